From an optimization exercise on the open Yosys and OpenROAD flow, aimed at small area and a short achievable clock period; shortcuts taken in it are not production practice.
Where RTL was checked, it was by simulation tests only, not by an equivalence proof against the original.
The runs stand in the order in which they began. Some may have run side by side, so a run need not build on the results above it, and the first need not be the original design.
Not every run is shown, and edits may drop behaviour that the tests do not exercise.
The RTL of runs 1, 12 and 21 was laid out without a check of its function.
Power figures rest on the tool's default switching activity, not on a simulated workload.

==> flow/constraint.sdc <==
create_clock -name core_clock -period 10.0 [get_ports {clk}]
set_input_delay 2.0000 -clock core_clock [delete_from_list [all_inputs] [get_ports {clk}]]
set_output_delay 2.0000 -clock core_clock [all_outputs]
set_load 0.01 [all_outputs]
==> flow/run.sh <==
#!/bin/bash
# synth_recipe.tcl (not shown) runs the flow's synth.tcl, then flattens the netlist and writes it again
# the make line also repeats each setting of config.mk as NAME=value (left out here)
make -C /OpenROAD-flow-scripts/flow DESIGN_CONFIG=/design/flow/config.mk WORK_HOME=/design/flow/orfs CLKGATE_MAP_FILE= SYNTH_SCRIPT=/design/flow/synth_recipe.tcl finish
==> flow/design.v <==
module fpga_top (clk, rstn, addr, we, dx, dw, dt, out);
  input clk;
  input we;
  input [255:0] dx;
  input [255:0] dw;
  input [15:0] dt;
  input [2:0] addr;
  input rstn;
  output out;
  wire [255:0] xn = dx ~^ dw;
  reg [255:0] p1;
  wire s1, c2;
  wire s3, c4;
  wire s5, c6;
  wire s7, c8;
  wire s9, c10;
  wire s11, c12;
  wire s13, c14;
  wire s15, c16;
  wire s17, c18;
  wire s19, c20;
  wire s21, c22;
  wire s23, c24;
  wire s25, c26;
  wire s27, c28;
  wire s29, c30;
  wire s31, c32;
  wire s33, c34;
  wire s35, c36;
  wire s37, c38;
  wire s39, c40;
  wire s41, c42;
  wire s43, c44;
  wire s45, c46;
  wire s47, c48;
  wire s49, c50;
  wire s51, c52;
  wire s53, c54;
  wire s55, c56;
  wire s57, c58;
  wire s59, c60;
  wire s61, c62;
  wire s63, c64;
  wire s65, c66;
  wire s67, c68;
  wire s69, c70;
  wire s71, c72;
  wire s73, c74;
  wire s75, c76;
  wire s77, c78;
  wire s79, c80;
  wire s81, c82;
  wire s83, c84;
  wire s85, c86;
  wire s87, c88;
  wire s89, c90;
  wire s91, c92;
  wire s93, c94;
  wire s95, c96;
  wire s97, c98;
  wire s99, c100;
  wire s101, c102;
  wire s103, c104;
  wire s105, c106;
  wire s107, c108;
  wire s109, c110;
  wire s111, c112;
  wire s113, c114;
  wire s115, c116;
  wire s117, c118;
  wire s119, c120;
  wire s121, c122;
  wire s123, c124;
  wire s125, c126;
  wire s127, c128;
  wire s129, c130;
  wire s131, c132;
  wire s133, c134;
  wire s135, c136;
  wire s137, c138;
  wire s139, c140;
  wire s141, c142;
  wire s143, c144;
  wire s145, c146;
  wire s147, c148;
  wire s149, c150;
  wire s151, c152;
  wire s153, c154;
  wire s155, c156;
  wire s157, c158;
  wire s159, c160;
  wire s161, c162;
  wire s163, c164;
  wire s165, c166;
  wire s167, c168;
  wire s169, c170;
  wire s171, c172;
  wire s173, c174;
  wire s175, c176;
  wire s177, c178;
  wire s179, c180;
  wire s181, c182;
  wire s183, c184;
  wire s185, c186;
  wire s187, c188;
  wire s189, c190;
  wire s191, c192;
  wire s193, c194;
  wire s195, c196;
  wire s197, c198;
  wire s199, c200;
  wire s201, c202;
  wire s203, c204;
  wire s205, c206;
  wire s207, c208;
  wire s209, c210;
  wire s211, c212;
  wire s213, c214;
  wire s215, c216;
  wire s217, c218;
  wire s219, c220;
  wire s221, c222;
  wire s223, c224;
  wire s225, c226;
  wire s227, c228;
  wire s229, c230;
  wire s231, c232;
  wire s233, c234;
  wire s235, c236;
  wire s237, c238;
  wire s239, c240;
  wire s241, c242;
  wire s243, c244;
  wire s245, c246;
  wire s247, c248;
  wire s249, c250;
  wire s251, c252;
  wire s253, c254;
  wire s255, c256;
  wire s257, c258;
  wire s259, c260;
  wire s261, c262;
  wire s263, c264;
  wire s265, c266;
  wire s267, c268;
  wire s269, c270;
  wire s271, c272;
  wire s273, c274;
  wire s275, c276;
  wire s277, c278;
  wire s279, c280;
  wire s281, c282;
  wire s283, c284;
  wire s285, c286;
  wire s287, c288;
  wire s289, c290;
  wire s291, c292;
  wire s293, c294;
  wire s295, c296;
  wire s297, c298;
  wire s299, c300;
  wire s301, c302;
  wire s303, c304;
  wire s305, c306;
  wire s307, c308;
  wire s309, c310;
  wire s311, c312;
  wire s313, c314;
  wire s315, c316;
  wire s317, c318;
  wire s319, c320;
  wire s321, c322;
  wire s323, c324;
  wire s325, c326;
  wire s327, c328;
  wire s329, c330;
  wire s331, c332;
  wire s333, c334;
  wire s335, c336;
  wire s337, c338;
  wire s339, c340;
  wire s341, c342;
  wire s343, c344;
  wire s345, c346;
  wire s347, c348;
  wire s349, c350;
  wire s351, c352;
  wire s353, c354;
  wire s355, c356;
  wire s357, c358;
  wire s359, c360;
  wire s361, c362;
  wire s363, c364;
  wire s365, c366;
  wire s367, c368;
  wire s369, c370;
  wire s371, c372;
  wire s373, c374;
  wire s375, c376;
  wire s377, c378;
  wire s379, c380;
  wire s381, c382;
  wire s383, c384;
  wire s385, c386;
  wire s387, c388;
  wire s389, c390;
  wire s391, c392;
  wire s393, c394;
  wire s395, c396;
  wire s397, c398;
  wire s399, c400;
  wire s401, c402;
  wire s403, c404;
  wire s405, c406;
  wire s407, c408;
  wire s409, c410;
  wire s411, c412;
  wire s413, c414;
  wire s415, c416;
  wire s417, c418;
  wire s419, c420;
  wire s421, c422;
  wire s423, c424;
  wire s425, c426;
  wire s427, c428;
  wire s429, c430;
  wire s431, c432;
  wire s433, c434;
  wire s435, c436;
  wire s437, c438;
  wire s439, c440;
  wire s441, c442;
  wire s443, c444;
  wire s445, c446;
  wire s447, c448;
  wire s449, c450;
  wire s451, c452;
  wire s453, c454;
  wire s455, c456;
  wire s457, c458;
  wire s459, c460;
  wire s461, c462;
  wire s463, c464;
  wire s465, c466;
  wire s467, c468;
  wire s469, c470;
  reg [26:0] p2;
  wire s471, c472;
  wire s473, c474;
  wire s475, c476;
  wire s477, c478;
  wire s479, c480;
  wire s481, c482;
  wire s483, c484;
  wire s485, c486;
  wire s487, c488;
  wire s489, c490;
  wire s491, c492;
  wire s493, c494;
  wire s495, c496;
  wire s497, c498;
  wire s499, c500;
  wire s501, c502;
  reg [15:0] wt1;
  reg wv1; reg [2:0] wa1;
  reg wv2; reg [2:0] wa2;
  assign s1 = p1[0] ^ p1[1] ^ p1[2];
  assign c2 = (p1[0] & p1[1]) | (p1[0] & p1[2]) | (p1[1] & p1[2]);
  assign s3 = p1[3] ^ p1[4] ^ p1[5];
  assign c4 = (p1[3] & p1[4]) | (p1[3] & p1[5]) | (p1[4] & p1[5]);
  assign s5 = p1[6] ^ p1[7] ^ p1[8];
  assign c6 = (p1[6] & p1[7]) | (p1[6] & p1[8]) | (p1[7] & p1[8]);
  assign s7 = p1[9] ^ p1[10] ^ p1[11];
  assign c8 = (p1[9] & p1[10]) | (p1[9] & p1[11]) | (p1[10] & p1[11]);
  assign s9 = p1[12] ^ p1[13] ^ p1[14];
  assign c10 = (p1[12] & p1[13]) | (p1[12] & p1[14]) | (p1[13] & p1[14]);
  assign s11 = p1[15] ^ p1[16] ^ p1[17];
  assign c12 = (p1[15] & p1[16]) | (p1[15] & p1[17]) | (p1[16] & p1[17]);
  assign s13 = p1[18] ^ p1[19] ^ p1[20];
  assign c14 = (p1[18] & p1[19]) | (p1[18] & p1[20]) | (p1[19] & p1[20]);
  assign s15 = p1[21] ^ p1[22] ^ p1[23];
  assign c16 = (p1[21] & p1[22]) | (p1[21] & p1[23]) | (p1[22] & p1[23]);
  assign s17 = p1[24] ^ p1[25] ^ p1[26];
  assign c18 = (p1[24] & p1[25]) | (p1[24] & p1[26]) | (p1[25] & p1[26]);
  assign s19 = p1[27] ^ p1[28] ^ p1[29];
  assign c20 = (p1[27] & p1[28]) | (p1[27] & p1[29]) | (p1[28] & p1[29]);
  assign s21 = p1[30] ^ p1[31] ^ p1[32];
  assign c22 = (p1[30] & p1[31]) | (p1[30] & p1[32]) | (p1[31] & p1[32]);
  assign s23 = p1[33] ^ p1[34] ^ p1[35];
  assign c24 = (p1[33] & p1[34]) | (p1[33] & p1[35]) | (p1[34] & p1[35]);
  assign s25 = p1[36] ^ p1[37] ^ p1[38];
  assign c26 = (p1[36] & p1[37]) | (p1[36] & p1[38]) | (p1[37] & p1[38]);
  assign s27 = p1[39] ^ p1[40] ^ p1[41];
  assign c28 = (p1[39] & p1[40]) | (p1[39] & p1[41]) | (p1[40] & p1[41]);
  assign s29 = p1[42] ^ p1[43] ^ p1[44];
  assign c30 = (p1[42] & p1[43]) | (p1[42] & p1[44]) | (p1[43] & p1[44]);
  assign s31 = p1[45] ^ p1[46] ^ p1[47];
  assign c32 = (p1[45] & p1[46]) | (p1[45] & p1[47]) | (p1[46] & p1[47]);
  assign s33 = p1[48] ^ p1[49] ^ p1[50];
  assign c34 = (p1[48] & p1[49]) | (p1[48] & p1[50]) | (p1[49] & p1[50]);
  assign s35 = p1[51] ^ p1[52] ^ p1[53];
  assign c36 = (p1[51] & p1[52]) | (p1[51] & p1[53]) | (p1[52] & p1[53]);
  assign s37 = p1[54] ^ p1[55] ^ p1[56];
  assign c38 = (p1[54] & p1[55]) | (p1[54] & p1[56]) | (p1[55] & p1[56]);
  assign s39 = p1[57] ^ p1[58] ^ p1[59];
  assign c40 = (p1[57] & p1[58]) | (p1[57] & p1[59]) | (p1[58] & p1[59]);
  assign s41 = p1[60] ^ p1[61] ^ p1[62];
  assign c42 = (p1[60] & p1[61]) | (p1[60] & p1[62]) | (p1[61] & p1[62]);
  assign s43 = p1[63] ^ p1[64] ^ p1[65];
  assign c44 = (p1[63] & p1[64]) | (p1[63] & p1[65]) | (p1[64] & p1[65]);
  assign s45 = p1[66] ^ p1[67] ^ p1[68];
  assign c46 = (p1[66] & p1[67]) | (p1[66] & p1[68]) | (p1[67] & p1[68]);
  assign s47 = p1[69] ^ p1[70] ^ p1[71];
  assign c48 = (p1[69] & p1[70]) | (p1[69] & p1[71]) | (p1[70] & p1[71]);
  assign s49 = p1[72] ^ p1[73] ^ p1[74];
  assign c50 = (p1[72] & p1[73]) | (p1[72] & p1[74]) | (p1[73] & p1[74]);
  assign s51 = p1[75] ^ p1[76] ^ p1[77];
  assign c52 = (p1[75] & p1[76]) | (p1[75] & p1[77]) | (p1[76] & p1[77]);
  assign s53 = p1[78] ^ p1[79] ^ p1[80];
  assign c54 = (p1[78] & p1[79]) | (p1[78] & p1[80]) | (p1[79] & p1[80]);
  assign s55 = p1[81] ^ p1[82] ^ p1[83];
  assign c56 = (p1[81] & p1[82]) | (p1[81] & p1[83]) | (p1[82] & p1[83]);
  assign s57 = p1[84] ^ p1[85] ^ p1[86];
  assign c58 = (p1[84] & p1[85]) | (p1[84] & p1[86]) | (p1[85] & p1[86]);
  assign s59 = p1[87] ^ p1[88] ^ p1[89];
  assign c60 = (p1[87] & p1[88]) | (p1[87] & p1[89]) | (p1[88] & p1[89]);
  assign s61 = p1[90] ^ p1[91] ^ p1[92];
  assign c62 = (p1[90] & p1[91]) | (p1[90] & p1[92]) | (p1[91] & p1[92]);
  assign s63 = p1[93] ^ p1[94] ^ p1[95];
  assign c64 = (p1[93] & p1[94]) | (p1[93] & p1[95]) | (p1[94] & p1[95]);
  assign s65 = p1[96] ^ p1[97] ^ p1[98];
  assign c66 = (p1[96] & p1[97]) | (p1[96] & p1[98]) | (p1[97] & p1[98]);
  assign s67 = p1[99] ^ p1[100] ^ p1[101];
  assign c68 = (p1[99] & p1[100]) | (p1[99] & p1[101]) | (p1[100] & p1[101]);
  assign s69 = p1[102] ^ p1[103] ^ p1[104];
  assign c70 = (p1[102] & p1[103]) | (p1[102] & p1[104]) | (p1[103] & p1[104]);
  assign s71 = p1[105] ^ p1[106] ^ p1[107];
  assign c72 = (p1[105] & p1[106]) | (p1[105] & p1[107]) | (p1[106] & p1[107]);
  assign s73 = p1[108] ^ p1[109] ^ p1[110];
  assign c74 = (p1[108] & p1[109]) | (p1[108] & p1[110]) | (p1[109] & p1[110]);
  assign s75 = p1[111] ^ p1[112] ^ p1[113];
  assign c76 = (p1[111] & p1[112]) | (p1[111] & p1[113]) | (p1[112] & p1[113]);
  assign s77 = p1[114] ^ p1[115] ^ p1[116];
  assign c78 = (p1[114] & p1[115]) | (p1[114] & p1[116]) | (p1[115] & p1[116]);
  assign s79 = p1[117] ^ p1[118] ^ p1[119];
  assign c80 = (p1[117] & p1[118]) | (p1[117] & p1[119]) | (p1[118] & p1[119]);
  assign s81 = p1[120] ^ p1[121] ^ p1[122];
  assign c82 = (p1[120] & p1[121]) | (p1[120] & p1[122]) | (p1[121] & p1[122]);
  assign s83 = p1[123] ^ p1[124] ^ p1[125];
  assign c84 = (p1[123] & p1[124]) | (p1[123] & p1[125]) | (p1[124] & p1[125]);
  assign s85 = p1[126] ^ p1[127] ^ p1[128];
  assign c86 = (p1[126] & p1[127]) | (p1[126] & p1[128]) | (p1[127] & p1[128]);
  assign s87 = p1[129] ^ p1[130] ^ p1[131];
  assign c88 = (p1[129] & p1[130]) | (p1[129] & p1[131]) | (p1[130] & p1[131]);
  assign s89 = p1[132] ^ p1[133] ^ p1[134];
  assign c90 = (p1[132] & p1[133]) | (p1[132] & p1[134]) | (p1[133] & p1[134]);
  assign s91 = p1[135] ^ p1[136] ^ p1[137];
  assign c92 = (p1[135] & p1[136]) | (p1[135] & p1[137]) | (p1[136] & p1[137]);
  assign s93 = p1[138] ^ p1[139] ^ p1[140];
  assign c94 = (p1[138] & p1[139]) | (p1[138] & p1[140]) | (p1[139] & p1[140]);
  assign s95 = p1[141] ^ p1[142] ^ p1[143];
  assign c96 = (p1[141] & p1[142]) | (p1[141] & p1[143]) | (p1[142] & p1[143]);
  assign s97 = p1[144] ^ p1[145] ^ p1[146];
  assign c98 = (p1[144] & p1[145]) | (p1[144] & p1[146]) | (p1[145] & p1[146]);
  assign s99 = p1[147] ^ p1[148] ^ p1[149];
  assign c100 = (p1[147] & p1[148]) | (p1[147] & p1[149]) | (p1[148] & p1[149]);
  assign s101 = p1[150] ^ p1[151] ^ p1[152];
  assign c102 = (p1[150] & p1[151]) | (p1[150] & p1[152]) | (p1[151] & p1[152]);
  assign s103 = p1[153] ^ p1[154] ^ p1[155];
  assign c104 = (p1[153] & p1[154]) | (p1[153] & p1[155]) | (p1[154] & p1[155]);
  assign s105 = p1[156] ^ p1[157] ^ p1[158];
  assign c106 = (p1[156] & p1[157]) | (p1[156] & p1[158]) | (p1[157] & p1[158]);
  assign s107 = p1[159] ^ p1[160] ^ p1[161];
  assign c108 = (p1[159] & p1[160]) | (p1[159] & p1[161]) | (p1[160] & p1[161]);
  assign s109 = p1[162] ^ p1[163] ^ p1[164];
  assign c110 = (p1[162] & p1[163]) | (p1[162] & p1[164]) | (p1[163] & p1[164]);
  assign s111 = p1[165] ^ p1[166] ^ p1[167];
  assign c112 = (p1[165] & p1[166]) | (p1[165] & p1[167]) | (p1[166] & p1[167]);
  assign s113 = p1[168] ^ p1[169] ^ p1[170];
  assign c114 = (p1[168] & p1[169]) | (p1[168] & p1[170]) | (p1[169] & p1[170]);
  assign s115 = p1[171] ^ p1[172] ^ p1[173];
  assign c116 = (p1[171] & p1[172]) | (p1[171] & p1[173]) | (p1[172] & p1[173]);
  assign s117 = p1[174] ^ p1[175] ^ p1[176];
  assign c118 = (p1[174] & p1[175]) | (p1[174] & p1[176]) | (p1[175] & p1[176]);
  assign s119 = p1[177] ^ p1[178] ^ p1[179];
  assign c120 = (p1[177] & p1[178]) | (p1[177] & p1[179]) | (p1[178] & p1[179]);
  assign s121 = p1[180] ^ p1[181] ^ p1[182];
  assign c122 = (p1[180] & p1[181]) | (p1[180] & p1[182]) | (p1[181] & p1[182]);
  assign s123 = p1[183] ^ p1[184] ^ p1[185];
  assign c124 = (p1[183] & p1[184]) | (p1[183] & p1[185]) | (p1[184] & p1[185]);
  assign s125 = p1[186] ^ p1[187] ^ p1[188];
  assign c126 = (p1[186] & p1[187]) | (p1[186] & p1[188]) | (p1[187] & p1[188]);
  assign s127 = p1[189] ^ p1[190] ^ p1[191];
  assign c128 = (p1[189] & p1[190]) | (p1[189] & p1[191]) | (p1[190] & p1[191]);
  assign s129 = p1[192] ^ p1[193] ^ p1[194];
  assign c130 = (p1[192] & p1[193]) | (p1[192] & p1[194]) | (p1[193] & p1[194]);
  assign s131 = p1[195] ^ p1[196] ^ p1[197];
  assign c132 = (p1[195] & p1[196]) | (p1[195] & p1[197]) | (p1[196] & p1[197]);
  assign s133 = p1[198] ^ p1[199] ^ p1[200];
  assign c134 = (p1[198] & p1[199]) | (p1[198] & p1[200]) | (p1[199] & p1[200]);
  assign s135 = p1[201] ^ p1[202] ^ p1[203];
  assign c136 = (p1[201] & p1[202]) | (p1[201] & p1[203]) | (p1[202] & p1[203]);
  assign s137 = p1[204] ^ p1[205] ^ p1[206];
  assign c138 = (p1[204] & p1[205]) | (p1[204] & p1[206]) | (p1[205] & p1[206]);
  assign s139 = p1[207] ^ p1[208] ^ p1[209];
  assign c140 = (p1[207] & p1[208]) | (p1[207] & p1[209]) | (p1[208] & p1[209]);
  assign s141 = p1[210] ^ p1[211] ^ p1[212];
  assign c142 = (p1[210] & p1[211]) | (p1[210] & p1[212]) | (p1[211] & p1[212]);
  assign s143 = p1[213] ^ p1[214] ^ p1[215];
  assign c144 = (p1[213] & p1[214]) | (p1[213] & p1[215]) | (p1[214] & p1[215]);
  assign s145 = p1[216] ^ p1[217] ^ p1[218];
  assign c146 = (p1[216] & p1[217]) | (p1[216] & p1[218]) | (p1[217] & p1[218]);
  assign s147 = p1[219] ^ p1[220] ^ p1[221];
  assign c148 = (p1[219] & p1[220]) | (p1[219] & p1[221]) | (p1[220] & p1[221]);
  assign s149 = p1[222] ^ p1[223] ^ p1[224];
  assign c150 = (p1[222] & p1[223]) | (p1[222] & p1[224]) | (p1[223] & p1[224]);
  assign s151 = p1[225] ^ p1[226] ^ p1[227];
  assign c152 = (p1[225] & p1[226]) | (p1[225] & p1[227]) | (p1[226] & p1[227]);
  assign s153 = p1[228] ^ p1[229] ^ p1[230];
  assign c154 = (p1[228] & p1[229]) | (p1[228] & p1[230]) | (p1[229] & p1[230]);
  assign s155 = p1[231] ^ p1[232] ^ p1[233];
  assign c156 = (p1[231] & p1[232]) | (p1[231] & p1[233]) | (p1[232] & p1[233]);
  assign s157 = p1[234] ^ p1[235] ^ p1[236];
  assign c158 = (p1[234] & p1[235]) | (p1[234] & p1[236]) | (p1[235] & p1[236]);
  assign s159 = p1[237] ^ p1[238] ^ p1[239];
  assign c160 = (p1[237] & p1[238]) | (p1[237] & p1[239]) | (p1[238] & p1[239]);
  assign s161 = p1[240] ^ p1[241] ^ p1[242];
  assign c162 = (p1[240] & p1[241]) | (p1[240] & p1[242]) | (p1[241] & p1[242]);
  assign s163 = p1[243] ^ p1[244] ^ p1[245];
  assign c164 = (p1[243] & p1[244]) | (p1[243] & p1[245]) | (p1[244] & p1[245]);
  assign s165 = p1[246] ^ p1[247] ^ p1[248];
  assign c166 = (p1[246] & p1[247]) | (p1[246] & p1[248]) | (p1[247] & p1[248]);
  assign s167 = p1[249] ^ p1[250] ^ p1[251];
  assign c168 = (p1[249] & p1[250]) | (p1[249] & p1[251]) | (p1[250] & p1[251]);
  assign s169 = p1[252] ^ p1[253] ^ p1[254];
  assign c170 = (p1[252] & p1[253]) | (p1[252] & p1[254]) | (p1[253] & p1[254]);
  assign s171 = s1 ^ s3 ^ s5;
  assign c172 = (s1 & s3) | (s1 & s5) | (s3 & s5);
  assign s173 = s7 ^ s9 ^ s11;
  assign c174 = (s7 & s9) | (s7 & s11) | (s9 & s11);
  assign s175 = s13 ^ s15 ^ s17;
  assign c176 = (s13 & s15) | (s13 & s17) | (s15 & s17);
  assign s177 = s19 ^ s21 ^ s23;
  assign c178 = (s19 & s21) | (s19 & s23) | (s21 & s23);
  assign s179 = s25 ^ s27 ^ s29;
  assign c180 = (s25 & s27) | (s25 & s29) | (s27 & s29);
  assign s181 = s31 ^ s33 ^ s35;
  assign c182 = (s31 & s33) | (s31 & s35) | (s33 & s35);
  assign s183 = s37 ^ s39 ^ s41;
  assign c184 = (s37 & s39) | (s37 & s41) | (s39 & s41);
  assign s185 = s43 ^ s45 ^ s47;
  assign c186 = (s43 & s45) | (s43 & s47) | (s45 & s47);
  assign s187 = s49 ^ s51 ^ s53;
  assign c188 = (s49 & s51) | (s49 & s53) | (s51 & s53);
  assign s189 = s55 ^ s57 ^ s59;
  assign c190 = (s55 & s57) | (s55 & s59) | (s57 & s59);
  assign s191 = s61 ^ s63 ^ s65;
  assign c192 = (s61 & s63) | (s61 & s65) | (s63 & s65);
  assign s193 = s67 ^ s69 ^ s71;
  assign c194 = (s67 & s69) | (s67 & s71) | (s69 & s71);
  assign s195 = s73 ^ s75 ^ s77;
  assign c196 = (s73 & s75) | (s73 & s77) | (s75 & s77);
  assign s197 = s79 ^ s81 ^ s83;
  assign c198 = (s79 & s81) | (s79 & s83) | (s81 & s83);
  assign s199 = s85 ^ s87 ^ s89;
  assign c200 = (s85 & s87) | (s85 & s89) | (s87 & s89);
  assign s201 = s91 ^ s93 ^ s95;
  assign c202 = (s91 & s93) | (s91 & s95) | (s93 & s95);
  assign s203 = s97 ^ s99 ^ s101;
  assign c204 = (s97 & s99) | (s97 & s101) | (s99 & s101);
  assign s205 = s103 ^ s105 ^ s107;
  assign c206 = (s103 & s105) | (s103 & s107) | (s105 & s107);
  assign s207 = s109 ^ s111 ^ s113;
  assign c208 = (s109 & s111) | (s109 & s113) | (s111 & s113);
  assign s209 = s115 ^ s117 ^ s119;
  assign c210 = (s115 & s117) | (s115 & s119) | (s117 & s119);
  assign s211 = s121 ^ s123 ^ s125;
  assign c212 = (s121 & s123) | (s121 & s125) | (s123 & s125);
  assign s213 = s127 ^ s129 ^ s131;
  assign c214 = (s127 & s129) | (s127 & s131) | (s129 & s131);
  assign s215 = s133 ^ s135 ^ s137;
  assign c216 = (s133 & s135) | (s133 & s137) | (s135 & s137);
  assign s217 = s139 ^ s141 ^ s143;
  assign c218 = (s139 & s141) | (s139 & s143) | (s141 & s143);
  assign s219 = s145 ^ s147 ^ s149;
  assign c220 = (s145 & s147) | (s145 & s149) | (s147 & s149);
  assign s221 = s151 ^ s153 ^ s155;
  assign c222 = (s151 & s153) | (s151 & s155) | (s153 & s155);
  assign s223 = s157 ^ s159 ^ s161;
  assign c224 = (s157 & s159) | (s157 & s161) | (s159 & s161);
  assign s225 = s163 ^ s165 ^ s167;
  assign c226 = (s163 & s165) | (s163 & s167) | (s165 & s167);
  assign s227 = s169 ^ p1[255];
  assign c228 = s169 & p1[255];
  assign s229 = c2 ^ c4 ^ c6;
  assign c230 = (c2 & c4) | (c2 & c6) | (c4 & c6);
  assign s231 = c8 ^ c10 ^ c12;
  assign c232 = (c8 & c10) | (c8 & c12) | (c10 & c12);
  assign s233 = c14 ^ c16 ^ c18;
  assign c234 = (c14 & c16) | (c14 & c18) | (c16 & c18);
  assign s235 = c20 ^ c22 ^ c24;
  assign c236 = (c20 & c22) | (c20 & c24) | (c22 & c24);
  assign s237 = c26 ^ c28 ^ c30;
  assign c238 = (c26 & c28) | (c26 & c30) | (c28 & c30);
  assign s239 = c32 ^ c34 ^ c36;
  assign c240 = (c32 & c34) | (c32 & c36) | (c34 & c36);
  assign s241 = c38 ^ c40 ^ c42;
  assign c242 = (c38 & c40) | (c38 & c42) | (c40 & c42);
  assign s243 = c44 ^ c46 ^ c48;
  assign c244 = (c44 & c46) | (c44 & c48) | (c46 & c48);
  assign s245 = c50 ^ c52 ^ c54;
  assign c246 = (c50 & c52) | (c50 & c54) | (c52 & c54);
  assign s247 = c56 ^ c58 ^ c60;
  assign c248 = (c56 & c58) | (c56 & c60) | (c58 & c60);
  assign s249 = c62 ^ c64 ^ c66;
  assign c250 = (c62 & c64) | (c62 & c66) | (c64 & c66);
  assign s251 = c68 ^ c70 ^ c72;
  assign c252 = (c68 & c70) | (c68 & c72) | (c70 & c72);
  assign s253 = c74 ^ c76 ^ c78;
  assign c254 = (c74 & c76) | (c74 & c78) | (c76 & c78);
  assign s255 = c80 ^ c82 ^ c84;
  assign c256 = (c80 & c82) | (c80 & c84) | (c82 & c84);
  assign s257 = c86 ^ c88 ^ c90;
  assign c258 = (c86 & c88) | (c86 & c90) | (c88 & c90);
  assign s259 = c92 ^ c94 ^ c96;
  assign c260 = (c92 & c94) | (c92 & c96) | (c94 & c96);
  assign s261 = c98 ^ c100 ^ c102;
  assign c262 = (c98 & c100) | (c98 & c102) | (c100 & c102);
  assign s263 = c104 ^ c106 ^ c108;
  assign c264 = (c104 & c106) | (c104 & c108) | (c106 & c108);
  assign s265 = c110 ^ c112 ^ c114;
  assign c266 = (c110 & c112) | (c110 & c114) | (c112 & c114);
  assign s267 = c116 ^ c118 ^ c120;
  assign c268 = (c116 & c118) | (c116 & c120) | (c118 & c120);
  assign s269 = c122 ^ c124 ^ c126;
  assign c270 = (c122 & c124) | (c122 & c126) | (c124 & c126);
  assign s271 = c128 ^ c130 ^ c132;
  assign c272 = (c128 & c130) | (c128 & c132) | (c130 & c132);
  assign s273 = c134 ^ c136 ^ c138;
  assign c274 = (c134 & c136) | (c134 & c138) | (c136 & c138);
  assign s275 = c140 ^ c142 ^ c144;
  assign c276 = (c140 & c142) | (c140 & c144) | (c142 & c144);
  assign s277 = c146 ^ c148 ^ c150;
  assign c278 = (c146 & c148) | (c146 & c150) | (c148 & c150);
  assign s279 = c152 ^ c154 ^ c156;
  assign c280 = (c152 & c154) | (c152 & c156) | (c154 & c156);
  assign s281 = c158 ^ c160 ^ c162;
  assign c282 = (c158 & c160) | (c158 & c162) | (c160 & c162);
  assign s283 = c164 ^ c166 ^ c168;
  assign c284 = (c164 & c166) | (c164 & c168) | (c166 & c168);
  assign s285 = s171 ^ s173 ^ s175;
  assign c286 = (s171 & s173) | (s171 & s175) | (s173 & s175);
  assign s287 = s177 ^ s179 ^ s181;
  assign c288 = (s177 & s179) | (s177 & s181) | (s179 & s181);
  assign s289 = s183 ^ s185 ^ s187;
  assign c290 = (s183 & s185) | (s183 & s187) | (s185 & s187);
  assign s291 = s189 ^ s191 ^ s193;
  assign c292 = (s189 & s191) | (s189 & s193) | (s191 & s193);
  assign s293 = s195 ^ s197 ^ s199;
  assign c294 = (s195 & s197) | (s195 & s199) | (s197 & s199);
  assign s295 = s201 ^ s203 ^ s205;
  assign c296 = (s201 & s203) | (s201 & s205) | (s203 & s205);
  assign s297 = s207 ^ s209 ^ s211;
  assign c298 = (s207 & s209) | (s207 & s211) | (s209 & s211);
  assign s299 = s213 ^ s215 ^ s217;
  assign c300 = (s213 & s215) | (s213 & s217) | (s215 & s217);
  assign s301 = s219 ^ s221 ^ s223;
  assign c302 = (s219 & s221) | (s219 & s223) | (s221 & s223);
  assign s303 = s225 ^ s227;
  assign c304 = s225 & s227;
  assign s305 = c172 ^ c174 ^ c176;
  assign c306 = (c172 & c174) | (c172 & c176) | (c174 & c176);
  assign s307 = c178 ^ c180 ^ c182;
  assign c308 = (c178 & c180) | (c178 & c182) | (c180 & c182);
  assign s309 = c184 ^ c186 ^ c188;
  assign c310 = (c184 & c186) | (c184 & c188) | (c186 & c188);
  assign s311 = c190 ^ c192 ^ c194;
  assign c312 = (c190 & c192) | (c190 & c194) | (c192 & c194);
  assign s313 = c196 ^ c198 ^ c200;
  assign c314 = (c196 & c198) | (c196 & c200) | (c198 & c200);
  assign s315 = c202 ^ c204 ^ c206;
  assign c316 = (c202 & c204) | (c202 & c206) | (c204 & c206);
  assign s317 = c208 ^ c210 ^ c212;
  assign c318 = (c208 & c210) | (c208 & c212) | (c210 & c212);
  assign s319 = c214 ^ c216 ^ c218;
  assign c320 = (c214 & c216) | (c214 & c218) | (c216 & c218);
  assign s321 = c220 ^ c222 ^ c224;
  assign c322 = (c220 & c222) | (c220 & c224) | (c222 & c224);
  assign s323 = c226 ^ c228 ^ s229;
  assign c324 = (c226 & c228) | (c226 & s229) | (c228 & s229);
  assign s325 = s231 ^ s233 ^ s235;
  assign c326 = (s231 & s233) | (s231 & s235) | (s233 & s235);
  assign s327 = s237 ^ s239 ^ s241;
  assign c328 = (s237 & s239) | (s237 & s241) | (s239 & s241);
  assign s329 = s243 ^ s245 ^ s247;
  assign c330 = (s243 & s245) | (s243 & s247) | (s245 & s247);
  assign s331 = s249 ^ s251 ^ s253;
  assign c332 = (s249 & s251) | (s249 & s253) | (s251 & s253);
  assign s333 = s255 ^ s257 ^ s259;
  assign c334 = (s255 & s257) | (s255 & s259) | (s257 & s259);
  assign s335 = s261 ^ s263 ^ s265;
  assign c336 = (s261 & s263) | (s261 & s265) | (s263 & s265);
  assign s337 = s267 ^ s269 ^ s271;
  assign c338 = (s267 & s269) | (s267 & s271) | (s269 & s271);
  assign s339 = s273 ^ s275 ^ s277;
  assign c340 = (s273 & s275) | (s273 & s277) | (s275 & s277);
  assign s341 = s279 ^ s281 ^ s283;
  assign c342 = (s279 & s281) | (s279 & s283) | (s281 & s283);
  assign s343 = c230 ^ c232 ^ c234;
  assign c344 = (c230 & c232) | (c230 & c234) | (c232 & c234);
  assign s345 = c236 ^ c238 ^ c240;
  assign c346 = (c236 & c238) | (c236 & c240) | (c238 & c240);
  assign s347 = c242 ^ c244 ^ c246;
  assign c348 = (c242 & c244) | (c242 & c246) | (c244 & c246);
  assign s349 = c248 ^ c250 ^ c252;
  assign c350 = (c248 & c250) | (c248 & c252) | (c250 & c252);
  assign s351 = c254 ^ c256 ^ c258;
  assign c352 = (c254 & c256) | (c254 & c258) | (c256 & c258);
  assign s353 = c260 ^ c262 ^ c264;
  assign c354 = (c260 & c262) | (c260 & c264) | (c262 & c264);
  assign s355 = c266 ^ c268 ^ c270;
  assign c356 = (c266 & c268) | (c266 & c270) | (c268 & c270);
  assign s357 = c272 ^ c274 ^ c276;
  assign c358 = (c272 & c274) | (c272 & c276) | (c274 & c276);
  assign s359 = c278 ^ c280 ^ c282;
  assign c360 = (c278 & c280) | (c278 & c282) | (c280 & c282);
  assign s361 = s285 ^ s287 ^ s289;
  assign c362 = (s285 & s287) | (s285 & s289) | (s287 & s289);
  assign s363 = s291 ^ s293 ^ s295;
  assign c364 = (s291 & s293) | (s291 & s295) | (s293 & s295);
  assign s365 = s297 ^ s299 ^ s301;
  assign c366 = (s297 & s299) | (s297 & s301) | (s299 & s301);
  assign s367 = c286 ^ c288 ^ c290;
  assign c368 = (c286 & c288) | (c286 & c290) | (c288 & c290);
  assign s369 = c292 ^ c294 ^ c296;
  assign c370 = (c292 & c294) | (c292 & c296) | (c294 & c296);
  assign s371 = c298 ^ c300 ^ c302;
  assign c372 = (c298 & c300) | (c298 & c302) | (c300 & c302);
  assign s373 = c304 ^ s305 ^ s307;
  assign c374 = (c304 & s305) | (c304 & s307) | (s305 & s307);
  assign s375 = s309 ^ s311 ^ s313;
  assign c376 = (s309 & s311) | (s309 & s313) | (s311 & s313);
  assign s377 = s315 ^ s317 ^ s319;
  assign c378 = (s315 & s317) | (s315 & s319) | (s317 & s319);
  assign s379 = s321 ^ s323 ^ s325;
  assign c380 = (s321 & s323) | (s321 & s325) | (s323 & s325);
  assign s381 = s327 ^ s329 ^ s331;
  assign c382 = (s327 & s329) | (s327 & s331) | (s329 & s331);
  assign s383 = s333 ^ s335 ^ s337;
  assign c384 = (s333 & s335) | (s333 & s337) | (s335 & s337);
  assign s385 = s339 ^ s341 ^ c170;
  assign c386 = (s339 & s341) | (s339 & c170) | (s341 & c170);
  assign s387 = c306 ^ c308 ^ c310;
  assign c388 = (c306 & c308) | (c306 & c310) | (c308 & c310);
  assign s389 = c312 ^ c314 ^ c316;
  assign c390 = (c312 & c314) | (c312 & c316) | (c314 & c316);
  assign s391 = c318 ^ c320 ^ c322;
  assign c392 = (c318 & c320) | (c318 & c322) | (c320 & c322);
  assign s393 = c324 ^ c326 ^ c328;
  assign c394 = (c324 & c326) | (c324 & c328) | (c326 & c328);
  assign s395 = c330 ^ c332 ^ c334;
  assign c396 = (c330 & c332) | (c330 & c334) | (c332 & c334);
  assign s397 = c336 ^ c338 ^ c340;
  assign c398 = (c336 & c338) | (c336 & c340) | (c338 & c340);
  assign s399 = c342 ^ s343 ^ s345;
  assign c400 = (c342 & s343) | (c342 & s345) | (s343 & s345);
  assign s401 = s347 ^ s349 ^ s351;
  assign c402 = (s347 & s349) | (s347 & s351) | (s349 & s351);
  assign s403 = s353 ^ s355 ^ s357;
  assign c404 = (s353 & s355) | (s353 & s357) | (s355 & s357);
  assign s405 = s359 ^ c284;
  assign c406 = s359 & c284;
  assign s407 = c344 ^ c346 ^ c348;
  assign c408 = (c344 & c346) | (c344 & c348) | (c346 & c348);
  assign s409 = c350 ^ c352 ^ c354;
  assign c410 = (c350 & c352) | (c350 & c354) | (c352 & c354);
  assign s411 = c356 ^ c358 ^ c360;
  assign c412 = (c356 & c358) | (c356 & c360) | (c358 & c360);
  assign s413 = s361 ^ s363 ^ s365;
  assign c414 = (s361 & s363) | (s361 & s365) | (s363 & s365);
  assign s415 = c362 ^ c364 ^ c366;
  assign c416 = (c362 & c364) | (c362 & c366) | (c364 & c366);
  assign s417 = s367 ^ s369 ^ s371;
  assign c418 = (s367 & s369) | (s367 & s371) | (s369 & s371);
  assign s419 = s373 ^ s375 ^ s377;
  assign c420 = (s373 & s375) | (s373 & s377) | (s375 & s377);
  assign s421 = s379 ^ s381 ^ s383;
  assign c422 = (s379 & s381) | (s379 & s383) | (s381 & s383);
  assign s423 = c368 ^ c370 ^ c372;
  assign c424 = (c368 & c370) | (c368 & c372) | (c370 & c372);
  assign s425 = c374 ^ c376 ^ c378;
  assign c426 = (c374 & c376) | (c374 & c378) | (c376 & c378);
  assign s427 = c380 ^ c382 ^ c384;
  assign c428 = (c380 & c382) | (c380 & c384) | (c382 & c384);
  assign s429 = c386 ^ s387 ^ s389;
  assign c430 = (c386 & s387) | (c386 & s389) | (s387 & s389);
  assign s431 = s391 ^ s393 ^ s395;
  assign c432 = (s391 & s393) | (s391 & s395) | (s393 & s395);
  assign s433 = s397 ^ s399 ^ s401;
  assign c434 = (s397 & s399) | (s397 & s401) | (s399 & s401);
  assign s435 = s403 ^ s405;
  assign c436 = s403 & s405;
  assign s437 = c388 ^ c390 ^ c392;
  assign c438 = (c388 & c390) | (c388 & c392) | (c390 & c392);
  assign s439 = c394 ^ c396 ^ c398;
  assign c440 = (c394 & c396) | (c394 & c398) | (c396 & c398);
  assign s441 = c400 ^ c402 ^ c404;
  assign c442 = (c400 & c402) | (c400 & c404) | (c402 & c404);
  assign s443 = c406 ^ s407 ^ s409;
  assign c444 = (c406 & s407) | (c406 & s409) | (s407 & s409);
  assign s445 = c408 ^ c410 ^ c412;
  assign c446 = (c408 & c410) | (c408 & c412) | (c410 & c412);
  assign s447 = c414 ^ s415 ^ s417;
  assign c448 = (c414 & s415) | (c414 & s417) | (s415 & s417);
  assign s449 = s419 ^ s421 ^ s385;
  assign c450 = (s419 & s421) | (s419 & s385) | (s421 & s385);
  assign s451 = c416 ^ c418 ^ c420;
  assign c452 = (c416 & c418) | (c416 & c420) | (c418 & c420);
  assign s453 = c422 ^ s423 ^ s425;
  assign c454 = (c422 & s423) | (c422 & s425) | (s423 & s425);
  assign s455 = s427 ^ s429 ^ s431;
  assign c456 = (s427 & s429) | (s427 & s431) | (s429 & s431);
  assign s457 = s433 ^ s435;
  assign c458 = s433 & s435;
  assign s459 = c424 ^ c426 ^ c428;
  assign c460 = (c424 & c426) | (c424 & c428) | (c426 & c428);
  assign s461 = c430 ^ c432 ^ c434;
  assign c462 = (c430 & c432) | (c430 & c434) | (c432 & c434);
  assign s463 = c436 ^ s437 ^ s439;
  assign c464 = (c436 & s437) | (c436 & s439) | (s437 & s439);
  assign s465 = s441 ^ s443 ^ s411;
  assign c466 = (s441 & s443) | (s441 & s411) | (s443 & s411);
  assign s467 = c438 ^ c440 ^ c442;
  assign c468 = (c438 & c440) | (c438 & c442) | (c440 & c442);
  assign s469 = c444 ^ s445;
  assign c470 = c444 & s445;
  assign s471 = p2[4] ^ p2[5] ^ p2[6];
  assign c472 = (p2[4] & p2[5]) | (p2[4] & p2[6]) | (p2[5] & p2[6]);
  assign s473 = p2[7] ^ p2[8] ^ p2[9];
  assign c474 = (p2[7] & p2[8]) | (p2[7] & p2[9]) | (p2[8] & p2[9]);
  assign s475 = p2[10] ^ p2[11] ^ p2[12];
  assign c476 = (p2[10] & p2[11]) | (p2[10] & p2[12]) | (p2[11] & p2[12]);
  assign s477 = p2[13] ^ p2[14] ^ p2[15];
  assign c478 = (p2[13] & p2[14]) | (p2[13] & p2[15]) | (p2[14] & p2[15]);
  assign s479 = p2[16] ^ p2[17];
  assign c480 = p2[16] & p2[17];
  assign s481 = p2[18] ^ p2[19] ^ p2[20];
  assign c482 = (p2[18] & p2[19]) | (p2[18] & p2[20]) | (p2[19] & p2[20]);
  assign s483 = p2[21] ^ p2[22] ^ p2[23];
  assign c484 = (p2[21] & p2[22]) | (p2[21] & p2[23]) | (p2[22] & p2[23]);
  assign s485 = p2[24] ^ p2[25] ^ p2[26];
  assign c486 = (p2[24] & p2[25]) | (p2[24] & p2[26]) | (p2[25] & p2[26]);
  assign s487 = c472 ^ c474 ^ s475;
  assign c488 = (c472 & c474) | (c472 & s475) | (c474 & s475);
  assign s489 = s477 ^ s479;
  assign c490 = s477 & s479;
  assign s491 = c476 ^ c478 ^ c480;
  assign c492 = (c476 & c478) | (c476 & c480) | (c478 & c480);
  assign s493 = s481 ^ s483;
  assign c494 = s481 & s483;
  assign s495 = c482 ^ c484 ^ s485;
  assign c496 = (c482 & c484) | (c482 & s485) | (c484 & s485);
  assign s497 = c488 ^ c490 ^ s491;
  assign c498 = (c488 & c490) | (c488 & s491) | (c490 & s491);
  assign s499 = c492 ^ c494 ^ s495;
  assign c500 = (c492 & c494) | (c492 & s495) | (c494 & s495);
  assign s501 = c500 ^ c496 ^ c486;
  assign c502 = (c500 & c496) | (c500 & c486) | (c496 & c486);
  wire [7:0] ra = {c502, s501, c498, s497, s487, s471, p2[2], p2[0]};
  wire [7:0] rb = {1'b0, 1'b0, s499, s493, s489, s473, p2[3], p2[1]};
  wire [8:0] fsum = ra + rb;
  wire [8:0] fpop = fsum[8:0];
  always @(posedge clk) begin
    p1[0] <= xn[0];
    p1[1] <= xn[1];
    p1[2] <= xn[2];
    p1[3] <= xn[3];
    p1[4] <= xn[4];
    p1[5] <= xn[5];
    p1[6] <= xn[6];
    p1[7] <= xn[7];
    p1[8] <= xn[8];
    p1[9] <= xn[9];
    p1[10] <= xn[10];
    p1[11] <= xn[11];
    p1[12] <= xn[12];
    p1[13] <= xn[13];
    p1[14] <= xn[14];
    p1[15] <= xn[15];
    p1[16] <= xn[16];
    p1[17] <= xn[17];
    p1[18] <= xn[18];
    p1[19] <= xn[19];
    p1[20] <= xn[20];
    p1[21] <= xn[21];
    p1[22] <= xn[22];
    p1[23] <= xn[23];
    p1[24] <= xn[24];
    p1[25] <= xn[25];
    p1[26] <= xn[26];
    p1[27] <= xn[27];
    p1[28] <= xn[28];
    p1[29] <= xn[29];
    p1[30] <= xn[30];
    p1[31] <= xn[31];
    p1[32] <= xn[32];
    p1[33] <= xn[33];
    p1[34] <= xn[34];
    p1[35] <= xn[35];
    p1[36] <= xn[36];
    p1[37] <= xn[37];
    p1[38] <= xn[38];
    p1[39] <= xn[39];
    p1[40] <= xn[40];
    p1[41] <= xn[41];
    p1[42] <= xn[42];
    p1[43] <= xn[43];
    p1[44] <= xn[44];
    p1[45] <= xn[45];
    p1[46] <= xn[46];
    p1[47] <= xn[47];
    p1[48] <= xn[48];
    p1[49] <= xn[49];
    p1[50] <= xn[50];
    p1[51] <= xn[51];
    p1[52] <= xn[52];
    p1[53] <= xn[53];
    p1[54] <= xn[54];
    p1[55] <= xn[55];
    p1[56] <= xn[56];
    p1[57] <= xn[57];
    p1[58] <= xn[58];
    p1[59] <= xn[59];
    p1[60] <= xn[60];
    p1[61] <= xn[61];
    p1[62] <= xn[62];
    p1[63] <= xn[63];
    p1[64] <= xn[64];
    p1[65] <= xn[65];
    p1[66] <= xn[66];
    p1[67] <= xn[67];
    p1[68] <= xn[68];
    p1[69] <= xn[69];
    p1[70] <= xn[70];
    p1[71] <= xn[71];
    p1[72] <= xn[72];
    p1[73] <= xn[73];
    p1[74] <= xn[74];
    p1[75] <= xn[75];
    p1[76] <= xn[76];
    p1[77] <= xn[77];
    p1[78] <= xn[78];
    p1[79] <= xn[79];
    p1[80] <= xn[80];
    p1[81] <= xn[81];
    p1[82] <= xn[82];
    p1[83] <= xn[83];
    p1[84] <= xn[84];
    p1[85] <= xn[85];
    p1[86] <= xn[86];
    p1[87] <= xn[87];
    p1[88] <= xn[88];
    p1[89] <= xn[89];
    p1[90] <= xn[90];
    p1[91] <= xn[91];
    p1[92] <= xn[92];
    p1[93] <= xn[93];
    p1[94] <= xn[94];
    p1[95] <= xn[95];
    p1[96] <= xn[96];
    p1[97] <= xn[97];
    p1[98] <= xn[98];
    p1[99] <= xn[99];
    p1[100] <= xn[100];
    p1[101] <= xn[101];
    p1[102] <= xn[102];
    p1[103] <= xn[103];
    p1[104] <= xn[104];
    p1[105] <= xn[105];
    p1[106] <= xn[106];
    p1[107] <= xn[107];
    p1[108] <= xn[108];
    p1[109] <= xn[109];
    p1[110] <= xn[110];
    p1[111] <= xn[111];
    p1[112] <= xn[112];
    p1[113] <= xn[113];
    p1[114] <= xn[114];
    p1[115] <= xn[115];
    p1[116] <= xn[116];
    p1[117] <= xn[117];
    p1[118] <= xn[118];
    p1[119] <= xn[119];
    p1[120] <= xn[120];
    p1[121] <= xn[121];
    p1[122] <= xn[122];
    p1[123] <= xn[123];
    p1[124] <= xn[124];
    p1[125] <= xn[125];
    p1[126] <= xn[126];
    p1[127] <= xn[127];
    p1[128] <= xn[128];
    p1[129] <= xn[129];
    p1[130] <= xn[130];
    p1[131] <= xn[131];
    p1[132] <= xn[132];
    p1[133] <= xn[133];
    p1[134] <= xn[134];
    p1[135] <= xn[135];
    p1[136] <= xn[136];
    p1[137] <= xn[137];
    p1[138] <= xn[138];
    p1[139] <= xn[139];
    p1[140] <= xn[140];
    p1[141] <= xn[141];
    p1[142] <= xn[142];
    p1[143] <= xn[143];
    p1[144] <= xn[144];
    p1[145] <= xn[145];
    p1[146] <= xn[146];
    p1[147] <= xn[147];
    p1[148] <= xn[148];
    p1[149] <= xn[149];
    p1[150] <= xn[150];
    p1[151] <= xn[151];
    p1[152] <= xn[152];
    p1[153] <= xn[153];
    p1[154] <= xn[154];
    p1[155] <= xn[155];
    p1[156] <= xn[156];
    p1[157] <= xn[157];
    p1[158] <= xn[158];
    p1[159] <= xn[159];
    p1[160] <= xn[160];
    p1[161] <= xn[161];
    p1[162] <= xn[162];
    p1[163] <= xn[163];
    p1[164] <= xn[164];
    p1[165] <= xn[165];
    p1[166] <= xn[166];
    p1[167] <= xn[167];
    p1[168] <= xn[168];
    p1[169] <= xn[169];
    p1[170] <= xn[170];
    p1[171] <= xn[171];
    p1[172] <= xn[172];
    p1[173] <= xn[173];
    p1[174] <= xn[174];
    p1[175] <= xn[175];
    p1[176] <= xn[176];
    p1[177] <= xn[177];
    p1[178] <= xn[178];
    p1[179] <= xn[179];
    p1[180] <= xn[180];
    p1[181] <= xn[181];
    p1[182] <= xn[182];
    p1[183] <= xn[183];
    p1[184] <= xn[184];
    p1[185] <= xn[185];
    p1[186] <= xn[186];
    p1[187] <= xn[187];
    p1[188] <= xn[188];
    p1[189] <= xn[189];
    p1[190] <= xn[190];
    p1[191] <= xn[191];
    p1[192] <= xn[192];
    p1[193] <= xn[193];
    p1[194] <= xn[194];
    p1[195] <= xn[195];
    p1[196] <= xn[196];
    p1[197] <= xn[197];
    p1[198] <= xn[198];
    p1[199] <= xn[199];
    p1[200] <= xn[200];
    p1[201] <= xn[201];
    p1[202] <= xn[202];
    p1[203] <= xn[203];
    p1[204] <= xn[204];
    p1[205] <= xn[205];
    p1[206] <= xn[206];
    p1[207] <= xn[207];
    p1[208] <= xn[208];
    p1[209] <= xn[209];
    p1[210] <= xn[210];
    p1[211] <= xn[211];
    p1[212] <= xn[212];
    p1[213] <= xn[213];
    p1[214] <= xn[214];
    p1[215] <= xn[215];
    p1[216] <= xn[216];
    p1[217] <= xn[217];
    p1[218] <= xn[218];
    p1[219] <= xn[219];
    p1[220] <= xn[220];
    p1[221] <= xn[221];
    p1[222] <= xn[222];
    p1[223] <= xn[223];
    p1[224] <= xn[224];
    p1[225] <= xn[225];
    p1[226] <= xn[226];
    p1[227] <= xn[227];
    p1[228] <= xn[228];
    p1[229] <= xn[229];
    p1[230] <= xn[230];
    p1[231] <= xn[231];
    p1[232] <= xn[232];
    p1[233] <= xn[233];
    p1[234] <= xn[234];
    p1[235] <= xn[235];
    p1[236] <= xn[236];
    p1[237] <= xn[237];
    p1[238] <= xn[238];
    p1[239] <= xn[239];
    p1[240] <= xn[240];
    p1[241] <= xn[241];
    p1[242] <= xn[242];
    p1[243] <= xn[243];
    p1[244] <= xn[244];
    p1[245] <= xn[245];
    p1[246] <= xn[246];
    p1[247] <= xn[247];
    p1[248] <= xn[248];
    p1[249] <= xn[249];
    p1[250] <= xn[250];
    p1[251] <= xn[251];
    p1[252] <= xn[252];
    p1[253] <= xn[253];
    p1[254] <= xn[254];
    p1[255] <= xn[255];
    p2[0] <= s413;
    p2[1] <= s303;
    p2[2] <= s447;
    p2[3] <= s449;
    p2[4] <= c448;
    p2[5] <= c450;
    p2[6] <= s451;
    p2[7] <= s453;
    p2[8] <= s455;
    p2[9] <= s457;
    p2[10] <= c452;
    p2[11] <= c454;
    p2[12] <= c456;
    p2[13] <= c458;
    p2[14] <= s459;
    p2[15] <= s461;
    p2[16] <= s463;
    p2[17] <= s465;
    p2[18] <= c460;
    p2[19] <= c462;
    p2[20] <= c464;
    p2[21] <= c466;
    p2[22] <= s467;
    p2[23] <= s469;
    p2[24] <= c468;
    p2[25] <= c470;
    p2[26] <= c446;
    wv1 <= we; wa1 <= addr; wt1 <= dt;
    wv2 <= wv1; wa2 <= wa1;
  end
  reg [8:0]  pmem [0:7];
  reg [15:0] tmem [0:7];
  always @(posedge clk) begin
    if (wv1) tmem[wa1] <= wt1;
    if (wv2) pmem[wa2] <= fpop;
  end
  reg [2:0] R;
  reg fresh;
  reg [8:0] XPp;
  reg [15:0] XPt;
  reg [8:0] Y;
  reg [15:0] S;
  reg outr;
  wire [15:0] XRt = fresh ? tmem[R] : XPt;
  wire byp = wv2 && (wa2 == R);
  wire [8:0] XRp = fresh ? (byp ? fpop : pmem[R]) : XPp;
  wire [15:0] Snext = S + {7'd0, Y};
  always @(posedge clk) begin
    if (!we) R <= addr;
    fresh <= ~we;
    XPp <= XRp;
    XPt <= XRt;
    if (rstn) begin
      Y <= 9'd0;
      S <= 16'd0;
      outr <= 1'b0;
    end else begin
      Y <= XPp;
      S <= Snext;
      outr <= Snext > XRt;
    end
  end
  assign out = outr;
endmodule
==> flow/config.mk <==
export PLATFORM = sky130hd
export DESIGN_NAME = fpga_top
export DESIGN_NICKNAME = fpga_top
export VERILOG_FILES = /design/flow/design.v
export SDC_FILE = /design/flow/constraint.sdc
export NUM_CORES = 4
export LEC_CHECK = 0
export CAP_MARGIN = 20
export CORE_MARGIN = 2
export CORE_UTILIZATION = 40
export SLEW_MARGIN = 20
==> results of run 1 <==
cells by family after synthesis:
logic type	synth area share [%]
compound gates	2.10
flops	53.0
xor+xnor	9.48
simple gates	2.51
fa+ha+maj	21.3
mux	5.95
buf+inv	5.64
stage by stage:
stage / util (%) / worst slack (ns) / instances / hold slack [ns]
global route: 53.5 / 6.07 / 3260 / 0.369
finish: 53.5 / 6.25 / 3261 / 0.367
detailed placement: 50.4 / 6.23 / 3145 / 0.362
CTS: 53.5 / 6.21 / 3255 / 0.365
floorplan: - / 6.49 / 1779 / 0.343
global placement: 50.4 / 6.25 / 3143 / 0.353
routing by layer:
| layer | global-route usage (%) | part of all wire (%) |
|---|---|---|
| met1 | 21.6 | 37 |
| met2 | 36.5 | 56 |
| met3 | 3.38 | 4.5 |
| met4 | 5.88 | 2.5 |
| met5 | 0 | 0.062 |
area by class of cell:
cell class	count	area [sq um]	share of cell area, %
Sequential cell	565	13400	40.0
Multi-Input combinational cell	853	10500	31.3
Timing Repair Buffer	542	5420	16.1
Clock buffer	76	1580	4.70
Inverter	340	1280	3.80
Tap cell	846	1060	3.15
Clock inverter	34	334	0.993
Antenna cell	5	12.5	0.0372
sequential cells by signal, indices dropped and copies added (netlist names), named ones only:
name,cells
p1,256
tmem,128
pmem,72
p2,27
S,16
XPt,16
wt1,16
XPp,9
Y,9
R,3
wa1,3
wa2,3
fresh,1
outr,1
wv1,1
wv2,1
power breakdown:
part	total [W]	internal [W]	switching, W	leakage [nW]
logic	0.00568	0.00233	0.00335	7.73
registers	0.00360	0.00346	0.000133	4.89
clock network	0.00212	0.00121	0.000917	0.937
total	0.0114	0.00700	0.00440	13.6
cell usage in the layout, fill, tap and decap left out, drive strengths merged, types with 2 or more instances in the layout:
cell type      instances
a21o                  20
o31ai                  2
mux2i                 25
xnor2                267
edfxtp               212
o311a                  2
mux4                  50
xor2                   7
clkinvlp               4
dfxtp                353
nor2b                 24
o21ai                  8
inv                  344
nor3                   6
nor2                  60
clkbuf                76
clkdlybuf4s50        534
nand2                 20
diode                  5
a21oi                 22
nand4                  6
bufinv                 3
mux2                  11
a221oi                 2
o21a                   6
nand2b                 8
clkinv                23
buf                    8
fa                   244
a21boi                 5
ha                    40
nand3                  2
and3                   2
a211oi                 4
worst max-delay path, cell delays in order, from the launching register on:
cell,delay [ns]
dfxtp_1,0.32
fa_1,0.53
inv_1,0.05
fa_1,0.55
fa_1,0.49
fa_1,0.59
fa_1,0.56
inv_1,0.06
fa_1,0.47
final timing paths:
path	slack (ns)	to	startpoint
min reg2reg	0.37	wv2$_DFF_P_	wv1$_DFF_P_
max	6.25	p2[2]$_DFF_P_	p1[240]$_DFF_P_
max reg2reg	6.25	p2[2]$_DFF_P_	p1[240]$_DFF_P_
min	0.37	wv2$_DFF_P_	wv1$_DFF_P_
==> results by group, run 1 <==
Run status
  – Status: timing/DRC/antenna clean

Layout
  – Final nets: 3178
  – Fin area: 0.0336 sq mm
  – Layout area overhead: 32.8%
  – Fraction of layout cells with a size suffix above 1: approximately 7.6%
  – Layout filler cell count: 5366

Place
  – IO buf count: 534
  – Global placement routability congestion: between 0.8 and 0.9
  – DP HPWL: 50.3 mm
  – Post-DP Area: between 0.03 and 0.04 sq mm

Power and ir drop
  – LEAKAGE: approximately 14 nW
  – PwrDens: 339 mW/mm^2
  – Peak VDD IR: 516 uV
  – Tot Pwr: 0.0114 W

Clock tree
  – Clock Tree Buf Depth: 3
  – CTS buffer count: 58
  – CTS tree: built
  – CTS resizes: 0
  – Clk sink count: 565
  – Clock-pin slew on the worst setup and hold paths: approximately 0.06 ns
  – Post-CTS Setup Bufs: 0
  – Root Driver: clkbuf_16
  – Clock latency (worst-skew pair): 0.63 ns
  – H-tree Lvls: 2
  – Hold Buf Count CTS: 0

Yosys
  – Yosys Warn Count: 1
  – Yosys reg bits: 565
  – Ys async rst share: 0%
  – Number of synthesized flops with an enable pin: around 210
  – Syn_nets: 2597
  – Sequential fraction of the synthesis area: 53.0%
  – Syn Inst Count: 1779
  – Synth top area share: 27.9%
  – Avg Inst Size Synth: 14.2 sq um
  – Synthesized cell area: 0.0253 sq mm
  – Most numerous cell in the Yosys netlist: dfxtp_1
  – Post-synth top cells: dfxtp_1 (353), inv_1 (338), xnor2_1 (267)
  – Synth unique cells: 52
  – Synth area leader: dfxtp_1
  – Synth Flop Type: dfxtp_1
  – Top cells by area, synth: dfxtp_1 (28%), edfxtp_1 (25%), fa_1 (19%), xnor2_1 (9.2%), inv_1 (5.0%)

STA
  – Setup violators final: 0
  – Crit path time final: 3.75 ns
  – Max Clk Rate: 267 MHz
  – Slew at the pin closest to its max-slew limit: roughly 1.1 ns
  – Worst slew margin: 29.7%
  – Crit share post-route: 37.5%
  – RSZ-0062 raised after global routing: no
  – Worst Skew: 0.0280 ns
  – Setup_tns: 0 ns
  – Final Hold Viols: 0
  – Max Slew Vio Count: 0

GRT
  – Vias in the first global route: 16162
  – First-pass GRT wire length: a little over 90 mm
  – Total GRT Usage: 19.1%
  – Initial antenna violation count: 9
  – Largest net degree at the start of global routing: 42
  – Total congestion overflow: 0

Floorplanning
  – Initial Util: 40.3%
  – Die ar.: 0.0653 sq mm
  – Core Area: 0.0629 sq mm
  – Die X: 256 um
  – Cell Rows: slightly above 90
  – Die Height: 256 um
  – I/O pin cnt: 535

Critical path
  – Type of origin of the critical path: register
  – Crit path kind: register to register
  – WP data required: approximately 11 ns
  – Critical path arrival: 4.25 ns
  – Crit. End Element: register
  – Reg2reg path depth: 8
  – Crit Path Max Fanout: 1

Drt
  – Final wirelength: 61.2 mm
  – Wirelength per Cell: approximately 19 um
  – Drt pass-1 iters: 4
  – 1st-iter DRT viols: 428
  – ANT nets after route: 0
  – Via density: 4.30
  – Vias post-DR: 14037
  – # DRC: 0

Hold path
  – Worst hold stages: 0
  – Hold WC Path Type: register to register

Run
  – Maxcap violations: 0
==> run 2: changes to the inputs <==
==> flow/design.v (replaced) <==
module fpga_top (clk, rstn, addr, we, dx, dw, dt, out);
  input clk;
  input we;
  input [255:0] dx;
  input [255:0] dw;
  input [15:0] dt;
  input [2:0] addr;
  input rstn;
  output out;
  wire [255:0] mm = dx ^ dw;
  wire s1, c2;
  wire s3, c4;
  wire s5, c6;
  wire s7, c8;
  wire s9, c10;
  wire s11, c12;
  wire s13, c14;
  wire s15, c16;
  wire s17, c18;
  wire s19, c20;
  wire s21, c22;
  wire s23, c24;
  wire s25, c26;
  wire s27, c28;
  wire s29, c30;
  wire s31, c32;
  wire s33, c34;
  wire s35, c36;
  wire s37, c38;
  wire s39, c40;
  wire s41, c42;
  wire s43, c44;
  wire s45, c46;
  wire s47, c48;
  wire s49, c50;
  wire s51, c52;
  wire s53, c54;
  wire s55, c56;
  wire s57, c58;
  wire s59, c60;
  wire s61, c62;
  wire s63, c64;
  wire s65, c66;
  wire s67, c68;
  wire s69, c70;
  wire s71, c72;
  wire s73, c74;
  wire s75, c76;
  wire s77, c78;
  wire s79, c80;
  wire s81, c82;
  wire s83, c84;
  wire s85, c86;
  wire s87, c88;
  wire s89, c90;
  wire s91, c92;
  wire s93, c94;
  wire s95, c96;
  wire s97, c98;
  wire s99, c100;
  wire s101, c102;
  wire s103, c104;
  wire s105, c106;
  wire s107, c108;
  wire s109, c110;
  wire s111, c112;
  wire s113, c114;
  wire s115, c116;
  wire s117, c118;
  wire s119, c120;
  wire s121, c122;
  wire s123, c124;
  wire s125, c126;
  wire s127, c128;
  wire s129, c130;
  wire s131, c132;
  wire s133, c134;
  wire s135, c136;
  wire s137, c138;
  wire s139, c140;
  wire s141, c142;
  wire s143, c144;
  wire s145, c146;
  wire s147, c148;
  wire s149, c150;
  wire s151, c152;
  wire s153, c154;
  wire s155, c156;
  wire s157, c158;
  wire s159, c160;
  wire s161, c162;
  wire s163, c164;
  wire s165, c166;
  wire s167, c168;
  wire s169, c170;
  wire s171, c172;
  wire s173, c174;
  wire s175, c176;
  wire s177, c178;
  wire s179, c180;
  wire s181, c182;
  wire s183, c184;
  wire s185, c186;
  wire s187, c188;
  wire s189, c190;
  wire s191, c192;
  wire s193, c194;
  wire s195, c196;
  wire s197, c198;
  wire s199, c200;
  wire s201, c202;
  wire s203, c204;
  wire s205, c206;
  wire s207, c208;
  wire s209, c210;
  wire s211, c212;
  wire s213, c214;
  wire s215, c216;
  wire s217, c218;
  wire s219, c220;
  wire s221, c222;
  wire s223, c224;
  wire s225, c226;
  wire s227, c228;
  wire s229, c230;
  wire s231, c232;
  wire s233, c234;
  wire s235, c236;
  wire s237, c238;
  wire s239, c240;
  wire s241, c242;
  wire s243, c244;
  wire s245, c246;
  wire s247, c248;
  wire s249, c250;
  wire s251, c252;
  wire s253, c254;
  wire s255, c256;
  wire s257, c258;
  wire s259, c260;
  wire s261, c262;
  wire s263, c264;
  wire s265, c266;
  wire s267, c268;
  wire s269, c270;
  wire s271, c272;
  wire s273, c274;
  wire s275, c276;
  wire s277, c278;
  wire s279, c280;
  wire s281, c282;
  wire s283, c284;
  reg [114:0] p1;
  wire s285, c286;
  wire s287, c288;
  wire s289, c290;
  wire s291, c292;
  wire s293, c294;
  wire s295, c296;
  wire s297, c298;
  wire s299, c300;
  wire s301, c302;
  wire s303, c304;
  wire s305, c306;
  wire s307, c308;
  wire s309, c310;
  wire s311, c312;
  wire s313, c314;
  wire s315, c316;
  wire s317, c318;
  wire s319, c320;
  wire s321, c322;
  wire s323, c324;
  wire s325, c326;
  wire s327, c328;
  wire s329, c330;
  wire s331, c332;
  wire s333, c334;
  wire s335, c336;
  wire s337, c338;
  wire s339, c340;
  wire s341, c342;
  wire s343, c344;
  wire s345, c346;
  wire s347, c348;
  wire s349, c350;
  wire s351, c352;
  wire s353, c354;
  wire s355, c356;
  wire s357, c358;
  wire s359, c360;
  wire s361, c362;
  wire s363, c364;
  wire s365, c366;
  wire s367, c368;
  wire s369, c370;
  wire s371, c372;
  wire s373, c374;
  wire s375, c376;
  wire s377, c378;
  wire s379, c380;
  wire s381, c382;
  wire s383, c384;
  wire s385, c386;
  wire s387, c388;
  wire s389, c390;
  wire s391, c392;
  wire s393, c394;
  wire s395, c396;
  wire s397, c398;
  wire s399, c400;
  wire s401, c402;
  wire s403, c404;
  wire s405, c406;
  wire s407, c408;
  wire s409, c410;
  wire s411, c412;
  wire s413, c414;
  wire s415, c416;
  wire s417, c418;
  wire s419, c420;
  wire s421, c422;
  wire s423, c424;
  wire s425, c426;
  wire s427, c428;
  wire s429, c430;
  wire s431, c432;
  wire s433, c434;
  wire s435, c436;
  wire s437, c438;
  wire s439, c440;
  wire s441, c442;
  wire s443, c444;
  wire s445, c446;
  wire s447, c448;
  wire s449, c450;
  wire s451, c452;
  wire s453, c454;
  wire s455, c456;
  wire s457, c458;
  wire s459, c460;
  wire s461, c462;
  wire s463, c464;
  wire s465, c466;
  wire s467, c468;
  wire s469, c470;
  wire s471, c472;
  wire s473, c474;
  wire s475, c476;
  wire s477, c478;
  wire s479, c480;
  wire s481, c482;
  wire s483, c484;
  wire s485, c486;
  reg [19:0] p2;
  wire s487, c488;
  wire s489, c490;
  wire s491, c492;
  wire s493, c494;
  wire s495, c496;
  wire s497, c498;
  wire s499, c500;
  wire s501, c502;
  reg [8:0] p3;
  reg [15:0] wt1;
  reg wv1; reg [2:0] wa1;
  reg wv2; reg [2:0] wa2;
  reg wv3; reg [2:0] wa3;
  assign s1 = mm[0] ^ mm[1] ^ mm[2];
  assign c2 = (mm[0] & mm[1]) | (mm[0] & mm[2]) | (mm[1] & mm[2]);
  assign s3 = mm[3] ^ mm[4] ^ mm[5];
  assign c4 = (mm[3] & mm[4]) | (mm[3] & mm[5]) | (mm[4] & mm[5]);
  assign s5 = mm[6] ^ mm[7] ^ mm[8];
  assign c6 = (mm[6] & mm[7]) | (mm[6] & mm[8]) | (mm[7] & mm[8]);
  assign s7 = mm[9] ^ mm[10] ^ mm[11];
  assign c8 = (mm[9] & mm[10]) | (mm[9] & mm[11]) | (mm[10] & mm[11]);
  assign s9 = mm[12] ^ mm[13] ^ mm[14];
  assign c10 = (mm[12] & mm[13]) | (mm[12] & mm[14]) | (mm[13] & mm[14]);
  assign s11 = mm[15] ^ mm[16] ^ mm[17];
  assign c12 = (mm[15] & mm[16]) | (mm[15] & mm[17]) | (mm[16] & mm[17]);
  assign s13 = mm[18] ^ mm[19] ^ mm[20];
  assign c14 = (mm[18] & mm[19]) | (mm[18] & mm[20]) | (mm[19] & mm[20]);
  assign s15 = mm[21] ^ mm[22] ^ mm[23];
  assign c16 = (mm[21] & mm[22]) | (mm[21] & mm[23]) | (mm[22] & mm[23]);
  assign s17 = mm[24] ^ mm[25] ^ mm[26];
  assign c18 = (mm[24] & mm[25]) | (mm[24] & mm[26]) | (mm[25] & mm[26]);
  assign s19 = mm[27] ^ mm[28] ^ mm[29];
  assign c20 = (mm[27] & mm[28]) | (mm[27] & mm[29]) | (mm[28] & mm[29]);
  assign s21 = mm[30] ^ mm[31] ^ mm[32];
  assign c22 = (mm[30] & mm[31]) | (mm[30] & mm[32]) | (mm[31] & mm[32]);
  assign s23 = mm[33] ^ mm[34] ^ mm[35];
  assign c24 = (mm[33] & mm[34]) | (mm[33] & mm[35]) | (mm[34] & mm[35]);
  assign s25 = mm[36] ^ mm[37] ^ mm[38];
  assign c26 = (mm[36] & mm[37]) | (mm[36] & mm[38]) | (mm[37] & mm[38]);
  assign s27 = mm[39] ^ mm[40] ^ mm[41];
  assign c28 = (mm[39] & mm[40]) | (mm[39] & mm[41]) | (mm[40] & mm[41]);
  assign s29 = mm[42] ^ mm[43] ^ mm[44];
  assign c30 = (mm[42] & mm[43]) | (mm[42] & mm[44]) | (mm[43] & mm[44]);
  assign s31 = mm[45] ^ mm[46] ^ mm[47];
  assign c32 = (mm[45] & mm[46]) | (mm[45] & mm[47]) | (mm[46] & mm[47]);
  assign s33 = mm[48] ^ mm[49] ^ mm[50];
  assign c34 = (mm[48] & mm[49]) | (mm[48] & mm[50]) | (mm[49] & mm[50]);
  assign s35 = mm[51] ^ mm[52] ^ mm[53];
  assign c36 = (mm[51] & mm[52]) | (mm[51] & mm[53]) | (mm[52] & mm[53]);
  assign s37 = mm[54] ^ mm[55] ^ mm[56];
  assign c38 = (mm[54] & mm[55]) | (mm[54] & mm[56]) | (mm[55] & mm[56]);
  assign s39 = mm[57] ^ mm[58] ^ mm[59];
  assign c40 = (mm[57] & mm[58]) | (mm[57] & mm[59]) | (mm[58] & mm[59]);
  assign s41 = mm[60] ^ mm[61] ^ mm[62];
  assign c42 = (mm[60] & mm[61]) | (mm[60] & mm[62]) | (mm[61] & mm[62]);
  assign s43 = mm[63] ^ mm[64] ^ mm[65];
  assign c44 = (mm[63] & mm[64]) | (mm[63] & mm[65]) | (mm[64] & mm[65]);
  assign s45 = mm[66] ^ mm[67] ^ mm[68];
  assign c46 = (mm[66] & mm[67]) | (mm[66] & mm[68]) | (mm[67] & mm[68]);
  assign s47 = mm[69] ^ mm[70] ^ mm[71];
  assign c48 = (mm[69] & mm[70]) | (mm[69] & mm[71]) | (mm[70] & mm[71]);
  assign s49 = mm[72] ^ mm[73] ^ mm[74];
  assign c50 = (mm[72] & mm[73]) | (mm[72] & mm[74]) | (mm[73] & mm[74]);
  assign s51 = mm[75] ^ mm[76] ^ mm[77];
  assign c52 = (mm[75] & mm[76]) | (mm[75] & mm[77]) | (mm[76] & mm[77]);
  assign s53 = mm[78] ^ mm[79] ^ mm[80];
  assign c54 = (mm[78] & mm[79]) | (mm[78] & mm[80]) | (mm[79] & mm[80]);
  assign s55 = mm[81] ^ mm[82] ^ mm[83];
  assign c56 = (mm[81] & mm[82]) | (mm[81] & mm[83]) | (mm[82] & mm[83]);
  assign s57 = mm[84] ^ mm[85] ^ mm[86];
  assign c58 = (mm[84] & mm[85]) | (mm[84] & mm[86]) | (mm[85] & mm[86]);
  assign s59 = mm[87] ^ mm[88] ^ mm[89];
  assign c60 = (mm[87] & mm[88]) | (mm[87] & mm[89]) | (mm[88] & mm[89]);
  assign s61 = mm[90] ^ mm[91] ^ mm[92];
  assign c62 = (mm[90] & mm[91]) | (mm[90] & mm[92]) | (mm[91] & mm[92]);
  assign s63 = mm[93] ^ mm[94] ^ mm[95];
  assign c64 = (mm[93] & mm[94]) | (mm[93] & mm[95]) | (mm[94] & mm[95]);
  assign s65 = mm[96] ^ mm[97] ^ mm[98];
  assign c66 = (mm[96] & mm[97]) | (mm[96] & mm[98]) | (mm[97] & mm[98]);
  assign s67 = mm[99] ^ mm[100] ^ mm[101];
  assign c68 = (mm[99] & mm[100]) | (mm[99] & mm[101]) | (mm[100] & mm[101]);
  assign s69 = mm[102] ^ mm[103] ^ mm[104];
  assign c70 = (mm[102] & mm[103]) | (mm[102] & mm[104]) | (mm[103] & mm[104]);
  assign s71 = mm[105] ^ mm[106] ^ mm[107];
  assign c72 = (mm[105] & mm[106]) | (mm[105] & mm[107]) | (mm[106] & mm[107]);
  assign s73 = mm[108] ^ mm[109] ^ mm[110];
  assign c74 = (mm[108] & mm[109]) | (mm[108] & mm[110]) | (mm[109] & mm[110]);
  assign s75 = mm[111] ^ mm[112] ^ mm[113];
  assign c76 = (mm[111] & mm[112]) | (mm[111] & mm[113]) | (mm[112] & mm[113]);
  assign s77 = mm[114] ^ mm[115] ^ mm[116];
  assign c78 = (mm[114] & mm[115]) | (mm[114] & mm[116]) | (mm[115] & mm[116]);
  assign s79 = mm[117] ^ mm[118] ^ mm[119];
  assign c80 = (mm[117] & mm[118]) | (mm[117] & mm[119]) | (mm[118] & mm[119]);
  assign s81 = mm[120] ^ mm[121] ^ mm[122];
  assign c82 = (mm[120] & mm[121]) | (mm[120] & mm[122]) | (mm[121] & mm[122]);
  assign s83 = mm[123] ^ mm[124] ^ mm[125];
  assign c84 = (mm[123] & mm[124]) | (mm[123] & mm[125]) | (mm[124] & mm[125]);
  assign s85 = mm[126] ^ mm[127] ^ mm[128];
  assign c86 = (mm[126] & mm[127]) | (mm[126] & mm[128]) | (mm[127] & mm[128]);
  assign s87 = mm[129] ^ mm[130] ^ mm[131];
  assign c88 = (mm[129] & mm[130]) | (mm[129] & mm[131]) | (mm[130] & mm[131]);
  assign s89 = mm[132] ^ mm[133] ^ mm[134];
  assign c90 = (mm[132] & mm[133]) | (mm[132] & mm[134]) | (mm[133] & mm[134]);
  assign s91 = mm[135] ^ mm[136] ^ mm[137];
  assign c92 = (mm[135] & mm[136]) | (mm[135] & mm[137]) | (mm[136] & mm[137]);
  assign s93 = mm[138] ^ mm[139] ^ mm[140];
  assign c94 = (mm[138] & mm[139]) | (mm[138] & mm[140]) | (mm[139] & mm[140]);
  assign s95 = mm[141] ^ mm[142] ^ mm[143];
  assign c96 = (mm[141] & mm[142]) | (mm[141] & mm[143]) | (mm[142] & mm[143]);
  assign s97 = mm[144] ^ mm[145] ^ mm[146];
  assign c98 = (mm[144] & mm[145]) | (mm[144] & mm[146]) | (mm[145] & mm[146]);
  assign s99 = mm[147] ^ mm[148] ^ mm[149];
  assign c100 = (mm[147] & mm[148]) | (mm[147] & mm[149]) | (mm[148] & mm[149]);
  assign s101 = mm[150] ^ mm[151] ^ mm[152];
  assign c102 = (mm[150] & mm[151]) | (mm[150] & mm[152]) | (mm[151] & mm[152]);
  assign s103 = mm[153] ^ mm[154] ^ mm[155];
  assign c104 = (mm[153] & mm[154]) | (mm[153] & mm[155]) | (mm[154] & mm[155]);
  assign s105 = mm[156] ^ mm[157] ^ mm[158];
  assign c106 = (mm[156] & mm[157]) | (mm[156] & mm[158]) | (mm[157] & mm[158]);
  assign s107 = mm[159] ^ mm[160] ^ mm[161];
  assign c108 = (mm[159] & mm[160]) | (mm[159] & mm[161]) | (mm[160] & mm[161]);
  assign s109 = mm[162] ^ mm[163] ^ mm[164];
  assign c110 = (mm[162] & mm[163]) | (mm[162] & mm[164]) | (mm[163] & mm[164]);
  assign s111 = mm[165] ^ mm[166] ^ mm[167];
  assign c112 = (mm[165] & mm[166]) | (mm[165] & mm[167]) | (mm[166] & mm[167]);
  assign s113 = mm[168] ^ mm[169] ^ mm[170];
  assign c114 = (mm[168] & mm[169]) | (mm[168] & mm[170]) | (mm[169] & mm[170]);
  assign s115 = mm[171] ^ mm[172] ^ mm[173];
  assign c116 = (mm[171] & mm[172]) | (mm[171] & mm[173]) | (mm[172] & mm[173]);
  assign s117 = mm[174] ^ mm[175] ^ mm[176];
  assign c118 = (mm[174] & mm[175]) | (mm[174] & mm[176]) | (mm[175] & mm[176]);
  assign s119 = mm[177] ^ mm[178] ^ mm[179];
  assign c120 = (mm[177] & mm[178]) | (mm[177] & mm[179]) | (mm[178] & mm[179]);
  assign s121 = mm[180] ^ mm[181] ^ mm[182];
  assign c122 = (mm[180] & mm[181]) | (mm[180] & mm[182]) | (mm[181] & mm[182]);
  assign s123 = mm[183] ^ mm[184] ^ mm[185];
  assign c124 = (mm[183] & mm[184]) | (mm[183] & mm[185]) | (mm[184] & mm[185]);
  assign s125 = mm[186] ^ mm[187] ^ mm[188];
  assign c126 = (mm[186] & mm[187]) | (mm[186] & mm[188]) | (mm[187] & mm[188]);
  assign s127 = mm[189] ^ mm[190] ^ mm[191];
  assign c128 = (mm[189] & mm[190]) | (mm[189] & mm[191]) | (mm[190] & mm[191]);
  assign s129 = mm[192] ^ mm[193] ^ mm[194];
  assign c130 = (mm[192] & mm[193]) | (mm[192] & mm[194]) | (mm[193] & mm[194]);
  assign s131 = mm[195] ^ mm[196] ^ mm[197];
  assign c132 = (mm[195] & mm[196]) | (mm[195] & mm[197]) | (mm[196] & mm[197]);
  assign s133 = mm[198] ^ mm[199] ^ mm[200];
  assign c134 = (mm[198] & mm[199]) | (mm[198] & mm[200]) | (mm[199] & mm[200]);
  assign s135 = mm[201] ^ mm[202] ^ mm[203];
  assign c136 = (mm[201] & mm[202]) | (mm[201] & mm[203]) | (mm[202] & mm[203]);
  assign s137 = mm[204] ^ mm[205] ^ mm[206];
  assign c138 = (mm[204] & mm[205]) | (mm[204] & mm[206]) | (mm[205] & mm[206]);
  assign s139 = mm[207] ^ mm[208] ^ mm[209];
  assign c140 = (mm[207] & mm[208]) | (mm[207] & mm[209]) | (mm[208] & mm[209]);
  assign s141 = mm[210] ^ mm[211] ^ mm[212];
  assign c142 = (mm[210] & mm[211]) | (mm[210] & mm[212]) | (mm[211] & mm[212]);
  assign s143 = mm[213] ^ mm[214] ^ mm[215];
  assign c144 = (mm[213] & mm[214]) | (mm[213] & mm[215]) | (mm[214] & mm[215]);
  assign s145 = mm[216] ^ mm[217] ^ mm[218];
  assign c146 = (mm[216] & mm[217]) | (mm[216] & mm[218]) | (mm[217] & mm[218]);
  assign s147 = mm[219] ^ mm[220] ^ mm[221];
  assign c148 = (mm[219] & mm[220]) | (mm[219] & mm[221]) | (mm[220] & mm[221]);
  assign s149 = mm[222] ^ mm[223] ^ mm[224];
  assign c150 = (mm[222] & mm[223]) | (mm[222] & mm[224]) | (mm[223] & mm[224]);
  assign s151 = mm[225] ^ mm[226] ^ mm[227];
  assign c152 = (mm[225] & mm[226]) | (mm[225] & mm[227]) | (mm[226] & mm[227]);
  assign s153 = mm[228] ^ mm[229] ^ mm[230];
  assign c154 = (mm[228] & mm[229]) | (mm[228] & mm[230]) | (mm[229] & mm[230]);
  assign s155 = mm[231] ^ mm[232] ^ mm[233];
  assign c156 = (mm[231] & mm[232]) | (mm[231] & mm[233]) | (mm[232] & mm[233]);
  assign s157 = mm[234] ^ mm[235] ^ mm[236];
  assign c158 = (mm[234] & mm[235]) | (mm[234] & mm[236]) | (mm[235] & mm[236]);
  assign s159 = mm[237] ^ mm[238] ^ mm[239];
  assign c160 = (mm[237] & mm[238]) | (mm[237] & mm[239]) | (mm[238] & mm[239]);
  assign s161 = mm[240] ^ mm[241] ^ mm[242];
  assign c162 = (mm[240] & mm[241]) | (mm[240] & mm[242]) | (mm[241] & mm[242]);
  assign s163 = mm[243] ^ mm[244] ^ mm[245];
  assign c164 = (mm[243] & mm[244]) | (mm[243] & mm[245]) | (mm[244] & mm[245]);
  assign s165 = mm[246] ^ mm[247] ^ mm[248];
  assign c166 = (mm[246] & mm[247]) | (mm[246] & mm[248]) | (mm[247] & mm[248]);
  assign s167 = mm[249] ^ mm[250] ^ mm[251];
  assign c168 = (mm[249] & mm[250]) | (mm[249] & mm[251]) | (mm[250] & mm[251]);
  assign s169 = mm[252] ^ mm[253] ^ mm[254];
  assign c170 = (mm[252] & mm[253]) | (mm[252] & mm[254]) | (mm[253] & mm[254]);
  assign s171 = s1 ^ s3 ^ s5;
  assign c172 = (s1 & s3) | (s1 & s5) | (s3 & s5);
  assign s173 = s7 ^ s9 ^ s11;
  assign c174 = (s7 & s9) | (s7 & s11) | (s9 & s11);
  assign s175 = s13 ^ s15 ^ s17;
  assign c176 = (s13 & s15) | (s13 & s17) | (s15 & s17);
  assign s177 = s19 ^ s21 ^ s23;
  assign c178 = (s19 & s21) | (s19 & s23) | (s21 & s23);
  assign s179 = s25 ^ s27 ^ s29;
  assign c180 = (s25 & s27) | (s25 & s29) | (s27 & s29);
  assign s181 = s31 ^ s33 ^ s35;
  assign c182 = (s31 & s33) | (s31 & s35) | (s33 & s35);
  assign s183 = s37 ^ s39 ^ s41;
  assign c184 = (s37 & s39) | (s37 & s41) | (s39 & s41);
  assign s185 = s43 ^ s45 ^ s47;
  assign c186 = (s43 & s45) | (s43 & s47) | (s45 & s47);
  assign s187 = s49 ^ s51 ^ s53;
  assign c188 = (s49 & s51) | (s49 & s53) | (s51 & s53);
  assign s189 = s55 ^ s57 ^ s59;
  assign c190 = (s55 & s57) | (s55 & s59) | (s57 & s59);
  assign s191 = s61 ^ s63 ^ s65;
  assign c192 = (s61 & s63) | (s61 & s65) | (s63 & s65);
  assign s193 = s67 ^ s69 ^ s71;
  assign c194 = (s67 & s69) | (s67 & s71) | (s69 & s71);
  assign s195 = s73 ^ s75 ^ s77;
  assign c196 = (s73 & s75) | (s73 & s77) | (s75 & s77);
  assign s197 = s79 ^ s81 ^ s83;
  assign c198 = (s79 & s81) | (s79 & s83) | (s81 & s83);
  assign s199 = s85 ^ s87 ^ s89;
  assign c200 = (s85 & s87) | (s85 & s89) | (s87 & s89);
  assign s201 = s91 ^ s93 ^ s95;
  assign c202 = (s91 & s93) | (s91 & s95) | (s93 & s95);
  assign s203 = s97 ^ s99 ^ s101;
  assign c204 = (s97 & s99) | (s97 & s101) | (s99 & s101);
  assign s205 = s103 ^ s105 ^ s107;
  assign c206 = (s103 & s105) | (s103 & s107) | (s105 & s107);
  assign s207 = s109 ^ s111 ^ s113;
  assign c208 = (s109 & s111) | (s109 & s113) | (s111 & s113);
  assign s209 = s115 ^ s117 ^ s119;
  assign c210 = (s115 & s117) | (s115 & s119) | (s117 & s119);
  assign s211 = s121 ^ s123 ^ s125;
  assign c212 = (s121 & s123) | (s121 & s125) | (s123 & s125);
  assign s213 = s127 ^ s129 ^ s131;
  assign c214 = (s127 & s129) | (s127 & s131) | (s129 & s131);
  assign s215 = s133 ^ s135 ^ s137;
  assign c216 = (s133 & s135) | (s133 & s137) | (s135 & s137);
  assign s217 = s139 ^ s141 ^ s143;
  assign c218 = (s139 & s141) | (s139 & s143) | (s141 & s143);
  assign s219 = s145 ^ s147 ^ s149;
  assign c220 = (s145 & s147) | (s145 & s149) | (s147 & s149);
  assign s221 = s151 ^ s153 ^ s155;
  assign c222 = (s151 & s153) | (s151 & s155) | (s153 & s155);
  assign s223 = s157 ^ s159 ^ s161;
  assign c224 = (s157 & s159) | (s157 & s161) | (s159 & s161);
  assign s225 = s163 ^ s165 ^ s167;
  assign c226 = (s163 & s165) | (s163 & s167) | (s165 & s167);
  assign s227 = s169 ^ mm[255];
  assign c228 = s169 & mm[255];
  assign s229 = c2 ^ c4 ^ c6;
  assign c230 = (c2 & c4) | (c2 & c6) | (c4 & c6);
  assign s231 = c8 ^ c10 ^ c12;
  assign c232 = (c8 & c10) | (c8 & c12) | (c10 & c12);
  assign s233 = c14 ^ c16 ^ c18;
  assign c234 = (c14 & c16) | (c14 & c18) | (c16 & c18);
  assign s235 = c20 ^ c22 ^ c24;
  assign c236 = (c20 & c22) | (c20 & c24) | (c22 & c24);
  assign s237 = c26 ^ c28 ^ c30;
  assign c238 = (c26 & c28) | (c26 & c30) | (c28 & c30);
  assign s239 = c32 ^ c34 ^ c36;
  assign c240 = (c32 & c34) | (c32 & c36) | (c34 & c36);
  assign s241 = c38 ^ c40 ^ c42;
  assign c242 = (c38 & c40) | (c38 & c42) | (c40 & c42);
  assign s243 = c44 ^ c46 ^ c48;
  assign c244 = (c44 & c46) | (c44 & c48) | (c46 & c48);
  assign s245 = c50 ^ c52 ^ c54;
  assign c246 = (c50 & c52) | (c50 & c54) | (c52 & c54);
  assign s247 = c56 ^ c58 ^ c60;
  assign c248 = (c56 & c58) | (c56 & c60) | (c58 & c60);
  assign s249 = c62 ^ c64 ^ c66;
  assign c250 = (c62 & c64) | (c62 & c66) | (c64 & c66);
  assign s251 = c68 ^ c70 ^ c72;
  assign c252 = (c68 & c70) | (c68 & c72) | (c70 & c72);
  assign s253 = c74 ^ c76 ^ c78;
  assign c254 = (c74 & c76) | (c74 & c78) | (c76 & c78);
  assign s255 = c80 ^ c82 ^ c84;
  assign c256 = (c80 & c82) | (c80 & c84) | (c82 & c84);
  assign s257 = c86 ^ c88 ^ c90;
  assign c258 = (c86 & c88) | (c86 & c90) | (c88 & c90);
  assign s259 = c92 ^ c94 ^ c96;
  assign c260 = (c92 & c94) | (c92 & c96) | (c94 & c96);
  assign s261 = c98 ^ c100 ^ c102;
  assign c262 = (c98 & c100) | (c98 & c102) | (c100 & c102);
  assign s263 = c104 ^ c106 ^ c108;
  assign c264 = (c104 & c106) | (c104 & c108) | (c106 & c108);
  assign s265 = c110 ^ c112 ^ c114;
  assign c266 = (c110 & c112) | (c110 & c114) | (c112 & c114);
  assign s267 = c116 ^ c118 ^ c120;
  assign c268 = (c116 & c118) | (c116 & c120) | (c118 & c120);
  assign s269 = c122 ^ c124 ^ c126;
  assign c270 = (c122 & c124) | (c122 & c126) | (c124 & c126);
  assign s271 = c128 ^ c130 ^ c132;
  assign c272 = (c128 & c130) | (c128 & c132) | (c130 & c132);
  assign s273 = c134 ^ c136 ^ c138;
  assign c274 = (c134 & c136) | (c134 & c138) | (c136 & c138);
  assign s275 = c140 ^ c142 ^ c144;
  assign c276 = (c140 & c142) | (c140 & c144) | (c142 & c144);
  assign s277 = c146 ^ c148 ^ c150;
  assign c278 = (c146 & c148) | (c146 & c150) | (c148 & c150);
  assign s279 = c152 ^ c154 ^ c156;
  assign c280 = (c152 & c154) | (c152 & c156) | (c154 & c156);
  assign s281 = c158 ^ c160 ^ c162;
  assign c282 = (c158 & c160) | (c158 & c162) | (c160 & c162);
  assign s283 = c164 ^ c166 ^ c168;
  assign c284 = (c164 & c166) | (c164 & c168) | (c166 & c168);
  assign s285 = p1[0] ^ p1[1] ^ p1[2];
  assign c286 = (p1[0] & p1[1]) | (p1[0] & p1[2]) | (p1[1] & p1[2]);
  assign s287 = p1[3] ^ p1[4] ^ p1[5];
  assign c288 = (p1[3] & p1[4]) | (p1[3] & p1[5]) | (p1[4] & p1[5]);
  assign s289 = p1[6] ^ p1[7] ^ p1[8];
  assign c290 = (p1[6] & p1[7]) | (p1[6] & p1[8]) | (p1[7] & p1[8]);
  assign s291 = p1[9] ^ p1[10] ^ p1[11];
  assign c292 = (p1[9] & p1[10]) | (p1[9] & p1[11]) | (p1[10] & p1[11]);
  assign s293 = p1[12] ^ p1[13] ^ p1[14];
  assign c294 = (p1[12] & p1[13]) | (p1[12] & p1[14]) | (p1[13] & p1[14]);
  assign s295 = p1[15] ^ p1[16] ^ p1[17];
  assign c296 = (p1[15] & p1[16]) | (p1[15] & p1[17]) | (p1[16] & p1[17]);
  assign s297 = p1[18] ^ p1[19] ^ p1[20];
  assign c298 = (p1[18] & p1[19]) | (p1[18] & p1[20]) | (p1[19] & p1[20]);
  assign s299 = p1[21] ^ p1[22] ^ p1[23];
  assign c300 = (p1[21] & p1[22]) | (p1[21] & p1[23]) | (p1[22] & p1[23]);
  assign s301 = p1[24] ^ p1[25] ^ p1[26];
  assign c302 = (p1[24] & p1[25]) | (p1[24] & p1[26]) | (p1[25] & p1[26]);
  assign s303 = p1[27] ^ p1[28];
  assign c304 = p1[27] & p1[28];
  assign s305 = p1[29] ^ p1[30] ^ p1[31];
  assign c306 = (p1[29] & p1[30]) | (p1[29] & p1[31]) | (p1[30] & p1[31]);
  assign s307 = p1[32] ^ p1[33] ^ p1[34];
  assign c308 = (p1[32] & p1[33]) | (p1[32] & p1[34]) | (p1[33] & p1[34]);
  assign s309 = p1[35] ^ p1[36] ^ p1[37];
  assign c310 = (p1[35] & p1[36]) | (p1[35] & p1[37]) | (p1[36] & p1[37]);
  assign s311 = p1[38] ^ p1[39] ^ p1[40];
  assign c312 = (p1[38] & p1[39]) | (p1[38] & p1[40]) | (p1[39] & p1[40]);
  assign s313 = p1[41] ^ p1[42] ^ p1[43];
  assign c314 = (p1[41] & p1[42]) | (p1[41] & p1[43]) | (p1[42] & p1[43]);
  assign s315 = p1[44] ^ p1[45] ^ p1[46];
  assign c316 = (p1[44] & p1[45]) | (p1[44] & p1[46]) | (p1[45] & p1[46]);
  assign s317 = p1[47] ^ p1[48] ^ p1[49];
  assign c318 = (p1[47] & p1[48]) | (p1[47] & p1[49]) | (p1[48] & p1[49]);
  assign s319 = p1[50] ^ p1[51] ^ p1[52];
  assign c320 = (p1[50] & p1[51]) | (p1[50] & p1[52]) | (p1[51] & p1[52]);
  assign s321 = p1[53] ^ p1[54] ^ p1[55];
  assign c322 = (p1[53] & p1[54]) | (p1[53] & p1[55]) | (p1[54] & p1[55]);
  assign s323 = p1[56] ^ p1[57] ^ p1[58];
  assign c324 = (p1[56] & p1[57]) | (p1[56] & p1[58]) | (p1[57] & p1[58]);
  assign s325 = p1[59] ^ p1[60] ^ p1[61];
  assign c326 = (p1[59] & p1[60]) | (p1[59] & p1[61]) | (p1[60] & p1[61]);
  assign s327 = p1[62] ^ p1[63] ^ p1[64];
  assign c328 = (p1[62] & p1[63]) | (p1[62] & p1[64]) | (p1[63] & p1[64]);
  assign s329 = p1[65] ^ p1[66] ^ p1[67];
  assign c330 = (p1[65] & p1[66]) | (p1[65] & p1[67]) | (p1[66] & p1[67]);
  assign s331 = p1[68] ^ p1[69] ^ p1[70];
  assign c332 = (p1[68] & p1[69]) | (p1[68] & p1[70]) | (p1[69] & p1[70]);
  assign s333 = p1[71] ^ p1[72] ^ p1[73];
  assign c334 = (p1[71] & p1[72]) | (p1[71] & p1[73]) | (p1[72] & p1[73]);
  assign s335 = p1[74] ^ p1[75] ^ p1[76];
  assign c336 = (p1[74] & p1[75]) | (p1[74] & p1[76]) | (p1[75] & p1[76]);
  assign s337 = p1[77] ^ p1[78] ^ p1[79];
  assign c338 = (p1[77] & p1[78]) | (p1[77] & p1[79]) | (p1[78] & p1[79]);
  assign s339 = p1[80] ^ p1[81] ^ p1[82];
  assign c340 = (p1[80] & p1[81]) | (p1[80] & p1[82]) | (p1[81] & p1[82]);
  assign s341 = p1[83] ^ p1[84] ^ p1[85];
  assign c342 = (p1[83] & p1[84]) | (p1[83] & p1[85]) | (p1[84] & p1[85]);
  assign s343 = p1[87] ^ p1[88] ^ p1[89];
  assign c344 = (p1[87] & p1[88]) | (p1[87] & p1[89]) | (p1[88] & p1[89]);
  assign s345 = p1[90] ^ p1[91] ^ p1[92];
  assign c346 = (p1[90] & p1[91]) | (p1[90] & p1[92]) | (p1[91] & p1[92]);
  assign s347 = p1[93] ^ p1[94] ^ p1[95];
  assign c348 = (p1[93] & p1[94]) | (p1[93] & p1[95]) | (p1[94] & p1[95]);
  assign s349 = p1[96] ^ p1[97] ^ p1[98];
  assign c350 = (p1[96] & p1[97]) | (p1[96] & p1[98]) | (p1[97] & p1[98]);
  assign s351 = p1[99] ^ p1[100] ^ p1[101];
  assign c352 = (p1[99] & p1[100]) | (p1[99] & p1[101]) | (p1[100] & p1[101]);
  assign s353 = p1[102] ^ p1[103] ^ p1[104];
  assign c354 = (p1[102] & p1[103]) | (p1[102] & p1[104]) | (p1[103] & p1[104]);
  assign s355 = p1[105] ^ p1[106] ^ p1[107];
  assign c356 = (p1[105] & p1[106]) | (p1[105] & p1[107]) | (p1[106] & p1[107]);
  assign s357 = p1[108] ^ p1[109] ^ p1[110];
  assign c358 = (p1[108] & p1[109]) | (p1[108] & p1[110]) | (p1[109] & p1[110]);
  assign s359 = p1[111] ^ p1[112] ^ p1[113];
  assign c360 = (p1[111] & p1[112]) | (p1[111] & p1[113]) | (p1[112] & p1[113]);
  assign s361 = s285 ^ s287 ^ s289;
  assign c362 = (s285 & s287) | (s285 & s289) | (s287 & s289);
  assign s363 = s291 ^ s293 ^ s295;
  assign c364 = (s291 & s293) | (s291 & s295) | (s293 & s295);
  assign s365 = s297 ^ s299 ^ s301;
  assign c366 = (s297 & s299) | (s297 & s301) | (s299 & s301);
  assign s367 = c286 ^ c288 ^ c290;
  assign c368 = (c286 & c288) | (c286 & c290) | (c288 & c290);
  assign s369 = c292 ^ c294 ^ c296;
  assign c370 = (c292 & c294) | (c292 & c296) | (c294 & c296);
  assign s371 = c298 ^ c300 ^ c302;
  assign c372 = (c298 & c300) | (c298 & c302) | (c300 & c302);
  assign s373 = c304 ^ s305 ^ s307;
  assign c374 = (c304 & s305) | (c304 & s307) | (s305 & s307);
  assign s375 = s309 ^ s311 ^ s313;
  assign c376 = (s309 & s311) | (s309 & s313) | (s311 & s313);
  assign s377 = s315 ^ s317 ^ s319;
  assign c378 = (s315 & s317) | (s315 & s319) | (s317 & s319);
  assign s379 = s321 ^ s323 ^ s325;
  assign c380 = (s321 & s323) | (s321 & s325) | (s323 & s325);
  assign s381 = s327 ^ s329 ^ s331;
  assign c382 = (s327 & s329) | (s327 & s331) | (s329 & s331);
  assign s383 = s333 ^ s335 ^ s337;
  assign c384 = (s333 & s335) | (s333 & s337) | (s335 & s337);
  assign s385 = s339 ^ s341 ^ p1[86];
  assign c386 = (s339 & s341) | (s339 & p1[86]) | (s341 & p1[86]);
  assign s387 = c306 ^ c308 ^ c310;
  assign c388 = (c306 & c308) | (c306 & c310) | (c308 & c310);
  assign s389 = c312 ^ c314 ^ c316;
  assign c390 = (c312 & c314) | (c312 & c316) | (c314 & c316);
  assign s391 = c318 ^ c320 ^ c322;
  assign c392 = (c318 & c320) | (c318 & c322) | (c320 & c322);
  assign s393 = c324 ^ c326 ^ c328;
  assign c394 = (c324 & c326) | (c324 & c328) | (c326 & c328);
  assign s395 = c330 ^ c332 ^ c334;
  assign c396 = (c330 & c332) | (c330 & c334) | (c332 & c334);
  assign s397 = c336 ^ c338 ^ c340;
  assign c398 = (c336 & c338) | (c336 & c340) | (c338 & c340);
  assign s399 = c342 ^ s343 ^ s345;
  assign c400 = (c342 & s343) | (c342 & s345) | (s343 & s345);
  assign s401 = s347 ^ s349 ^ s351;
  assign c402 = (s347 & s349) | (s347 & s351) | (s349 & s351);
  assign s403 = s353 ^ s355 ^ s357;
  assign c404 = (s353 & s355) | (s353 & s357) | (s355 & s357);
  assign s405 = s359 ^ p1[114];
  assign c406 = s359 & p1[114];
  assign s407 = c344 ^ c346 ^ c348;
  assign c408 = (c344 & c346) | (c344 & c348) | (c346 & c348);
  assign s409 = c350 ^ c352 ^ c354;
  assign c410 = (c350 & c352) | (c350 & c354) | (c352 & c354);
  assign s411 = c356 ^ c358 ^ c360;
  assign c412 = (c356 & c358) | (c356 & c360) | (c358 & c360);
  assign s413 = s361 ^ s363 ^ s365;
  assign c414 = (s361 & s363) | (s361 & s365) | (s363 & s365);
  assign s415 = c362 ^ c364 ^ c366;
  assign c416 = (c362 & c364) | (c362 & c366) | (c364 & c366);
  assign s417 = s367 ^ s369 ^ s371;
  assign c418 = (s367 & s369) | (s367 & s371) | (s369 & s371);
  assign s419 = s373 ^ s375 ^ s377;
  assign c420 = (s373 & s375) | (s373 & s377) | (s375 & s377);
  assign s421 = s379 ^ s381 ^ s383;
  assign c422 = (s379 & s381) | (s379 & s383) | (s381 & s383);
  assign s423 = c368 ^ c370 ^ c372;
  assign c424 = (c368 & c370) | (c368 & c372) | (c370 & c372);
  assign s425 = c374 ^ c376 ^ c378;
  assign c426 = (c374 & c376) | (c374 & c378) | (c376 & c378);
  assign s427 = c380 ^ c382 ^ c384;
  assign c428 = (c380 & c382) | (c380 & c384) | (c382 & c384);
  assign s429 = c386 ^ s387 ^ s389;
  assign c430 = (c386 & s387) | (c386 & s389) | (s387 & s389);
  assign s431 = s391 ^ s393 ^ s395;
  assign c432 = (s391 & s393) | (s391 & s395) | (s393 & s395);
  assign s433 = s397 ^ s399 ^ s401;
  assign c434 = (s397 & s399) | (s397 & s401) | (s399 & s401);
  assign s435 = s403 ^ s405;
  assign c436 = s403 & s405;
  assign s437 = c388 ^ c390 ^ c392;
  assign c438 = (c388 & c390) | (c388 & c392) | (c390 & c392);
  assign s439 = c394 ^ c396 ^ c398;
  assign c440 = (c394 & c396) | (c394 & c398) | (c396 & c398);
  assign s441 = c400 ^ c402 ^ c404;
  assign c442 = (c400 & c402) | (c400 & c404) | (c402 & c404);
  assign s443 = c406 ^ s407 ^ s409;
  assign c444 = (c406 & s407) | (c406 & s409) | (s407 & s409);
  assign s445 = c408 ^ c410 ^ c412;
  assign c446 = (c408 & c410) | (c408 & c412) | (c410 & c412);
  assign s447 = c414 ^ s415 ^ s417;
  assign c448 = (c414 & s415) | (c414 & s417) | (s415 & s417);
  assign s449 = s419 ^ s421 ^ s385;
  assign c450 = (s419 & s421) | (s419 & s385) | (s421 & s385);
  assign s451 = c416 ^ c418 ^ c420;
  assign c452 = (c416 & c418) | (c416 & c420) | (c418 & c420);
  assign s453 = c422 ^ s423 ^ s425;
  assign c454 = (c422 & s423) | (c422 & s425) | (s423 & s425);
  assign s455 = s427 ^ s429 ^ s431;
  assign c456 = (s427 & s429) | (s427 & s431) | (s429 & s431);
  assign s457 = s433 ^ s435;
  assign c458 = s433 & s435;
  assign s459 = c424 ^ c426 ^ c428;
  assign c460 = (c424 & c426) | (c424 & c428) | (c426 & c428);
  assign s461 = c430 ^ c432 ^ c434;
  assign c462 = (c430 & c432) | (c430 & c434) | (c432 & c434);
  assign s463 = c436 ^ s437 ^ s439;
  assign c464 = (c436 & s437) | (c436 & s439) | (s437 & s439);
  assign s465 = s441 ^ s443 ^ s411;
  assign c466 = (s441 & s443) | (s441 & s411) | (s443 & s411);
  assign s467 = c438 ^ c440 ^ c442;
  assign c468 = (c438 & c440) | (c438 & c442) | (c440 & c442);
  assign s469 = c444 ^ s445;
  assign c470 = c444 & s445;
  assign s471 = c448 ^ c450 ^ s451;
  assign c472 = (c448 & c450) | (c448 & s451) | (c450 & s451);
  assign s473 = s453 ^ s455 ^ s457;
  assign c474 = (s453 & s455) | (s453 & s457) | (s455 & s457);
  assign s475 = c452 ^ c454 ^ c456;
  assign c476 = (c452 & c454) | (c452 & c456) | (c454 & c456);
  assign s477 = c458 ^ s459 ^ s461;
  assign c478 = (c458 & s459) | (c458 & s461) | (s459 & s461);
  assign s479 = s463 ^ s465;
  assign c480 = s463 & s465;
  assign s481 = c460 ^ c462 ^ c464;
  assign c482 = (c460 & c462) | (c460 & c464) | (c462 & c464);
  assign s483 = c466 ^ s467 ^ s469;
  assign c484 = (c466 & s467) | (c466 & s469) | (s467 & s469);
  assign s485 = c468 ^ c470 ^ c446;
  assign c486 = (c468 & c470) | (c468 & c446) | (c470 & c446);
  assign s487 = p2[6] ^ p2[7] ^ p2[8];
  assign c488 = (p2[6] & p2[7]) | (p2[6] & p2[8]) | (p2[7] & p2[8]);
  assign s489 = p2[9] ^ p2[10];
  assign c490 = p2[9] & p2[10];
  assign s491 = p2[11] ^ p2[12] ^ p2[13];
  assign c492 = (p2[11] & p2[12]) | (p2[11] & p2[13]) | (p2[12] & p2[13]);
  assign s493 = p2[14] ^ p2[15];
  assign c494 = p2[14] & p2[15];
  assign s495 = p2[16] ^ p2[17] ^ p2[18];
  assign c496 = (p2[16] & p2[17]) | (p2[16] & p2[18]) | (p2[17] & p2[18]);
  assign s497 = c488 ^ c490 ^ s491;
  assign c498 = (c488 & c490) | (c488 & s491) | (c490 & s491);
  assign s499 = c492 ^ c494 ^ s495;
  assign c500 = (c492 & c494) | (c492 & s495) | (c494 & s495);
  assign s501 = c500 ^ c496 ^ p2[19];
  assign c502 = (c500 & c496) | (c500 & p2[19]) | (c496 & p2[19]);
  wire [7:0] ra = {c502, s501, c498, s497, s487, p2[4], p2[2], p2[0]};
  wire [7:0] rb = {1'b0, 1'b0, s499, s493, s489, p2[5], p2[3], p2[1]};
  wire [8:0] mcount = ra + rb;
  wire [8:0] pc = 9'd256 - mcount;
  always @(posedge clk) begin
    p1[0] <= s171;
    p1[1] <= s173;
    p1[2] <= s175;
    p1[3] <= s177;
    p1[4] <= s179;
    p1[5] <= s181;
    p1[6] <= s183;
    p1[7] <= s185;
    p1[8] <= s187;
    p1[9] <= s189;
    p1[10] <= s191;
    p1[11] <= s193;
    p1[12] <= s195;
    p1[13] <= s197;
    p1[14] <= s199;
    p1[15] <= s201;
    p1[16] <= s203;
    p1[17] <= s205;
    p1[18] <= s207;
    p1[19] <= s209;
    p1[20] <= s211;
    p1[21] <= s213;
    p1[22] <= s215;
    p1[23] <= s217;
    p1[24] <= s219;
    p1[25] <= s221;
    p1[26] <= s223;
    p1[27] <= s225;
    p1[28] <= s227;
    p1[29] <= c172;
    p1[30] <= c174;
    p1[31] <= c176;
    p1[32] <= c178;
    p1[33] <= c180;
    p1[34] <= c182;
    p1[35] <= c184;
    p1[36] <= c186;
    p1[37] <= c188;
    p1[38] <= c190;
    p1[39] <= c192;
    p1[40] <= c194;
    p1[41] <= c196;
    p1[42] <= c198;
    p1[43] <= c200;
    p1[44] <= c202;
    p1[45] <= c204;
    p1[46] <= c206;
    p1[47] <= c208;
    p1[48] <= c210;
    p1[49] <= c212;
    p1[50] <= c214;
    p1[51] <= c216;
    p1[52] <= c218;
    p1[53] <= c220;
    p1[54] <= c222;
    p1[55] <= c224;
    p1[56] <= c226;
    p1[57] <= c228;
    p1[58] <= s229;
    p1[59] <= s231;
    p1[60] <= s233;
    p1[61] <= s235;
    p1[62] <= s237;
    p1[63] <= s239;
    p1[64] <= s241;
    p1[65] <= s243;
    p1[66] <= s245;
    p1[67] <= s247;
    p1[68] <= s249;
    p1[69] <= s251;
    p1[70] <= s253;
    p1[71] <= s255;
    p1[72] <= s257;
    p1[73] <= s259;
    p1[74] <= s261;
    p1[75] <= s263;
    p1[76] <= s265;
    p1[77] <= s267;
    p1[78] <= s269;
    p1[79] <= s271;
    p1[80] <= s273;
    p1[81] <= s275;
    p1[82] <= s277;
    p1[83] <= s279;
    p1[84] <= s281;
    p1[85] <= s283;
    p1[86] <= c170;
    p1[87] <= c230;
    p1[88] <= c232;
    p1[89] <= c234;
    p1[90] <= c236;
    p1[91] <= c238;
    p1[92] <= c240;
    p1[93] <= c242;
    p1[94] <= c244;
    p1[95] <= c246;
    p1[96] <= c248;
    p1[97] <= c250;
    p1[98] <= c252;
    p1[99] <= c254;
    p1[100] <= c256;
    p1[101] <= c258;
    p1[102] <= c260;
    p1[103] <= c262;
    p1[104] <= c264;
    p1[105] <= c266;
    p1[106] <= c268;
    p1[107] <= c270;
    p1[108] <= c272;
    p1[109] <= c274;
    p1[110] <= c276;
    p1[111] <= c278;
    p1[112] <= c280;
    p1[113] <= c282;
    p1[114] <= c284;
    p2[0] <= s413;
    p2[1] <= s303;
    p2[2] <= s447;
    p2[3] <= s449;
    p2[4] <= s471;
    p2[5] <= s473;
    p2[6] <= c472;
    p2[7] <= c474;
    p2[8] <= s475;
    p2[9] <= s477;
    p2[10] <= s479;
    p2[11] <= c476;
    p2[12] <= c478;
    p2[13] <= c480;
    p2[14] <= s481;
    p2[15] <= s483;
    p2[16] <= c482;
    p2[17] <= c484;
    p2[18] <= s485;
    p2[19] <= c486;
    p3 <= pc;
    wv1 <= we; wa1 <= addr; wt1 <= dt;
    wv2 <= wv1; wa2 <= wa1;
    wv3 <= wv2; wa3 <= wa2;
  end
  reg [8:0]  pmem [0:7];
  reg [15:0] tmem [0:7];
  always @(posedge clk) begin
    if (wv1) tmem[wa1] <= wt1;
    if (wv3) pmem[wa3] <= p3;
  end
  reg [2:0] R;
  reg fresh;
  reg [8:0] XPp;
  reg [15:0] XPt;
  reg [15:0] Sn;
  reg outr;
  wire [15:0] XRt = fresh ? tmem[R] : XPt;
  reg XPpend;
  wire hitP = wv2 && (wa2 == R);
  wire hitF = wv3 && (wa3 == R);
  wire [8:0] XPe = XPpend ? p3 : XPp;
  wire [8:0] XRp = fresh ? (hitF ? p3 : pmem[R]) : XPe;
  always @(posedge clk) XPpend <= fresh && hitP;
  always @(posedge clk) begin
    if (!we) R <= addr;
    fresh <= ~we;
    XPp <= XRp;
    XPt <= XRt;
    if (rstn) begin
      Sn <= 16'd0;
      outr <= 1'b0;
    end else begin
      Sn <= Sn + {7'd0, XPe};
      outr <= Sn > XRt;
    end
  end
  assign out = outr;
endmodule
==> results by group, run 2 <==
Drt
  – Final wirelength: 65.6 mm
  – ANT nets after route: 0
  – Wirelength per Cell: roughly 22 um
  – Vias post-DR: 13471
  – # DRC: 0
  – Via density: 4.56
  – Drt pass-1 iters: 5
  – Met2 routed WL: 32.0 mm
  – 1st-iter DRT viols: slightly above 600
  – Wl on met1: ~28 mm
  – Met3 WL: 4.54 mm
  – Top sig layer: met5

Yosys
  – Syn_nets: 2414
  – Synth top area share: 27.5%
  – Avg Inst Size Synth: 14.0 sq um
  – Yosys reg bits: 422
  – Syn Inst Count: 1589
  – Top cells by area, synth: edfxtp_1 (27%), fa_1 (22%), dfxtp_1 (20%), xnor2_1 (6.9%), mux4_2 (5.1%)
  – Number of synthesized flops with an enable pin: a little over 200
  – Synth Flop Type: dfxtp_1
  – Post-synth top cells: inv_1 (287), fa_1 (244), dfxtp_1 (219)
  – Synth area leader: edfxtp_1
  – Synthesized cell area: 0.0222 sq mm
  – Sequential fraction of the synthesis area: 47.2%
  – Ys async rst share: 0%
  – Most numerous cell in the Yosys netlist: inv_1
  – Synth unique cells: 44
  – Yosys Warn Count: 1

GRT
  – Vias in the first global route: roughly 15000
  – Total GRT Usage: 23.4%
  – Initial antenna violation count: 21
  – Total congestion overflow: 0
  – Largest net degree at the start of global routing: 33
  – First-pass GRT wire length: 95.0 mm

STA
  – Max Slew Vio Count: 0
  – Max Clk Rate: around 270 MHz
  – Crit share post-route: 36.9%
  – Setup_tns: 0 ns
  – RSZ-0062 raised after global routing: no
  – Slew at the pin closest to its max-slew limit: approximately 0.99 ns
  – Final Hold Viols: 0
  – Setup violators final: 0
  – Crit path time final: 3.69 ns
  – Final worst setup slack: 6.31 ns
  – Worst slew margin: between 30% and 40%
  – Worst Skew: 0.0189 ns

Place
  – Dpl cells: 2860
  – DP HPWL: 54.8 mm
  – Global placement routability congestion: 0.909
  – Post-DP Area: approximately 0.028 sq mm
  – IO buf count: 534
  – Post-Place Setup Slack: 5.85 ns

Floorplanning
  – Die X: 240 um
  – I/O pin cnt: 535
  – Die ar.: 0.0574 sq mm
  – Core Area: 0.0550 sq mm
  – Cell Rows: 86
  – Die Height: 240 um
  – Initial Util: between 40% and 50%

Clock tree
  – CTS tree: built
  – Clock-pin slew on the worst setup and hold paths: 0.06 ns
  – Root Driver: clkbuf_16
  – Clk sink count: 422
  – CTS buffer count: 44
  – Post-CTS Setup Bufs: 0
  – H-tree Lvls: 2
  – Hold Buf Count CTS: 0
  – Clock Tree Buf Depth: 3
  – Clock latency (worst-skew pair): 0.57 ns
  – CTS resizes: 0

Layout
  – Fin area: 0.0300 sq mm
  – Most flop-heavy register: tmem
  – Layout area overhead: 35.1%
  – Layout filler cell count: 4620
  – Fraction of layout cells with a size suffix above 1: 7.47%
  – Largest register FFs: 128
  – Final nets: about 3000
  – Final Instance Count excl. Fillers: ~3000
  – Commonest non-fill, non-tap cells in the layout: clkdlybuf4s50_1 (534), inv_1 (287), fa_1 (244), dfxtp_1 (216), edfxtp_1 (203)
  – Biggest regs: tmem: 128 flops, p1: 115 flops, pmem: 72 flops
  – Most common cell after layout, fill and taps aside: clkdlybuf4s50_1

Critical path
  – Critical path arrival: 4.14 ns
  – Crit path kind: register to register
  – Crit Path Max Fanout: 32
  – WP data required: 10.45 ns
  – Type of origin of the critical path: register
  – Crit. End Element: register

Power and ir drop
  – Peak VDD IR: 425 uV
  – PwrDens: 307 mW/mm^2
  – LEAKAGE: 12.0 nW
  – Tot Pwr: 0.00922 W

Run status
  – Status: timing/DRC/antenna clean

Hold path
  – Hold WC Path Type: register to register
  – HP Start: wa2[1]$_DFF_P_

Run
  – Maxcap violations: 0
-- run 2: area by class of cell --
cell class | instances | area (sq um) | share of cell area, %
inverters | 288 | 1080 | 3.61
well taps | 748 | 936 | 3.12
clock buffers | 65 | 1330 | 4.44
flip-flops and latches | 422 | 10500 | 35.0
diodes | 9 | 22.5 | 0.0751
clock inverters | 17 | 134 | 0.447
repair buffers | 547 | 5440 | 18.2
multi-input cells | 856 | 10600 | 35.2
-- run 2: where the power goes --
part / leakage [nW] / total (W) / switching, W / internal, W
logic: 7.59 / 0.00499 / 0.00274 / 0.00224
registers: 3.69 / 0.00259 / 0.000227 / 0.00236
clock network: 0.720 / 0.00165 / 0.000692 / 0.000953
-- run 2: per-stage QoR --
stage / hold WS, ns / utilization [%]
4_1_cts: 0.366 / 54.5
5_1_grt: 0.367 / 54.5
3_3_place_gp: 0.355 / 51.8
2_1_floorplan: 0.330 / -
6_report: 0.367 / 54.5
3_5_place_dp: 0.357 / 51.8
-- run 2: final timing paths --
path | endpoint | slack, ns | cells past startpoint
worst max-delay path | outr$_SDFF_PP0_ | 6.31 | 9
worst min-delay path | wa3[1]$_DFF_P_ | 0.37 | 0
worst max register to register | outr$_SDFF_PP0_ | 6.31 | 9
worst min register to register | wa3[1]$_DFF_P_ | 0.37 | 0
-- run 2: kinds of logic after synthesis --
group / count (synthesis) / synth area share (%)
flops: 422 / 47.2
simple gates: 129 / 2.69
fa+ha+maj: 291 / 24.7
mux: 88 / 6.87
compound gates: 77 / 2.41
xor+xnor: 271 / 10.7
buf+inv: 311 / 5.46
-- run 2: critical path, cell delays in order, from the launching register on --
cell	delay [ns]
dfxtp_2	0.79
buf_4	0.65
mux4_2	0.59
mux2i_1	0.25
a21o_1	0.20
ha_1	0.23
and4_1	0.19
a221oi_1	0.27
o21ai_0	0.13
o21a_1	0.21
-- run 2: metal layers --
metal	vias up	track usage, %
met5	-	0
met4	22	7.12
met3	89	5.88
met2	407	38.5
met1	6691	30.7
li1	6262	-
==> run 3: changes to the inputs <==
==> flow/flow/run.sh (new file) <==
#!/bin/bash
# The standard layout (standard.sh), with the port buffers made of
# sky130_fd_sc_hd__buf_1 instead of the buffer the resizer picks by default.
set -euo pipefail
bash standard.sh "BUFFER_PORTS_ARGS=-buffer_cell sky130_fd_sc_hd__buf_1" finish > standard_flow.log 2>&1
==> flow/standard.sh (new file) <==
#!/bin/bash
# synth_recipe.tcl (not shown) runs the flow's synth.tcl, then flattens the netlist and writes it again
# the make line also repeats each setting of config.mk as NAME=value (left out here)
make -C /OpenROAD-flow-scripts/flow DESIGN_CONFIG=/design/flow/config.mk WORK_HOME=/design/flow/orfs CLKGATE_MAP_FILE= SYNTH_SCRIPT=/design/flow/synth_recipe.tcl "${@:-finish}"
removed: flow/run.sh
==> results by group, run 3 <==
Run status
  – Status: timing/DRC/antenna clean

Hold path
  – HP Start: wv2$_DFF_P_
  – Hold EP: wv3$_DFF_P_
  – Worst hold stages: 0
  – Hold WC Path Type: register to register

Clock tree
  – CTS buffer count: between 40 and 50
  – Clock-pin slew on the worst setup and hold paths: approximately 0.060 ns
  – Clock latency (worst-skew pair): approximately 0.59 ns
  – Clk sink count: 422
  – H-tree Lvls: 2
  – CTS resizes: 0
  – Post-CTS Setup Bufs: 0
  – Hold Buf Count CTS: 0
  – Root Driver: clkbuf_16
  – Clock Tree Buf Depth: 3
  – CTS tree: built

Yosys
  – Top cells by area, synth: edfxtp_1 (27%), fa_1 (22%), dfxtp_1 (20%), xnor2_1 (6.9%), mux4_2 (5.1%)
  – Sequential fraction of the synthesis area: 47.2%
  – Synthesized cell area: 0.0222 sq mm
  – Ys async rst share: 0%
  – Syn Inst Count: 1589
  – Synth unique cells: 44
  – Number of synthesized flops with an enable pin: between 200 and 250
  – Yosys Warn Count: 1
  – Area fraction in compound gates after synthesis: 2.41%
  – Yosys reg bits: 422
  – Synth Area in Simple Gates: 2.69%
  – Combinational family with the most area after synthesis: adder cells
  – Most numerous cell in the Yosys netlist: inv_1
  – Post-synth top cells: inv_1 (287), fa_1 (244), dfxtp_1 (219)
  – Synth Area in Adders: approximately a quarter
  – Post-Synth XOR/XNOR Area: 10.7%
  – Avg Inst Size Synth: 14.0 sq um
  – Synth Flop Type: dfxtp_1
  – Synth area leader: edfxtp_1
  – Syn_nets: 2414
  – Synth top area share: 27.5%
  – Multiplexer share of the synthesized area: under 10%

Power and ir drop
  – Tot Pwr: ~0.0094 W
  – PwrDens: between 300 and 400 mW/mm^2
  – Int Pwr: between 0.005 and 0.006 W
  – Sw frac: roughly two fifths
  – Clock power share: 19.8%
  – Peak VDD IR: slightly below 400 uV
  – Combinational share of power: 52.7%
  – Sequential Power Share: between 20% and 30%
  – LEAKAGE: 10.6 nW
  – Psw: between 0.003 and 0.004 W

Layout
  – Largest register FFs: 128
  – Fin area: ~0.027 sq mm
  – Final Instance Count excl. Fillers: 2946
  – Biggest regs: tmem: 128 flops, p1: 115 flops, pmem: 72 flops
  – Commonest non-fill, non-tap cells in the layout: buf_1 (534), inv_1 (287), fa_1 (244), dfxtp_1 (216), edfxtp_1 (203)
  – Layout area overhead: 21.0%
  – Final nets: 2984
  – Most flop-heavy register: tmem
  – Fin util: 48.8%
  – Fraction of layout cells with a size suffix above 1: 7.56%
  – Most common cell after layout, fill and taps aside: buf_1

Floorplanning
  – Die ar.: ~0.057 sq mm
  – Cell Rows: 86
  – Core Area: 0.0550 sq mm
  – Initial Util: 40.4%
  – Die X: around 240 um
  – I/O pin cnt: 535
  – Die Height: between 200 and 250 um

Critical path
  – Crit. End Element: register
  – Critical R2R Capture: outr$_SDFF_PP0_
  – Crit path max-delay cell type: dfxtp_2
  – Top delay family on crit path: flip-flops
  – Type of origin of the critical path: register
  – CP Cell Sequence: buf_4 > mux4_2 > mux2i_1 > a21o_1 > ha_1 > and4_1 > a221oi_1 > o21ai_0 > o21a_1
  – Crit path kind: register to register
  – Critical path arrival: 4.04 ns
  – Crit Path Max Fanout: 30
  – Reg2reg path depth: 9
  – Worst stage delay on the critical path: 0.85 ns
  – CP Buf/Inv Count: 1
  – WP data required: 10.49 ns
  – Setup slack, reg-to-reg: 6.45 ns

Place
  – IO buf count: ~530
  – Global placement routability congestion: between 0.9 and 1
  – DP HPWL: 51.5 mm
  – Dpl cells: 2857
  – Post-DP Area: 0.0252 sq mm

Drt
  – Via density: 4.60
  – Drt pass-1 iters: 7
  – Vias post-DR: between 10000 and 15000
  – # DRC: 0
  – 1st-iter DRT viols: 677
  – ANT nets after route: 0
  – Final wirelength: roughly 62 mm
  – Wirelength per Cell: about 21 um

GRT
  – Largest net degree at the start of global routing: 33
  – Vias in the first global route: 14814
  – Initial antenna violation count: 8
  – Total congestion overflow: 0
  – Total GRT Usage: 22.1%
  – First-pass GRT wire length: 90.1 mm

STA
  – RSZ-0062 raised after global routing: no
  – Worst slew margin: 28.8%
  – Setup_tns: 0 ns
  – Setup violators final: 0
  – Worst Skew: around 0.016 ns
  – Max Slew Vio Count: 0
  – Crit share post-route: 35.5%
  – Max Clk Rate: 282 MHz
  – Slew at the pin closest to its max-slew limit: between 1 and 1.5 ns
  – Final Hold Viols: 0
  – Crit path time final: approximately 3.6 ns

Run
  – Maxcap violations: 0
## run 3: cell counts after synthesis
Identical to the previous run, type by type.
## run 3: cells by family (layout without fill, tap and decap cells)
group                    count (synthesis)  after routing
flip-flops                             422            422
XOR/XNOR                               271            271
AO/OA/AOI/OAI                           77             77
other                                    0              1
buffers and inverters                  311            919
AND/OR/NAND/NOR                        129            129
adder cells (fa/ha/maj)                291            291
multiplexers                            88             88
## run 3: layer usage
metal | part of all wire (%) | up-vias | GRT usage (%)
met5 | 0.12 | - | 0
met4 | 2.2 | 12 | 5.32
met3 | 7.4 | 82 | 5.45
met2 | 48 | 430 | 36.1
met1 | 43 | 6778 | 29.7
li1 | - | 6261 | -
## run 3: stage by stage
step	hold slack [ns]	worst slack [ns]
finish	0.365	6.45
global route	0.374	6.14
CTS	0.364	6.33
detailed placement	0.346	6.23
global placement	0.354	6.20
floorplan	0.330	6.72
## run 3: area by class of cell
class / instances / area, sq um
tap: 748 / 936
inverter: 288 / 1080
sequential: 422 / 10500
clock inverter: 26 / 390
multi-input combinational: 856 / 10600
timing repair buffer: 544 / 2100
antenna: 1 / 2.50
fill: 4977 / 28100
clock buffer: 61 / 1300
## run 3: worst max path at each step
stage	from	endpoint	slack (ns)	cells past startpoint
detailed placement	dx[88]	p1[9]$_DFF_P_	6.23	5
global route	register	outr$_SDFF_PP0_	6.14	9
finish	register	outr$_SDFF_PP0_	6.45	9
global placement	dx[89]	p1[9]$_DFF_P_	6.20	5
floorplan	dx[8]	p1[0]$_DFF_P_	6.72	4
CTS	register	outr$_SDFF_PP0_	6.33	9
## run 3: power by group through the flow
stage                     Clock, W  Sequential (W)  Combinational (W)
after floorplan                  0         0.00253            0.00350
after global placement           0         0.00261            0.00488
after detailed placement         0         0.00262            0.00502
after CTS                  0.00190         0.00259            0.00509
after global routing       0.00196         0.00263            0.00583
final                      0.00186         0.00258            0.00495
==> run 4: changes to the inputs <==
==> flow/flow/run.sh (replaced) <==
#!/bin/bash
# The standard layout (standard.sh), with port buffers made of
# sky130_fd_sc_hd__buf_1, and timing repair aimed at a 3 ns period.
set -euo pipefail
bash standard.sh "BUFFER_PORTS_ARGS=-buffer_cell sky130_fd_sc_hd__buf_1" SETUP_SLACK_MARGIN=7 finish > standard_flow.log 2>&1
==> results by group, run 4 <==
Floorplanning
  – Die Height: approximately 240 um
  – Die ar.: between 0.05 and 0.06 sq mm
  – I/O pin cnt: 535
  – Initial Util: slightly above 40%
  – Cell Rows: between 80 and 90
  – Core Area: between 0.05 and 0.06 sq mm
  – Die X: 240 um

Layout
  – Fraction of layout cells with a size suffix above 1: around 17%
  – Layout area overhead: 27.6%
  – Layout filler cell count: 4781
  – Most flop-heavy register: tmem
  – Commonest non-fill, non-tap cells in the layout: buf_1 (521), inv_1 (269), dfxtp_1 (209), edfxtp_1 (203), fa_1 (164)
  – Most common cell after layout, fill and taps aside: buf_1
  – Largest register FFs: ~130
  – Biggest regs: tmem: 128 flops, p1: 115 flops, pmem: 72 flops
  – Final nets: 2987

Power and ir drop
  – Tot Pwr: around 0.0095 W
  – Sequential Power Share: 27.3%
  – PwrDens: between 300 and 400 mW/mm^2
  – Clock power share: 18.9%
  – Psw: 0.00374 W
  – LEAKAGE: 11.0 nW
  – Combinational share of power: 53.8%
  – Sw frac: 39.5%
  – Int Pwr: 0.00573 W
  – Peak VDD IR: between 400 and 500 uV

Yosys
  – Number of synthesized flops with an enable pin: 203
  – Synthesized cell area: 0.0222 sq mm
  – Syn Inst Count: 1589
  – Synth top area share: 27.5%
  – Top cells by area, synth: edfxtp_1 (27%), fa_1 (22%), dfxtp_1 (20%), xnor2_1 (6.9%), mux4_2 (5.1%)
  – Yosys reg bits: between 400 and 500
  – Sequential fraction of the synthesis area: 47.2%
  – Synth unique cells: 44
  – Avg Inst Size Synth: 14.0 sq um
  – Ys async rst share: 0%
  – Syn_nets: 2414
  – Synth Flop Type: dfxtp_1
  – Yosys Warn Count: 1
  – Synth area leader: edfxtp_1
  – Most numerous cell in the Yosys netlist: inv_1
  – Post-synth top cells: inv_1 (287), fa_1 (244), dfxtp_1 (219)

GRT
  – Largest net degree at the start of global routing: 51
  – Vias in the first global route: 14920
  – Initial antenna violation count: 15
  – First-pass GRT wire length: 90.4 mm
  – Total congestion overflow: 0
  – Total GRT Usage: 22.1%

Drt
  – 1st-iter DRT viols: 732
  – Final wirelength: 61.7 mm
  – Via density: 4.56
  – Drt pass-1 iters: 5
  – Wirelength per Cell: about 21 um
  – Vias post-DR: between 10000 and 15000
  – # DRC: 0
  – ANT nets after route: 0

STA
  – Final Hold Viols: 0
  – Worst hold slack: around 0.35 ns
  – Crit share post-route: a little under a third
  – Slew at the pin closest to its max-slew limit: 1.05 ns
  – Max Clk Rate: 318 MHz
  – Crit path time final: roughly 3.1 ns
  – Setup_tns: 0 ns
  – RSZ-0062 raised after global routing: yes
  – Worst slew margin: 29.5%
  – Setup violators final: 0
  – Max Slew Vio Count: 0
  – Worst Skew: 0.0183 ns

Critical path
  – WP data required: 10.45 ns
  – Type of origin of the critical path: primary input
  – Crit Path Max Fanout: 1
  – Crit. End Element: register
  – Critical path arrival: between 3 and 4 ns
  – Crit path kind: primary input to register

Clock tree
  – Clock-pin slew on the worst setup and hold paths: 0.06 ns
  – CTS buffer count: 47
  – Hold Buf Count CTS: 0
  – Clk sink count: 422
  – Clock latency (worst-skew pair): about 0.6 ns
  – CTS tree: built
  – Clock Tree Buf Depth: 3
  – Root Driver: clkbuf_16
  – H-tree Lvls: 2

Place
  – IO buf count: 534
  – Global placement routability congestion: 0.968
  – DP HPWL: approximately 51 mm

Run
  – Maxcap violations: 0

Run status
  – Status: timing/DRC/antenna clean

Hold path
  – Hold WC Path Type: register to register
run 4: cell counts after synthesis:
Identical to the previous run, type by type.
run 4: layout make-up:
class                           instances  area (sq um)  area share, %
Antenna cell                            6          15.0         0.0530
Clock buffer                           63          1310           4.61
Clock inverter                         25           327           1.15
Inverter                              288          1080           3.83
Multi-Input combinational cell        856         12000           42.4
Sequential cell                       422         10500           37.1
Tap cell                              748           936           3.30
Timing Repair Buffer                  547          2150           7.60
run 4: timing repair:
item	CTS	global route
pin swaps	21	11
resized for setup	35	33
setup buffers	0	1
endpoints found under the setup margin	17	19
run 4: cells by family after synthesis:
family / synth area share [%]
DFF: 47.2
AOI/OAI and AO/OA: 2.41
and+or+nand+nor: 2.69
xor gates and xnor gates: 10.7
adders and majority gates: 24.7
buffers and inverters: 5.46
muxes: 6.87
run 4: worst max-delay path, stage by stage:
cell	delay, ns
buf_1	0.08
xnor2_1	0.14
fa_1	0.60
clkinvlp_4	0.26
fa_1	0.51
run 4: metrics by stage:
| stage | cells | area [sq um] | setup slack (ns) | utilization, % |
|---|---|---|---|---|
| 2_1_floorplan | 1589 | 23600 | 6.72 | - |
| 3_3_place_gp | 2858 | 26500 | 6.17 | 48.2 |
| 3_5_place_dp | 2858 | 26500 | 6.14 | 48.2 |
| 4_1_cts | 2946 | 28200 | 6.86 | 51.3 |
| 5_1_grt | 2951 | 28300 | 6.86 | 51.5 |
| 6_report | 2955 | 28300 | 6.85 | 51.5 |
run 4: metal layers:
| metal | global-route usage (%) | wire length [um] |
|---|---|---|
| met3 | 4.92 | 3950 |
| met2 | 36.4 | 30100 |
| met5 | 2.16 | 263 |
| met1 | 28.7 | 25300 |
| met4 | 7.80 | 2050 |
run 4: power groups by stage:
stage          clock network [W]  registers [W]  logic, W
6_report                 0.00179        0.00258   0.00509
3_3_place_gp                   0        0.00261   0.00493
2_1_floorplan                  0        0.00253   0.00355
5_1_grt                  0.00190        0.00263   0.00607
3_5_place_dp                   0        0.00262   0.00502
4_1_cts                  0.00183        0.00259   0.00514
run 4: path summary, 6_finish.rpt:
path	startpoint	endpoint	slack [ns]	cells past startpoint
max reg2reg	p1[29]$_DFF_P_	p2[5]$_DFF_P_	7.01	9
max	dx[8]	p1[0]$_DFF_P_	6.85	5
min reg2reg	wv2$_DFF_P_	wv3$_DFF_P_	0.35	0
min	wv2$_DFF_P_	wv3$_DFF_P_	0.35	0
==> run 5: changes to the inputs <==
--- a/flow/config.mk
+++ b/flow/config.mk
@@ -7,2 +7,3 @@
 export LEC_CHECK = 0
+export ABC_CLOCK_PERIOD_IN_PS = 3000
 export CAP_MARGIN = 20
==> results by group, run 5 <==
Run status
  – Status: timing/DRC/antenna clean

Floorplanning
  – Die ar.: 0.0574 sq mm
  – Core Area: 0.0550 sq mm
  – Initial Util: 40.4%
  – Die X: 240 um
  – I/O pin cnt: 535
  – Die Height: 240 um
  – Cell Rows: between 80 and 90

STA
  – Max Clk Rate: between 300 and 400 MHz
  – Crit share post-route: between 30% and 40%
  – Setup_tns: 0 ns
  – Worst hold slack: 0.355 ns
  – Final worst setup slack: around 6.9 ns
  – Crit path time final: between 3 and 4 ns
  – RSZ-0062 raised after global routing: yes
  – Slew at the pin closest to its max-slew limit: 1.05 ns
  – Setup violators final: 0
  – Worst slew margin: 29.5%
  – Worst Skew: roughly 0.018 ns
  – Max Slew Vio Count: 0
  – Final Hold Viols: 0

Critical path
  – Type of origin of the critical path: primary input
  – Worst stage delay on the critical path: 0.60 ns
  – Top delay family on crit path: adder cells
  – Crit Path Max Fanout: 1
  – Crit path kind: primary input to register
  – Crit path max-delay cell type: fa_1
  – CP Buf/Inv Count: 2
  – CP Cell Sequence: buf_1 > xnor2_1 > fa_1 > clkinvlp_4 > fa_1
  – Crit. End Element: register
  – WP data required: between 10 and 15 ns
  – CP dominant cell by count: fa_1
  – Critical path arrival: 3.59 ns

Yosys
  – Avg Inst Size Synth: 14.0 sq um
  – Top cells by area, synth: edfxtp_1 (27%), fa_1 (22%), dfxtp_1 (20%), xnor2_1 (6.9%), mux4_2 (5.1%)
  – Number of synthesized flops with an enable pin: 203
  – Synth Flop Type: dfxtp_1
  – Synth Area in Simple Gates: ~2.7%
  – Multiplexer share of the synthesized area: under 10%
  – Synth Area in Adders: 24.7%
  – Syn Inst Count: 1589
  – Synth unique cells: 44
  – Post-Synth XOR/XNOR Area: 10.7%
  – Yosys reg bits: 422
  – Combinational family with the most area after synthesis: adder cells
  – Most numerous cell in the Yosys netlist: inv_1
  – Synth area leader: edfxtp_1
  – Area fraction in compound gates after synthesis: approximately 2.4%
  – Syn_nets: 2414
  – Synthesized cell area: roughly 0.022 sq mm
  – Post-synth top cells: inv_1 (287), fa_1 (244), dfxtp_1 (219)
  – Ys async rst share: 0%
  – Synth top area share: 27.5%
  – Sequential fraction of the synthesis area: 47.2%
  – Yosys Warn Count: 1

Layout
  – Fraction of layout cells with a size suffix above 1: 16.9%
  – Commonest non-fill, non-tap cells in the layout: buf_1 (521), inv_1 (269), dfxtp_1 (209), edfxtp_1 (203), fa_1 (164)
  – Fin util: between 50% and 60%
  – Layout area overhead: 27.6%
  – Largest register FFs: 128
  – Most common cell after layout, fill and taps aside: buf_1
  – Most flop-heavy register: tmem
  – Biggest regs: tmem: 128 flops, p1: 115 flops, pmem: 72 flops
  – Layout filler cell count: 4781
  – Final nets: 2987

Drt
  – 1st-iter DRT viols: 732
  – Drt pass-1 iters: 5
  – # DRC: 0
  – ANT nets after route: 0
  – Via density: 4.56
  – Vias post-DR: 13464
  – Final wirelength: 61.7 mm
  – Wirelength per Cell: ~21 um

Clock tree
  – H-tree Lvls: 2
  – Clock Tree Buf Depth: 3
  – Clock-pin slew on the worst setup and hold paths: approximately 0.060 ns
  – Clock latency (worst-skew pair): 0.59 ns
  – Clk sink count: 422
  – CTS buffer count: 47
  – CTS tree: built
  – Root Driver: clkbuf_16

Place
  – Global placement routability congestion: roughly 0.97
  – Post-Place Setup Slack: 6.14 ns
  – DP HPWL: 50.6 mm
  – IO buf count: 534

GRT
  – Total congestion overflow: 0
  – First-pass GRT wire length: 90.4 mm
  – Largest net degree at the start of global routing: 51
  – Vias in the first global route: ~15000
  – Total GRT Usage: 22.1%
  – Initial antenna violation count: 15

Run
  – Maxcap violations: 0

Hold path
  – Hold WC Path Type: register to register

Power and ir drop
  – LEAKAGE: 11.0 nW
  – Peak VDD IR: 461 uV
  – PwrDens: 334 mW/mm^2
  – Tot Pwr: 0.00947 W
-- run 5: cell counts after synthesis --
No cell type changed its count.
-- run 5: path summary, 6_finish.rpt --
path,from,endpoint,slack (ns),depth (start not counted)
max reg2reg,p1[29]$_DFF_P_,p2[5]$_DFF_P_,7.01,9
min reg2reg,wv2$_DFF_P_,wv3$_DFF_P_,0.35,0
min,wv2$_DFF_P_,wv3$_DFF_P_,0.35,0
max,dx[8],p1[0]$_DFF_P_,6.85,5
-- run 5: repair_timing --
item / CTS / global route
setup buffers: 0 / 1
resized for setup: 35 / 33
pin swaps: 21 / 11
hold buffers: 0 / 0
endpoints found under the setup margin: 17 / 19
cloned: 0 / 0
hold endpoints to repair: 0 / 0
-- run 5: kinds of logic (layout without fill, tap and decap cells) --
group,Yosys count,count (layout)
AND/OR/NAND/NOR,129,129
adder cells (fa/ha/maj),291,291
other,0,6
flip-flops,422,422
multiplexers,88,88
AO/OA/AOI/OAI,77,77
buffers and inverters,311,923
XOR/XNOR,271,271
-- run 5: final cells by class --
cell class	instances	area (sq um)	area share, %
Clock inverter	25	327	1.15
Clock buffer	63	1310	4.61
Inverter	288	1080	3.83
Tap cell	748	936	3.30
Sequential cell	422	10500	37.1
Antenna cell	6	15.0	0.0530
Multi-Input combinational cell	856	12000	42.4
Timing Repair Buffer	547	2150	7.60
-- run 5: routing by layer --
layer  part of all wire, %  track usage, %  routed length, um  vias to the layer above
met2                    49            36.4              30100                      441
met5                  0.43            2.16                263                        -
met3                   6.4            4.92               3950                      101
li1                      -               -                  -                     6262
met1                    41            28.7              25300                     6644
met4                   3.3            7.80               2050                       16
-- run 5: power by group --
part | total, W | internal [W] | switching [W]
Combinational | 0.00509 | 0.00228 | 0.00281
Clock | 0.00179 | 0.00108 | 0.000710
Sequential | 0.00258 | 0.00237 | 0.000219
Total | 0.00947 | 0.00573 | 0.00374
-- run 5: worst reg2reg max path, cell delays in order (launching register included) --
cell     delay, ns
dfxtp_2       0.35
inv_1         0.06
fa_2          0.55
inv_1         0.06
fa_1          0.39
inv_1         0.08
fa_1          0.40
inv_1         0.08
fa_1          0.44
fa_1          0.46
-- run 5: through the flow --
stage               std cells  instance area (sq um)
floorplan                1589                  23600
global placement         2858                  26500
detailed placement       2858                  26500
CTS                      2946                  28200
global route             2951                  28300
finish                   2955                  28300
==> run 6: changes to the inputs <==
==> flow/flow/run.sh (replaced) <==
#!/bin/bash
# The standard layout with three changes:
#  1. after the standard synthesis, invpush.py flips full adders (and xor/xnor
#     gates) to remove most inverters between them (same function, same registers);
#  2. the port buffers are sky130_fd_sc_hd__buf_1;
#  3. timing repair aims at a shorter period (SETUP_SLACK_MARGIN).
set -euo pipefail
MARGIN=${MARGIN:-7.3}
bash standard.sh synth > flow_synth.log 2>&1
R=orfs/results/sky130hd/fpga_top/base
cp $R/1_2_yosys.v $R/1_2_yosys.standard.v
python3 flow/invpush.py $R/1_2_yosys.standard.v $R/1_2_yosys.v > flow_invpush.log 2>&1
rm -f $R/1_synth.odb $R/1_synth.sdc
bash standard.sh "BUFFER_PORTS_ARGS=-buffer_cell sky130_fd_sc_hd__buf_1" SETUP_SLACK_MARGIN=$MARGIN finish > flow_layout.log 2>&1
==> flow/flow/invpush.py (new file) <==
#!/usr/bin/env python3
"""Rewrite a mapped Yosys netlist so that fewer inverters sit between full adders.

A full adder is self-dual: FA(~a,~b,~c) = (~sum, ~cout).  So any sky130 fa cell may be
"flipped": it then computes the complement of its old outputs from the complement of its
old inputs.  This script chooses which full adders to flip so that the fewest signals need
an inverter, removes every inverter of the netlist and adds back one inverter per signal
that still needs its complement.  Registers, ports and all other cells are untouched.

usage: invpush.py IN.v OUT.v
"""
import re, sys, random

src = open(sys.argv[1]).read()
inst_re = re.compile(r'^  (sky130_fd_sc_hd__\w+) (\S+)\s*\((.*?)\n  \);\n', re.S | re.M)
pin_re = re.compile(r'\.(\w+)\(([^()]*?)\)')

insts = []
for m in inst_re.finditer(src):
    typ, name, body = m.group(1), m.group(2), m.group(3)
    pins = [(p, n.strip()) for p, n in pin_re.findall(body)]
    insts.append(dict(typ=typ, name=name, pins=pins, span=m.span()))

OUTPINS = {'X', 'Y', 'Q', 'Q_N', 'SUM', 'COUT', 'HI', 'LO'}
def is_inv(t): return re.fullmatch(r'sky130_fd_sc_hd__(clk)?inv_\d+', t) is not None
def is_fa(t): return re.fullmatch(r'sky130_fd_sc_hd__fa_\d+', t) is not None
def is_x(t): return re.fullmatch(r'sky130_fd_sc_hd__x(n)?or2_\d+', t) is not None
def is_flip(t): return is_fa(t) or is_x(t)

# output ports
outports = set()
for m in re.finditer(r'^\s*output\s+(\[[^\]]*\]\s*)?(\w+);', src, re.M):
    outports.add(m.group(2))
def base(n):
    return re.sub(r'\s*\[\d+\]\s*$', '', n).lstrip('\\').strip()

driver = {}
for i, c in enumerate(insts):
    for p, n in c['pins']:
        if p in OUTPINS:
            driver[n] = (i, p)

inv_of = {}  # net driven by an inverter -> its input net
for c in insts:
    if is_inv(c['typ']):
        d = dict(c['pins'])
        inv_of[d['Y']] = d['A']
# an inverter driving a port stays; keep it simple: refuse
for y in inv_of:
    if base(y) in outports:
        sys.exit('inverter drives an output port: ' + y)

def root(n):
    q = 0
    while n in inv_of:
        n = inv_of[n]; q ^= 1
    return n, q

fas = [i for i, c in enumerate(insts) if is_flip(c['typ'])]
faidx = {i: k for k, i in enumerate(fas)}
x = [0] * len(fas)

# loads: (root, q, fa_k or None)
loads = {}
for i, c in enumerate(insts):
    if is_inv(c['typ']):
        continue
    for p, n in c['pins']:
        if p in OUTPINS or n == '' or n.startswith("1'") or n == 'clk':
            continue
        r, q = root(n)
        loads.setdefault(r, []).append((q, faidx.get(i) if is_fa(c['typ']) else None, i, p))
# output port nets driven through inverters: none (checked)

def drvflip(r):
    d = driver.get(r)
    if d is not None and d[0] in faidx:
        return faidx[d[0]]
    return None

roots = list(loads)
rdrv = {r: drvflip(r) for r in roots}
# roots touching each fa
touch = [[] for _ in fas]
for r in roots:
    s = set()
    if rdrv[r] is not None: s.add(rdrv[r])
    for q, k, i, p in loads[r]:
        if k is not None: s.add(k)
    for k in s: touch[k].append(r)

def cost_root(r):
    d = rdrv[r]
    dp = x[d] if d is not None else 0
    for q, k, i, p in loads[r]:
        e = x[k] if k is not None else 0
        if q ^ e ^ dp:
            return 1
    return 0

def total():
    return sum(cost_root(r) for r in roots)

before = sum(1 for c in insts if is_inv(c['typ']))
best = total()
random.seed(1)
import math
cur = best
bestx = list(x)
T = 2.0
n = len(fas)
iters = 400000
for it in range(iters):
    T = 2.0 * (1 - it / iters) + 0.01
    k = random.randrange(n)
    old = sum(cost_root(r) for r in touch[k])
    x[k] ^= 1
    new = sum(cost_root(r) for r in touch[k])
    dlt = new - old
    if dlt <= 0 or random.random() < math.exp(-dlt / T):
        cur += dlt
        if cur < best:
            best = cur; bestx = list(x)
    else:
        x[k] ^= 1
x[:] = bestx
after = total()

# rewrite
out = []
pos = 0
newinv = []
need = {r for r in roots if cost_root(r)}
invnet = {r: f'_invp{j}_' for j, r in enumerate(sorted(need))}
repl = {}
for i, c in enumerate(insts):
    if is_inv(c['typ']):
        repl[i] = ''
        continue
    changed = False
    pins = []
    for p, n in c['pins']:
        if p in OUTPINS or n == '' or n.startswith("1'") or n == 'clk':
            pins.append((p, n)); continue
        r, q = root(n)
        d = rdrv[r]
        dp = x[d] if d is not None else 0
        e = x[faidx[i]] if (i in faidx and is_fa(c['typ'])) else 0
        nn = invnet[r] if (q ^ e ^ dp) else r
        pins.append((p, nn))
    typ = c['typ']
    if is_x(typ) and x[faidx[i]]:
        # xor2 drives X, xnor2 drives Y
        if 'xnor2' in typ:
            typ = typ.replace('xnor2', 'xor2'); pins = [('X' if p == 'Y' else p, n) for p, n in pins]
        else:
            typ = typ.replace('xor2', 'xnor2'); pins = [('Y' if p == 'X' else p, n) for p, n in pins]
    body = ',\n'.join(f'    .{p}({n} )' if n.startswith('\\') else f'    .{p}({n})' for p, n in pins)
    repl[i] = f"  {typ} {c['name']} (\n{body}\n  );\n"
for r in sorted(need):
    newinv.append(f"  sky130_fd_sc_hd__inv_1 {invnet[r]}cell (\n    .A({r + ' ' if r.startswith(chr(92)) else r}),\n    .Y({invnet[r]})\n  );\n")
for i, c in enumerate(insts):
    a, b = c['span']
    out.append(src[pos:a]); out.append(repl[i]); pos = b
rest = src[pos:]
k = rest.rfind('endmodule')
rest = rest[:k] + ''.join(newinv) + rest[k:]
out.append(rest)
text = ''.join(out)
# declare the new wires
decl = ''.join(f'  wire {invnet[r]};\n' for r in sorted(need))
text = re.sub(r'(\n  output out;\n  wire out;\n)', lambda m: m.group(1) + decl, text, count=1) if decl else text
assert all(f'wire {invnet[r]};' in text for r in need)
open(sys.argv[2], 'w').write(text)
print(f'invpush: {len(fas)} full adders and xors, {sum(x)} flipped; inverters {before} -> {len(need)}', file=sys.stderr)
--- a/flow/config.mk
+++ b/flow/config.mk
@@ -7,3 +7,2 @@
 export LEC_CHECK = 0
-export ABC_CLOCK_PERIOD_IN_PS = 3000
 export CAP_MARGIN = 20
==> results by group, run 6 <==
Run status
  – Status: timing/DRC/antenna clean

Run
  – Maxcap violations: 0

Floorplanning
  – Initial Util: between 40% and 50%
  – Die Height: roughly 230 um
  – I/O pin cnt: 535
  – Core Area: between 0.05 and 0.06 sq mm
  – Die X: 235 um
  – Cell Rows: 84
  – Die ar.: 0.0550 sq mm

Clock tree
  – Clock Tree Buf Depth: 3
  – CTS tree: built
  – Clk sink count: about 420
  – CTS buffer count: 45
  – Clock-pin slew on the worst setup and hold paths: 0.07 ns
  – H-tree Lvls: 2
  – Root Driver: clkbuf_16
  – Hold Buf Count CTS: 0
  – Clock latency (worst-skew pair): 0.58 ns

STA
  – Final Hold Viols: 0
  – Crit path time final: 3.06 ns
  – Worst slew margin: 26.3%
  – RSZ-0062 raised after global routing: yes
  – Crit share post-route: 30.6%
  – Max Slew Vio Count: 0
  – Max Clk Rate: 327 MHz
  – Worst Skew: 0.0178 ns
  – Setup_tns: 0 ns
  – Setup violators final: 0
  – Slew at the pin closest to its max-slew limit: 1.10 ns

Layout
  – Most flop-heavy register: tmem
  – Fraction of layout cells with a size suffix above 1: 48.6%
  – Final Instance Count excl. Fillers: 2638
  – Layout filler cell count: 4077
  – Most common cell after layout, fill and taps aside: edfxtp_1
  – Biggest regs: tmem: 128 flops, p1: 115 flops, pmem: 72 flops
  – Fin area: approximately 0.030 sq mm
  – Final nets: 2740
  – Layout area overhead: 41.7%
  – Largest register FFs: 128
  – Commonest non-fill, non-tap cells in the layout: edfxtp_1 (203), dfxtp_1 (194), buf_1 (191), fa_2 (189), xor2_2 (169)

GRT
  – Total congestion overflow: 0
  – Total GRT Usage: ~24%
  – Vias in the first global route: 14378
  – First-pass GRT wire length: roughly 92 mm
  – Largest net degree at the start of global routing: 51
  – Initial antenna violation count: 7

Critical path
  – Setup slack, reg-to-reg: 7.06 ns
  – Worst stage delay on the critical path: 0.36 ns
  – Crit path kind: register to output pin
  – Top delay family on crit path: flip-flops
  – CP Cell Sequence: buf_6
  – CP Buf/Inv Count: 1
  – WP data required: 8.00 ns
  – Crit path max-delay cell type: dfxtp_4
  – Critical path arrival: 1.06 ns
  – Crit Path Max Fanout: 1
  – Crit. End Element: output pin
  – Type of origin of the critical path: register

Drt
  – Wirelength per Cell: 25.6 um
  – # DRC: 0
  – Drt pass-1 iters: 5
  – 1st-iter DRT viols: 756
  – Final wirelength: ~67 mm
  – Vias post-DR: 12747
  – ANT nets after route: 0
  – Via density: slightly below 5

Hold path
  – Hold WC Path Type: register to register

Yosys
  – Avg Inst Size Synth: 15.8 sq um
  – Syn_nets: 2167
  – Synthesized cell area: 0.0213 sq mm
  – Syn Inst Count: 1342
  – Yosys Warn Count: 1

Place
  – IO buf count: 534
  – Dpl cells: roughly 2600
  – Post-DP Area: 0.0245 sq mm
  – DP HPWL: 53.4 mm
  – Global placement routability congestion: 0.925

Power and ir drop
  – Psw: between 0.003 and 0.004 W
  – Combinational share of power: 57.4%
  – Clock power share: approximately 17%
  – PwrDens: 338 mW/mm^2
  – Sw frac: 37.4%
  – Int Pwr: 0.00637 W
  – Tot Pwr: a little over 0.01 W
  – Sequential Power Share: about a quarter
  – Peak VDD IR: 476 uV
  – LEAKAGE: 11.3 nW
## run 6: routing by layer
layer,track usage (%),wire length [um],up-vias
li1,-,-,5556
met1,32.2,27500,6598
met2,37.4,31500,491
met3,10.1,6880,90
met4,5.66,1480,12
met5,0,77,-
## run 6: final timing paths
check                                      from              end  cells after the start
worst max-delay path            outr$_SDFF_PP0_              out                      1
worst min-delay path                wv2$_DFF_P_      wv3$_DFF_P_                      0
worst max register to register         register  outr$_SDFF_PP0_                      9
worst min register to register      wv2$_DFF_P_      wv3$_DFF_P_                      0
## run 6: area by class of cell
type	count	area, sq um	area share (%)
Multi-Input combinational cell	856	13200	43.8
Sequential cell	422	10500	34.9
Timing Repair Buffer	549	3880	12.9
Clock buffer	67	1320	4.38
Tap cell	688	861	2.86
Clock inverter	14	189	0.627
Inverter	41	154	0.511
Antenna cell	1	2.50	0.00830
## run 6: timing repair
action,in CTS,in global routing
setup endpoints to repair,133,109
pin swaps,238,291
setup buffers,2,1
hold endpoints to repair,0,0
gates resized for setup,516,655
## run 6: through the flow
step	util (%)	worst slack [ns]	hold slack [ns]
global route	57.4	6.91	0.367
CTS	52.8	6.92	0.366
floorplan	-	6.75	0.330
detailed placement	46.6	6.18	0.357
finish	57.4	6.94	0.370
global placement	46.5	6.21	0.356
## run 6: power by group through the flow
stage               combinational, W  sequential (W)  clock (W)
floorplan                    0.00348         0.00256          0
global placement             0.00497         0.00264          0
detailed placement           0.00513         0.00265          0
CTS                          0.00567         0.00263    0.00173
global route                 0.00667         0.00267    0.00179
finish                       0.00585         0.00263    0.00170
==> run 7: changes to the inputs <==
--- a/flow/flow/run.sh
+++ b/flow/flow/run.sh
@@ -7,3 +7,3 @@
 set -euo pipefail
-MARGIN=${MARGIN:-7.3}
+MARGIN=${MARGIN:-7}
 bash standard.sh synth > flow_synth.log 2>&1
==> results by group, run 7 <==
STA
  – Crit path time final: 3.05 ns
  – Worst hold slack: 0.362 ns
  – Setup violators final: 0
  – Worst slew margin: 27.9%
  – Worst Skew: around 0.024 ns
  – Max Slew Vio Count: 0
  – RSZ-0062 raised after global routing: yes
  – Crit share post-route: between 30% and 40%
  – Slew at the pin closest to its max-slew limit: ~1.1 ns
  – Final Hold Viols: 0
  – Setup_tns: 0 ns
  – Max Clk Rate: 328 MHz

Critical path
  – Type of origin of the critical path: register
  – WP depth: 1
  – CP Buf/Inv Count: 1
  – Critical path arrival: 1.05 ns
  – Crit path max-delay cell type: dfxtp_2
  – Reg2reg path depth: 5
  – Worst stage delay on the critical path: 0.36 ns
  – RR Startpoint: p1[56]$_DFF_P_
  – Critical Path Sink: out
  – Crit path kind: register to output pin
  – Crit Path Max Fanout: 1
  – WP data required: ~8 ns
  – Critical R2R Capture: p2[5]$_DFF_P_
  – Setup slack, reg-to-reg: 7.07 ns
  – Top delay family on crit path: flip-flops
  – CP Cell Sequence: buf_6
  – Crit path launch: outr$_SDFF_PP0_
  – Crit. End Element: output pin

Layout
  – Fraction of layout cells with a size suffix above 1: between 10% and 20%
  – Most common cell after layout, fill and taps aside: buf_1
  – Biggest regs: tmem: 128 flops, p1: 115 flops, pmem: 72 flops
  – Commonest non-fill, non-tap cells in the layout: buf_1 (498), xor2_1 (229), dfxtp_1 (213), fa_1 (212), edfxtp_1 (203)
  – Final nets: 2736
  – Layout area overhead: 23.2%
  – Largest register FFs: 128
  – Layout filler cell count: 4538
  – Most flop-heavy register: tmem

Clock tree
  – Clock-pin slew on the worst setup and hold paths: 0.06 ns
  – Clk sink count: 422
  – Clock latency (worst-skew pair): 0.58 ns
  – Root Driver: clkbuf_16
  – H-tree Lvls: 2
  – Clock Tree Buf Depth: 3
  – CTS tree: built
  – Hold Buf Count CTS: 0
  – CTS buffer count: between 40 and 50

Floorplanning
  – Cell Rows: 84
  – Die Height: roughly 230 um
  – Initial Util: 40.5%
  – Die X: 235 um
  – Core Area: 0.0526 sq mm
  – Die ar.: 0.0550 sq mm
  – I/O pin cnt: roughly 540

Hold path
  – Worst hold stages: 0
  – Hold WC Path Type: register to register

Drt
  – 1st-iter DRT viols: just under 800
  – Vias post-DR: 12829
  – # DRC: 0
  – Via density: 4.86
  – Drt pass-1 iters: 7
  – Final wirelength: ~65 mm
  – Wirelength per Cell: between 20 and 25 um
  – ANT nets after route: 0

GRT
  – Total congestion overflow: 0
  – Vias in the first global route: roughly 14000
  – Total GRT Usage: 24.2%
  – Largest net degree at the start of global routing: 51
  – First-pass GRT wire length: 92.6 mm
  – Initial antenna violation count: 16

Place
  – IO buf count: 534
  – Global placement routability congestion: 0.889
  – DP HPWL: ~54 mm

Power and ir drop
  – PwrDens: about 350 mW/mm^2
  – Sequential Power Share: 28.1%
  – Clock power share: 18.7%
  – Peak VDD IR: 418 uV
  – Psw: around 0.0035 W
  – Sw frac: a little under two fifths
  – LEAKAGE: 9.78 nW
  – Combinational share of power: 53.2%
  – Int Pwr: 0.00577 W
  – Tot Pwr: 0.00929 W

Yosys
  – Synthesized cell area: 0.0213 sq mm
  – Avg Inst Size Synth: 15.8 sq um
  – Syn Inst Count: between 1000 and 1500
  – Yosys Warn Count: 1
  – Syn_nets: between 2000 and 2500

Run
  – Maxcap violations: 0

Run status
  – Status: timing/DRC/antenna clean
## run 7: cell types whose count changed in the layout (fill, tap and decap cells not counted), moves of 92 or more
| cell | before | now |
|---|---|---|
| buf_1 | 191 | 498 |
| xor2_1 | 51 | 229 |
| fa_1 | 55 | 212 |
| fa_2 | 189 | 32 |
| buf_6 | 141 | 1 |
| xor2_2 | 169 | 32 |
| clkbuf_2 | 103 | 11 |
## run 7: power groups by stage
stage	sequential (W)	clock, W	combinational (W)
after floorplan	0.00255	0	0.00332
after global placement	0.00264	0	0.00471
after detailed placement	0.00265	0	0.00482
after CTS	0.00262	0.00177	0.00489
after global routing	0.00266	0.00183	0.00574
final	0.00261	0.00173	0.00494
## run 7: worst min-delay path by stage
| stage | start | endpoint |
|---|---|---|
| 3_5_place_dp | wv2$_DFF_P_ | wv3$_DFF_P_ |
| 3_3_place_gp | wv2$_DFF_P_ | wv3$_DFF_P_ |
| 6_report | wa2[0]$_DFF_P_ | wa3[0]$_DFF_P_ |
| 4_1_cts | wa2[0]$_DFF_P_ | wa3[0]$_DFF_P_ |
| 5_1_grt | wa2[0]$_DFF_P_ | wa3[0]$_DFF_P_ |
| 2_1_floorplan | wv2$_DFF_P_ | wv3$_DFF_P_ |
## run 7: metrics by stage
stage	std cells	util (%)	setup slack [ns]	cell area [sq um]
global route	2639	49.8	6.92	26200
CTS	2634	49.6	6.92	26100
floorplan	1342	-	6.75	21500
detailed placement	2550	46.5	6.21	24400
global placement	2548	46.4	6.26	24400
finish	2639	49.8	6.95	26200
## run 7: layout make-up
class | count | area [sq um] | area share (%)
Multi-Input combinational cell | 856 | 10900 | 41.8
Sequential cell | 422 | 10500 | 40.0
Timing Repair Buffer | 545 | 2190 | 8.34
Clock buffer | 64 | 1320 | 5.04
Tap cell | 688 | 861 | 3.29
Clock inverter | 19 | 231 | 0.884
Inverter | 41 | 154 | 0.588
Antenna cell | 4 | 10.0 | 0.0382
## run 7: metal layers
layer | vias up | GRT usage [%] | part of all wire (%)
met3 | 95 | 7.84 | 9.2
met1 | 6488 | 33.7 | 43
met2 | 494 | 37.0 | 45
met5 | - | 1.52 | 0.24
met4 | 22 | 5.54 | 1.8
li1 | 5730 | - | -
## run 7: timing repair
item | in CTS | in global routing
cloned | 0 | 0
pin swaps | 2 | 16
gates resized for setup | 37 | 32
buffers inserted | 1 | 0
endpoints found under the setup margin | 20 | 28
==> run 8: changes to the inputs <==
--- a/flow/config.mk
+++ b/flow/config.mk
@@ -9,3 +9,3 @@
 export CORE_MARGIN = 2
-export CORE_UTILIZATION = 40
+export CORE_UTILIZATION = 60
 export SLEW_MARGIN = 20
==> results by group, run 8 <==
Run status
  – Status: timing/DRC/antenna clean

Floorplanning
  – Die Height: 192 um
  – Core Area: 0.0347 sq mm
  – Initial Util: between 60 and 70%
  – Cell Rows: ~70
  – Die X: a little under 200 um
  – I/O pin cnt: 535
  – Die ar.: 0.0370 sq mm

STA
  – Final worst setup slack: 6.99 ns
  – Worst Skew: about 0.023 ns
  – Setup violators final: 0
  – Crit share post-route: 30.1%
  – Worst slew margin: 25.9%
  – Max Slew Vio Count: 0
  – Max Clk Rate: ~330 MHz
  – RSZ-0062 raised after global routing: yes
  – Final Hold Viols: 0
  – Setup_tns: 0 ns
  – Crit path time final: about 3 ns
  – Slew at the pin closest to its max-slew limit: roughly 1.1 ns

Critical path
  – Type of origin of the critical path: primary input
  – Crit Path Max Fanout: 1
  – Critical path arrival: 3.41 ns
  – WP data required: about 10 ns
  – Crit path kind: primary input to register
  – Reg2reg path depth: 5
  – Crit. End Element: register

Power and ir drop
  – Combinational share of power: 53.5%
  – LEAKAGE: just under 10 nW
  – PwrDens: 360 mW/mm^2
  – Peak VDD IR: ~460 uV
  – Sw frac: 37.9%
  – Tot Pwr: 0.00940 W
  – Int Pwr: ~0.0058 W
  – Clock power share: 18.7%
  – Sequential Power Share: roughly 28%
  – Psw: around 0.0036 W

Layout
  – Biggest regs: tmem: 128 flops, p1: 115 flops, pmem: 72 flops
  – Layout filler cell count: 2177
  – Final nets: ~2700
  – Fraction of layout cells with a size suffix above 1: 15.2%
  – Most common cell after layout, fill and taps aside: buf_1
  – Layout area overhead: 22.9%
  – Commonest non-fill, non-tap cells in the layout: buf_1 (491), dfxtp_1 (214), fa_1 (211), xor2_1 (207), edfxtp_1 (203)
  – Largest register FFs: 128
  – Most flop-heavy register: tmem
  – Fin area: 0.0261 sq mm

Clock tree
  – CTS buffer count: 43
  – Hold Buf Count CTS: 0
  – Clock-pin slew on the worst setup and hold paths: 0.06 ns
  – CTS tree: built
  – Root Driver: clkbuf_16
  – Clk sink count: 422
  – Clock Tree Buf Depth: 3
  – H-tree Lvls: 2
  – Clock latency (worst-skew pair): 0.55 ns

GRT
  – Initial antenna violation count: 16
  – Largest net degree at the start of global routing: 51
  – Total congestion overflow: 0
  – Total GRT Usage: 35.5%
  – Vias in the first global route: between 10000 and 15000
  – First-pass GRT wire length: 90.3 mm

Place
  – IO buf count: 534
  – DP HPWL: roughly 52 mm
  – Post-DP Area: about 0.024 sq mm
  – Global placement routability congestion: just over 1
  – Post-Place Setup Slack: approximately 6.3 ns

Drt
  – Via density: between 5 and 6
  – ANT nets after route: 0
  – 1st-iter DRT viols: 1075
  – Drt pass-1 iters: 5
  – # DRC: 0
  – Wirelength per Cell: 27.1 um
  – Vias post-DR: between 10000 and 15000
  – Final wirelength: ~65 mm

Run
  – Maxcap violations: 0

Yosys
  – Avg Inst Size Synth: 15.8 sq um
  – Synthesized cell area: 0.0213 sq mm
  – Syn_nets: 2167
  – Syn Inst Count: 1342
  – Yosys Warn Count: 1

Hold path
  – Hold WC Path Type: register to register
  – Worst hold stages: 0
-- run 8: layout make-up --
cell class                 instances  area, sq um  area share (%)
antenna                           12         30.0           0.115
multi-input combinational        856        11200            42.7
sequential                       422        10500            40.1
tap                              455          569            2.18
clock buffer                      57         1260            4.83
timing repair buffer             542         2170            8.30
inverter                          41          154           0.589
clock inverter                    22          318            1.22
-- run 8: path summary, 6_finish.rpt --
path,startpoint,endpoint,slack (ns)
worst max-delay path,dx[13],p1[1]$_DFF_P_,6.99
worst max register to register,p1[79]$_DFF_P_,p2[5]$_DFF_P_,7.05
worst min-delay path,wv2$_DFF_P_,wv3$_DFF_P_,0.36
worst min register to register,wv2$_DFF_P_,wv3$_DFF_P_,0.36
-- run 8: what timing repair did --
action	CTS	global route
setup buffers	1	2
pin swaps	6	24
resized for setup	48	58
setup endpoints to repair	31	30
gates cloned	0	0
-- run 8: power by group through the flow --
stage | Clock (W) | Sequential (W) | Combinational [W]
5_1_grt | 0.00184 | 0.00265 | 0.00570
4_1_cts | 0.00177 | 0.00262 | 0.00495
6_report | 0.00176 | 0.00261 | 0.00503
2_1_floorplan | 0 | 0.00255 | 0.00332
3_5_place_dp | 0 | 0.00265 | 0.00481
3_3_place_gp | 0 | 0.00263 | 0.00456
-- run 8: critical path: stages --
cell    delay [ns]
buf_1         0.12
xor2_1        0.24
fa_1          0.52
fa_1          0.53
-- run 8: metrics by stage --
step,utilization [%],cells,hold WS (ns)
after global routing,75.3,2403,0.357
after global placement,69.3,2312,0.350
after floorplan,-,1342,0.330
after detailed placement,69.3,2312,0.354
after CTS,74.3,2392,0.355
final,75.3,2407,0.356
-- run 8: metal layers --
metal,track usage [%],vias to the layer above,share of wire [%]
li1,-,5712,-
met1,46.9,6830,37
met2,54.8,667,48
met3,14.3,94,12
met4,9.81,10,2.6
met5,0,-,0.095
==> run 9: changes to the inputs <==
--- a/flow/config.mk
+++ b/flow/config.mk
@@ -9,3 +9,4 @@
 export CORE_MARGIN = 2
-export CORE_UTILIZATION = 60
+export CORE_UTILIZATION = 40
+export CTS_BUF_LIST = sky130_fd_sc_hd__clkbuf_8
 export SLEW_MARGIN = 20
==> results by group, run 9 <==
Critical path
  – Critical path arrival: 1.09 ns
  – Critical R2R Capture: p2[5]$_DFF_P_
  – CP Buf/Inv Count: 1
  – Crit path max-delay cell type: dfxtp_2
  – CP Cell Sequence: buf_6
  – Crit. End Element: output pin
  – Crit path kind: register to output pin
  – Type of origin of the critical path: register
  – Reg2reg path depth: 5
  – Crit Path Max Fanout: 1
  – Setup slack, reg-to-reg: between 7 and 8 ns
  – WP data required: 8.00 ns
  – RR Startpoint: p1[35]$_DFF_P_
  – Worst stage delay on the critical path: 0.37 ns
  – Top delay family on crit path: flip-flops

Floorplanning
  – Die X: roughly 230 um
  – Cell Rows: 84
  – I/O pin cnt: 535
  – Core Area: 0.0526 sq mm
  – Initial Util: approximately two fifths
  – Die ar.: 0.0550 sq mm
  – Die Height: 235 um

GRT
  – First-pass GRT wire length: 92.8 mm
  – Total congestion overflow: 0
  – Total GRT Usage: roughly 24%
  – Initial antenna violation count: 15
  – Largest net degree at the start of global routing: 51
  – Vias in the first global route: 14336

Layout
  – Final nets: about 2800
  – Commonest non-fill, non-tap cells in the layout: buf_1 (512), xor2_1 (232), dfxtp_1 (212), fa_1 (209), edfxtp_1 (203)
  – Largest register FFs: 128
  – Layout filler cell count: 4607
  – Fin util: 49.5%
  – Biggest regs: tmem: 128 flops, p1: 115 flops, pmem: 72 flops
  – Fraction of layout cells with a size suffix above 1: 14.2%
  – Most flop-heavy register: tmem
  – Most common cell after layout, fill and taps aside: buf_1
  – Layout area overhead: 22.4%

Yosys
  – Avg Inst Size Synth: approximately 16 sq um
  – Syn_nets: 2167
  – Synthesized cell area: 0.0213 sq mm
  – Yosys Warn Count: 1
  – Syn Inst Count: 1342

Clock tree
  – CTS tree: built
  – Clock latency (worst-skew pair): ~0.64 ns
  – Clock-pin slew on the worst setup and hold paths: 0.06 ns
  – Root Driver: clkbuf_8
  – CTS buffer count: 72
  – Clk sink count: approximately 420
  – Hold Buf Count CTS: 0
  – H-tree Lvls: 3
  – Clock Tree Buf Depth: 3

Run status
  – Status: timing/DRC/antenna clean

Drt
  – Via density: 4.85
  – # DRC: 0
  – ANT nets after route: 0
  – 1st-iter DRT viols: 752
  – Final wirelength: roughly 65 mm
  – Wirelength per Cell: 24.3 um
  – Drt pass-1 iters: 5
  – Vias post-DR: 13050

STA
  – Max Slew Vio Count: 0
  – Slew at the pin closest to its max-slew limit: 1.14 ns
  – Worst Skew: 0.0337 ns
  – Final Hold Viols: 0
  – Setup violators final: 0
  – Crit share post-route: 30.9%
  – Crit path time final: 3.09 ns
  – RSZ-0062 raised after global routing: yes
  – Max Clk Rate: about 320 MHz
  – Setup_tns: 0 ns
  – Worst slew margin: 23.4%

Hold path
  – Hold EP: wa3[0]$_DFF_P_
  – Worst hold stages: 0
  – Hold WC Path Type: register to register
  – HP Start: wa2[0]$_DFF_P_

Place
  – Global placement routability congestion: 0.889
  – DP HPWL: 53.7 mm
  – IO buf count: 534

Power and ir drop
  – LEAKAGE: between 9 and 10 nW
  – PwrDens: 346 mW/mm^2
  – Peak VDD IR: between 400 and 500 uV

Run
  – Maxcap violations: 0
-- run 9: cell count changes in the layout (fill, tap and decap cells not counted), moves of 19 or more --
| cell | previous run | this run |
|---|---|---|
| clkbuf_8 | 5 | 85 |
| clkbuf_16 | 47 | 0 |
| xor2_1 | 207 | 232 |
| inv_1 | 41 | 65 |
| buf_1 | 491 | 512 |
| xor2_2 | 48 | 29 |
-- run 9: worst max path at each step --
stage | start | end | slack, ns | depth (start not counted)
after global placement | dx[85] | p1[9]$_DFF_P_ | 6.26 | 4
after floorplan | dw[110] | p1[12]$_DFF_P_ | 6.75 | 3
after CTS | outr$_SDFF_PP0_ | out | 6.87 | 1
after global routing | outr$_SDFF_PP0_ | out | 6.86 | 1
final | outr$_SDFF_PP0_ | out | 6.91 | 1
after detailed placement | dx[82] | p1[9]$_DFF_P_ | 6.21 | 4
-- run 9: power breakdown --
part / switching (W) / internal (W)
clock network: 0.000703 / 0.000831
registers: 0.000250 / 0.00237
logic: 0.00255 / 0.00232
-- run 9: layout make-up --
class	instances	area (sq um)	area share [%]
Antenna cell	4	10.0	0.0385
Clock buffer	85	1170	4.50
Clock inverter	49	272	1.04
Inverter	41	154	0.591
Multi-Input combinational cell	856	10900	41.9
Sequential cell	422	10500	40.3
Tap cell	688	861	3.31
Timing Repair Buffer	545	2170	8.33
-- run 9: per-layer routing --
metal  track usage (%)  part of all wire, %  wire length (um)  up-vias
li1                  -                    -                 -     5810
met1              33.9                   44             28700     6605
met2              36.9                   45             29500      533
met3              8.01                  9.0              5870       82
met4              5.35                  1.6              1030       20
met5              1.52                 0.22               143        -
-- run 9: what timing repair did --
| action | 4_1_cts | 5_1_grt |
|---|---|---|
| setup buffers | 1 | 0 |
| pin swaps | 2 | 16 |
| gates resized for setup | 26 | 29 |
| endpoints found under the setup margin | 13 | 27 |
-- run 9: per-stage QoR --
step	cells	setup slack [ns]	area, sq um	hold slack [ns]	total power, W
after floorplan	1342	6.75	21500	0.330	0.00588
after global placement	2548	6.26	24400	0.355	0.00735
after detailed placement	2550	6.21	24400	0.355	0.00747
after CTS	2685	6.87	25900	0.359	0.00904
after global routing	2690	6.86	26000	0.362	0.00998
final	2690	6.91	26000	0.357	0.00901
==> run 10: changes to the inputs <==
--- a/flow/config.mk
+++ b/flow/config.mk
@@ -10,3 +10,3 @@
 export CORE_UTILIZATION = 40
-export CTS_BUF_LIST = sky130_fd_sc_hd__clkbuf_8
+export CTS_BUF_LIST = sky130_fd_sc_hd__clkbuf_4
 export SLEW_MARGIN = 20
==> results by group, run 10 <==
Clock tree
  – CTS tree: built
  – CTS buffer count: 107
  – Post-CTS Setup Bufs: 0
  – Clk sink count: 422
  – H-tree Lvls: 3
  – Clock Tree Buf Depth: 3
  – Clock latency (worst-skew pair): roughly 0.86 ns
  – Clock-pin slew on the worst setup and hold paths: about 0.080 ns
  – Root Driver: clkbuf_4

GRT
  – Total GRT Usage: 24.4%
  – Initial antenna violation count: 20
  – Largest net degree at the start of global routing: 51
  – First-pass GRT wire length: about 93 mm
  – Vias in the first global route: 14597
  – Met2 Use GR: a little under two fifths
  – M3 GR Usage: 11.3%
  – Met1 GRT Util: 31.9%
  – Busiest grt layer: met2
  – Total congestion overflow: 0

Layout
  – Layout area overhead: 22.4%
  – Final nets: about 2800
  – Biggest regs: tmem: 128 flops, p1: 115 flops, pmem: 72 flops
  – Commonest non-fill, non-tap cells in the layout: buf_1 (531), xor2_1 (233), dfxtp_1 (213), fa_1 (213), edfxtp_1 (203)
  – Fraction of layout cells with a size suffix above 1: 16.5%
  – Most common cell after layout, fill and taps aside: buf_1
  – Largest register FFs: 128
  – Most flop-heavy register: tmem

Critical path
  – Crit path max-delay cell type: dfxtp_2
  – Reg2reg path depth: 9
  – Setup slack, reg-to-reg: between 6 and 7 ns
  – Crit Path Max Fanout: 1
  – Critical path arrival: 1.32 ns
  – CP Buf/Inv Count: 1
  – CP Cell Sequence: buf_6
  – WP data required: ~8.0 ns
  – Type of origin of the critical path: register
  – Crit path kind: register to output pin
  – Crit. End Element: output pin
  – Worst stage delay on the critical path: 0.37 ns
  – Critical R2R Capture: outr$_SDFF_PP0_
  – Top delay family on crit path: flip-flops

STA
  – Max Clk Rate: approximately 300 MHz
  – Worst hold slack: 0.345 ns
  – Final Hold Viols: 0
  – Crit share post-route: 33.2%
  – Setup_tns: 0 ns
  – Setup violators final: 0
  – Crit path time final: around 3.3 ns
  – RSZ-0062 raised after global routing: yes
  – Max Slew Vio Count: 0
  – Slew at the pin closest to its max-slew limit: 1.12 ns
  – Worst slew margin: 25.3%
  – Worst Skew: around 0.054 ns

Floorplanning
  – Die ar.: 0.0550 sq mm
  – Die X: between 200 and 250 um
  – Die Height: 235 um
  – I/O pin cnt: 535
  – Core Area: 0.0526 sq mm
  – Initial Util: 40.5%
  – Cell Rows: 84

Hold path
  – Worst hold stages: 0
  – Hold EP: wa3[1]$_DFF_P_
  – HP Start: wa2[1]$_DFF_P_
  – Hold WC Path Type: register to register

Power and ir drop
  – PwrDens: 347 mW/mm^2
  – Peak VDD IR: 420 uV
  – LEAKAGE: 9.81 nW

Drt
  – # DRC: 0
  – 1st-iter DRT viols: 718
  – Via density: ~4.8
  – ANT nets after route: 0
  – Vias post-DR: 13231
  – Final wirelength: 65.6 mm
  – Wirelength per Cell: between 20 and 25 um
  – Drt pass-1 iters: 7

Place
  – IO buf count: 534
  – DP HPWL: around 54 mm
  – Global placement routability congestion: 0.889

Yosys
  – Syn Inst Count: 1342
  – Yosys Warn Count: 1
  – Synthesized cell area: 0.0213 sq mm
  – Avg Inst Size Synth: approximately 16 sq um
  – Syn_nets: 2167

Run
  – Maxcap violations: 0

Run status
  – Status: timing/DRC/antenna clean
[run 10: power by group]
part,internal [W],switching [W]
registers,0.00236,0.000251
logic,0.00230,0.00254
clock network,0.000842,0.000717
total,0.00551,0.00351
[run 10: layer usage]
| metal | up-vias | share of wire, % |
|---|---|---|
| li1 | 5959 | - |
| met1 | 6600 | 41 |
| met2 | 555 | 45 |
| met3 | 95 | 11 |
| met4 | 22 | 2.1 |
| met5 | - | 0.25 |
[run 10: worst register-to-register path, cell delays in order (launching register included)]
cell,delay [ns]
dfxtp_4,0.65
buf_6,0.46
mux4_2,0.58
mux2i_1,0.16
a21o_1,0.16
ha_1,0.24
and4_1,0.21
a221oi_1,0.30
o21ai_0,0.12
o21a_1,0.18
[run 10: final cells by class]
cell class / count / area, sq um
fill: 4664 / 26500
multi-input combinational: 856 / 10900
sequential: 422 / 10500
timing repair buffer: 544 / 2120
clock buffer: 174 / 1310
tap: 688 / 861
clock inverter: 27 / 190
inverter: 41 / 154
antenna: 9 / 22.5
[run 10: how the worst max path moves through the flow]
stage,start,to,slack (ns),cells after the start
floorplan,dw[110],p1[12]$_DFF_P_,6.75,3
global placement,dx[85],p1[9]$_DFF_P_,6.26,4
detailed placement,dx[82],p1[9]$_DFF_P_,6.21,4
CTS,outr$_SDFF_PP0_,out,6.57,1
global route,outr$_SDFF_PP0_,out,6.56,1
finish,outr$_SDFF_PP0_,out,6.68,1
[run 10: metrics by stage]
| step | setup WS (ns) | cells | utilization [%] | instance area, sq um | total power (W) |
|---|---|---|---|---|---|
| 5_1_grt | 6.56 | 2759 | 49.5 | 26000 | 0.0100 |
| 4_1_cts | 6.57 | 2751 | 49.3 | 25900 | 0.00907 |
| 6_report | 6.68 | 2761 | 49.5 | 26000 | 0.00902 |
| 2_1_floorplan | 6.75 | 1342 | - | 21500 | 0.00588 |
| 3_5_place_dp | 6.21 | 2550 | 46.5 | 24400 | 0.00747 |
| 3_3_place_gp | 6.26 | 2548 | 46.4 | 24400 | 0.00735 |
[run 10: repair_timing]
| item | in CTS | in global routing |
|---|---|---|
| endpoints found under the hold margin | 0 | 0 |
| hold buffers | 0 | 0 |
| resized for setup | 9 | 18 |
| endpoints found under the setup margin | 6 | 21 |
| pin swaps | 0 | 12 |
==> run 11: changes to the inputs <==
--- a/flow/flow/run.sh
+++ b/flow/flow/run.sh
@@ -5,3 +5,4 @@
 #  2. the port buffers are sky130_fd_sc_hd__buf_1;
-#  3. timing repair aims at a shorter period (SETUP_SLACK_MARGIN).
+#  3. timing repair aims at a shorter period (SETUP_SLACK_MARGIN);
+#  4. clock tree of clkbuf_8 without dummy loads.
 set -euo pipefail
@@ -13,2 +14,2 @@
 rm -f $R/1_synth.odb $R/1_synth.sdc
-bash standard.sh "BUFFER_PORTS_ARGS=-buffer_cell sky130_fd_sc_hd__buf_1" SETUP_SLACK_MARGIN=$MARGIN finish > flow_layout.log 2>&1
+bash standard.sh "BUFFER_PORTS_ARGS=-buffer_cell sky130_fd_sc_hd__buf_1" SETUP_SLACK_MARGIN=$MARGIN "CTS_ARGS=-sink_clustering_enable -repair_clock_nets -dont_use_dummy_load -buf_list sky130_fd_sc_hd__clkbuf_8" finish > flow_layout.log 2>&1
--- a/flow/config.mk
+++ b/flow/config.mk
@@ -10,3 +10,2 @@
 export CORE_UTILIZATION = 40
-export CTS_BUF_LIST = sky130_fd_sc_hd__clkbuf_4
 export SLEW_MARGIN = 20
==> results by group, run 11 <==
Critical path
  – Crit Path Max Fanout: 1
  – CP Buf/Inv Count: 1
  – Worst stage delay on the critical path: 0.36 ns
  – CP Cell Sequence: buf_6
  – Crit path launch: outr$_SDFF_PP0_
  – Type of origin of the critical path: register
  – RR Startpoint: p1[35]$_DFF_P_
  – Crit path kind: register to output pin
  – Crit. End Element: output pin
  – Top delay family on crit path: flip-flops
  – Crit path max-delay cell type: dfxtp_2
  – WP data required: 8.00 ns
  – Critical path arrival: 1.07 ns

STA
  – Crit path time final: 3.07 ns
  – Crit share post-route: a little under a third
  – Worst hold slack: ~0.36 ns
  – Worst slew margin: 26.7%
  – Setup violators final: 0
  – Worst Skew: 0.0617 ns
  – Setup_tns: 0 ns
  – Final Hold Viols: 0
  – RSZ-0062 raised after global routing: yes
  – Max Clk Rate: 326 MHz
  – Max Slew Vio Count: 0
  – Slew at the pin closest to its max-slew limit: about 1.1 ns

Drt
  – # DRC: 0
  – Vias post-DR: 12866
  – Final wirelength: 65.2 mm
  – 1st-iter DRT viols: 717
  – Wirelength per Cell: 24.8 um
  – Drt pass-1 iters: 5
  – Via density: 4.89
  – ANT nets after route: 0

Floorplanning
  – Core Area: ~0.053 sq mm
  – Die X: approximately 230 um
  – Die Height: 235 um
  – Cell Rows: 84
  – Die ar.: around 0.055 sq mm
  – Initial Util: 40.5%
  – I/O pin cnt: 535

GRT
  – Total congestion overflow: 0
  – Largest net degree at the start of global routing: 51
  – Total GRT Usage: ~24%
  – Initial antenna violation count: 16
  – First-pass GRT wire length: between 90 and 100 mm
  – Vias in the first global route: 14258

Layout
  – Biggest regs: tmem: 128 flops, p1: 115 flops, pmem: 72 flops
  – Most common cell after layout, fill and taps aside: buf_1
  – Most flop-heavy register: tmem
  – Largest register FFs: 128
  – Fraction of layout cells with a size suffix above 1: 13.2%
  – Commonest non-fill, non-tap cells in the layout: buf_1 (509), xor2_1 (232), dfxtp_1 (213), fa_1 (210), edfxtp_1 (203)
  – Layout area overhead: 20.3%
  – Final nets: around 2800

Power and ir drop
  – Peak VDD IR: between 400 and 500 uV
  – Combinational share of power: 55.8%
  – PwrDens: between 300 and 400 mW/mm^2
  – Psw: 0.00340 W
  – Sequential Power Share: between 30% and 40%
  – Clock power share: 14.2%
  – Int Pwr: 0.00532 W
  – LEAKAGE: 9.51 nW
  – Sw frac: 39.0%

Yosys
  – Avg Inst Size Synth: about 16 sq um
  – Yosys Warn Count: 1
  – Syn Inst Count: 1342
  – Synthesized cell area: 0.0213 sq mm
  – Syn_nets: 2167

Place
  – DP HPWL: 53.7 mm
  – Global placement routability congestion: 0.889
  – IO buf count: roughly 530

Hold path
  – HP Start: wv1$_DFF_P_
  – Hold WC Path Type: register to register

Run status
  – Status: timing/DRC/antenna clean

Clock tree
  – CTS buffer count: slightly above 70
  – CTS tree: built
  – Clock latency (worst-skew pair): 0.63 ns
  – Root Driver: clkbuf_8
  – Clock-pin slew on the worst setup and hold paths: 0.05 ns
  – H-tree Lvls: 3
  – Clk sink count: 422
  – Clock Tree Buf Depth: 3

Run
  – Maxcap violations: 0
## run 11: per-stage QoR
stage                     cell area [sq um]  power, W  util [%]  cells  setup slack [ns]
after floorplan                       21500   0.00588         -   1342              6.75
after global placement                24400   0.00735      46.4   2548              6.26
after detailed placement              24400   0.00747      46.5   2550              6.21
after CTS                             25500   0.00875      48.5   2623              6.88
after global routing                  25600   0.00968      48.7   2629              6.88
final                                 25600   0.00872      48.7   2629              6.93
## run 11: metal layers
metal,share of wire (%),up-vias,global-route usage [%],routed length (um)
met5,0.22,-,1.52,143
met4,1.6,20,5.42,1060
met3,9.4,81,8.94,6140
met2,45,518,36.9,29400
met1,44,6502,33.1,28400
li1,-,5745,-,-
## run 11: final timing paths
kind                   endpoint  slack (ns)  cells after the start
hold reg to reg     wv2$_DFF_P_        0.36                      0
setup / recovery            out        6.93                      1
hold / removal      wv2$_DFF_P_        0.36                      0
setup reg to reg  p2[5]$_DFF_P_        7.04                      5
## run 11: final cells by class
type                    instances  area [sq um]
inverters                      41           154
diodes                          5          12.5
multi-input cells             856         10900
repair buffers                545          2170
well taps                     688           861
fillers                      4605         27000
clock buffers                  72           991
flip-flops and latches        422         10500
## run 11: timing repair
| action | CTS | global route |
|---|---|---|
| setup endpoints to repair | 17 | 22 |
| pin swaps | 7 | 14 |
| gates resized for setup | 28 | 28 |
| setup buffers | 1 | 0 |
| hold buffers | 0 | 0 |
## run 11: power by group through the flow
stage          clock [W]  sequential (W)  combinational, W
4_1_cts          0.00128         0.00262           0.00485
6_report         0.00124         0.00262           0.00486
2_1_floorplan          0         0.00255           0.00332
3_3_place_gp           0         0.00264           0.00471
3_5_place_dp           0         0.00265           0.00482
5_1_grt          0.00135         0.00266           0.00567
==> run 12: changes to the inputs <==
--- a/flow/design.v
+++ b/flow/design.v
@@ -264,3 +264,2 @@
   reg [8:0] p3;
-  reg [15:0] wt1;
   reg wv1; reg [2:0] wa1;
@@ -911,3 +910,3 @@
     p3 <= pc;
-    wv1 <= we; wa1 <= addr; wt1 <= dt;
+    wv1 <= we; wa1 <= addr;
     wv2 <= wv1; wa2 <= wa1;
@@ -918,3 +917,3 @@
   always @(posedge clk) begin
-    if (wv1) tmem[wa1] <= wt1;
+    if (we) tmem[addr] <= dt;
     if (wv3) pmem[wa3] <= p3;
==> results by group, run 12 <==
Layout
  – Largest register FFs: 128
  – Layout area overhead: 20.9%
  – Most common cell after layout, fill and taps aside: buf_1
  – Biggest regs: tmem: 128 flops, p1: 115 flops, pmem: 72 flops
  – Fin util: 48.6%
  – Most flop-heavy register: tmem
  – Fraction of layout cells with a size suffix above 1: 13.4%
  – Commonest non-fill, non-tap cells in the layout: buf_1 (519), xor2_1 (231), fa_1 (211), edfxtp_1 (203), dfxtp_1 (198)
  – Final nets: 2760

Yosys
  – Syn Inst Count: about 1300
  – Syn_nets: 2164
  – Avg Inst Size Synth: 15.7 sq um
  – Synthesized cell area: approximately 0.021 sq mm
  – Yosys Warn Count: 1

Critical path
  – Type of origin of the critical path: register
  – CP Cell Sequence: buf_6
  – Crit path max-delay cell type: dfxtp_2
  – Crit path kind: register to output pin
  – Crit Path Max Fanout: 1
  – Critical path arrival: between 1 and 1.5 ns
  – CP Buf/Inv Count: 1
  – Worst stage delay on the critical path: 0.32 ns
  – Top delay family on crit path: flip-flops
  – WP data required: 8.00 ns
  – Crit. End Element: output pin

STA
  – RSZ-0062 raised after global routing: yes
  – Final worst setup slack: 6.97 ns
  – Max Slew Vio Count: 0
  – Max Clk Rate: approximately 330 MHz
  – Setup_tns: 0 ns
  – Setup violators final: 0
  – Final Hold Viols: 0
  – Crit path time final: 3.03 ns
  – Slew at the pin closest to its max-slew limit: roughly 1.1 ns
  – Worst Skew: roughly 0.041 ns
  – Crit share post-route: 30.3%
  – Worst slew margin: ~28%

Floorplanning
  – I/O pin cnt: 535
  – Die X: 233 um
  – Initial Util: 40.2%
  – Die Height: 233 um
  – Die ar.: 0.0545 sq mm
  – Cell Rows: 84
  – Core Area: 0.0523 sq mm

Clock tree
  – Hold Buf Count CTS: 0
  – CTS tree: built
  – Clock-pin slew on the worst setup and hold paths: 0.06 ns
  – CTS buffer count: 71
  – H-tree Lvls: 3
  – Clk sink count: between 400 and 500
  – Clock Tree Buf Depth: 3
  – Clock latency (worst-skew pair): 0.62 ns
  – Root Driver: clkbuf_8

GRT
  – Initial antenna violation count: 12
  – First-pass GRT wire length: 91.2 mm
  – Vias in the first global route: 14043
  – Total congestion overflow: 0
  – Largest net degree at the start of global routing: 37
  – Total GRT Usage: 24.0%

Drt
  – Via density: 4.95
  – Wirelength per Cell: 24.5 um
  – Final wirelength: 64.5 mm
  – 1st-iter DRT viols: 785
  – # DRC: 0
  – ANT nets after route: 0
  – Drt pass-1 iters: 4
  – Vias post-DR: 13001

Place
  – Global placement routability congestion: about 0.94
  – Post-Place Setup Slack: 6.06 ns
  – DP HPWL: 53.5 mm
  – IO buf count: approximately 530

Run
  – Maxcap violations: 0

Power and ir drop
  – LEAKAGE: around 9.4 nW
  – PwrDens: 351 mW/mm^2
  – Peak VDD IR: 499 uV

Hold path
  – Hold WC Path Type: register to register

Run status
  – Status: timing/DRC/antenna clean
## run 12: where the power goes
part	switching (W)	leakage [nW]	internal, W	total (W)
Sequential	0.000261	3.56	0.00231	0.00257
Combinational	0.00271	5.34	0.00244	0.00515
Clock	0.000599	0.511	0.000624	0.00122
Total	0.00357	9.41	0.00537	0.00895
## run 12: timing repair
action | CTS | global route
setup endpoints to repair | 141 | 66
cloned | 0 | 0
pin swaps | 5 | 15
gates resized for setup | 23 | 37
buffers inserted | 3 | 10
## run 12: final cells by class
| class | count | area (sq um) |
|---|---|---|
| Fill cell | 4599 | 26900 |
| Sequential cell | 406 | 10200 |
| Timing Repair Buffer | 550 | 2240 |
| Antenna cell | 5 | 12.5 |
| Clock buffer | 71 | 977 |
| Multi-Input combinational cell | 864 | 11000 |
| Tap cell | 688 | 861 |
| Inverter | 42 | 158 |
## run 12: worst paths after layout
kind	from	endpoint	slack [ns]	cells after the start
max	outr$_SDFF_PP0_	out	6.97	1
min	wa1[0]$_DFF_P_	wa2[0]$_DFF_P_	0.33	0
max reg2reg	register	outr$_SDFF_PP0_	7.03	7
min reg2reg	wa1[0]$_DFF_P_	wa2[0]$_DFF_P_	0.33	0
## run 12: stage by stage
stage	hold WS (ns)	std cells	cell area [sq um]	power, W
after floorplan	0.310	1339	21300	0.00592
final	0.328	2626	25500	0.00895
after global routing	0.333	2622	25400	0.00986
after detailed placement	0.315	2537	24100	0.00768
after CTS	0.329	2611	25200	0.00895
after global placement	0.314	2537	24100	0.00752
## run 12: routing by layer
metal	global-route usage [%]	up-vias	routed length, um	share of wire (%)
met1	33.9	6591	27800	43
met5	0	-	114	0.18
met4	5.85	18	1320	2.0
met2	37.2	529	29800	46
li1	-	5760	-	-
met3	6.35	103	5390	8.4
==> run 13: changes to the inputs <==
--- a/flow/design.v
+++ b/flow/design.v
@@ -920,3 +920,14 @@
   end
-  reg [2:0] R;
+  reg [7:0] Roh;             
+  reg [15:0] tsel;
+  reg [8:0] psel;
+  integer i;
+  always @(*) begin
+    tsel = 16'd0;
+    psel = 9'd0;
+    for (i = 0; i < 8; i = i + 1) begin
+      tsel = tsel | (tmem[i] & {16{Roh[i]}});
+      psel = psel | (pmem[i] & {9{Roh[i]}});
+    end
+  end
   reg fresh;
@@ -926,11 +937,11 @@
   reg outr;
-  wire [15:0] XRt = fresh ? tmem[R] : XPt;
+  wire [15:0] XRt = fresh ? tsel : XPt;
   reg XPpend;
-  wire hitP = wv2 && (wa2 == R);
-  wire hitF = wv3 && (wa3 == R);
+  wire hitP = wv2 && Roh[wa2];
+  wire hitF = wv3 && Roh[wa3];
   wire [8:0] XPe = XPpend ? p3 : XPp;
-  wire [8:0] XRp = fresh ? (hitF ? p3 : pmem[R]) : XPe;
+  wire [8:0] XRp = fresh ? (hitF ? p3 : psel) : XPe;
   always @(posedge clk) XPpend <= fresh && hitP;
   always @(posedge clk) begin
-    if (!we) R <= addr;
+    if (!we) Roh <= 8'd1 << addr;
     fresh <= ~we;
--- a/flow/flow/run.sh
+++ b/flow/flow/run.sh
@@ -14,2 +14,2 @@
 rm -f $R/1_synth.odb $R/1_synth.sdc
-bash standard.sh "BUFFER_PORTS_ARGS=-buffer_cell sky130_fd_sc_hd__buf_1" SETUP_SLACK_MARGIN=$MARGIN "CTS_ARGS=-sink_clustering_enable -repair_clock_nets -dont_use_dummy_load -buf_list sky130_fd_sc_hd__clkbuf_8" finish > flow_layout.log 2>&1
+bash standard.sh "BUFFER_PORTS_ARGS=-buffer_cell sky130_fd_sc_hd__buf_1" SETUP_SLACK_MARGIN=$MARGIN "CTS_ARGS=-sink_clustering_enable -repair_clock_nets -dont_use_dummy_load -buf_list sky130_fd_sc_hd__clkbuf_8 -sink_clustering_size 14 -sink_clustering_max_diameter 60" finish > flow_layout.log 2>&1
==> results by group, run 13 <==
Yosys
  – Yosys Warn Count: 1
  – Avg Inst Size Synth: 14.9 sq um
  – Synthesized cell area: 0.0207 sq mm
  – Syn_nets: roughly 2200
  – Syn Inst Count: roughly 1400

GRT
  – First-pass GRT wire length: 88.9 mm
  – Total GRT Usage: 23.1%
  – Total congestion overflow: 0
  – Largest net degree at the start of global routing: 52
  – Initial antenna violation count: 14
  – Vias in the first global route: 13934

Clock tree
  – Clock-pin slew on the worst setup and hold paths: 0.09 ns
  – Clock latency (worst-skew pair): ~0.64 ns
  – Hold Buf Count CTS: 0
  – CTS tree: built
  – Clk sink count: 408
  – Clock Tree Buf Depth: 3
  – CTS buffer count: 40
  – H-tree Lvls: 2
  – Root Driver: clkbuf_8

STA
  – Worst Skew: between 0.09 and 0.1 ns
  – Max Clk Rate: 319 MHz
  – Worst slew margin: a little under a third
  – Max Slew Vio Count: 0
  – Crit path time final: 3.14 ns
  – Final Hold Viols: 0
  – Worst hold slack: 0.388 ns
  – Crit share post-route: a little under a third
  – Setup violators final: 0
  – RSZ-0062 raised after global routing: yes
  – Slew at the pin closest to its max-slew limit: 1.04 ns
  – Setup_tns: 0 ns

Drt
  – ANT nets after route: 0
  – Vias post-DR: 13071
  – Wirelength per Cell: between 20 and 25 um
  – # DRC: 0
  – 1st-iter DRT viols: 870
  – Via density: 4.98
  – Drt pass-1 iters: 5
  – Final wirelength: 62.1 mm

Layout
  – Most common cell after layout, fill and taps aside: buf_1
  – Layout area overhead: 19.2%
  – Layout filler cell count: 4539
  – Area occupied by multi-input gates: 0.0106 sq mm
  – Fraction of layout cells with a size suffix above 1: under 10%
  – Most flop-heavy register: tmem
  – Largest register FFs: 128
  – Commonest non-fill, non-tap cells in the layout: buf_1 (531), xor2_1 (233), edfxtp_1 (208), fa_1 (207), dfxtp_1 (199)
  – Final nets: 2772
  – Final Instance Count excl. Fillers: 2627
  – Fin util: 48.2%
  – Register Area: about 0.010 sq mm
  – Biggest regs: tmem: 128 flops, p1: 115 flops, pmem: 72 flops

Floorplanning
  – Die X: 232 um
  – Die ar.: 0.0536 sq mm
  – Core Area: 0.0512 sq mm
  – Die Height: 232 um
  – Initial Util: 40.4%
  – Cell Rows: 83
  – I/O pin cnt: about 540

Run status
  – Status: timing/DRC/antenna clean

Critical path
  – Crit path kind: primary input to register
  – Type of origin of the critical path: primary input
  – Crit path max-delay cell type: nor2_2
  – Crit Path Max Fanout: 16
  – CP Cell Sequence: buf_1 > nand2_1 > nor2_2
  – WP data required: 10.25 ns
  – Top delay family on crit path: simple AND/OR/NAND/NOR gates
  – Worst stage delay on the critical path: about 0.8 ns
  – Critical path arrival: 3.39 ns
  – Setup slack, reg-to-reg: 7.07 ns
  – Crit. End Element: register
  – CP Buf/Inv Count: 1

Run
  – Maxcap violations: 0

Power and ir drop
  – Peak VDD IR: 505 uV
  – LEAKAGE: slightly above 9 nW
  – PwrDens: 344 mW/mm^2

Place
  – DP HPWL: approximately 50 mm
  – Dpl cells: around 2600
  – Global placement routability congestion: 0.969
  – IO buf count: 534

Hold path
  – Hold WC Path Type: register to register
## run 13: cell count changes in the layout (fill, tap and decap cells not counted), moves of 6 or more
cell | previous run | this run
inv_1 | 42 | 36
nand2_1 | 22 | 12
mux4_2 | 50 | 2
clkbuf_2 | 10 | 2
clkbuf_8 | 71 | 40
nor2_1 | 44 | 55
nand4_1 | 4 | 12
o22ai_1 | 9 | 0
and4_1 | 0 | 15
xnor2_1 | 8 | 2
a22oi_1 | 0 | 96
mux2i_1 | 28 | 11
buf_1 | 519 | 531
## run 13: routing by layer
layer  wire length (um)  global-route usage (%)  vias up
li1                   -                       -     5889
met1              25000                    29.8     6630
met2              31400                    39.5      427
met3               3680                    4.49      103
met4               1810                    7.16       22
met5                138                       0        -
## run 13: area by class of cell
type                            count  share of cell area [%]
Timing Repair Buffer              550                    9.17
Inverter                           37                   0.573
Antenna cell                        2                  0.0203
Multi-Input combinational cell    910                    43.0
Tap cell                          680                    3.45
Clock buffer                       40                    2.23
Sequential cell                   408                    41.5
## run 13: worst paths after layout
check / startpoint / cells after the start / to
worst max-delay path: addr[1] / 3 / tmem[3][9]$_DFFE_PP_
worst min-delay path: wv2$_DFF_P_ / 0 / wv3$_DFF_P_
worst max register to register: p1[46]$_DFF_P_ / 5 / p2[5]$_DFF_P_
worst min register to register: wv2$_DFF_P_ / 0 / wv3$_DFF_P_
## run 13: power by group
part	switching, W	internal (W)	total (W)
combinational	0.00266	0.00240	0.00506
sequential	0.000231	0.00230	0.00253
clock	0.000532	0.000357	0.000889
total	0.00343	0.00506	0.00849
## run 13: repair_timing
item | 4_1_cts | 5_1_grt
gates resized for setup | 25 | 30
setup buffers | 2 | 3
setup endpoints to repair | 93 | 91
pin swaps | 9 | 16
cloned | 0 | 1
## run 13: per-stage QoR
stage,power [W],setup slack [ns],area [sq um]
3_5_place_dp,0.00759,6.18,23800
6_report,0.00849,6.86,24700
5_1_grt,0.00936,6.76,24700
2_1_floorplan,0.00582,6.75,21000
3_3_place_gp,0.00735,6.24,23800
4_1_cts,0.00861,6.88,24500
==> run 14: changes to the inputs <==
--- a/flow/flow/run.sh
+++ b/flow/flow/run.sh
@@ -14,2 +14,2 @@
 rm -f $R/1_synth.odb $R/1_synth.sdc
-bash standard.sh "BUFFER_PORTS_ARGS=-buffer_cell sky130_fd_sc_hd__buf_1" SETUP_SLACK_MARGIN=$MARGIN "CTS_ARGS=-sink_clustering_enable -repair_clock_nets -dont_use_dummy_load -buf_list sky130_fd_sc_hd__clkbuf_8 -sink_clustering_size 14 -sink_clustering_max_diameter 60" finish > flow_layout.log 2>&1
+bash standard.sh "BUFFER_PORTS_ARGS=-buffer_cell sky130_fd_sc_hd__buf_1" SETUP_SLACK_MARGIN=$MARGIN "CTS_ARGS=-sink_clustering_enable -repair_clock_nets -dont_use_dummy_load -buf_list sky130_fd_sc_hd__clkbuf_8 -sink_clustering_size 18 -sink_clustering_max_diameter 70" finish > flow_layout.log 2>&1
==> results by group, run 14 <==
Layout
  – Commonest non-fill, non-tap cells in the layout: buf_1 (533), xor2_1 (234), edfxtp_1 (208), dfxtp_1 (195), fa_1 (195)
  – Most common cell after layout, fill and taps aside: buf_1
  – Fraction of layout cells with a size suffix above 1: 8.48%
  – Most flop-heavy register: tmem
  – Fin util: 47.9%
  – Final nets: about 2800
  – Layout area overhead: 18.3%
  – Fin area: between 0.02 and 0.025 sq mm
  – Layout filler cell count: 4563
  – Biggest regs: tmem: 128 flops, p1: 115 flops, pmem: 72 flops
  – Largest register FFs: ~130
  – Final Instance Count excl. Fillers: approximately 2600

Floorplanning
  – Die ar.: 0.0536 sq mm
  – Cell Rows: 83
  – Core Area: ~0.051 sq mm
  – Initial Util: 40.4%
  – I/O pin cnt: about 540
  – Die X: 232 um
  – Die Height: 232 um

STA
  – Setup_tns: 0 ns
  – Worst slew margin: 30.1%
  – RSZ-0062 raised after global routing: yes
  – Worst Skew: 0.0677 ns
  – Setup violators final: 0
  – Final Hold Viols: 0
  – Slew at the pin closest to its max-slew limit: 1.04 ns
  – Crit path time final: 3.08 ns
  – Worst hold slack: 0.364 ns
  – Max Clk Rate: 324 MHz
  – Max Slew Vio Count: 0
  – Crit share post-route: approximately 31%

Clock tree
  – Clock Tree Buf Depth: 3
  – CTS buffer count: 30
  – CTS tree: built
  – Clock-pin slew on the worst setup and hold paths: 0.10 ns
  – H-tree Lvls: 1
  – Clock latency (worst-skew pair): approximately 0.66 ns
  – Hold Buf Count CTS: 0
  – Root Driver: clkbuf_8
  – Clk sink count: approximately 410

GRT
  – Total congestion overflow: 0
  – Vias in the first global route: 13777
  – Largest net degree at the start of global routing: 52
  – Initial antenna violation count: 14
  – First-pass GRT wire length: 88.5 mm
  – Total GRT Usage: 22.9%

Hold path
  – Hold EP: wv3$_DFF_P_
  – HP Start: wv2$_DFF_P_
  – Worst hold stages: 0
  – Hold WC Path Type: register to register

Run
  – Maxcap violations: 0

Critical path
  – Setup slack, reg-to-reg: about 7.1 ns
  – CP Cell Sequence: buf_2
  – Critical R2R Capture: p2[5]$_DFF_P_
  – Crit path max-delay cell type: dfxtp_1
  – Worst stage delay on the critical path: 0.31 ns
  – Crit. End Element: output pin
  – Crit path kind: register to output pin
  – WP data required: 8.00 ns
  – Crit Path Max Fanout: 1
  – CP Buf/Inv Count: 1
  – RR Startpoint: p1[77]$_DFF_P_
  – Reg2reg path depth: 5
  – Top delay family on crit path: flip-flops
  – Type of origin of the critical path: register
  – Critical path arrival: 1.08 ns

Yosys
  – Synthesized cell area: 0.0207 sq mm
  – Yosys Warn Count: 1
  – Syn_nets: around 2200
  – Avg Inst Size Synth: 14.9 sq um
  – Syn Inst Count: around 1400

Drt
  – # DRC: 0
  – ANT nets after route: 0
  – Vias post-DR: 12998
  – Drt pass-1 iters: 7
  – Via density: 4.96
  – Wirelength per Cell: 23.5 um
  – Final wirelength: 61.5 mm
  – 1st-iter DRT viols: 807

Place
  – Post-DP Area: 0.0238 sq mm
  – IO buf count: 534
  – Dpl cells: roughly 2600
  – DP HPWL: 50.3 mm
  – Global placement routability congestion: 0.969

Run status
  – Status: timing/DRC/antenna clean

Power and ir drop
  – PwrDens: 347 mW/mm^2
  – Peak VDD IR: 540 uV
  – LEAKAGE: 8.97 nW
## run 14: per-stage QoR
step	power (W)	worst slack [ns]
3_3_place_gp	0.00735	6.24
2_1_floorplan	0.00582	6.75
6_report	0.00849	6.92
4_1_cts	0.00854	6.86
3_5_place_dp	0.00759	6.18
5_1_grt	0.00932	6.84
## run 14: per-layer routing
| metal | vias to the layer above | GRT usage, % | routed length (um) |
|---|---|---|---|
| li1 | 5875 | - | - |
| met1 | 6568 | 29.8 | 25000 |
| met2 | 443 | 39.5 | 31300 |
| met3 | 90 | 4.37 | 3580 |
| met4 | 22 | 5.48 | 1470 |
| met5 | - | 0 | 125 |
## run 14: worst max path at each step
stage | endpoint | cells past startpoint | slack, ns | from
5_1_grt | out | 1 | 6.84 | outr$_SDFF_PP0_
2_1_floorplan | p1[0]$_DFF_P_ | 3 | 6.75 | dw[8]
3_5_place_dp | tmem[6][1]$_DFFE_PP_ | 3 | 6.18 | addr[1]
3_3_place_gp | tmem[6][1]$_DFFE_PP_ | 3 | 6.24 | addr[1]
6_report | out | 1 | 6.92 | outr$_SDFF_PP0_
4_1_cts | out | 1 | 6.86 | outr$_SDFF_PP0_
## run 14: timing repair
action                     CTS  global route
buffers inserted             2             3
pin swaps                   13            25
setup endpoints to repair   93            23
resized for setup           28            30
## run 14: report_power, final
part           leakage [nW]  total (W)  switching, W  internal, W
clock network         0.216   0.000771      0.000503     0.000267
logic                  5.18    0.00519       0.00271      0.00248
registers              3.57    0.00253      0.000231      0.00230
## run 14: cell type report
type                       instances  area, sq um  area share [%]
tap                              680          851            3.47
sequential                       408        10300            41.9
multi-input combinational        910        10700            43.5
antenna                            4         10.0          0.0409
inverter                          37          141           0.577
timing repair buffer             549         2170            8.87
clock buffer                      30          413            1.69
==> run 15: changes to the inputs <==
--- a/flow/flow/run.sh
+++ b/flow/flow/run.sh
@@ -8,3 +8,3 @@
 set -euo pipefail
-MARGIN=${MARGIN:-7}
+MARGIN=${MARGIN:-6.8}
 bash standard.sh synth > flow_synth.log 2>&1
==> results by group, run 15 <==
Floorplanning
  – Die Height: 232 um
  – I/O pin cnt: between 500 and 600
  – Initial Util: 40.4%
  – Die ar.: about 0.054 sq mm
  – Die X: ~230 um
  – Core Area: 0.0512 sq mm
  – Cell Rows: 83

Power and ir drop
  – Peak VDD IR: 394 uV
  – LEAKAGE: 8.97 nW
  – PwrDens: roughly 330 mW/mm^2

Drt
  – Wirelength per Cell: around 23 um
  – ANT nets after route: 0
  – Final wirelength: 61.0 mm
  – Via density: 4.91
  – Vias post-DR: 12862
  – 1st-iter DRT viols: 905
  – # DRC: 0
  – Drt pass-1 iters: 5

Layout
  – Biggest regs: tmem: 128 flops, p1: 115 flops, pmem: 72 flops
  – Layout area overhead: 17.1%
  – Largest register FFs: 128
  – Fraction of layout cells with a size suffix above 1: 5.44%
  – Most flop-heavy register: tmem
  – Commonest non-fill, non-tap cells in the layout: buf_1 (533), fa_1 (239), xor2_1 (235), edfxtp_1 (208), dfxtp_1 (199)
  – Final nets: 2758
  – Most common cell after layout, fill and taps aside: buf_1

Clock tree
  – H-tree Lvls: 1
  – CTS tree: built
  – Clock latency (worst-skew pair): slightly below 0.7 ns
  – Clk sink count: 408
  – Clock-pin slew on the worst setup and hold paths: 0.09 ns
  – Post-CTS Setup Bufs: 0
  – Clock Tree Buf Depth: 3
  – Root Driver: clkbuf_8
  – CTS buffer count: 30

STA
  – Max Slew Vio Count: 0
  – Crit share post-route: 31.5%
  – Final Hold Viols: 0
  – Worst slew margin: between 20 and 25%
  – Max Clk Rate: 318 MHz
  – Worst Skew: 0.152 ns
  – Crit path time final: 3.15 ns
  – RSZ-0062 raised after global routing: yes
  – Setup violators final: 0
  – Final worst setup slack: slightly below 7 ns
  – Worst hold slack: about 0.40 ns
  – Setup_tns: 0 ns
  – Slew at the pin closest to its max-slew limit: between 1 and 1.5 ns

Critical path
  – CP Buf/Inv Count: 2
  – WP data required: 10.31 ns
  – Top delay family on crit path: simple AND/OR/NAND/NOR gates
  – CP Cell Sequence: buf_1 > inv_1 > nand2_1 > nor3_4
  – Worst stage delay on the critical path: 0.91 ns
  – Crit Path Max Fanout: 16
  – Critical path arrival: 3.45 ns
  – Crit path kind: primary input to register
  – Crit path max-delay cell type: nor3_4
  – Crit. End Element: register
  – Type of origin of the critical path: primary input

Place
  – IO buf count: 534
  – Post-Place Setup Slack: 6.14 ns
  – Global placement routability congestion: 0.944
  – DP HPWL: 49.9 mm

GRT
  – Initial antenna violation count: 22
  – Largest net degree at the start of global routing: 52
  – First-pass GRT wire length: just under 90 mm
  – Vias in the first global route: 13837
  – Total GRT Usage: 22.7%
  – Total congestion overflow: 0

Hold path
  – Hold WC Path Type: register to register

Yosys
  – Syn_nets: 2215
  – Synthesized cell area: between 0.02 and 0.025 sq mm
  – Syn Inst Count: 1390
  – Avg Inst Size Synth: 14.9 sq um
  – Yosys Warn Count: 1

Run
  – Maxcap violations: 0

Run status
  – Status: timing/DRC/antenna clean
-- run 15: cell types whose count changed in the layout (fill, tap and decap cells not counted), moves of 5 or more --
cell,previous run,this run
fa_2,49,5
nor2_4,6,1
fa_1,195,239
diode_2,4,10
-- run 15: report_power, final --
part           internal (W)  total [W]  switching [W]
Clock              0.000267   0.000774       0.000507
Combinational       0.00220    0.00471        0.00251
Sequential          0.00230    0.00254       0.000235
Total               0.00477    0.00803        0.00325
-- run 15: layout make-up --
type | instances | area [sq um]
multi-input combinational | 910 | 10500
fill | 4579 | 27000
tap | 680 | 851
antenna | 10 | 25.0
sequential | 408 | 10300
clock buffer | 30 | 413
timing repair buffer | 546 | 2110
inverter | 37 | 139
-- run 15: stage by stage --
step | std cells | total power [W] | instance area (sq um) | util, %
6_report | 2621 | 0.00803 | 24200 | 47.3
5_1_grt | 2614 | 0.00885 | 24200 | 47.3
4_1_cts | 2610 | 0.00824 | 24200 | 47.2
3_5_place_dp | 2580 | 0.00745 | 23800 | 46.4
3_3_place_gp | 2578 | 0.00726 | 23700 | 46.4
2_1_floorplan | 1390 | 0.00582 | 20900 | -
-- run 15: per-layer routing --
| layer | wire length, um | GRT usage (%) | vias to the layer above |
|---|---|---|---|
| li1 | - | - | 5863 |
| met1 | 25200 | 29.5 | 6498 |
| met5 | 164 | 0 | - |
| met2 | 30800 | 39.5 | 393 |
| met4 | 1250 | 4.98 | 24 |
| met3 | 3630 | 4.42 | 84 |
-- run 15: timing repair --
item                                    in CTS  in global routing
hold buffers                                 0                  0
gates resized for setup                      3                  5
gates cloned                                 0                  0
endpoints found under the setup margin       3                 18
-- run 15: final timing paths --
| check | from | endpoint | slack (ns) | cells after the start |
|---|---|---|---|---|
| min reg2reg | wa2[2]$_DFF_P_ | wa3[2]$_DFF_P_ | 0.40 | 0 |
| max | addr[2] | tmem[0][4]$_DFFE_PP_ | 6.85 | 4 |
| max reg2reg | p1[53]$_DFF_P_ | p2[5]$_DFF_P_ | 6.88 | 5 |
| min | wa2[2]$_DFF_P_ | wa3[2]$_DFF_P_ | 0.40 | 0 |
==> run 16: changes to the inputs <==
--- a/flow/flow/run.sh
+++ b/flow/flow/run.sh
@@ -8,3 +8,3 @@
 set -euo pipefail
-MARGIN=${MARGIN:-6.8}
+MARGIN=${MARGIN:-7}
 bash standard.sh synth > flow_synth.log 2>&1
@@ -14,2 +14,2 @@
 rm -f $R/1_synth.odb $R/1_synth.sdc
-bash standard.sh "BUFFER_PORTS_ARGS=-buffer_cell sky130_fd_sc_hd__buf_1" SETUP_SLACK_MARGIN=$MARGIN "CTS_ARGS=-sink_clustering_enable -repair_clock_nets -dont_use_dummy_load -buf_list sky130_fd_sc_hd__clkbuf_8 -sink_clustering_size 18 -sink_clustering_max_diameter 70" finish > flow_layout.log 2>&1
+bash standard.sh "BUFFER_PORTS_ARGS=-buffer_cell sky130_fd_sc_hd__buf_1" SETUP_SLACK_MARGIN=$MARGIN "CTS_ARGS=-sink_clustering_enable -repair_clock_nets -dont_use_dummy_load -buf_list sky130_fd_sc_hd__clkbuf_8 -sink_clustering_size 18 -sink_clustering_max_diameter 70 -root_buf sky130_fd_sc_hd__clkbuf_16" finish > flow_layout.log 2>&1
==> results by group, run 16 <==
Layout
  – Most common cell after layout, fill and taps aside: buf_1
  – Biggest regs: tmem: 128 flops, p1: 115 flops, pmem: 72 flops
  – Layout area overhead: 19.1%
  – Commonest non-fill, non-tap cells in the layout: buf_1 (524), xor2_1 (229), edfxtp_1 (208), fa_1 (199), dfxtp_1 (194)
  – Most flop-heavy register: tmem
  – Final Instance Count excl. Fillers: roughly 2600
  – Fraction of layout cells with a size suffix above 1: 9.14%
  – Fin area: between 0.02 and 0.025 sq mm
  – Fin util: 48.2%
  – Final nets: 2763
  – Largest register FFs: 128
  – Layout filler cell count: 4543

Critical path
  – Worst stage delay on the critical path: approximately 0.48 ns
  – Crit. End Element: register
  – WP data required: between 10 and 15 ns
  – Crit path max-delay cell type: fa_1
  – CP dominant cell by count: fa_1
  – Crit Path Max Fanout: 1
  – Critical path arrival: 3.43 ns
  – Type of origin of the critical path: primary input
  – Crit path kind: primary input to register
  – CP Cell Sequence: buf_1 > xor2_1 > fa_1 > fa_1

Drt
  – Via density: 4.96
  – Vias post-DR: 12984
  – Final wirelength: 61.7 mm
  – # DRC: 0
  – Wirelength per Cell: 23.6 um
  – Drt pass-1 iters: 7
  – ANT nets after route: 0
  – 1st-iter DRT viols: 850

Clock tree
  – CTS buffer count: 30
  – Clock Tree Buf Depth: 3
  – CTS tree: built
  – H-tree Lvls: 1
  – Clock-pin slew on the worst setup and hold paths: 0.10 ns
  – Clock latency (worst-skew pair): between 0.5 and 0.6 ns
  – Root Driver: clkbuf_16
  – Clk sink count: 408

STA
  – Worst Skew: approximately 0.050 ns
  – Setup_tns: 0 ns
  – RSZ-0062 raised after global routing: yes
  – Crit share post-route: a little under a third
  – Slew at the pin closest to its max-slew limit: 1.06 ns
  – Setup violators final: 0
  – Max Slew Vio Count: 0
  – Max Clk Rate: 333 MHz
  – Crit path time final: 3.00 ns
  – Worst slew margin: 28.8%
  – Final Hold Viols: 0

Floorplanning
  – Die X: between 200 and 250 um
  – Initial Util: 40.4%
  – I/O pin cnt: 535
  – Cell Rows: 83
  – Die ar.: 0.0536 sq mm
  – Core Area: roughly 0.051 sq mm
  – Die Height: around 230 um

GRT
  – Largest net degree at the start of global routing: 52
  – Initial antenna violation count: 13
  – Vias in the first global route: 13889
  – Total GRT Usage: 22.9%
  – First-pass GRT wire length: 88.7 mm
  – Total congestion overflow: 0

Run status
  – Status: timing/DRC/antenna clean

Place
  – Global placement routability congestion: roughly 0.97
  – DP HPWL: between 50 and 60 mm
  – Post-DP Area: 0.0238 sq mm
  – IO buf count: 534
  – Dpl cells: around 2600

Power and ir drop
  – LEAKAGE: 9.05 nW
  – Psw: 0.00344 W
  – Int Pwr: 0.00506 W
  – Clock power share: about a tenth
  – Sequential Power Share: 29.9%
  – Peak VDD IR: 526 uV
  – PwrDens: approximately 340 mW/mm^2
  – Combinational share of power: 60.7%
  – Sw frac: 40.5%

Yosys
  – Avg Inst Size Synth: 14.9 sq um
  – Yosys Warn Count: 1
  – Syn_nets: ~2200
  – Synthesized cell area: 0.0207 sq mm
  – Syn Inst Count: 1390

Run
  – Maxcap violations: 0

Hold path
  – Hold WC Path Type: register to register
[run 16: changes by cell type in the layout (fill, tap and decap cells not counted), sizes merged]
cell,previous run,this run
buf,546,545
diode,10,2
clkbuf,30,36
[run 16: per-layer routing]
metal | part of all wire, % | global-route usage (%) | vias to the layer above
li1 | - | - | 5864
met1 | 41 | 29.6 | 6587
met2 | 51 | 39.6 | 417
met3 | 5.6 | 4.26 | 94
met4 | 2.6 | 6.19 | 22
met5 | 0.19 | 0 | -
[run 16: repair_timing]
item	in CTS	in global routing
pin swaps	13	32
resized for setup	26	51
buffers inserted	4	4
hold buffers	0	0
endpoints found under the setup margin	112	79
hold endpoints to repair	0	0
gates cloned	0	0
[run 16: worst max-delay path, delay by kind of cell]
kind,cells,cell delay (ns)
adders and majority gates,2,0.94
xor gates and xnor gates,1,0.21
buffers and inverters,1,0.27
[run 16: final cells by class]
cell class	instances	area, sq um	area share, %
Sequential cell	408	10300	41.6
Inverter	37	141	0.573
Antenna cell	2	5.00	0.0203
Clock buffer	30	447	1.81
Multi-Input combinational cell	910	10700	43.3
Tap cell	680	851	3.45
Timing Repair Buffer	551	2280	9.25
[run 16: power by group through the flow]
stage / combinational (W) / clock, W / sequential (W)
floorplan: 0.00333 / 0 / 0.00249
global route: 0.00587 / 0.000891 / 0.00258
global placement: 0.00479 / 0 / 0.00256
detailed placement: 0.00501 / 0 / 0.00257
CTS: 0.00520 / 0.000831 / 0.00254
finish: 0.00515 / 0.000802 / 0.00254
[run 16: path summary, 6_finish.rpt]
path | startpoint | end | slack (ns) | cells past startpoint
max reg2reg | p1[3]$_DFF_P_ | p2[4]$_DFF_P_ | 7.07 | 5
min reg2reg | wv2$_DFF_P_ | wv3$_DFF_P_ | 0.37 | 0
min | wv2$_DFF_P_ | wv3$_DFF_P_ | 0.37 | 0
max | dx[93] | p1[10]$_DFF_P_ | 7.00 | 4
[run 16: stage by stage]
| step | setup slack (ns) | hold WS [ns] | total power (W) |
|---|---|---|---|
| global placement | 6.24 | 0.360 | 0.00735 |
| floorplan | 6.75 | 0.310 | 0.00582 |
| global route | 6.96 | 0.377 | 0.00934 |
| CTS | 6.80 | 0.365 | 0.00857 |
| detailed placement | 6.18 | 0.343 | 0.00759 |
| finish | 7.00 | 0.368 | 0.00849 |
==> run 17: changes to the inputs <==
--- a/flow/flow/run.sh
+++ b/flow/flow/run.sh
@@ -8,3 +8,3 @@
 set -euo pipefail
-MARGIN=${MARGIN:-7}
+MARGIN=${MARGIN:-7.1}
 bash standard.sh synth > flow_synth.log 2>&1
@@ -14,2 +14,2 @@
 rm -f $R/1_synth.odb $R/1_synth.sdc
-bash standard.sh "BUFFER_PORTS_ARGS=-buffer_cell sky130_fd_sc_hd__buf_1" SETUP_SLACK_MARGIN=$MARGIN "CTS_ARGS=-sink_clustering_enable -repair_clock_nets -dont_use_dummy_load -buf_list sky130_fd_sc_hd__clkbuf_8 -sink_clustering_size 18 -sink_clustering_max_diameter 70 -root_buf sky130_fd_sc_hd__clkbuf_16" finish > flow_layout.log 2>&1
+bash standard.sh "BUFFER_PORTS_ARGS=-buffer_cell sky130_fd_sc_hd__buf_1" SETUP_SLACK_MARGIN=$MARGIN "CTS_ARGS=-sink_clustering_enable -repair_clock_nets -dont_use_dummy_load -buf_list sky130_fd_sc_hd__clkbuf_8 -sink_clustering_size 18 -sink_clustering_max_diameter 70" finish > flow_layout.log 2>&1
==> results by group, run 17 <==
Hold path
  – Hold WC Path Type: register to register

Layout
  – Fin util: 48.6%
  – Most common cell after layout, fill and taps aside: buf_1
  – Fraction of layout cells with a size suffix above 1: 11.5%
  – Most flop-heavy register: tmem
  – Layout area overhead: 20.1%
  – Biggest regs: tmem: 128 flops, p1: 115 flops, pmem: 72 flops
  – Largest register FFs: 128
  – Final nets: 2773
  – Commonest non-fill, non-tap cells in the layout: buf_1 (528), xor2_1 (230), edfxtp_1 (208), fa_1 (180), dfxtp_1 (178)

Critical path
  – Type of origin of the critical path: register
  – CP Buf/Inv Count: 1
  – WP data required: about 8 ns
  – Crit. End Element: output pin
  – Top delay family on crit path: flip-flops
  – Crit Path Max Fanout: 1
  – Crit path kind: register to output pin
  – Critical path arrival: 1.09 ns
  – CP Cell Sequence: buf_2
  – Crit path max-delay cell type: dfxtp_1
  – Worst stage delay on the critical path: 0.31 ns

Floorplanning
  – Die ar.: 0.0536 sq mm
  – Initial Util: 40.4%
  – Cell Rows: 83
  – Core Area: ~0.051 sq mm
  – I/O pin cnt: 535
  – Die Height: roughly 230 um
  – Die X: 232 um

GRT
  – First-pass GRT wire length: 88.0 mm
  – Total congestion overflow: 0
  – Initial antenna violation count: 19
  – Largest net degree at the start of global routing: 52
  – Total GRT Usage: 22.8%
  – Vias in the first global route: 14174

Power and ir drop
  – Peak VDD IR: 463 uV
  – Int Pwr: ~0.0051 W
  – PwrDens: between 300 and 400 mW/mm^2
  – Combinational share of power: 61.0%
  – LEAKAGE: 9.07 nW
  – Sw frac: between 40% and 50%
  – Clock power share: 9.0%
  – Sequential Power Share: 30.1%
  – Psw: 0.00340 W

Yosys
  – Synthesized cell area: between 0.02 and 0.025 sq mm
  – Syn Inst Count: 1390
  – Syn_nets: 2215
  – Yosys Warn Count: 1
  – Avg Inst Size Synth: between 10 and 15 sq um

STA
  – RSZ-0062 raised after global routing: yes
  – Crit path time final: 3.09 ns
  – Worst Skew: 0.0637 ns
  – Max Clk Rate: 323 MHz
  – Max Slew Vio Count: 0
  – Worst slew margin: 30.6%
  – Slew at the pin closest to its max-slew limit: just over 1 ns
  – Setup violators final: 0
  – Crit share post-route: 30.9%
  – Setup_tns: 0 ns
  – Final Hold Viols: 0

Run
  – Maxcap violations: 0

Drt
  – # DRC: 0
  – Drt pass-1 iters: 5
  – 1st-iter DRT viols: 908
  – Via density: roughly 5
  – Wl on met1: 24.7 mm
  – Met3 WL: ~4.0 mm
  – Wirelength per Cell: 23.3 um
  – Final wirelength: slightly above 60 mm
  – Vias post-DR: 13119
  – Top sig layer: met5
  – Met2 routed WL: approximately 31 mm
  – ANT nets after route: 0

Run status
  – Status: timing/DRC/antenna clean

Place
  – DP HPWL: 50.0 mm
  – Global placement routability congestion: between 0.9 and 1
  – IO buf count: 534

Clock tree
  – Root Driver: clkbuf_8
  – Hold Buf Count CTS: 0
  – Clock latency (worst-skew pair): 0.66 ns
  – Clock-pin slew on the worst setup and hold paths: 0.11 ns
  – Clock Tree Buf Depth: 3
  – Clk sink count: 408
  – H-tree Lvls: 1
  – CTS tree: built
  – CTS buffer count: 29
[run 17: power by group through the flow]
stage	clock [W]	sequential [W]	combinational, W
final	0.000760	0.00255	0.00517
after global routing	0.000842	0.00259	0.00600
after CTS	0.000789	0.00255	0.00514
after detailed placement	0	0.00257	0.00489
after global placement	0	0.00256	0.00479
after floorplan	0	0.00249	0.00333
[run 17: area by class of cell]
type | instances | area, sq um
diodes | 10 | 25.0
fillers | 4480 | 26300
multi-input cells | 910 | 10800
clock buffers | 29 | 399
repair buffers | 562 | 2390
well taps | 680 | 851
inverters | 37 | 155
flip-flops and latches | 408 | 10300
[run 17: timing repair]
action                                  in CTS  in global routing
endpoints found under the setup margin     135                 15
pin swaps                                   43                 30
gates resized for setup                     58                 53
cloned                                       0                  0
setup buffers                               17                  2
[run 17: metal layers]
metal | vias up | GRT usage [%]
li1 | 5898 | -
met1 | 6643 | 29.6
met2 | 475 | 39.1
met3 | 85 | 4.64
met4 | 18 | 6.17
met5 | - | 0
[run 17: final timing paths]
check | start | endpoint | slack [ns] | depth (start not counted)
worst max-delay path | outr$_SDFF_PP0_ | out | 6.91 | 1
worst min-delay path | wv2$_DFF_P_ | wv3$_DFF_P_ | 0.36 | 0
worst max register to register | p1[78]$_DFF_P_ | p2[5]$_DFF_P_ | 7.08 | 5
worst min register to register | wv2$_DFF_P_ | wv3$_DFF_P_ | 0.36 | 0
[run 17: stage by stage]
stage | total power, W | cells | cell area, sq um | setup slack, ns | hold WS [ns]
6_report | 0.00847 | 2636 | 24900 | 6.91 | 0.359
5_1_grt | 0.00944 | 2632 | 24900 | 6.84 | 0.383
4_1_cts | 0.00848 | 2624 | 24700 | 6.84 | 0.375
3_5_place_dp | 0.00746 | 2578 | 23900 | 6.13 | 0.358
3_3_place_gp | 0.00735 | 2577 | 23900 | 6.17 | 0.350
2_1_floorplan | 0.00582 | 1390 | 21100 | 6.75 | 0.310
==> run 18: changes to the inputs <==
--- a/flow/flow/run.sh
+++ b/flow/flow/run.sh
@@ -8,3 +8,3 @@
 set -euo pipefail
-MARGIN=${MARGIN:-7.1}
+MARGIN=${MARGIN:-7}
 bash standard.sh synth > flow_synth.log 2>&1
--- a/flow/config.mk
+++ b/flow/config.mk
@@ -9,3 +9,3 @@
 export CORE_MARGIN = 2
-export CORE_UTILIZATION = 40
+export CORE_UTILIZATION = 55
 export SLEW_MARGIN = 20
==> results by group, run 18 <==
Critical path
  – Reg2reg path depth: 5
  – WP data required: 8.00 ns
  – Critical R2R Capture: p2[5]$_DFF_P_
  – Crit. End Element: output pin
  – CP Buf/Inv Count: 1
  – WP depth: 1
  – Worst stage delay on the critical path: 0.32 ns
  – Crit path launch: outr$_SDFF_PP0_
  – Top delay family on crit path: flip-flops
  – Crit path max-delay cell type: dfxtp_2
  – Setup slack, reg-to-reg: 7.05 ns
  – Type of origin of the critical path: register
  – RR Startpoint: p1[31]$_DFF_P_
  – Crit path kind: register to output pin
  – CP Cell Sequence: buf_6
  – Critical path arrival: 1.02 ns
  – Critical Path Sink: out
  – Crit Path Max Fanout: 1

STA
  – Setup_tns: 0 ns
  – Crit share post-route: a little under a third
  – Setup violators final: 0
  – Final worst setup slack: 6.98 ns
  – Worst Skew: 0.0403 ns
  – RSZ-0062 raised after global routing: yes
  – Worst slew margin: 29.6%
  – Final Hold Viols: 0
  – Worst hold slack: 0.368 ns
  – Crit path time final: 3.02 ns
  – Slew at the pin closest to its max-slew limit: between 1 and 1.5 ns
  – Max Clk Rate: 331 MHz
  – Max Slew Vio Count: 0

GRT
  – Met1 GRT Util: 47.5%
  – Vias in the first global route: 13850
  – Largest net degree at the start of global routing: 52
  – First-pass GRT wire length: 91.0 mm
  – M3 GR Usage: between 5 and 6%
  – Busiest grt layer: met2
  – Met2 Use GR: 54.0%
  – Total congestion overflow: 0
  – Initial antenna violation count: 21
  – Total GRT Usage: 33.5%

Layout
  – Commonest non-fill, non-tap cells in the layout: buf_1 (522), xor2_1 (233), fa_1 (211), edfxtp_1 (208), dfxtp_1 (196)
  – Most flop-heavy register: tmem
  – Layout area overhead: 17.7%
  – Largest register FFs: 128
  – Fin area: 0.0244 sq mm
  – Final Instance Count excl. Fillers: 2464
  – Final nets: 2766
  – Fraction of layout cells with a size suffix above 1: 8.25%
  – Most common cell after layout, fill and taps aside: buf_1
  – Biggest regs: tmem: 128 flops, p1: 115 flops, pmem: 72 flops

Power and ir drop
  – Sequential Power Share: 30.7%
  – Peak VDD IR: 417 uV
  – Sw frac: 40.2%
  – Int Pwr: 0.00494 W
  – PwrDens: 339 mW/mm^2
  – Psw: approximately 0.0033 W
  – Clock power share: 9.0%
  – LEAKAGE: 9.06 nW
  – Combinational share of power: between 60% and 70%

Drt
  – # DRC: 0
  – Final wirelength: approximately 65 mm
  – ANT nets after route: 0
  – Wirelength per Cell: 26.4 um
  – Drt pass-1 iters: 7
  – 1st-iter DRT viols: 1050
  – Via density: 5.42
  – Vias post-DR: 13358

Floorplanning
  – Die Height: 198 um
  – Die X: 198 um
  – Cell Rows: 71
  – Die ar.: 0.0392 sq mm
  – Core Area: 0.0374 sq mm
  – Initial Util: 55.4%
  – I/O pin cnt: about 540

Place
  – Post-DP Area: 0.0236 sq mm
  – Post-Place Setup Slack: 6.11 ns
  – Dpl cells: 2409
  – DP HPWL: around 53 mm
  – IO buf count: 534
  – Global placement routability congestion: 0.972

Clock tree
  – Clock-pin slew on the worst setup and hold paths: 0.10 ns
  – Clock Tree Buf Depth: 3
  – CTS buffer count: 29
  – Clk sink count: 408
  – H-tree Lvls: 1
  – Clock latency (worst-skew pair): 0.61 ns
  – Root Driver: clkbuf_8
  – Hold Buf Count CTS: 0
  – CTS tree: built

Yosys
  – Avg Inst Size Synth: 14.9 sq um
  – Synthesized cell area: just over 0.02 sq mm
  – Syn Inst Count: roughly 1400
  – Yosys Warn Count: 1
  – Syn_nets: 2215

Run
  – Maxcap violations: 0

Hold path
  – Hold WC Path Type: register to register

Run status
  – Status: timing/DRC/antenna clean
## run 18: worst min-delay path by stage
stage                               from             end  slack [ns]  depth (start not counted)
final                     wa1[0]$_DFF_P_  wa2[0]$_DFF_P_        0.37                          0
after global routing      wa1[0]$_DFF_P_  wa2[0]$_DFF_P_        0.37                          0
after CTS                 wa1[0]$_DFF_P_  wa2[0]$_DFF_P_        0.37                          0
after detailed placement  wa1[0]$_DFF_P_  wa2[0]$_DFF_P_        0.34                          0
after global placement    wa1[0]$_DFF_P_  wa2[0]$_DFF_P_        0.35                          0
after floorplan           wa1[0]$_DFF_P_  wa2[0]$_DFF_P_        0.31                          0
## run 18: power groups by stage
stage	sequential (W)	clock, W	combinational, W
after floorplan	0.00249	0	0.00333
after global placement	0.00256	0	0.00462
after detailed placement	0.00257	0	0.00482
after CTS	0.00254	0.000760	0.00492
after global routing	0.00258	0.000814	0.00561
final	0.00254	0.000748	0.00498
## run 18: final cells by class
type	instances	area, sq um
Fill cell	2863	13000
Multi-Input combinational cell	910	10600
Sequential cell	408	10300
Timing Repair Buffer	555	2310
Tap cell	511	639
Clock buffer	29	399
Inverter	37	141
Antenna cell	14	35.0
## run 18: routing by layer
layer  wire [um]  vias up
met5          30        -
met4        1650        4
met3        4720       93
met2       31700      551
met1       26900     6829
li1            -     5881
## run 18: timing repair
action | in CTS | in global routing
setup buffers | 1 | 11
endpoints found under the setup margin | 94 | 109
pin swaps | 7 | 24
gates resized for setup | 24 | 28
## run 18: stage by stage
stage	util (%)	power (W)
floorplan	-	0.00582
global placement	63.1	0.00719
detailed placement	63.1	0.00739
CTS	64.4	0.00822
global route	65.2	0.00901
finish	65.2	0.00826
==> run 19: changes to the inputs <==
--- a/flow/flow/invpush.py
+++ b/flow/flow/invpush.py
@@ -135,2 +135,3 @@
 repl = {}
+newc = {}
 for i, c in enumerate(insts):
@@ -157,4 +158,45 @@
             typ = typ.replace('xor2', 'xnor2'); pins = [('Y' if p == 'X' else p, n) for p, n in pins]
+    newc[i] = (typ, pins)
+# Full adders are symmetric in A, B and CIN, and CIN is their fastest input:
+# give each full adder's latest-arriving input to CIN and the earliest to A.
+ndrv = {}
+for i, (typ, pins) in newc.items():
+    for p, n in pins:
+        if p in OUTPINS:
+            ndrv[n] = (i, p)
+for r in need:
+    ndrv[invnet[r]] = ('inv', r)
+DLY = {'SUM': 0.5, 'COUT': 0.42}
+arr = {}
+sys.setrecursionlimit(100000)
+def arrival(n):
+    if n in arr:
+        return arr[n]
+    arr[n] = 0.0
+    d = ndrv.get(n)
+    if d is None:
+        a = 0.0
+    elif d[0] == 'inv':
+        a = arrival(d[1]) + 0.06
+    else:
+        typ, pins = newc[d[0]]
+        if re.search(r'__(e?df|sdf|dl)', typ):
+            a = 0.0
+        else:
+            ins = [arrival(m) for p, m in pins if p not in OUTPINS and m and not m.startswith("1'") and m != 'clk']
+            a = (max(ins) if ins else 0.0) + DLY.get(d[1], 0.25)
+    arr[n] = a
+    return a
+nswap = 0
+for i, (typ, pins) in newc.items():
+    if is_fa(typ):
+        pd = dict(pins)
+        ins = sorted([pd['A'], pd['B'], pd['CIN']], key=arrival)
+        if ins != [pd['A'], pd['B'], pd['CIN']]:
+            nswap += 1
+        pd['A'], pd['B'], pd['CIN'] = ins
+        pins = [(p, pd[p]) for p, n in pins]
     body = ',\n'.join(f'    .{p}({n} )' if n.startswith('\\') else f'    .{p}({n})' for p, n in pins)
-    repl[i] = f"  {typ} {c['name']} (\n{body}\n  );\n"
+    repl[i] = f"  {typ} {insts[i]['name']} (\n{body}\n  );\n"
+print(f'invpush: {nswap} full adders had their inputs reordered', file=sys.stderr)
 for r in sorted(need):
--- a/flow/config.mk
+++ b/flow/config.mk
@@ -7,5 +7,6 @@
 export LEC_CHECK = 0
+export ABC_AREA = 1
 export CAP_MARGIN = 20
 export CORE_MARGIN = 2
-export CORE_UTILIZATION = 55
+export CORE_UTILIZATION = 40
 export SLEW_MARGIN = 20
==> results by group, run 19 <==
Place
  – IO buf count: 534
  – Global placement routability congestion: 0.981
  – DP HPWL: 54.1 mm

STA
  – Max Slew Vio Count: 0
  – Crit path time final: 3.07 ns
  – Max Clk Rate: 325 MHz
  – Worst slew margin: 33.0%
  – Final Hold Viols: 0
  – Worst hold slack: slightly below 0.3 ns
  – Slew at the pin closest to its max-slew limit: 1.00 ns
  – Crit share post-route: 30.7%
  – Setup violators final: 0
  – RSZ-0062 raised after global routing: yes
  – Worst Skew: 0.0883 ns
  – Setup_tns: 0 ns

Layout
  – Layout area overhead: 21.0%
  – Layout filler cell count: 4742
  – Fraction of layout cells with a size suffix above 1: between 10% and 20%
  – Most flop-heavy register: tmem
  – Largest register FFs: 128
  – Area occupied by multi-input gates: 0.0116 sq mm
  – Biggest regs: tmem: 128 flops, p1: 115 flops, pmem: 72 flops
  – Most common cell after layout, fill and taps aside: buf_1
  – Register Area: about 0.010 sq mm
  – Commonest non-fill, non-tap cells in the layout: buf_1 (528), nand2_1 (278), edfxtp_1 (208), xor2_1 (201), dfxtp_1 (197)
  – Final nets: 3037

Clock tree
  – Clock-pin slew on the worst setup and hold paths: 0.11 ns
  – Clock latency (worst-skew pair): roughly 0.64 ns
  – H-tree Lvls: 1
  – Clk sink count: slightly above 400
  – Root Driver: clkbuf_8
  – Clock Tree Buf Depth: 3
  – Hold Buf Count CTS: 0
  – CTS tree: built
  – CTS buffer count: 28

Yosys
  – Syn_nets: 2486
  – Synthesized cell area: between 0.02 and 0.025 sq mm
  – Avg Inst Size Synth: 12.8 sq um
  – Syn Inst Count: 1661
  – Yosys Warn Count: 1

Critical path
  – Crit path launch: outr$_SDFF_PP0_
  – Top delay family on crit path: flip-flops
  – Crit path max-delay cell type: dfxtp_1
  – Crit. End Element: output pin
  – Crit path kind: register to output pin
  – Crit Path Max Fanout: 1
  – CP Cell Sequence: buf_2
  – Reg2reg path depth: 5
  – Critical R2R Capture: p2[5]$_DFF_P_
  – WP data required: 8.00 ns
  – Critical path arrival: 1.07 ns
  – CP Buf/Inv Count: 1
  – Worst stage delay on the critical path: 0.31 ns
  – RR Startpoint: p1[74]$_DFF_P_
  – Type of origin of the critical path: register
  – Setup slack, reg-to-reg: 7.06 ns

Power and ir drop
  – Peak VDD IR: 466 uV
  – LEAKAGE: 9.47 nW
  – PwrDens: 308 mW/mm^2

Floorplanning
  – Die Height: around 230 um
  – Die ar.: 0.0550 sq mm
  – Initial Util: 40.5%
  – Cell Rows: 84
  – Die X: 235 um
  – I/O pin cnt: 535
  – Core Area: about 0.053 sq mm

GRT
  – First-pass GRT wire length: ~94 mm
  – Vias in the first global route: about 15000
  – Total congestion overflow: 0
  – Largest net degree at the start of global routing: 30
  – Initial antenna violation count: 6
  – Total GRT Usage: between 20 and 25%

Drt
  – Wirelength per Cell: 22.1 um
  – Drt pass-1 iters: 5
  – Via density: 4.78
  – Vias post-DR: 13883
  – # DRC: 0
  – ANT nets after route: 0
  – Final wirelength: 64.2 mm
  – 1st-iter DRT viols: 697

Run
  – Maxcap violations: 0

Run status
  – Status: timing/DRC/antenna clean

Hold path
  – Hold EP: wa2[2]$_DFF_P_
  – Worst hold stages: 0
  – HP Start: wa1[2]$_DFF_P_
  – Hold WC Path Type: register to register
-- run 19: cell count changes in the layout (fill, tap and decap cells not counted), sizes merged, moves of 15 or more --
cell   change
nand3     +53
a21o      -19
inv       +55
a21oi     +25
and4      -15
nand2    +267
a22oi     -96
o21ai     +23
-- run 19: report_power, final --
group          leakage, nW  switching, W  internal, W
sequential            3.57      0.000234      0.00230
clock                0.201      0.000505     0.000251
combinational         5.70       0.00247      0.00216
total                 9.47       0.00321      0.00471
-- run 19: layer usage --
| layer | GRT usage (%) | vias up | part of all wire (%) |
|---|---|---|---|
| met1 | 29.5 | 6978 | 41 |
| li1 | - | 6469 | - |
| met2 | 42.6 | 373 | 53 |
| met5 | 0 | - | 0.014 |
| met3 | 2.77 | 61 | 4.3 |
| met4 | 3.95 | 2 | 1.8 |
-- run 19: per-stage QoR --
| step | setup WS, ns | util (%) | instance area (sq um) | instances | power, W |
|---|---|---|---|---|---|
| 6_report | 6.93 | 49.0 | 25700 | 2903 | 0.00792 |
| 5_1_grt | 6.86 | 49.0 | 25700 | 2900 | 0.00881 |
| 4_1_cts | 6.87 | 48.7 | 25600 | 2892 | 0.00806 |
| 3_5_place_dp | 5.41 | 47.8 | 25100 | 2859 | 0.00726 |
| 3_3_place_gp | 5.50 | 47.8 | 25100 | 2858 | 0.00716 |
| 2_1_floorplan | 6.50 | - | 22500 | 1661 | 0.00578 |
-- run 19: repair_timing --
item,in CTS,in global routing
setup endpoints to repair,121,23
gates cloned,0,1
pin swaps,7,3
gates resized for setup,14,13
setup buffers,5,3
-- run 19: worst max path at each step --
| stage | endpoint | depth (start not counted) |
|---|---|---|
| after floorplan | tmem[3][0]$_DFFE_PP_ | 2 |
| after global placement | tmem[5][14]$_DFFE_PP_ | 3 |
| after detailed placement | tmem[5][11]$_DFFE_PP_ | 3 |
| after CTS | out | 1 |
| after global routing | out | 1 |
| final | out | 1 |
-- run 19: layout make-up --
class	instances	area share, %
Multi-Input combinational cell	1121	45.0
Sequential cell	408	39.8
Antenna cell	5	0.0486
Tap cell	688	3.35
Inverter	96	1.46
Timing Repair inverter	1	0.0292
Timing Repair Buffer	556	8.73
Clock buffer	28	1.50
==> run 20: changes to the inputs <==
--- a/flow/config.mk
+++ b/flow/config.mk
@@ -7,3 +7,2 @@
 export LEC_CHECK = 0
-export ABC_AREA = 1
 export CAP_MARGIN = 20
==> results by group, run 20 <==
Run status
  – Status: timing/DRC/antenna clean

STA
  – Final worst setup slack: slightly below 7 ns
  – Crit share post-route: 30.7%
  – Worst slew margin: 27.9%
  – Crit path time final: 3.07 ns
  – Setup violators final: 0
  – Final Hold Viols: 0
  – RSZ-0062 raised after global routing: yes
  – Setup_tns: 0 ns
  – Max Clk Rate: 326 MHz
  – Worst Skew: 0.0701 ns
  – Max Slew Vio Count: 0
  – Slew at the pin closest to its max-slew limit: 1.08 ns

GRT
  – Initial antenna violation count: 16
  – Total GRT Usage: 22.8%
  – Largest net degree at the start of global routing: 52
  – Total congestion overflow: 0
  – Vias in the first global route: 14079
  – First-pass GRT wire length: a little under 90 mm

Yosys
  – Yosys Warn Count: 1
  – Syn_nets: 2215
  – Avg Inst Size Synth: 14.9 sq um
  – Syn Inst Count: approximately 1400
  – Synthesized cell area: 0.0207 sq mm

Clock tree
  – CTS buffer count: 29
  – Clk sink count: 408
  – CTS tree: built
  – Clock-pin slew on the worst setup and hold paths: ~0.1 ns
  – Hold Buf Count CTS: 0
  – Clock Tree Buf Depth: 3
  – H-tree Lvls: 1
  – Root Driver: clkbuf_8
  – Clock latency (worst-skew pair): 0.65 ns

Drt
  – Vias post-DR: 12980
  – Via density: 4.96
  – # DRC: 0
  – ANT nets after route: 0
  – Final wirelength: a little over 60 mm
  – Wirelength per Cell: approximately 23 um
  – Drt pass-1 iters: 7
  – 1st-iter DRT viols: approximately 800

Layout
  – Biggest regs: tmem: 128 flops, p1: 115 flops, pmem: 72 flops
  – Most common cell after layout, fill and taps aside: buf_1
  – Most flop-heavy register: tmem
  – Commonest non-fill, non-tap cells in the layout: buf_1 (529), xor2_1 (234), fa_1 (211), edfxtp_1 (208), dfxtp_1 (198)
  – Final nets: 2759
  – Fraction of layout cells with a size suffix above 1: 7.40%
  – Largest register FFs: between 100 and 150
  – Layout filler cell count: 4609
  – Layout area overhead: 18.0%

Critical path
  – CP Cell Sequence: buf_2
  – WP data required: 8.00 ns
  – RR Startpoint: Roh[1]$_SDFFCE_PP0N_
  – CP Buf/Inv Count: 1
  – Critical path arrival: 1.07 ns
  – Reg2reg path depth: 11
  – Top delay family on crit path: flip-flops
  – Crit. End Element: output pin
  – Crit Path Max Fanout: 1
  – Type of origin of the critical path: register
  – Crit path max-delay cell type: dfxtp_1
  – Setup slack, reg-to-reg: 7.03 ns
  – Worst stage delay on the critical path: ~0.3 ns
  – Critical R2R Capture: outr$_SDFF_PP0_
  – Crit path kind: register to output pin

Power and ir drop
  – PwrDens: 329 mW/mm^2
  – Peak VDD IR: ~500 uV
  – LEAKAGE: 8.99 nW

Floorplanning
  – Die X: 232 um
  – Die ar.: ~0.054 sq mm
  – Core Area: 0.0512 sq mm
  – Initial Util: around two fifths
  – Die Height: 232 um
  – I/O pin cnt: 535
  – Cell Rows: 83

Place
  – Post-Place Setup Slack: 6.01 ns
  – Global placement routability congestion: 1.02
  – DP HPWL: ~50 mm
  – IO buf count: 534

Hold path
  – Hold WC Path Type: register to register
  – Worst hold stages: 0
  – Hold EP: wv3$_DFF_P_
  – HP Start: wv2$_DFF_P_

Run
  – Maxcap violations: 0
==> run 20: layer usage <==
metal	GRT usage (%)	share of wire [%]
met1	29.5	41
met2	39.5	50
met3	5.04	6.5
met4	4.48	1.9
met5	0	0.20
==> run 20: through the flow <==
stage	total power [W]	hold slack [ns]	area [sq um]	std cells	util, %
6_report	0.00804	0.374	24400	2619	47.7
5_1_grt	0.00891	0.382	24400	2613	47.7
4_1_cts	0.00817	0.373	24300	2609	47.5
3_5_place_dp	0.00737	0.345	23800	2579	46.5
3_3_place_gp	0.00725	0.355	23800	2578	46.5
2_1_floorplan	0.00582	0.310	21000	1390	-
==> run 20: how the worst max path moves through the flow <==
stage          cells after the start                   end  slack (ns)            start
5_1_grt                            1                   out        6.88  outr$_SDFF_PP0_
2_1_floorplan                      3         p1[0]$_DFF_P_        6.75            dw[8]
6_report                           1                   out        6.93  outr$_SDFF_PP0_
4_1_cts                            1                   out        6.88  outr$_SDFF_PP0_
3_3_place_gp                       3  tmem[5][1]$_DFFE_PP_        6.16          addr[0]
3_5_place_dp                       3  tmem[5][2]$_DFFE_PP_        6.01          addr[0]
==> run 20: final cells by class <==
cell class / count / area (sq um) / area share (%)
multi-input combinational: 910 / 10600 / 43.3
sequential: 408 / 10300 / 42.0
timing repair buffer: 548 / 2190 / 8.95
tap: 680 / 851 / 3.48
clock buffer: 29 / 399 / 1.63
inverter: 37 / 141 / 0.579
antenna: 7 / 17.5 / 0.0717
==> run 20: power by group <==
part	switching, W	internal, W
Clock	0.000503	0.000259
Sequential	0.000233	0.00230
Combinational	0.00250	0.00225
==> run 20: what timing repair did <==
item	in CTS	in global routing
pin swaps	3	10
gates cloned	0	0
gates resized for setup	17	22
setup endpoints to repair	75	30
hold endpoints to repair	0	0
buffers inserted	1	3
==> run 21: changes to the inputs <==
--- a/flow/design.v
+++ b/flow/design.v
@@ -264,2 +264,3 @@
   reg [8:0] p3;
+  reg [15:0] wt1;
   reg wv1; reg [2:0] wa1;
@@ -910,3 +911,3 @@
     p3 <= pc;
-    wv1 <= we; wa1 <= addr;
+    wv1 <= we; wa1 <= addr; wt1 <= dt;
     wv2 <= wv1; wa2 <= wa1;
@@ -917,3 +918,3 @@
   always @(posedge clk) begin
-    if (we) tmem[addr] <= dt;
+    if (wv1) tmem[wa1] <= wt1;
     if (wv3) pmem[wa3] <= p3;
==> results by group, run 21 <==
Power and ir drop
  – LEAKAGE: 9.17 nW
  – Tot Pwr: 0.00826 W
  – PwrDens: ~330 mW/mm^2
  – Peak VDD IR: ~480 uV

Drt
  – ANT nets after route: 0
  – Final wirelength: 63.2 mm
  – 1st-iter DRT viols: between 700 and 800
  – Wirelength per Cell: 23.8 um
  – Vias post-DR: 13059
  – # DRC: 0
  – Drt pass-1 iters: 5
  – Via density: between 4 and 5

STA
  – Setup violators final: 0
  – Max Clk Rate: 329 MHz
  – Max Slew Vio Count: 0
  – Worst Skew: 0.0818 ns
  – Slew at the pin closest to its max-slew limit: 1.12 ns
  – Setup_tns: 0 ns
  – Final Hold Viols: 0
  – Worst hold slack: 0.367 ns
  – Worst slew margin: 25.0%
  – Crit path time final: around 3.0 ns
  – Crit share post-route: around 30%
  – RSZ-0062 raised after global routing: yes

Floorplanning
  – Die X: 233 um
  – I/O pin cnt: 535
  – Die Height: 233 um
  – Cell Rows: 84
  – Die ar.: 0.0544 sq mm
  – Initial Util: 40.3%
  – Core Area: 0.0522 sq mm

Clock tree
  – Clock-pin slew on the worst setup and hold paths: 0.10 ns
  – CTS buffer count: 34
  – Clock Tree Buf Depth: 3
  – Root Driver: clkbuf_8
  – Clk sink count: 424
  – CTS tree: built
  – Clock latency (worst-skew pair): 0.62 ns
  – H-tree Lvls: 2

Place
  – Dpl cells: approximately 2600
  – IO buf count: 534
  – Global placement routability congestion: 0.918
  – Post-DP Area: 0.0242 sq mm
  – DP HPWL: 51.6 mm

Layout
  – Fraction of layout cells with a size suffix above 1: 8.04%
  – Final nets: 2780
  – Layout filler cell count: 4615
  – Fin area: 0.0248 sq mm
  – Largest register FFs: about 130
  – Commonest non-fill, non-tap cells in the layout: buf_1 (525), xor2_1 (232), dfxtp_1 (211), fa_1 (211), edfxtp_1 (208)
  – Most flop-heavy register: tmem
  – Biggest regs: tmem: 128 flops, p1: 115 flops, pmem: 72 flops
  – Most common cell after layout, fill and taps aside: buf_1
  – Final Instance Count excl. Fillers: roughly 2700
  – Layout area overhead: 18.1%

GRT
  – Largest net degree at the start of global routing: 52
  – Total GRT Usage: 23.3%
  – Initial antenna violation count: 25
  – First-pass GRT wire length: 89.1 mm
  – Total congestion overflow: 0
  – Vias in the first global route: 13890

Critical path
  – Crit Path Max Fanout: 1
  – WP data required: 8.00 ns
  – Crit path kind: register to output pin
  – Critical R2R Capture: p2[5]$_DFF_P_
  – RR Startpoint: p1[67]$_DFF_P_
  – Type of origin of the critical path: register
  – Critical Path Sink: out
  – CP Cell Sequence: buf_2
  – Worst stage delay on the critical path: 0.31 ns
  – Crit path max-delay cell type: dfxtp_1
  – Crit path launch: outr$_SDFF_PP0_
  – Crit. End Element: output pin
  – Reg2reg path depth: 5
  – Setup slack, reg-to-reg: 7.05 ns
  – Top delay family on crit path: flip-flops
  – Critical path arrival: 1.04 ns
  – CP Buf/Inv Count: 1
  – WP depth: 1

Yosys
  – Avg Inst Size Synth: 15.0 sq um
  – Syn_nets: approximately 2200
  – Synthesized cell area: 0.0210 sq mm
  – Yosys Warn Count: 1
  – Syn Inst Count: ~1400

Run
  – Maxcap violations: 0

Hold path
  – Hold WC Path Type: register to register

Run status
  – Status: timing/DRC/antenna clean
==> run 21: area by class of cell <==
class / count / area, sq um / share of cell area [%]
multi-input combinational: 908 / 10600 / 42.6
timing repair buffer: 551 / 2190 / 8.80
sequential: 424 / 10600 / 42.6
clock buffer: 34 / 468 / 1.88
antenna: 13 / 32.5 / 0.131
inverter: 36 / 135 / 0.544
tap: 688 / 861 / 3.47
==> run 21: worst min path at each step <==
| stage | to | cells after the start | from | slack, ns |
|---|---|---|---|---|
| 3_3_place_gp | wv3$_DFF_P_ | 0 | wv2$_DFF_P_ | 0.36 |
| 5_1_grt | wv3$_DFF_P_ | 0 | wv2$_DFF_P_ | 0.37 |
| 3_5_place_dp | wv3$_DFF_P_ | 0 | wv2$_DFF_P_ | 0.35 |
| 4_1_cts | wv3$_DFF_P_ | 0 | wv2$_DFF_P_ | 0.37 |
| 2_1_floorplan | wv3$_DFF_P_ | 0 | wv2$_DFF_P_ | 0.33 |
| 6_report | wv3$_DFF_P_ | 0 | wv2$_DFF_P_ | 0.37 |
==> run 21: what timing repair did <==
action                                  4_1_cts  5_1_grt
endpoints found under the setup margin        9       13
resized for setup                            15       31
pin swaps                                     1        7
gates cloned                                  0        0
buffers inserted                              5        0
hold buffers                                  0        0
==> run 21: stage by stage <==
| stage | worst slack, ns | utilization (%) |
|---|---|---|
| floorplan | 6.75 | - |
| global placement | 6.28 | 46.2 |
| detailed placement | 6.29 | 46.2 |
| CTS | 6.90 | 47.3 |
| global route | 6.90 | 47.5 |
| finish | 6.96 | 47.6 |
==> run 21: power breakdown <==
group	internal, W	switching [W]
sequential	0.00237	0.000256
combinational	0.00228	0.00252
clock	0.000307	0.000530
==> run 21: layer usage <==
metal	part of all wire (%)	vias up	wire, um	global-route usage [%]
met5	0.27	-	170	0
met4	3.3	26	2060	9.04
met3	8.0	110	5090	7.06
met2	50	429	31300	38.2
met1	39	6567	24600	28.9
li1	-	5927	-	-
==> run 22: changes to the inputs <==
--- a/flow/design.v
+++ b/flow/design.v
@@ -264,3 +264,2 @@
   reg [8:0] p3;
-  reg [15:0] wt1;
   reg wv1; reg [2:0] wa1;
@@ -911,3 +910,3 @@
     p3 <= pc;
-    wv1 <= we; wa1 <= addr; wt1 <= dt;
+    wv1 <= we; wa1 <= addr;
     wv2 <= wv1; wa2 <= wa1;
@@ -918,3 +917,3 @@
   always @(posedge clk) begin
-    if (wv1) tmem[wa1] <= wt1;
+    if (we) tmem[addr] <= dt;
     if (wv3) pmem[wa3] <= p3;
--- a/flow/config.mk
+++ b/flow/config.mk
@@ -11 +11,2 @@
 export SLEW_MARGIN = 20
+export TNS_END_PERCENT = 5
==> results by group, run 22 <==
Run status
  – Status: timing/DRC/antenna clean

Hold path
  – HP Start: wa2[1]$_DFF_P_
  – Worst hold stages: 0
  – Hold EP: wa3[1]$_DFF_P_
  – Hold WC Path Type: register to register

Layout
  – Final nets: 2756
  – Most flop-heavy register: tmem
  – Fin util: 47.0%
  – Largest register FFs: 128
  – Fin area: 0.0240 sq mm
  – Commonest non-fill, non-tap cells in the layout: buf_1 (533), xor2_1 (263), fa_1 (244), edfxtp_1 (208), dfxtp_1 (199)
  – Most common cell after layout, fill and taps aside: buf_1
  – Fraction of layout cells with a size suffix above 1: 3.78%
  – Final Instance Count excl. Fillers: 2619
  – Layout area overhead: 16.1%
  – Layout filler cell count: 4623
  – Biggest regs: tmem: 128 flops, p1: 115 flops, pmem: 72 flops

Critical path
  – Critical path arrival: 3.45 ns
  – Critical R2R Capture: p2[5]$_DFF_P_
  – CP Cell Sequence: buf_1 > nand2_1 > nor2_2
  – Crit path max-delay cell type: nor2_2
  – Top delay family on crit path: simple AND/OR/NAND/NOR gates
  – Reg2reg path depth: 5
  – CP Buf/Inv Count: 1
  – Worst stage delay on the critical path: 0.88 ns
  – Setup slack, reg-to-reg: 6.94 ns
  – Crit path launch: addr[2]
  – WP data required: 10.27 ns
  – RR Startpoint: p1[53]$_DFF_P_
  – Crit path kind: primary input to register
  – Crit. End Element: register
  – Type of origin of the critical path: primary input
  – Crit Path Max Fanout: 16

STA
  – Crit share post-route: 31.8%
  – Crit path time final: roughly 3.2 ns
  – Worst hold slack: 0.394 ns
  – Worst slew margin: 26.0%
  – Setup_tns: 0 ns
  – Max Slew Vio Count: 0
  – Worst Skew: ~0.050 ns
  – Slew at the pin closest to its max-slew limit: approximately 1.1 ns
  – RSZ-0062 raised after global routing: yes
  – Max Clk Rate: 314 MHz
  – Final Hold Viols: 0
  – Setup violators final: 0

GRT
  – Total congestion overflow: 0
  – Total GRT Usage: 22.6%
  – First-pass GRT wire length: 87.3 mm
  – Initial antenna violation count: 19
  – Largest net degree at the start of global routing: 52
  – Vias in the first global route: 14045

Yosys
  – Yosys Warn Count: 1
  – Syn_nets: 2215
  – Synthesized cell area: 0.0207 sq mm
  – Avg Inst Size Synth: 14.9 sq um
  – Syn Inst Count: between 1000 and 1500

Drt
  – # DRC: 0
  – Drt pass-1 iters: 5
  – Vias post-DR: 12988
  – Wirelength per Cell: 23.0 um
  – Via density: 4.96
  – Final wirelength: 60.3 mm
  – ANT nets after route: 0
  – 1st-iter DRT viols: roughly 840

Clock tree
  – CTS buffer count: 28
  – H-tree Lvls: 1
  – CTS tree: built
  – Clk sink count: 408
  – Clock latency (worst-skew pair): 0.65 ns
  – Clock-pin slew on the worst setup and hold paths: 0.10 ns
  – Clock Tree Buf Depth: 3
  – Root Driver: clkbuf_8

Floorplanning
  – Initial Util: 40.4%
  – Cell Rows: 83
  – Core Area: between 0.05 and 0.06 sq mm
  – Die X: around 230 um
  – I/O pin cnt: approximately 540
  – Die Height: 232 um
  – Die ar.: 0.0536 sq mm

Place
  – Post-DP Area: approximately 0.024 sq mm
  – DP HPWL: 49.0 mm
  – Global placement routability congestion: 0.935
  – IO buf count: 534
  – Dpl cells: 2577

Power and ir drop
  – Peak VDD IR: 375 uV
  – LEAKAGE: 8.93 nW
  – PwrDens: 330 mW/mm^2

Run
  – Maxcap violations: 0
run 22: per-layer routing:
| metal | wire length [um] | global-route usage, % |
|---|---|---|
| met3 | 3980 | 5.24 |
| met4 | 1120 | 5.32 |
| met2 | 30700 | 38.8 |
| met5 | 149 | 0.735 |
| met1 | 24400 | 28.9 |
run 22: power by group:
part	switching (W)	internal (W)	total (W)
clock network	0.000502	0.000251	0.000753
logic	0.00248	0.00216	0.00465
registers	0.000222	0.00230	0.00252
total	0.00321	0.00472	0.00793
run 22: per-stage QoR:
step / setup slack, ns / total power, W
CTS: 6.84 / 0.00817
floorplan: 6.75 / 0.00581
finish: 6.82 / 0.00793
detailed placement: 6.13 / 0.00740
global route: 6.75 / 0.00892
global placement: 6.18 / 0.00725
run 22: area by class of cell:
class,instances,area [sq um],share of cell area [%]
antenna,10,25.0,0.104
clock buffer,28,385,1.60
inverter,37,141,0.588
multi-input combinational,910,10300,42.6
tap,680,851,3.54
sequential,408,10300,42.6
timing repair buffer,546,2130,8.88
run 22: how the worst max path moves through the flow:
stage	cells past startpoint	slack (ns)	endpoint
finish	3	6.82	tmem[7][2]$_DFFE_PP_
global route	11	6.75	outr$_SDFF_PP0_
CTS	3	6.84	tmem[1][2]$_DFFE_PP_
detailed placement	3	6.13	tmem[5][1]$_DFFE_PP_
global placement	3	6.18	tmem[5][6]$_DFFE_PP_
floorplan	3	6.75	p1[0]$_DFF_P_
run 22: timing repair:
| item | CTS | global route |
|---|---|---|
| hold buffers | 0 | 0 |
| endpoints found under the setup margin | 118 | 99 |
| pin swaps | 0 | 1 |
| gates cloned | 0 | 0 |
| gates resized for setup | 3 | 7 |
| buffers inserted | 0 | 1 |
==> run 23: changes to the inputs <==
--- a/flow/design.v
+++ b/flow/design.v
@@ -944,2 +944,39 @@
   always @(posedge clk) XPpend <= fresh && hitP;
+  wire [15:0] cg0 = Sn & ~XRt;
+  wire [15:0] cl0 = ~Sn & XRt;
+  wire [7:0] cg1, cl1;
+  assign cg1[0] = cg0[1] | (~cl0[1] & cg0[0]);
+  assign cl1[0] = cl0[1] | (~cg0[1] & cl0[0]);
+  assign cg1[1] = cg0[3] | (~cl0[3] & cg0[2]);
+  assign cl1[1] = cl0[3] | (~cg0[3] & cl0[2]);
+  assign cg1[2] = cg0[5] | (~cl0[5] & cg0[4]);
+  assign cl1[2] = cl0[5] | (~cg0[5] & cl0[4]);
+  assign cg1[3] = cg0[7] | (~cl0[7] & cg0[6]);
+  assign cl1[3] = cl0[7] | (~cg0[7] & cl0[6]);
+  assign cg1[4] = cg0[9] | (~cl0[9] & cg0[8]);
+  assign cl1[4] = cl0[9] | (~cg0[9] & cl0[8]);
+  assign cg1[5] = cg0[11] | (~cl0[11] & cg0[10]);
+  assign cl1[5] = cl0[11] | (~cg0[11] & cl0[10]);
+  assign cg1[6] = cg0[13] | (~cl0[13] & cg0[12]);
+  assign cl1[6] = cl0[13] | (~cg0[13] & cl0[12]);
+  assign cg1[7] = cg0[15] | (~cl0[15] & cg0[14]);
+  assign cl1[7] = cl0[15] | (~cg0[15] & cl0[14]);
+  wire [3:0] cg2, cl2;
+  assign cg2[0] = cg1[1] | (~cl1[1] & cg1[0]);
+  assign cl2[0] = cl1[1] | (~cg1[1] & cl1[0]);
+  assign cg2[1] = cg1[3] | (~cl1[3] & cg1[2]);
+  assign cl2[1] = cl1[3] | (~cg1[3] & cl1[2]);
+  assign cg2[2] = cg1[5] | (~cl1[5] & cg1[4]);
+  assign cl2[2] = cl1[5] | (~cg1[5] & cl1[4]);
+  assign cg2[3] = cg1[7] | (~cl1[7] & cg1[6]);
+  assign cl2[3] = cl1[7] | (~cg1[7] & cl1[6]);
+  wire [1:0] cg3, cl3;
+  assign cg3[0] = cg2[1] | (~cl2[1] & cg2[0]);
+  assign cl3[0] = cl2[1] | (~cg2[1] & cl2[0]);
+  assign cg3[1] = cg2[3] | (~cl2[3] & cg2[2]);
+  assign cl3[1] = cl2[3] | (~cg2[3] & cl2[2]);
+  wire [0:0] cg4, cl4;
+  assign cg4[0] = cg3[1] | (~cl3[1] & cg3[0]);
+  assign cl4[0] = cl3[1] | (~cg3[1] & cl3[0]);
+  wire sgt = cg4[0];
   always @(posedge clk) begin
@@ -954,3 +991,3 @@
       Sn <= Sn + {7'd0, XPe};
-      outr <= Sn > XRt;
+      outr <= sgt;
     end
--- a/flow/config.mk
+++ b/flow/config.mk
@@ -11,2 +11 @@
 export SLEW_MARGIN = 20
-export TNS_END_PERCENT = 5
==> results by group, run 23 <==
Run
  – Maxcap violations: 0

Critical path
  – Critical path arrival: around 1.1 ns
  – Crit. End Element: output pin
  – Crit Path Max Fanout: 1
  – WP data required: 8.00 ns
  – Type of origin of the critical path: register
  – Worst stage delay on the critical path: 0.34 ns
  – CP Buf/Inv Count: 1
  – Crit path max-delay cell type: dfxtp_2
  – Top delay family on crit path: flip-flops
  – CP Cell Sequence: buf_6
  – Crit path kind: register to output pin

Hold path
  – Hold WC Path Type: register to register

Layout
  – Register Area: roughly 0.010 sq mm
  – Final nets: approximately 2700
  – Fraction of layout cells with a size suffix above 1: about 8.7%
  – Most common cell after layout, fill and taps aside: buf_1
  – Biggest regs: tmem: 128 flops, p1: 115 flops, pmem: 72 flops
  – Commonest non-fill, non-tap cells in the layout: buf_1 (530), xor2_1 (228), edfxtp_1 (208), fa_1 (208), dfxtp_1 (194)
  – Area occupied by multi-input gates: 0.0104 sq mm
  – Fin area: 0.0243 sq mm
  – Largest register FFs: 128
  – Layout filler cell count: 4524
  – Layout area overhead: 18.5%
  – Most flop-heavy register: tmem

Clock tree
  – Clock-pin slew on the worst setup and hold paths: 0.11 ns
  – H-tree Lvls: 1
  – Clk sink count: 408
  – Clock latency (worst-skew pair): 0.66 ns
  – CTS tree: built
  – Root Driver: clkbuf_8
  – Hold Buf Count CTS: 0
  – Clock Tree Buf Depth: 3
  – CTS buffer count: 29

Run status
  – Status: timing/DRC/antenna clean

GRT
  – Vias in the first global route: between 10000 and 15000
  – Largest net degree at the start of global routing: 56
  – Total GRT Usage: 22.4%
  – Total congestion overflow: 0
  – Initial antenna violation count: 13
  – First-pass GRT wire length: around 87 mm

Place
  – DP HPWL: 48.0 mm
  – IO buf count: 534
  – Global placement routability congestion: 0.930
  – Post-DP Area: between 0.02 and 0.025 sq mm

STA
  – Crit share post-route: slightly above 30%
  – Worst slew margin: 26.1%
  – Max Slew Vio Count: 0
  – Setup_tns: 0 ns
  – Worst Skew: ~0.094 ns
  – Crit path time final: 3.12 ns
  – Setup violators final: 0
  – RSZ-0062 raised after global routing: yes
  – Worst hold slack: 0.344 ns
  – Final Hold Viols: 0
  – Slew at the pin closest to its max-slew limit: 1.10 ns
  – Max Clk Rate: 321 MHz

Drt
  – Wirelength per Cell: 23.0 um
  – Via density: 4.91
  – Vias post-DR: 12774
  – Drt pass-1 iters: 5
  – 1st-iter DRT viols: 902
  – Final wirelength: 59.8 mm
  – # DRC: 0
  – ANT nets after route: 0

Floorplanning
  – Cell Rows: between 80 and 90
  – I/O pin cnt: between 500 and 600
  – Die Height: around 230 um
  – Die ar.: 0.0531 sq mm
  – Core Area: roughly 0.051 sq mm
  – Initial Util: 40.2%
  – Die X: approximately 230 um

Yosys
  – Syn_nets: roughly 2200
  – Syn Inst Count: about 1400
  – Avg Inst Size Synth: 15.0 sq um
  – Yosys Warn Count: 1
  – Synthesized cell area: 0.0205 sq mm

Power and ir drop
  – Peak VDD IR: about 470 uV
  – LEAKAGE: 8.71 nW
  – PwrDens: 328 mW/mm^2
run 23: cell count changes in the layout (fill, tap and decap cells not counted), moves of 7 or more:
| cell | before | now |
|---|---|---|
| a31oi_1 | 1 | 8 |
| a21o_1 | 19 | 9 |
| xor2_2 | 0 | 29 |
| fa_1 | 244 | 208 |
| a221oi_1 | 3 | 14 |
| ha_1 | 47 | 31 |
| and4_1 | 15 | 3 |
| a22oi_1 | 96 | 62 |
| maj3_1 | 0 | 10 |
| xor2_1 | 263 | 228 |
| a21oi_1 | 29 | 20 |
| xnor2_1 | 2 | 12 |
| fa_2 | 0 | 36 |
| a22o_1 | 2 | 16 |
run 23: worst paths after layout:
| kind | depth (start not counted) | start | slack (ns) | end |
|---|---|---|---|---|
| worst max register to register | 5 | p1[51]$_DFF_P_ | 7.06 | p2[5]$_DFF_P_ |
| worst min register to register | 0 | wa1[0]$_DFF_P_ | 0.34 | wa2[0]$_DFF_P_ |
| worst min-delay path | 0 | wa1[0]$_DFF_P_ | 0.34 | wa2[0]$_DFF_P_ |
| worst max-delay path | 1 | outr$_SDFF_PP0_ | 6.88 | out |
run 23: layout make-up:
type	instances	share of cell area, %
flip-flops and latches	408	42.2
clock buffers	29	1.64
repair buffers	555	9.43
diodes	6	0.0617
inverters	40	0.628
multi-input cells	884	42.6
well taps	680	3.50
run 23: per-stage QoR:
step,worst slack [ns],cells,power [W],utilization [%]
floorplan,6.75,1367,0.00570,-
global placement,6.18,2555,0.00716,46.2
detailed placement,6.12,2555,0.00731,46.2
CTS,6.80,2587,0.00813,47.1
global route,6.83,2598,0.00882,47.7
finish,6.88,2602,0.00799,47.7
run 23: power breakdown:
group / switching, W / total [W] / internal (W)
combinational: 0.00245 / 0.00468 / 0.00223
clock: 0.000498 / 0.000756 / 0.000259
sequential: 0.000246 / 0.00255 / 0.00230
run 23: metal layers:
metal	up-vias	share of wire, %	track usage, %
met3	95	7.2	5.69
met1	6454	40	28.9
li1	5774	-	-
met5	-	0.16	0
met2	435	50	38.1
met4	16	2.3	5.06
run 23: timing repair:
item,in CTS,in global routing
buffers inserted,3,9
endpoints found under the setup margin,95,108
resized for setup,20,37
pin swaps,4,20
run 23: worst reg2reg max path, stage by stage, from the launching register on:
cell and delay, ns:
dfxtp_1 0.34, fa_1 0.44, fa_2 0.61, fa_1 0.45, fa_1 0.49, fa_1 0.48
==> run 24: changes to the inputs <==
--- a/flow/flow/run.sh
+++ b/flow/flow/run.sh
@@ -14,2 +14,2 @@
 rm -f $R/1_synth.odb $R/1_synth.sdc
-bash standard.sh "BUFFER_PORTS_ARGS=-buffer_cell sky130_fd_sc_hd__buf_1" SETUP_SLACK_MARGIN=$MARGIN "CTS_ARGS=-sink_clustering_enable -repair_clock_nets -dont_use_dummy_load -buf_list sky130_fd_sc_hd__clkbuf_8 -sink_clustering_size 18 -sink_clustering_max_diameter 70" finish > flow_layout.log 2>&1
+bash standard.sh "BUFFER_PORTS_ARGS=-buffer_cell sky130_fd_sc_hd__buf_1" SETUP_SLACK_MARGIN=$MARGIN "CTS_ARGS=-sink_clustering_enable -repair_clock_nets -dont_use_dummy_load -buf_list sky130_fd_sc_hd__clkbuf_8 -sink_clustering_size 18 -sink_clustering_max_diameter 70 -root_buf sky130_fd_sc_hd__clkbuf_16" finish > flow_layout.log 2>&1
==> results by group, run 24 <==
Run status
  – Status: timing/DRC/antenna clean

Yosys
  – Syn Inst Count: 1367
  – Syn_nets: roughly 2200
  – Yosys Warn Count: 1
  – Avg Inst Size Synth: 15.0 sq um
  – Synthesized cell area: 0.0205 sq mm

Run
  – Maxcap violations: 0

STA
  – Setup violators final: 0
  – Worst hold slack: 0.346 ns
  – Slew at the pin closest to its max-slew limit: 1.09 ns
  – Worst Skew: 0.0680 ns
  – Final worst setup slack: 6.97 ns
  – Max Clk Rate: ~330 MHz
  – Setup_tns: 0 ns
  – Crit path time final: 3.03 ns
  – Max Slew Vio Count: 0
  – Worst slew margin: between 20% and 30%
  – Crit share post-route: 30.3%
  – Final Hold Viols: 0
  – RSZ-0062 raised after global routing: yes

Floorplanning
  – Die ar.: 0.0531 sq mm
  – Core Area: 0.0510 sq mm
  – I/O pin cnt: 535
  – Die Height: 231 um
  – Cell Rows: 83
  – Initial Util: approximately 40%
  – Die X: 231 um

GRT
  – Busiest grt layer: met2
  – Largest net degree at the start of global routing: 56
  – Initial antenna violation count: 13
  – Vias in the first global route: 13986
  – M3 GR Usage: under 10%
  – Total GRT Usage: 22.4%
  – Total congestion overflow: 0
  – Met1 GRT Util: 29.0%
  – First-pass GRT wire length: 86.7 mm
  – Met2 Use GR: a little under two fifths

Drt
  – Via density: about 4.9
  – ANT nets after route: 0
  – # DRC: 0
  – Wirelength per Cell: 23.0 um
  – Final wirelength: 59.7 mm
  – Vias post-DR: roughly 13000
  – 1st-iter DRT viols: 974
  – Drt pass-1 iters: 5

Power and ir drop
  – PwrDens: 329 mW/mm^2
  – Peak VDD IR: 469 uV
  – LEAKAGE: 8.75 nW

Layout
  – Layout filler cell count: 4506
  – Fraction of layout cells with a size suffix above 1: 9.29%
  – Layout area overhead: 19.0%
  – Biggest regs: tmem: 128 flops, p1: 115 flops, pmem: 72 flops
  – Most flop-heavy register: tmem
  – Largest register FFs: 128
  – Final nets: 2728
  – Commonest non-fill, non-tap cells in the layout: buf_1 (526), xor2_1 (224), edfxtp_1 (208), fa_1 (208), dfxtp_1 (192)
  – Area occupied by multi-input gates: 0.0104 sq mm
  – Register Area: 0.0103 sq mm
  – Most common cell after layout, fill and taps aside: buf_1
  – Fin util: 47.9%

Critical path
  – Crit Path Max Fanout: 1
  – Crit. End Element: register
  – Type of origin of the critical path: primary input
  – Critical path arrival: 3.46 ns
  – Crit path kind: primary input to register
  – WP data required: 10.42 ns

Hold path
  – Hold WC Path Type: register to register

Clock tree
  – Root Driver: clkbuf_16
  – Clock Tree Buf Depth: 3
  – Clock latency (worst-skew pair): 0.57 ns
  – CTS tree: built
  – Clock-pin slew on the worst setup and hold paths: 0.11 ns
  – Hold Buf Count CTS: 0
  – Clk sink count: 408
  – H-tree Lvls: 1
  – CTS buffer count: 29

Place
  – Global placement routability congestion: 0.930
  – DP HPWL: approximately 48 mm
  – IO buf count: 534
  – Post-Place Setup Slack: 6.12 ns
## run 24: final cells by class
type	count	area share, %
Timing Repair Buffer	556	9.49
Multi-Input combinational cell	884	42.5
Tap cell	680	3.48
Sequential cell	408	42.0
Inverter	40	0.625
Antenna cell	5	0.0512
Clock buffer	29	1.77
## run 24: metal layers
layer,part of all wire [%],up-vias,wire length (um)
li1,-,5769,-
met1,40,6475,24000
met2,50,464,29800
met3,7.5,95,4470
met4,2.4,16,1410
met5,0.16,-,98
## run 24: metrics by stage
stage / cell area [sq um] / power, W / std cells
2_1_floorplan: 20800 / 0.00570 / 1367
3_3_place_gp: 23600 / 0.00716 / 2555
3_5_place_dp: 23600 / 0.00731 / 2555
4_1_cts: 24200 / 0.00818 / 2592
5_1_grt: 24400 / 0.00886 / 2599
6_report: 24400 / 0.00802 / 2602
## run 24: timing repair
| action | CTS | global route |
|---|---|---|
| gates resized for setup | 26 | 41 |
| pin swaps | 7 | 22 |
| endpoints found under the setup margin | 136 | 86 |
| buffers inserted | 8 | 5 |
## run 24: path summary, 6_finish.rpt
check	start	end	slack (ns)	cells past startpoint
setup / recovery	dw[243]	p1[27]$_DFF_P_	6.97	4
hold / removal	wa1[0]$_DFF_P_	wa2[0]$_DFF_P_	0.35	0
setup reg to reg	p1[60]$_DFF_P_	p2[5]$_DFF_P_	7.06	5
hold reg to reg	wa1[0]$_DFF_P_	wa2[0]$_DFF_P_	0.35	0
## run 24: worst max-delay path: stages
cell and delay, ns:
buf_1 0.10, xor2_2 0.19, fa_2 0.73, fa_1 0.43
## run 24: power breakdown
part           total [W]  switching, W  internal [W]
combinational    0.00468       0.00245       0.00223
clock           0.000788      0.000500      0.000288
sequential       0.00255      0.000246       0.00231
total            0.00802       0.00319       0.00483
==> run 25: changes to the inputs <==
--- a/flow/flow/run.sh
+++ b/flow/flow/run.sh
@@ -14,2 +14,2 @@
 rm -f $R/1_synth.odb $R/1_synth.sdc
-bash standard.sh "BUFFER_PORTS_ARGS=-buffer_cell sky130_fd_sc_hd__buf_1" SETUP_SLACK_MARGIN=$MARGIN "CTS_ARGS=-sink_clustering_enable -repair_clock_nets -dont_use_dummy_load -buf_list sky130_fd_sc_hd__clkbuf_8 -sink_clustering_size 18 -sink_clustering_max_diameter 70 -root_buf sky130_fd_sc_hd__clkbuf_16" finish > flow_layout.log 2>&1
+bash standard.sh "BUFFER_PORTS_ARGS=-buffer_cell sky130_fd_sc_hd__buf_1" SETUP_SLACK_MARGIN=$MARGIN "CTS_ARGS=-sink_clustering_enable -repair_clock_nets -dont_use_dummy_load -buf_list sky130_fd_sc_hd__clkbuf_8 -sink_clustering_size 12 -sink_clustering_max_diameter 50" finish > flow_layout.log 2>&1
==> results by group, run 25 <==
STA
  – Setup_tns: 0 ns
  – Final worst setup slack: about 7 ns
  – Crit path time final: slightly above 3 ns
  – Max Slew Vio Count: 0
  – Crit share post-route: 30.4%
  – Worst Skew: 0.0681 ns
  – Setup violators final: 0
  – Max Clk Rate: 329 MHz
  – Slew at the pin closest to its max-slew limit: 1.11 ns
  – RSZ-0062 raised after global routing: yes
  – Final Hold Viols: 0
  – Worst slew margin: 25.8%

GRT
  – Initial antenna violation count: 13
  – Total GRT Usage: 22.6%
  – Largest net degree at the start of global routing: 56
  – Total congestion overflow: 0
  – Vias in the first global route: 14083
  – First-pass GRT wire length: 87.0 mm

Layout
  – Fraction of layout cells with a size suffix above 1: 9.33%
  – Largest register FFs: between 100 and 150
  – Layout filler cell count: around 4500
  – Most common cell after layout, fill and taps aside: buf_1
  – Most flop-heavy register: tmem
  – Biggest regs: tmem: 128 flops, p1: 115 flops, pmem: 72 flops
  – Fin util: between 40% and 50%
  – Commonest non-fill, non-tap cells in the layout: buf_1 (529), xor2_1 (228), edfxtp_1 (208), fa_1 (208), dfxtp_1 (195)
  – Final nets: 2741
  – Fin area: 0.0245 sq mm
  – Layout area overhead: 19.4%

Place
  – Post-DP Area: about 0.024 sq mm
  – DP HPWL: 48.0 mm
  – Global placement routability congestion: 0.930
  – IO buf count: approximately 530
  – Post-Place Setup Slack: 6.12 ns

Floorplanning
  – Cell Rows: a little over 80
  – Die X: 231 um
  – I/O pin cnt: 535
  – Core Area: 0.0510 sq mm
  – Die Height: between 200 and 250 um
  – Die ar.: approximately 0.053 sq mm
  – Initial Util: between 40% and 50%

Clock tree
  – H-tree Lvls: 2
  – CTS tree: built
  – Clock Tree Buf Depth: 3
  – Clk sink count: roughly 410
  – CTS buffer count: 44
  – Root Driver: clkbuf_8
  – Clock-pin slew on the worst setup and hold paths: 0.08 ns
  – Hold Buf Count CTS: 0
  – Clock latency (worst-skew pair): just over 0.6 ns

Run status
  – Status: timing/DRC/antenna clean

Drt
  – ANT nets after route: 0
  – Wirelength per Cell: 23.0 um
  – 1st-iter DRT viols: 926
  – Final wirelength: roughly 60 mm
  – # DRC: 0
  – Vias post-DR: 12915
  – Via density: 4.94
  – Drt pass-1 iters: 5

Critical path
  – CP Buf/Inv Count: 1
  – Crit path kind: register to output pin
  – Crit path launch: outr$_SDFF_PP0_
  – RR Startpoint: p1[51]$_DFF_P_
  – Top delay family on crit path: flip-flops
  – Crit Path Max Fanout: 1
  – WP data required: 8.00 ns
  – Crit. End Element: output pin
  – Worst stage delay on the critical path: 0.33 ns
  – CP Cell Sequence: buf_6
  – Type of origin of the critical path: register
  – Crit path max-delay cell type: dfxtp_2
  – Critical path arrival: around 1.0 ns

Yosys
  – Syn_nets: 2176
  – Yosys Warn Count: 1
  – Avg Inst Size Synth: 15.0 sq um
  – Syn Inst Count: 1367
  – Synthesized cell area: 0.0205 sq mm

Hold path
  – Hold WC Path Type: register to register
  – HP Start: wa1[0]$_DFF_P_

Power and ir drop
  – LEAKAGE: 8.81 nW
  – Peak VDD IR: 472 uV
  – PwrDens: 333 mW/mm^2
  – Tot Pwr: about 0.0082 W

Run
  – Maxcap violations: 0
run 25: through the flow:
| step | hold WS (ns) | std cells |
|---|---|---|
| 2_1_floorplan | 0.310 | 1367 |
| 3_3_place_gp | 0.328 | 2555 |
| 3_5_place_dp | 0.324 | 2555 |
| 4_1_cts | 0.354 | 2604 |
| 5_1_grt | 0.361 | 2612 |
| 6_report | 0.344 | 2615 |
run 25: per-layer routing:
metal / vias up / track usage (%) / wire, um
met5: - / 0 / 105
met4: 16 / 6.37 / 1500
met3: 110 / 5.11 / 4150
met2: 487 / 38.1 / 29900
met1: 6496 / 29.4 / 24400
li1: 5806 / - / -
run 25: what timing repair did:
item	CTS	global route
gates resized for setup	26	27
buffers inserted	5	6
pin swaps	6	15
endpoints found under the setup margin	103	112
run 25: path summary, 6_finish.rpt:
check                           slack [ns]              to  depth (start not counted)
worst max-delay path                  6.96             out                          1
worst min-delay path                  0.34  wa2[0]$_DFF_P_                          0
worst max register to register        7.05   p2[5]$_DFF_P_                          5
worst min register to register        0.34  wa2[0]$_DFF_P_                          0
run 25: final cells by class:
cell class	instances	area, sq um	area share, %
inverter	40	153	0.623
antenna	5	12.5	0.0511
multi-input combinational	884	10400	42.2
clock buffer	44	606	2.47
timing repair buffer	554	2280	9.29
tap	680	851	3.47
sequential	408	10300	41.9
run 25: report_power, final:
part	switching, W	internal [W]
Sequential	0.000248	0.00231
Clock	0.000531	0.000391
Combinational	0.00245	0.00223
==> run 26: changes to the inputs <==
--- a/flow/config.mk
+++ b/flow/config.mk
@@ -9,3 +9,3 @@
 export CORE_MARGIN = 2
-export CORE_UTILIZATION = 40
+export CORE_UTILIZATION = 55
 export SLEW_MARGIN = 20
==> results by group, run 26 <==
Yosys
  – Synthesized cell area: roughly 0.02 sq mm
  – Yosys Warn Count: 1
  – Avg Inst Size Synth: 15.0 sq um
  – Syn Inst Count: about 1400
  – Syn_nets: 2176

Place
  – Post-DP Area: 0.0233 sq mm
  – IO buf count: 534
  – Global placement routability congestion: 0.981
  – DP HPWL: 52.6 mm

STA
  – Worst Skew: 0.0432 ns
  – RSZ-0062 raised after global routing: yes
  – Slew at the pin closest to its max-slew limit: 1.08 ns
  – Max Slew Vio Count: 0
  – Setup_tns: 0 ns
  – Worst hold slack: 0.311 ns
  – Max Clk Rate: 331 MHz
  – Worst slew margin: 27.9%
  – Final Hold Viols: 0
  – Setup violators final: 0
  – Crit path time final: 3.02 ns
  – Crit share post-route: 30.2%

Drt
  – Wirelength per Cell: 26.6 um
  – Via density: 5.44
  – Vias post-DR: 13082
  – Final wirelength: ~64 mm
  – Drt pass-1 iters: 8
  – 1st-iter DRT viols: 1121
  – ANT nets after route: 0
  – # DRC: 0

Layout
  – Area occupied by multi-input gates: 0.0104 sq mm
  – Biggest regs: tmem: 128 flops, p1: 115 flops, pmem: 72 flops
  – Fin area: 0.0244 sq mm
  – Most common cell after layout, fill and taps aside: buf_1
  – Layout area overhead: 18.7%
  – Commonest non-fill, non-tap cells in the layout: buf_1 (508), xor2_1 (217), fa_1 (211), edfxtp_1 (208), dfxtp_1 (189)
  – Most flop-heavy register: tmem
  – Largest register FFs: 128
  – Register Area: between 0.01 and 0.015 sq mm
  – Fraction of layout cells with a size suffix above 1: approximately 11%
  – Final nets: 2739
  – Layout filler cell count: 2724

Critical path
  – Crit path kind: primary input to register
  – CP Buf/Inv Count: 1
  – WP data required: 10.42 ns
  – Worst stage delay on the critical path: 0.48 ns
  – Top delay family on crit path: adder cells
  – CP Cell Sequence: buf_1 > xor2_1 > fa_1 > fa_1
  – Critical path arrival: 3.45 ns
  – Type of origin of the critical path: primary input
  – Crit. End Element: register
  – CP dominant cell by count: fa_1
  – Crit path max-delay cell type: fa_1
  – Crit Path Max Fanout: 1

Floorplanning
  – I/O pin cnt: between 500 and 600
  – Die ar.: 0.0389 sq mm
  – Die Height: 197 um
  – Die X: 197 um
  – Cell Rows: 70
  – Initial Util: 55.9%
  – Core Area: 0.0367 sq mm

GRT
  – Initial antenna violation count: 18
  – Total congestion overflow: 0
  – First-pass GRT wire length: 90.5 mm
  – Largest net degree at the start of global routing: 37
  – Vias in the first global route: 13909
  – Total GRT Usage: 33.6%

Clock tree
  – Root Driver: clkbuf_8
  – CTS tree: built
  – Clock Tree Buf Depth: 3
  – Clock latency (worst-skew pair): 0.57 ns
  – Clk sink count: 408
  – CTS buffer count: 42
  – H-tree Lvls: 2
  – Clock-pin slew on the worst setup and hold paths: 0.08 ns

Power and ir drop
  – PwrDens: 335 mW/mm^2
  – Peak VDD IR: 374 uV
  – Tot Pwr: about 0.0082 W
  – LEAKAGE: 8.88 nW

Run status
  – Status: timing/DRC/antenna clean

Hold path
  – Hold WC Path Type: register to register

Run
  – Maxcap violations: 0
## run 26: per-layer routing
metal  GRT usage (%)  wire (um)  vias to the layer above
met5               0         29                        -
met2            55.6      31500                      574
met3            6.59       5210                       79
met1            46.5      25700                     6629
met4            7.69       1490                        4
li1                -          -                     5796
## run 26: power by group
group | internal [W] | switching (W)
clock | 0.000374 | 0.000511
combinational | 0.00226 | 0.00246
sequential | 0.00231 | 0.000246
total | 0.00494 | 0.00322
## run 26: what timing repair did
item	in CTS	in global routing
setup endpoints to repair	130	87
pin swaps	8	22
cloned	0	0
buffers inserted	7	4
hold buffers	0	0
endpoints found under the hold margin	0	0
resized for setup	46	43
## run 26: path summary, 6_finish.rpt
kind / start / slack [ns] / depth (start not counted) / end
max reg2reg: p1[53]$_DFF_P_ / 7.04 / 5 / p2[5]$_DFF_P_
max: dw[238] / 6.98 / 4 / p1[26]$_DFF_P_
min: wa1[1]$_DFF_P_ / 0.31 / 0 / wa2[1]$_DFF_P_
min reg2reg: wa1[1]$_DFF_P_ / 0.31 / 0 / wa2[1]$_DFF_P_
## run 26: cell type report
| cell class | instances | area share (%) |
|---|---|---|
| Multi-Input combinational cell | 884 | 42.8 |
| Clock buffer | 42 | 2.37 |
| Sequential cell | 408 | 42.2 |
| Tap cell | 468 | 2.40 |
| Inverter | 40 | 0.627 |
| Antenna cell | 10 | 0.103 |
| Timing Repair Buffer | 554 | 9.48 |
## run 26: per-stage QoR
step / setup slack [ns] / instances / util [%]
final: 6.98 / 2406 / 66.4
after global routing: 6.95 / 2402 / 66.3
after CTS: 6.70 / 2392 / 65.6
after detailed placement: 6.08 / 2343 / 63.5
after global placement: 6.13 / 2343 / 63.5
after floorplan: 6.75 / 1367 / -
==> run 27: changes to the inputs <==
--- a/flow/flow/run.sh
+++ b/flow/flow/run.sh
@@ -8,3 +8,3 @@
 set -euo pipefail
-MARGIN=${MARGIN:-7}
+MARGIN=${MARGIN:-6.9}
 bash standard.sh synth > flow_synth.log 2>&1
--- a/flow/config.mk
+++ b/flow/config.mk
@@ -9,3 +9,3 @@
 export CORE_MARGIN = 2
-export CORE_UTILIZATION = 55
+export CORE_UTILIZATION = 40
 export SLEW_MARGIN = 20
==> results by group, run 27 <==
GRT
  – First-pass GRT wire length: around 85 mm
  – Vias in the first global route: about 14000
  – Largest net degree at the start of global routing: 56
  – Total GRT Usage: 22.1%
  – Total congestion overflow: 0
  – Initial antenna violation count: 10

Yosys
  – Synthesized cell area: 0.0205 sq mm
  – Avg Inst Size Synth: 15.0 sq um
  – Syn Inst Count: roughly 1400
  – Yosys Warn Count: 1
  – Syn_nets: 2176

Drt
  – Met3 WL: 3.69 mm
  – ANT nets after route: 0
  – Drt pass-1 iters: 5
  – Wirelength per Cell: 22.5 um
  – # DRC: 0
  – Top sig layer: met5
  – Vias post-DR: ~13000
  – 1st-iter DRT viols: 606
  – Via density: 4.87
  – Final wirelength: 58.7 mm
  – Wl on met1: 23.5 mm
  – Met2 routed WL: just over 30 mm

Run
  – Maxcap violations: 0

STA
  – Final Hold Viols: 0
  – Max Slew Vio Count: 0
  – Setup violators final: 0
  – Setup_tns: 0 ns
  – Worst Skew: 0.0923 ns
  – Worst slew margin: 25.3%
  – RSZ-0062 raised after global routing: yes
  – Crit path time final: 3.10 ns
  – Max Clk Rate: ~320 MHz
  – Crit share post-route: a little under a third
  – Slew at the pin closest to its max-slew limit: 1.12 ns

Power and ir drop
  – Peak VDD IR: 465 uV
  – Psw: about 0.0032 W
  – PwrDens: about 330 mW/mm^2
  – Sw frac: about 40%
  – Int Pwr: 0.00494 W
  – LEAKAGE: 8.81 nW
  – Sequential Power Share: roughly 31%
  – Combinational share of power: 57.5%
  – Clock power share: 11.6%

Clock tree
  – Root Driver: clkbuf_8
  – Clock latency (worst-skew pair): roughly 0.64 ns
  – Hold Buf Count CTS: 0
  – Clk sink count: 408
  – Clock-pin slew on the worst setup and hold paths: 0.08 ns
  – Clock Tree Buf Depth: 3
  – CTS buffer count: 46
  – CTS tree: built
  – H-tree Lvls: 2

Layout
  – Fin util: 49.1%
  – Fraction of layout cells with a size suffix above 1: about an eighth
  – Largest register FFs: about 130
  – Biggest regs: tmem: 128 flops, p1: 115 flops, pmem: 72 flops
  – Most common cell after layout, fill and taps aside: buf_1
  – Most flop-heavy register: tmem
  – Commonest non-fill, non-tap cells in the layout: buf_1 (531), edfxtp_1 (208), xor2_1 (201), dfxtp_1 (196), fa_1 (157)
  – Layout area overhead: 22.0%
  – Layout filler cell count: between 4000 and 5000
  – Final nets: between 2000 and 3000

Critical path
  – Crit path kind: primary input to register
  – Critical R2R Capture: p2[5]$_DFF_P_
  – Crit Path Max Fanout: 1
  – Setup slack, reg-to-reg: 6.99 ns
  – WP depth: 4
  – Reg2reg path depth: 5
  – Worst stage delay on the critical path: 0.79 ns
  – Critical path arrival: ~3.6 ns
  – Top delay family on crit path: adder cells
  – CP Cell Sequence: buf_1 > xor2_2 > fa_1 > fa_2
  – RR Startpoint: p1[77]$_DFF_P_
  – Crit. End Element: register
  – Type of origin of the critical path: primary input
  – CP Buf/Inv Count: 1
  – Crit path max-delay cell type: fa_1
  – WP data required: 10.48 ns

Place
  – IO buf count: about 530
  – Global placement routability congestion: 0.897
  – DP HPWL: approximately 48 mm

Floorplanning
  – Die X: 231 um
  – Core Area: 0.0510 sq mm
  – I/O pin cnt: about 540
  – Die ar.: 0.0531 sq mm
  – Die Height: between 200 and 250 um
  – Cell Rows: 83
  – Initial Util: about 40%

Run status
  – Status: timing/DRC/antenna clean

Hold path
  – Hold WC Path Type: register to register
  – Hold EP: wv2$_DFF_P_
  – Worst hold stages: 0
  – HP Start: wv1$_DFF_P_
==> run 27: cell types whose count changed in the layout (fill, tap and decap cells not counted), sizes merged <==
cell / change
buf: +5
clkbuf: -5
diode: -5
==> run 27: area by class of cell <==
type | count | area (sq um) | share of cell area [%]
diodes | 5 | 12.5 | 0.0500
clock buffers | 46 | 633 | 2.53
inverters | 40 | 150 | 0.600
multi-input cells | 884 | 11000 | 43.8
flip-flops and latches | 408 | 10300 | 41.0
well taps | 680 | 851 | 3.40
repair buffers | 550 | 2160 | 8.62
==> run 27: timing repair <==
item,4_1_cts,5_1_grt
gates resized for setup,13,14
pin swaps,0,5
setup endpoints to repair,90,75
buffers inserted,0,6
==> run 27: power groups by stage <==
| stage | registers (W) | clock network (W) | logic [W] |
|---|---|---|---|
| after floorplan | 0.00249 | 0 | 0.00325 |
| after global placement | 0.00257 | 0 | 0.00464 |
| after detailed placement | 0.00257 | 0 | 0.00479 |
| after CTS | 0.00254 | 0.000982 | 0.00485 |
| after global routing | 0.00258 | 0.00104 | 0.00547 |
| final | 0.00254 | 0.000947 | 0.00470 |
==> run 27: how the worst max path moves through the flow <==
stage,startpoint,end
after global placement,addr[0],tmem[1][10]$_DFFE_PP_
after detailed placement,addr[0],tmem[1][10]$_DFFE_PP_
final,dw[243],p1[27]$_DFF_P_
after global routing,outr$_SDFF_PP0_,out
after CTS,addr[0],tmem[1][10]$_DFFE_PP_
after floorplan,addr[2],tmem[1][0]$_DFFE_PP_
==> run 27: through the flow <==
step	hold WS, ns	instances	instance area [sq um]	worst slack, ns	total power, W
after floorplan	0.310	1367	21500	6.69	0.00574
after global placement	0.348	2556	24200	6.20	0.00721
after detailed placement	0.326	2556	24200	6.10	0.00736
after CTS	0.301	2602	24900	6.75	0.00837
after global routing	0.296	2609	25000	6.88	0.00909
final	0.300	2613	25000	6.90	0.00818
==> run 27: metal layers <==
metal	GRT usage [%]	vias up
met5	0	-
met4	5.48	10
met3	4.35	66
met2	38.9	411
met1	28.1	6471
li1	-	5771

[static timing again, ports no longer ideal]
In the flow no input, the clock included, has a driving cell. The finished layouts below were timed again as built, in two steps.
Step 1 (the two cells are an assumption about what drives the block):
set clk [get_ports {clk}]
set_driving_cell -lib_cell sky130_fd_sc_hd__clkbuf_16 $clk
set_driving_cell -lib_cell sky130_fd_sc_hd__buf_2 [delete_from_list [all_inputs] $clk]
Step 2 times the ports against the registers' clock, not the clock port: input delays grow and output delays shrink by t, the midpoint of the rising clock arrivals with the driver on.
a / b / c = no drivers / after step 1 / after step 2; a / b = the first two.
run	t, ns	setup slack, ns	cell pins on the clock port's net
run 1	0.677	6.250 / 6.250 / 6.250	1
run 2	0.623	6.306 / 6.306 / 5.802	1
run 3	0.643	6.450 / 6.450 / 6.191	1
run 4	0.633	6.854 / 6.890 / 6.258	1
run 5	0.633	6.854 / 6.890 / 6.258	1
run 6	0.624	6.938 / 6.883 / 6.427	1
run 7	0.624	6.949 / 6.891 / 6.366	1
run 8	0.595	6.989 / 6.964 / 6.406	1
run 9	0.679	6.905 / 6.848 / 6.342	1
run 10	0.879	6.677 / 6.629 / 6.121	1
run 11	0.651	6.934 / 6.883 / 6.360	1
run 12	0.651	6.966 / 6.915 / 6.326	1
run 13	0.629	6.865 / 6.882 / 6.253	1
run 14	0.668	6.916 / 6.873 / 6.388	1
run 15	0.654	6.855 / 6.843 / 6.224	1
run 16	0.589	6.999 / 6.962 / 6.416	1
run 17	0.670	6.906 / 6.865 / 6.389	1
run 18	0.655	6.979 / 6.919 / 6.355	1
run 19	0.653	6.927 / 6.874 / 6.391	1
run 20	0.658	6.933 / 6.895 / 6.344	1
run 21	0.626	6.960 / 6.914 / 6.384	1
run 22	0.658	6.817 / 6.830 / 6.172	1
run 23	0.654	6.881 / 6.843 / 6.396	1
run 24	0.577	6.967 / 6.937 / 6.414	1
run 25	0.623	6.959 / 6.918 / 6.361	1
run 26	0.595	6.977 / 6.934 / 6.389	1
run 27	0.633	6.902 / 6.876 / 6.278	1
After both steps every run listed still meets setup and hold. For run 22, which loses most, drivers alone change the setup slack by +0.013 ns; drivers and shift together by -0.645 ns.
